This design comes from an exercise in tuning for small area and a short achievable clock period on the open sky130 flow, not from production work.
RTL that was checked went through simulation tests only; none was proved equivalent to the original.
The runs stand in the order in which they began. Some may have run side by side, so a run need not build on the results above it, and the first need not be the original design.
The series may have gaps, and a smaller design here may also do less where the tests do not look.
Only the layout flow was run in runs 2 to 15, 18, 20, 21, 28 to 31 and 36 to 40; the RTL was not checked for function there.
The clock port is modelled as an ideal driver; clocking choices that lean on that would not hold on a real chip.
No activity file was given, so power comes from the tool's default toggle rates.

### flow/constraint.sdc
create_clock -name core_clock -period 8.0 [get_ports {clk}]
set_input_delay 1.6000 -clock core_clock [delete_from_list [all_inputs] [get_ports {clk}]]
set_output_delay 1.6000 -clock core_clock [all_outputs]
set_load 0.01 [all_outputs]
### flow/config.mk
export PLATFORM = sky130hd
export DESIGN_NAME = SCPU
export DESIGN_NICKNAME = SCPU
export VERILOG_FILES = /design/flow/design.v
export SDC_FILE = /design/flow/constraint.sdc
export NUM_CORES = 8
export LEC_CHECK = 0
export CAP_MARGIN = 20
export CORE_MARGIN = 2
export CORE_UTILIZATION = 40
export SLEW_MARGIN = 20
### flow/design.v
module SCPU(
    clk,
    rst_n,
    in_valid,
    instruction,
    MEM_out,
    busy,
    out_valid,
    out0,
    out1,
    out2,
    out3,
    out4,
    out5,
    out6,
    out7,
    out8,
    out9,
    out10,
    out11,
    out12,
    out13,
    out14,
    out15,
    WEN,
    ADDR,
    MEM_in
);
input clk, rst_n, in_valid;
input [18:0] instruction;  
output reg busy, out_valid;
output reg signed [15:0] out0, out1, out2, out3, out4, out5, out6, out7, out8, out9, out10, out11, out12, out13, out14, out15;
input signed [15:0] MEM_out;  
output reg WEN;  
output reg signed [15:0] MEM_in;  
output reg [12:0] ADDR;  
reg [18:0] instruction_ff,instruction_ff2;  
reg signed [15:0] rs,rt,rd,rl;  
reg [3:0] func,func_ff;  
reg signed [15:0] rs_ff,rt_ff,rd_ff,rl_ff;  
reg signed [7:0] imm,imm_ff;  
reg signed [31:0] mul,mul_ff;  
reg signed [15:0] data_out,data_out_ff;  
reg signed [15:0] data_out2,data_out2_ff;  
reg WEN_ff; 
reg signed [15:0] MEM_in_ff;
reg [12:0] ADDR_ff;
reg valid_ff,valid_ff2;  
always @(posedge clk or negedge rst_n) begin
	if(!rst_n)begin
		rs <= 0;
		rd <= 0;
		rt <= 0;
		rl <= 0;
		func <= 0;
		imm <= 0;
		instruction_ff <= 0;
		valid_ff <= 0;
	end
	else begin
		valid_ff <= in_valid;
		if(in_valid) begin  
			if(instruction[18:16]==0) begin 
				func <= instruction[3:0] ;
				if( instruction[15:12] == 0 ) rs <= out0;
				else if( instruction[15:12] == 1 ) rs <= out1;
				else if( instruction[15:12] == 2 ) rs <= out2;
				else if( instruction[15:12] == 3 ) rs <= out3;
				else if( instruction[15:12] == 4 ) rs <= out4;
				else if( instruction[15:12] == 5 ) rs <= out5;
				else if( instruction[15:12] == 6 ) rs <= out6;
				else if( instruction[15:12] == 7 ) rs <= out7;
				else if( instruction[15:12] == 8 ) rs <= out8;
				else if( instruction[15:12] == 9 ) rs <= out9;
				else if( instruction[15:12] == 10 ) rs <= out10;
				else if( instruction[15:12] == 11 ) rs <= out11;
				else if( instruction[15:12] == 12 ) rs <= out12;
				else if( instruction[15:12] == 13 ) rs <= out13;
				else if( instruction[15:12] == 14 ) rs <= out14;
				else rs <= out15;
				if( instruction[11:8] == 0 ) rt <= out0;
				else if( instruction[11:8] == 1 ) rt <= out1;
				else if( instruction[11:8] == 2 ) rt <= out2;
				else if( instruction[11:8] == 3 ) rt <= out3;
				else if( instruction[11:8] == 4 ) rt <= out4;
				else if( instruction[11:8] == 5 ) rt <= out5;
				else if( instruction[11:8] == 6 ) rt <= out6;
				else if( instruction[11:8] == 7 ) rt <= out7;
				else if( instruction[11:8] == 8 ) rt <= out8;
				else if( instruction[11:8] == 9 ) rt <= out9;
				else if( instruction[11:8] == 10 ) rt <= out10;
				else if( instruction[11:8] == 11 ) rt <= out11;
				else if( instruction[11:8] == 12 ) rt <= out12;
				else if( instruction[11:8] == 13 ) rt <= out13;
				else if( instruction[11:8] == 14 ) rt <= out14;
				else rt <= out15;
				if( instruction[7:4] == 0 ) rd <= out0;
				else if( instruction[7:4] == 1 ) rd <= out1;
				else if( instruction[7:4] == 2 ) rd <= out2;
				else if( instruction[7:4] == 3 ) rd <= out3;
				else if( instruction[7:4] == 4 ) rd <= out4;
				else if( instruction[7:4] == 5 ) rd <= out5;
				else if( instruction[7:4] == 6 ) rd <= out6;
				else if( instruction[7:4] == 7 ) rd <= out7;
				else if( instruction[7:4] == 8 ) rd <= out8;
				else if( instruction[7:4] == 9 ) rd <= out9;
				else if( instruction[7:4] == 10 ) rd <= out10;
				else if( instruction[7:4] == 11 ) rd <= out11;
				else if( instruction[7:4] == 12 ) rd <= out12;
				else if( instruction[7:4] == 13 ) rd <= out13;
				else if( instruction[7:4] == 14 ) rd <= out14;
				else rd <= out15;
			end
			else if((instruction[18:16]==1)||(instruction[18:16]==2)||(instruction[18:16]==7)) begin 
				if( instruction[15:12] == 0 ) rs <= out0;
				else if( instruction[15:12] == 1 ) rs <= out1;
				else if( instruction[15:12] == 2 ) rs <= out2;
				else if( instruction[15:12] == 3 ) rs <= out3;
				else if( instruction[15:12] == 4 ) rs <= out4;
				else if( instruction[15:12] == 5 ) rs <= out5;
				else if( instruction[15:12] == 6 ) rs <= out6;
				else if( instruction[15:12] == 7 ) rs <= out7;
				else if( instruction[15:12] == 8 ) rs <= out8;
				else if( instruction[15:12] == 9 ) rs <= out9;
				else if( instruction[15:12] == 10 ) rs <= out10;
				else if( instruction[15:12] == 11 ) rs <= out11;
				else if( instruction[15:12] == 12 ) rs <= out12;
				else if( instruction[15:12] == 13 ) rs <= out13;
				else if( instruction[15:12] == 14 ) rs <= out14;
				else rs <= out15;
				if( instruction[11:8] == 0 ) rt <= out0;
				else if( instruction[11:8] == 1 ) rt <= out1;
				else if( instruction[11:8] == 2 ) rt <= out2;
				else if( instruction[11:8] == 3 ) rt <= out3;
				else if( instruction[11:8] == 4 ) rt <= out4;
				else if( instruction[11:8] == 5 ) rt <= out5;
				else if( instruction[11:8] == 6 ) rt <= out6;
				else if( instruction[11:8] == 7 ) rt <= out7;
				else if( instruction[11:8] == 8 ) rt <= out8;
				else if( instruction[11:8] == 9 ) rt <= out9;
				else if( instruction[11:8] == 10 ) rt <= out10;
				else if( instruction[11:8] == 11 ) rt <= out11;
				else if( instruction[11:8] == 12 ) rt <= out12;
				else if( instruction[11:8] == 13 ) rt <= out13;
				else if( instruction[11:8] == 14 ) rt <= out14;
				else rt <= out15;
				if( instruction[7:4] == 0 ) rd <= out0;
				else if( instruction[7:4] == 1 ) rd <= out1;
				else if( instruction[7:4] == 2 ) rd <= out2;
				else if( instruction[7:4] == 3 ) rd <= out3;
				else if( instruction[7:4] == 4 ) rd <= out4;
				else if( instruction[7:4] == 5 ) rd <= out5;
				else if( instruction[7:4] == 6 ) rd <= out6;
				else if( instruction[7:4] == 7 ) rd <= out7;
				else if( instruction[7:4] == 8 ) rd <= out8;
				else if( instruction[7:4] == 9 ) rd <= out9;
				else if( instruction[7:4] == 10 ) rd <= out10;
				else if( instruction[7:4] == 11 ) rd <= out11;
				else if( instruction[7:4] == 12 ) rd <= out12;
				else if( instruction[7:4] == 13 ) rd <= out13;
				else if( instruction[7:4] == 14 ) rd <= out14;
				else rd <= out15;
				if( instruction[3:0] == 0 ) rl <= out0;
				else if( instruction[3:0] == 1 ) rl <= out1;
				else if( instruction[3:0] == 2 ) rl <= out2;
				else if( instruction[3:0] == 3 ) rl <= out3;
				else if( instruction[3:0] == 4 ) rl <= out4;
				else if( instruction[3:0] == 5 ) rl <= out5;
				else if( instruction[3:0] == 6 ) rl <= out6;
				else if( instruction[3:0] == 7 ) rl <= out7;
				else if( instruction[3:0] == 8 ) rl <= out8;
				else if( instruction[3:0] == 9 ) rl <= out9;
				else if( instruction[3:0] == 10 ) rl <= out10;
				else if( instruction[3:0] == 11 ) rl <= out11;
				else if( instruction[3:0] == 12 ) rl <= out12;
				else if( instruction[3:0] == 13 ) rl <= out13;
				else if( instruction[3:0] == 14 ) rl <= out14;
				else rl <= out15;
			end
			else if((instruction[18:16]==3)||(instruction[18:16]==4)||(instruction[18:16]==5)||(instruction[18:16]==6)) begin
				imm <= instruction[7:0] ;
				if( instruction[15:12] == 0 ) rs <= out0;
				else if( instruction[15:12] == 1 ) rs <= out1;
				else if( instruction[15:12] == 2 ) rs <= out2;
				else if( instruction[15:12] == 3 ) rs <= out3;
				else if( instruction[15:12] == 4 ) rs <= out4;
				else if( instruction[15:12] == 5 ) rs <= out5;
				else if( instruction[15:12] == 6 ) rs <= out6;
				else if( instruction[15:12] == 7 ) rs <= out7;
				else if( instruction[15:12] == 8 ) rs <= out8;
				else if( instruction[15:12] == 9 ) rs <= out9;
				else if( instruction[15:12] == 10 ) rs <= out10;
				else if( instruction[15:12] == 11 ) rs <= out11;
				else if( instruction[15:12] == 12 ) rs <= out12;
				else if( instruction[15:12] == 13 ) rs <= out13;
				else if( instruction[15:12] == 14 ) rs <= out14;
				else rs <= out15;
				if( instruction[11:8] == 0 ) rt <= out0;
				else if( instruction[11:8] == 1 ) rt <= out1;
				else if( instruction[11:8] == 2 ) rt <= out2;
				else if( instruction[11:8] == 3 ) rt <= out3;
				else if( instruction[11:8] == 4 ) rt <= out4;
				else if( instruction[11:8] == 5 ) rt <= out5;
				else if( instruction[11:8] == 6 ) rt <= out6;
				else if( instruction[11:8] == 7 ) rt <= out7;
				else if( instruction[11:8] == 8 ) rt <= out8;
				else if( instruction[11:8] == 9 ) rt <= out9;
				else if( instruction[11:8] == 10 ) rt <= out10;
				else if( instruction[11:8] == 11 ) rt <= out11;
				else if( instruction[11:8] == 12 ) rt <= out12;
				else if( instruction[11:8] == 13 ) rt <= out13;
				else if( instruction[11:8] == 14 ) rt <= out14;
				else rt <= out15;
			end
			else begin
				rs <= 0;
				rt <= 0;
				rd <= 0;
				rl <= 0;
				func <= 0;
				imm <= 0;
			end
			instruction_ff <= instruction ;  
		end
	end
end
always @(posedge clk) begin
	rs_ff <= rs;
	rt_ff <= rt;
	instruction_ff2 <= instruction_ff ;
end
always @(posedge clk or negedge rst_n) begin
	if(!rst_n) valid_ff2 <= 0;
	else valid_ff2 <= valid_ff;
end
always @ (*) begin
	data_out = 0;
	data_out2 = 0;
	mul = 0;
	WEN = 1;
	ADDR = rs[12:0] + imm;
	MEM_in = rt;
	if(instruction_ff[18:16]==0) begin
		case(func) 
			3'b000:		data_out= rs & rt ;    
			3'b001 : 	data_out = rs | rt ;   
			3'b010 : 	data_out = rs ^ rt ;   
			3'b011 :	data_out = rs + rt ;   
			3'b100 :	data_out = rs - rt ;   
		endcase
	end
	else if(instruction_ff[18:16]==1) begin 
		mul = rs * rt;
	end
	else if(instruction_ff[18:16]==2) begin 
		if(rs==rt) begin
			data_out = 1;
			data_out2 = 0;
		end
		else begin
			data_out = 0;
			data_out2 = 1;
		end
	end
	else if(instruction_ff[18:16]==3) begin
		data_out = rs + imm ;
	end
	else if(instruction_ff[18:16]==4) begin
		data_out = rs - imm ;
	end
	if(instruction_ff[18:16]==5) begin
		WEN = !valid_ff;  
		ADDR = rs[12:0] + imm;
		MEM_in = rt;
	end
	else if(instruction_ff[18:16]==6) begin
		WEN = 1;  
		ADDR = rs[12:0] + imm;
	end
	else if(instruction_ff[18:16]==7) begin
		if(rs<rt) begin
			data_out = 1;  
			data_out2 = 0;  
		end
		else begin
			data_out = 0;   
			data_out2 = 1;   
		end
	end
end
always @(posedge clk or negedge rst_n) begin
	if(!rst_n)begin
		out0 <= 0;
		out1 <= 0;
		out2 <= 0;
		out3 <= 0;
		out4 <= 0;
		out5 <= 0;
		out6 <= 0;
		out7 <= 0;
		out8 <= 0;
		out9 <= 0;
		out10 <= 0;
		out11 <= 0;
		out12 <= 0;
		out13 <= 0;
		out14 <= 0;
		out15 <= 0;
		out_valid <= 0;
		busy <= 0;
	end
	else begin
		if(!valid_ff2) begin
			out_valid <= 0;
		end
		else if(instruction_ff2[18:16]==0) begin
			out_valid <= 1;  
			if( instruction_ff2[7:4] == 0 ) out0 <= data_out_ff;
			else if( instruction_ff2[7:4] == 1 ) out1 <= data_out_ff;
			else if( instruction_ff2[7:4] == 2 ) out2 <= data_out_ff;
			else if( instruction_ff2[7:4] == 3 ) out3 <= data_out_ff;
			else if( instruction_ff2[7:4] == 4 ) out4 <= data_out_ff;
			else if( instruction_ff2[7:4] == 5 ) out5 <= data_out_ff;
			else if( instruction_ff2[7:4] == 6 ) out6 <= data_out_ff;
			else if( instruction_ff2[7:4] == 7 ) out7 <= data_out_ff;
			else if( instruction_ff2[7:4] == 8 ) out8 <= data_out_ff;
			else if( instruction_ff2[7:4] == 9 ) out9 <= data_out_ff;
			else if( instruction_ff2[7:4] == 10 ) out10 <= data_out_ff;
			else if( instruction_ff2[7:4] == 11 ) out11 <= data_out_ff;
			else if( instruction_ff2[7:4] == 12 ) out12 <= data_out_ff;
			else if( instruction_ff2[7:4] == 13 ) out13 <= data_out_ff;
			else if( instruction_ff2[7:4] == 14 ) out14 <= data_out_ff;
			else out15 <= data_out_ff;
		end
		else if(instruction_ff2[18:16]==1) begin 
			out_valid <= 1;
			if( instruction_ff2[7:4] == 0 ) out0 <= mul_ff[31:16];
			else if( instruction_ff2[7:4] == 1 ) out1 <= mul_ff[31:16];
			else if( instruction_ff2[7:4] == 2 ) out2 <= mul_ff[31:16];
			else if( instruction_ff2[7:4] == 3 ) out3 <= mul_ff[31:16];
			else if( instruction_ff2[7:4] == 4 ) out4 <= mul_ff[31:16];
			else if( instruction_ff2[7:4] == 5 ) out5 <= mul_ff[31:16];
			else if( instruction_ff2[7:4] == 6 ) out6 <= mul_ff[31:16];
			else if( instruction_ff2[7:4] == 7 ) out7 <= mul_ff[31:16];
			else if( instruction_ff2[7:4] == 8 ) out8 <= mul_ff[31:16];
			else if( instruction_ff2[7:4] == 9 ) out9 <= mul_ff[31:16];
			else if( instruction_ff2[7:4] == 10 ) out10 <= mul_ff[31:16];
			else if( instruction_ff2[7:4] == 11 ) out11 <= mul_ff[31:16];
			else if( instruction_ff2[7:4] == 12 ) out12 <= mul_ff[31:16];
			else if( instruction_ff2[7:4] == 13 ) out13 <= mul_ff[31:16];
			else if( instruction_ff2[7:4] == 14 ) out14 <= mul_ff[31:16];
			else out15 <= mul_ff[31:16];
			if( instruction_ff2[3:0] == 0 ) out0 <= mul_ff[15:0];
			else if( instruction_ff2[3:0] == 1 ) out1 <= mul_ff[15:0];
			else if( instruction_ff2[3:0] == 2 ) out2 <= mul_ff[15:0];
			else if( instruction_ff2[3:0] == 3 ) out3 <= mul_ff[15:0];
			else if( instruction_ff2[3:0] == 4 ) out4 <= mul_ff[15:0];
			else if( instruction_ff2[3:0] == 5 ) out5 <= mul_ff[15:0];
			else if( instruction_ff2[3:0] == 6 ) out6 <= mul_ff[15:0];
			else if( instruction_ff2[3:0] == 7 ) out7 <= mul_ff[15:0];
			else if( instruction_ff2[3:0] == 8 ) out8 <= mul_ff[15:0];
			else if( instruction_ff2[3:0] == 9 ) out9 <= mul_ff[15:0];
			else if( instruction_ff2[3:0] == 10 ) out10 <= mul_ff[15:0];
			else if( instruction_ff2[3:0] == 11 ) out11 <= mul_ff[15:0];
			else if( instruction_ff2[3:0] == 12 ) out12 <= mul_ff[15:0];
			else if( instruction_ff2[3:0] == 13 ) out13 <= mul_ff[15:0];
			else if( instruction_ff2[3:0] == 14 ) out14 <= mul_ff[15:0];
			else out15 <= mul_ff[15:0];
		end
		else if(instruction_ff2[18:16]==2) begin
			out_valid <= 1;
			if( instruction_ff2[7:4] == 0 ) out0 <= data_out_ff;
			else if( instruction_ff2[7:4] == 1 ) out1 <= data_out_ff;
			else if( instruction_ff2[7:4] == 2 ) out2 <= data_out_ff;
			else if( instruction_ff2[7:4] == 3 ) out3 <= data_out_ff;
			else if( instruction_ff2[7:4] == 4 ) out4 <= data_out_ff;
			else if( instruction_ff2[7:4] == 5 ) out5 <= data_out_ff;
			else if( instruction_ff2[7:4] == 6 ) out6 <= data_out_ff;
			else if( instruction_ff2[7:4] == 7 ) out7 <= data_out_ff;
			else if( instruction_ff2[7:4] == 8 ) out8 <= data_out_ff;
			else if( instruction_ff2[7:4] == 9 ) out9 <= data_out_ff;
			else if( instruction_ff2[7:4] == 10 ) out10 <= data_out_ff;
			else if( instruction_ff2[7:4] == 11 ) out11 <= data_out_ff;
			else if( instruction_ff2[7:4] == 12 ) out12 <= data_out_ff;
			else if( instruction_ff2[7:4] == 13 ) out13 <= data_out_ff;
			else if( instruction_ff2[7:4] == 14 ) out14 <= data_out_ff;
			else out15 <= data_out_ff;
			if( instruction_ff2[3:0] == 0 ) out0 <= data_out2_ff;
			else if( instruction_ff2[3:0] == 1 ) out1 <= data_out2_ff;
			else if( instruction_ff2[3:0] == 2 ) out2 <= data_out2_ff;
			else if( instruction_ff2[3:0] == 3 ) out3 <= data_out2_ff;
			else if( instruction_ff2[3:0] == 4 ) out4 <= data_out2_ff;
			else if( instruction_ff2[3:0] == 5 ) out5 <= data_out2_ff;
			else if( instruction_ff2[3:0] == 6 ) out6 <= data_out2_ff;
			else if( instruction_ff2[3:0] == 7 ) out7 <= data_out2_ff;
			else if( instruction_ff2[3:0] == 8 ) out8 <= data_out2_ff;
			else if( instruction_ff2[3:0] == 9 ) out9 <= data_out2_ff;
			else if( instruction_ff2[3:0] == 10 ) out10 <= data_out2_ff;
			else if( instruction_ff2[3:0] == 11 ) out11 <= data_out2_ff;
			else if( instruction_ff2[3:0] == 12 ) out12 <= data_out2_ff;
			else if( instruction_ff2[3:0] == 13 ) out13 <= data_out2_ff;
			else if( instruction_ff2[3:0] == 14 ) out14 <= data_out2_ff;
			else out15 <= data_out2_ff;
		end
		else if(instruction_ff2[18:16]==7) begin
			out_valid <= 1;
			if( instruction_ff2[7:4] == 0 ) out0 <= data_out_ff;
			else if( instruction_ff2[7:4] == 1 ) out1 <= data_out_ff;
			else if( instruction_ff2[7:4] == 2 ) out2 <= data_out_ff;
			else if( instruction_ff2[7:4] == 3 ) out3 <= data_out_ff;
			else if( instruction_ff2[7:4] == 4 ) out4 <= data_out_ff;
			else if( instruction_ff2[7:4] == 5 ) out5 <= data_out_ff;
			else if( instruction_ff2[7:4] == 6 ) out6 <= data_out_ff;
			else if( instruction_ff2[7:4] == 7 ) out7 <= data_out_ff;
			else if( instruction_ff2[7:4] == 8 ) out8 <= data_out_ff;
			else if( instruction_ff2[7:4] == 9 ) out9 <= data_out_ff;
			else if( instruction_ff2[7:4] == 10 ) out10 <= data_out_ff;
			else if( instruction_ff2[7:4] == 11 ) out11 <= data_out_ff;
			else if( instruction_ff2[7:4] == 12 ) out12 <= data_out_ff;
			else if( instruction_ff2[7:4] == 13 ) out13 <= data_out_ff;
			else if( instruction_ff2[7:4] == 14 ) out14 <= data_out_ff;
			else out15 <= data_out_ff;
			if( instruction_ff2[3:0] == 0 ) out0 <= data_out2_ff;
			else if( instruction_ff2[3:0] == 1 ) out1 <= data_out2_ff;
			else if( instruction_ff2[3:0] == 2 ) out2 <= data_out2_ff;
			else if( instruction_ff2[3:0] == 3 ) out3 <= data_out2_ff;
			else if( instruction_ff2[3:0] == 4 ) out4 <= data_out2_ff;
			else if( instruction_ff2[3:0] == 5 ) out5 <= data_out2_ff;
			else if( instruction_ff2[3:0] == 6 ) out6 <= data_out2_ff;
			else if( instruction_ff2[3:0] == 7 ) out7 <= data_out2_ff;
			else if( instruction_ff2[3:0] == 8 ) out8 <= data_out2_ff;
			else if( instruction_ff2[3:0] == 9 ) out9 <= data_out2_ff;
			else if( instruction_ff2[3:0] == 10 ) out10 <= data_out2_ff;
			else if( instruction_ff2[3:0] == 11 ) out11 <= data_out2_ff;
			else if( instruction_ff2[3:0] == 12 ) out12 <= data_out2_ff;
			else if( instruction_ff2[3:0] == 13 ) out13 <= data_out2_ff;
			else if( instruction_ff2[3:0] == 14 ) out14 <= data_out2_ff;
			else out15 <= data_out2_ff;
		end
		else if(instruction_ff2[18:16]==3) begin
			out_valid <= 1;
			if( instruction_ff2[11:8] == 0 ) out0 <= data_out_ff;
			else if( instruction_ff2[11:8] == 1 ) out1 <= data_out_ff;
			else if( instruction_ff2[11:8] == 2 ) out2 <= data_out_ff;
			else if( instruction_ff2[11:8] == 3 ) out3 <= data_out_ff;
			else if( instruction_ff2[11:8] == 4 ) out4 <= data_out_ff;
			else if( instruction_ff2[11:8] == 5 ) out5 <= data_out_ff;
			else if( instruction_ff2[11:8] == 6 ) out6 <= data_out_ff;
			else if( instruction_ff2[11:8] == 7 ) out7 <= data_out_ff;
			else if( instruction_ff2[11:8] == 8 ) out8 <= data_out_ff;
			else if( instruction_ff2[11:8] == 9 ) out9 <= data_out_ff;
			else if( instruction_ff2[11:8] == 10 ) out10 <= data_out_ff;
			else if( instruction_ff2[11:8] == 11 ) out11 <= data_out_ff;
			else if( instruction_ff2[11:8] == 12 ) out12 <= data_out_ff;
			else if( instruction_ff2[11:8] == 13 ) out13 <= data_out_ff;
			else if( instruction_ff2[11:8] == 14 ) out14 <= data_out_ff;
			else out15 <= data_out_ff;
		end
		else if(instruction_ff2[18:16]==4) begin
			out_valid <= 1;
			if( instruction_ff2[11:8] == 0 ) out0 <= data_out_ff;
			else if( instruction_ff2[11:8] == 1 ) out1 <= data_out_ff;
			else if( instruction_ff2[11:8] == 2 ) out2 <= data_out_ff;
			else if( instruction_ff2[11:8] == 3 ) out3 <= data_out_ff;
			else if( instruction_ff2[11:8] == 4 ) out4 <= data_out_ff;
			else if( instruction_ff2[11:8] == 5 ) out5 <= data_out_ff;
			else if( instruction_ff2[11:8] == 6 ) out6 <= data_out_ff;
			else if( instruction_ff2[11:8] == 7 ) out7 <= data_out_ff;
			else if( instruction_ff2[11:8] == 8 ) out8 <= data_out_ff;
			else if( instruction_ff2[11:8] == 9 ) out9 <= data_out_ff;
			else if( instruction_ff2[11:8] == 10 ) out10 <= data_out_ff;
			else if( instruction_ff2[11:8] == 11 ) out11 <= data_out_ff;
			else if( instruction_ff2[11:8] == 12 ) out12 <= data_out_ff;
			else if( instruction_ff2[11:8] == 13 ) out13 <= data_out_ff;
			else if( instruction_ff2[11:8] == 14 ) out14 <= data_out_ff;
			else out15 <= data_out_ff;
		end
		else if(instruction_ff2[18:16]==5) begin
			out_valid <= 1;
		end
		else if(instruction_ff2[18:16]==6) begin
			out_valid <= 1;
			if( instruction_ff2[11:8] == 0 ) out0 <= MEM_out;
			else if( instruction_ff2[11:8] == 1 ) out1 <= MEM_out;
			else if( instruction_ff2[11:8] == 2 ) out2 <= MEM_out;
			else if( instruction_ff2[11:8] == 3 ) out3 <= MEM_out;
			else if( instruction_ff2[11:8] == 4 ) out4 <= MEM_out;
			else if( instruction_ff2[11:8] == 5 ) out5 <= MEM_out;
			else if( instruction_ff2[11:8] == 6 ) out6 <= MEM_out;
			else if( instruction_ff2[11:8] == 7 ) out7 <= MEM_out;
			else if( instruction_ff2[11:8] == 8 ) out8 <= MEM_out;
			else if( instruction_ff2[11:8] == 9 ) out9 <= MEM_out;
			else if( instruction_ff2[11:8] == 10 ) out10 <= MEM_out;
			else if( instruction_ff2[11:8] == 11 ) out11 <= MEM_out;
			else if( instruction_ff2[11:8] == 12 ) out12 <= MEM_out;
			else if( instruction_ff2[11:8] == 13 ) out13 <= MEM_out;
			else if( instruction_ff2[11:8] == 14 ) out14 <= MEM_out;
			else out15 <= MEM_out;
		end
	end
end
always @(posedge clk) begin
	data_out_ff <= data_out;
	data_out2_ff <= data_out2;
	mul_ff <= mul;
end
endmodule
### flow/run.sh
#!/bin/bash
# synth_recipe.tcl (not shown) runs the flow's synth.tcl, then flattens the netlist and writes it again
# the make line also repeats each setting of config.mk as NAME=value (left out here)
make -C /OpenROAD-flow-scripts/flow DESIGN_CONFIG=/design/flow/config.mk WORK_HOME=/design/flow/orfs CLKGATE_MAP_FILE= SYNTH_SCRIPT=/design/flow/synth_recipe.tcl finish
==> metrics list, run 1 <==
- Measured in cells, the most critical reg-to-reg path has a length of 19.
* Hold_ws: 368 ps
* Ports placed on the boundary: 326
- Cell chain of the critical path: clkinv_1 > nor2_1 > fa_1 > inv_1 > fa_1 > fa_1 > fa_1 > fa_1 > fa_1 > inv_1 > ha_1 > nand3_1 > nor3_1 > or4b_1 > a21oi_1 > o31ai_1 > a21oi_1 > o21a_1 > nor3_2
* Worst min path class: flip-flop to flip-flop
- The layout has 11700 filler cells.
* Worst Path Class, Setup: flip-flop to flip-flop
- Along the worst hold path, the cell count comes to 0.
- Final setup skew: 45.8 ps
- Global-route total usage across every layer: 50.2%
- CTS Buf Count: 54
- Post-synthesis async set-or-reset flop share: 83.2%
- Of the total synthesized cell area, the portion taken by XOR and XNOR cells is 1.12%.
- Worst-margin pin slew: 1410 ps
- The die covers 120000 µm².
- The later pin in the worst-skew pair is clocked with a latency of 700 ps.
- Post-CTS setup-driven buffer insertion count: 0
- Across the run, the number of max-cap violations was 0.
- Final standard cell utilization of the core: 45.8%
* Worst Setup Start Kind: flip-flop
- Fin crit period: 7000 ps
* Placed instance count: 8115
- After synthesis, the cell types taking the most area are dfrtp_1, nand2_1, fa_1.
* Non-filler instance count after layout: 8269
* Number of detailed-routing iterations run before antenna repair: 12
- The first global-routing pass estimated 425 mm of wire.
- In this run the vertical extent of the chip is 346 µm.
* Share of final-layout standard cells stronger than drive strength 1: 8.29%
- Maximum buffer depth of the clock tree: 3
- After synthesis, the largest family of logic cells by area is compound AO/OA/AOI/OAI gates.
- Share of the synthesized area in compound gates (AO/OA/AOI/OAI): 27.2%
- Clock-pin slew was measured on the worst setup and hold paths at 70 ps.
* Kind of cell adding the most delay to the critical path: adder cells
- CTS tree: built
* Core region area: 116000 µm²
- The floorplan has 125 rows.
- Measured along the x axis, the die boundary spans 346 µm.
- Setup total negative slack on the finished layout was measured at 0 ps.
- Among the stages of the critical path, the cell type that occurs most often is fa_1.
- Area growth from synthesis to final layout: 13.4%
* Critical path depth in cells: 19
- Antenna-violating nets left: 0
- Max-slew violation count: 0
- In this run the register-to-register setup slack is 1000 ps.
- In this run the number of H-tree levels came out at 2.
- After synthesis, the largest area contributor takes up 17.0% of total cell area.
- Dividing the detail-routed wire length by the instance count gives 37.5 µm.
- Sequential standard cell area: 9280 µm²
- The worst setup path is captured at a flip-flop.
- Final hold violation count: 0
- During placement, the flow inserted port buffers numbering 324.
- Highest clock frequency the design can meet: 143 MHz
- Avg Inst Size Synth: 7.01 µm²
- Final period utilization: 87.5%
* Required time of the worst setup path: 8560 ps
- Leading cell type by number of instances after synthesis: nand2_1
- Summing every instance area after synthesis gives 46900 µm².
- Number of buffers inserted for hold repair after clock tree synthesis: 0
- The number of buffers and inverters on the critical path is 3.
- Setup repair after global routing left no endpoint under its margin.
- Share of cell area taken by muxes after synthesis: 4.45%
- Count of routing violations after the opening detailed-route iteration: 11200
- Summed over all layers, the global routing overflow is 0.
- For this run, the number of Yosys warnings is 1.
- The synthesized netlist devotes 15.6% of its cell area to adder and majority cells.
* Sequential fraction of the synthesis area: 19.7%
* Number of remaining DRC errors: 0
- In this run, synthesis inferred 0 flip-flops with an integrated enable.
* Worst slew slack as a fraction of its limit: 5.67%
- On the worst path, the slowest cell contributes a delay of 890 ps.
* Flip-flop count of the largest register after layout: 32
- The tree built by TritonCTS fans out to 382 sinks.
- Dominant register cell in the synthesized netlist: dfrtp_1
* Count of mapped cells out of synthesis: 6692
- The number of gates resized after CTS was 0.
- Entering global routing, the biggest net connects 96 pins.
- Area share of and/or/nand/nor cells after synthesis: 23.2%
* Multi-input combinational cell area: 33800 µm²
* Max stage delay cell, worst path: dfrtp_1
- The initial antenna violation count came to 41.
- Arrival time of the worst setup path: 7550 ps
- Cell chosen for the clock root: clkbuf_16
- Run status: finished clean
- Setup violations remaining at the end of the flow were counted as 0.
- Weighted congestion at the end of routability-driven global placement: 1.08
- The largest total area in the synthesized netlist belongs to dfrtp_1.
- The final route contains 57900 vias.
- Flops & latches, synth: 382
- Number of global-route vias before repair: 52000
- Using the TritonRoute via totals, the vias-per-cell ratio works out to 7.01.
- In the final design database the tool counted 7118 nets.
- Final wirelength: 310 mm
- Library cells used by synthesis: 112
- Maximum net fanout on the critical path: 17
* Largest register by flop count: mul_ff
- Detailed placement ended at an HPWL of 209 mm.
- Once the floorplan was initialized, standard cells occupied 40.4% of the core.
- Cell types with the highest counts after synthesis: nand2_1, nor2_1, a21oi_1, a31oi_1, o21ai_0
==> final cells by class <==
class / count / share of cell area, %
repair buffers: 510 / 8.84
flip-flops and latches: 382 / 17.4
well taps: 1524 / 3.58
clock buffers: 70 / 2.90
clock inverters: 31 / 0.567
multi-input cells: 5303 / 63.6
diodes: 47 / 0.221
inverters: 402 / 2.84
==> worst register-to-register path, cell delays in order (launching register included) <==
cell and delay, ps:
dfrtp_1 890, clkinv_1 680, nor2_1 300, fa_1 450
inv_1 100, fa_1 410, fa_1 460, fa_1 520
fa_1 440, fa_1 490, inv_1 40, ha_1 380
nand3_1 140, nor3_1 240, or4b_1 560, a21oi_1 250
o31ai_1 140, a21oi_1 180, o21a_1 140, nor3_2 40
==> routing by layer <==
layer / wire (µm) / global-route usage, % / up-vias / part of all wire [%]
met1: 116000 / 64.5 / 27700 / 37
met5: 687 / 2.56 / - / 0.22
li1: - / - / 23200 / -
met3: 52200 / 24.5 / 1408 / 17
met4: 27300 / 35.7 / 36 / 8.8
met2: 114000 / 64.0 / 5510 / 37
==> path summary, 6_finish.rpt <==
check / end / startpoint
min: instruction_ff2[2]$_DFF_P_ / instruction_ff[2]$_DFFE_PN0P_
max in group asynchronous: out14[14]$_DFFE_PN0P_ / rst_n
max reg2reg: mul_ff[30]$_SDFF_PP0_ / rs[9]$_DFFE_PN0P_
min reg2reg: instruction_ff2[2]$_DFF_P_ / instruction_ff[2]$_DFFE_PN0P_
min in group asynchronous: imm[5]$_DFFE_PN0P_ / rst_n
max: mul_ff[30]$_SDFF_PP0_ / rs[9]$_DFFE_PN0P_
==> per-stage QoR <==
step                      worst slack, ps  cell area [µm²]
after global placement               1220            51100
after detailed placement             1180            51100
final                                1000            53200
after global routing                  632            53100
after CTS                            1150            52900
after floorplan                      1990            46900
==> placed cells by master, fill, tap and decap left out, types with 142 or more instances in the layout <==
master | Yosys | routed
nand2_1 | 1654 | 1652
inv_1 | 384 | 378
a31oi_1 | 393 | 393
fa_1 | 266 | 266
a21oi_1 | 476 | 473
nor3_1 | 146 | 142
nor2_1 | 627 | 611
clkdlybuf4s50_1 | 0 | 315
o21ai_0 | 389 | 387
dfrtp_1 | 318 | 318
buf_4 | 29 | 181
ha_1 | 161 | 161
==> cell families (layout without fill, tap and decap cells) <==
group                      after synthesis  in the layout
DFF                                    382            382
muxes                                  156            156
buffers and inverters                 1007           1013
AOI/OAI and AO/OA                     1984           1984
other                                    1             48
xor gates and xnor gates                60             60
adders and majority gates              427            427
and+or+nand+nor                       2675           2675
Power of run 1 is not shown: default switching activity piles up to over one toggle a cycle in this logic, so the estimate is an artifact.
==> run 2: too many edits to list; what changed since run 1 <==
flow/design.v: 507 -> 503 lines; modules unchanged: 0
  SCPU: edited, 507 -> 503 lines, shown in part
==> module SCPU as of run 2, first 24 of 503 lines <==
module SCPU(clk, rst_n, in_valid, instruction, MEM_out, busy, out_valid, out0, out1, out2, out3, out4, out5, out6, out7, out8, out9, out10, out11, out12, out13, out14, out15, WEN, ADDR, MEM_in);
input clk, rst_n, in_valid;
input [18:0] instruction;
input [15:0] MEM_out;
output busy, out_valid, WEN;
output [12:0] ADDR;
output [15:0] MEM_in;
output reg [15:0] out0, out1, out2, out3, out4, out5, out6, out7, out8, out9, out10, out11, out12, out13, out14, out15;
assign busy = 1'b0;
wire [3:0] rs_a = instruction[15:12];
wire [3:0] rt_a = instruction[11:8];
reg [15:0] rdA, rdB;
always @(*) begin
  case (rs_a)
    4'd0: rdA = out0;
    4'd1: rdA = out1;
    4'd2: rdA = out2;
    4'd3: rdA = out3;
    4'd4: rdA = out4;
    4'd5: rdA = out5;
    4'd6: rdA = out6;
    4'd7: rdA = out7;
    4'd8: rdA = out8;
    4'd9: rdA = out9;
==> run 2 against run 1 <==
Synthesized cell count shrank 42%. Critical path depth down 7. Die area is 36% lower. Worst setup slack gained 1200 ps. Cell area shrank 33%. Sequential share of layout area up 7.5 points. Register-to-register slack improved by 2000 ps. Maximum frequency grew 21%. Non-clock buffer count down 52. Routed wire length fell by 50%. Via count shrank 41%. Sequential cell count down 2.
==> metrics list, run 2 <==
- Kind of cell adding the most delay to the critical path: compound AO/OA/AOI/OAI gates
- The max-slew violation total from the final report is 0.
* Post-CTS setup-driven buffer insertion count: 0
- Of all nets on the critical path, the largest fanout is 23.
* Dominant register cell in the synthesized netlist: dfrtp_1
- The library cells used most frequently in the layout, excluding fill and tap cells, are nand2_1, o21ai_0, nor2_1.
- After synthesis, the netlist uses 79 different library cells.
- DR vias/cell: 6.77
* Die Outline Area: 77000 µm²
* Mapped cell area: 29900 µm²
- Cell types with the highest counts after synthesis: nand2_1, o21ai_0, nor2_1, clkbuf_1, a22oi_1
- Number of detailed-routing iterations run before antenna repair: 7
* Fin crit period: 5800 ps
* Setup repair after global routing missed its margin: no
- DP Wirelength: 109 mm
- Nets: 4268
- After filler insertion, the fill cell instance count of the layout stands at 7245.
- Required time of the worst setup path: 6400 ps
* Initial antenna violation count: 7
- The worst path uses 72.6% of the clock period.
* Final setup skew: 31.6 ps
- Most frequent standard cell in the layout excluding fill and tap cells: nand2_1
- Input and output buffers added on the ports amount to 324.
- Type of destination of the critical path: output pin
* Final sum of negative setup slack: 0 ps
- The largest total area in the synthesized netlist belongs to dfrtp_1.
- Pin count of the biggest net entering global routing: 166
- Setup violations remaining at the end of the flow were counted as 0.
- Sequential fraction of the synthesis area: 29.8%
* Arrival time of the worst setup path: 4200 ps
* Avg Inst Size Synth: 7.70 µm²
* CP bufs+invs: 2
- Core region area: 74200 µm²
- Sum of overflow across all layers after global routing: 0
- CTS tree: built
* Cell chain of the critical path: ha_1 > inv_1 > fa_1 > nor2b_1 > o21ai_0 > a21boi_0 > o21ai_0 > a21boi_0 > o21a_1 > o2111ai_1 > xnor2_1 > clkdlybuf4s50_1
* Chip Width: 277 µm
- In the post-synthesis netlist, the cell with the most instances is nand2_1.
* Hold_ws: 362 ps
* Worst slew slack as a fraction of its limit: 18.7%
- Across all layers, the routed design uses 34100 vias.
- The H-tree was split into 2 levels.
- The first global-routing pass estimated 222 mm of wire.
* Worst min path class: flip-flop to flip-flop
* Post-detailed-route wirelength per cell: 30.7 µm
- The later pin in the worst-skew pair is clocked with a latency of 610 ps.
- Maximum buffer depth of the clock tree: 3
- The worst setup path is launched from a flip-flop.
- Final hold violation count: 0
- In this run the core area contains 100 standard-cell rows.
* Dominant cells by area after synthesis: dfrtp_1, dfxtp_1, a22oi_1
- In the synthesized netlist the async set-or-reset flop fraction comes to 68.7%.
- The final layout contains routed wiring with a total length of 154 mm.
- Share of final-layout standard cells stronger than drive strength 1: 7.08%
- Once detail routing completed, the nets flagged for antenna violations numbered 0.
- The cell sitting at the root of the clock tree is a clkbuf_16.
* Run status: finished clean
* Worst Path Class, Setup: flip-flop to output pin
- Highest clock frequency the design can meet: 172 MHz
- Power density over cell area: 417 nW/µm²
- Of the post-synthesis cell area, the dominant cell type holds 21.8%.
- From bottom edge to top edge, the die measures 277 µm.
- Global-route total usage across every layer: 38.6%
* # Max-Cap Violations: 0
* Total clock sinks: 380
- After detailed routing, the number of remaining DRC violations is 0.
- Max stage delay cell, worst path: dfxtp_1
- Ports placed on the boundary: 326
- Effective utilization at floorplan: 40.3%
* Worst VDD drop: 206 µV
- The number of global-route vias before repair was 31500.
* EDFF count, synth: 0
* CTS Buf Count: 43
* PostCTS Resize Cnt: 0
* Area growth from synthesis to final layout: 19.6%
- Number of synthesis warnings: 1
- Flops & latches, synth: 380
- Number of buffers inserted for hold repair after clock tree synthesis: 0
- Worst-margin pin slew: 1200 ps
* Leakage power summed over all cells: 14.3 nW
- The largest single stage delay on the critical path is 810 ps.
* Clock edge transition at the registers on the reported setup and hold paths: 70 ps
* Weighted congestion at the end of routability-driven global placement: 1.00
- Count of routing violations after the opening detailed-route iteration: 5628
* Count of mapped cells out of synthesis: 3885
[run 2: metrics by stage]
step / setup slack (ps) / total power, mW / util, % / cells / cell area [µm²]
after floorplan: 3730 / 8.16 / - / 3885 / 29900
after global placement: 2840 / 12.4 / 46.2 / 4958 / 34200
after detailed placement: 2820 / 12.4 / 46.2 / 4959 / 34300
after CTS: 2200 / 14.6 / 48.2 / 5036 / 35800
after global routing: 1860 / 15.5 / 48.2 / 5036 / 35800
final: 2200 / 14.9 / 48.2 / 5038 / 35800
[run 2: path summary, 6_finish.rpt]
check,endpoint,depth (start not counted),slack [ps],startpoint
min reg2reg,out_valid_r$_DFF_PN0_,0,360,v2$_DFF_PN0_
max,ADDR[12],12,2200,f1[0]$_DFF_P_
max reg2reg,q16_0$_DFF_P_,15,2980,B[6]$_DFF_P_
min in group asynchronous,out2[8]$_DFFE_PN0P_,1,1020,rst_n
max in group asynchronous,out11[14]$_DFFE_PN0P_,2,5490,rst_n
min,out_valid_r$_DFF_PN0_,0,360,v2$_DFF_PN0_
[run 2: worst reg2reg max path: cells and delay by family (launching register included)]
kind	cells	cell delay, ps
buffers and inverters	3	1020
AND/OR/NAND/NOR	2	620
flip-flops	1	310
adder cells (fa/ha/maj)	4	1910
AO/OA/AOI/OAI	6	1070
[run 2: routing by layer]
metal | global-route usage, % | wire length, µm | vias up
met4 | 20.8 | 10000 | 4
met2 | 54.3 | 63000 | 2699
li1 | - | - | 14500
met1 | 53.0 | 60500 | 16400
met3 | 11.2 | 20900 | 579
met5 | 0 | 26 | -
[run 2: final cells by class]
class / instances / area (µm²) / share of cell area, %
timing repair buffer: 458 / 4270 / 11.9
inverter: 150 / 563 / 1.57
sequential: 380 / 8920 / 24.9
antenna: 2 / 5.00 / 0.0140
multi-input combinational: 3002 / 19300 / 53.9
clock inverter: 24 / 305 / 0.853
clock buffer: 53 / 1200 / 3.37
tap: 969 / 1210 / 3.39
[run 2: power by group]
part / leakage (nW) / internal, mW / switching (mW) / total (mW)
clock network: 0.735 / 1.27 / 0.931 / 2.20
registers: 4.12 / 2.71 / 1.50 / 4.22
logic: 9.44 / 3.31 / 5.18 / 8.49
total: 14.3 / 7.29 / 7.61 / 14.9
[run 2: cells by family (layout without fill, tap and decap cells)]
group                    Yosys count  count (layout)  synth area share (%)
flip-flops                       380             380                  29.8
buffers and inverters            503             685                  6.38
other                              1               3                0.0125
multiplexers                      32              32                  1.09
XOR/XNOR                          78              78                  2.28
AND/OR/NAND/NOR                 1147            1147                  16.5
AO/OA/AOI/OAI                   1534            1534                  33.1
adder cells (fa/ha/maj)          210             210                  10.8
==> run 3: changes to the inputs <==
--- a/flow/config.mk
+++ b/flow/config.mk
@@ -8,4 +8,5 @@
 export CAP_MARGIN = 20
 export CORE_MARGIN = 2
 export CORE_UTILIZATION = 40
+export SETUP_SLACK_MARGIN = 5
 export SLEW_MARGIN = 20
==> run 3 against run 2 <==
Still clean on timing, DRC and antenna. Sequential share of layout area down 3.2 points. Via count increased by 13%. Register-to-register slack better by 1100 ps. Clock power about the same. Core utilization rose by 9.3 points. Critical endpoint unchanged. Largest power group unchanged.
==> metrics list, run 3 <==
- Run status: finished clean
* Type of destination of the critical path: output pin
* Final setup skew: 101 ps
* DR vias/cell: 7.02
- Final period utilization: 55.4%
* DP Wirelength: 119 mm
- Together, buffers and inverters on the worst path number 2.
* # Max-Cap Violations: 0
* Cell area after layout: 42700 µm²
- The internal portion of the total power is 9.01 mW.
* Net load switching power: 9.49 mW
- Die Outline Area: 77000 µm²
* Cell chosen for the clock root: clkbuf_16
- Post-detailed-route wirelength per cell: 34.4 µm
* Sequential fraction of the synthesis area: 29.8%
- For met1 alone, demand over resource in global routing was 58.0%.
- Final sum of negative setup slack: 0 ps
- The top cell type by area accounts for 21.8% of the synthesized area.
- Nets: 4708
- The floorplan has 100 rows.
* Maximum buffer depth of the clock tree: 3
- Pin count of the biggest net entering global routing: 138
- Antenna-violating nets left: 0
- Among all flip-flop cells after synthesis, the most frequent one is dfrtp_1.
- In this run, the clock network consumes 11.9% of the power.
- Of the total power, the share spent switching nets is 51.3%.
- Leading cell type by number of instances after synthesis: nand2_1
- Number of cells on the worst hold path: 0
- The signal on the critical path passes through ha_4 > inv_2 > fa_2 > nor2b_2 > o21ai_2 > a21boi_2 > o21ai_2 > a21boi_2 > o21a_1 > o2111ai_2 > xnor2_2 > buf_2.
* Effective utilization at floorplan: 40.3%
- Cell types with the highest counts after synthesis: nand2_1, o21ai_0, nor2_1, clkbuf_1, a22oi_1
* Power density over cell area: 434 nW/µm²
- Post-synthesis async set-or-reset flop share: 68.7%
- Among cell families on the critical path, the largest total delay comes from compound AO/OA/AOI/OAI gates.
- The initial antenna violation count came to 13.
- CTS tree: built
- Count of mapped cells out of synthesis: 3885
- Headroom to the max-slew limit came out at 17.7%.
- For this run, global-route usage on met3 was measured as 17.3%.
- Mapped cell area: 29900 µm²
- Setup repair after global routing missed its margin: yes
* Worst Setup Start Kind: flip-flop
* Required time of the worst setup path: 6400 ps
- Clock edge transition at the registers on the reported setup and hold paths: 60 ps
- The die is 277 µm wide.
- In the final layout, the share of cells above drive strength 1 is 29.7%.
- Vias post-DR: 38500
- Count of routing violations after the opening detailed-route iteration: 6850
- Top library cells by usage in the layout, fill and taps aside: nand2_1, buf_4, o21ai_0
- Max stage delay cell, worst path: dfxtp_4
* Worst min path class: flip-flop to flip-flop
* Worst-margin pin slew: 1230 ps
- Number of remaining DRC errors: 0
- Layer carrying the most global-route usage: met2
* Total clock sinks: 380
* Leakage power summed over all cells: 17.6 nW
- Static timing analysis puts the maximum clock frequency at 226 MHz.
- In this run the number of H-tree levels came out at 2.
- The critical path in this run is classified as flip-flop to output pin.
- EDFF count, synth: 0
* Number of global-route vias before repair: 35500
- Summed over all layers, the routed wires come to 189 mm.
- The netlist uses 79 different library cells.
- Pin placement for this block handled 326 I/O pins.
- dfrtp_1 takes more of the synthesized area than any other cell.
- Counting the buffers created by CTS gives 44.
- Global-route total usage across every layer: 46.9%
- Combinational logic is responsible for 65.4% of the overall power.
- The library cell used most frequently in the layout, excluding fill and tap cells, is nand2_1.
* Fin crit period: 4430 ps
- The total overflow left after global routing is 0.
- Count of input and output buffers: 324
- The tightest hold path in the finished design has a slack of 356 ps.
- Critical path depth in cells: 12
- Along the worst path, the maximum fanout reaches 3.
- Per report_power, the sequential group accounts for 22.7% of the total.
- The congestion estimate from routability-driven global placement came to 1.04.
- Setup violations remaining at the end of the flow were counted as 0.
- Clk latency of the worst-skew pair: 640 ps
- Standard cell area after detailed placement: 34500 µm²
* Die boundary height: 277 µm
- Area growth from synthesis to final layout: 42.6%
- Data on the critical path arrives at its endpoint at 2830 ps.
- IR analysis of the VDD net gives a maximum drop of 241 µV.
* Flops & latches, synth: 380
- The first detailed-routing pass took 10 iterations.
- Avg Inst Size Synth: 7.70 µm²
- Sorting the synthesized cells by area gives the leading types as dfrtp_1, dfxtp_1, a22oi_1.
* Logic depth of the worst register-to-register path: 13
* Wire length of the first global-routing pass: 264 mm
- The largest single stage delay on the critical path is 380 ps.
- For this run, the number of Yosys warnings is 1.
- Total design power: 18.5 mW
- Global routing used 66.5% of the available met2 tracks.
- The floorplan step defined a core boundary enclosing 74200 µm².
- The max-slew violation total from the final report is 0.
- Final hold violation count: 0
[run 3: cell counts after synthesis]
Identical to the previous run, type by type.
[run 3: timing repair]
action / CTS / global route
setup endpoints to repair: 537 / 297
pin swaps: 106 / 95
cloned: 31 / 3
resized for setup: 1103 / 213
hold buffers: 0 / 0
setup buffers: 346 / 72
[run 3: routing by layer]
layer	up-vias	wire length [µm]
li1	15400	-
met1	18100	65900
met2	3758	75200
met3	1190	28300
met4	16	19200
met5	-	180
[run 3: area by class of cell]
class / count / area (µm²)
inverters: 150 / 803
flip-flops and latches: 380 / 9280
repair buffers: 886 / 8710
diodes: 8 / 20.0
clock buffers: 59 / 1290
repair inverters: 9 / 138
multi-input cells: 3004 / 21000
clock inverters: 23 / 251
well taps: 969 / 1210
fillers: 6672 / 31500
[run 3: worst paths after layout]
path                         startpoint               endpoint  slack [ps]
min in group asynchronous         rst_n  out10[13]$_DFFE_PN0P_         840
hold reg to reg            v2$_DFF_PN0_  out_valid_r$_DFF_PN0_         360
hold / removal             v2$_DFF_PN0_  out_valid_r$_DFF_PN0_         360
setup / recovery           A[0]$_DFF_P_               ADDR[12]        3570
max in group asynchronous         rst_n   out10[1]$_DFFE_PN0P_        5950
setup reg to reg           A[3]$_DFF_P_          q16_0$_DFF_P_        4050
[run 3: metrics by stage]
| stage | setup WS [ps] | instances | util, % |
|---|---|---|---|
| 2_1_floorplan | 4340 | 3885 | - |
| 3_3_place_gp | 3060 | 4942 | 46.4 |
| 3_5_place_dp | 2980 | 4945 | 46.5 |
| 4_1_cts | 3530 | 5404 | 55.7 |
| 5_1_grt | 3500 | 5481 | 57.5 |
| 6_report | 3570 | 5488 | 57.5 |
[run 3: power groups by stage]
| stage | Clock, mW | Sequential (mW) | Combinational (mW) |
|---|---|---|---|
| final | 2.20 | 4.20 | 12.1 |
| after CTS | 2.18 | 4.10 | 10.9 |
| after global placement | 0 | 4.40 | 8.40 |
| after global routing | 2.26 | 4.17 | 12.5 |
| after floorplan | 0 | 3.74 | 4.65 |
| after detailed placement | 0 | 4.37 | 8.43 |
[run 3: cells by family after synthesis]
kind of cell	after synthesis	share of synthesized area, %
AOI/OAI and AO/OA	1534	33.1
muxes	32	1.09
xor gates and xnor gates	78	2.28
and+or+nand+nor	1147	16.5
other	1	0.0125
adders and majority gates	210	10.8
buffers and inverters	503	6.38
DFF	380	29.8
==> run 4: changes to the inputs <==
--- a/flow/design.v
+++ b/flow/design.v
@@ -60,10 +60,14 @@
   A <= rdA;
   B <= rdB;
 end
+wire [8:0] alo_n = {1'b0, rdA[7:0]} + {1'b0, instruction[7:0]};
+reg [7:0] alo;
+reg ac8;
+always @(posedge clk) begin alo <= alo_n[7:0]; ac8 <= alo_n[8]; end
 wire [7:0] imm = f1[7:0];
 wire [3:0] func = f1[3:0];
 assign WEN = ~(v1 & (op1 == 3'd5));
-assign ADDR = A[12:0] + {5'b0, imm};
+assign ADDR = {A[12:8] + {4'b0, ac8}, alo};
 assign MEM_in = B;
 wire mm = (op1 == 3'd1);
 wire [16:0] bx = {B, 1'b0};
==> flow/flow/run.sh (new file) <==
#!/bin/bash
set -euo pipefail
bash standard.sh "BUFFER_PORTS_ARGS=-buffer_cell sky130_fd_sc_hd__buf_1" finish > standard.log 2>&1
==> flow/standard.sh (new file) <==
#!/bin/bash
# synth_recipe.tcl (not shown) runs the flow's synth.tcl, then flattens the netlist and writes it again
# the make line also repeats each setting of config.mk as NAME=value (left out here)
make -C /OpenROAD-flow-scripts/flow DESIGN_CONFIG=/design/flow/config.mk WORK_HOME=/design/flow/orfs CLKGATE_MAP_FILE= SYNTH_SCRIPT=/design/flow/synth_recipe.tcl "${@:-finish}"
removed: flow/run.sh
==> run 4 against run 3 <==
Sequential share of layout area up 0.86 points. Worst setup slack better by 590 ps. Synthesized cell count down 0.77%. Non-clock buffer count fell by 97. Clock-buffer cell count up 8. Register-to-register slack better by 230 ps. First-iteration DRC count fell by 5.3%. Clock skew is 55 ps lower. Die area rose by 1.2%. Routed wire length up 2.1%. Hold slack gained 14 ps. Cell count decreased by 2.5%. Largest cell class unchanged.
==> metrics list, run 4 <==
* Run status: finished clean
* Count of routing violations after the opening detailed-route iteration: 6487
- Once detail routing completed, the nets flagged for antenna violations numbered 0.
- After routing the design area is 41000 µm².
- Clock latency on the worst-skew pair, taken at its later pin, is 630 ps.
- Final hold violation count: 0
* Flops & latches, synth: 389
- Vias post-DR: 37700
* Worst Setup Start Kind: primary input
- Dominant register cell in the synthesized netlist: dfrtp_1
- Worst slew slack as a fraction of its limit: 18.3%
* Area share of and/or/nand/nor cells after synthesis: 15.6%
* Type of destination of the critical path: flip-flop
- Post-synthesis async set-or-reset flop share: 67.1%
- Weighted congestion at the end of routability-driven global placement: 1.10
- Most frequent standard cell in the layout excluding fill and tap cells: o21ai_0
* XOR/XNOR share of the synthesized area: 2.34%
- Initial antenna violation count: 15
* Fin crit period: 3840 ps
- Row generation in the floorplan step produced 100 rows.
- Setup violations remaining at the end of the flow were counted as 0.
- In this run the standard cell core region covers 74700 µm².
- Nets: 4573
* Portion of synthesized cell area occupied by the leading cell type: 21.6%
- dfrtp_1 takes more of the synthesized area than any other cell.
* Cell types with the highest counts after synthesis: o21ai_0, nor2_1, nand2_1, clkbuf_1, dfrtp_1
- The floorplan step set the die height to 279 µm.
- Number of global-route vias before repair: 33800
* Post-detailed-route wirelength per cell: 36.0 µm
- In the layout the commonest cells are o21ai_0, nand2_1, nor2_1.
- Final wirelength: 193 mm
- Count of input and output buffers: 324
- Summing the sequential cell areas from Yosys gives 30.0% of the chip area.
- Library cells used by synthesis: 79
* Power density over cell area: 434 nW/µm²
* Required time of the worst setup path: 8520 ps
- DP Wirelength: 128 mm
- Of the total synthesized cell area, the portion taken by full adders, half adders and majority gates is 10.9%.
* CTS Buf Count: 46
- Dividing the final minimum period by the clock period gives 48.0%.
- Worst VDD drop: 270 µV
* Avg Inst Size Synth: 7.86 µm²
* Maximum net fanout on the critical path: 5
- By area, the combinational part of the netlist is dominated by compound AO/OA/AOI/OAI gates.
* Least setup slack across all paths after layout: 4160 ps
- For this run, the detailed router's first-pass iteration total came to 11.
* Worst min path class: flip-flop to flip-flop
* Total clock sinks: 389
* Chip Width: 279 µm
* Pre-CTS setup slack: 2610 ps
- Arrival time of the worst setup path: 4360 ps
* Setup repair after global routing missed its margin: yes
* Leading cell type by number of instances after synthesis: o21ai_0
- Share of the synthesized area in compound gates (AO/OA/AOI/OAI): 32.5%
* Dominant cells by area after synthesis: dfrtp_1, dfxtp_1, o21ai_0
- Max stage delay cell, worst path: nor3_4
* EDFF count, synth: 0
* Maximum level of the CTS H-tree: 2
* CTS tree: built
- Across the run, the number of max-cap violations was 0.
* Final setup skew: 45.3 ps
* Area growth from synthesis to final layout: 35.4%
* Global-route total usage across every layer: 47.2%
- Traced cell by cell, the critical path runs through buf_12 > buf_12 > nand2b_4 > buf_6 > buf_6 > nor3_4 > buf_4 > a22oi_1 > and3_1 > a41oi_4 > ha_4 > a21o_1 > a21oi_2 > o21bai_1 > a21oi_2 > nor2b_1 > o21ai_1 > nand2b_1.
* Mapped cell area: 30300 µm²
- Worst Path Class, Setup: primary input to flip-flop
* Maximum buffer depth of the clock tree: 3
* Number of remaining DRC errors: 0
* Max incr delay on CP: 280 ps
- Max-slew violation count: 0
- Highest clock frequency the design can meet: 260 MHz
* Sum of overflow across all layers after global routing: 0
- 326 I/O pins were placed.
- Final standard cell utilization of the core: 54.9%
- Count of mapped cells out of synthesis: 3855
- For this run, the number of Yosys warnings is 1.
- Cell chosen for the clock root: clkbuf_16
- Summing all placed instances gives a cell area of 32900 µm².
- Clock-pin slew was measured on the worst setup and hold paths at 60 ps.
- The die covers 77900 µm².
- Share of cell area taken by muxes after synthesis: 2.04%
- Pin count of the biggest net entering global routing: 142
* Leakage power summed over all cells: 16.4 nW
- In the final layout, the share of cells above drive strength 1 is 27.5%.
- DR vias/cell: 7.05
* FILL cells: 6693
- The first global-routing pass estimated 263 mm of wire.
- Worst-margin pin slew: 1220 ps
- Effective utilization at floorplan: 40.6%
- For the final routed database, the setup TNS stands at 0 ps.
-- run 4: changes by cell type in the layout (fill, tap and decap cells not counted), moves of 34 or more --
cell | previous run | this run
a22oi_1 | 305 | 181
clkdlybuf4s15_1 | 34 | 0
dfrtp_2 | 197 | 62
dfrtp_1 | 64 | 199
dlygate4sd2_1 | 216 | 0
buf_1 | 0 | 288
buf_4 | 411 | 294
nand2_1 | 419 | 342
-- run 4: per-stage QoR --
stage | hold WS [ps] | power [mW] | instances
after floorplan | 331 | 8.44 | 3855
after detailed placement | 342 | 12.2 | 4915
after CTS | 368 | 16.4 | 5284
after global placement | 337 | 12.2 | 4915
after global routing | 388 | 18.1 | 5343
final | 371 | 17.8 | 5349
-- run 4: logic make-up (layout without fill, tap and decap cells) --
| kind of cell | Yosys count | count (layout) |
|---|---|---|
| adders and majority gates | 215 | 215 |
| xor gates and xnor gates | 81 | 81 |
| DFF | 389 | 389 |
| muxes | 60 | 60 |
| other | 1 | 7 |
| and+or+nand+nor | 1095 | 1097 |
| AOI/OAI and AO/OA | 1499 | 1499 |
| buffers and inverters | 515 | 1032 |
-- run 4: worst paths after layout --
path | to | cells after the start | slack, ps | start
min in group asynchronous | out15[10]$_DFFE_PN0P_ | 2 | 1250 | rst_n
hold / removal | out_valid_r$_DFF_PN0_ | 0 | 370 | v2$_DFF_PN0_
hold reg to reg | out_valid_r$_DFF_PN0_ | 0 | 370 | v2$_DFF_PN0_
setup reg to reg | q16_0$_DFF_P_ | 17 | 4280 | B[8]$_DFF_P_
max in group asynchronous | out10[2]$_DFFE_PN0P_ | 3 | 5240 | rst_n
setup / recovery | ac8$_DFF_P_ | 18 | 4160 | instruction[13]
-- run 4: layer usage --
metal	share of wire, %	global-route usage [%]
met5	0.089	0.625
met4	8.7	30.0
met3	15	17.5
met2	40	66.9
met1	36	60.3
-- run 4: cell type report --
cell class	instances	area [µm²]	area share [%]
inverters	156	742	1.81
multi-input cells	2953	21600	52.7
diodes	6	15.0	0.0366
repair inverters	3	25.0	0.0610
repair buffers	789	6570	16.0
clock buffers	67	1350	3.30
clock inverters	17	206	0.503
flip-flops and latches	389	9270	22.6
well taps	969	1210	2.96
-- run 4: what timing repair did --
action                     4_1_cts  5_1_grt
setup buffers                  256       54
gates resized for setup        629      246
gates cloned                    29        3
setup endpoints to repair      324      327
hold buffers                     0        0
pin swaps                      166      136
-- run 4: worst max-delay path, delay by kind of cell --
| family | cells | cell delay [ps] |
|---|---|---|
| AO/OA/AOI/OAI | 7 | 1030 |
| AND/OR/NAND/NOR | 5 | 820 |
| buffers and inverters | 5 | 610 |
| adder cells (fa/ha/maj) | 1 | 260 |
-- run 4: power by group --
group / internal [mW] / switching [mW] / leakage, nW
combinational: 4.09 / 6.28 / 11.6
clock: 1.25 / 0.947 / 0.764
sequential: 2.84 / 2.37 / 4.07
==> run 5: changes to the inputs <==
--- a/flow/config.mk
+++ b/flow/config.mk
@@ -5,6 +5,7 @@
 export SDC_FILE = /design/flow/constraint.sdc
 export NUM_CORES = 8
 export LEC_CHECK = 0
+export ABC_CLOCK_PERIOD_IN_PS = 3000
 export CAP_MARGIN = 20
 export CORE_MARGIN = 2
 export CORE_UTILIZATION = 40
==> run 5 against run 4 <==
Non-clock buffer count did not move. Die area did not move. Clock power about the same. Sequential power hardly changed. Cell count did not move. Routed wire length did not move. Sequential share of layout area unchanged. Critical path depth did not move. Area after synthesis did not move. Register-to-register slack barely moved. Clock skew stayed put.
==> metrics list, run 5 <==
* Type of destination of the critical path: flip-flop
- FILL cells: 6693
* Maximum level of the CTS H-tree: 2
- Worst Setup SP: instruction[13]
- Number of cells on the worst hold path: 0
- Cell types with the highest counts after synthesis: o21ai_0, nor2_1, nand2_1, clkbuf_1, dfrtp_1
- Clk latency of the worst-skew pair: 630 ps
* Worst Min Path Start: v2$_DFF_PN0_
* CP bufs+invs: 5
- Relative to the synthesized area, the layout overhead comes to 35.4%.
- Leading cell type by number of instances after synthesis: o21ai_0
* Setup repair after global routing missed its margin: yes
* Worst VDD drop: 270 µV
- After detailed routing, the number of remaining DRC violations is 0.
* Worst-margin pin slew: 1220 ps
- Worst flop-to-flop path startpoint: B[8]$_DFF_P_
* Weighted congestion at the end of routability-driven global placement: 1.10
* Setup Viol. Count Final: 0
* Antenna-violating nets left: 0
- After clock tree synthesis, the clock-pin slew on the worst setup and hold paths is 60 ps.
- Arrival time of the worst setup path: 4360 ps
- Maximum net fanout on the critical path: 5
* DR vias/cell: 7.05
* Count of input and output buffers: 324
- The cell sitting at the root of the clock tree is a clkbuf_16.
* Run status: finished clean
- CTS Buf Count: 46
* Required time of the worst setup path: 8520 ps
- The most used flip-flop cell after synthesis is dfrtp_1.
* Share of final-layout standard cells stronger than drive strength 1: 27.5%
* Post-detailed-route wirelength per cell: 36.0 µm
- The share of the Yosys chip area taken by registers is 30.0%.
* Number of synthesis warnings: 1
- Max incr delay on CP: 280 ps
- The number of cells on the worst reg-to-reg path is 17.
- Between clock sinks in the finished design, the worst skew comes to 45.3 ps.
- Entering global routing, the biggest net connects 142 pins.
* Die Outline Area: 77900 µm²
* Final sum of negative setup slack: 0 ps
- STA classifies the critical path startpoint as a primary input.
* Most frequent standard cell in the layout excluding fill and tap cells: o21ai_0
* Number of detailed-routing iterations run before antenna repair: 11
* Maximum buffer depth of the clock tree: 3
- Max stage delay cell, worst path: nor3_4
- Flops & latches, synth: 389
- Count of standard-cell rows: 100
- Count of routing violations after the opening detailed-route iteration: 6487
* Effective utilization at floorplan: 40.6%
* Library cells used by synthesis: 79
* Number of global-route vias before repair: 33800
- Worst slew slack as a fraction of its limit: 18.3%
* # Max-Cap Violations: 0
* Power density over cell area: 434 nW/µm²
- Vias post-DR: 37700
* Total clock sinks: 389
- Highest clock frequency the design can meet: 260 MHz
- The initial antenna violation count is 15.
- The min-delay analysis places its worst path in the category flip-flop to flip-flop.
- Core region area: 74700 µm²
- Setup slack, reg-to-reg: 4280 ps
* Count of mapped cells out of synthesis: 3855
* Sum of overflow across all layers after global routing: 0
- In this run the vertical extent of the chip is 279 µm.
- For this design, the CTS-stage hold fixing added 0 buffers.
* Chip Width: 279 µm
- Leakage power summed over all cells: 16.4 nW
- Worst r2r dst: q16_0$_DFF_P_
- The worst path uses 48.0% of the clock period.
- Ports placed on the boundary: 326
- Traced cell by cell, the critical path runs through buf_12 > buf_12 > nand2b_4 > buf_6 > buf_6 > nor3_4 > buf_4 > a22oi_1 > and3_1 > a41oi_4 > ha_4 > a21o_1 > a21oi_2 > o21bai_1 > a21oi_2 > nor2b_1 > o21ai_1 > nand2b_1.
* Top cell type by total area after synthesis: dfrtp_1
- The critical path is of the primary input to flip-flop type.
* Wire length of the first global-routing pass: 263 mm
- Yosys mapped a number of flops with a built-in enable equal to 0.
- Global routing used 47.2% of the available tracks across all layers.
- The top cell types in the final layout, fill and taps aside, are o21ai_0, nand2_1, nor2_1.
* Kind of cell adding the most delay to the critical path: compound AO/OA/AOI/OAI gates
- Final wirelength: 193 mm
* Non-filler instance count after layout: 5349
- End of the worst hold path: out_valid_r$_DFF_PN0_
* Avg Inst Size Synth: 7.86 µm²
* Final hold violation count: 0
- The max-slew violation total from the final report came to 0.
- After synthesis, the share of flip-flops with an asynchronous set or reset is 67.1%.
- Summed over all nets, the half-perimeter wirelength after detailed placement is 128 mm.
- Placed instance count: 4915
* Fin crit period: 3840 ps
- CTS tree: built
- Portion of synthesized cell area occupied by the leading cell type: 21.6%
* Dominant cells by area after synthesis: dfrtp_1, dfxtp_1, o21ai_0
- In the final design database the tool counted 4573 nets.
- Mapped cell area: 30300 µm²
==> run 5: cell counts after synthesis <==
Identical to the previous run, type by type.
==> run 5: worst max-delay path by stage <==
| stage | endpoint | slack (ps) | depth (start not counted) |
|---|---|---|---|
| 6_report | ac8$_DFF_P_ | 4160 | 18 |
| 5_1_grt | ac8$_DFF_P_ | 4090 | 19 |
| 4_1_cts | ac8$_DFF_P_ | 4110 | 17 |
| 3_5_place_dp | ac8$_DFF_P_ | 2610 | 14 |
| 3_3_place_gp | ac8$_DFF_P_ | 2520 | 14 |
| 2_1_floorplan | ac8$_DFF_P_ | 3920 | 15 |
==> run 5: cell type report <==
cell class | instances | area [µm²] | area share (%)
clock inverter | 17 | 206 | 0.503
antenna | 6 | 15.0 | 0.0366
timing repair inverter | 3 | 25.0 | 0.0610
tap | 969 | 1210 | 2.96
multi-input combinational | 2953 | 21600 | 52.7
clock buffer | 67 | 1350 | 3.30
sequential | 389 | 9270 | 22.6
timing repair buffer | 789 | 6570 | 16.0
inverter | 156 | 742 | 1.81
==> run 5: cell families (layout without fill, tap and decap cells) <==
logic type / count (synthesis) / in the layout / synth area share [%]
adders and majority gates: 215 / 215 / 10.9
muxes: 60 / 60 / 2.04
DFF: 389 / 389 / 30.0
other: 1 / 7 / 0.0124
xor gates and xnor gates: 81 / 81 / 2.34
AOI/OAI and AO/OA: 1499 / 1499 / 32.5
buffers and inverters: 515 / 1032 / 6.57
and+or+nand+nor: 1095 / 1097 / 15.6
==> run 5: power by group <==
part           internal (mW)  switching (mW)  leakage (nW)
logic                   4.09            6.28          11.6
clock network           1.25           0.947         0.764
registers               2.84            2.37          4.07
total                   8.19            9.60          16.4
==> run 5: routing by layer <==
metal	wire length (µm)	vias up	part of all wire [%]	track usage [%]
met4	16700	16	8.7	30.0
li1	-	15000	-	-
met1	69700	18300	36	60.3
met5	172	-	0.089	0.625
met3	29100	930	15	17.5
met2	77100	3487	40	66.9
==> run 5: stage by stage <==
stage,hold slack [ps],instance area (µm²),utilization (%),setup WS [ps],power [mW]
finish,371,41000,54.9,4160,17.8
global route,388,41000,54.9,4090,18.1
CTS,368,39600,53.0,4110,16.4
detailed placement,342,32900,44.0,2610,12.2
global placement,337,32900,44.0,2520,12.2
floorplan,331,31300,-,3920,8.44
==> run 5: repair_timing <==
action                     in CTS  in global routing
cloned                         29                  3
pin swaps                     166                136
setup buffers                 256                 54
gates resized for setup       629                246
setup endpoints to repair     324                327
## Run 6: large edit since run 5, in outline
flow/design.v: 507 -> 568 lines; modules unchanged: 0
  SCPU: edited, 507 -> 164 lines, not shown
  scpu_rd: new, 18 lines, not shown
  scpu_ag: new, 9 lines, not shown
  scpu_mul: new, 277 lines, shown in part
  scpu_alu: new, 30 lines, not shown
  scpu_fin: new, 70 lines, not shown
==> module scpu_mul as of run 6, first 8 of 277 lines <==
module scpu_mul(a, b, mm, r);
input [15:0] a, b;
input mm;
output [61:0] r;
wire [16:0] bx = {b, 1'b0};
wire [16:0] ax = {a[15], a};
wire [7:0] one, two, ng, nsx;
assign one[0] = mm & (bx[1] ^ bx[0]);
--- a/flow/config.mk
+++ b/flow/config.mk
@@ -5,9 +5,10 @@
 export SDC_FILE = /design/flow/constraint.sdc
 export NUM_CORES = 8
 export LEC_CHECK = 0
-export ABC_CLOCK_PERIOD_IN_PS = 3000
 export CAP_MARGIN = 20
 export CORE_MARGIN = 2
 export CORE_UTILIZATION = 40
 export SETUP_SLACK_MARGIN = 5
 export SLEW_MARGIN = 20
+export SYNTH_HIERARCHICAL = 1
+export SYNTH_MINIMUM_KEEP_SIZE = 0
==> run 6 against run 5 <==
Worst setup slack improved by 150 ps. Total power is 21% higher. Hold slack worse by 18 ps. Core utilization is 1.7 points lower. Die area up 18%. First-iteration DRC count rose by 18%. Area after synthesis increased by 18%. Largest cell class unchanged. Highest routed layer unchanged.
==> metrics list, run 6 <==
* Run status: finished clean
* Worst flop-to-flop path startpoint: B[9]$_DFF_P_
- Number of detailed-routing iterations run before antenna repair: 9
- Pre-CTS setup slack: 3040 ps
- Dividing the detail-routed wire length by the instance count gives 37.7 µm.
- Global-route total usage across every layer: 43.5%
* Die boundary height: 303 µm
- Number of global-route vias before repair: 36500
- Entering global routing, the biggest net connects 155 pins.
- Counting instances, the worst hold path has a depth of 0.
- For the pin with the worst max-slew slack, the measured transition is 1280 ps.
- Met2 Track Usage GR: 57.9%
* Cell chosen for the clock root: clkbuf_16
- Antenna-violating nets left: 0
- In the finished design, the share of the clock period the worst path needs comes to 46.1%.
- Counting the fill cells in the layout gives 7675.
* Final setup skew: 38.7 ps
- The number of cells on the worst reg-to-reg path is 11.
* Clk latency of the worst-skew pair: 630 ps
- Wire length of the first global-routing pass: 286 mm
- Final wirelength: 214 mm
- The number of hold-slack violations in the final timing report came to 0.
* Cell chain of the critical path: buf_12 > xor2_4 > and2_4 > a222oi_1 > nand2b_4 > fa_2 > fa_2 > fa_1 > inv_2 > fa_2 > or2_4
* Arrival time of the worst setup path: 4180 ps
- Setup repair after global routing could not meet its margin everywhere.
* Count of standard-cell rows: 109
- For this design, the CTS-stage hold fixing added 0 buffers.
* Layer carrying the most global-route usage: met2
* Max incr delay on CP: 520 ps
* Weighted congestion at the end of routability-driven global placement: 1.03
* Vias post-DR: 41100
* Core region area: 88500 µm²
- Max-cap violations in this run came to 0.
- STA classifies the critical path endpoint as a flip-flop.
- Non-filler instance count after layout: 5679
* Count of input and output buffers: 324
* Critical path depth in cells: 11
* Top library cells by usage in the layout, fill and taps aside: a21oi_1, buf_1, nand3_1
- The floorplan step defined a die boundary enclosing 91900 µm².
- TritonCTS built the clock tree.
- Sequential standard cell area: 9430 µm²
- Grouping stages by cell kind, the critical path spends the most delay in adder cells.
* Worst VDD drop: 465 µV
* Area growth from synthesis to final layout: 31.5%
* Critical path's most frequent cell: fa_2
* Highest clock frequency the design can meet: 271 MHz
- Clock edge transition at the registers on the reported setup and hold paths: 60 ps
* Effective utilization at floorplan: 40.4%
- Counting the buffers created by CTS gives 46.
- During I/O placement, the number of pins put on the boundary was 326.
* Worst Setup Start Kind: flip-flop
- The wire-length estimate of the detail-placed layout is 124 mm.
- GR Util met1: 57.7%
* Worst min path class: flip-flop to flip-flop
- Total clock sinks: 395
- The library cell used most frequently in the layout, excluding fill and tap cells, is a21oi_1.
- Once placement completed, the tool counted placed cells totaling 5183.
- Chip Width: 303 µm
- The completed layout was analyzed and its total power is 21.6 mW.
- The longest clock path from root to sink contains 3 buffers.
* Setup slack, reg-to-reg: 4310 ps
- Mapped cell area: 35800 µm²
- Required time of the worst setup path: 8490 ps
- Of the cells placed in the final design, the portion with a size suffix greater than 1 is 32.8%.
- Met3 GRT Util: 17.6%
- After layout, the worst setup slack is 4310 ps.
* Avg Inst Size Synth: 8.50 µm²
- Worst r2r dst: q18_1$_DFF_P_
* Leakage power summed over all cells: 17.7 nW
- Sum of overflow across all layers after global routing: 0
- For this design the ratio of total power to cell area is 458 nW/µm².
- Final sum of negative setup slack: 0 ps
* Count of routing violations after the opening detailed-route iteration: 7639
- Max-slew violation count: 0
- Nets: 4702
* Max stage delay cell, worst path: fa_1
- Count of mapped cells out of synthesis: 4210
- CP endpoint: q18_1$_DFF_P_
- Worst slew slack as a fraction of its limit: 14.6%
- The critical path is of the flip-flop to flip-flop type.
* Initial antenna violation count: 15
* DR vias/cell: 7.23
- In the routed design, unresolved DRC markers number 0.
* Maximum net fanout on the critical path: 5
* CP bufs+invs: 2
- Maximum level of the CTS H-tree: 2
- Multi-input combinational cell area: 26000 µm²
* Fin crit period: 3690 ps
* Worst Setup SP: B[9]$_DFF_P_
- Yosys printed 9 warnings.
- Setup Viol. Count Final: 0
## run 6: report_power, final
part | internal, mW | switching, mW
combinational | 5.55 | 8.29
sequential | 2.90 | 2.37
clock | 1.47 | 0.977
## run 6: what timing repair did
| item | in CTS | in global routing |
|---|---|---|
| pin swaps | 148 | 211 |
| setup endpoints to repair | 410 | 286 |
| endpoints found under the hold margin | 0 | 0 |
| setup buffers | 223 | 100 |
| resized for setup | 634 | 340 |
| cloned | 57 | 19 |
## run 6: how the worst min path moves through the flow
stage                       startpoint  slack, ps      endpoint
after floorplan           v2$_DFF_PN0_        330  ov$_DFF_PN0_
after global placement    v2$_DFF_PN0_        340  ov$_DFF_PN0_
after detailed placement  v2$_DFF_PN0_        340  ov$_DFF_PN0_
after CTS                 v2$_DFF_PN0_        350  ov$_DFF_PN0_
after global routing      v2$_DFF_PN0_        360  ov$_DFF_PN0_
final                     v2$_DFF_PN0_        350  ov$_DFF_PN0_
## run 6: final cells by class
| type | instances | area share (%) |
|---|---|---|
| antenna | 12 | 0.0638 |
| clock buffer | 60 | 2.75 |
| clock inverter | 24 | 0.832 |
| inverter | 170 | 1.53 |
| multi-input combinational | 3058 | 55.3 |
| sequential | 395 | 20.0 |
| tap | 1165 | 3.10 |
| timing repair buffer | 794 | 16.3 |
| timing repair inverter | 1 | 0.0346 |
## run 6: routing by layer
metal	wire length (µm)	vias up	part of all wire, %
met3	35600	1142	17
met1	77300	19900	36
met4	20300	16	9.5
met2	80700	4004	38
li1	-	16000	-
met5	338	-	0.16
## run 6: stage by stage
step / util [%] / hold WS, ps / cell area (µm²)
after global routing: 53.1 / 360 / 47000
after floorplan: - / 331 / 36700
after global placement: 41.2 / 336 / 36500
final: 53.2 / 353 / 47100
after detailed placement: 41.3 / 341 / 36500
after CTS: 50.0 / 350 / 44300
## Run 7: large edit since run 6, in outline
flow/design.v: 568 -> 625 lines; modules unchanged: 3
  SCPU: edited, 164 -> 190 lines, shown in part
  scpu_mul: edited, 277 -> 221 lines, not shown
  scpu_fin: edited, 70 -> 157 lines, not shown
==> module SCPU as of run 7, first 14 of 190 lines <==
module SCPU(clk, rst_n, in_valid, instruction, MEM_out, busy, out_valid, out0, out1, out2, out3, out4, out5, out6, out7, out8, out9, out10, out11, out12, out13, out14, out15, WEN, ADDR, MEM_in);
input clk, rst_n, in_valid;
input [18:0] instruction;
input [15:0] MEM_out;
output busy, out_valid, WEN;
output [12:0] ADDR;
output [15:0] MEM_in;
output reg [15:0] out0, out1, out2, out3, out4, out5, out6, out7, out8, out9, out10, out11, out12, out13, out14, out15;
assign busy = 1'b0;
wire [15:0] rdA, rdB;
scpu_rd u_rd(.r({out15, out14, out13, out12, out11, out10, out9, out8, out7, out6, out5, out4, out3, out2, out1, out0}), .rs(instruction[15:12]), .rt(instruction[11:8]), .a(rdA), .b(rdB));
wire [7:0] alo_n;
wire ac8_n;
wire [4:0] ahp1_n;
==> run 7 against run 6 <==
Clock-buffer cell count increased by 15. First-iteration DRC count decreased by 10%. Critical path depth grew 4. Largest cell class unchanged.
==> metrics list, run 7 <==
- The run finished with no timing, DRC or antenna violations.
- For this run, design rule violations remaining after detail routing come to 0.
- The internal portion of the total power is 9.41 mW.
- Setup repair after global routing missed its margin: yes
- In the detailed route, the total length drawn on met2 is 75.8 mm.
- Most frequent standard cell in the layout excluding fill and tap cells: a21oi_1
- Along the worst path, the maximum fanout reaches 5.
* Arrival time of the worst setup path: 4170 ps
- The analysis attributes to cell leakage a power of 16.9 nW.
- For the pin with the worst max-slew slack, the measured transition is 1390 ps.
- CP endpoint: out10[14]$_DFFE_PN0P_
- Die Outline Area: 88000 µm²
- Worst Min Path Start: v2$_DFF_PN0_
- On the critical path the largest part of the delay comes from compound AO/OA/AOI/OAI gates.
- The initialized floorplan defines 107 standard-cell rows.
* Ports placed on the boundary: 326
* Maximum buffer depth of the clock tree: 3
- Count of mapped cells out of synthesis: 4024
* Fin crit period: 3690 ps
* Critical path depth in cells: 15
* Number of buffers inserted for hold repair after clock tree synthesis: 0
* Met3 routed WL: 28.3 mm
- Logic depth of the worst register-to-register path: 15
* Total design power: 20.5 mW
- Averaged over all synthesized cells, the footprint is 8.51 µm².
* DP Wirelength: 116 mm
- DR vias/cell: 6.96
- Setup violations remaining at the end of the flow were counted as 0.
- Relative to the synthesized area, the layout overhead comes to 28.5%.
- The worst-case IR drop observed on VDD is 349 µV.
- Met1 layer wirelength in the final routing: 69.5 mm
* Total clock sinks: 421
- The later pin in the worst-skew pair is clocked with a latency of 630 ps.
* Worst Setup SP: q12_2$_DFF_P_
* Max-slew violation count: 0
- For the worst setup path, the data required time is 8480 ps.
* Vias post-DR: 37700
- For this run, the share of the core covered by cells in the final layout is 51.8%.
- The initial antenna violation count came to 11.
* CTS Buf Count: 51
- Count of routing violations after the opening detailed-route iteration: 6845
* Worst Path Class, Setup: flip-flop to flip-flop
- Top library cells by usage in the layout, fill and taps aside: a21oi_1, buf_1, nand3_1
- With fillers left out, the area of the finished cells amounts to 44000 µm².
- Worst slew slack as a fraction of its limit: 7.49%
- The Yosys step of the flow raised 9 warnings.
- Static timing analysis puts the maximum clock frequency at 271 MHz.
* Max stage delay cell, worst path: fa_2
- Worst flop-to-flop path startpoint: q12_2$_DFF_P_
- Switching part of the total power: 54.2%
- Setup slack, reg-to-reg: 4310 ps
- The path class of the tightest hold or removal check is flip-flop to flip-flop.
- TritonCTS built the clock tree.
- Final sum of negative setup slack: 0 ps
* Standard cell area after detailed placement: 35500 µm²
- Nets: 4458
* Mapped cell area: 34200 µm²
- Per report_power, the sequential group accounts for 25.6% of the total.
- Among the stages of the critical path, the cell type that occurs most often is buf_6.
* Effective utilization at floorplan: 40.3%
* Multi-input combinational cell area: 24300 µm²
- The filler cells instantiated in the layout total 7695.
* Antenna-violating nets left: 0
- The critical path goes through fa_2 > ha_4 > and3_4 > a32o_2 > a31oi_4 > buf_6 > a21oi_4 > o211ai_1 > a21oi_2 > xor2_2 > buf_6 > mux2_4 > buf_12 > nor3_2 > o31ai_1.
* Wire length of the first global-routing pass: 260 mm
- Combinational logic is responsible for 62.4% of the overall power.
- The cell sitting at the root of the clock tree is a clkbuf_16.
- Clock edge transition at the registers on the reported setup and hold paths: 60 ps
* Sequential standard cell area: 9930 µm²
* Final hold violation count: 0
* Max incr delay on CP: 650 ps
* Sum of overflow across all layers after global routing: 0
- CP bufs+invs: 3
- Entering global routing, the biggest net connects 157 pins.
- Post-detailed-route wirelength per cell: 35.6 µm
- The clock network is responsible for 12.0% of the overall power.
- Input and output buffers added on the ports amount to 324.
- STA classifies the critical path startpoint as a flip-flop.
* Power density over cell area: 467 nW/µm²
- Share of final-layout standard cells stronger than drive strength 1: 30.7%
- Weighted congestion at the end of routability-driven global placement: 1.06
- Maximum level of the CTS H-tree: 2
- The number of global-route vias before repair came to 33400.
- The pre-antenna-repair detailed-routing pass consisted of 10 iterations.
- Routed signal wires occupy layers up through met5.
* Core region area: 85000 µm²
- Chip Width: 297 µm
- Across the routed clock network, the largest skew measured is 22.0 ps.
* Type of destination of the critical path: flip-flop
* Final wirelength: 193 mm
- Measured along the y axis, the die boundary spans 297 µm.
- # Max-Cap Violations: 0
- Worst r2r dst: out10[14]$_DFFE_PN0P_
- The worst path uses 46.1% of the clock period.
* Global-route total usage across every layer: 41.3%
* Net load switching power: 11.1 mW
-- run 7: layout make-up --
cell class | instances | area share [%]
clock buffer | 75 | 3.47
timing repair buffer | 693 | 13.7
multi-input combinational | 2928 | 55.3
timing repair inverter | 1 | 0.0199
antenna | 3 | 0.0171
sequential | 421 | 22.5
clock inverter | 20 | 0.534
inverter | 124 | 1.15
tap | 1144 | 3.25
-- run 7: worst register-to-register path, cell delays in order, from the launching register on --
cell and delay (ps):
dfxtp_2 320, fa_2 650, ha_4 240, and3_4 170, a32o_2 240, a31oi_4 230
buf_6 150, a21oi_4 60, o211ai_1 290, a21oi_2 120, xor2_2 210, buf_6 150
mux2_4 360, buf_12 180, nor3_2 100, o31ai_1 90
-- run 7: power by group through the flow --
stage	registers [mW]	clock network [mW]	logic (mW)
detailed placement	4.94	0	8.70
global placement	5.00	0	8.59
floorplan	4.08	0	5.38
finish	5.26	2.47	12.8
global route	5.12	2.55	13.0
CTS	5.01	2.47	11.0
-- run 7: repair_timing --
| action | CTS | global route |
|---|---|---|
| endpoints found under the setup margin | 418 | 331 |
| buffers inserted | 146 | 100 |
| cloned | 42 | 8 |
| pin swaps | 173 | 189 |
| resized for setup | 449 | 357 |
-- run 7: layer usage --
layer	vias to the layer above	track usage, %
met2	3382	56.5
met1	18300	53.7
met4	10	30.2
met3	876	14.1
met5	-	0
li1	15100	-
-- run 7: stage by stage --
| step | instances | hold WS, ps | setup slack (ps) |
|---|---|---|---|
| floorplan | 4024 | 331 | 4400 |
| global placement | 5012 | 336 | 3270 |
| detailed placement | 5012 | 349 | 3290 |
| CTS | 5295 | 362 | 4400 |
| global route | 5406 | 372 | 4260 |
| finish | 5409 | 357 | 4310 |
-- run 7: worst min-delay path by stage --
stage	end	slack (ps)	cells past startpoint
2_1_floorplan	ov$_DFF_PN0_	330	0
3_3_place_gp	ov$_DFF_PN0_	340	0
3_5_place_dp	ov$_DFF_PN0_	350	0
4_1_cts	ov$_DFF_PN0_	360	0
5_1_grt	ov$_DFF_PN0_	370	0
6_report	ov$_DFF_PN0_	360	0
==> run 8: changes to the inputs <==
==> flow/design.v: back to that of run 4 <==
--- a/flow/config.mk
+++ b/flow/config.mk
@@ -7,8 +7,6 @@
 export LEC_CHECK = 0
 export CAP_MARGIN = 20
 export CORE_MARGIN = 2
-export CORE_UTILIZATION = 40
+export CORE_UTILIZATION = 60
 export SETUP_SLACK_MARGIN = 5
 export SLEW_MARGIN = 20
-export SYNTH_HIERARCHICAL = 1
-export SYNTH_MINIMUM_KEEP_SIZE = 0
==> run 8 against run 7 <==
The flow now stops in global routing. Area after synthesis is 12% lower. Synthesized cell count decreased by 4.2%.
==> metrics list, run 8 <==
- The cell sitting at the root of the clock tree is a clkbuf_16.
- Weighted congestion at the end of routability-driven global placement: 1.19
- Mapped cell area: 30300 µm²
* CTS Buf Count: 40
- Wire length of the first global-routing pass: 309 mm
- Run status: stopped before the end
- Entering global routing, the biggest net connects 185 pins.
- Stage where the flow stopped: global routing
- DP Wirelength: 113 mm
* Count of mapped cells out of synthesis: 3855
- Number of global-route vias before repair: 43300
* Number of synthesis warnings: 1
- Maximum buffer depth of the clock tree: 3
* Flops & latches, synth: 389
- Leading cell type by number of instances after synthesis: o21ai_0
* Global-route total usage across every layer: 80.3%
- Die boundary height: 229 µm
- Synthesis instantiated 79 different standard cells from the library.
* Ports placed on the boundary: 326
- Sequential fraction of the synthesis area: 30.0%
- Top cell type by total area after synthesis: dfrtp_1
- The synthesized design contains 0 enable-type register cells.
* Effective utilization at floorplan: 60.6%
* Cell types with the highest counts after synthesis: o21ai_0, nor2_1, nand2_1, clkbuf_1, dfrtp_1
* Count of input and output buffers: 324
* Dominant cells by area after synthesis: dfrtp_1, dfxtp_1, o21ai_0
- Measured along the x axis, the die boundary spans 229 µm.
* Maximum level of the CTS H-tree: 2
* Count of standard-cell rows: 82
- Timing analysis after detailed placement gives a worst setup slack of 2720 ps.
- Post-synthesis async set-or-reset flop share: 67.1%
- Portion of synthesized cell area occupied by the leading cell type: 21.6%
* Dominant register cell in the synthesized netlist: dfrtp_1
- Avg Inst Size Synth: 7.86 µm²
* Total clock sinks: 389
- Err: [ERROR GRT-0116] Global routing finished with congestion. Check the congestion regions in the DRC Viewer.
- Global routing finished with a remaining overflow of 49.
## run 8: per-stage QoR
stage | instance area (µm²) | utilization [%] | instances | hold slack [ps]
after detailed placement | 32400 | 64.9 | 4611 | 371
after floorplan | 31300 | - | 3855 | 331
after global placement | 32400 | 64.9 | 4610 | 337
after CTS | 38500 | 77.0 | 4915 | 384
## run 8: worst max-delay path by stage
stage | slack [ps] | from | to
after floorplan | 3920 | instruction[13] | ac8$_DFF_P_
after global placement | 2730 | instruction[12] | ac8$_DFF_P_
after detailed placement | 2720 | instruction[14] | ac8$_DFF_P_
after CTS | 3920 | instruction[15] | ac8$_DFF_P_
## run 8: kinds of logic after synthesis
| family | share of synthesized area, % |
|---|---|
| compound gates | 32.5 |
| xor+xnor | 2.34 |
| fa+ha+maj | 10.9 |
| buf+inv | 6.57 |
| flops | 30.0 |
| mux | 2.04 |
| other cells | 0.0124 |
| simple gates | 15.6 |
## run 8: what timing repair did
item	in CTS
hold buffers	0
gates cloned	27
gates resized for setup	553
setup buffers	207
setup endpoints to repair	348
pin swaps	155
## run 8: per-layer routing
metal	global-route usage, %	GRT overflow
met4	75.8	22
met1	83.0	0
met3	67.2	2
met2	94.0	24
met5	33.8	1
==> run 9: changes to the inputs <==
--- a/flow/config.mk
+++ b/flow/config.mk
@@ -5,8 +5,9 @@
 export SDC_FILE = /design/flow/constraint.sdc
 export NUM_CORES = 8
 export LEC_CHECK = 0
+export ABC_AREA = 1
 export CAP_MARGIN = 20
 export CORE_MARGIN = 2
-export CORE_UTILIZATION = 60
+export CORE_UTILIZATION = 40
 export SETUP_SLACK_MARGIN = 5
 export SLEW_MARGIN = 20
==> run 9 against run 8 <==
The run now finishes clean. Area after synthesis shrank 5.1%. Synthesized cell count grew 5.1%.
==> metrics list, run 9 <==
* Nets: 4728
- Share of the synthesized area in compound gates (AO/OA/AOI/OAI): 16.4%
- Setup slack on the worst reg-to-reg path comes out at 4210 ps.
* Clock edge transition at the registers on the reported setup and hold paths: 60 ps
- 326 I/O pins were placed.
* Count of input and output buffers: 324
* Cell Int Power: 6.49 mW
* Maximum level of the CTS H-tree: 2
- The worst-case IR drop observed on VDD is 233 µV.
- Fin crit period: 3790 ps
- The floorplan step defined a die boundary enclosing 74000 µm².
* Clk latency of the worst-skew pair: 620 ps
* Main combinational cell family by area after synthesis: simple AND/OR/NAND/NOR gates
* Pre-CTS setup slack: 2970 ps
* Mapped cell area: 28700 µm²
* Worst r2r dst: q14_0$_DFF_P_
- Leakage power summed over all cells: 17.3 nW
* Share of cell area taken by muxes after synthesis: 0.109%
- Global routing used 40.2% of the available tracks.
- The final route contains 32900 vias.
- Antenna-violating nets left: 0
- Dividing the detail-routed via count by the number of cells gives 5.99.
- Per report_power, the sequential group accounts for 29.2% of the total.
* Post-synthesis async set-or-reset flop share: 67.1%
* Max incr delay on CP: 540 ps
- The number of global-route vias before repair was 31200.
- DP Wirelength: 111 mm
- Chip Width: 272 µm
- Worst Min Path Start: v2$_DFF_PN0_
- Of all nets on the critical path, the largest fanout is 8.
* Worst-margin pin slew: 1220 ps
* Post-synthesis adder-cell area fraction: 10.8%
* Required time of the worst setup path: 8480 ps
* Initial antenna violation count: 9
- Highest clock frequency the design can meet: 264 MHz
- Combinational fraction of design power: 55.0%
* Type of destination of the critical path: flip-flop
- In this run the clock root is driven by a clkbuf_16.
- In the final timing run, aggregate negative setup slack is 0 ps.
- Weighted congestion at the end of routability-driven global placement: 1.06
- Avg Inst Size Synth: 7.10 µm²
- Along the worst hold path, the cell count comes to 0.
- The max-slew violation total from the final report is 0.
- Synthesis inferred 389 register bits.
- # Max-Cap Violations: 0
* Worst Setup Start Kind: flip-flop
- Worst Path Class, Setup: flip-flop to flip-flop
- Most frequent standard cell in the layout excluding fill and tap cells: nand2_1
* Portion of synthesized cell area occupied by the leading cell type: 22.7%
- After detailed routing, the number of remaining DRC violations is 0.
- Total clock sinks: 389
* Worst min path class: flip-flop to flip-flop
- Pin count of the biggest net entering global routing: 162
- The post-route netlist has 17.9% of its cells at a drive strength greater than 1.
- Logic depth of the worst register-to-register path: 15
- Of the total power, the share spent switching nets is 54.3%.
- Setup violations remaining at the end of the flow were counted as 0.
- Dividing the final minimum period by the clock period gives 47.4%.
- Final setup skew: 46.1 ps
- Net load switching power: 7.71 mW
* Setup repair after global routing missed its margin: yes
* Worst slew slack as a fraction of its limit: 18.5%
- Worst flop-to-flop path startpoint: op1[0]$_DFF_P_
* Effective utilization at floorplan: 40.3%
- nand2_1 is the most common cell in the netlist.
* Number of detailed-routing iterations run before antenna repair: 7
* Library cells used by synthesis: 55
- Counting along the longest clock path gives a buffer depth of 3.
- Run status: finished clean
- Area growth from synthesis to final layout: 28.1%
- XOR/XNOR share of the synthesized area: 4.57%
- The floorplan step set the die height to 272 µm.
- Dominant cells by area after synthesis: dfrtp_1, nand2_1, inv_1
* Final hold violation count: 0
- Arrival time of the worst setup path: 4270 ps
- Power comes to 14.2 mW.
* FILL cells: 6998
- Final wirelength: 155 mm
- In this run, the number of DRC markers left after iteration 0 of detailed routing was 3992.
- After synthesis, flip-flops and latches occupy 31.6% of the total area.
- Core region area: 71400 µm²
- Kind of cell adding the most delay to the critical path: adder cells
* End of the worst hold path: out_valid_r$_DFF_PN0_
* Max stage delay cell, worst path: fa_1
- The most used flip-flop cell after synthesis is dfrtp_1.
- EDFF count, synth: 0
- Top cell type by total area after synthesis: dfrtp_1
- The clock network burns 15.8% of the power.
* Post-detailed-route wirelength per cell: 28.2 µm
* Sum of overflow across all layers after global routing: 0
- TritonCTS built the clock tree.
- Cell types with the highest counts after synthesis: nand2_1, inv_1, o22ai_1, nand3_1, dfrtp_1
- Cell chain of the critical path: inv_4 > nor2_4 > nand2_8 > buf_12 > buf_6 > nor2_4 > clkinv_4 > buf_12 > xor2_2 > fa_2 > fa_1 > fa_1 > inv_2 > fa_2 > or2_4
- Least setup slack across all paths after layout: 4210 ps
- The top cell types in the final layout, fill and taps aside, are nand2_1, inv_1, nand3_1.
- In this run, CTS created clock tree buffers numbering 46.
- Final standard cell utilization of the core: 51.6%
* Wire length of the first global-routing pass: 217 mm
* Area share of and/or/nand/nor cells after synthesis: 23.4%
* Count of standard-cell rows: 98
- Number of buffers inserted for hold repair after clock tree synthesis: 0
- CP bufs+invs: 6
* Count of mapped cells out of synthesis: 4050
- Number of synthesis warnings: 1
- Power density over cell area: 386 nW/µm²
run 9: changes by cell type after synthesis, moves of 187 or more:
cell      delta
inv_1      +604
nand2_1    +535
o21ai_0    -272
nand3_1    +268
o22ai_1    +263
a22oi_1    -198
nor2_1     -192
a21oi_1    -187
clkbuf_1   -187
run 9: logic make-up (layout without fill, tap and decap cells):
family          after synthesis  after routing
compound gates              740            740
xor+xnor                    150            150
fa+ha+maj                   197            197
buf+inv                     973           1452
flops                       389            389
mux                           3              3
other cells                   1              8
simple gates               1597           1599
run 9: layout make-up:
type | count | area (µm²) | share of cell area, %
timing repair inverter | 3 | 18.8 | 0.0510
antenna | 7 | 17.5 | 0.0476
timing repair buffer | 573 | 3710 | 10.1
inverter | 790 | 3170 | 8.60
multi-input combinational | 2690 | 18000 | 49.0
clock buffer | 66 | 1320 | 3.58
sequential | 389 | 9140 | 24.8
tap | 950 | 1190 | 3.23
clock inverter | 20 | 240 | 0.652
run 9: layer usage:
metal / track usage, % / part of all wire [%]
met1: 48.0 / 35
met2: 62.1 / 44
met3: 10.1 / 11
met4: 31.5 / 9.8
met5: 0 / 0.038
run 9: power groups by stage:
stage	registers, mW	logic [mW]	clock network (mW)
floorplan	3.72	3.74	0
global route	4.14	8.21	2.32
detailed placement	4.02	6.80	0
global placement	4.06	6.78	0
finish	4.15	7.81	2.24
CTS	4.03	7.25	2.25
run 9: metrics by stage:
stage	std cells	hold slack [ps]	instance area (µm²)
detailed placement	5189	337	31200
floorplan	4050	331	29200
finish	5488	345	36800
global placement	5189	335	31200
global route	5482	355	36800
CTS	5427	349	35600
run 9: worst max-delay path by stage:
| stage | to | cells past startpoint | startpoint |
|---|---|---|---|
| 2_1_floorplan | q18_1$_DFF_P_ | 14 | op1[0]$_DFF_P_ |
| 3_3_place_gp | ac8$_DFF_P_ | 15 | instruction[14] |
| 6_report | q14_0$_DFF_P_ | 15 | op1[0]$_DFF_P_ |
| 3_5_place_dp | ac8$_DFF_P_ | 15 | instruction[14] |
| 4_1_cts | q20_1$_DFF_P_ | 14 | op1[0]$_DFF_P_ |
| 5_1_grt | q18_1$_DFF_P_ | 17 | op1[0]$_DFF_P_ |
run 9: timing repair:
item	4_1_cts	5_1_grt
setup buffers	146	53
hold endpoints to repair	0	0
pin swaps	122	85
gates cloned	6	0
endpoints found under the setup margin	130	224
gates resized for setup	363	165
## Run 10: large edit since run 9, in outline
flow/design.v: 507 -> 569 lines; modules unchanged: 0
  SCPU: edited, 507 -> 163 lines, not shown
  scpu_s1: new, 23 lines, not shown
  scpu_s2: new, 303 lines, not shown
  scpu_s3: new, 80 lines, not shown
==> run 10 against run 9 <==
Still clean. Cell area shrank 0.68%. Routed wire length is 7.2% higher. Sequential share of layout area grew 1.6 points. Clock-buffer cell count is 6 higher. Cell count shrank 2.6%. Register-to-register slack better by 380 ps. Maximum frequency grew 8.9%. First-iteration DRC count is 3.4% higher. Area after synthesis down 1.3%. Non-clock buffer count up 13. Hold slack improved by 2.5 ps. Critical path type is now primary input to flip-flop.
==> metrics list, run 10 <==
- EDFF count, synth: 0
- Final standard cell utilization of the core: 52.1%
- The H-tree was split into 2 levels.
- CTS tree: built
- Setup repair after global routing missed its margin: yes
* Worst Setup Start Kind: primary input
- Worst slew slack as a fraction of its limit: 17.6%
- Final hold violation count: 0
* DR vias/cell: 6.06
- Of all cell types, the one taking the most synthesized area is dfrtp_1.
- Die boundary height: 270 µm
- The count of nets left with antenna violations once routing finished came out at 0.
- Core region area: 70100 µm²
- Count of routing violations after the opening detailed-route iteration: 4127
- The floorplan has 97 rows.
- Run status: finished clean
- The count of buffers added on input and output ports is 324.
- From synthesis to final layout, the design area changed by 28.9%.
* Clock edge transition at the registers on the reported setup and hold paths: 60 ps
* Share of final-layout standard cells stronger than drive strength 1: 18.5%
- Number of global-route vias before repair: 30300
- Subtracting the final worst setup slack from the clock period gives 3480 ps.
- For this design, the sink count on the clock tree is 411.
- Along the worst hold path, the cell count comes to 0.
* Worst min path class: flip-flop to flip-flop
- Number of buffers inserted for hold repair after clock tree synthesis: 0
* Cell chosen for the clock root: clkbuf_16
- Effective utilization at floorplan: 40.4%
* Worst Setup SP: instruction[15]
- The largest single stage delay on the critical path is 410 ps.
* Leading cell type by number of instances after synthesis: nand2_1
- The average instance in the mapped netlist occupies 7.30 µm².
- Setup Viol. Count Final: 0
- The library cell used most frequently in the layout, excluding fill and tap cells, is nand2_1.
- Sequential elements use 33.6% of the synthesized area.
- Logic depth of the worst register-to-register path: 13
- Global routing used 43.6% of the available tracks across all layers.
- Maximum buffer depth of the clock tree: 3
- Library cells used by synthesis: 53
- Die Outline Area: 73100 µm²
- After synthesis, the most frequently instantiated cells are nand2_1, inv_1, nor2_1, o22ai_1, dfrtp_1.
* Cell area after layout: 36600 µm²
- CTS Buf Count: 48
* Worst Min Path Start: v2$_DFF_PN0_
- Clk latency of the worst-skew pair: 640 ps
* End of the worst hold path: ov$_DFF_PN0_
- CP bufs+invs: 6
- STA puts the critical path data required time at 8510 ps.
* Arrival time of the worst setup path: 3990 ps
- Portion of synthesized cell area occupied by the leading cell type: 23.0%
- Yosys printed 3 warnings.
- Vias post-DR: 32400
- Summing every instance area after synthesis gives 28400 µm².
* Post-synthesis async set-or-reset flop share: 63.7%
* Final setup skew: 44.6 ps
- On the critical path the largest part of the delay comes from simple AND/OR/NAND/NOR gates.
* Final sum of negative setup slack: 0 ps
* Worst flop-to-flop path startpoint: B[3]$_DFF_P_
* Sequential standard cell area: 9670 µm²
- Count of mapped cells out of synthesis: 3884
- Max-slew violation count: 0
- Cell chain of the critical path: buf_16 > inv_12 > nand3_4 > clkinvlp_4 > buf_4 > nand2_1 > o211ai_1 > nor4_2 > nand4_1 > buf_4 > ha_4 > nand2_1 > a21oi_2 > nor2_1 > nor2_1 > buf_4 > nor2_1
* Number of detailed-routing iterations run before antenna repair: 8
- In this run the critical register-to-register path is captured at q18_1$_DFF_P_.
- Weighted congestion at the end of routability-driven global placement: 1.09
- The worst register-to-register path has a setup slack of 4590 ps.
- Sorting the synthesized cells by area gives the leading types as dfrtp_1, nand2_1, dfxtp_1.
* Standard cell area after detailed placement: 31000 µm²
- Final hold analysis gives a worst-case slack of 348 ps.
- Wire length of the first global-routing pass: 228 mm
- The net count of the finished layout is 4607.
- Worst Path Class, Setup: primary input to flip-flop
- Multi-input combinational cell area: 17900 µm²
- Max-cap violations in this run came to 0.
* Dominant register cell in the synthesized netlist: dfrtp_1
- Post-detailed-route wirelength per cell: 31.0 µm
- Chip Width: 270 µm
- The library cells used most frequently in the layout, excluding fill and tap cells, are nand2_1, inv_1, nor2_1.
- Flops & latches, synth: 411
- Static timing analysis puts the maximum clock frequency at 287 MHz.
- Pin count of the biggest net entering global routing: 148
* Final period utilization: 43.5%
- Ports placed on the boundary: 326
* Sum of overflow across all layers after global routing: 0
- For the pin with the worst max-slew slack, the measured transition is 1240 ps.
- Final wirelength: 166 mm
- Max stage delay cell, worst path: nor4_2
- DP Wirelength: 124 mm
* Number of remaining DRC errors: 0
- FILL cells: 6888
* Type of destination of the critical path: flip-flop
- The initial antenna violation count came to 7.
* Maximum net fanout on the critical path: 8
## run 10: cell types whose count changed after synthesis, sizes merged, moves of 53 or more
cell    change
inv       -241
nand3     -213
nor2      +205
a21oi     +123
o22ai      -71
a221oi     +53
## run 10: what timing repair did
| item | CTS | global route |
|---|---|---|
| cloned | 5 | 0 |
| gates resized for setup | 327 | 184 |
| pin swaps | 92 | 97 |
| buffers inserted | 160 | 55 |
| endpoints found under the setup margin | 130 | 182 |
## run 10: kinds of logic after synthesis
logic type	share of synthesized area, %
xor gates and xnor gates	4.60
other	0.0132
adders and majority gates	11.5
and+or+nand+nor	22.8
buffers and inverters	9.98
AOI/OAI and AO/OA	17.3
muxes	0.110
DFF	33.6
## run 10: final cells by class
| cell class | instances | share of cell area, % |
|---|---|---|
| Antenna cell | 6 | 0.0411 |
| Clock buffer | 72 | 4.01 |
| Clock inverter | 17 | 0.520 |
| Inverter | 549 | 6.31 |
| Multi-Input combinational cell | 2763 | 48.9 |
| Sequential cell | 411 | 26.4 |
| Tap cell | 940 | 3.22 |
| Timing Repair Buffer | 586 | 10.5 |
| Timing Repair inverter | 1 | 0.0137 |
## run 10: how the worst max path moves through the flow
stage          cells after the start                to  slack, ps
5_1_grt                           20  alo_r[7]$_DFF_P_       4400
2_1_floorplan                     20  alo_r[7]$_DFF_P_       4300
4_1_cts                           19     ac8_r$_DFF_P_       4610
3_5_place_dp                      17     ac8_r$_DFF_P_       2720
6_report                          17  alo_r[6]$_DFF_P_       4520
3_3_place_gp                      17  alo_r[7]$_DFF_P_       2680
## run 10: through the flow
stage	setup slack, ps	std cells
3_3_place_gp	2680	5027
3_5_place_dp	2720	5027
5_1_grt	4400	5339
4_1_cts	4610	5281
6_report	4520	5345
2_1_floorplan	4300	3884
## run 10: metal layers
| metal | GRT usage, % | wire, µm |
|---|---|---|
| met1 | 51.0 | 58400 |
| met2 | 68.3 | 72600 |
| met4 | 34.2 | 16600 |
| met5 | 0 | 38 |
| met3 | 11.0 | 18000 |
Power of run 10 is not shown: the default activity estimate is doubtful for this run.
==> run 11: changes to the inputs <==
--- a/flow/config.mk
+++ b/flow/config.mk
@@ -11,3 +11,5 @@
 export CORE_UTILIZATION = 40
 export SETUP_SLACK_MARGIN = 5
 export SLEW_MARGIN = 20
+export SYNTH_HIERARCHICAL = 1
+export SYNTH_MINIMUM_KEEP_SIZE = 0
==> run 11 against run 10 <==
Die area is 11% higher. Clock-buffer cell count shrank 1. Clock skew shrank 23 ps. Largest cell class unchanged. Highest routed layer unchanged. First-iteration DRC count shrank 2.1%. Global-route usage shrank 8.4 points. Routed wire length is 10% lower. Cell count grew 13%. Area after synthesis rose by 11%. Critical path depth down 5.
==> metrics list, run 11 <==
* Weighted congestion at the end of routability-driven global placement: 1.02
* Sum of overflow across all layers after global routing: 0
- Core region area: 78600 µm²
* Count of mapped cells out of synthesis: 4648
* Standard cell area after detailed placement: 33500 µm²
* Portion of synthesized cell area occupied by the leading cell type: 20.7%
* DR vias/cell: 5.71
- The tightest min-delay check is of the flip-flop to flip-flop type.
- DP Wirelength: 108 mm
* Effective utilization at floorplan: 40.2%
- The critical path is of the flip-flop to flip-flop type.
* Number of detailed-routing iterations run before antenna repair: 6
* Library cells used by synthesis: 60
* Flops & latches, synth: 412
- The library cells used most frequently in the layout, excluding fill and tap cells, are nand2_1, nor2_1, inv_1.
- Dominant register cell in the synthesized netlist: dfrtp_1
- TritonCTS built the clock tree.
- The largest individual stage delay along the critical path comes from the cell fa_1.
- CTS Buf Count: 49
* Number of global-route vias before repair: 32000
* Sequential fraction of the synthesis area: 30.3%
* Dominant cells by area after synthesis: dfrtp_1, nand2_1, dfxtp_1
* Number of synthesis warnings: 9
- CTS built an H-tree with a depth of 2.
- Wire length of the first global-routing pass: 215 mm
- Number of remaining DRC errors: 0
* Leading cell type by number of instances after synthesis: nand2_1
* Final setup skew: 21.9 ps
- The commonest cells after synthesis are nand2_1, nor2_1, inv_1, nand3_1, dfrtp_1.
- Cell area after layout: 38600 µm²
* Antenna-violating nets left: 0
- The synthesized design contains 0 enable-type register cells.
- Worst slew slack as a fraction of its limit: 22.3%
* Die Outline Area: 81200 µm²
- Count of standard-cell rows: 103
- Clock-pin slew was measured on the worst setup and hold paths at 60 ps.
- Entering global routing, the biggest net connects 115 pins.
- Count of routing violations after the opening detailed-route iteration: 4042
- STA classifies the critical path endpoint as a flip-flop.
- Setup repair after global routing missed its margin: yes
* Vias post-DR: 34600
- Fill cells in the final layout number 7839.
- Chip Width: 285 µm
- Initial antenna violation count: 4
- The area growth from synthesis to layout is 22.2%.
- Timing would allow up to 298 MHz.
* Final period utilization: 42.0%
- In this run the cell area of the synthesized design comes to 31600 µm².
- Global routing used 35.2% of the available tracks across all layers.
- Counting both buffers and inverters, the worst setup path holds a total of 5.
* Max-slew violation count: 0
- Final standard cell utilization of the core: 49.1%
* Final wirelength: 148 mm
* Arrival time of the worst setup path: 3900 ps
* Avg Inst Size Synth: 6.79 µm²
- Kind of cell adding the most delay to the critical path: adder cells
- The largest total area in the synthesized netlist belongs to dfrtp_1.
* Total clock sinks: 412
* Worst-margin pin slew: 1160 ps
- Run status: finished clean
* Fin crit period: 3360 ps
* Final hold violation count: 0
* Post-synthesis async set-or-reset flop share: 63.6%
* Post-detailed-route wirelength per cell: 24.5 µm
- From bottom edge to top edge, the die measures 285 µm.
- STA puts the critical path data required time at 8540 ps.
- During placement, the flow inserted port buffers numbering 324.
- In the final timing run, aggregate negative setup slack is 0 ps.
- No sink is reached through more buffers than the 3 on the longest clock path.
- # Max-Cap Violations: 0
- Walking the worst path, the cells encountered are clkinvlp_4 > buf_6 > o21ai_4 > clkbuf_16 > o22ai_4 > xor2_2 > fa_2 > inv_2 > fa_1 > fa_1 > inv_2 > fa_2.
- Setup Viol. Count Final: 0
- Share of final-layout standard cells stronger than drive strength 1: 16.6%
- Leaving out fill and tap cells, the most frequent cell in the layout is nand2_1.
- Cell chosen for the clock root: clkbuf_16
- Ports placed on the boundary: 326
- The worst setup path is launched from a flip-flop.
- Max incr delay on CP: 560 ps
- Maximum net fanout on the critical path: 4
- Clk latency of the worst-skew pair: 610 ps
- Nets: 5224
## run 11: changes by cell type after synthesis, moves of 50 or more
cell     previous run  this run
nand3_1           120       341
a21oi_1           182       103
inv_1             516       393
nand2_1           953      1390
nand4_1            27        77
nor2_1            415       674
o22ai_1           284       147
buf_4              19        83
## run 11: kinds of logic (layout without fill, tap and decap cells)
family | count (synthesis) | after routing | share of synthesized area, %
fa+ha+maj | 212 | 212 | 10.5
other cells | 2 | 3 | 0.0238
compound gates | 520 | 520 | 9.94
mux | 1 | 1 | 0.0317
simple gates | 2602 | 2604 | 34.5
buf+inv | 743 | 1107 | 10.4
flops | 412 | 412 | 30.3
xor+xnor | 156 | 156 | 4.33
## run 11: routing by layer
layer | GRT usage, % | part of all wire (%)
met3 | 6.88 | 10
met5 | 0 | 0.015
met1 | 46.2 | 39
met2 | 55.6 | 45
met4 | 16.9 | 5.9
## run 11: worst paths after layout
kind | endpoint | start | slack, ps | cells after the start
setup reg to reg | q17_1$_DFF_P_ | B[5]$_DFF_P_ | 4640 | 12
hold / removal | ov$_DFF_PN0_ | v2$_DFF_PN0_ | 350 | 0
min in group asynchronous | out11[11]$_DFF_PN0_ | rst_n | 1020 | 1
max in group asynchronous | out3[0]$_DFF_PN0_ | rst_n | 5800 | 2
setup / recovery | q17_1$_DFF_P_ | B[5]$_DFF_P_ | 4640 | 12
hold reg to reg | ov$_DFF_PN0_ | v2$_DFF_PN0_ | 350 | 0
## run 11: repair_timing
item,4_1_cts,5_1_grt
setup endpoints to repair,120,103
buffers inserted,145,35
cloned,7,2
gates resized for setup,286,142
hold endpoints to repair,0,0
hold buffers,0,0
pin swaps,69,98
## run 11: layout make-up
cell class,instances,area (µm²),area share (%)
Antenna cell,1,2.50,0.00649
Clock buffer,71,1430,3.71
Inverter,439,1910,4.94
Tap cell,1050,1310,3.40
Timing Repair inverter,2,13.8,0.0357
Multi-Input combinational cell,3495,20300,52.5
Clock inverter,20,280,0.726
Sequential cell,412,9670,25.1
Timing Repair Buffer,575,3710,9.61
## run 11: worst register-to-register path: cells and delay by family (launching register included)
kind                     cells  cell delay, ps
XOR/XNOR                     1             170
flip-flops                   1             410
adder cells (fa/ha/maj)      4            1890
AO/OA/AOI/OAI                2             270
buffers and inverters        5             560
## run 11: metrics by stage
step / cells / setup slack [ps] / hold slack, ps
floorplan: 4648 / 4310 / 331
global placement: 5784 / 2630 / 334
detailed placement: 5784 / 2590 / 335
CTS: 6027 / 4720 / 350
global route: 6064 / 4560 / 372
finish: 6065 / 4640 / 349
## run 11: modules after synthesis, one instance, submodules excluded
module	cells inside	copies in the design
scpu_s2	1052	1
SCPU	459	1
scpu_s1	879	1
scpu_s3	2258	1
Power of run 11 is not shown: the default activity estimate is doubtful for this run.
## Run 12: large edit since run 11, in outline
flow/design.v: 569 -> 623 lines; modules unchanged: 0
  SCPU: edited, 163 -> 189 lines, not shown
  scpu_s1: edited, 23 -> 25 lines, not shown
  scpu_s2: edited, 303 -> 247 lines, shown in part
  scpu_s3: edited, 80 -> 162 lines, not shown
==> module scpu_s2, changes in run 12, first 13 of 83 lines <==
@@ -2,7 +2,7 @@
 input [15:0] a, b;
 input [2:0] op;
 input [7:0] f;
-output [61:0] m;
+output [86:0] m;
 output [15:0] r1;
 output r2b;
 wire [16:0] bx = {b, 1'b0};
@@ -48,7 +48,7 @@
 assign nsx[6] = ~pp6[16];
 wire [16:0] pp7 = (({17{one[7]}} & ax) | ({17{two[7]}} & {ax[15:0], 1'b0})) ^ {17{ng[7]}};
 assign nsx[7] = ~pp7[16];
--- a/flow/config.mk
+++ b/flow/config.mk
@@ -11,5 +11,3 @@
 export CORE_UTILIZATION = 40
 export SETUP_SLACK_MARGIN = 5
 export SLEW_MARGIN = 20
-export SYNTH_HIERARCHICAL = 1
-export SYNTH_MINIMUM_KEEP_SIZE = 0
==> run 12 against run 11 <==
Cell count down 9.8%. Maximum frequency decreased by 2.4%. Global-route usage up 4.0 points. Non-clock buffer count shrank 17. Sequential share of layout area increased by 2.4 points. Critical endpoint is now c81_r$_DFF_P_. Largest cell class unchanged. Core utilization up 2.0 points. Clock-buffer cell count did not move.
==> metrics list, run 12 <==
- Cell chosen for the clock root: clkbuf_16
- Max incr delay on CP: 440 ps
- Highest clock frequency the design can meet: 291 MHz
- After detailed routing, the number of remaining DRC violations is 0.
* Worst min path class: flip-flop to flip-flop
* Topmost layer with routed signal wires: met4
* Clock edge transition at the registers on the reported setup and hold paths: 60 ps
- Met1 layer wirelength in the final routing: 58.1 mm
- Required time of the worst setup path: 8530 ps
- Nets: 4717
- Dominant cells by area after synthesis: dfrtp_1, nand2_1, dfxtp_1
- The cell count after synthesis came out at 4017.
- Setup repair after global routing missed its margin: yes
- Clock tree synthesis found a total of 441 sinks.
- For the final database, setup skew stands at 15.6 ps.
* Kind of cell adding the most delay to the critical path: adder cells
- Max-slew violation count: 0
* Setup Viol. Count Final: 0
- The share of synthesized area in the top cell type comes to 22.2%.
- The worst setup path is launched from a primary input.
* Critical path's most frequent cell: inv_2
* Final wirelength: 156 mm
- Fin crit period: 3440 ps
- The mapped netlist covers 29400 µm².
- Cell types with the highest counts after synthesis: nand2_1, inv_1, nor2_1, dfrtp_1, o22ai_1
- Of all flip-flops after synthesis, the portion carrying an async set or reset was 59.4%.
- Library cells used by synthesis: 60
- dfrtp_1 takes more of the synthesized area than any other cell.
- Number of global-route vias before repair: 29900
- Number of detailed-routing iterations run before antenna repair: 5
- Share of final-layout standard cells stronger than drive strength 1: 16.4%
- Count of routing violations after the opening detailed-route iteration: 3920
* Number of synthesis warnings: 3
* # Max-Cap Violations: 0
* CTS Buf Count: 52
- In the detailed route, the total length drawn on met3 is 17.5 mm.
* FILL cells: 7235
- Detailed routing inserted a total of 32100 vias.
* Dominant register cell in the synthesized netlist: dfrtp_1
* Maximum level of the CTS H-tree: 2
- The initial antenna violation count came to 1.
- Max stage delay cell, worst path: fa_2
* Routed wl met2: 69.4 mm
- After detailed routing, the number of vias per cell comes to 5.87.
* Wire length of the first global-routing pass: 214 mm
* Worst-margin pin slew: 1270 ps
- Die boundary height: 275 µm
- Summed over all layers, the global routing overflow is 0.
- Once detail routing completed, the nets flagged for antenna violations numbered 0.
- The die covers 75600 µm².
- The worst pin sits at a relative slew slack of 14.7%.
- Final period utilization: 43.0%
- The initial utilization of the core area, before any placement, comes to 40.3%.
- In this run the mean area of a mapped cell was 7.31 µm².
- After legalization and detailed placement, the total HPWL measured 113 mm.
- Summed over all failing endpoints, the final setup total negative slack is 0 ps.
- Count of input and output buffers: 324
- At the later pin of the worst-skew pair, clock insertion delay measures 640 ps.
- In this run the horizontal extent of the chip is 275 µm.
- Flops & latches, synth: 441
* Pin count of the biggest net entering global routing: 73
- Count of standard-cell rows: 99
* Type of destination of the critical path: flip-flop
- CP bufs+invs: 5
- The top cell types in the final layout, fill and taps aside, are nand2_1, inv_1, nor2_1.
- Weighted congestion at the end of routability-driven global placement: 1.05
- 326 I/O pins were placed.
- Walking the worst path, the cells encountered are buf_12 > clkinv_8 > nor2_4 > nand3_4 > inv_8 > a22o_1 > a211oi_2 > nand4_1 > ha_2 > inv_2 > fa_2 > inv_2 > ha_4 > nand3_2 > xnor2_1.
- For this run, the total global-route usage over all layers was measured as 39.2%.
* Area growth from synthesis to final layout: 26.7%
* Core region area: 72800 µm²
- Maximum buffer depth of the clock tree: 3
- After detailed routing, the average wire length per cell comes to 28.5 µm.
- Worst Path Class, Setup: primary input to flip-flop
* EDFF count, synth: 0
- The run finished with no timing, DRC or antenna violations.
- Final hold violation count: 0
- TritonCTS built the clock tree.
* Maximum net fanout on the critical path: 7
* Most frequent standard cell in the layout excluding fill and tap cells: nand2_1
- Arrival time of the worst setup path: 3970 ps
- Leading cell type by number of instances after synthesis: nand2_1
- Sequential cells were found to cover 34.5% of the synthesized design area.
[run 12: path summary, 6_finish.rpt]
check,start,endpoint,slack (ps),depth (start not counted)
setup reg to reg,B[7]$_DFF_P_,q15_2$_DFF_P_,5030,11
hold reg to reg,v2$_DFF_PN0_,ov$_DFF_PN0_,350,0
min in group asynchronous,rst_n,out0[11]$_DFFE_PN0P_,1200,2
hold / removal,v2$_DFF_PN0_,ov$_DFF_PN0_,350,0
max in group asynchronous,rst_n,out15[2]$_DFFE_PN0P_,5210,3
setup / recovery,instruction[13],c81_r$_DFF_P_,4560,15
[run 12: worst reg2reg max path: stages, from the launching register on]
cell and delay (ps):
dfxtp_2 360, buf_12 160, clkinvlp_4 120, buf_12 150, o21ai_4 220, buf_6 170, o22ai_2 70, xor2_1 190
fa_1 520, inv_2 40, fa_2 340, fa_1 490
[run 12: final cells by class]
type                    count  area [µm²]  share of cell area (%)
diodes                      1        2.50                 0.00672
clock inverters            25         278                   0.746
clock buffers              71        1530                    4.10
multi-input cells        2880       18200                    48.8
repair buffers            558        3600                    9.66
inverters                 533        2230                    5.99
flip-flops and latches    441       10200                    27.5
well taps                 959        1200                    3.22
repair inverters            1        7.51                  0.0202
[run 12: cell families (layout without fill, tap and decap cells)]
group                    count (synthesis)  after routing  share of synthesized area [%]
flip-flops                             441            441                           34.5
buffers and inverters                  707           1188                           9.79
adder cells (fa/ha/maj)                212            212                           11.3
AO/OA/AOI/OAI                          743            744                           15.2
other                                    1              2                         0.0128
multiplexers                             7              7                          0.260
AND/OR/NAND/NOR                       1755           1765                           24.4
XOR/XNOR                               151            151                           4.50
[run 12: layer usage]
layer,up-vias,GRT usage [%]
li1,14000,-
met1,15400,48.8
met2,2166,62.7
met3,554,9.16
met4,0,21.9
met5,-,0
[run 12: metrics by stage]
| step | worst slack [ps] | instance area [µm²] | cells | hold WS [ps] | util (%) |
|---|---|---|---|---|---|
| floorplan | 4270 | 29600 | 4017 | 331 | - |
| global placement | 2970 | 31700 | 5193 | 342 | 43.5 |
| detailed placement | 2960 | 31700 | 5193 | 343 | 43.5 |
| CTS | 4690 | 35700 | 5403 | 352 | 49.1 |
| global route | 4560 | 37200 | 5468 | 353 | 51.1 |
| finish | 4560 | 37200 | 5469 | 346 | 51.1 |
[run 12: timing repair]
| item | 4_1_cts | 5_1_grt |
|---|---|---|
| hold buffers | 0 | 0 |
| buffers inserted | 108 | 56 |
| hold endpoints to repair | 0 | 0 |
| gates resized for setup | 323 | 221 |
| pin swaps | 58 | 85 |
| cloned | 6 | 9 |
| setup endpoints to repair | 409 | 290 |
Power of run 12 is not shown: the default activity estimate is doubtful for this run.
## Run 13: large edit since run 12, in outline
flow/design.v: 623 -> 572 lines; modules unchanged: 1
  SCPU: edited, 189 -> 164 lines, not shown
  scpu_s2: edited, 247 -> 303 lines, shown in part
  scpu_s3: edited, 162 -> 80 lines, not shown
==> module scpu_s2, changes in run 13, first 13 of 83 lines <==
@@ -2,7 +2,7 @@
 input [15:0] a, b;
 input [2:0] op;
 input [7:0] f;
-output [86:0] m;
+output [61:0] m;
 output [15:0] r1;
 output r2b;
 wire [16:0] bx = {b, 1'b0};
@@ -48,7 +48,7 @@
 assign nsx[6] = ~pp6[16];
 wire [16:0] pp7 = (({17{one[7]}} & ax) | ({17{two[7]}} & {ax[15:0], 1'b0})) ^ {17{ng[7]}};
 assign nsx[7] = ~pp7[16];
==> run 13 against run 12 <==
Still clean. Via count down 0.11%. Worst setup slack better by 18 ps. Maximum frequency is 0.52% higher. Routed wire length down 2.8%. First-iteration DRC count decreased by 4.3%. Cell count decreased by 0.27%. Cell area down 0.80%. Clock-buffer cell count increased by 3. Critical endpoint unchanged.
==> metrics list, run 13 <==
* Clk latency of the worst-skew pair: 640 ps
- Count of input and output buffers: 324
* Post-detailed-route wirelength per cell: 27.8 µm
- STA classifies the critical path endpoint as a flip-flop.
* Mapped cell area: 29000 µm²
* Top library cells by usage in the layout, fill and taps aside: nand2_1, inv_1, nor2_1
- After synthesis, flip-flops and latches occupy 33.3% of the total area.
* Run status: finished clean
* Antenna-violating nets left: 0
* Maximum buffer depth of the clock tree: 3
* Sequential standard cell area: 9760 µm²
- The number of global-route vias before repair was 30100.
- Clock edge transition at the registers on the reported setup and hold paths: 60 ps
- Wire length of the first global-routing pass: 213 mm
- Detailed routing placed a total of 15.0 mm of wire on met3.
- Count of standard-cell rows: 98
- Cell chosen for the clock root: clkbuf_16
* Final period utilization: 42.8%
- TritonCTS built the clock tree.
- The routed design could run at a clock period as short as 3420 ps.
* Share of final-layout standard cells stronger than drive strength 1: 18.3%
- Met1 layer wirelength in the final routing: 56.7 mm
- The routed design uses 68.2 mm of met2 wire.
- Worst Setup Start Kind: primary input
- The min-delay analysis places its worst path in the category flip-flop to flip-flop.
- Dominant cells by area after synthesis: dfrtp_1, nand2_1, dfxtp_1
- Worst Setup SP: instruction[12]
* Die boundary height: 273 µm
* Max incr delay on CP: 430 ps
- Number of synthesis warnings: 3
- Number of remaining DRC errors: 0
- Ports placed on the boundary: 326
- Global routing finished with a remaining overflow of 0.
* Final sum of negative setup slack: 0 ps
- Dividing the synthesized area by the synthesized cell count gives 7.23 µm².
- The max-slew violation total from the final report was 0.
* Number of detailed-routing iterations run before antenna repair: 6
- The region available for standard cell placement spans 71600 µm².
* Highest clock frequency the design can meet: 292 MHz
- Worst slew slack as a fraction of its limit: 20.1%
- In the routed layout, each cell is associated on average with a via count of 5.88.
- Weighted congestion at the end of routability-driven global placement: 1.06
- The die covers 74600 µm².
- Number of cells on the worst hold path: 0
- Portion of synthesized cell area occupied by the leading cell type: 22.5%
* Initial antenna violation count: 3
- Logic depth of the worst register-to-register path: 12
- For this design, the CTS-stage hold fixing added 0 buffers.
- STA puts the critical path data required time at 8500 ps.
- Detailed placement ended at an HPWL of 113 mm.
- The finished cells cover 36900 µm².
- In the global route stage, overall resource usage came out at 39.3%.
* Worst Min Path Start: v2$_DFF_PN0_
* Post-synthesis async set-or-reset flop share: 62.8%
* Top cell type by total area after synthesis: dfrtp_1
- The synthesized netlist contains 59 unique library cells.
- Cell chain of the critical path: buf_12 > clkinv_8 > nor2_4 > buf_6 > nand3_4 > inv_4 > a221oi_2 > nand4_1 > ha_2 > inv_2 > fa_2 > inv_2 > ha_4 > nand3_2 > xnor2_1
- The routed layout has 32100 vias.
* Worst flop-to-flop path startpoint: B[8]$_DFF_P_
- Entering global routing, the biggest net connects 146 pins.
- Final setup skew: 40.9 ps
- Once placement finished, the instance area stood at 31600 µm².
- The initial utilization of the core area, before any placement, comes to 40.5%.
* Dominant register cell in the synthesized netlist: dfrtp_1
* Arrival time of the worst setup path: 3920 ps
- Setup repair after global routing missed its margin: yes
* Nets: 4713
* Cell types with the highest counts after synthesis: nand2_1, inv_1, nor2_1, o22ai_1, dfrtp_1
* Multi-input combinational cell area: 18200 µm²
* Count of mapped cells out of synthesis: 4006
- Chip Width: 273 µm
- Maximum level of the CTS H-tree: 2
- Maximum net fanout on the critical path: 10
* Final hold violation count: 0
* Flops & latches, synth: 417
- FILL cells: 7117
- Worst-margin pin slew: 1200 ps
- Critical path's most frequent cell: inv_2
- Final standard cell utilization of the core: 51.6%
- Worst Path Class, Setup: primary input to flip-flop
* Count of routing violations after the opening detailed-route iteration: 3752
- From synthesis to final layout, the design area changed by 27.4%.
- The largest individual stage delay along the critical path comes from the cell fa_2.
- CTS Buf Count: 49
- In this run the top signal layer used is met5.
- Setup Viol. Count Final: 0
* Leading cell type by number of instances after synthesis: nand2_1
- Yosys mapped a number of flops with a built-in enable equal to 0.
- Summed over all layers, the routed wires come to 152 mm.
- Total clock sinks: 417
- Most frequent standard cell in the layout excluding fill and tap cells: nand2_1
- # Max-Cap Violations: 0
run 13: cell count changes in the layout (fill, tap and decap cells not counted), sizes merged, moves of 5 or more:
| cell | change |
|---|---|
| nor4 | -5 |
| inv | +55 |
| a211oi | +7 |
| nand3 | -25 |
| o21a | +5 |
| nor2 | +5 |
| a22o | +5 |
| nor3 | +5 |
| nand2 | -49 |
| a21oi | -21 |
| dfxtp | -24 |
| o22ai | +29 |
run 13: area by class of cell:
cell class	instances	area share, %
repair buffers	561	9.70
inverters	599	6.91
multi-input cells	2835	49.2
diodes	1	0.00678
clock inverters	16	0.502
flip-flops and latches	417	26.4
repair inverters	1	0.0136
clock buffers	74	4.02
well taps	950	3.22
run 13: critical path, delay by kind of cell:
kind                     cells  cell delay, ps
AO/OA/AOI/OAI                1             290
XOR/XNOR                     1             130
adder cells (fa/ha/maj)      3             850
buffers and inverters        6             550
AND/OR/NAND/NOR              4             480
run 13: kinds of logic (layout without fill, tap and decap cells):
| logic type | after synthesis | after routing | share of synthesized area [%] |
|---|---|---|---|
| AO/OA/AOI/OAI | 765 | 767 | 16.2 |
| XOR/XNOR | 151 | 151 | 4.56 |
| adder cells (fa/ha/maj) | 211 | 211 | 11.4 |
| buffers and inverters | 756 | 1251 | 10.3 |
| flip-flops | 417 | 417 | 33.3 |
| multiplexers | 7 | 7 | 0.263 |
| other | 1 | 2 | 0.0129 |
| AND/OR/NAND/NOR | 1698 | 1698 | 23.9 |
run 13: final timing paths:
kind	end	slack [ps]
worst min-delay path	ov$_DFF_PN0_	360
worst min register to register	ov$_DFF_PN0_	360
min in group asynchronous	out2[9]$_DFFE_PN0P_	1060
worst max register to register	q21_1$_DFF_P_	4600
worst max-delay path	c81_r$_DFF_P_	4580
max in group asynchronous	out13[6]$_DFFE_PN0P_	5410
run 13: stage by stage:
step                      hold WS (ps)  cells  worst slack (ps)
final                              361   5454              4580
after global routing               377   5453              4550
after CTS                          363   5398              4680
after detailed placement           350   5166              2650
after global placement             337   5166              2730
after floorplan                    331   4006              4310
run 13: repair_timing:
item | in CTS | in global routing
pin swaps | 102 | 66
cloned | 3 | 0
buffers inserted | 139 | 55
gates resized for setup | 326 | 201
setup endpoints to repair | 187 | 196
run 13: per-layer routing:
metal,up-vias,track usage (%)
met1,15400,48.8
met2,2126,63.3
met4,2,23.5
li1,14000,-
met5,-,0
met3,597,7.64
Power of run 13 is not shown: the default activity estimate is doubtful for this run.
==> run 14: changes to the inputs <==
--- a/flow/design.v
+++ b/flow/design.v
@@ -182,9 +182,15 @@
 end
 assign rda = ta;
 assign rdb = tb;
-assign {c4, s0} = {1'b0, ta[3:0]} + {1'b0, ins[3:0]};
-assign {c80, s10} = {1'b0, ta[7:4]} + {1'b0, ins[7:4]};
-assign {c81, s11} = {1'b0, ta[7:4]} + {1'b0, ins[7:4]} + 5'd1;
+wire [7:0] ag = ta[7:0] & ins[7:0];
+wire [7:0] at = ta[7:0] | ins[7:0];
+wire [7:0] ap = ta[7:0] ^ ins[7:0];
+assign s0 = ap[3:0] ^ {(ag[0] & at[1] & at[2]) | (ag[1] & at[2]) | (ag[2]), (ag[0] & at[1]) | (ag[1]), (ag[0]), 1'b0};
+assign c4 = (ag[0] & at[1] & at[2] & at[3]) | (ag[1] & at[2] & at[3]) | (ag[2] & at[3]) | (ag[3]);
+assign s10 = ap[7:4] ^ {(ag[4] & at[5] & at[6]) | (ag[5] & at[6]) | (ag[6]), (ag[4] & at[5]) | (ag[5]), (ag[4]), 1'b0};
+assign c80 = (ag[4] & at[5] & at[6] & at[7]) | (ag[5] & at[6] & at[7]) | (ag[6] & at[7]) | (ag[7]);
+assign s11 = ap[7:4] ^ {(at[4] & at[5] & at[6]) | (ag[4] & at[5] & at[6]) | (ag[5] & at[6]) | (ag[6]), (at[4] & at[5]) | (ag[4] & at[5]) | (ag[5]), (at[4]) | (ag[4]), (1'b1)};
+assign c81 = (at[4] & at[5] & at[6] & at[7]) | (ag[4] & at[5] & at[6] & at[7]) | (ag[5] & at[6] & at[7]) | (ag[6] & at[7]) | (ag[7]);
 assign ahp1 = ta[12:8] + 5'd1;
 endmodule
 module scpu_s2(a, b, op, f, m, r1, r2b);
@@ -470,7 +476,8 @@
 wire [15:0] y0 = (op == 3'd0) ? b : {{8{f[7]}}, f};
 wire [15:0] sum = a + (y0 ^ {16{sub}}) + {15'd0, sub};
 wire eq = (a == b);
-wire lt = ($signed(a) < $signed(b));
+wire signed [15:0] sa = a, sb = b;
+wire lt = (sa < sb);
 wire cmp = (op == 3'd2) ? eq : lt;
 reg [15:0] t;
 always @(*) begin
==> run 14 against run 13 <==
Register-to-register slack is essentially flat. Critical path depth shrank 3. Still clean on timing, DRC and antenna. Sequential share of layout area grew 0.22 points. Cell count shrank 0.26%. First-iteration DRC count grew 11%. Die area grew 0.24%. Sequential cell count is the same. Highest routed layer unchanged. Non-clock buffer count grew 7.
==> metrics list, run 14 <==
- The flow ran to the end and the layout has no timing, DRC or antenna violations.
- At the end of the flow, the number of nets in the layout was 4704.
- For this design, the sink count on the clock tree is 417.
- The cell sitting at the root of the clock tree is a clkbuf_16.
- Pin count of the biggest net entering global routing: 158
* Number of remaining DRC errors: 0
* Worst Min Path Start: v2$_DFF_PN0_
- OpenSTA, run right after detailed placement, puts the worst setup slack at 3300 ps.
* Vias post-DR: 32600
- Setup slack, reg-to-reg: 4590 ps
* Hold_ws: 346 ps
- Global-route total usage across every layer: 41.5%
- Counting along the longest clock path gives a buffer depth of 3.
- The die covers 74800 µm².
- The area growth from synthesis to layout is 26.2%.
- The worst pin sits at a relative slew slack of 17.9%.
- In the post-route analysis, the smallest setup slack over all paths is 4590 ps.
* Number of global-route vias before repair: 30500
* Flops & latches, synth: 417
- STA classifies the critical path endpoint as a flip-flop.
- Leading cell type by number of instances after synthesis: nand2_1
- At the end of routability-driven placement, the weighted congestion stood at 1.07.
- Sequential elements use 33.3% of the synthesized area.
* Dominant register cell in the synthesized netlist: dfrtp_1
* Post-synthesis async set-or-reset flop share: 62.8%
- Top library cells by usage in the layout, fill and taps aside: nand2_1, inv_1, nor2_1
* Portion of synthesized cell area occupied by the leading cell type: 22.5%
- Max-slew violation count: 0
- Effective utilization at floorplan: 40.5%
- Buffers placed on the I/O ports in this run total 324.
- Number of synthesis warnings: 3
* Worst-margin pin slew: 1230 ps
- Clock tree synthesis inserted a total of 48 buffers.
* DP Wirelength: 118 mm
- Count of routing violations after the opening detailed-route iteration: 4182
* Logic depth of the worst register-to-register path: 12
- Setup Viol. Count Final: 0
- For the worst setup path, the data required time is 8480 ps.
* Final sum of negative setup slack: 0 ps
* Maximum net fanout on the critical path: 5
- The cell count after synthesis came out at 3992.
* Number of detailed-routing iterations run before antenna repair: 8
* Avg Inst Size Synth: 7.27 µm²
- Worst min path class: flip-flop to flip-flop
- Final period utilization: 42.7%
- The number of hold-slack violations in the final timing report came to 0.
* Worst flop-to-flop path startpoint: B[7]$_DFF_P_
* End of the worst hold path: ov$_DFF_PN0_
- In this run the horizontal extent of the chip is 273 µm.
* EDFF count, synth: 0
* Antenna-violating nets left: 0
* Worst Setup Start Kind: flip-flop
- Worst Path Class, Setup: flip-flop to flip-flop
- In this run the count of I/O pins placed on the die edge is 326.
* Share of final-layout standard cells stronger than drive strength 1: 17.4%
* Sum of overflow across all layers after global routing: 0
* CTS tree: built
- Highest clock frequency the design can meet: 293 MHz
- Dominant cells by area after synthesis: dfrtp_1, nand2_1, dfxtp_1
- Worst r2r dst: q15_1$_DFF_P_
- The H-tree generated during clock tree synthesis spans 2 levels.
- The region available for standard cell placement spans 71700 µm².
* Mapped cell area: 29000 µm²
- In the routed layout, each cell is associated on average with a via count of 5.99.
* Arrival time of the worst setup path: 3890 ps
- # Max-Cap Violations: 0
* Library cells used by synthesis: 65
- The initial antenna violation count is 4.
* Most frequent standard cell in the layout excluding fill and tap cells: nand2_1
- Final wirelength: 160 mm
- Clock edge transition at the registers on the reported setup and hold paths: 60 ps
- Clock skew on the completed layout was measured at 19.6 ps.
* Setup repair after global routing missed its margin: yes
* Cell types with the highest counts after synthesis: nand2_1, inv_1, nor2_1, o22ai_1, dfrtp_1
* Number of cells on the worst hold path: 0
- The first global-routing pass estimated 222 mm of wire.
* Top cell type by total area after synthesis: dfrtp_1
* Post-detailed-route wirelength per cell: 29.4 µm
* Clk latency of the worst-skew pair: 610 ps
* Count of standard-cell rows: 98
* Fin crit period: 3410 ps
* Die boundary height: 273 µm
run 14: what timing repair did:
| item | 4_1_cts | 5_1_grt |
|---|---|---|
| hold buffers | 0 | 0 |
| gates cloned | 4 | 3 |
| resized for setup | 258 | 192 |
| buffers inserted | 126 | 67 |
| endpoints found under the setup margin | 142 | 151 |
| pin swaps | 60 | 63 |
run 14: final cells by class:
cell class                      instances  area [µm²]
Clock inverter                         21         203
Multi-Input combinational cell       2833       17900
Timing Repair Buffer                  568        3670
Fill cell                            7109       35100
Timing Repair inverter                  1        5.00
Antenna cell                            1        2.50
Sequential cell                       417        9770
Inverter                              580        2510
Clock buffer                           69        1380
Tap cell                              950        1190
run 14: cells by family after synthesis:
family                     after synthesis  share of synthesized area, %
AOI/OAI and AO/OA                      789                          16.5
xor gates and xnor gates               152                          4.58
adders and majority gates              217                          11.6
buffers and inverters                  747                          10.3
DFF                                    417                          33.3
muxes                                    7                         0.263
other                                    1                        0.0129
and+or+nand+nor                       1662                          23.4
run 14: through the flow:
stage,util (%),cell area [µm²],cells
after floorplan,-,29800,3992
after global placement,44.1,31700,5147
after detailed placement,44.2,31700,5148
after CTS,49.2,35300,5368
after global routing,51.1,36600,5439
final,51.1,36600,5440
run 14: critical path: stages, from the launching register on:
cell and delay [ps]:
dfxtp_4 450, clkinvlp_4 260, o21ai_4 310, buf_6 140
o22ai_2 50, xor2_1 160, fa_2 520, inv_1 50
fa_2 330, inv_2 70, fa_2 420, inv_2 60
fa_2 440
run 14: worst max path at each step:
stage	from	slack, ps	endpoint
2_1_floorplan	instruction[15]	4570	s11_r[3]$_DFF_P_
3_3_place_gp	instruction[15]	3240	s11_r[3]$_DFF_P_
3_5_place_dp	instruction[15]	3300	s11_r[3]$_DFF_P_
4_1_cts	B[7]$_DFF_P_	4690	q19_1$_DFF_P_
5_1_grt	B[7]$_DFF_P_	4540	q21_1$_DFF_P_
6_report	B[7]$_DFF_P_	4590	q15_1$_DFF_P_
run 14: routing by layer:
metal	GRT usage (%)	part of all wire, %	vias to the layer above
met1	52.3	37	15600
li1	-	-	13900
met3	10.9	12	626
met4	26.5	7.9	2
met2	62.9	43	2443
met5	0	0.011	-
Power of run 14 is not shown: the default activity estimate is doubtful for this run.
==> run 15: too many edits to list; what changed since run 14 <==
flow/design.v: 579 -> 635 lines; modules unchanged: 1
  SCPU: edited, 164 -> 189 lines, not shown
  scpu_s2: edited, 304 -> 248 lines, not shown
  scpu_s3: edited, 80 -> 162 lines, not shown
  scpu_wbit: new, 5 lines
==> module scpu_wbit as of run 15 <==
module scpu_wbit(s2, w2, s1, w1, h, q, d);
input s2, w2, s1, w1, h, q;
output d;
assign d = (s2 & w2) | (s1 & w1) | (h & q);
endmodule
--- a/flow/config.mk
+++ b/flow/config.mk
@@ -9,5 +9,7 @@
 export CAP_MARGIN = 20
 export CORE_MARGIN = 2
 export CORE_UTILIZATION = 40
+export CTS_CLUSTER_DIAMETER = 100
+export CTS_CLUSTER_SIZE = 25
 export SETUP_SLACK_MARGIN = 5
 export SLEW_MARGIN = 20
==> run 15 against run 14 <==
Still clean on timing, DRC and antenna. Register-to-register slack gained 360 ps. Area after synthesis up 0.65%. Largest cell class unchanged. Die area grew 0.64%. First-iteration DRC count increased by 2.0%. Critical path depth decreased by 8. Maximum frequency is 5.2% higher. Sequential cell count up 24. Routed wire length decreased by 3.4%. Non-clock buffer count fell by 7. Cell count fell by 1.1%. Sequential share of layout area grew 1.6 points. Worst setup slack improved by 170 ps.
==> metrics list, run 15 <==
* Run status: finished clean
* Number of detailed-routing iterations run before antenna repair: 7
- Headroom to the max-slew limit came out at 3.50%.
- The library cells used most frequently in the layout, excluding fill and tap cells, are nand2_1, inv_1, nor2_1.
- Initial antenna violation count: 3
* # Max-Cap Violations: 0
* Setup slack, reg-to-reg: 4950 ps
- Clock edge transition at the registers on the reported setup and hold paths: 100 ps
* Fin crit period: 3240 ps
* Non-filler instance count after layout: 5382
* Antenna-violating nets left: 0
- EDFF count, synth: 0
- Buffers inserted to repair hold after CTS numbered 0.
- Flops & latches, synth: 441
- Area growth from synthesis to final layout: 24.0%
- The first global-routing pass estimated 212 mm of wire.
- For the final database, setup skew stands at 48.6 ps.
- Of the available clock period, the critical path in the final layout requires 40.5%.
- Worst r2r dst: q15_2$_DFF_P_
* Die Outline Area: 75300 µm²
* Post-synthesis async set-or-reset flop share: 59.4%
* Number of synthesis warnings: 3
- The first routing iteration left 4266 violations.
- Library cells used by synthesis: 62
- In this run the most critical hold path is launched from v2$_DFF_PN0_.
- After floorplanning, the core was divided into 99 placement rows.
* Chip Width: 274 µm
- Number of global-route vias before repair: 29600
- End of the worst hold path: ov$_DFF_PN0_
- In the final routed layout, each cell accounts on average for 28.7 µm.
- Vias post-DR: 32100
* Maximum net fanout on the critical path: 5
* Most frequent standard cell in the layout excluding fill and tap cells: nand2_1
- Based on the critical path, the design can be clocked at up to 308 MHz.
- Setup repair after global routing could not meet its margin everywhere.
* Dominant register cell in the synthesized netlist: dfrtp_1
- Final wirelength: 155 mm
- Core region area: 72700 µm²
- The initial utilization of the core area, before any placement, comes to 40.2%.
- In this run the count of I/O pins placed on the die edge is 326.
- Measured on the finished design, the core utilization comes to 49.9%.
* Cell chain of the critical path: a21o_4 > nand2_4 > o21ai_2 > buf_2
- Cell types with the highest counts after synthesis: nand2_1, inv_1, nor2_1, dfrtp_1, o22ai_1
* Max incr delay on CP: 480 ps
* Count of mapped cells out of synthesis: 3975
- In the final timing run, aggregate negative setup slack is 0 ps.
* Die boundary height: 274 µm
- Across every metal layer, demand over resource in global routing totals 39.0%.
- Setup slack on the critical path of the routed design comes to 4760 ps.
- Data arrives at the worst endpoint at 1640 ps.
- The tree built by TritonCTS fans out to 441 sinks.
- Worst Path Class, Setup: flip-flop to output pin
* Final hold violation count: 0
* Dominant cells by area after synthesis: dfrtp_1, nand2_1, dfxtp_1
* Setup Viol. Count Final: 0
* Number of remaining DRC errors: 0
* Sequential fraction of the synthesis area: 34.7%
* Worst min path class: flip-flop to flip-flop
- Counting instances, the worst hold path has a depth of 0.
- Avg Inst Size Synth: 7.35 µm²
- The worst register-to-register path has a depth of 10.
- Maximum level of the CTS H-tree: 1
- CTS Buf Count: 26
- Leading cell type by number of instances after synthesis: nand2_1
- For the worst-skew pair, the clock arrives at the later sink with an insertion delay of 660 ps.
* Required time of the worst setup path: 6400 ps
- In the final layout, the share of cells above drive strength 1 is 15.7%.
- DR vias/cell: 5.96
- Cell chosen for the clock root: clkbuf_16
- Sum of overflow across all layers after global routing: 0
* CTS tree: built
* Mapped cell area: 29200 µm²
- Together, buffers and inverters on the worst path number 1.
* Worst Setup Start Kind: flip-flop
- On the critical path the largest part of the delay comes from flip-flops.
- Type of destination of the critical path: output pin
* Worst-margin pin slew: 1440 ps
- At the end of routability-driven placement, the weighted congestion stood at 1.06.
- Max stage delay cell, worst path: dfxtp_1
- Pin count of the biggest net entering global routing: 149
* Max-slew violation count: 0
- In this run, placement finished with an instance count of 5144.
- Top cell type by total area after synthesis: dfrtp_1
* DP Wirelength: 115 mm
- Nets: 4663
- Worst flop-to-flop path startpoint: B[10]$_DFF_P_
- OpenSTA, run right after detailed placement, puts the worst setup slack at 3250 ps.
- The clock passes through at most 3 buffers.
- Count of input and output buffers: 324
- The synthesized design devotes to its leading area cell type 22.3% of total area.
run 15: changes by cell type after synthesis, sizes merged, moves of 6 or more:
cell,previous run,this run
inv,556,499
nand2,1019,1059
dfxtp,155,179
o21ai,175,154
a22oi,6,25
clkbuf,75,91
o22ai,268,252
a211oi,23,9
buf,92,78
o2111ai,12,26
a21oi,211,198
a221oi,50,38
nor4,7,16
a22o,0,6
run 15: cells by family after synthesis:
family,Yosys count,share of synthesized area [%]
AOI/OAI and AO/OA,751,15.7
xor gates and xnor gates,153,4.58
adders and majority gates,218,11.6
buffers and inverters,692,9.38
DFF,441,34.7
muxes,7,0.261
other,1,0.0128
and+or+nand+nor,1712,23.8
run 15: worst reg2reg max path, delay by kind of cell (launching register included):
family          cells  cell delay [ps]
flops               1              490
fa+ha+maj           3             1370
xor+xnor            1              100
buf+inv             3              520
simple gates        2              240
compound gates      1              180
run 15: worst max-delay path by stage:
stage	to	slack (ps)	cells after the start	from
floorplan	c81_r$_DFF_P_	4630	14	instruction[15]
global placement	s10_r[1]$_DFF_P_	3260	11	instruction[15]
detailed placement	s10_r[2]$_DFF_P_	3250	11	instruction[15]
CTS	ADDR[10]	4780	3	c4_r$_DFF_P_
global route	ADDR[9]	4740	4	c4_r$_DFF_P_
finish	ADDR[9]	4760	4	c80_r$_DFF_P_
run 15: per-stage QoR:
stage	area, µm²	hold slack [ps]
6_report	36200	371
5_1_grt	36200	382
4_1_cts	34300	376
3_5_place_dp	31500	350
3_3_place_gp	31500	348
2_1_floorplan	29400	331
run 15: final cells by class:
| cell class | count | area (µm²) |
|---|---|---|
| sequential | 441 | 10200 |
| clock inverter | 12 | 170 |
| fill | 7167 | 36500 |
| clock buffer | 31 | 691 |
| tap | 959 | 1200 |
| multi-input combinational | 2854 | 18100 |
| antenna | 1 | 2.50 |
| inverter | 523 | 2250 |
| timing repair buffer | 561 | 3600 |
run 15: repair_timing:
action                     CTS  global route
buffers inserted            91            86
resized for setup          301           239
gates cloned                 6            10
pin swaps                   34            84
setup endpoints to repair  367           335
run 15: per-layer routing:
metal  global-route usage, %  up-vias  wire (µm)
met5                       0        -         27
met4                    22.1        4      11200
met1                    49.1    15500      58300
met3                    8.31      556      16700
met2                    62.0     2183      68500
li1                        -    13800          -
Power of run 15 is not shown: the default activity estimate is doubtful for this run.
==> run 16: changes to the inputs <==
--- a/flow/design.v
+++ b/flow/design.v
@@ -625,7 +625,13 @@
 wire [15:0] w2 = mul ? p[15:0] : {15'd0, r2b};
 genvar g;
 generate for (g = 0; g < 16; g = g + 1) begin : wb
-  assign nr[16*g +: 16] = (we2 && d2 == g) ? w2 : (we1 && d1 == g) ? w1 : r[16*g +: 16];
+  wire s2 = we2 && d2 == g;
+  wire s1 = we1 && d1 == g && !s2;
+  wire h = !(s1 | s2);
+  genvar k;
+  for (k = 0; k < 16; k = k + 1) begin : bt
+    scpu_wbit u(.s2(s2), .w2(w2[k]), .s1(s1), .w1(w1[k]), .h(h), .q(r[16*g+k]), .d(nr[16*g+k]));
+  end
 end endgenerate
 endmodule
 module scpu_wbit(s2, w2, s1, w1, h, q, d);
--- a/flow/config.mk
+++ b/flow/config.mk
@@ -13,3 +13,5 @@
 export CTS_CLUSTER_SIZE = 25
 export SETUP_SLACK_MARGIN = 5
 export SLEW_MARGIN = 20
+export SYNTH_HIERARCHICAL = 1
+export SYNTH_MINIMUM_KEEP_SIZE = 0
==> run 16 against run 15 <==
Register-to-register slack better by 70 ps. Worst setup slack better by 120 ps. Core utilization is 0.59 points lower. Sequential cell count is 2 higher. Cell area is 1.2% higher. Critical endpoint is now ADDR[5]. Clock-buffer cell count is 2 lower. Via count is 2.4% higher. Highest routed layer is now met4.
==> metrics list, run 16 <==
- Number of synthesis warnings: 9
* Leading cell type by number of instances after synthesis: nand2_1
* Final wirelength: 153 mm
- Maximum level of the CTS H-tree: 1
* Met3 GRT Util: 7.03%
* Worst slew slack as a fraction of its limit: 16.9%
* Number of remaining DRC errors: 0
* CP bufs+invs: 2
- Of all flip-flops after synthesis, the portion carrying an async set or reset was 59.1%.
- The endpoint identified for the worst register-to-register timing path is q17_2$_DFF_P_.
- Routability-driven placement finished with a final weighted congestion of 1.03.
* Avg Inst Size Synth: 7.21 µm²
* Count of mapped cells out of synthesis: 4164
- Sorting the synthesized cells by how often they occur yields nand2_1, nand3_1, inv_1, dfrtp_1, nor2_1.
* Initial antenna violation count: 0
- Post-detailed-route wirelength per cell: 27.4 µm
- Critical path depth in cells: 3
- Summing over every cut layer, the via total after detailed routing is 32900.
- EDFF count, synth: 0
- Walking the worst path, the cells encountered are buf_4 > o21ai_4 > buf_2.
- Entering global routing, the biggest net connects 157 pins.
* Maximum net fanout on the critical path: 8
* Clk latency of the worst-skew pair: 660 ps
- After global routing, the most crowded layer is met2.
- The biggest area contributor in the post-synthesis netlist is dfrtp_1.
* Global-route total usage across every layer: 37.7%
* Count of input and output buffers: 324
* DP Wirelength: 113 mm
- Highest clock frequency the design can meet: 320 MHz
- Area growth from synthesis to final layout: 22.1%
- For the worst flop-to-flop path, the logic depth is 11.
- Dominant register cell in the synthesized netlist: dfrtp_1
- After synthesis the netlist holds a flip-flop and latch count of 443.
- Antenna-violating nets left: 0
- Final setup skew: 33.2 ps
* Total clock sinks: 443
- Run status: finished clean
- Worst Min Path Start: v2$_DFF_PN0_
- The tree is rooted in a clkbuf_16.
- Number of detailed-routing iterations run before antenna repair: 6
* Wire length of the first global-routing pass: 215 mm
* Mapped cell area: 30000 µm²
- Portion of synthesized cell area occupied by the leading cell type: 21.7%
- Type of destination of the critical path: output pin
* Clock edge transition at the registers on the reported setup and hold paths: 100 ps
- Counting instances, the worst hold path has a depth of 0.
* Nets: 4857
- The worst hold path terminates at ov$_DFF_PN0_.
- Ports placed on the boundary: 326
* Arrival time of the worst setup path: 1520 ps
- Worst Setup Start Kind: flip-flop
- In the final layout, the share of cells above drive strength 1 is 15.7%.
* Setup Viol. Count Final: 0
- Required time of the worst setup path: 6400 ps
* Final standard cell utilization of the core: 49.3%
* Worst min path class: flip-flop to flip-flop
- Final hold violation count: 0
- Final sum of negative setup slack: 0 ps
* CTS tree: built
- N_diodes: 0
- FILL cells: 7359
- Library cells used by synthesis: 56
* Kind of cell adding the most delay to the critical path: flip-flops
- The worst setup path is of the flip-flop to output pin kind.
- Count of standard-cell rows: 100
- Sum of overflow across all layers after global routing: 0
* GR Util met1: 49.2%
* Max incr delay on CP: 410 ps
* Met2 Track Usage GR: 59.9%
- From left edge to right edge, the die measures 278 µm.
* Number of global-route vias before repair: 30400
- Max-slew violation count: 0
- Count of routing violations after the opening detailed-route iteration: 3983
* Worst flop-to-flop path startpoint: B[9]$_DFF_P_
* DR vias/cell: 5.89
- Top library cells by usage in the layout, fill and taps aside: nand2_1, nand3_1, inv_1
- # Max-Cap Violations: 0
- The floorplan step set the die height to 278 µm.
- Setup slack, reg-to-reg: 5020 ps
- The floorplan step defined a die boundary enclosing 77300 µm².
- Setup repair after global routing could not meet its margin everywhere.
- For the pin with the worst max-slew slack, the measured transition is 1250 ps.
- Effective utilization at floorplan: 40.3%
* Core region area: 74400 µm²
- After clock tree synthesis, the flow added hold-fix buffers numbering 0.
* Sequential fraction of the synthesis area: 33.9%
- Buffers inserted during clock tree synthesis total 27.
- Dominant cells by area after synthesis: dfrtp_1, nand2_1, dfxtp_1
- Most frequent standard cell in the layout excluding fill and tap cells: nand2_1
- On the critical path, the stage with the largest delay is an instance of dfxtp_4.
- The worst path uses 39.0% of the clock period.
- No sink is reached through more buffers than the 3 on the longest clock path.
- For the finished layout, the period the worst path requires is 3120 ps.
==> run 16: kinds of logic after synthesis <==
logic type / share of synthesized area [%]
AOI/OAI and AO/OA: 9.27
xor gates and xnor gates: 4.49
adders and majority gates: 11.5
buffers and inverters: 8.60
DFF: 33.9
muxes: 0.0333
other: 0.0250
and+or+nand+nor: 32.2
==> run 16: what timing repair did <==
action                                  CTS  global route
endpoints found under the setup margin  360           351
hold endpoints to repair                  0             0
gates cloned                              9             6
buffers inserted                         85            82
resized for setup                       245           284
pin swaps                                37            81
==> run 16: metal layers <==
metal / vias to the layer above / part of all wire [%]
met5: - / 0
met4: 0 / 6.3
met3: 508 / 11
met2: 2278 / 44
met1: 15700 / 38
li1: 14400 / -
==> run 16: how the worst max path moves through the flow <==
| stage | end | slack, ps | from |
|---|---|---|---|
| 2_1_floorplan | c81_r$_DFF_P_ | 4660 | instruction[12] |
| 3_3_place_gp | s11_r[3]$_DFF_P_ | 3460 | instruction[15] |
| 3_5_place_dp | s11_r[3]$_DFF_P_ | 3430 | instruction[15] |
| 4_1_cts | ADDR[12] | 4820 | c4_r$_DFF_P_ |
| 5_1_grt | s0_r[3]$_DFF_P_ | 4840 | instruction[14] |
| 6_report | ADDR[5] | 4880 | c4_r$_DFF_P_ |
==> run 16: area by class of cell <==
class / count / area (µm²) / share of cell area [%]
Multi-Input combinational cell: 3142 / 18700 / 51.0
Sequential cell: 443 / 10300 / 28.1
Timing Repair Buffer: 576 / 3780 / 10.3
Inverter: 403 / 1730 / 4.71
Tap cell: 969 / 1210 / 3.31
Clock buffer: 29 / 683 / 1.86
Clock inverter: 17 / 240 / 0.655
Timing Repair inverter: 4 / 30.0 / 0.0819
==> run 16: stage by stage <==
step | instance area, µm² | hold WS, ps | worst slack (ps) | instances
floorplan | 30200 | 331 | 4660 | 4165
global placement | 32200 | 333 | 3460 | 5355
detailed placement | 32300 | 336 | 3430 | 5355
CTS | 34900 | 359 | 4820 | 5495
global route | 36700 | 379 | 4840 | 5583
finish | 36700 | 356 | 4880 | 5583
==> run 16: per-module statistics from Yosys, one instance, submodules excluded <==
module	flip-flops and latches	cells	area (µm²)
scpu_wbit	0	4	16.3
SCPU	443	505	10500
scpu_s2	0	997	7190
scpu_s1	0	930	4550
scpu_s3	0	708	3660
Power of run 16 is not shown: the default activity estimate is doubtful for this run.
==> run 17: changes to the inputs <==
==> flow/flow/run.sh (replaced) <==
#!/bin/bash
set -euo pipefail
MARGIN=5.3
bash standard.sh "BUFFER_PORTS_ARGS=-buffer_cell sky130_fd_sc_hd__buf_1" "SETUP_SLACK_MARGIN=$MARGIN" finish > standard.log 2>&1
--- a/flow/config.mk
+++ b/flow/config.mk
@@ -11,7 +11,6 @@
 export CORE_UTILIZATION = 40
 export CTS_CLUSTER_DIAMETER = 100
 export CTS_CLUSTER_SIZE = 25
-export SETUP_SLACK_MARGIN = 5
 export SLEW_MARGIN = 20
 export SYNTH_HIERARCHICAL = 1
 export SYNTH_MINIMUM_KEEP_SIZE = 0
==> run 17 against run 16 <==
Area after synthesis is the same. First-iteration DRC count grew 22%. Synthesized cell count is the same. Routed wire length grew 16%.
==> metrics list, run 17 <==
- The run finished with no timing, DRC or antenna violations.
- Leaving out fill and tap cells, the most frequent cell in the layout is nand2_1.
* Area growth from synthesis to final layout: 55.3%
- At the later pin of the worst-skew pair, clock insertion delay measures 680 ps.
- Final period utilization: 39.0%
- Kind of cell adding the most delay to the critical path: flip-flops
- Final sum of negative setup slack: 0 ps
* Setup slack, reg-to-reg: 4990 ps
* Final setup skew: 54.7 ps
* CTS Buf Count: 29
- Effective utilization at floorplan: 40.3%
- STA classifies the critical path startpoint as a flip-flop.
- After detailed placement, the total cell area comes to 32600 µm².
- Together, buffers and inverters on the worst path number 2.
* Die boundary height: 278 µm
* Count of input and output buffers: 324
* DP Wirelength: 115 mm
- The biggest area contributor in the post-synthesis netlist is dfrtp_1.
- Arrival time of the worst setup path: 1520 ps
* Placed instance count: 5356
- The max-slew violation total from the final report is 0.
- The total area inside the core boundary comes to 74400 µm².
- Setup Viol. Count Final: 0
- Maximum level of the CTS H-tree: 1
- Type of destination of the critical path: output pin
- In this run the tightest slew margin relative to its limit is 15.5%.
- Clock edge transition at the registers on the reported setup and hold paths: 100 ps
- Leading cell type by number of instances after synthesis: nand2_1
- EDFF count, synth: 0
- For this run, design rule violations remaining after detail routing come to 0.
* Post-detailed-route wirelength per cell: 29.6 µm
- Library cells used by synthesis: 56
* Sequential fraction of the synthesis area: 33.9%
- Total clock sinks: 443
- For this run, the leading register cell type out of synthesis is dfrtp_1.
- Number of synthesis warnings: 9
- Non-filler instance count after layout: 5997
* Final wirelength: 177 mm
- Synthesis handed over a netlist of 4164 instances.
* Ports placed on the boundary: 326
- Maximum net fanout on the critical path: 4
- Top library cells by usage in the layout, fill and taps aside: nand2_1, buf_4, inv_1
- The initial antenna violation count came to 5.
- Final hold violation count: 0
* Flops & latches, synth: 443
- Cell chosen for the clock root: clkbuf_16
- Global routing used 41.9% of the available tracks across all layers.
- Portion of synthesized cell area occupied by the leading cell type: 21.7%
- Counting flops with an async set or reset pin after synthesis yields a share of 59.1%.
- Entering global routing, the biggest net connects 148 pins.
- After floorplanning, the core was divided into 100 placement rows.
* Nets: 5265
* Cell types with the highest counts after synthesis: nand2_1, nand3_1, inv_1, dfrtp_1, nor2_1
- Worst r2r dst: q16_2$_DFF_P_
* # Max-Cap Violations: 0
- Chip Width: 278 µm
- The critical path in this run is classified as flip-flop to output pin.
- Mapped cell area: 30000 µm²
* Weighted congestion at the end of routability-driven global placement: 1.07
* Dominant cells by area after synthesis: dfrtp_1, nand2_1, dfxtp_1
* Worst-margin pin slew: 1260 ps
- Summing over every cut layer, the via total after detailed routing is 36900.
* End of the worst hold path: ov$_DFF_PN0_
* Die Outline Area: 77300 µm²
- Number of detailed-routing iterations run before antenna repair: 9
- Logic depth of the worst register-to-register path: 10
- Cell area after layout: 46600 µm²
- Once detail routing completed, the nets flagged for antenna violations numbered 0.
- Worst min path class: flip-flop to flip-flop
* Avg Inst Size Synth: 7.21 µm²
* Number of cells on the worst hold path: 0
* Cell chain of the critical path: buf_8 > o21ai_4 > buf_6
* Wire length of the first global-routing pass: 237 mm
- Setup repair after global routing missed its margin: yes
* Fin crit period: 3120 ps
- Among all stages on the critical path, the largest delay is contributed by dfxtp_4.
- Maximum buffer depth of the clock tree: 3
* Hold_ws: 358 ps
- In this run the most critical hold path is launched from v2$_DFF_PN0_.
- Highest clock frequency the design can meet: 321 MHz
- STA puts the critical path data required time at 6400 ps.
- Dividing the detail-routed via count by the number of cells gives 6.15.
- The detailed router finished its first iteration with 4863 violations.
- CTS tree: built
- The post-route netlist has 46.5% of its cells at a drive strength greater than 1.
* Worst flop-to-flop path startpoint: B[7]$_DFF_P_
- In this design, the stage delay of the slowest critical-path cell is 390 ps.
- Number of global-route vias before repair: 33400
* Sum of overflow across all layers after global routing: 0
[run 17: layout make-up]
type / instances / area (µm²)
Antenna cell: 1 / 2.50
Fill cell: 6121 / 27800
Multi-Input combinational cell: 3151 / 23300
Clock inverter: 17 / 282
Inverter: 403 / 1780
Sequential cell: 443 / 10500
Clock buffer: 36 / 762
Timing Repair inverter: 3 / 23.8
Tap cell: 969 / 1210
Timing Repair Buffer: 974 / 8730
[run 17: timing repair]
action | CTS | global route
gates resized for setup | 1004 | 1285
gates cloned | 22 | 10
hold buffers | 0 | 0
endpoints found under the setup margin | 653 | 658
setup buffers | 439 | 116
pin swaps | 160 | 407
[run 17: routing by layer]
metal / vias to the layer above / global-route usage [%] / part of all wire, % / wire length [µm]
li1: 15200 / - / - / -
met1: 17700 / 51.0 / 35 / 61800
met4: 10 / 25.5 / 8.9 / 15800
met3: 917 / 12.5 / 13 / 23800
met2: 2998 / 65.4 / 43 / 75900
met5: - / 0 / 0.047 / 84
[run 17: worst register-to-register path, stage by stage (launching register included)]
cell and delay (ps):
dfxtp_4 480, buf_6 170, clkinvlp_4 150, buf_6 150, o21ai_4 210, o22ai_2 100, xor2_1 180, fa_2 540
inv_2 40, fa_2 360, fa_2 520
[run 17: cells by family after synthesis]
kind of cell    count (synthesis)  share of synthesized area (%)
xor+xnor                      154                           4.49
mux                             1                         0.0333
flops                         443                           33.9
compound gates                459                           9.27
buf+inv                       583                           8.60
fa+ha+maj                     222                           11.5
other cells                     2                         0.0250
simple gates                 2300                           32.2
[run 17: Yosys stat by module, one instance, submodules excluded]
module	area (µm²)	cells	times used
SCPU	10500	505	1
scpu_s1	4550	930	1
scpu_s2	7190	997	1
scpu_s3	3660	708	1
scpu_wbit	16.3	4	256
[run 17: how the worst max path moves through the flow]
stage                    startpoint              end  slack (ps)  cells past startpoint
detailed placement  instruction[15]  s0_r[3]$_DFF_P_        3480                     13
CTS                    c4_r$_DFF_P_          ADDR[4]        4870                      3
global route           c4_r$_DFF_P_          ADDR[9]        4860                      5
global placement    instruction[15]  s0_r[3]$_DFF_P_        3500                     13
finish                 c4_r$_DFF_P_          ADDR[4]        4880                      3
floorplan           instruction[12]    c81_r$_DFF_P_        4660                     17
[run 17: through the flow]
| step | util, % | setup slack (ps) |
|---|---|---|
| final | 62.6 | 4880 |
| after global routing | 62.6 | 4860 |
| after CTS | 54.8 | 4870 |
| after detailed placement | 43.7 | 3480 |
| after global placement | 43.7 | 3500 |
| after floorplan | - | 4660 |
Power of run 17 is not shown: the default activity estimate is doubtful for this run.
--- run 18: outline of the changes from run 17 ---
flow/design.v: 641 -> 590 lines; modules unchanged: 2
  SCPU: edited, 189 -> 164 lines, not shown
  scpu_s2: edited, 248 -> 304 lines, not shown
  scpu_s3: edited, 168 -> 86 lines, not shown
==> flow/flow/run.sh (replaced) <==
#!/bin/bash
set -euo pipefail
bash standard.sh "BUFFER_PORTS_ARGS=-buffer_cell sky130_fd_sc_hd__buf_1" finish > standard.log 2>&1
--- a/flow/config.mk
+++ b/flow/config.mk
@@ -11,6 +11,7 @@
 export CORE_UTILIZATION = 40
 export CTS_CLUSTER_DIAMETER = 100
 export CTS_CLUSTER_SIZE = 25
+export SETUP_SLACK_MARGIN = 5
 export SLEW_MARGIN = 20
 export SYNTH_HIERARCHICAL = 1
 export SYNTH_MINIMUM_KEEP_SIZE = 0
==> run 18 against run 17 <==
Highest routed layer unchanged. Routed wire length fell by 8.7%. Area after synthesis fell by 1.9%. Sequential cell count fell by 25. Cell count fell by 7.0%. Die area fell by 1.9%. Critical endpoint is now q15_1$_DFF_P_.
==> metrics list, run 18 <==
* Library cells used by synthesis: 57
- Leaving out fill and tap cells, the most frequent cells in the layout are nand2_1, nand3_1, inv_1.
* Weighted congestion at the end of routability-driven global placement: 1.04
- In the routed layout, each cell is associated on average with a via count of 5.95.
- Post-synthesis async set-or-reset flop share: 62.7%
- Fin crit period: 3370 ps
- The number of hold-slack violations in the final timing report came to 0.
- Counting flops with a built-in enable in the synthesized netlist gives 0.
- The die is 275 µm tall.
- Setup repair after global routing could not meet its margin everywhere.
- The run finished with no timing, DRC or antenna violations.
- Final period utilization: 42.1%
* Number of synthesis warnings: 9
* Core region area: 73000 µm²
* Vias post-DR: 33200
- Share of final-layout standard cells stronger than drive strength 1: 17.4%
* Ports placed on the boundary: 326
- Pin count of the biggest net entering global routing: 155
- The die is 275 µm wide.
* Setup Viol. Count Final: 0
- After synthesis, the cell types taking the most area are dfrtp_1, nand2_1, dfxtp_1.
- Summing the areas of all xor and xnor instances in the mapped netlist gives 4.61% of the synthesized area.
- Of the post-synthesis cell area, the dominant cell type holds 22.2%.
- Initial antenna violation count: 6
* CTS tree: built
- Mapped cell area: 29500 µm²
- Flops & latches, synth: 418
* Worst-margin pin slew: 1310 ps
- The first routing iteration left 4246 violations.
- In the routed design, unresolved DRC markers number 0.
- For the final routed database, the setup TNS stands at 0 ps.
- The layout has 7267 filler cells.
* Dominant register cell in the synthesized netlist: dfrtp_1
- Area share of and/or/nand/nor cells after synthesis: 32.5%
- By count the netlist is led by nand2_1, inv_1, nand3_1, dfrtp_1, nor2_1.
- Maximum buffer depth of the clock tree: 3
- Effective utilization at floorplan: 40.4%
* Top cell type by total area after synthesis: dfrtp_1
* Clock edge transition at the registers on the reported setup and hold paths: 110 ps
- The first detailed-routing pass ran for 7 iterations.
- Most frequent standard cell in the layout excluding fill and tap cells: nand2_1
* # Max-Cap Violations: 0
* Max-slew violation count: 0
- The share of the Yosys chip area taken by registers is 32.8%.
- Wire length of the first global-routing pass: 226 mm
- Worst Path Class, Setup: flip-flop to flip-flop
* Global-route total usage across every layer: 41.6%
- The number of cells on the worst reg-to-reg path is 11.
* Count of mapped cells out of synthesis: 4147
- The synthesized netlist devotes 9.65% of its cell area to compound gates.
- For this design, the CTS-stage hold fixing added 0 buffers.
- Post-synthesis adder-cell area fraction: 11.6%
- A synthesized cell averages 7.11 µm².
- Leading cell type by number of instances after synthesis: nand2_1
- Required time of the worst setup path: 8550 ps
- Compared with the post-synthesis result, the final layout area differs by 23.3%.
- Worst min path class: flip-flop to flip-flop
* CTS Buf Count: 25
- The floorplan step defined a die boundary enclosing 75900 µm².
- Sum of overflow across all layers after global routing: 0
- Nets: 4859
* Hold_ws: 363 ps
* Clk latency of the worst-skew pair: 640 ps
- Along the worst path, the maximum fanout reaches 6.
- Count of standard-cell rows: 99
- Highest clock frequency the design can meet: 297 MHz
* Number of global-route vias before repair: 30600
- Counting instances, the worst hold path has a depth of 0.
* DP Wirelength: 119 mm
* Type of destination of the critical path: flip-flop
- Antenna-violating nets left: 0
- After synthesis, the largest family of logic cells by area is simple AND/OR/NAND/NOR gates.
- The cell sitting at the root of the clock tree is a clkbuf_16.
- After detailed routing, the average wire length per cell comes to 29.0 µm.
- Final wirelength: 162 mm
- The clock net in this run drives a total of 418 sinks.
- Final standard cell utilization of the core: 49.8%
- STA puts the critical path data arrival time at 3920 ps.
- Port buffering added 324 buffers.
- Worst Setup Start Kind: flip-flop
* Share of cell area taken by muxes after synthesis: 0.0340%
- Worst slew slack as a fraction of its limit: 12.9%
- CTS built an H-tree with a depth of 1.
* Final setup skew: 53.0 ps
[run 18: cell types whose count changed after synthesis, moves of 6 or more]
cell	previous run	this run
nand3_1	390	384
buf_2	48	40
buf_4	85	71
nand2_2	24	15
inv_1	356	387
dfxtp_1	181	156
[run 18: what timing repair did]
item	CTS	global route
gates cloned	5	0
resized for setup	292	185
endpoints found under the setup margin	212	160
hold endpoints to repair	0	0
buffers inserted	165	38
pin swaps	74	77
[run 18: final timing paths]
path	startpoint	slack, ps	to
setup reg to reg	B[3]$_DFF_P_	4630	q15_1$_DFF_P_
setup / recovery	B[3]$_DFF_P_	4630	q15_1$_DFF_P_
hold reg to reg	v2$_DFF_PN0_	360	ov$_DFF_PN0_
hold / removal	v2$_DFF_PN0_	360	ov$_DFF_PN0_
min in group asynchronous	rst_n	1000	out6[6]$_DFF_PN0_
max in group asynchronous	rst_n	5540	out14[12]$_DFF_PN0_
[run 18: final cells by class]
cell class	count	area (µm²)	area share [%]
Clock buffer	33	656	1.80
Timing Repair Buffer	589	3810	10.5
Multi-Input combinational cell	3131	18800	51.7
Clock inverter	12	165	0.454
Timing Repair inverter	2	13.8	0.0379
Tap cell	959	1200	3.30
Antenna cell	1	2.50	0.00688
Inverter	434	1890	5.19
Sequential cell	418	9830	27.0
[run 18: per-layer routing]
metal  global-route usage, %  up-vias  wire length, µm
met5                       0        -               46
met4                    23.8        8            12800
met3                    9.50      634            16900
met2                    66.2     2288            72300
met1                    51.8    15900            60000
li1                        -    14300                -
[run 18: modules after synthesis, one instance, submodules excluded]
module	cells inside	flip-flops and latches
SCPU	480	418
scpu_s1	930	0
scpu_s2	1039	0
scpu_s3	674	0
scpu_wbit	4	0
[run 18: through the flow]
stage          std cells  area [µm²]  worst slack [ps]
6_report            5579       36400              4630
5_1_grt             5578       36300              4570
4_1_cts             5540       35400              4680
3_5_place_dp        5325       32100              3190
3_3_place_gp        5324       32100              3220
2_1_floorplan       4147       30300              4660
[run 18: cells by family (layout without fill, tap and decap cells)]
family          after synthesis  count (layout)
compound gates              465             466
buf+inv                     599            1070
mux                           1               1
fa+ha+maj                   220             220
other cells                   2               3
simple gates               2287            2287
xor+xnor                    155             155
flops                       418             418
[run 18: worst max-delay path, stage by stage, from the launching register on]
cell,delay (ps)
dfxtp_4,530
nor2_4,120
o21ai_4,300
buf_6,150
o22ai_2,50
xor2_1,160
fa_2,350
inv_2,60
fa_1,440
fa_1,530
inv_2,40
fa_2,510
Power of run 18 is not shown: the default activity estimate is doubtful for this run.
==> run 19: changes to the inputs <==
==> flow/design.v: back to that of run 16 <==
--- a/flow/config.mk
+++ b/flow/config.mk
@@ -11,7 +11,7 @@
 export CORE_UTILIZATION = 40
 export CTS_CLUSTER_DIAMETER = 100
 export CTS_CLUSTER_SIZE = 25
-export SETUP_SLACK_MARGIN = 5
+export SETUP_SLACK_MARGIN = 4.8
 export SLEW_MARGIN = 20
 export SYNTH_HIERARCHICAL = 1
 export SYNTH_MINIMUM_KEEP_SIZE = 0
==> run 19 against run 18 <==
Die area rose by 1.9%. Cell count fell by 1.5%. Hold slack lost 3.1 ps. Sequential cell count increased by 25.
==> metrics list, run 19 <==
- Summing the areas of all compound-gate instances in the mapped netlist gives 9.27% of the synthesized area.
- Sequential standard cell area: 10200 µm²
* Number of buffers inserted for hold repair after clock tree synthesis: 0
* Cell types with the highest counts after synthesis: nand2_1, nand3_1, inv_1, dfrtp_1, nor2_1
- Dominant cells by area after synthesis: dfrtp_1, nand2_1, dfxtp_1
* Setup slack, reg-to-reg: 4700 ps
- The worst hold path belongs to the class flip-flop to flip-flop.
* Final hold violation count: 0
- Maximum level of the CTS H-tree: 1
- Portion of synthesized cell area occupied by the leading cell type: 21.7%
* Maximum buffer depth of the clock tree: 3
* Arrival time of the worst setup path: 3790 ps
- Count of mapped cells out of synthesis: 4164
- The synthesized netlist devotes 4.49% of its cell area to XOR and XNOR gates.
* Area growth from synthesis to final layout: 15.3%
* Number of synthesis warnings: 9
- Die boundary height: 278 µm
- Setup Viol. Count Final: 0
- The netlist uses 56 different library cells.
- Clock edge transition at the registers on the reported setup and hold paths: 100 ps
- In the routed layout, each cell is associated on average with a via count of 5.86.
* Initial antenna violation count: 5
- Final wirelength: 149 mm
* Number of global-route vias before repair: 29800
- Dominant register cell in the synthesized netlist: dfrtp_1
* Count of routing violations after the opening detailed-route iteration: 3968
- After layout, the worst path uses 41.2% of the clock period.
- Final sum of negative setup slack: 0 ps
- Type of destination of the critical path: flip-flop
- In the post-synthesis netlist, the cell with the most instances is nand2_1.
- Worst slew slack as a fraction of its limit: 5.65%
* Weighted congestion at the end of routability-driven global placement: 1.02
- CTS tree: built
- Required time of the worst setup path: 8490 ps
- Maximum net fanout on the critical path: 17
- Setup repair after global routing missed its margin: yes
* Worst-margin pin slew: 1410 ps
* # Max-Cap Violations: 0
- For this run, design rule violations remaining after detail routing come to 0.
- Sequential fraction of the synthesis area: 33.9%
* DP Wirelength: 113 mm
* Post-synthesis adder-cell area fraction: 11.5%
- Die Outline Area: 77300 µm²
* Wire length of the first global-routing pass: 211 mm
* Worst Path Class, Setup: flip-flop to flip-flop
* Area share of and/or/nand/nor cells after synthesis: 32.2%
- Highest clock frequency the design can meet: 303 MHz
- Clock tree synthesis found a total of 443 sinks.
- The library cell used most frequently in the layout, excluding fill and tap cells, is nand2_1.
- FILL cells: 7582
- Run status: finished clean
* Cell chosen for the clock root: clkbuf_16
- Chip Width: 278 µm
- TritonCTS created 25 clock buffers.
* Mapped cell area: 30000 µm²
* Fin crit period: 3300 ps
- Sum of overflow across all layers after global routing: 0
* Clk latency of the worst-skew pair: 630 ps
- Worst Setup Start Kind: flip-flop
- In the layout the commonest cells are nand2_1, nand3_1, inv_1.
- In the final design database the tool counted 4768 nets.
- In the synthesized netlist the async set-or-reset flop fraction comes to 59.1%.
- In this run the tool buffered the top-level ports with 324 buffer cells.
- Multi-input combinational cell area: 18000 µm²
- The final route contains 32200 vias.
- Averaged over all synthesized cells, the footprint is 7.21 µm².
- Effective utilization at floorplan: 40.3%
* Pin count of the biggest net entering global routing: 113
- The largest total area in the synthesized netlist belongs to dfrtp_1.
- Share of cell area taken by muxes after synthesis: 0.0333%
- Global routing used 37.0% of the available tracks across all layers.
* Final setup skew: 49.3 ps
- In the final routed layout, each cell accounts on average for 27.1 µm.
- Synthesis inferred 443 register bits.
* Core region area: 74400 µm²
- Antenna-violating nets left: 0
- During I/O placement, the number of pins put on the boundary was 326.
* Number of detailed-routing iterations run before antenna repair: 7
- Share of final-layout standard cells stronger than drive strength 1: 9.88%
- Counting flops with a built-in enable in the synthesized netlist gives 0.
* Main combinational cell family by area after synthesis: simple AND/OR/NAND/NOR gates
- Max-slew violation count: 0
- Count of standard-cell rows: 100
run 19: changes by cell type after synthesis, sizes merged, moves of 3 or more:
| cell | previous run | this run |
|---|---|---|
| a211oi | 17 | 14 |
| nand3 | 391 | 401 |
| xnor2 | 17 | 13 |
| nand2 | 1509 | 1517 |
| dfxtp | 156 | 181 |
| buf | 127 | 146 |
| nor2 | 247 | 244 |
| clkbuf | 38 | 34 |
| o21bai | 9 | 6 |
| xor2 | 138 | 141 |
| inv | 417 | 385 |
run 19: per-module statistics from Yosys (local to each module, per instance):
module,area [µm²],cells,flip-flops and latches
scpu_s1,4550,930,0
SCPU,10500,505,443
scpu_wbit,16.3,4,0
scpu_s2,7190,997,0
scpu_s3,3660,708,0
run 19: repair_timing:
action                                  4_1_cts  5_1_grt
pin swaps                                    14       28
endpoints found under the setup margin      188      277
gates cloned                                  3        2
buffers inserted                             36       53
resized for setup                           106      113
run 19: path summary, 6_finish.rpt:
check	endpoint	start	depth (start not counted)
setup / recovery	out13[1]$_DFF_PN0_	ld2$_DFF_P_	5
hold / removal	ov$_DFF_PN0_	v2$_DFF_PN0_	0
setup reg to reg	out13[1]$_DFF_PN0_	ld2$_DFF_P_	5
hold reg to reg	ov$_DFF_PN0_	v2$_DFF_PN0_	0
max in group asynchronous	out12[7]$_DFF_PN0_	rst_n	2
min in group asynchronous	out3[11]$_DFF_PN0_	rst_n	1
run 19: stage by stage:
stage          instances  util (%)  instance area, µm²  setup slack [ps]  hold WS (ps)
5_1_grt             5497      46.5               34600              4620           370
2_1_floorplan       4165         -               30200              4660           331
4_1_cts             5440      45.4               33800              4800           363
6_report            5497      46.5               34600              4700           360
3_5_place_dp        5356      43.3               32300              3410           339
3_3_place_gp        5356      43.3               32200              3430           335
run 19: cells by family after synthesis:
family                     after synthesis
AOI/OAI and AO/OA                      459
muxes                                    1
DFF                                    443
buffers and inverters                  583
and+or+nand+nor                       2300
other                                    2
adders and majority gates              222
xor gates and xnor gates               154
run 19: cell type report:
type                    count  area share [%]
multi-input cells        3140            51.9
flip-flops and latches    443            29.5
repair buffers            494            7.93
inverters                 403            4.81
well taps                 969            3.50
clock buffers              35            1.97
clock inverters            10           0.390
repair inverters            1          0.0253
diodes                      2          0.0144
run 19: metal layers:
layer | wire length [µm] | global-route usage (%) | part of all wire, %
met1 | 58200 | 48.6 | 39
met2 | 65700 | 58.3 | 44
met3 | 15500 | 7.47 | 10
met4 | 9280 | 18.1 | 6.2
met5 | 27 | 0 | 0.018
run 19: critical path: stages, from the launching register on:
cell and delay [ps]:
dfxtp_1 820, inv_1 620, o21ai_1 1250, nand2_8 250
nand2_1 160, nand3_1 80
Power of run 19 is not shown: the default activity estimate is doubtful for this run.
--- run 20: outline of the changes from run 19 ---
flow/design.v: 641 -> 785 lines; modules unchanged: 3
  scpu_s1: edited, 31 -> 29 lines, not shown
  scpu_s2: edited, 248 -> 384 lines, not shown
  scpu_rbit: new, 5 lines
  scpu_pbit: new, 5 lines
==> module scpu_rbit as of run 20 <==
module scpu_rbit(s, d, y);
input [15:0] s, d;
output y;
assign y = |(s & d);
endmodule
==> module scpu_pbit as of run 20 <==
module scpu_pbit(one, two, ng, a, am1, p);
input one, two, ng, a, am1;
output p;
assign p = ((one & a) | (two & am1)) ^ ng;
endmodule
--- a/flow/config.mk
+++ b/flow/config.mk
@@ -5,7 +5,6 @@
 export SDC_FILE = /design/flow/constraint.sdc
 export NUM_CORES = 8
 export LEC_CHECK = 0
-export ABC_AREA = 1
 export CAP_MARGIN = 20
 export CORE_MARGIN = 2
 export CORE_UTILIZATION = 40
==> run 20 against run 19 <==
Via count fell by 14%. Routed wire length shrank 4.2%. Area after synthesis shrank 3.0%. Critical path type unchanged. Die area shrank 3.0%. First-iteration DRC count rose by 15%. Synthesized cell count decreased by 35%.
==> metrics list, run 20 <==
- Highest clock frequency the design can meet: 268 MHz
- Post-synthesis async set-or-reset flop share: 59.1%
- In this run the critical register-to-register path is launched from q4_0$_DFF_P_.
- Number of remaining DRC errors: 0
- The die is 274 µm tall.
- Measured against its own limit, the worst slew margin works out to 17.9%.
- Worst r2r dst: out6[13]$_DFF_PN0_
- Setup slack, reg-to-reg: 4270 ps
- Data on the critical path arrives at its endpoint at 4220 ps.
* Standard cell area after detailed placement: 32400 µm²
* Non-filler instance count after layout: 4212
- Data on the critical path is required at its endpoint by 8490 ps.
* Total design power: 15.6 mW
* Number of detailed-routing iterations run before antenna repair: 10
* Weighted congestion at the end of routability-driven global placement: 0.990
- Leakage power summed over all cells: 16.0 nW
- Share of the synthesized area in compound gates (AO/OA/AOI/OAI): 30.9%
- The count of nets left with antenna violations once routing finished came out at 0.
- In this run, post-CTS hold repair placed 0 buffers.
* Maximum net fanout on the critical path: 9
- Core region area: 71700 µm²
* Wire length of the first global-routing pass: 199 mm
* Count of input and output buffers: 324
- Pre-CTS setup slack: 3190 ps
- The setup path with the least slack is of type flip-flop to flip-flop.
- Once the floorplan was initialized, standard cells occupied 40.6% of the core.
- The worst setup path is captured at a flip-flop.
- Once placement completed, the tool counted placed cells totaling 3969.
* Number of synthesis warnings: 8
* Count of routing violations after the opening detailed-route iteration: 4551
- TritonCTS built the clock tree.
* Number of cells on the worst hold path: 0
- In this run the clock root is driven by a clkbuf_16.
* Area share of and/or/nand/nor cells after synthesis: 6.61%
- After routing the design area is 36300 µm².
- Post-detailed-route wirelength per cell: 33.8 µm
- Power density over cell area: 429 nW/µm²
* Run status: finished clean
- STA classifies the critical path startpoint as a flip-flop.
* Share of cell area taken by muxes after synthesis: 1.14%
- Max-slew violation count: 0
- Area growth from synthesis to final layout: 24.8%
- Clock-pin slew was measured on the worst setup and hold paths at 110 ps.
- Sum of overflow across all layers after global routing: 0
- CTS Buf Count: 25
- Setup total negative slack on the finished layout was measured at 0 ps.
* Main combinational cell family by area after synthesis: compound AO/OA/AOI/OAI gates
- Number of global-route vias before repair: 27100
- Of the available clock period, the critical path in the final layout requires 46.6%.
* Least setup slack across all paths after layout: 4270 ps
- The clock net in this run drives a total of 443 sinks.
* Flops & latches, synth: 443
- Measured along the x axis, the die boundary spans 274 µm.
* Final wirelength: 143 mm
- Maximum level of the CTS H-tree: 1
- Nets: 3504
- Worst min path class: flip-flop to flip-flop
* Worst-margin pin slew: 1230 ps
* DP Wirelength: 97.7 mm
* Most frequent standard cell in the layout excluding fill and tap cells: inv_1
- By count the netlist is led by inv_1, dfrtp_1, a222oi_1, dfxtp_1, xnor2_1.
- Synthesis produced 2713 cells.
- The die covers 75000 µm².
- The worst register-to-register path has a depth of 16.
- Count of standard-cell rows: 98
- Final hold violation count: 0
- The initial antenna violation count is 4.
- In the layout the commonest cells are inv_1, buf_1, dfrtp_1.
* Vias post-DR: 27800
- Setup repair after global routing missed its margin: yes
- Entering global routing, the biggest net connects 159 pins.
- Hold timing on the final database bottoms out at a slack of 373 ps.
* Ports placed on the boundary: 326
- In the synthesized netlist the dominant register cell turns out to be dfrtp_1.
* Setup Viol. Count Final: 0
- In the final layout, the share of cells above drive strength 1 is 26.1%.
- Final setup skew: 27.3 ps
* Avg Inst Size Synth: 10.7 µm²
- The clock passes through at most 3 buffers.
- Summing the areas of all fa, ha and maj instances in the mapped netlist gives 12.0% of the synthesized area.
- Mapped cell area: 29100 µm²
- Fin crit period: 3730 ps
- dfrtp_1 takes more of the synthesized area than any other cell.
* EDFF count, synth: 0
- XOR/XNOR share of the synthesized area: 6.16%
- Sequential fraction of the synthesis area: 35.0%
- Cells fill 50.7% of the core in the end.
- For hold timing, the worst endpoint is ov$_DFF_PN0_.
- The worst hold path begins at v2$_DFF_PN0_.
- Across every metal layer, demand over resource in global routing totals 36.6%.
- Worst VDD drop: 348 µV
- The later pin in the worst-skew pair is clocked with a latency of 620 ps.
- DR vias/cell: 6.59
* Portion of synthesized cell area occupied by the leading cell type: 22.4%
- Leading cell type by number of instances after synthesis: inv_1
- Dominant cells by area after synthesis: dfrtp_1, dfxtp_1, a222oi_1
- Library cells used by synthesis: 87
- # Max-Cap Violations: 0
==> run 20: changes by cell type in the layout (fill, tap and decap cells not counted), moves of 141 or more <==
cell	before	now
a222oi_1	0	256
nand2_1	1465	50
nand3_1	377	18
o22ai_1	150	9
xnor2_1	13	158
==> run 20: worst max-delay path by stage <==
stage | cells after the start | endpoint | slack, ps | startpoint
floorplan | 9 | s10_r[3]$_DFF_P_ | 4530 | instruction[13]
finish | 16 | out6[13]$_DFF_PN0_ | 4270 | q4_0$_DFF_P_
global placement | 11 | s10_r[3]$_DFF_P_ | 3320 | instruction[15]
detailed placement | 11 | s10_r[3]$_DFF_P_ | 3190 | instruction[15]
global route | 16 | out10[13]$_DFF_PN0_ | 4180 | q4_0$_DFF_P_
CTS | 16 | out2[13]$_DFF_PN0_ | 4240 | q4_0$_DFF_P_
==> run 20: kinds of logic after synthesis <==
| group | Yosys count |
|---|---|
| mux | 31 |
| fa+ha+maj | 225 |
| flops | 443 |
| buf+inv | 548 |
| xor+xnor | 205 |
| simple gates | 369 |
| other cells | 3 |
| compound gates | 889 |
==> run 20: per-module statistics from Yosys, one instance, submodules excluded <==
module     flip-flops and latches  copies in the design  cells inside  area (µm²)
SCPU                          443                     1           470       10400
scpu_pbit                       0                   136             2        21.3
scpu_rbit                       0                    32             9         101
scpu_s1                         0                     1           104         702
scpu_s2                         0                     1           640        5290
scpu_s3                         0                     1           427        3050
scpu_wbit                       0                   256             2        13.8
==> run 20: timing repair <==
action / 4_1_cts / 5_1_grt
setup endpoints to repair: 359 / 315
setup buffers: 133 / 56
pin swaps: 75 / 60
gates cloned: 4 / 2
hold endpoints to repair: 0 / 0
resized for setup: 176 / 69
==> run 20: power breakdown <==
part	total, mW	switching (mW)	internal (mW)
Combinational	9.49	5.69	3.81
Sequential	4.55	1.46	3.09
Clock	1.53	0.890	0.638
==> run 20: per-layer routing <==
layer | GRT usage [%] | vias up | part of all wire [%]
met5 | 0.128 | - | 0.021
met4 | 20.4 | 4 | 6.7
met3 | 7.91 | 378 | 10
met2 | 58.7 | 1806 | 46
met1 | 45.8 | 14200 | 37
li1 | - | 11400 | -
==> run 20: final cells by class <==
cell class	instances	area, µm²
multi-input cells	1730	18200
clock inverters	11	135
repair buffers	609	4240
inverters	432	1620
well taps	950	1190
clock buffers	35	683
flip-flops and latches	443	10200
fillers	6571	35400
diodes	2	5.00
==> run 20: critical path: stages (launching register included) <==
cell      delay, ps
dfxtp_2         330
inv_2            30
fa_1            550
inv_2            50
ha_4            150
or3_4           370
o221a_4         280
a211oi_4        240
buf_6           160
nor4_4           60
or3b_4          400
a311oi_4        280
a211oi_4         50
buf_6           160
buf_12          150
a222oi_1        260
inv_1            70
==> run 21: changes to the inputs <==
--- a/flow/config.mk
+++ b/flow/config.mk
@@ -10,7 +10,7 @@
 export CORE_UTILIZATION = 40
 export CTS_CLUSTER_DIAMETER = 100
 export CTS_CLUSTER_SIZE = 25
-export SETUP_SLACK_MARGIN = 4.8
+export SETUP_SLACK_MARGIN = 5
 export SLEW_MARGIN = 20
 export SYNTH_HIERARCHICAL = 1
 export SYNTH_MINIMUM_KEEP_SIZE = 0
==> run 21 against run 20 <==
Cell count grew 1.7%. Clock skew rose by 8.6 ps. Core utilization grew 1.8 points. Register-to-register slack gained 180 ps. Routed wire length is 1.7% higher. Sequential share of layout area fell by 0.80 points. Via count increased by 1.3%. Area after synthesis unchanged. Critical path depth down 2. Die area is the same. First-iteration DRC count is 2.5% higher. Largest cell class unchanged. Highest routed layer unchanged.
==> metrics list, run 21 <==
* Run status: finished clean
- Library cells used by synthesis: 87
- Global-route total usage across every layer: 37.4%
* Count of mapped cells out of synthesis: 2713
* Hold_ws: 369 ps
- DR vias/cell: 6.57
- In the final routed layout, each cell accounts on average for 33.8 µm.
- Cells fill 52.5% of the core in the end.
- Sequential elements use 35.0% of the synthesized area.
- Die boundary height: 274 µm
- Share of final-layout standard cells stronger than drive strength 1: 30.7%
- The path with the worst hold slack has its endpoint at ov$_DFF_PN0_.
- In this run the number of H-tree levels came out at 1.
* Cell chosen for the clock root: clkbuf_16
- The min-delay analysis places its worst path in the category flip-flop to flip-flop.
* Chip Width: 274 µm
* Number of detailed-routing iterations run before antenna repair: 12
- After synthesis the cells add up to 29100 µm².
- Initial antenna violation count: 6
* Max-slew violation count: 0
- Clock skew on the completed layout was measured at 35.9 ps.
* Clk latency of the worst-skew pair: 650 ps
- Count of input and output buffers: 324
* Top library cells by usage in the layout, fill and taps aside: inv_1, buf_1, a222oi_1
* Worst Path Class, Setup: flip-flop to flip-flop
- Setup repair after global routing missed its margin: yes
- Counting cells, the worst reg-to-reg path comes to 14.
* Die Outline Area: 75000 µm²
- Most frequent standard cell in the layout excluding fill and tap cells: inv_1
* Worst slew slack as a fraction of its limit: 15.1%
- Standard cell area after detailed placement: 32500 µm²
* Total clock sinks: 443
- In this run, synthesis produced a sequential element count of 443.
- Arrival time of the worst setup path: 4050 ps
* Nets: 3575
- Number of synthesis warnings: 8
- Yosys mapped a number of flops with a built-in enable equal to 0.
* Avg Inst Size Synth: 10.7 µm²
* Placed instance count: 3962
- Cell area after layout: 37600 µm²
- OpenSTA, run right after detailed placement, puts the worst setup slack at 3320 ps.
- FILL cells: 6439
* Number of remaining DRC errors: 0
* Portion of synthesized cell area occupied by the leading cell type: 22.4%
* Core region area: 71700 µm²
- At the end of routability-driven placement, the weighted congestion stood at 1.01.
- CTS Buf Count: 26
- STA classifies the critical path startpoint as a flip-flop.
- Dividing the final minimum period by the clock period gives 44.3%.
* Pin count of the biggest net entering global routing: 162
- Vias post-DR: 28100
- After clock tree synthesis, the clock-pin slew on the worst setup and hold paths is 90 ps.
- Effective utilization at floorplan: 40.6%
- Number of cells on the worst hold path: 0
* Worst Min Path Start: v2$_DFF_PN0_
* Setup slack, reg-to-reg: 4450 ps
- By area the synthesized netlist is led by dfrtp_1, dfxtp_1, a222oi_1.
- Number of global-route vias before repair: 27700
- Dominant register cell in the synthesized netlist: dfrtp_1
- DP Wirelength: 98.9 mm
- Number of buffers inserted for hold repair after clock tree synthesis: 0
- TritonCTS built the clock tree.
- The first global-routing pass estimated 203 mm of wire.
* # Max-Cap Violations: 0
- Along the worst path, the maximum fanout reaches 16.
- Worst r2r dst: out0[13]$_DFF_PN0_
* Final hold violation count: 0
- Maximum buffer depth of the clock tree: 3
* Area growth from synthesis to final layout: 29.2%
* Count of standard-cell rows: 98
- Type of destination of the critical path: flip-flop
- At the pin with the least slew margin, the transition time is 1270 ps.
- The routed design has 145 mm of wire.
* Count of routing violations after the opening detailed-route iteration: 4663
- Antenna-violating nets left: 0
- Setup violations remaining at the end of the flow were counted as 0.
* Top cell type by total area after synthesis: dfrtp_1
* Cell types with the highest counts after synthesis: inv_1, dfrtp_1, a222oi_1, dfxtp_1, xnor2_1
- The worst-case IR drop observed on VDD is 342 µV.
- Of all flip-flops after synthesis, the portion carrying an async set or reset was 59.1%.
- Summed over all layers, the global routing overflow is 0.
* Non-filler instance count after layout: 4284
- Leading cell type by number of instances after synthesis: inv_1
* Power density over cell area: 432 nW/µm²
- Power comes to 16.3 mW.
* Required time of the worst setup path: 8500 ps
* Ports placed on the boundary: 326
- Fin crit period: 3550 ps
- Leakage power summed over all cells: 16.5 nW
- The worst register-to-register path begins at q4_0$_DFF_P_.
* Final sum of negative setup slack: 0 ps
* Least setup slack across all paths after layout: 4450 ps
- Highest clock frequency the design can meet: 282 MHz
==> run 21: final cells by class <==
type / instances / area (µm²) / share of cell area (%)
diodes: 2 / 5.00 / 0.0133
clock inverters: 11 / 191 / 0.509
well taps: 950 / 1190 / 3.16
clock buffers: 37 / 723 / 1.92
inverters: 432 / 1620 / 4.32
multi-input cells: 1732 / 18600 / 49.3
repair buffers: 677 / 5030 / 13.4
flip-flops and latches: 443 / 10300 / 27.4
==> run 21: critical path: stages (launching register included) <==
cell	delay (ps)
dfxtp_2	340
inv_2	40
fa_1	540
inv_2	60
ha_4	160
or3_4	370
o221a_4	250
a211oi_4	260
nor4_2	100
or3b_4	410
a311oi_4	260
a211oi_4	90
buf_12	200
a222oi_1	240
inv_1	80
==> run 21: how the worst max path moves through the flow <==
stage	start	to	slack [ps]	depth (start not counted)
floorplan	instruction[13]	s10_r[3]$_DFF_P_	4560	9
global placement	instruction[15]	s11_r[3]$_DFF_P_	3400	11
detailed placement	instruction[14]	s11_r[3]$_DFF_P_	3320	10
CTS	q4_0$_DFF_P_	out0[13]$_DFF_PN0_	4360	14
global route	q4_0$_DFF_P_	out15[13]$_DFF_PN0_	4270	14
finish	q4_0$_DFF_P_	out0[13]$_DFF_PN0_	4450	14
==> run 21: cell families after synthesis <==
| logic type | share of synthesized area [%] |
|---|---|
| compound gates | 30.9 |
| simple gates | 6.61 |
| other cells | 0.0387 |
| mux | 1.14 |
| fa+ha+maj | 12.0 |
| flops | 35.0 |
| buf+inv | 8.19 |
| xor+xnor | 6.16 |
==> run 21: routing by layer <==
metal / track usage (%) / share of wire, % / vias up
li1: - / - / 11600
met1: 45.0 / 36 / 14200
met2: 59.4 / 45 / 1932
met3: 9.11 / 11 / 436
met4: 24.4 / 8.4 / 8
met5: 0 / 0.037 / -
==> run 21: power breakdown <==
| part | internal, mW | total, mW | leakage [nW] | switching [mW] |
|---|---|---|---|---|
| Clock | 0.704 | 1.63 | 0.431 | 0.922 |
| Combinational | 4.12 | 10.1 | 11.1 | 5.95 |
| Sequential | 3.11 | 4.57 | 4.95 | 1.47 |
==> run 21: modules after synthesis, one instance, submodules excluded <==
module     cells inside  flip-flops and latches
SCPU                470                     443
scpu_s1             104                       0
scpu_rbit             9                       0
scpu_s3             427                       0
scpu_wbit             2                       0
scpu_pbit             2                       0
scpu_s2             640                       0
==> run 21: what timing repair did <==
action	in CTS	in global routing
cloned	8	5
endpoints found under the setup margin	406	319
resized for setup	253	118
pin swaps	106	85
setup buffers	208	50
==> run 22: changes to the inputs <==
==> flow/design.v: back to that of run 16 <==
==> flow/flow/run.sh (replaced) <==
#!/bin/bash
# The standard layout with two changes:
# 1. After the standard synthesis, the combinational logic between the
#    registers (and the full/half adder cells) is mapped again by abc with an
#    area-recovering &nf script (flow/remap.abc). Registers, adder cells,
#    their names and their connections are kept exactly as the standard
#    synthesis made them.
# 2. The port buffers are plain buf_1 cells (the resizer may still resize
#    them) instead of the default choice.
# Each tool's output goes to a log file of its own in this folder.
set -euo pipefail
HERE=$(pwd)
PORTS="BUFFER_PORTS_ARGS=-buffer_cell sky130_fd_sc_hd__buf_1"
RES=$HERE/orfs/results/$FLOW_PLATFORM/SCPU/base
LIB=$FLOW_HOME/platforms/$FLOW_PLATFORM/lib/sky130_fd_sc_hd__tt_025C_1v80.lib
YOSYS=$(command -v yosys || echo $FLOW_HOME/../tools/install/yosys/bin/yosys)

# 1. standard synthesis
bash standard.sh "$PORTS" $RES/1_2_yosys.v > standard_synth.log 2>&1
cp $RES/1_2_yosys.v $HERE/standard_1_2_yosys.v

# 2. remap the combinational logic
python3 flow/comb_lib.py $LIB $HERE/comb.lib fa_,ha_,fah,conb,lpflow,probe > comb_lib.log 2>&1
cat > $HERE/remap.ys <<EOY
read_liberty -lib $LIB
read_liberty -overwrite $HERE/comb.lib
read_verilog $HERE/standard_1_2_yosys.v
hierarchy -check -top $FLOW_TOP
flatten
opt_clean -purge
read_liberty -lib -overwrite $LIB
tee -o $HERE/remap_before.txt stat -liberty $LIB
abc -liberty $HERE/comb.lib -script $HERE/flow/remap.abc
opt_clean -purge
hilomap -singleton -hicell sky130_fd_sc_hd__conb_1 HI -locell sky130_fd_sc_hd__conb_1 LO
splitnets
opt_clean -purge
tee -o $HERE/remap_after.txt stat -liberty $LIB
check -assert
write_verilog -noattr -nohex -nodec $HERE/remapped_1_2_yosys.v
EOY
$YOSYS -l remap.log -q $HERE/remap.ys > /dev/null 2>&1
cp $HERE/remapped_1_2_yosys.v $RES/1_2_yosys.v
touch $RES/1_2_yosys.v

# 3. the rest of the standard layout
bash standard.sh "$PORTS" finish > standard.log 2>&1
==> flow/flow/comb_lib.py (new file) <==
#!/usr/bin/env python3
# write a liberty holding only the combinational cells (no ff/latch, no fa/ha) of the input liberty
import re, sys
src = open(sys.argv[1]).read()
skip = set(sys.argv[3].split(',')) if len(sys.argv) > 3 else set()
m = re.search(r'\n\s*cell\s*\(', src)
head = src[:m.start()]
parts = re.split(r'(\n\s*cell\s*\()', src[m.start():])
out = [head]
i = 1
body_end = None
cells = []
while i < len(parts):
    cells.append(parts[i] + parts[i+1]); i += 2
# the last cell chunk carries the library's closing brace
last = cells[-1]
close = last.rstrip()
assert close.endswith('}')
cells[-1] = close[:-1]
for c in cells:
    name = re.match(r'\s*cell\s*\(\s*"?(\w+)"?', c.strip()).group(1)
    if re.search(r'\b(ff|latch|statetable)\s*\(', c): continue
    short = name.replace('sky130_fd_sc_hd__', '')
    if any(short.startswith(s) for s in skip): continue
    out.append(c)
out.append('\n}\n')
open(sys.argv[2], 'w').write(''.join(out))
==> flow/flow/remap.abc (new file) <==
&get -n
&st
&dch
&nf -R 1000
&put
topo
--- a/flow/config.mk
+++ b/flow/config.mk
@@ -5,6 +5,7 @@
 export SDC_FILE = /design/flow/constraint.sdc
 export NUM_CORES = 8
 export LEC_CHECK = 0
+export ABC_AREA = 1
 export CAP_MARGIN = 20
 export CORE_MARGIN = 2
 export CORE_UTILIZATION = 40
==> run 22 against run 21 <==
Register-to-register slack improved by 170 ps. Largest cell class unchanged. Hold slack got worse by 1.1 ps. Sequential cell count did not move. Global-route usage rose by 7.3 points. Cell count fell by 1.9%. Maximum frequency rose by 4.3%. Clock-buffer cell count fell by 4. Critical path type is now primary input to flip-flop. Sequential share of layout area rose by 1.0 points. Via count rose by 6.0%. Non-clock buffer count rose by 21. Die area fell by 11%.
==> metrics list, run 22 <==
- Type of destination of the critical path: flip-flop
- With fillers left out, the area of the finished cells amounts to 36200 µm².
* Avg Inst Size Synth: 9.92 µm²
- Data on the critical path arrives at its endpoint at 3940 ps.
* Highest clock frequency the design can meet: 294 MHz
* Logic depth of the worst register-to-register path: 15
* Clock edge transition at the registers on the reported setup and hold paths: 90 ps
- In the layout the commonest cells are a22oi_1, buf_1, buf_4.
- In this run the tightest slew margin relative to its limit is 19.4%.
- Standard cell area after detailed placement: 29600 µm²
- The first global-routing pass estimated 214 mm of wire.
- Core region area: 64100 µm²
* Sum of overflow across all layers after global routing: 0
- Global-route total usage across every layer: 44.6%
- Relative to the synthesized area, the layout overhead comes to 40.2%.
- The number of hold-slack violations in the final timing report was 0.
* Clk latency of the worst-skew pair: 650 ps
* Maximum buffer depth of the clock tree: 3
- The synthesized netlist occupies a cell area of 25800 µm².
* Vias post-DR: 29800
- For this design, the CTS-stage hold fixing added 0 buffers.
- Max-slew violation count: 0
* Cell chosen for the clock root: clkbuf_16
- CTS tree: built
* Worst Path Class, Setup: primary input to flip-flop
- Number of global-route vias before repair: 28600
- Final sum of negative setup slack: 0 ps
- After detailed routing, the average wire length per cell comes to 37.2 µm.
* Antenna-violating nets left: 0
- Worst Setup Start Kind: primary input
- The first routing iteration left 5117 violations.
* DR vias/cell: 7.10
- Before antenna repair, the detailed router went through 15 iterations.
- Clock tree synthesis inserted a total of 25 buffers.
- For this run, the number of Yosys warnings is 9.
- Setup slack, reg-to-reg: 4620 ps
* Worst-margin pin slew: 1210 ps
- Ports placed on the boundary: 326
* Final setup skew: 41.8 ps
- # Max-Cap Violations: 0
- Setup repair after global routing could not meet its margin everywhere.
* Share of final-layout standard cells stronger than drive strength 1: 29.2%
- The initialized floorplan defines 93 standard-cell rows.
- Die boundary height: 258 µm
* Maximum level of the CTS H-tree: 1
- The die covers 66600 µm².
* Chip Width: 258 µm
- Number of cells on the worst hold path: 0
- Worst min path class: flip-flop to flip-flop
- End of the worst hold path: ov$_DFF_PN0_
- The initial antenna violation count was 5.
* Final period utilization: 42.5%
* Setup Viol. Count Final: 0
- Total clock sinks: 443
* Effective utilization at floorplan: 40.3%
- Wires add up to 156 mm.
- DP Wirelength: 99.8 mm
- Worst Min Path Start: v2$_DFF_PN0_
- Nets: 3589
* Most frequent standard cell in the layout excluding fill and tap cells: a22oi_1
- Required time of the worst setup path: 8540 ps
- Fin crit period: 3400 ps
* Maximum net fanout on the critical path: 16
- Worst r2r dst: out14[9]$_DFF_PN0_
- Count of mapped cells out of synthesis: 2601
- Buffers placed on the I/O ports in this run total 324.
- Number of remaining DRC errors: 0
* Weighted congestion at the end of routability-driven global placement: 1.01
* Worst flop-to-flop path startpoint: q4_0$_DFF_P_
- The run finished with no timing, DRC or antenna violations.
- Entering global routing, the biggest net connects 111 pins.
- Counting the fill cells in the layout gives 5598.
run 22: changes by cell type in the layout (fill, tap and decap cells not counted), moves of 127 or more:
cell	delta
inv_1	-424
a22oi_1	+368
a222oi_1	-160
nand2_1	+154
o21ai_2	+131
a22oi_2	-127
run 22: final cells by class:
type,count,area (µm²),area share [%]
Clock buffer,33,656,1.81
Inverter,119,508,1.40
Clock inverter,11,128,0.353
Tap cell,855,1070,2.96
Multi-Input combinational cell,2042,18300,50.7
Timing Repair Buffer,698,5210,14.4
Sequential cell,443,10300,28.4
Antenna cell,2,5.00,0.0138
run 22: layer usage:
metal	up-vias	GRT usage (%)	wire length (µm)	share of wire, %
li1	11600	-	-	-
met1	14700	54.2	55600	36
met2	2675	65.4	65400	42
met3	833	16.9	21400	14
met4	7	30.8	13900	8.9
met5	-	0.997	170	0.11
run 22: how the worst max path moves through the flow:
stage	start	slack, ps	endpoint	cells past startpoint
after floorplan	instruction[13]	4360	s11_r[3]$_DFF_P_	11
after global placement	instruction[14]	3170	c81_r$_DFF_P_	8
after detailed placement	instruction[14]	3100	c81_r$_DFF_P_	8
after CTS	c4_r$_DFF_P_	4600	ADDR[8]	5
after global routing	q4_0$_DFF_P_	4530	out3[12]$_DFF_PN0_	19
final	instruction[15]	4600	s11_r[3]$_DFF_P_	13
run 22: critical path: stages:
cell,delay [ps]
buf_12,120
buf_16,130
and3_4,280
a22oi_1,250
nand2_1,100
or4_4,550
clkinv_4,80
ha_4,140
clkinv_4,50
a21oi_4,180
o21ai_4,90
a21oi_2,190
xnor2_1,140
run 22: what timing repair did:
action                                  in CTS  in global routing
buffers inserted                           165                 86
endpoints found under the setup margin     382                372
cloned                                      14                  4
gates resized for setup                    633                297
pin swaps                                  201                144
hold endpoints to repair                     0                  0
run 22: stage by stage:
step / setup slack [ps] / utilization [%] / cells / hold WS [ps]
after floorplan: 4360 / - / 2602 / 331
final: 4600 / 56.4 / 4203 / 367
after global routing: 4530 / 56.4 / 4201 / 387
after CTS: 4600 / 53.5 / 4110 / 373
after global placement: 3170 / 46.2 / 3885 / 343
after detailed placement: 3100 / 46.2 / 3887 / 343
Power of run 22 is not shown: the default activity estimate is doubtful for this run.
==> run 23: changes to the inputs <==
==> flow/flow/run.sh (replaced) <==
#!/bin/bash
set -euo pipefail
bash standard.sh "BUFFER_PORTS_ARGS=-buffer_cell sky130_fd_sc_hd__buf_1" finish > standard.log 2>&1
--- a/flow/config.mk
+++ b/flow/config.mk
@@ -8,7 +8,7 @@
 export ABC_AREA = 1
 export CAP_MARGIN = 20
 export CORE_MARGIN = 2
-export CORE_UTILIZATION = 40
+export CORE_UTILIZATION = 45
 export CTS_CLUSTER_DIAMETER = 100
 export CTS_CLUSTER_SIZE = 25
 export SETUP_SLACK_MARGIN = 5
removed: flow/flow/comb_lib.py
removed: flow/flow/remap.abc
==> run 23 against run 22 <==
Clock skew shrank 1.4 ps. Die area grew 3.4%. Core utilization shrank 1.8 points. Sequential share of layout area grew 0.15 points. Critical path depth shrank 9. Via count grew 9.6%. Register-to-register slack gained 390 ps. Sequential cell count is the same. Clock-buffer cell count shrank 1. Routed wire length shrank 1.4%. Non-clock buffer count shrank 158. Synthesized cell count grew 60%.
==> metrics list, run 23 <==
- Worst Setup Start Kind: flip-flop
- Post-synthesis async set-or-reset flop share: 59.1%
- CTS Buf Count: 26
* Hold_ws: 373 ps
- Fin crit period: 3160 ps
- Global-route total usage across every layer: 42.7%
* Max stage delay cell, worst path: dfxtp_4
- After layout, the worst path uses 39.5% of the clock period.
- Number of buffers inserted for hold repair after clock tree synthesis: 0
- In this run the core area contains 94 standard-cell rows.
* Die boundary height: 262 µm
* Final hold violation count: 0
* Arrival time of the worst setup path: 1560 ps
* Flops & latches, synth: 443
- The post-route netlist has 14.3% of its cells at a drive strength greater than 1.
- The count of buffers added on input and output ports is 324.
- dfrtp_1 takes more of the synthesized area than any other cell.
* Maximum level of the CTS H-tree: 1
- Number of detailed-routing iterations run before antenna repair: 6
- The die covers 68800 µm².
- Share of cell area taken by muxes after synthesis: 0.0333%
- Setup Viol. Count Final: 0
- Final sum of negative setup slack: 0 ps
* Maximum buffer depth of the clock tree: 3
- Entering global routing, the biggest net connects 147 pins.
- STA classifies the critical path endpoint as an output pin.
* Number of remaining DRC errors: 0
- Summed over all nets, the half-perimeter wirelength after detailed placement is 115 mm.
- The initial utilization of the core area, before any placement, comes to 45.5%.
- On the worst path, the slowest cell contributes a delay of 390 ps.
- DR vias/cell: 6.00
* Portion of synthesized cell area occupied by the leading cell type: 21.7%
- The cell count after synthesis came out at 4164.
* Maximum net fanout on the critical path: 7
* Max-slew violation count: 0
- CTS tree: built
- After clock tree synthesis, the clock-pin slew on the worst setup and hold paths is 100 ps.
- By count the netlist is led by nand2_1, nand3_1, inv_1, dfrtp_1, nor2_1.
* Final standard cell utilization of the core: 54.7%
- The die is 262 µm wide.
- Of the synthesized area, sequential elements account for 33.9%.
- Total clock sinks: 443
- Yosys printed 9 warnings.
* Post-synthesis adder-cell area fraction: 11.5%
- The congestion estimate from routability-driven global placement came to 1.02.
- Kind of cell adding the most delay to the critical path: flip-flops
* Area share of and/or/nand/nor cells after synthesis: 32.2%
- For this run, the post-layout net count is 4821.
* Critical path's most frequent cell: buf_6
- At the later pin of the worst-skew pair, clock insertion delay measures 650 ps.
- The first global-routing pass estimated 217 mm of wire.
* Vias post-DR: 32700
- The netlist uses 56 different library cells.
* # Max-Cap Violations: 0
* Initial antenna violation count: 4
* Run status: finished clean
- CP bufs+invs: 3
- Each instance of the synthesized netlist takes up on average 7.21 µm².
* Top library cells by usage in the layout, fill and taps aside: nand2_1, nand3_1, inv_1
* Share of the synthesized area in compound gates (AO/OA/AOI/OAI): 9.27%
- In this run the remaining antenna-violating nets after routing total 0.
- The setup path with the least slack is of type flip-flop to output pin.
- The core region is 66000 µm².
* Area growth from synthesis to final layout: 20.1%
* Leading cell type by number of instances after synthesis: nand2_1
* Cell chain of the critical path: buf_6 > buf_6 > o21ai_4 > buf_6
- By area, the combinational part of the netlist is dominated by simple AND/OR/NAND/NOR gates.
* Ports placed on the boundary: 326
* Dominant register cell in the synthesized netlist: dfrtp_1
- The synthesized netlist devotes 4.49% of its cell area to XOR and XNOR gates.
* Final setup skew: 40.4 ps
* Most frequent standard cell in the layout excluding fill and tap cells: nand2_1
- In this run the cell area of the synthesized design comes to 30000 µm².
- The synthesized design contains 0 enable-type register cells.
* Worst slew slack as a fraction of its limit: 19.1%
- Setup repair after global routing could not meet its margin everywhere.
- By area the synthesized netlist is led by dfrtp_1, nand2_1, dfxtp_1.
- The number of global-route vias before repair came to 30400.
- Dividing the detail-routed wire length by the instance count gives 28.3 µm.
* Count of routing violations after the opening detailed-route iteration: 4230
- Final wirelength: 154 mm
- Highest clock frequency the design can meet: 317 MHz
- The path class of the tightest hold or removal check is flip-flop to flip-flop.
* Sum of overflow across all layers after global routing: 0
- Cell chosen for the clock root: clkbuf_16
- Fill cells in the final layout number 6482.
- At the pin with the least slew margin, the transition time is 1210 ps.
* Required time of the worst setup path: 6400 ps
==> run 23: changes by cell type in the layout (fill, tap and decap cells not counted), sizes merged, moves of 148 or more <==
cell and change:
a22oi -374, buf -159, inv +372, nand2 +1303, nand3 +368, o21ai -153, xnor2 -148
==> run 23: worst reg2reg max path, stage by stage (launching register included) <==
cell,delay [ps]
dfxtp_2,350
buf_12,150
inv_2,80
buf_12,160
nand2_4,130
o21ai_4,100
buf_4,160
o22ai_1,160
xor2_1,220
fa_1,470
fa_1,420
inv_1,80
fa_1,400
==> run 23: path summary, 6_finish.rpt <==
| path | start | end | slack (ps) | cells after the start |
|---|---|---|---|---|
| setup / recovery | c4_r$_DFF_P_ | ADDR[4] | 4840 | 4 |
| hold / removal | v2$_DFF_PN0_ | ov$_DFF_PN0_ | 370 | 0 |
| setup reg to reg | B[9]$_DFF_P_ | q20_2$_DFF_P_ | 5010 | 12 |
| hold reg to reg | v2$_DFF_PN0_ | ov$_DFF_PN0_ | 370 | 0 |
| max in group asynchronous | rst_n | out13[0]$_DFF_PN0_ | 5330 | 3 |
| min in group asynchronous | rst_n | out1[7]$_DFF_PN0_ | 890 | 1 |
==> run 23: logic make-up (layout without fill, tap and decap cells) <==
kind of cell,after synthesis,in the layout
and+or+nand+nor,2300,2306
buffers and inverters,583,989
AOI/OAI and AO/OA,459,460
DFF,443,443
adders and majority gates,222,222
xor gates and xnor gates,154,154
other,2,4
muxes,1,1
==> run 23: area by class of cell <==
cell class,instances,area [µm²],share of cell area (%)
inverters,403,1700,4.72
repair inverters,1,11.3,0.0312
diodes,1,2.50,0.00694
well taps,864,1080,3.00
repair buffers,540,3520,9.75
flip-flops and latches,443,10300,28.6
multi-input cells,3146,18600,51.5
clock inverters,13,171,0.475
clock buffers,32,693,1.92
==> run 23: per-stage QoR <==
step                worst slack, ps  instance area, µm²  cells
floorplan                      4660               30200   4165
global placement               3450               32100   5244
detailed placement             3390               32100   5244
CTS                            4790               34700   5380
global route                   4810               36100   5442
finish                         4840               36100   5443
==> run 23: timing repair <==
action / 4_1_cts / 5_1_grt
gates cloned: 8 / 9
setup buffers: 83 / 53
gates resized for setup: 249 / 204
pin swaps: 35 / 55
endpoints found under the setup margin: 356 / 333
==> run 23: per-module statistics from Yosys (local to each module, per instance) <==
module     copies in the design  cells
SCPU                          1    505
scpu_s2                       1    997
scpu_s1                       1    930
scpu_s3                       1    708
scpu_wbit                   256      4
==> run 23: metal layers <==
layer	global-route usage, %	share of wire (%)	vias up
met5	0	0.0091	-
met4	22.8	6.8	4
met3	7.64	10	497
met2	68.7	45	2159
met1	54.9	38	15700
li1	-	-	14300
Power of run 23 is not shown: the default activity estimate is doubtful for this run.
==> run 24: changes to the inputs <==
--- a/flow/config.mk
+++ b/flow/config.mk
@@ -8,10 +8,11 @@
 export ABC_AREA = 1
 export CAP_MARGIN = 20
 export CORE_MARGIN = 2
-export CORE_UTILIZATION = 45
+export CORE_UTILIZATION = 40
 export CTS_CLUSTER_DIAMETER = 100
 export CTS_CLUSTER_SIZE = 25
 export SETUP_SLACK_MARGIN = 5
 export SLEW_MARGIN = 20
 export SYNTH_HIERARCHICAL = 1
 export SYNTH_MINIMUM_KEEP_SIZE = 0
+export TNS_END_PERCENT = 5
==> run 24 against run 23 <==
First-iteration DRC count is 3.9% lower. Critical path type is now primary input to flip-flop. Sequential cell count unchanged. Synthesized cell count stayed put. Still clean on timing, DRC and antenna. Area after synthesis did not move. Hold slack worse by 2.8 ps. Cell area decreased by 2.9%.
==> metrics list, run 24 <==
- Run status: finished clean
- Number of global-route vias before repair: 30100
- CTS tree: built
- After clock tree synthesis, the flow added hold-fix buffers numbering 0.
- In this run the standard cell core region covers 74400 µm².
* Maximum level of the CTS H-tree: 1
- Final period utilization: 40.0%
- In this run the clock root is driven by a clkbuf_16.
- Grouping stages by cell kind, the critical path spends the most delay in simple AND/OR/NAND/NOR gates.
- Dominant register cell in the synthesized netlist: dfrtp_1
- Count of standard-cell rows: 100
- The worst setup path is launched from a primary input.
- Max incr delay on CP: 410 ps
- Post-synthesis adder-cell area fraction: 11.5%
* # Max-Cap Violations: 0
- Leading cell type by number of instances after synthesis: nand2_1
- After synthesis, the cell types taking the most area are dfrtp_1, nand2_1, dfxtp_1.
- Type of destination of the critical path: flip-flop
- Detailed placement ended at an HPWL of 115 mm.
- The critical path goes through buf_1 > nor2_1 > nand3_1 > inv_1 > nand2_1 > nand4_1 > nor3_1 > nand3_1.
* Count of mapped cells out of synthesis: 4164
- Max-slew violation count: 0
- Worst Path Class, Setup: primary input to flip-flop
- The pre-antenna-repair detailed-routing pass consisted of 6 iterations.
* Multi-input combinational cell area: 18100 µm²
- In the routed design, unresolved DRC markers number 0.
- Highest clock frequency the design can meet: 313 MHz
- From bottom edge to top edge, the die measures 278 µm.
- Setup violations remaining at the end of the flow were counted as 0.
- Summing over every cut layer, the via total after detailed routing is 32500.
- Post-detailed-route wirelength per cell: 28.0 µm
- Headroom to the max-slew limit came out at 14.2%.
- Top cell type by total area after synthesis: dfrtp_1
- Among the stages of the critical path, the cell type that occurs most often is nand3_1.
* Initial antenna violation count: 4
- Of the cells placed in the final design, the portion with a size suffix greater than 1 is 10.5%.
- Chip Width: 278 µm
- FILL cells: 7509
- At the worst endpoint, the arrival time is 3630 ps.
* Flops & latches, synth: 443
- Top library cells by usage in the layout, fill and taps aside: nand2_1, nand3_1, inv_1
* Pin count of the biggest net entering global routing: 133
- Pre-CTS setup slack: 3450 ps
- The count of buffers added on input and output ports is 324.
- Portion of synthesized cell area occupied by the leading cell type: 21.7%
* Weighted congestion at the end of routability-driven global placement: 1.02
* Required time of the worst setup path: 8430 ps
- EDFF count, synth: 0
- For this configuration, the core starts out at a cell density of 40.3%.
* Number of synthesis warnings: 9
- Global routing finished with a remaining overflow of 0.
- After detailed routing, the total wire length is 154 mm.
* Clock edge transition at the registers on the reported setup and hold paths: 100 ps
* Maximum buffer depth of the clock tree: 3
* CP bufs+invs: 2
* Worst-margin pin slew: 1280 ps
- Using the TritonRoute via totals, the vias-per-cell ratio works out to 5.91.
* Total clock sinks: 443
- A synthesized cell averages 7.21 µm².
- After the last flow step, the layout net total stands at 4773.
- On the final layout, the worst clock skew is 61.6 ps.
* Most frequent standard cell in the layout excluding fill and tap cells: nand2_1
- The first global-routing pass estimated 216 mm of wire.
- Mapped cell area: 30000 µm²
* Area share of and/or/nand/nor cells after synthesis: 32.2%
* Antenna-violating nets left: 0
- In this run the worst path has a maximum fanout of 13.
- Final sum of negative setup slack: 0 ps
* Clk latency of the worst-skew pair: 660 ps
- After synthesis, flip-flops and latches occupy 33.9% of the total area.
* XOR/XNOR share of the synthesized area: 4.49%
* Cell types with the highest counts after synthesis: nand2_1, nand3_1, inv_1, dfrtp_1, nor2_1
- Main combinational cell family by area after synthesis: simple AND/OR/NAND/NOR gates
- Final hold violation count: 0
- Share of cell area taken by muxes after synthesis: 0.0333%
* Worst min path class: flip-flop to flip-flop
* Ports placed on the boundary: 326
- The area growth from synthesis to layout is 16.6%.
- Setup repair after global routing missed its margin: yes
* Max stage delay cell, worst path: inv_1
- Count of routing violations after the opening detailed-route iteration: 4063
- In the synthesized netlist the async set-or-reset flop fraction comes to 59.1%.
* CTS Buf Count: 25
* Share of the synthesized area in compound gates (AO/OA/AOI/OAI): 9.27%
- After synthesis, the netlist uses 56 different library cells.
- Die Outline Area: 77300 µm²
- The sequential cells in the finished layout cover a total of 10200 µm².
* Global-route total usage across every layer: 38.2%
- Fin crit period: 3200 ps
- Least setup slack across all paths after layout: 4800 ps
run 24: cell counts after synthesis:
No cell type changed its count.
run 24: path summary, 6_finish.rpt:
path	from	end	slack (ps)	cells after the start
max in group asynchronous	rst_n	out12[7]$_DFF_PN0_	5710	2
setup reg to reg	ld2$_DFF_P_	out14[11]$_DFF_PN0_	4890	5
hold / removal	v2$_DFF_PN0_	ov$_DFF_PN0_	370	0
min in group asynchronous	rst_n	out6[12]$_DFF_PN0_	980	1
setup / recovery	instruction[8]	B[7]$_DFF_P_	4800	8
hold reg to reg	v2$_DFF_PN0_	ov$_DFF_PN0_	370	0
run 24: cell families after synthesis:
family / after synthesis
AO/OA/AOI/OAI: 459
other: 2
XOR/XNOR: 154
flip-flops: 443
adder cells (fa/ha/maj): 222
multiplexers: 1
AND/OR/NAND/NOR: 2300
buffers and inverters: 583
run 24: worst register-to-register path, delay by kind of cell (launching register included):
family | cells | cell delay [ps]
flip-flops | 1 | 790
AND/OR/NAND/NOR | 3 | 710
AO/OA/AOI/OAI | 1 | 880
buffers and inverters | 1 | 630
run 24: metal layers:
metal  global-route usage, %  vias to the layer above  part of all wire (%)
met5                       0                        -                 0.025
met3                    7.29                      495                    11
li1                        -                    14200                     -
met1                    50.9                    15700                    39
met4                    17.9                        6                   5.9
met2                    59.8                     2142                    44
run 24: area by class of cell:
type | instances | area share, %
tap | 969 | 3.46
clock inverter | 13 | 0.511
multi-input combinational | 3145 | 51.8
antenna | 4 | 0.0286
timing repair inverter | 3 | 0.0750
sequential | 443 | 29.2
inverter | 403 | 4.74
clock buffer | 30 | 1.96
timing repair buffer | 492 | 8.25
run 24: repair_timing:
item                                    4_1_cts  5_1_grt
endpoints found under the setup margin      360      373
pin swaps                                    34       14
cloned                                        7        7
setup buffers                                64       17
resized for setup                           185       94
run 24: per-stage QoR:
stage / hold slack (ps) / std cells / area [µm²] / util [%]
6_report: 370 / 5502 / 35000 / 47.1
5_1_grt: 386 / 5498 / 35000 / 47.0
4_1_cts: 373 / 5474 / 34400 / 46.2
3_5_place_dp: 342 / 5360 / 32300 / 43.4
3_3_place_gp: 347 / 5360 / 32300 / 43.4
2_1_floorplan: 331 / 4165 / 30200 / -
run 24: per-module statistics from Yosys (local to each module, per instance):
module / cells inside / flops+latches
SCPU: 505 / 443
scpu_s2: 997 / 0
scpu_wbit: 4 / 0
scpu_s3: 708 / 0
scpu_s1: 930 / 0
Power of run 24 is not shown: the default activity estimate is doubtful for this run.
==> run 25: changes to the inputs <==
==> flow/flow/run.sh (replaced) <==
#!/bin/bash
set -euo pipefail
bash standard.sh "BUFFER_PORTS_ARGS=-buffer_cell sky130_fd_sc_hd__buf_1" RECOVER_POWER=100 finish > standard.log 2>&1
==> run 25 against run 24 <==
The layout now fails its checks (capacitance limit, slew limit). Worst setup slack worse by 2100 ps. Hold slack worse by 3.1 ps. Routed wire length hardly changed. Die area stayed put. Via count is 0.22% higher. Critical path depth is 2 higher. Maximum frequency is 40% lower. Highest routed layer unchanged.
==> metrics list, run 25 <==
- Entering global routing, the biggest net connects 133 pins.
- The path class of the tightest hold or removal check is flip-flop to flip-flop.
- In the finished design, the share of the clock period the worst path needs comes to 66.7%.
- Chip Width: 278 µm
- Worst r2r dst: q14_2$_DFF_P_
- Number of cells on the worst hold path: 0
- Maximum buffer depth of the clock tree: 3
- The worst path needs 5330 ps of the cycle, external delays included.
- Ports placed on the boundary: 326
* Area growth from synthesis to final layout: 14.4%
- Weighted congestion at the end of routability-driven global placement: 1.02
* Maximum level of the CTS H-tree: 1
- Final hold violation count: 0
* Final setup skew: 59.9 ps
- Across the run, the number of max-cap violations was 9.
- In the post-synthesis netlist, the cell with the most instances is nand2_1.
* Setup slack, reg-to-reg: 2670 ps
- In the routed layout, each cell is associated on average with a via count of 5.92.
- Summing the areas of all compound-gate instances in the mapped netlist gives 9.27% of the synthesized area.
- Once detail routing completed, the nets flagged for antenna violations numbered 0.
- Worst flop-to-flop path startpoint: B[3]$_DFF_P_
- Data on the critical path is required at its endpoint by 8570 ps.
* DP Wirelength: 115 mm
* Die Outline Area: 77300 µm²
- Of all cell types, the one taking the most synthesized area is dfrtp_1.
- For this run the aggregate overflow at the end of global routing stands at 0.
- Avg Inst Size Synth: 7.21 µm²
- Top library cells by usage in the layout, fill and taps aside: nand2_1, nand3_1, inv_1
- The final route contains 32600 vias.
- Setup violations remaining at the end of the flow were counted as 0.
- After floorplanning, the core was sized to cover 74400 µm².
- Most frequent standard cell in the layout excluding fill and tap cells: nand2_1
- For the worst setup path, the data arrival time is 5900 ps.
- By area, the combinational part of the netlist is dominated by simple AND/OR/NAND/NOR gates.
* Clk latency of the worst-skew pair: 650 ps
- In this run, synthesis produced a sequential element count of 443.
- Total clock sinks: 443
* Post-detailed-route wirelength per cell: 28.0 µm
* Logic depth of the worst register-to-register path: 10
* Area share of and/or/nand/nor cells after synthesis: 32.2%
* Initial antenna violation count: 10
- Multiplexer cells account for 0.0333% of the synthesized area.
- CTS tree: built
* Wire length of the first global-routing pass: 216 mm
* Number of detailed-routing iterations run before antenna repair: 6
* Dominant register cell in the synthesized netlist: dfrtp_1
* Reasons for failing layout checks: capacitance limit, slew limit
- Yosys printed 9 warnings.
- Summing the areas of all xor and xnor instances in the mapped netlist gives 4.49% of the synthesized area.
- Share of final-layout standard cells stronger than drive strength 1: 8.21%
- The final layout contains 4773 nets.
- The count of buffers added on input and output ports is 324.
- The worst setup path is of the flip-flop to flip-flop kind.
- STA classifies the critical path endpoint as a flip-flop.
* Count of standard-cell rows: 100
* End of the worst hold path: ov$_DFF_PN0_
- Number of remaining DRC errors: 0
- Highest clock frequency the design can meet: 187 MHz
- Count of routing violations after the opening detailed-route iteration: 4135
* Setup repair after global routing missed its margin: yes
- Synthesis produced 4164 cells.
- The tree is rooted in a clkbuf_16.
* Maximum net fanout on the critical path: 19
- At the pin with the least slew margin, the transition time is 2440 ps.
* Max-slew violation count: 154
* Final wirelength: 154 mm
* Clock edge transition at the registers on the reported setup and hold paths: 110 ps
* Cell types with the highest counts after synthesis: nand2_1, nand3_1, inv_1, dfrtp_1, nor2_1
* Worst slew slack as a fraction of its limit: -62.7%
- The run finished, with violations left.
- Of the total synthesized cell area, the portion taken by full adders, half adders and majority gates is 11.5%.
* EDFF count, synth: 0
* Final sum of negative setup slack: 0 ps
- Global-route total usage across every layer: 38.2%
- CTS Buf Count: 25
- Effective utilization at floorplan: 40.3%
- The number of global-route vias before repair came to 30100.
- The netlist uses 56 different library cells.
- Worst Min Path Start: v2$_DFF_PN0_
- The floorplan step set the die height to 278 µm.
* Portion of synthesized cell area occupied by the leading cell type: 21.7%
* Post-synthesis async set-or-reset flop share: 59.1%
- Of the synthesized area, sequential elements account for 33.9%.
- Mapped cell area: 30000 µm²
- The worst setup path is launched from a flip-flop.
* Dominant cells by area after synthesis: dfrtp_1, nand2_1, dfxtp_1
==> run 25: cell counts after synthesis <==
No cell type changed its count.
==> run 25: through the flow <==
step / setup slack, ps / area (µm²) / util (%) / hold WS, ps / std cells
after floorplan: 4650 / 30200 / - / 331 / 4165
after global placement: 3510 / 32300 / 43.4 / 347 / 5360
after detailed placement: 3450 / 32300 / 43.4 / 342 / 5360
after CTS: 4770 / 34400 / 46.2 / 373 / 5474
after global routing: 2460 / 34400 / 46.2 / 386 / 5499
final: 2670 / 34400 / 46.2 / 367 / 5504
==> run 25: worst max-delay path, stage by stage, from the launching register on <==
cell        delay (ps)
dfxtp_1            330
clkbuf_1          1020
clkinvlp_2        1060
o21ai_0            340
clkbuf_1           600
o22ai_1            180
xor2_1             210
fa_1               410
inv_1               90
fa_1               480
fa_1               550
==> run 25: worst max path at each step <==
stage               startpoint                  end  slack (ps)  depth (start not counted)
6_report          B[3]$_DFF_P_        q14_2$_DFF_P_        2670                         10
5_1_grt           B[3]$_DFF_P_        q18_2$_DFF_P_        2460                          9
4_1_cts          q20_0$_DFF_P_  out11[11]$_DFF_PN0_        4770                         13
3_5_place_dp   instruction[15]     s11_r[3]$_DFF_P_        3450                         16
3_3_place_gp   instruction[15]      s0_r[3]$_DFF_P_        3510                         13
2_1_floorplan  instruction[14]     s11_r[3]$_DFF_P_        4650                         18
==> run 25: timing repair <==
item,4_1_cts,5_1_grt
buffers inserted,64,17
endpoints found under the hold margin,0,0
setup endpoints to repair,360,373
hold buffers,0,0
gates resized for setup,185,94
cloned,7,7
pin swaps,34,14
==> run 25: layer usage <==
layer,routed length [µm],track usage (%),vias up,share of wire [%]
li1,-,-,14200,-
met1,59900,50.9,15600,39
met2,67700,59.8,2266,44
met3,17300,7.29,490,11
met4,9050,17.9,10,5.9
met5,69,0,-,0.045
==> run 25: area by class of cell <==
type | count | area, µm²
Sequential cell | 443 | 10200
Timing Repair inverter | 3 | 26.3
Clock buffer | 30 | 686
Tap cell | 969 | 1210
Fill cell | 7625 | 40100
Inverter | 403 | 1650
Clock inverter | 13 | 179
Antenna cell | 6 | 15.0
Multi-Input combinational cell | 3145 | 17700
Timing Repair Buffer | 492 | 2690
==> run 25: cells by family after synthesis <==
group / count (synthesis)
and+or+nand+nor: 2300
muxes: 1
other: 2
buffers and inverters: 583
adders and majority gates: 222
AOI/OAI and AO/OA: 459
DFF: 443
xor gates and xnor gates: 154
==> run 25: Yosys stat by module, one instance, submodules excluded <==
module	cells	flip-flops and latches	times used
SCPU	505	443	1
scpu_s2	997	0	1
scpu_s1	930	0	1
scpu_s3	708	0	1
scpu_wbit	4	0	256
Power of run 25 is not shown: the default activity estimate is doubtful for this run.
==> run 26: changes to the inputs <==
==> flow/flow/run.sh (replaced) <==
#!/bin/bash
set -euo pipefail
bash standard.sh "BUFFER_PORTS_ARGS=-buffer_cell sky130_fd_sc_hd__buf_1" "POST_CTS_TCL=$(pwd)/flow/post_cts.tcl" finish > standard.log 2>&1
==> flow/flow/post_cts.tcl (new file) <==
# After CTS and its timing repair: downsize cells that are off the paths
# that limit the period (keeping the setup slack margin), then legalize.
log_cmd repair_timing -recover_power 100 -setup_margin $::env(SETUP_SLACK_MARGIN) -match_cell_footprint -verbose
set result [catch { detailed_placement } msg]
if { $result != 0 } { error "Detailed placement failed after power recovery: $msg" }
log_cmd estimate_parasitics -placement
report_worst_slack
--- a/flow/config.mk
+++ b/flow/config.mk
@@ -6,13 +6,13 @@
 export NUM_CORES = 8
 export LEC_CHECK = 0
 export ABC_AREA = 1
-export CAP_MARGIN = 20
+export CAP_MARGIN = 0
 export CORE_MARGIN = 2
 export CORE_UTILIZATION = 40
 export CTS_CLUSTER_DIAMETER = 100
 export CTS_CLUSTER_SIZE = 25
 export SETUP_SLACK_MARGIN = 5
-export SLEW_MARGIN = 20
+export SLEW_MARGIN = 0
 export SYNTH_HIERARCHICAL = 1
 export SYNTH_MINIMUM_KEEP_SIZE = 0
 export TNS_END_PERCENT = 5
==> run 26 against run 25 <==
Highest routed layer unchanged. Cell count increased by 0.96%. Area after synthesis unchanged. Now clean on timing, DRC and antenna. Worst setup slack better by 2100 ps. Clock skew about the same. Global-route usage hardly changed.
==> metrics list, run 26 <==
- Sequential fraction of the synthesis area: 33.9%
* Max stage delay cell, worst path: inv_1
- Final sum of negative setup slack: 0 ps
- The floorplan step defined a core boundary enclosing 74400 µm².
* Kind of cell adding the most delay to the critical path: simple AND/OR/NAND/NOR gates
- Setup repair after global routing could not meet its margin everywhere.
* Placed instance count: 5360
- Critical path's most frequent cell: nand3_1
* Count of input and output buffers: 324
- Type of destination of the critical path: flip-flop
* Avg Inst Size Synth: 7.21 µm²
- Synthesis produced a netlist whose cell count is 4164.
- Antenna-violating nets left: 0
- Counting flops and latches in the post-synthesis netlist gives 443.
- Pre-CTS setup slack: 3450 ps
* Area growth from synthesis to final layout: 18.6%
- Top library cells by usage in the layout, fill and taps aside: nand2_1, nand3_1, inv_1
- Most frequent standard cell in the layout excluding fill and tap cells: nand2_1
* Number of remaining DRC errors: 0
- Nets: 4831
* Setup Viol. Count Final: 0
- The setup path with the least slack is of type primary input to flip-flop.
- Worst slew slack as a fraction of its limit: 11.0%
* Final hold violation count: 0
- TritonCTS built the clock tree.
* Number of detailed-routing iterations run before antenna repair: 7
- Chip Width: 278 µm
- The worst setup path is launched from a primary input.
- Arrival time of the worst setup path: 3630 ps
* Mapped cell area: 30000 µm²
- Ranked by instance count, the synthesized netlist is headed by nand2_1, nand3_1, inv_1, dfrtp_1, nor2_1.
* Die Outline Area: 77300 µm²
- For this design, the sink count on the clock tree is 443.
- Of all cell types, the one taking the most synthesized area is dfrtp_1.
* Logic depth of the worst register-to-register path: 6
* Initial antenna violation count: 3
- Highest clock frequency the design can meet: 312 MHz
* Sum of overflow across all layers after global routing: 0
- Final wirelength: 156 mm
- Topmost layer with routed signal wires: met5
- Clock skew on the completed layout was measured at 60.0 ps.
* Weighted congestion at the end of routability-driven global placement: 1.02
- Once detailed placement completed, the half-perimeter wirelength came to 115 mm.
* Dominant cells by area after synthesis: dfrtp_1, nand2_1, dfxtp_1
- After detailed routing, the wire length on met1 is 61.1 mm.
- Die boundary height: 278 µm
- Along the worst hold path, the cell count comes to 0.
- For this block, the via count after detailed routing is 32700.
* Leading cell type by number of instances after synthesis: nand2_1
* Portion of synthesized cell area occupied by the leading cell type: 21.7%
- DR vias/cell: 5.89
- Dividing the final minimum period by the clock period gives 40.0%.
- After the first detailed-routing iteration, the DRC count stood at 4150.
* Post-synthesis async set-or-reset flop share: 59.1%
- Clock edge transition at the registers on the reported setup and hold paths: 100 ps
- EDFF count, synth: 0
- The worst path in the final design needs a cycle of 3200 ps, including I/O delays and setup.
- The worst path meets setup with 4800 ps of slack.
- # Max-Cap Violations: 0
- The max-slew violation total from the final report was 0.
- Detailed routing placed a total of 68.8 mm of wire on met2.
- Counting both buffers and inverters, the worst setup path holds a total of 2.
- Critical path depth in cells: 8
- The flow ran to the end and the layout has no timing, DRC or antenna violations.
* Number of global-route vias before repair: 30000
- Pin count of the biggest net entering global routing: 133
- Ports placed on the boundary: 326
- For this run, the slowest stage of the critical path takes 420 ps.
* Share of final-layout standard cells stronger than drive strength 1: 11.8%
- For this configuration, the core starts out at a cell density of 40.3%.
* Post-detailed-route wirelength per cell: 28.0 µm
* Worst-margin pin slew: 1330 ps
- After detailed placement, the total cell area comes to 32300 µm².
- The Yosys step of the flow raised 9 warnings.
- In this run the worst hold path is classified as flip-flop to flip-flop.
- Non-filler instance count after layout: 5557
- Cell chain of the critical path: buf_1 > nor2_1 > nand3_1 > inv_1 > nand2_1 > nand4_1 > nor3_1 > nand3_1
- At the worst endpoint, the required time is 8430 ps.
- Count of standard-cell rows: 100
- Global routing used 38.2% of the available tracks.
* Wire length of the first global-routing pass: 216 mm
- In this run, distinct cell masters in the synthesized netlist total 56.
- The clock reaches the later pin of the worst-skew pair after 650 ps.
- Cell area after layout: 35600 µm²
* Met3 routed WL: 16.8 mm
- Maximum net fanout on the critical path: 13
- In the synthesized netlist the dominant register cell turns out to be dfrtp_1.
## run 26: path summary, 6_finish.rpt
path | start | endpoint | slack [ps]
setup / recovery | instruction[8] | B[7]$_DFF_P_ | 4800
hold / removal | v2$_DFF_PN0_ | ov$_DFF_PN0_ | 370
setup reg to reg | ld2$_DFF_P_ | out13[3]$_DFF_PN0_ | 4940
hold reg to reg | v2$_DFF_PN0_ | ov$_DFF_PN0_ | 370
max in group asynchronous | rst_n | we1$_DFF_PN0_ | 6070
min in group asynchronous | rst_n | out7[12]$_DFF_PN0_ | 790
## run 26: kinds of logic (layout without fill, tap and decap cells)
family | Yosys count | after routing | synth area share [%]
and+or+nand+nor | 2300 | 2304 | 32.2
buffers and inverters | 583 | 1000 | 8.60
AOI/OAI and AO/OA | 459 | 460 | 9.27
DFF | 443 | 443 | 33.9
adders and majority gates | 222 | 222 | 11.5
xor gates and xnor gates | 154 | 154 | 4.49
other | 2 | 4 | 0.0250
muxes | 1 | 1 | 0.0333
## run 26: cell type report
cell class,count,area (µm²)
Sequential cell,443,10200
Clock inverter,13,179
Fill cell,7468,38800
Antenna cell,1,2.50
Clock buffer,30,686
Multi-Input combinational cell,3144,18200
Inverter,403,1680
Timing Repair inverter,4,33.8
Timing Repair Buffer,550,3400
Tap cell,969,1210
## run 26: metrics by stage
stage	utilization, %	hold WS, ps
after detailed placement	43.4	342
after floorplan	-	331
after global routing	47.8	386
final	47.8	367
after global placement	43.4	347
## run 26: per-layer routing
metal	up-vias	track usage [%]
met5	-	0
li1	14300	-
met4	4	17.8
met2	2229	59.8
met3	498	7.12
met1	15700	51.0
## run 26: Yosys stat by module, one instance, submodules excluded
module     cells  copies in the design  flip-flops and latches  area, µm²
scpu_s1      930                     1                       0       4550
scpu_s2      997                     1                       0       7190
scpu_s3      708                     1                       0       3660
scpu_wbit      4                   256                       0       16.3
SCPU         505                     1                     443      10500
Power of run 26 is not shown: the default activity estimate is doubtful for this run.
==> run 27: changes to the inputs <==
==> flow/flow/run.sh (replaced) <==
#!/bin/bash
set -euo pipefail
bash standard.sh "BUFFER_PORTS_ARGS=-buffer_cell sky130_fd_sc_hd__buf_1" finish > standard.log 2>&1
removed: flow/flow/post_cts.tcl
==> run 27 against run 26 <==
Still clean on timing, DRC and antenna. Maximum frequency is 1.6% higher. Core utilization decreased by 0.82 points. Cell count fell by 1.1%. Sequential cell count unchanged. Cell area is 1.7% lower. Critical endpoint is now ADDR[6]. Largest cell class unchanged.
==> metrics list, run 27 <==
* Worst Path Class, Setup: flip-flop to output pin
- After synthesis the netlist holds a flip-flop and latch count of 443.
- nand2_1 is the most common cell in the netlist.
* Cell chosen for the clock root: clkbuf_16
- Pin count of the biggest net entering global routing: 133
* Maximum buffer depth of the clock tree: 3
* Die boundary height: 278 µm
- Sorting the synthesized cells by area gives the leading types as dfrtp_1, nand2_1, dfxtp_1.
* Worst r2r dst: out14[11]$_DFF_PN0_
- Sequential fraction of the synthesis area: 33.9%
* Pre-CTS setup slack: 3450 ps
- The worst register-to-register path has a depth of 5.
- 0 antenna diodes ended up in the layout.
* Clk latency of the worst-skew pair: 660 ps
- TritonCTS built the clock tree.
* Required time of the worst setup path: 6400 ps
- In this run the worst setup path terminates at ADDR[6].
- In this run the cell area measured after placement is 32300 µm².
- For the pin with the worst max-slew slack, the measured transition is 1270 ps.
* EDFF count, synth: 0
- The detail route stage leaves a number of antenna-violating nets equal to 0.
- The most used flip-flop cell after synthesis is dfrtp_1.
- Type of destination of the critical path: output pin
* Highest clock frequency the design can meet: 317 MHz
- FILL cells: 7514
* Final wirelength: 154 mm
- Cells fill 47.0% of the core in the end.
- After floorplanning, the core was sized to cover 74400 µm².
- The area growth from synthesis to layout is 16.5%.
* DR vias/cell: 5.91
- The number of hold-slack violations in the final timing report was 0.
- The clock period could shrink to 3150 ps.
* Mapped cell area: 30000 µm²
- Top library cells by usage in the layout, fill and taps aside: nand2_1, nand3_1, inv_1
* Worst slew slack as a fraction of its limit: 15.0%
- Cell types with the highest counts after synthesis: nand2_1, nand3_1, inv_1, dfrtp_1, nor2_1
* Setup repair after global routing missed its margin: yes
- Share of final-layout standard cells stronger than drive strength 1: 10.5%
- In the routed design, unresolved DRC markers number 0.
- At the end of routability-driven placement, the weighted congestion stood at 1.02.
* Initial antenna violation count: 4
- Count of input and output buffers: 324
* Worst flop-to-flop path startpoint: ld2$_DFF_P_
- In the final design database the tool counted 4773 nets.
- On the final layout, the worst clock skew is 63.6 ps.
- After layout, the worst path uses 39.4% of the clock period.
- Chip Width: 278 µm
* Max-slew violation count: 0
- Count of routing violations after the opening detailed-route iteration: 3980
- For the final routed database, the setup TNS stands at 0 ps.
- Effective utilization at floorplan: 40.3%
* Portion of synthesized cell area occupied by the leading cell type: 21.7%
* Setup Viol. Count Final: 0
* Sum of overflow across all layers after global routing: 0
- After routing the design area is 35000 µm².
- Wire length of the first global-routing pass: 216 mm
- The worst hold path belongs to the class flip-flop to flip-flop.
- Number of synthesis warnings: 9
- DP Wirelength: 115 mm
- Post-detailed-route wirelength per cell: 28.0 µm
- For this run, the total global-route usage over all layers was measured as 38.2%.
- Total clock sinks: 443
- Library cells used by synthesis: 56
- Tracing the worst setup path back leads to its startpoint at c4_r$_DFF_P_.
- Counting the buffers created by CTS gives 25.
* Number of detailed-routing iterations run before antenna repair: 8
- Ports placed on the boundary: 326
- Worst Setup Start Kind: flip-flop
- The number of global-route vias before repair was 30100.
- Buffers inserted to repair hold after CTS numbered 0.
* Least setup slack across all paths after layout: 4850 ps
- Most frequent standard cell in the layout excluding fill and tap cells: nand2_1
- The die covers 77300 µm².
- Along the worst path, the maximum fanout reaches 4.
* # Max-Cap Violations: 0
* Avg Inst Size Synth: 7.21 µm²
* Setup slack, reg-to-reg: 4890 ps
* Count of standard-cell rows: 100
- Post-synthesis async set-or-reset flop share: 59.1%
* Count of mapped cells out of synthesis: 4164
- The flow ran to the end and the layout has no timing, DRC or antenna violations.
* Arrival time of the worst setup path: 1550 ps
- Top cell type by total area after synthesis: dfrtp_1
- Clock edge transition at the registers on the reported setup and hold paths: 100 ps
- Maximum level of the CTS H-tree: 1
* Vias post-DR: 32500
-- run 27: cell type report --
cell class              instances  area [µm²]  share of cell area (%)
repair buffers                492        2890                    8.26
multi-input cells            3145       18100                    51.8
flip-flops and latches        443       10200                    29.2
clock inverters                13         179                   0.511
clock buffers                  30         686                    1.96
well taps                     969        1210                    3.46
inverters                     403        1660                    4.74
repair inverters                3        26.3                  0.0751
-- run 27: kinds of logic after synthesis --
logic type                 count (synthesis)  synth area share, %
and+or+nand+nor                         2300                 32.2
buffers and inverters                    583                 8.60
AOI/OAI and AO/OA                        459                 9.27
DFF                                      443                 33.9
adders and majority gates                222                 11.5
xor gates and xnor gates                 154                 4.49
other                                      2               0.0250
muxes                                      1               0.0333
-- run 27: layer usage --
layer	track usage, %	up-vias	wire length, µm
met2	59.8	2117	67800
met5	0	-	22
met4	17.9	4	8830
met3	7.29	466	16600
met1	50.9	15700	60800
li1	-	14200	-
-- run 27: worst min-delay path by stage --
stage / start / endpoint / slack (ps) / depth (start not counted)
2_1_floorplan: v2$_DFF_PN0_ / ov$_DFF_PN0_ / 330 / 0
3_3_place_gp: v2$_DFF_PN0_ / ov$_DFF_PN0_ / 350 / 0
3_5_place_dp: v2$_DFF_PN0_ / ov$_DFF_PN0_ / 340 / 0
4_1_cts: v2$_DFF_PN0_ / ov$_DFF_PN0_ / 370 / 0
5_1_grt: v2$_DFF_PN0_ / ov$_DFF_PN0_ / 390 / 0
6_report: v2$_DFF_PN0_ / ov$_DFF_PN0_ / 370 / 0
-- run 27: timing repair --
| action | 4_1_cts | 5_1_grt |
|---|---|---|
| setup endpoints to repair | 360 | 373 |
| gates resized for setup | 185 | 93 |
| setup buffers | 64 | 17 |
| pin swaps | 34 | 13 |
| gates cloned | 7 | 7 |
-- run 27: metrics by stage --
step                      std cells  hold slack (ps)
final                          5498              368
after CTS                      5474              373
after global routing           5498              386
after floorplan                4165              331
after detailed placement       5360              342
after global placement         5360              347
-- run 27: Yosys stat by module, one instance, submodules excluded --
module	copies in the design	cells inside
SCPU	1	505
scpu_wbit	256	4
scpu_s2	1	997
scpu_s3	1	708
scpu_s1	1	930
-- run 27: critical path, cell delays in order (launching register included) --
cell and delay (ps):
dfxtp_4 370, clkbuf_4 200, o21ai_4 210, clkbuf_2 170
Power of run 27 is not shown: the default activity estimate is doubtful for this run.
==> run 28: changes to the inputs <==
--- a/flow/design.v
+++ b/flow/design.v
@@ -11,7 +11,71 @@
 wire [3:0] s0_n, s10_n, s11_n;
 wire c4_n, c80_n, c81_n;
 wire [4:0] ahp1_n;
-scpu_s1 u_s1(.r({out15, out14, out13, out12, out11, out10, out9, out8, out7, out6, out5, out4, out3, out2, out1, out0}), .ins(instruction), .rda(rdA), .rdb(rdB), .s0(s0_n), .c4(c4_n), .s10(s10_n), .c80(c80_n), .s11(s11_n), .c81(c81_n), .ahp1(ahp1_n));
+wire [255:0] xi_s1_r = {out15, out14, out13, out12, out11, out10, out9, out8, out7, out6, out5, out4, out3, out2, out1, out0};
+wire [18:0] xi_s1_ins = instruction;
+wire [15:0] xo_s1_rda;
+assign rdA = xo_s1_rda;
+wire [15:0] xo_s1_rdb;
+assign rdB = xo_s1_rdb;
+wire [3:0] xo_s1_s0;
+assign s0_n = xo_s1_s0;
+wire  xo_s1_c4;
+assign c4_n = xo_s1_c4;
+wire [3:0] xo_s1_s10;
+assign s10_n = xo_s1_s10;
+wire  xo_s1_c80;
+assign c80_n = xo_s1_c80;
+wire [3:0] xo_s1_s11;
+assign s11_n = xo_s1_s11;
+wire  xo_s1_c81;
+assign c81_n = xo_s1_c81;
+wire [4:0] xo_s1_ahp1;
+assign ahp1_n = xo_s1_ahp1;
+if (1) begin : s1
+  wire [255:0] r = xi_s1_r;
+  wire [18:0] ins = xi_s1_ins;
+  wire [15:0] rda;
+  assign xo_s1_rda = rda;
+  wire [15:0] rdb;
+  assign xo_s1_rdb = rdb;
+  wire [3:0] s0;
+  assign xo_s1_s0 = s0;
+  wire  c4;
+  assign xo_s1_c4 = c4;
+  wire [3:0] s10;
+  assign xo_s1_s10 = s10;
+  wire  c80;
+  assign xo_s1_c80 = c80;
+  wire [3:0] s11;
+  assign xo_s1_s11 = s11;
+  wire  c81;
+  assign xo_s1_c81 = c81;
+  wire [4:0] ahp1;
+  assign xo_s1_ahp1 = ahp1;
+wire [15:0] sa = 16'd1 << ins[15:12];
+wire [15:0] sb = 16'd1 << ins[11:8];
+reg [15:0] ta, tb;
+integer i;
+always @(*) begin
+  ta = 16'd0; tb = 16'd0;
+  for (i = 0; i < 16; i = i + 1) begin
+    ta = ta | (r[16*i +: 16] & {16{sa[i]}});
+    tb = tb | (r[16*i +: 16] & {16{sb[i]}});
+  end
+end
+assign rda = ta;
+assign rdb = tb;
+wire [7:0] ag = ta[7:0] & ins[7:0];
+wire [7:0] at = ta[7:0] | ins[7:0];
+wire [7:0] ap = ta[7:0] ^ ins[7:0];
+assign s0 = ap[3:0] ^ {(ag[0] & at[1] & at[2]) | (ag[1] & at[2]) | (ag[2]), (ag[0] & at[1]) | (ag[1]), (ag[0]), 1'b0};
+assign c4 = (ag[0] & at[1] & at[2] & at[3]) | (ag[1] & at[2] & at[3]) | (ag[2] & at[3]) | (ag[3]);
+assign s10 = ap[7:4] ^ {(ag[4] & at[5] & at[6]) | (ag[5] & at[6]) | (ag[6]), (ag[4] & at[5]) | (ag[5]), (ag[4]), 1'b0};
+assign c80 = (ag[4] & at[5] & at[6] & at[7]) | (ag[5] & at[6] & at[7]) | (ag[6] & at[7]) | (ag[7]);
+assign s11 = ap[7:4] ^ {(at[4] & at[5] & at[6]) | (ag[4] & at[5] & at[6]) | (ag[5] & at[6]) | (ag[6]), (at[4] & at[5]) | (ag[4] & at[5]) | (ag[5]), (at[4]) | (ag[4]), (1'b1)};
+assign c81 = (at[4] & at[5] & at[6] & at[7]) | (ag[4] & at[5] & at[6] & at[7]) | (ag[5] & at[6] & at[7]) | (ag[6] & at[7]) | (ag[7]);
+assign ahp1 = ta[12:8] + 5'd1;
+end
 reg v1, wen_r;
 reg [2:0] op1;
 reg [11:0] f1;
@@ -38,193 +102,27 @@
 wire [86:0] mrow;
 wire [15:0] r1_n;
 wire r2b_n;
-scpu_s2 u_s2(.a(A), .b(B), .op(op1), .f(f1[7:0]), .m(mrow), .r1(r1_n), .r2b(r2b_n));
-reg v2, we1, we2, ld2, mul2, ov, r2b_r;
-reg [3:0] d1, d2;
-reg [15:0] r1_r;
-reg q0_0, q0_1, q1_0, q2_0, q2_1, q2_2, q3_0, q3_1, q4_0, q4_1, q4_2, q5_0, q5_1, q5_2, q6_0, q6_1, q6_2, q7_0, q7_1, q7_2, q8_0, q8_1, q8_2, q9_0, q9_1, q9_2, q10_0, q10_1, q10_2, q11_0, q11_1, q11_2, q12_0, q12_1, q12_2, q13_0, q13_1, q13_2, q14_0, q14_1, q14_2, q15_0, q15_1, q15_2, q16_0, q16_1, q16_2, q17_0, q17_1, q17_2, q18_0, q18_1, q18_2, q19_0, q19_1, q19_2, q20_0, q20_1, q20_2, q21_0, q21_1, q21_2, q22_0, q22_1, q22_2, q23_0, q23_1, q23_2, q24_0, q24_1, q24_2, q25_0, q25_1, q25_2, q26_0, q26_1, q26_2, q27_0, q27_1, q27_2, q28_0, q28_1, q28_2, q29_0, q29_1, q30_0, q31_0;
-always @(posedge clk or negedge rst_n)
-  if (!rst_n) begin v2 <= 1'b0; we1 <= 1'b0; we2 <= 1'b0; end
-  else begin
-    v2 <= v1;
-    we1 <= v1 & (op1 != 3'd5);
-    we2 <= v1 & ((op1 == 3'd1) | (op1 == 3'd2) | (op1 == 3'd7));
-  end
-always @(posedge clk) begin
-  ld2 <= (op1 == 3'd6);
-  mul2 <= (op1 == 3'd1);
-  d1 <= ((op1 == 3'd3) | (op1 == 3'd4) | (op1 == 3'd6)) ? f1[11:8] : f1[7:4];
-  d2 <= f1[3:0];
-  r1_r <= r1_n;
-  r2b_r <= r2b_n;
-  q0_0 <= mrow[0];
-  q0_1 <= mrow[1];
-  q1_0 <= mrow[2];
-  q2_0 <= mrow[3];
-  q2_1 <= mrow[4];
-  q2_2 <= mrow[5];
-  q3_0 <= mrow[6];
-  q3_1 <= mrow[7];
-  q4_0 <= mrow[8];
-  q4_1 <= mrow[9];
-  q4_2 <= mrow[10];
-  q5_0 <= mrow[11];
-  q5_1 <= mrow[12];
-  q5_2 <= mrow[13];
-  q6_0 <= mrow[14];
-  q6_1 <= mrow[15];
-  q6_2 <= mrow[16];
-  q7_0 <= mrow[17];
-  q7_1 <= mrow[18];
-  q7_2 <= mrow[19];
-  q8_0 <= mrow[20];
-  q8_1 <= mrow[21];
-  q8_2 <= mrow[22];
-  q9_0 <= mrow[23];
-  q9_1 <= mrow[24];
-  q9_2 <= mrow[25];
-  q10_0 <= mrow[26];
-  q10_1 <= mrow[27];
-  q10_2 <= mrow[28];
-  q11_0 <= mrow[29];
-  q11_1 <= mrow[30];
-  q11_2 <= mrow[31];
-  q12_0 <= mrow[32];
-  q12_1 <= mrow[33];
-  q12_2 <= mrow[34];
-  q13_0 <= mrow[35];
-  q13_1 <= mrow[36];
-  q13_2 <= mrow[37];
-  q14_0 <= mrow[38];
-  q14_1 <= mrow[39];
-  q14_2 <= mrow[40];
-  q15_0 <= mrow[41];
-  q15_1 <= mrow[42];
-  q15_2 <= mrow[43];
-  q16_0 <= mrow[44];
-  q16_1 <= mrow[45];
-  q16_2 <= mrow[46];
-  q17_0 <= mrow[47];
-  q17_1 <= mrow[48];
-  q17_2 <= mrow[49];
-  q18_0 <= mrow[50];
-  q18_1 <= mrow[51];
-  q18_2 <= mrow[52];
-  q19_0 <= mrow[53];
-  q19_1 <= mrow[54];
-  q19_2 <= mrow[55];
-  q20_0 <= mrow[56];
-  q20_1 <= mrow[57];
-  q20_2 <= mrow[58];
-  q21_0 <= mrow[59];
-  q21_1 <= mrow[60];
-  q21_2 <= mrow[61];
-  q22_0 <= mrow[62];
-  q22_1 <= mrow[63];
-  q22_2 <= mrow[64];
-  q23_0 <= mrow[65];
-  q23_1 <= mrow[66];
-  q23_2 <= mrow[67];
-  q24_0 <= mrow[68];
-  q24_1 <= mrow[69];
-  q24_2 <= mrow[70];
-  q25_0 <= mrow[71];
-  q25_1 <= mrow[72];
-  q25_2 <= mrow[73];
-  q26_0 <= mrow[74];
-  q26_1 <= mrow[75];
-  q26_2 <= mrow[76];
-  q27_0 <= mrow[77];
-  q27_1 <= mrow[78];
-  q27_2 <= mrow[79];
-  q28_0 <= mrow[80];
-  q28_1 <= mrow[81];
-  q28_2 <= mrow[82];
-  q29_0 <= mrow[83];
-  q29_1 <= mrow[84];
-  q30_0 <= mrow[85];
-  q31_0 <= mrow[86];
-end
-wire [255:0] nrf;
-scpu_s3 u_s3(.q({q31_0, q30_0, q29_1, q29_0, q28_2, q28_1, q28_0, q27_2, q27_1, q27_0, q26_2, q26_1, q26_0, q25_2, q25_1, q25_0, q24_2, q24_1, q24_0, q23_2, q23_1, q23_0, q22_2, q22_1, q22_0, q21_2, q21_1, q21_0, q20_2, q20_1, q20_0, q19_2, q19_1, q19_0, q18_2, q18_1, q18_0, q17_2, q17_1, q17_0, q16_2, q16_1, q16_0, q15_2, q15_1, q15_0, q14_2, q14_1, q14_0, q13_2, q13_1, q13_0, q12_2, q12_1, q12_0, q11_2, q11_1, q11_0, q10_2, q10_1, q10_0, q9_2, q9_1, q9_0, q8_2, q8_1, q8_0, q7_2, q7_1, q7_0, q6_2, q6_1, q6_0, q5_2, q5_1, q5_0, q4_2, q4_1, q4_0, q3_1, q3_0, q2_2, q2_1, q2_0, q1_0, q0_1, q0_0}), .r1(r1_r), .r2b(r2b_r), .mul(mul2), .ld(ld2), .we1(we1), .we2(we2), .d1(d1), .d2(d2), .mo(MEM_out), .r({out15, out14, out13, out12, out11, out10, out9, out8, out7, out6, out5, out4, out3, out2, out1, out0}), .nr(nrf));
-assign out_valid = ov;
-always @(posedge clk or negedge rst_n)
-  if (!rst_n) begin
-    ov <= 1'b0;
-    out0 <= 16'd0;
-    out1 <= 16'd0;
-    out2 <= 16'd0;
-    out3 <= 16'd0;
-    out4 <= 16'd0;
-    out5 <= 16'd0;
-    out6 <= 16'd0;
-    out7 <= 16'd0;
-    out8 <= 16'd0;
-    out9 <= 16'd0;
-    out10 <= 16'd0;
-    out11 <= 16'd0;
-    out12 <= 16'd0;
-    out13 <= 16'd0;
-    out14 <= 16'd0;
-    out15 <= 16'd0;
-  end else begin
-    ov <= v2;
-    out0 <= nrf[15:0];
-    out1 <= nrf[31:16];
-    out2 <= nrf[47:32];
-    out3 <= nrf[63:48];
-    out4 <= nrf[79:64];
-    out5 <= nrf[95:80];
-    out6 <= nrf[111:96];
-    out7 <= nrf[127:112];
-    out8 <= nrf[143:128];
-    out9 <= nrf[159:144];
-    out10 <= nrf[175:160];
-    out11 <= nrf[191:176];
-    out12 <= nrf[207:192];
-    out13 <= nrf[223:208];
-    out14 <= nrf[239:224];
-    out15 <= nrf[255:240];
-  end
-endmodule
-module scpu_s1(r, ins, rda, rdb, s0, c4, s10, c80, s11, c81, ahp1);
-input [255:0] r;
-input [18:0] ins;
-output [15:0] rda, rdb;
-output [3:0] s0, s10, s11;
-output c4, c80, c81;
-output [4:0] ahp1;
-wire [15:0] sa = 16'd1 << ins[15:12];
-wire [15:0] sb = 16'd1 << ins[11:8];
-reg [15:0] ta, tb;
-integer i;
-always @(*) begin
-  ta = 16'd0; tb = 16'd0;
-  for (i = 0; i < 16; i = i + 1) begin
-    ta = ta | (r[16*i +: 16] & {16{sa[i]}});
-    tb = tb | (r[16*i +: 16] & {16{sb[i]}});
-  end
-end
-assign rda = ta;
-assign rdb = tb;
-wire [7:0] ag = ta[7:0] & ins[7:0];
-wire [7:0] at = ta[7:0] | ins[7:0];
-wire [7:0] ap = ta[7:0] ^ ins[7:0];
-assign s0 = ap[3:0] ^ {(ag[0] & at[1] & at[2]) | (ag[1] & at[2]) | (ag[2]), (ag[0] & at[1]) | (ag[1]), (ag[0]), 1'b0};
-assign c4 = (ag[0] & at[1] & at[2] & at[3]) | (ag[1] & at[2] & at[3]) | (ag[2] & at[3]) | (ag[3]);
-assign s10 = ap[7:4] ^ {(ag[4] & at[5] & at[6]) | (ag[5] & at[6]) | (ag[6]), (ag[4] & at[5]) | (ag[5]), (ag[4]), 1'b0};
-assign c80 = (ag[4] & at[5] & at[6] & at[7]) | (ag[5] & at[6] & at[7]) | (ag[6] & at[7]) | (ag[7]);
-assign s11 = ap[7:4] ^ {(at[4] & at[5] & at[6]) | (ag[4] & at[5] & at[6]) | (ag[5] & at[6]) | (ag[6]), (at[4] & at[5]) | (ag[4] & at[5]) | (ag[5]), (at[4]) | (ag[4]), (1'b1)};
-assign c81 = (at[4] & at[5] & at[6] & at[7]) | (ag[4] & at[5] & at[6] & at[7]) | (ag[5] & at[6] & at[7]) | (ag[6] & at[7]) | (ag[7]);
-assign ahp1 = ta[12:8] + 5'd1;
-endmodule
-module scpu_s2(a, b, op, f, m, r1, r2b);
-input [15:0] a, b;
-input [2:0] op;
-input [7:0] f;
-output [86:0] m;
-output [15:0] r1;
-output r2b;
+wire [15:0] xi_s2_a = A;
+wire [15:0] xi_s2_b = B;
+wire [2:0] xi_s2_op = op1;
+wire [7:0] xi_s2_f = f1[7:0];
+wire [86:0] xo_s2_m;
+assign mrow = xo_s2_m;
+wire [15:0] xo_s2_r1;
+assign r1_n = xo_s2_r1;
+wire  xo_s2_r2b;
+assign r2b_n = xo_s2_r2b;
+if (1) begin : s2
+  wire [15:0] a = xi_s2_a;
+  wire [15:0] b = xi_s2_b;
+  wire [2:0] op = xi_s2_op;
+  wire [7:0] f = xi_s2_f;
+  wire [86:0] m;
+  assign xo_s2_m = m;
+  wire [15:0] r1;
+  assign xo_s2_r1 = r1;
+  wire  r2b;
+  assign xo_s2_r2b = r2b;
 wire [16:0] bx = {b, 1'b0};
 wire [16:0] ax = {a[15], a};
 wire [7:0] one, two, ng, nsx;
@@ -465,14 +363,141 @@
 end
 assign r1 = t;
 assign r2b = ~cmp;
-endmodule
-module scpu_s3(q, r1, r2b, mul, ld, we1, we2, d1, d2, mo, r, nr);
-input [86:0] q;
-input [15:0] r1, mo;
-input r2b, mul, ld, we1, we2;
-input [3:0] d1, d2;
-input [255:0] r;
-output [255:0] nr;
+end
+reg v2, we1, we2, ld2, mul2, ov, r2b_r;
+reg [3:0] d1, d2;
+reg [15:0] r1_r;
+reg q0_0, q0_1, q1_0, q2_0, q2_1, q2_2, q3_0, q3_1, q4_0, q4_1, q4_2, q5_0, q5_1, q5_2, q6_0, q6_1, q6_2, q7_0, q7_1, q7_2, q8_0, q8_1, q8_2, q9_0, q9_1, q9_2, q10_0, q10_1, q10_2, q11_0, q11_1, q11_2, q12_0, q12_1, q12_2, q13_0, q13_1, q13_2, q14_0, q14_1, q14_2, q15_0, q15_1, q15_2, q16_0, q16_1, q16_2, q17_0, q17_1, q17_2, q18_0, q18_1, q18_2, q19_0, q19_1, q19_2, q20_0, q20_1, q20_2, q21_0, q21_1, q21_2, q22_0, q22_1, q22_2, q23_0, q23_1, q23_2, q24_0, q24_1, q24_2, q25_0, q25_1, q25_2, q26_0, q26_1, q26_2, q27_0, q27_1, q27_2, q28_0, q28_1, q28_2, q29_0, q29_1, q30_0, q31_0;
+always @(posedge clk or negedge rst_n)
+  if (!rst_n) begin v2 <= 1'b0; we1 <= 1'b0; we2 <= 1'b0; end
+  else begin
+    v2 <= v1;
+    we1 <= v1 & (op1 != 3'd5);
+    we2 <= v1 & ((op1 == 3'd1) | (op1 == 3'd2) | (op1 == 3'd7));
+  end
+always @(posedge clk) begin
+  ld2 <= (op1 == 3'd6);
+  mul2 <= (op1 == 3'd1);
+  d1 <= ((op1 == 3'd3) | (op1 == 3'd4) | (op1 == 3'd6)) ? f1[11:8] : f1[7:4];
+  d2 <= f1[3:0];
+  r1_r <= r1_n;
+  r2b_r <= r2b_n;
+  q0_0 <= mrow[0];
+  q0_1 <= mrow[1];
+  q1_0 <= mrow[2];
+  q2_0 <= mrow[3];
+  q2_1 <= mrow[4];
+  q2_2 <= mrow[5];
+  q3_0 <= mrow[6];
+  q3_1 <= mrow[7];
+  q4_0 <= mrow[8];
+  q4_1 <= mrow[9];
+  q4_2 <= mrow[10];
+  q5_0 <= mrow[11];
+  q5_1 <= mrow[12];
+  q5_2 <= mrow[13];
+  q6_0 <= mrow[14];
+  q6_1 <= mrow[15];
+  q6_2 <= mrow[16];
+  q7_0 <= mrow[17];
+  q7_1 <= mrow[18];
+  q7_2 <= mrow[19];
+  q8_0 <= mrow[20];
+  q8_1 <= mrow[21];
+  q8_2 <= mrow[22];
+  q9_0 <= mrow[23];
+  q9_1 <= mrow[24];
+  q9_2 <= mrow[25];
+  q10_0 <= mrow[26];
+  q10_1 <= mrow[27];
+  q10_2 <= mrow[28];
+  q11_0 <= mrow[29];
+  q11_1 <= mrow[30];
+  q11_2 <= mrow[31];
+  q12_0 <= mrow[32];
+  q12_1 <= mrow[33];
+  q12_2 <= mrow[34];
+  q13_0 <= mrow[35];
+  q13_1 <= mrow[36];
+  q13_2 <= mrow[37];
+  q14_0 <= mrow[38];
+  q14_1 <= mrow[39];
+  q14_2 <= mrow[40];
+  q15_0 <= mrow[41];
+  q15_1 <= mrow[42];
+  q15_2 <= mrow[43];
+  q16_0 <= mrow[44];
+  q16_1 <= mrow[45];
+  q16_2 <= mrow[46];
+  q17_0 <= mrow[47];
+  q17_1 <= mrow[48];
+  q17_2 <= mrow[49];
+  q18_0 <= mrow[50];
+  q18_1 <= mrow[51];
+  q18_2 <= mrow[52];
+  q19_0 <= mrow[53];
+  q19_1 <= mrow[54];
+  q19_2 <= mrow[55];
+  q20_0 <= mrow[56];
+  q20_1 <= mrow[57];
+  q20_2 <= mrow[58];
+  q21_0 <= mrow[59];
+  q21_1 <= mrow[60];
+  q21_2 <= mrow[61];
+  q22_0 <= mrow[62];
+  q22_1 <= mrow[63];
+  q22_2 <= mrow[64];
+  q23_0 <= mrow[65];
+  q23_1 <= mrow[66];
+  q23_2 <= mrow[67];
+  q24_0 <= mrow[68];
+  q24_1 <= mrow[69];
+  q24_2 <= mrow[70];
+  q25_0 <= mrow[71];
+  q25_1 <= mrow[72];
+  q25_2 <= mrow[73];
+  q26_0 <= mrow[74];
+  q26_1 <= mrow[75];
+  q26_2 <= mrow[76];
+  q27_0 <= mrow[77];
+  q27_1 <= mrow[78];
+  q27_2 <= mrow[79];
+  q28_0 <= mrow[80];
+  q28_1 <= mrow[81];
+  q28_2 <= mrow[82];
+  q29_0 <= mrow[83];
+  q29_1 <= mrow[84];
+  q30_0 <= mrow[85];
+  q31_0 <= mrow[86];
+end
+wire [255:0] nrf;
+wire [86:0] xi_s3_q = {q31_0, q30_0, q29_1, q29_0, q28_2, q28_1, q28_0, q27_2, q27_1, q27_0, q26_2, q26_1, q26_0, q25_2, q25_1, q25_0, q24_2, q24_1, q24_0, q23_2, q23_1, q23_0, q22_2, q22_1, q22_0, q21_2, q21_1, q21_0, q20_2, q20_1, q20_0, q19_2, q19_1, q19_0, q18_2, q18_1, q18_0, q17_2, q17_1, q17_0, q16_2, q16_1, q16_0, q15_2, q15_1, q15_0, q14_2, q14_1, q14_0, q13_2, q13_1, q13_0, q12_2, q12_1, q12_0, q11_2, q11_1, q11_0, q10_2, q10_1, q10_0, q9_2, q9_1, q9_0, q8_2, q8_1, q8_0, q7_2, q7_1, q7_0, q6_2, q6_1, q6_0, q5_2, q5_1, q5_0, q4_2, q4_1, q4_0, q3_1, q3_0, q2_2, q2_1, q2_0, q1_0, q0_1, q0_0};
+wire [15:0] xi_s3_r1 = r1_r;
+wire  xi_s3_r2b = r2b_r;
+wire  xi_s3_mul = mul2;
+wire  xi_s3_ld = ld2;
+wire  xi_s3_we1 = we1;
+wire  xi_s3_we2 = we2;
+wire [3:0] xi_s3_d1 = d1;
+wire [3:0] xi_s3_d2 = d2;
+wire [15:0] xi_s3_mo = MEM_out;
+wire [255:0] xi_s3_r = {out15, out14, out13, out12, out11, out10, out9, out8, out7, out6, out5, out4, out3, out2, out1, out0};
+wire [255:0] xo_s3_nr;
+assign nrf = xo_s3_nr;
+if (1) begin : s3
+  wire [86:0] q = xi_s3_q;
+  wire [15:0] r1 = xi_s3_r1;
+  wire  r2b = xi_s3_r2b;
+  wire  mul = xi_s3_mul;
+  wire  ld = xi_s3_ld;
+  wire  we1 = xi_s3_we1;
+  wire  we2 = xi_s3_we2;
+  wire [3:0] d1 = xi_s3_d1;
+  wire [3:0] d2 = xi_s3_d2;
+  wire [15:0] mo = xi_s3_mo;
+  wire [255:0] r = xi_s3_r;
+  wire [255:0] nr;
+  assign xo_s3_nr = nr;
 wire q0_0 = q[0];
 wire q0_1 = q[1];
 wire q1_0 = q[2];
@@ -624,7 +649,7 @@
 wire [15:0] w1 = mul ? p[31:16] : x1;
 wire [15:0] w2 = mul ? p[15:0] : {15'd0, r2b};
 genvar g;
-generate for (g = 0; g < 16; g = g + 1) begin : wb
+for (g = 0; g < 16; g = g + 1) begin : wb
   wire s2 = we2 && d2 == g;
   wire s1 = we1 && d1 == g && !s2;
   wire h = !(s1 | s2);
@@ -632,7 +657,47 @@
   for (k = 0; k < 16; k = k + 1) begin : bt
     scpu_wbit u(.s2(s2), .w2(w2[k]), .s1(s1), .w1(w1[k]), .h(h), .q(r[16*g+k]), .d(nr[16*g+k]));
   end
-end endgenerate
+end
+end
+assign out_valid = ov;
+always @(posedge clk or negedge rst_n)
+  if (!rst_n) begin
+    ov <= 1'b0;
+    out0 <= 16'd0;
+    out1 <= 16'd0;
+    out2 <= 16'd0;
+    out3 <= 16'd0;
+    out4 <= 16'd0;
+    out5 <= 16'd0;
+    out6 <= 16'd0;
+    out7 <= 16'd0;
+    out8 <= 16'd0;
+    out9 <= 16'd0;
+    out10 <= 16'd0;
+    out11 <= 16'd0;
+    out12 <= 16'd0;
+    out13 <= 16'd0;
+    out14 <= 16'd0;
+    out15 <= 16'd0;
+  end else begin
+    ov <= v2;
+    out0 <= nrf[15:0];
+    out1 <= nrf[31:16];
+    out2 <= nrf[47:32];
+    out3 <= nrf[63:48];
+    out4 <= nrf[79:64];
+    out5 <= nrf[95:80];
+    out6 <= nrf[111:96];
+    out7 <= nrf[127:112];
+    out8 <= nrf[143:128];
+    out9 <= nrf[159:144];
+    out10 <= nrf[175:160];
+    out11 <= nrf[191:176];
+    out12 <= nrf[207:192];
+    out13 <= nrf[223:208];
+    out14 <= nrf[239:224];
+    out15 <= nrf[255:240];
+  end
 endmodule
 module scpu_wbit(s2, w2, s1, w1, h, q, d);
 input s2, w2, s1, w1, h, q;
--- a/flow/config.mk
+++ b/flow/config.mk
@@ -6,13 +6,13 @@
 export NUM_CORES = 8
 export LEC_CHECK = 0
 export ABC_AREA = 1
-export CAP_MARGIN = 0
+export CAP_MARGIN = 10
 export CORE_MARGIN = 2
 export CORE_UTILIZATION = 40
 export CTS_CLUSTER_DIAMETER = 100
 export CTS_CLUSTER_SIZE = 25
 export SETUP_SLACK_MARGIN = 5
-export SLEW_MARGIN = 0
+export SLEW_MARGIN = 10
 export SYNTH_HIERARCHICAL = 1
 export SYNTH_MINIMUM_KEEP_SIZE = 0
-export TNS_END_PERCENT = 5
+export TNS_END_PERCENT = 20
==> run 28 against run 27 <==
Highest routed layer unchanged. Cell area is 0.22% lower. Via count is 4.0% lower. Global-route usage is 3.5 points higher. Maximum frequency is 2.9% lower. Register-to-register slack better by 70 ps. Critical endpoint is now ADDR[9]. Still clean on timing, DRC and antenna. Critical path depth stayed put. Core utilization is 2.9 points higher.
==> metrics list, run 28 <==
- Run status: finished clean
- After filler insertion, the fill cell instance count of the layout stands at 7022.
- Clk latency of the worst-skew pair: 660 ps
* Effective utilization at floorplan: 40.4%
- In the final design database the tool counted 4476 nets.
- Area share of and/or/nand/nor cells after synthesis: 27.3%
- Final wirelength: 157 mm
- Count of mapped cells out of synthesis: 3761
- In this run the standard cell core region covers 70000 µm².
* DP Wirelength: 117 mm
- Post-synthesis adder-cell area fraction: 12.0%
- For the pin with the worst max-slew slack, the measured transition is 1310 ps.
* Number of cells on the worst hold path: 0
- Setup slack on the worst reg-to-reg path comes out at 4960 ps.
- TritonCTS created 28 clock buffers.
* Mapped cell area: 28300 µm²
- Weighted congestion at the end of routability-driven global placement: 1.04
- Sequential standard cell area: 10200 µm²
* Max-slew violation count: 0
* Maximum net fanout on the critical path: 6
* Dominant register cell in the synthesized netlist: dfrtp_1
- Cell chosen for the clock root: clkbuf_16
- Number of buffers inserted for hold repair after clock tree synthesis: 0
* Share of the synthesized area in compound gates (AO/OA/AOI/OAI): 13.2%
* Worst min path class: flip-flop to flip-flop
- The number of hold-slack violations in the final timing report came to 0.
* Vias post-DR: 31200
- Post-synthesis async set-or-reset flop share: 59.4%
- With fillers left out, the area of the finished cells amounts to 34900 µm².
- Before antenna repair, the detailed router went through 8 iterations.
- Clock edge transition at the registers on the reported setup and hold paths: 100 ps
- Die boundary height: 270 µm
* Most frequent standard cell in the layout excluding fill and tap cells: nand2_1
- After the first detailed-routing iteration, the DRC count stood at 3710.
- Worst Setup Start Kind: flip-flop
- Of the post-synthesis cell area, the part taken by muxes is 0.234%.
- The clock passes through at most 3 buffers.
- The worst pin sits at a relative slew slack of 12.5%.
- The worst path needs 3250 ps of the cycle, external delays included.
- After detailed routing, the average wire length per cell comes to 30.3 µm.
- Number of remaining DRC errors: 0
- # Max-Cap Violations: 0
- Final setup skew: 52.0 ps
* Area growth from synthesis to final layout: 23.5%
- For this run, the top clock speed supported by timing is 308 MHz.
- Antenna-violating nets left: 0
- The number of cells on the worst reg-to-reg path is 13.
- Dividing the detail-routed via count by the number of cells gives 6.02.
- The first global-routing pass estimated 221 mm of wire.
- Worst Path Class, Setup: flip-flop to output pin
* Avg Inst Size Synth: 7.52 µm²
* Top cell type by total area after synthesis: dfrtp_1
- Share of final-layout standard cells stronger than drive strength 1: 13.6%
- Arrival time of the worst setup path: 1650 ps
* Standard cell area after detailed placement: 31200 µm²
- Sum of overflow across all layers after global routing: 0
- In this run the biggest area consumer among cell types represents 23.1% of the synthesized area.
* Cell types with the highest counts after synthesis: nand2_1, nand3_1, inv_1, dfrtp_1, nor2_1
- Top library cells by usage in the layout, fill and taps aside: nand2_1, inv_1, nand3_1
- CTS tree: built
- Required time of the worst setup path: 6400 ps
- Die Outline Area: 72900 µm²
- CTS built an H-tree with a depth of 1.
* Global-route total usage across every layer: 41.7%
* Number of synthesis warnings: 7
* Flops & latches, synth: 441
* Final period utilization: 40.6%
- Among all cell types in the netlist, the one instantiated most often is nand2_1.
- Multi-input combinational cell area: 17800 µm²
- 326 I/O pins were placed.
* Setup repair after global routing missed its margin: yes
- The initialized floorplan defines 97 standard-cell rows.
- The initial antenna violation count is 5.
- Pin count of the biggest net entering global routing: 148
* Main combinational cell family by area after synthesis: simple AND/OR/NAND/NOR gates
* Final sum of negative setup slack: 0 ps
- Setup violations remaining at the end of the flow were counted as 0.
- Count of input and output buffers: 324
* Library cells used by synthesis: 57
* Number of global-route vias before repair: 29700
- After Yosys synthesis, XOR and XNOR cells account for 4.80% of the synthesized area.
- Sequential fraction of the synthesis area: 35.9%
* Chip Width: 270 µm
* Total clock sinks: 441
- By area the synthesized netlist is led by dfrtp_1, nand2_1, dfxtp_1.
- Yosys mapped a number of flops with a built-in enable equal to 0.
* Type of destination of the critical path: output pin
==> run 28: final timing paths <==
kind | start | end
worst min register to register | v2$_DFF_PN0_ | ov$_DFF_PN0_
worst max register to register | q9_0$_DFF_P_ | out9[0]$_DFF_PN0_
min in group asynchronous | rst_n | out9[1]$_DFF_PN0_
worst max-delay path | c4_r$_DFF_P_ | ADDR[9]
max in group asynchronous | rst_n | out0[11]$_DFF_PN0_
worst min-delay path | v2$_DFF_PN0_ | ov$_DFF_PN0_
==> run 28: modules after synthesis (local to each module, per instance) <==
module	times used	cell area (µm²)	cells	flops+latches
SCPU	1	24100	2737	441
scpu_wbit	256	16.3	4	0
==> run 28: per-stage QoR <==
stage | hold WS [ps] | setup WS (ps) | utilization (%) | instances
finish | 359 | 4750 | 49.9 | 5183
CTS | 364 | 4730 | 48.6 | 5151
detailed placement | 340 | 3180 | 44.5 | 5021
floorplan | 331 | 4540 | - | 3761
global route | 378 | 4730 | 49.9 | 5182
global placement | 347 | 3140 | 44.5 | 5021
==> run 28: worst max-delay path, cell delays in order (launching register included) <==
cell and delay, ps:
dfxtp_4 410, a21o_4 270, o21ai_4 170, buf_2 150
==> run 28: cell families after synthesis <==
group | count (synthesis)
AOI/OAI and AO/OA | 606
xor gates and xnor gates | 155
adders and majority gates | 218
buffers and inverters | 485
DFF | 441
muxes | 6
other | 1
and+or+nand+nor | 1849
==> run 28: layer usage <==
metal	routed length [µm]	up-vias	global-route usage [%]
li1	-	13500	-
met1	59700	15100	52.9
met2	69500	2092	65.2
met3	17300	514	10.5
met4	10700	4	22.6
met5	31	-	0
==> run 28: timing repair <==
item	CTS	global route
gates resized for setup	300	165
pin swaps	48	19
hold endpoints to repair	0	0
gates cloned	4	3
setup buffers	75	27
setup endpoints to repair	427	387
==> run 28: final cells by class <==
cell class,instances,share of cell area (%)
Antenna cell,2,0.0143
Clock inverter,12,0.720
Timing Repair Buffer,515,8.66
Clock buffer,39,2.28
Sequential cell,441,29.2
Inverter,395,4.92
Tap cell,940,3.37
Multi-Input combinational cell,2839,50.9
Power of run 28 is not shown: the default activity estimate is doubtful for this run.
==> run 29: changes to the inputs <==
--- a/flow/design.v
+++ b/flow/design.v
@@ -650,13 +650,7 @@
 wire [15:0] w2 = mul ? p[15:0] : {15'd0, r2b};
 genvar g;
 for (g = 0; g < 16; g = g + 1) begin : wb
-  wire s2 = we2 && d2 == g;
-  wire s1 = we1 && d1 == g && !s2;
-  wire h = !(s1 | s2);
-  genvar k;
-  for (k = 0; k < 16; k = k + 1) begin : bt
-    scpu_wbit u(.s2(s2), .w2(w2[k]), .s1(s1), .w1(w1[k]), .h(h), .q(r[16*g+k]), .d(nr[16*g+k]));
-  end
+  assign nr[16*g +: 16] = (we2 && d2 == g) ? w2 : (we1 && d1 == g) ? w1 : r[16*g +: 16];
 end
 end
 assign out_valid = ov;
@@ -699,8 +693,3 @@
     out15 <= nrf[255:240];
   end
 endmodule
-module scpu_wbit(s2, w2, s1, w1, h, q, d);
-input s2, w2, s1, w1, h, q;
-output d;
-assign d = (s2 & w2) | (s1 & w1) | (h & q);
-endmodule
--- a/flow/config.mk
+++ b/flow/config.mk
@@ -13,6 +13,4 @@
 export CTS_CLUSTER_SIZE = 25
 export SETUP_SLACK_MARGIN = 5
 export SLEW_MARGIN = 10
-export SYNTH_HIERARCHICAL = 1
-export SYNTH_MINIMUM_KEEP_SIZE = 0
 export TNS_END_PERCENT = 20
==> run 29 against run 28 <==
Largest cell class unchanged. Worst setup slack better by 5.0 ps. Sequential cell count stayed put. Via count is 0.94% higher. Critical path depth is 1 higher. Clock-buffer cell count is 2 lower. Critical endpoint is now ADDR[10]. Clock skew is 7.6 ps higher. Global-route usage is 4.9 points lower. Core utilization is 2.3 points lower.
==> metrics list, run 29 <==
- FILL cells: 7512
- Of the cells placed in the final design, the portion with a size suffix greater than 1 is 11.6%.
- For this design the top-level I/O count stands at 326.
- Entering global routing, the biggest net connects 98 pins.
- The path class of the tightest hold or removal check is flip-flop to flip-flop.
- TritonCTS built the clock tree.
* Worst Path Class, Setup: flip-flop to output pin
- Highest clock frequency the design can meet: 308 MHz
* Avg Inst Size Synth: 7.41 µm²
* Initial antenna violation count: 1
- In the final routed layout, each cell accounts on average for 27.4 µm.
* Share of the synthesized area in compound gates (AO/OA/AOI/OAI): 15.6%
- After detailed routing, the number of vias per cell comes to 5.90.
- Library cells used by synthesis: 65
* Run status: finished clean
- Fin crit period: 3240 ps
- Leading cell type by number of instances after synthesis: nand2_1
- CTS Buf Count: 27
* Number of buffers inserted for hold repair after clock tree synthesis: 0
* Number of synthesis warnings: 1
- For this block, the via count after detailed routing is 31500.
- The library cell used most frequently in the layout, excluding fill and tap cells, is nand2_1.
* Main combinational cell family by area after synthesis: simple AND/OR/NAND/NOR gates
- For this run, the leading register cell type out of synthesis is dfrtp_1.
* Die Outline Area: 76500 µm²
- Worst-margin pin slew: 1180 ps
- Weighted congestion at the end of routability-driven global placement: 1.07
- Leaving out fill and tap cells, the most frequent cells in the layout are nand2_1, inv_1, nor2_1.
- EDFF count, synth: 0
- Between clock sinks in the finished design, the worst skew comes to 59.5 ps.
- The max-slew violation total from the final report came to 0.
- Setup Viol. Count Final: 0
- Count of standard-cell rows: 99
- Final hold violation count: 0
* Number of remaining DRC errors: 0
- Core region area: 73300 µm²
* Cell types with the highest counts after synthesis: nand2_1, inv_1, nor2_1, o22ai_1, dfrtp_1
- Flops & latches, synth: 441
* Top cell type by total area after synthesis: dfrtp_1
- Clock-pin slew was measured on the worst setup and hold paths at 100 ps.
- Chip Width: 277 µm
- The tool flagged a number of max-cap violations equal to 0.
* Post-synthesis async set-or-reset flop share: 59.4%
- Maximum level of the CTS H-tree: 1
- Wire length of the first global-routing pass: 208 mm
- Sequential fraction of the synthesis area: 34.1%
- The die is 277 µm tall.
- After synthesis, the cell types taking the most area are dfrtp_1, dfxtp_1, nand2_1.
- Portion of synthesized cell area occupied by the leading cell type: 22.0%
* Setup repair after global routing missed its margin: yes
- Global routing consumed, on the met1 layer, 45.5% of the routing resources.
- Final period utilization: 40.5%
- Area share of and/or/nand/nor cells after synthesis: 23.8%
- Global routing used 36.8% of the available tracks across all layers.
- The number of global-route vias before repair was 29700.
- Effective utilization at floorplan: 40.6%
- Area growth from synthesis to final layout: 17.3%
* DP Wirelength: 112 mm
- Of all nets on the critical path, the largest fanout is 6.
* Number of detailed-routing iterations run before antenna repair: 6
- Count of routing violations after the opening detailed-route iteration: 4187
* Final wirelength: 146 mm
* Mapped cell area: 29700 µm²
- Once detail routing completed, the nets flagged for antenna violations numbered 0.
* Cell chosen for the clock root: clkbuf_16
* Post-synthesis adder-cell area fraction: 11.4%
- The worst setup path is captured at an output pin.
* N_diodes: 0
* Met2 Track Usage GR: 59.5%
* Worst slew slack as a fraction of its limit: 21.3%
* Met3 GRT Util: 7.18%
- Counting every sink on the clock net gives 441.
- Summing the areas of all xor and xnor instances in the mapped netlist gives 4.48% of the synthesized area.
- Data arrives at the worst endpoint at 1640 ps.
- Clk latency of the worst-skew pair: 650 ps
* Layer carrying the most global-route usage: met2
* Count of mapped cells out of synthesis: 4015
- Required time of the worst setup path: 6400 ps
- Worst Setup Start Kind: flip-flop
- The longest clock path from root to sink contains 3 buffers.
* Final sum of negative setup slack: 0 ps
- Nets: 4608
* Count of input and output buffers: 324
- The total overflow left after global routing is 0.
* Share of cell area taken by muxes after synthesis: 0.257%
## run 29: worst paths after layout
path,from,to,slack (ps),cells after the start
setup / recovery,c4_r$_DFF_P_,ADDR[10],4760,4
hold / removal,v2$_DFF_PN0_,ov$_DFF_PN0_,370,0
setup reg to reg,B[1]$_DFF_P_,q16_2$_DFF_P_,4920,11
hold reg to reg,v2$_DFF_PN0_,ov$_DFF_PN0_,370,0
max in group asynchronous,rst_n,v2$_DFF_PN0_,5460,2
min in group asynchronous,rst_n,out11[11]$_DFFE_PN0P_,1120,1
## run 29: kinds of logic (layout without fill, tap and decap cells)
family                   count (synthesis)  count (layout)
buffers and inverters                  763            1119
XOR/XNOR                               152             152
AO/OA/AOI/OAI                          772             773
flip-flops                             441             441
other                                    1               1
AND/OR/NAND/NOR                       1661            1661
multiplexers                             7               7
adder cells (fa/ha/maj)                218             218
## run 29: layer usage
metal	vias up	routed length, µm	share of wire, %
met5	-	10	0.0068
li1	13800	-	-
met4	2	11400	7.8
met2	2153	65700	45
met3	541	14700	10
met1	15000	54400	37
## run 29: critical path, cell delays in order (launching register included)
cell and delay, ps:
dfxtp_4 420, a21o_4 300, nand2_4 100, o21ai_4 70
buf_6 120
## run 29: area by class of cell
type                       instances  area, µm²  area share (%)
clock buffer                      37        743            2.13
clock inverter                    12        181           0.520
inverter                         586       2390            6.86
multi-input combinational       2812      17300            49.6
sequential                       441      10200            29.2
tap                              959       1200            3.44
timing repair buffer             483       2860            8.20
timing repair inverter             1       3.75          0.0108
## run 29: stage by stage
stage	std cells	setup WS (ps)	cell area (µm²)	hold WS (ps)	utilization [%]
floorplan	4015	4540	29800	331	-
global placement	5174	3440	31800	333	43.3
detailed placement	5174	3450	31800	353	43.3
CTS	5308	4760	34300	375	46.7
global route	5331	4730	34900	384	47.6
finish	5331	4760	34900	367	47.6
## run 29: what timing repair did
action | in CTS | in global routing
endpoints found under the setup margin | 243 | 346
resized for setup | 243 | 78
cloned | 4 | 0
pin swaps | 42 | 18
setup buffers | 81 | 23
Power of run 29 is not shown: the default activity estimate is doubtful for this run.
==> run 30: changes to the inputs <==
--- a/flow/design.v
+++ b/flow/design.v
@@ -650,7 +650,13 @@
 wire [15:0] w2 = mul ? p[15:0] : {15'd0, r2b};
 genvar g;
 for (g = 0; g < 16; g = g + 1) begin : wb
-  assign nr[16*g +: 16] = (we2 && d2 == g) ? w2 : (we1 && d1 == g) ? w1 : r[16*g +: 16];
+  wire s2 = we2 && d2 == g;
+  wire s1 = we1 && d1 == g && !s2;
+  wire h = !(s1 | s2);
+  genvar k;
+  for (k = 0; k < 16; k = k + 1) begin : bt
+    scpu_wbit u(.s2(s2), .w2(w2[k]), .s1(s1), .w1(w1[k]), .h(h), .q(r[16*g+k]), .d(nr[16*g+k]));
+  end
 end
 end
 assign out_valid = ov;
@@ -693,3 +699,8 @@
     out15 <= nrf[255:240];
   end
 endmodule
+module scpu_wbit(s2, w2, s1, w1, h, q, d);
+input s2, w2, s1, w1, h, q;
+output d;
+assign d = (s2 & w2) | (s1 & w1) | (h & q);
+endmodule
==> flow/flow/run.sh (replaced) <==
#!/bin/bash
# The standard layout with two changes:
# 1. After the standard synthesis, the combinational logic between the
#    registers (and the full/half adder cells) is mapped again by abc with an
#    area-recovering &nf script (flow/remap.abc). Registers, adder cells,
#    their names and their connections are kept exactly as the standard
#    synthesis made them.
# 2. The port buffers are plain buf_1 cells (the resizer may still resize
#    them) instead of the default choice.
# Each tool's output goes to a log file of its own in this folder.
set -euo pipefail
HERE=$(pwd)
PORTS="BUFFER_PORTS_ARGS=-buffer_cell sky130_fd_sc_hd__buf_1"
RES=$HERE/orfs/results/$FLOW_PLATFORM/SCPU/base
LIB=$FLOW_HOME/platforms/$FLOW_PLATFORM/lib/sky130_fd_sc_hd__tt_025C_1v80.lib
YOSYS=$(command -v yosys || echo $FLOW_HOME/../tools/install/yosys/bin/yosys)

# 1. standard synthesis
bash standard.sh "$PORTS" $RES/1_2_yosys.v > standard_synth.log 2>&1
cp $RES/1_2_yosys.v $HERE/standard_1_2_yosys.v

# 2. remap the combinational logic
python3 flow/comb_lib.py $LIB $HERE/comb.lib fa_,ha_,fah,conb,lpflow,probe > comb_lib.log 2>&1
cat > $HERE/remap.ys <<EOY
read_liberty -lib $LIB
read_liberty -overwrite $HERE/comb.lib
read_verilog $HERE/standard_1_2_yosys.v
hierarchy -check -top $FLOW_TOP
flatten
opt_clean -purge
read_liberty -lib -overwrite $LIB
tee -o $HERE/remap_before.txt stat -liberty $LIB
abc -liberty $HERE/comb.lib -script $HERE/flow/remap.abc
opt_clean -purge
hilomap -singleton -hicell sky130_fd_sc_hd__conb_1 HI -locell sky130_fd_sc_hd__conb_1 LO
splitnets
opt_clean -purge
tee -o $HERE/remap_after.txt stat -liberty $LIB
check -assert
write_verilog -noattr -nohex -nodec $HERE/remapped_1_2_yosys.v
EOY
$YOSYS -l remap.log -q $HERE/remap.ys > /dev/null 2>&1
cp $HERE/remapped_1_2_yosys.v $RES/1_2_yosys.v
touch $RES/1_2_yosys.v

# 3. the rest of the standard layout
bash standard.sh "$PORTS" finish > standard.log 2>&1
==> flow/flow/comb_lib.py (new file) <==
#!/usr/bin/env python3
# write a liberty holding only the combinational cells (no ff/latch, no fa/ha) of the input liberty
import re, sys
src = open(sys.argv[1]).read()
skip = set(sys.argv[3].split(',')) if len(sys.argv) > 3 else set()
m = re.search(r'\n\s*cell\s*\(', src)
head = src[:m.start()]
parts = re.split(r'(\n\s*cell\s*\()', src[m.start():])
out = [head]
i = 1
body_end = None
cells = []
while i < len(parts):
    cells.append(parts[i] + parts[i+1]); i += 2
# the last cell chunk carries the library's closing brace
last = cells[-1]
close = last.rstrip()
assert close.endswith('}')
cells[-1] = close[:-1]
for c in cells:
    name = re.match(r'\s*cell\s*\(\s*"?(\w+)"?', c.strip()).group(1)
    if re.search(r'\b(ff|latch|statetable)\s*\(', c): continue
    short = name.replace('sky130_fd_sc_hd__', '')
    if any(short.startswith(s) for s in skip): continue
    out.append(c)
out.append('\n}\n')
open(sys.argv[2], 'w').write(''.join(out))
==> flow/flow/remap.abc (new file) <==
&get -n
&st
&dch
&nf
&put
topo
--- a/flow/config.mk
+++ b/flow/config.mk
@@ -13,4 +13,6 @@
 export CTS_CLUSTER_SIZE = 25
 export SETUP_SLACK_MARGIN = 5
 export SLEW_MARGIN = 10
+export SYNTH_HIERARCHICAL = 1
+export SYNTH_MINIMUM_KEEP_SIZE = 0
 export TNS_END_PERCENT = 20
==> run 30 against run 29 <==
Synthesized cell count down 35%. Die area down 13%. Highest routed layer unchanged. Non-clock buffer count increased by 128. Clock skew is essentially flat. Still clean on timing, DRC and antenna. Global-route usage rose by 5.4 points. Worst setup slack worse by 160 ps. First-iteration DRC count is 16% higher. Largest cell class unchanged. Sequential cell count unchanged.
==> metrics list, run 30 <==
* Met1 layer wirelength in the final routing: 50.9 mm
- The die is 259 µm wide.
- For this run, the slowest stage of the critical path takes 600 ps.
* Worst Setup Start Kind: primary input
- Routed wl met2: 62.1 mm
* Effective utilization at floorplan: 40.3%
* Mapped cell area: 26000 µm²
- Ports placed on the boundary: 326
* Maximum net fanout on the critical path: 5
- Met3 routed WL: 19.9 mm
* Maximum level of the CTS H-tree: 1
- Type of destination of the critical path: flip-flop
- FILL cells: 5817
* Setup Viol. Count Final: 0
* Max stage delay cell, worst path: or4_4
- Setup repair after global routing could not meet its margin everywhere.
- The clock arrives with 59.4 ps of skew.
- In the finished design, the share of the clock period the worst path needs comes to 42.5%.
- After detailed routing, the number of vias per cell comes to 7.00.
* Number of buffers inserted for hold repair after clock tree synthesis: 0
- Run status: finished clean
* Initial antenna violation count: 4
- Traced cell by cell, the critical path runs through buf_12 > buf_12 > buf_6 > and4b_4 > a221o_1 > or4_4 > clkinv_4 > ha_4 > clkinv_4 > a21oi_4 > o21ai_2 > a21oi_2 > xnor2_1.
- Avg Inst Size Synth: 9.88 µm²
- The worst path in the final design needs a cycle of 3400 ps, including I/O delays and setup.
- Broken down by cell family, the worst path's largest delay share belongs to simple AND/OR/NAND/NOR gates.
* Count of standard-cell rows: 93
- After clock tree synthesis, the clock-pin slew on the worst setup and hold paths is 90 ps.
- At the end of the flow, the number of nets in the layout was 3523.
- Across the run, the number of max-cap violations was 0.
* Topmost layer with routed signal wires: met5
* Wire length of the first global-routing pass: 205 mm
- The max-slew violation total from the final report is 0.
- Worst slew slack as a fraction of its limit: 10.2%
* CTS Buf Count: 25
* Highest clock frequency the design can meet: 294 MHz
- Maximum buffer depth of the clock tree: 3
- Count of routing violations after the opening detailed-route iteration: 4842
- Worst Path Class, Setup: primary input to flip-flop
- Total clock sinks: 441
- Global-route total usage across every layer: 42.2%
- Data on the critical path is required at its endpoint by 8550 ps.
- Count of input and output buffers: 324
- CTS tree: built
* Clk latency of the worst-skew pair: 660 ps
- Count of mapped cells out of synthesis: 2627
* Arrival time of the worst setup path: 3950 ps
* Share of final-layout standard cells stronger than drive strength 1: 19.2%
- Number of detailed-routing iterations run before antenna repair: 14
* Number of global-route vias before repair: 28300
- Top library cells by usage in the layout, fill and taps aside: a22oi_1, buf_1, nand2_1
- Relative to the synthesized area, the layout overhead comes to 31.5%.
- Setup slack, reg-to-reg: 4670 ps
- Worst-margin pin slew: 1340 ps
* DP Wirelength: 97.6 mm
* Most frequent standard cell in the layout excluding fill and tap cells: a22oi_1
- The routed layout has 29000 vias.
* Final wirelength: 147 mm
- In the final routed layout, each cell accounts on average for 35.6 µm.
* Sum of overflow across all layers after global routing: 0
* Core region area: 64300 µm²
* Final hold violation count: 0
- Final sum of negative setup slack: 0 ps
- In this run the remaining antenna-violating nets after routing total 0.
* Die Outline Area: 66900 µm²
- Entering global routing, the biggest net connects 138 pins.
- Clock tree synthesis selected as its root buffer the cell clkbuf_16.
* Number of synthesis warnings: 7
- Counting both buffers and inverters, the worst setup path holds a total of 5.
- For this run, design rule violations remaining after detail routing come to 0.
- The die is 259 µm tall.
- At the end of routability-driven placement, the weighted congestion stood at 1.01.
- Worst min path class: flip-flop to flip-flop
[run 30: worst register-to-register path: stages (launching register included)]
cell      delay [ps]
dfxtp_2          340
fa_1             520
ha_4             340
nand2_2          110
o31ai_4          370
a211o_1          260
nor4bb_1         360
o21ai_0          160
a31oi_1          240
buf_4            300
o21ai_0          160
[run 30: worst paths after layout]
path,startpoint,end,depth (start not counted)
min in group asynchronous,rst_n,out7[7]$_DFF_PN0_,1
worst max register to register,q4_0$_DFF_P_,out8[14]$_DFF_PN0_,10
worst min-delay path,v2$_DFF_PN0_,ov$_DFF_PN0_,0
worst max-delay path,instruction[15],s11_r[3]$_DFF_P_,13
worst min register to register,v2$_DFF_PN0_,ov$_DFF_PN0_,0
max in group asynchronous,rst_n,out14[10]$_DFF_PN0_,2
[run 30: layer usage]
| metal | vias up | track usage [%] |
|---|---|---|
| met4 | 8 | 30.4 |
| met2 | 2601 | 63.6 |
| met3 | 779 | 13.8 |
| met5 | - | 0.712 |
| met1 | 14000 | 50.5 |
| li1 | 11600 | - |
[run 30: through the flow]
stage	setup slack, ps	instance area [µm²]	instances	hold WS (ps)	utilization (%)
2_1_floorplan	4400	26300	2627	331	-
3_5_place_dp	3160	29500	3899	341	45.8
6_report	4600	34100	4141	363	53.0
5_1_grt	4570	34100	4140	385	53.0
4_1_cts	4610	33200	4106	367	51.6
3_3_place_gp	3210	29500	3899	342	45.8
[run 30: what timing repair did]
action | 4_1_cts | 5_1_grt
cloned | 8 | 4
resized for setup | 332 | 149
buffers inserted | 154 | 30
setup endpoints to repair | 392 | 337
pin swaps | 99 | 49
[run 30: cell type report]
| cell class | instances | area (µm²) | share of cell area (%) |
|---|---|---|---|
| Multi-Input combinational cell | 2062 | 17400 | 51.0 |
| Sequential cell | 441 | 10200 | 29.9 |
| Timing Repair Buffer | 611 | 4100 | 12.0 |
| Tap cell | 855 | 1070 | 3.13 |
| Clock buffer | 34 | 669 | 1.96 |
| Inverter | 126 | 519 | 1.52 |
| Clock inverter | 11 | 143 | 0.418 |
| Antenna cell | 1 | 2.50 | 0.00733 |
Power of run 30 is not shown: the default activity estimate is doubtful for this run.
==> run 31: changes to the inputs <==
--- a/flow/design.v
+++ b/flow/design.v
@@ -650,13 +650,7 @@
 wire [15:0] w2 = mul ? p[15:0] : {15'd0, r2b};
 genvar g;
 for (g = 0; g < 16; g = g + 1) begin : wb
-  wire s2 = we2 && d2 == g;
-  wire s1 = we1 && d1 == g && !s2;
-  wire h = !(s1 | s2);
-  genvar k;
-  for (k = 0; k < 16; k = k + 1) begin : bt
-    scpu_wbit u(.s2(s2), .w2(w2[k]), .s1(s1), .w1(w1[k]), .h(h), .q(r[16*g+k]), .d(nr[16*g+k]));
-  end
+  assign nr[16*g +: 16] = (we2 && d2 == g) ? w2 : (we1 && d1 == g) ? w1 : r[16*g +: 16];
 end
 end
 assign out_valid = ov;
@@ -699,8 +693,3 @@
     out15 <= nrf[255:240];
   end
 endmodule
-module scpu_wbit(s2, w2, s1, w1, h, q, d);
-input s2, w2, s1, w1, h, q;
-output d;
-assign d = (s2 & w2) | (s1 & w1) | (h & q);
-endmodule
==> flow/flow/run.sh (replaced) <==
#!/bin/bash
set -euo pipefail
bash standard.sh "BUFFER_PORTS_ARGS=-buffer_cell sky130_fd_sc_hd__buf_1" finish > standard.log 2>&1
--- a/flow/config.mk
+++ b/flow/config.mk
@@ -11,8 +11,6 @@
 export CORE_UTILIZATION = 40
 export CTS_CLUSTER_DIAMETER = 100
 export CTS_CLUSTER_SIZE = 25
-export SETUP_SLACK_MARGIN = 5
+export SETUP_SLACK_MARGIN = 4.6
 export SLEW_MARGIN = 10
-export SYNTH_HIERARCHICAL = 1
-export SYNTH_MINIMUM_KEEP_SIZE = 0
 export TNS_END_PERCENT = 20
removed: flow/flow/comb_lib.py
removed: flow/flow/remap.abc
==> run 31 against run 30 <==
Routed wire length is 3.1% lower. Register-to-register slack worse by 70 ps. Cell area is 2.7% lower. Maximum frequency is 4.4% lower. Area after synthesis is 15% higher. Worst setup slack worse by 160 ps. Global-route usage is 6.3 points lower. Via count is 6.8% higher. Hold slack worse by 6.4 ps. Clock-buffer cell count is 1 higher. First-iteration DRC count is 17% lower. Sequential share of layout area is 0.63 points higher.
==> metrics list, run 31 <==
- Mapped cell area: 29700 µm²
* Core region area: 73300 µm²
- Vias post-DR: 31000
- CTS built an H-tree with a depth of 1.
- Logic depth of the worst register-to-register path: 10
- Global routing used 35.9% of the available tracks across all layers.
* Setup repair after global routing missed its margin: yes
* Leading cell type by number of instances after synthesis: nand2_1
- Counting both buffers and inverters, the worst setup path holds a total of 2.
* Number of buffers inserted for hold repair after clock tree synthesis: 0
- Max-slew violation count: 0
- The clock drives 441 sinks.
- Cell chosen for the clock root: clkbuf_16
* Nets: 4525
- Highest clock frequency the design can meet: 281 MHz
* Top cell type by total area after synthesis: dfrtp_1
* Most frequent standard cell in the layout excluding fill and tap cells: nand2_1
- Count of routing violations after the opening detailed-route iteration: 4025
- Sum of overflow across all layers after global routing: 0
* Number of synthesis warnings: 1
* Share of final-layout standard cells stronger than drive strength 1: 7.27%
- The die covers 76500 µm².
* Clk latency of the worst-skew pair: 650 ps
* Clock edge transition at the registers on the reported setup and hold paths: 100 ps
* Dominant register cell in the synthesized netlist: dfrtp_1
- Portion of synthesized cell area occupied by the leading cell type: 22.0%
* Count of standard-cell rows: 99
- The critical path starts at A[12]$_DFF_P_.
- Required time of the worst setup path: 6400 ps
- The tightest min-delay check is of the flip-flop to flip-flop type.
- Wire length of the first global-routing pass: 204 mm
* # Max-Cap Violations: 0
* Worst Min Path Start: v2$_DFF_PN0_
- Port buffering added 324 buffers.
* Cell types with the highest counts after synthesis: nand2_1, inv_1, nor2_1, o22ai_1, dfrtp_1
- Counting I/O delays and the setup requirement, the final critical path takes 3560 ps.
- At the pin with the least slew margin, the transition time is 1260 ps.
- Of all flip-flops after synthesis, the portion carrying an async set or reset was 59.4%.
- Final setup skew: 59.3 ps
- The worst pin sits at a relative slew slack of 16.0%.
- Worst flop-to-flop path startpoint: B[7]$_DFF_P_
- The number of global-route vias before repair is 29200.
* Count of mapped cells out of synthesis: 4015
* Type of destination of the critical path: output pin
- DR vias/cell: 5.90
- In this design, the stage delay of the slowest critical-path cell is 540 ps.
- The number of different library cells used by synthesis comes to 65.
- Worst Setup Start Kind: flip-flop
- Avg Inst Size Synth: 7.41 µm²
- Weighted congestion at the end of routability-driven global placement: 1.05
- The critical path is of the flip-flop to output pin type.
- The pre-antenna-repair detailed-routing pass consisted of 7 iterations.
- The initial utilization of the core area, before any placement, comes to 40.6%.
* Share of the synthesized area in compound gates (AO/OA/AOI/OAI): 15.6%
- Share of cell area taken by muxes after synthesis: 0.257%
- Of the synthesized area, sequential elements account for 34.1%.
- N_diodes: 0
* Final hold violation count: 0
* Final period utilization: 44.5%
- After synthesis, the largest family of logic cells by area is simple AND/OR/NAND/NOR gates.
* Die boundary height: 277 µm
* Post-detailed-route wirelength per cell: 27.2 µm
- After Yosys synthesis, and, or, nand and nor cells account for 23.8% of the synthesized area.
- Cell chain of the critical path: clkinv_4 > o21ai_1 > buf_1
- Ports placed on the boundary: 326
- Of the total synthesized cell area, the portion taken by full adders, half adders and majority gates is 11.4%.
* Setup slack, reg-to-reg: 4600 ps
- XOR/XNOR share of the synthesized area: 4.48%
* Final sum of negative setup slack: 0 ps
* Setup Viol. Count Final: 0
- CTS Buf Count: 27
* Number of cells on the worst hold path: 0
- Initial antenna violation count: 3
- Kind of cell adding the most delay to the critical path: flip-flops
- Antenna-violating nets left: 0
* Worst r2r dst: q21_2$_DFF_P_
- Flops & latches, synth: 441
* Top library cells by usage in the layout, fill and taps aside: nand2_1, inv_1, nor2_1
* Final wirelength: 143 mm
- Max stage delay cell, worst path: dfxtp_1
* End of the worst hold path: ov$_DFF_PN0_
- For this run, design rule violations remaining after detail routing come to 0.
- Along the worst path, the maximum fanout reaches 18.
* EDFF count, synth: 0
* DP Wirelength: 112 mm
- Yosys attributes the largest share of cell area to dfrtp_1, dfxtp_1, nand2_1.
* CTS tree: built
* Maximum buffer depth of the clock tree: 3
- For the worst setup path, the data arrival time is 1960 ps.
- Chip Width: 277 µm
* Area growth from synthesis to final layout: 11.7%
- The flow ran to the end and the layout has no timing, DRC or antenna violations.
- Pin count of the biggest net entering global routing: 140
run 31: area by class of cell:
cell class                      instances  area (µm²)
Inverter                              586        2280
Clock inverter                         14         224
Fill cell                            7572       40100
Sequential cell                       441       10100
Multi-Input combinational cell       2811       16700
Timing Repair Buffer                  402        1890
Clock buffer                           35         716
Tap cell                              959        1200
run 31: what timing repair did:
item,in CTS,in global routing
setup buffers,7,15
endpoints found under the hold margin,0,0
pin swaps,2,9
endpoints found under the setup margin,71,62
gates resized for setup,52,37
run 31: kinds of logic after synthesis:
family | count (synthesis)
other | 1
AND/OR/NAND/NOR | 1661
flip-flops | 441
buffers and inverters | 763
multiplexers | 7
XOR/XNOR | 152
AO/OA/AOI/OAI | 772
adder cells (fa/ha/maj) | 218
run 31: how the worst max path moves through the flow:
| stage | cells past startpoint | end | slack [ps] |
|---|---|---|---|
| floorplan | 16 | s11_r[3]$_DFF_P_ | 4540 |
| global placement | 15 | s11_r[3]$_DFF_P_ | 3490 |
| detailed placement | 15 | s11_r[3]$_DFF_P_ | 3460 |
| CTS | 3 | ADDR[12] | 4530 |
| global route | 14 | r1_r[15]$_DFF_P_ | 4450 |
| finish | 3 | ADDR[12] | 4440 |
run 31: worst register-to-register path: cells and delay by family (launching register included):
family | cells | cell delay (ps)
fa+ha+maj | 3 | 1380
simple gates | 2 | 530
compound gates | 1 | 170
xor+xnor | 1 | 180
buf+inv | 3 | 520
flops | 1 | 530
run 31: metal layers:
layer | up-vias | GRT usage [%] | wire length, µm
met5 | - | 0 | 23
li1 | 13600 | - | -
met4 | 4 | 20.5 | 10700
met2 | 2074 | 58.2 | 64200
met3 | 499 | 6.08 | 13500
met1 | 14800 | 45.5 | 54400
run 31: stage by stage:
| step | instances | area, µm² | setup WS [ps] | util, % | hold WS (ps) |
|---|---|---|---|---|---|
| 6_report | 5248 | 33200 | 4440 | 45.3 | 357 |
| 5_1_grt | 5248 | 33200 | 4450 | 45.3 | 367 |
| 4_1_cts | 5232 | 32900 | 4530 | 44.9 | 359 |
| 3_5_place_dp | 5176 | 31800 | 3460 | 43.3 | 336 |
| 3_3_place_gp | 5176 | 31800 | 3490 | 43.3 | 334 |
| 2_1_floorplan | 4015 | 29800 | 4540 | - | 331 |
Power of run 31 is not shown: the default activity estimate is doubtful for this run.
==> run 32: changes to the inputs <==
==> flow/design.v: back to that of run 16 <==
==> flow/config.mk (replaced) <==
export PLATFORM = sky130hd
export DESIGN_NAME = SCPU
export DESIGN_NICKNAME = SCPU
export VERILOG_FILES = /design/flow/design.v
export SDC_FILE = /design/flow/constraint.sdc
export NUM_CORES = 8
export LEC_CHECK = 0
export ABC_AREA = 1
export CAP_MARGIN = 0
export CORE_MARGIN = 2
export CORE_UTILIZATION = 40
export CTS_CLUSTER_DIAMETER = 100
export CTS_CLUSTER_SIZE = 25
export PLACE_DENSITY = 0.75
export SETUP_SLACK_MARGIN = 5
export SLEW_MARGIN = 0
export SYNTH_HIERARCHICAL = 1
export SYNTH_MINIMUM_KEEP_SIZE = 0
export TNS_END_PERCENT = 5
==> run 32 against run 31 <==
Critical path depth is 2 lower. Global-route usage rose by 1.5 points. Clock-buffer cell count up 1. Cell area is 5.3% higher. Clock skew is 16 ps higher. First-iteration DRC count increased by 6.4%. Hold slack lost 1.1 ps. Maximum frequency up 13%. Register-to-register slack improved by 330 ps. Worst setup slack gained 420 ps. Largest cell class unchanged.
==> metrics list, run 32 <==
* Library cells used by synthesis: 56
* Cell chosen for the clock root: clkbuf_16
* Type of destination of the critical path: output pin
- Avg Inst Size Synth: 7.21 µm²
- Count of mapped cells out of synthesis: 4164
- Most frequent standard cell in the layout excluding fill and tap cells: nand2_1
- Arrival time of the worst setup path: 1540 ps
* Count of standard-cell rows: 100
- Sum of overflow across all layers after global routing: 0
- Setup repair after global routing could not meet its margin everywhere.
- Ports placed on the boundary: 326
- Measured on the finished design, the core utilization comes to 47.0%.
- Weighted congestion at the end of routability-driven global placement: 1.05
- Pin count of the biggest net entering global routing: 144
* Top library cells by usage in the layout, fill and taps aside: nand2_1, nand3_1, inv_1
- Global-route total usage across every layer: 37.4%
- The startpoint identified for the worst register-to-register timing path is B[11]$_DFF_P_.
* Final wirelength: 151 mm
- The first global-routing pass estimated 214 mm of wire.
- The number of global-route vias before repair came to 30900.
* DR vias/cell: 6.02
- Flops & latches, synth: 443
- Maximum level of the CTS H-tree: 1
* CTS Buf Count: 26
- Nets: 4763
* Core region area: 74400 µm²
- Effective utilization at floorplan: 40.3%
- In this run the tightest slew margin relative to its limit is 6.76%.
- Of all nets on the critical path, the largest fanout is 5.
- Clock tree synthesis found a total of 443 sinks.
- The number of hold-slack violations in the final timing report is 0.
- Clk latency of the worst-skew pair: 670 ps
- Broken down by cell family, the worst path's largest delay share belongs to flip-flops.
- Chip Width: 278 µm
- Antenna-violating nets left: 0
* Worst Setup Start Kind: flip-flop
- # Max-Cap Violations: 0
- The largest total area in the synthesized netlist belongs to dfrtp_1.
* Worst-margin pin slew: 1390 ps
- Setup slack, reg-to-reg: 4930 ps
- Setup violations remaining at the end of the flow were counted as 0.
* Final setup skew: 75.5 ps
- Clock edge transition at the registers on the reported setup and hold paths: 100 ps
- The largest individual stage delay along the critical path comes from the cell dfrtp_1.
- Worst Min Path Start: v2$_DFF_PN0_
- After detailed routing, the average wire length per cell comes to 27.5 µm.
- The clock passes through at most 3 buffers.
- Portion of synthesized cell area occupied by the leading cell type: 21.7%
- TritonCTS built the clock tree.
- The initial antenna violation count is 4.
- Worst min path class: flip-flop to flip-flop
- Dominant register cell in the synthesized netlist: dfrtp_1
- Cell chain of the critical path: buf_1
- After layout, the worst path uses 39.3% of the clock period.
* Max-slew violation count: 0
- The first detailed-routing pass ran for 7 iterations.
- Worst Path Class, Setup: flip-flop to output pin
- Share of final-layout standard cells stronger than drive strength 1: 10.5%
- In this run the vertical extent of the chip is 278 µm.
- CP bufs+invs: 1
- Die Outline Area: 77300 µm²
* Leading cell type by number of instances after synthesis: nand2_1
- Dominant cells by area after synthesis: dfrtp_1, nand2_1, dfxtp_1
- Post-synthesis async set-or-reset flop share: 59.1%
- DP Wirelength: 114 mm
- Subtracting the final worst setup slack from the clock period gives 3140 ps.
- In the routed design, unresolved DRC markers number 0.
- Vias post-DR: 33100
- In this run the tool buffered the top-level ports with 324 buffer cells.
- Counting instances in the post-synthesis netlist gives the leading cell types as nand2_1, nand3_1, inv_1, dfrtp_1, nor2_1.
- Count of routing violations after the opening detailed-route iteration: 4281
- Mapped cell area: 30000 µm²
- For this run, the register share of the synthesized area comes to 33.9%.
- Setup total negative slack on the finished layout was measured at 0 ps.
- Run status: finished clean
- Hold_ws: 356 ps
* EDFF count, synth: 0
- Max incr delay on CP: 660 ps
- From synthesis to final layout, the design area changed by 16.4%.
* Required time of the worst setup path: 6400 ps
* Worst Setup SP: out11[13]$_DFF_PN0_
- Highest clock frequency the design can meet: 318 MHz
* Number of synthesis warnings: 9
run 32: cell types whose count changed after synthesis, sizes merged, moves of 11 or more:
cell / before / now
a21oi: 186 / 91
a22o: 0 / 11
a22oi: 19 / 4
buf: 101 / 146
clkbuf: 76 / 34
inv: 566 / 385
nand2: 980 / 1517
nand3: 172 / 401
nand4: 28 / 90
nor2: 381 / 244
nor3: 53 / 34
nor4: 25 / 5
o21ai: 168 / 123
o22ai: 309 / 152
run 32: through the flow:
stage	setup WS [ps]	area (µm²)	std cells
final	4860	35000	5493
after floorplan	4650	30200	4165
after global routing	4820	35000	5492
after CTS	4800	34200	5452
after detailed placement	3480	32200	5350
after global placement	3470	32200	5350
run 32: layout make-up:
| cell class | count | area (µm²) |
|---|---|---|
| timing repair inverter | 2 | 20.0 |
| sequential | 443 | 10200 |
| antenna | 1 | 2.50 |
| tap | 969 | 1210 |
| multi-input combinational | 3141 | 18100 |
| inverter | 403 | 1700 |
| timing repair buffer | 486 | 2780 |
| fill | 7437 | 39500 |
| clock buffer | 36 | 719 |
| clock inverter | 12 | 190 |
run 32: path summary, 6_finish.rpt:
| check | cells after the start | endpoint |
|---|---|---|
| max | 1 | out11[13] |
| min | 0 | ov$_DFF_PN0_ |
| max reg2reg | 10 | q20_2$_DFF_P_ |
| min reg2reg | 0 | ov$_DFF_PN0_ |
| max in group asynchronous | 3 | out6[4]$_DFF_PN0_ |
| min in group asynchronous | 1 | out0[7]$_DFF_PN0_ |
run 32: cells by family (layout without fill, tap and decap cells):
group / after synthesis / count (layout) / synth area share, %
simple gates: 2300 / 2302 / 32.2
buf+inv: 583 / 939 / 8.60
compound gates: 459 / 459 / 9.27
flops: 443 / 443 / 33.9
fa+ha+maj: 222 / 222 / 11.5
xor+xnor: 154 / 154 / 4.49
other cells: 2 / 4 / 0.0250
mux: 1 / 1 / 0.0333
run 32: timing repair:
action,CTS,global route
pin swaps,29,30
buffers inserted,50,37
cloned,4,3
hold buffers,0,0
endpoints found under the setup margin,365,394
resized for setup,171,108
run 32: layer usage:
metal / share of wire, % / GRT usage, % / wire (µm) / vias to the layer above
met3: 13 / 10.4 / 19600 / 699
met2: 44 / 58.3 / 65700 / 2654
met4: 8.0 / 22.7 / 12000 / 6
li1: - / - / - / 14200
met1: 36 / 46.2 / 53700 / 15500
met5: 0.023 / 0 / 34 / -
run 32: modules after synthesis (local to each module, per instance):
module / times used / cell area, µm² / flip-flops and latches
scpu_s2: 1 / 7190 / 0
scpu_wbit: 256 / 16.3 / 0
SCPU: 1 / 10500 / 443
scpu_s1: 1 / 4550 / 0
scpu_s3: 1 / 3660 / 0
run 32: worst register-to-register path, stage by stage (launching register included):
cell and delay [ps]:
dfxtp_2 390, inv_6 200, nand2_1 200, nand2_1 170, nand2_4 150, o22ai_1 190, xor2_1 230, fa_1 460
fa_1 430, inv_1 80, fa_1 410
Power of run 32 is not shown: the default activity estimate is doubtful for this run.
==> run 33: changes to the inputs <==
--- a/flow/config.mk
+++ b/flow/config.mk
@@ -11,7 +11,7 @@
 export CORE_UTILIZATION = 40
 export CTS_CLUSTER_DIAMETER = 100
 export CTS_CLUSTER_SIZE = 25
-export PLACE_DENSITY = 0.75
+export PLACE_DENSITY = 0.5
 export SETUP_SLACK_MARGIN = 5
 export SLEW_MARGIN = 0
 export SYNTH_HIERARCHICAL = 1
==> run 33 against run 32 <==
Area after synthesis unchanged. Critical path depth unchanged. First-iteration DRC count shrank 9.8%. Sequential share of layout area is 0.11 points lower. Clock skew down 32 ps.
==> metrics list, run 33 <==
- Die Outline Area: 77300 µm²
- DR vias/cell: 5.74
* Portion of synthesized cell area occupied by the leading cell type: 21.7%
- CTS Buf Count: 28
- Summing the areas of all xor and xnor instances in the mapped netlist gives 4.49% of the synthesized area.
- The clock reaches the later pin of the worst-skew pair after 650 ps.
- Run status: finished clean
- The initial antenna violation count was 3.
- Sorting the synthesized cells by area gives the leading types as dfrtp_1, nand2_1, dfxtp_1.
* Weighted congestion at the end of routability-driven global placement: 1.00
* Worst-margin pin slew: 1240 ps
- Summing the sequential cell areas from Yosys gives 33.9% of the chip area.
- Fin crit period: 3190 ps
* Antenna-violating nets left: 0
* Maximum buffer depth of the clock tree: 3
- Dominant register cell in the synthesized netlist: dfrtp_1
* Max stage delay cell, worst path: dfxtp_1
* Max incr delay on CP: 730 ps
- Before antenna repair, the detailed router went through 6 iterations.
- Worst Path Class, Setup: flip-flop to output pin
- Number of synthesis warnings: 9
- Hold_ws: 366 ps
* Global-route total usage across every layer: 39.0%
- Logic depth of the worst register-to-register path: 6
* Pin count of the biggest net entering global routing: 93
- The multi-input combinational cells in the finished layout cover a total of 18100 µm².
- Count of standard-cell rows: 100
* Setup repair after global routing missed its margin: yes
- Top cell type by total area after synthesis: dfrtp_1
- Sequential standard cell area: 10200 µm²
* CP bufs+invs: 1
- Yosys instantiated no cell more often than nand2_1.
* Nets: 4774
* Post-detailed-route wirelength per cell: 28.2 µm
* Mapped cell area: 30000 µm²
- After detailed routing, the number of remaining DRC violations is 0.
* Cell area after layout: 35100 µm²
* Count of input and output buffers: 324
- After Yosys synthesis, full adders, half adders and majority gates account for 11.5% of the synthesized area.
- Share of the synthesized area in compound gates (AO/OA/AOI/OAI): 9.27%
* Setup slack, reg-to-reg: 4920 ps
- STA classifies the critical path startpoint as a flip-flop.
* Number of cells on the worst hold path: 0
* Highest clock frequency the design can meet: 314 MHz
* Final sum of negative setup slack: 0 ps
- Final hold violation count: 0
- After synthesis, the largest family of logic cells by area is simple AND/OR/NAND/NOR gates.
- Share of cell area taken by muxes after synthesis: 0.0333%
- Measured against its own limit, the worst slew margin works out to 17.0%.
- The number of hold buffers added after CTS was 0.
- Clock tree synthesis found a total of 443 sinks.
- After clock tree synthesis, the clock-pin slew on the worst setup and hold paths is 100 ps.
- Counting the fill cells in the layout gives 7644.
- For this block, the routed nets add up to 155 mm of wire.
- DP Wirelength: 119 mm
* Area share of and/or/nand/nor cells after synthesis: 32.2%
- The die is 278 µm tall.
- Required time of the worst setup path: 6400 ps
- CTS built an H-tree with a depth of 1.
- The library cell used most frequently in the layout, excluding fill and tap cells, is nand2_1.
- The number of global-route vias before repair is 29500.
- In the final layout, the share of cells above drive strength 1 is 10.7%.
- Yosys mapped the design onto 56 distinct sky130hd cell types.
* Avg Inst Size Synth: 7.21 µm²
- Max-cap violations in this run came to 0.
* Core region area: 74400 µm²
- The startpoint identified for the worst register-to-register timing path is A[14]$_DFF_P_.
- End of the worst hold path: ov$_DFF_PN0_
- Chip Width: 278 µm
- Grouping stages by cell kind, the critical path spends the most delay in flip-flops.
* Cell types with the highest counts after synthesis: nand2_1, nand3_1, inv_1, dfrtp_1, nor2_1
- Setup violations remaining at the end of the flow were counted as 0.
- Top library cells by usage in the layout, fill and taps aside: nand2_1, nand3_1, inv_1
* Effective utilization at floorplan: 40.3%
* Count of mapped cells out of synthesis: 4164
- Flops & latches, synth: 443
- Vias post-DR: 31600
* Standard cell area after detailed placement: 32300 µm²
- Count of routing violations after the opening detailed-route iteration: 3863
- Of all flip-flops after synthesis, the portion carrying an async set or reset was 59.1%.
- Arrival time of the worst setup path: 1590 ps
* CTS tree: built
- Area growth from synthesis to final layout: 16.9%
- Ports placed on the boundary: 326
- Wire length of the first global-routing pass: 220 mm
- The max-slew violation total from the final report came to 0.
* Final period utilization: 39.8%
* Worst r2r dst: q17_2$_DFF_P_
* Cell chosen for the clock root: clkbuf_16
* Worst min path class: flip-flop to flip-flop
* Sum of overflow across all layers after global routing: 0
* EDFF count, synth: 0
- Maximum net fanout on the critical path: 6
* Worst Min Path Start: v2$_DFF_PN0_
- Type of destination of the critical path: output pin
- Cell chain of the critical path: buf_1
- Final setup skew: 43.6 ps
run 33: cell counts after synthesis:
Identical to the previous run, type by type.
run 33: worst max path at each step:
stage | start | to | depth (start not counted)
after detailed placement | instruction[15] | c81_r$_DFF_P_ | 17
after CTS | q4_0$_DFF_P_ | out6[5]$_DFF_PN0_ | 17
final | B[14]$_DFF_P_ | MEM_in[14] | 1
after floorplan | instruction[14] | s11_r[3]$_DFF_P_ | 18
after global routing | instruction[14] | c81_r$_DFF_P_ | 14
after global placement | instruction[15] | c81_r$_DFF_P_ | 17
run 33: final cells by class:
| class | count | share of cell area [%] |
|---|---|---|
| multi-input cells | 3143 | 51.6 |
| flip-flops and latches | 443 | 29.1 |
| repair buffers | 494 | 8.18 |
| inverters | 403 | 4.80 |
| well taps | 969 | 3.45 |
| clock buffers | 36 | 2.14 |
| clock inverters | 16 | 0.691 |
| repair inverters | 1 | 0.0250 |
| diodes | 3 | 0.0214 |
run 33: logic make-up (layout without fill, tap and decap cells):
family | Yosys count | in the layout
AND/OR/NAND/NOR | 2300 | 2304
buffers and inverters | 583 | 950
AO/OA/AOI/OAI | 459 | 459
flip-flops | 443 | 443
adder cells (fa/ha/maj) | 222 | 222
XOR/XNOR | 154 | 154
other | 2 | 6
multiplexers | 1 | 1
run 33: stage by stage:
step	setup slack (ps)	util [%]	std cells
floorplan	4650	-	4165
global placement	3360	43.4	5366
detailed placement	3230	43.4	5366
CTS	4770	46.2	5478
global route	4780	47.1	5505
finish	4810	47.2	5508
run 33: repair_timing:
| item | 4_1_cts | 5_1_grt |
|---|---|---|
| setup endpoints to repair | 379 | 374 |
| cloned | 4 | 4 |
| resized for setup | 179 | 104 |
| pin swaps | 31 | 21 |
| buffers inserted | 56 | 23 |
run 33: per-layer routing:
layer	vias to the layer above	track usage, %	part of all wire [%]
li1	14200	-	-
met1	15400	50.9	40
met2	1659	63.9	47
met3	369	5.90	7.8
met4	6	17.3	5.3
met5	-	0	0.025
run 33: modules after synthesis (local to each module, per instance):
| module | area, µm² | cells inside | copies in the design |
|---|---|---|---|
| scpu_wbit | 16.3 | 4 | 256 |
| SCPU | 10500 | 505 | 1 |
| scpu_s1 | 4550 | 930 | 1 |
| scpu_s2 | 7190 | 997 | 1 |
| scpu_s3 | 3660 | 708 | 1 |
Power of run 33 is not shown: the default activity estimate is doubtful for this run.
==> run 34: changes to the inputs <==
--- a/flow/design.v
+++ b/flow/design.v
@@ -11,7 +11,76 @@
 wire [3:0] s0_n, s10_n, s11_n;
 wire c4_n, c80_n, c81_n;
 wire [4:0] ahp1_n;
-scpu_s1 u_s1(.r({out15, out14, out13, out12, out11, out10, out9, out8, out7, out6, out5, out4, out3, out2, out1, out0}), .ins(instruction), .rda(rdA), .rdb(rdB), .s0(s0_n), .c4(c4_n), .s10(s10_n), .c80(c80_n), .s11(s11_n), .c81(c81_n), .ahp1(ahp1_n));
+wire [255:0] xi_s1_r = {out15, out14, out13, out12, out11, out10, out9, out8, out7, out6, out5, out4, out3, out2, out1, out0};
+wire [18:0] xi_s1_ins = instruction;
+wire [15:0] xo_s1_rda;
+assign rdA = xo_s1_rda;
+wire [15:0] xo_s1_rdb;
+assign rdB = xo_s1_rdb;
+wire [3:0] xo_s1_s0;
+assign s0_n = xo_s1_s0;
+wire  xo_s1_c4;
+assign c4_n = xo_s1_c4;
+wire [3:0] xo_s1_s10;
+assign s10_n = xo_s1_s10;
+wire  xo_s1_c80;
+assign c80_n = xo_s1_c80;
+wire [3:0] xo_s1_s11;
+assign s11_n = xo_s1_s11;
+wire  xo_s1_c81;
+assign c81_n = xo_s1_c81;
+wire [4:0] xo_s1_ahp1;
+assign ahp1_n = xo_s1_ahp1;
+if (1) begin : s1
+  wire [255:0] r = xi_s1_r;
+  wire [18:0] ins = xi_s1_ins;
+  wire [15:0] rda;
+  assign xo_s1_rda = rda;
+  wire [15:0] rdb;
+  assign xo_s1_rdb = rdb;
+  wire [3:0] s0;
+  assign xo_s1_s0 = s0;
+  wire  c4;
+  assign xo_s1_c4 = c4;
+  wire [3:0] s10;
+  assign xo_s1_s10 = s10;
+  wire  c80;
+  assign xo_s1_c80 = c80;
+  wire [3:0] s11;
+  assign xo_s1_s11 = s11;
+  wire  c81;
+  assign xo_s1_c81 = c81;
+  wire [4:0] ahp1;
+  assign xo_s1_ahp1 = ahp1;
+wire [15:0] sa = 16'd1 << ins[15:12];
+wire [15:0] sb = 16'd1 << ins[11:8];
+wire [15:0] sa0, sa1, sb0, sb1;
+scpu_dec4 da0(.a(ins[15:12]), .y(sa0));
+scpu_dec4 da1(.a(ins[15:12]), .y(sa1));
+scpu_dec4 db0(.a(ins[11:8]), .y(sb0));
+scpu_dec4 db1(.a(ins[11:8]), .y(sb1));
+reg [15:0] ta, tb;
+integer i;
+always @(*) begin
+  ta = 16'd0; tb = 16'd0;
+  for (i = 0; i < 16; i = i + 1) begin
+    ta = ta | (r[16*i +: 16] & {{8{sa1[i]}}, {8{sa0[i]}}});
+    tb = tb | (r[16*i +: 16] & {{8{sb1[i]}}, {8{sb0[i]}}});
+  end
+end
+assign rda = ta;
+assign rdb = tb;
+wire [7:0] ag = ta[7:0] & ins[7:0];
+wire [7:0] at = ta[7:0] | ins[7:0];
+wire [7:0] ap = ta[7:0] ^ ins[7:0];
+assign s0 = ap[3:0] ^ {(ag[0] & at[1] & at[2]) | (ag[1] & at[2]) | (ag[2]), (ag[0] & at[1]) | (ag[1]), (ag[0]), 1'b0};
+assign c4 = (ag[0] & at[1] & at[2] & at[3]) | (ag[1] & at[2] & at[3]) | (ag[2] & at[3]) | (ag[3]);
+assign s10 = ap[7:4] ^ {(ag[4] & at[5] & at[6]) | (ag[5] & at[6]) | (ag[6]), (ag[4] & at[5]) | (ag[5]), (ag[4]), 1'b0};
+assign c80 = (ag[4] & at[5] & at[6] & at[7]) | (ag[5] & at[6] & at[7]) | (ag[6] & at[7]) | (ag[7]);
+assign s11 = ap[7:4] ^ {(at[4] & at[5] & at[6]) | (ag[4] & at[5] & at[6]) | (ag[5] & at[6]) | (ag[6]), (at[4] & at[5]) | (ag[4] & at[5]) | (ag[5]), (at[4]) | (ag[4]), (1'b1)};
+assign c81 = (at[4] & at[5] & at[6] & at[7]) | (ag[4] & at[5] & at[6] & at[7]) | (ag[5] & at[6] & at[7]) | (ag[6] & at[7]) | (ag[7]);
+assign ahp1 = ta[12:8] + 5'd1;
+end
 reg v1, wen_r;
 reg [2:0] op1;
 reg [11:0] f1;
@@ -38,193 +107,27 @@
 wire [86:0] mrow;
 wire [15:0] r1_n;
 wire r2b_n;
-scpu_s2 u_s2(.a(A), .b(B), .op(op1), .f(f1[7:0]), .m(mrow), .r1(r1_n), .r2b(r2b_n));
-reg v2, we1, we2, ld2, mul2, ov, r2b_r;
-reg [3:0] d1, d2;
-reg [15:0] r1_r;
-reg q0_0, q0_1, q1_0, q2_0, q2_1, q2_2, q3_0, q3_1, q4_0, q4_1, q4_2, q5_0, q5_1, q5_2, q6_0, q6_1, q6_2, q7_0, q7_1, q7_2, q8_0, q8_1, q8_2, q9_0, q9_1, q9_2, q10_0, q10_1, q10_2, q11_0, q11_1, q11_2, q12_0, q12_1, q12_2, q13_0, q13_1, q13_2, q14_0, q14_1, q14_2, q15_0, q15_1, q15_2, q16_0, q16_1, q16_2, q17_0, q17_1, q17_2, q18_0, q18_1, q18_2, q19_0, q19_1, q19_2, q20_0, q20_1, q20_2, q21_0, q21_1, q21_2, q22_0, q22_1, q22_2, q23_0, q23_1, q23_2, q24_0, q24_1, q24_2, q25_0, q25_1, q25_2, q26_0, q26_1, q26_2, q27_0, q27_1, q27_2, q28_0, q28_1, q28_2, q29_0, q29_1, q30_0, q31_0;
-always @(posedge clk or negedge rst_n)
-  if (!rst_n) begin v2 <= 1'b0; we1 <= 1'b0; we2 <= 1'b0; end
-  else begin
-    v2 <= v1;
-    we1 <= v1 & (op1 != 3'd5);
-    we2 <= v1 & ((op1 == 3'd1) | (op1 == 3'd2) | (op1 == 3'd7));
-  end
-always @(posedge clk) begin
-  ld2 <= (op1 == 3'd6);
-  mul2 <= (op1 == 3'd1);
-  d1 <= ((op1 == 3'd3) | (op1 == 3'd4) | (op1 == 3'd6)) ? f1[11:8] : f1[7:4];
-  d2 <= f1[3:0];
-  r1_r <= r1_n;
-  r2b_r <= r2b_n;
-  q0_0 <= mrow[0];
-  q0_1 <= mrow[1];
-  q1_0 <= mrow[2];
-  q2_0 <= mrow[3];
-  q2_1 <= mrow[4];
-  q2_2 <= mrow[5];
-  q3_0 <= mrow[6];
-  q3_1 <= mrow[7];
-  q4_0 <= mrow[8];
-  q4_1 <= mrow[9];
-  q4_2 <= mrow[10];
-  q5_0 <= mrow[11];
-  q5_1 <= mrow[12];
-  q5_2 <= mrow[13];
-  q6_0 <= mrow[14];
-  q6_1 <= mrow[15];
-  q6_2 <= mrow[16];
-  q7_0 <= mrow[17];
-  q7_1 <= mrow[18];
-  q7_2 <= mrow[19];
-  q8_0 <= mrow[20];
-  q8_1 <= mrow[21];
-  q8_2 <= mrow[22];
-  q9_0 <= mrow[23];
-  q9_1 <= mrow[24];
-  q9_2 <= mrow[25];
-  q10_0 <= mrow[26];
-  q10_1 <= mrow[27];
-  q10_2 <= mrow[28];
-  q11_0 <= mrow[29];
-  q11_1 <= mrow[30];
-  q11_2 <= mrow[31];
-  q12_0 <= mrow[32];
-  q12_1 <= mrow[33];
-  q12_2 <= mrow[34];
-  q13_0 <= mrow[35];
-  q13_1 <= mrow[36];
-  q13_2 <= mrow[37];
-  q14_0 <= mrow[38];
-  q14_1 <= mrow[39];
-  q14_2 <= mrow[40];
-  q15_0 <= mrow[41];
-  q15_1 <= mrow[42];
-  q15_2 <= mrow[43];
-  q16_0 <= mrow[44];
-  q16_1 <= mrow[45];
-  q16_2 <= mrow[46];
-  q17_0 <= mrow[47];
-  q17_1 <= mrow[48];
-  q17_2 <= mrow[49];
-  q18_0 <= mrow[50];
-  q18_1 <= mrow[51];
-  q18_2 <= mrow[52];
-  q19_0 <= mrow[53];
-  q19_1 <= mrow[54];
-  q19_2 <= mrow[55];
-  q20_0 <= mrow[56];
-  q20_1 <= mrow[57];
-  q20_2 <= mrow[58];
-  q21_0 <= mrow[59];
-  q21_1 <= mrow[60];
-  q21_2 <= mrow[61];
-  q22_0 <= mrow[62];
-  q22_1 <= mrow[63];
-  q22_2 <= mrow[64];
-  q23_0 <= mrow[65];
-  q23_1 <= mrow[66];
-  q23_2 <= mrow[67];
-  q24_0 <= mrow[68];
-  q24_1 <= mrow[69];
-  q24_2 <= mrow[70];
-  q25_0 <= mrow[71];
-  q25_1 <= mrow[72];
-  q25_2 <= mrow[73];
-  q26_0 <= mrow[74];
-  q26_1 <= mrow[75];
-  q26_2 <= mrow[76];
-  q27_0 <= mrow[77];
-  q27_1 <= mrow[78];
-  q27_2 <= mrow[79];
-  q28_0 <= mrow[80];
-  q28_1 <= mrow[81];
-  q28_2 <= mrow[82];
-  q29_0 <= mrow[83];
-  q29_1 <= mrow[84];
-  q30_0 <= mrow[85];
-  q31_0 <= mrow[86];
-end
-wire [255:0] nrf;
-scpu_s3 u_s3(.q({q31_0, q30_0, q29_1, q29_0, q28_2, q28_1, q28_0, q27_2, q27_1, q27_0, q26_2, q26_1, q26_0, q25_2, q25_1, q25_0, q24_2, q24_1, q24_0, q23_2, q23_1, q23_0, q22_2, q22_1, q22_0, q21_2, q21_1, q21_0, q20_2, q20_1, q20_0, q19_2, q19_1, q19_0, q18_2, q18_1, q18_0, q17_2, q17_1, q17_0, q16_2, q16_1, q16_0, q15_2, q15_1, q15_0, q14_2, q14_1, q14_0, q13_2, q13_1, q13_0, q12_2, q12_1, q12_0, q11_2, q11_1, q11_0, q10_2, q10_1, q10_0, q9_2, q9_1, q9_0, q8_2, q8_1, q8_0, q7_2, q7_1, q7_0, q6_2, q6_1, q6_0, q5_2, q5_1, q5_0, q4_2, q4_1, q4_0, q3_1, q3_0, q2_2, q2_1, q2_0, q1_0, q0_1, q0_0}), .r1(r1_r), .r2b(r2b_r), .mul(mul2), .ld(ld2), .we1(we1), .we2(we2), .d1(d1), .d2(d2), .mo(MEM_out), .r({out15, out14, out13, out12, out11, out10, out9, out8, out7, out6, out5, out4, out3, out2, out1, out0}), .nr(nrf));
-assign out_valid = ov;
-always @(posedge clk or negedge rst_n)
-  if (!rst_n) begin
-    ov <= 1'b0;
-    out0 <= 16'd0;
-    out1 <= 16'd0;
-    out2 <= 16'd0;
-    out3 <= 16'd0;
-    out4 <= 16'd0;
-    out5 <= 16'd0;
-    out6 <= 16'd0;
-    out7 <= 16'd0;
-    out8 <= 16'd0;
-    out9 <= 16'd0;
-    out10 <= 16'd0;
-    out11 <= 16'd0;
-    out12 <= 16'd0;
-    out13 <= 16'd0;
-    out14 <= 16'd0;
-    out15 <= 16'd0;
-  end else begin
-    ov <= v2;
-    out0 <= nrf[15:0];
-    out1 <= nrf[31:16];
-    out2 <= nrf[47:32];
-    out3 <= nrf[63:48];
-    out4 <= nrf[79:64];
-    out5 <= nrf[95:80];
-    out6 <= nrf[111:96];
-    out7 <= nrf[127:112];
-    out8 <= nrf[143:128];
-    out9 <= nrf[159:144];
-    out10 <= nrf[175:160];
-    out11 <= nrf[191:176];
-    out12 <= nrf[207:192];
-    out13 <= nrf[223:208];
-    out14 <= nrf[239:224];
-    out15 <= nrf[255:240];
-  end
-endmodule
-module scpu_s1(r, ins, rda, rdb, s0, c4, s10, c80, s11, c81, ahp1);
-input [255:0] r;
-input [18:0] ins;
-output [15:0] rda, rdb;
-output [3:0] s0, s10, s11;
-output c4, c80, c81;
-output [4:0] ahp1;
-wire [15:0] sa = 16'd1 << ins[15:12];
-wire [15:0] sb = 16'd1 << ins[11:8];
-reg [15:0] ta, tb;
-integer i;
-always @(*) begin
-  ta = 16'd0; tb = 16'd0;
-  for (i = 0; i < 16; i = i + 1) begin
-    ta = ta | (r[16*i +: 16] & {16{sa[i]}});
-    tb = tb | (r[16*i +: 16] & {16{sb[i]}});
-  end
-end
-assign rda = ta;
-assign rdb = tb;
-wire [7:0] ag = ta[7:0] & ins[7:0];
-wire [7:0] at = ta[7:0] | ins[7:0];
-wire [7:0] ap = ta[7:0] ^ ins[7:0];
-assign s0 = ap[3:0] ^ {(ag[0] & at[1] & at[2]) | (ag[1] & at[2]) | (ag[2]), (ag[0] & at[1]) | (ag[1]), (ag[0]), 1'b0};
-assign c4 = (ag[0] & at[1] & at[2] & at[3]) | (ag[1] & at[2] & at[3]) | (ag[2] & at[3]) | (ag[3]);
-assign s10 = ap[7:4] ^ {(ag[4] & at[5] & at[6]) | (ag[5] & at[6]) | (ag[6]), (ag[4] & at[5]) | (ag[5]), (ag[4]), 1'b0};
-assign c80 = (ag[4] & at[5] & at[6] & at[7]) | (ag[5] & at[6] & at[7]) | (ag[6] & at[7]) | (ag[7]);
-assign s11 = ap[7:4] ^ {(at[4] & at[5] & at[6]) | (ag[4] & at[5] & at[6]) | (ag[5] & at[6]) | (ag[6]), (at[4] & at[5]) | (ag[4] & at[5]) | (ag[5]), (at[4]) | (ag[4]), (1'b1)};
-assign c81 = (at[4] & at[5] & at[6] & at[7]) | (ag[4] & at[5] & at[6] & at[7]) | (ag[5] & at[6] & at[7]) | (ag[6] & at[7]) | (ag[7]);
-assign ahp1 = ta[12:8] + 5'd1;
-endmodule
-module scpu_s2(a, b, op, f, m, r1, r2b);
-input [15:0] a, b;
-input [2:0] op;
-input [7:0] f;
-output [86:0] m;
-output [15:0] r1;
-output r2b;
+wire [15:0] xi_s2_a = A;
+wire [15:0] xi_s2_b = B;
+wire [2:0] xi_s2_op = op1;
+wire [7:0] xi_s2_f = f1[7:0];
+wire [86:0] xo_s2_m;
+assign mrow = xo_s2_m;
+wire [15:0] xo_s2_r1;
+assign r1_n = xo_s2_r1;
+wire  xo_s2_r2b;
+assign r2b_n = xo_s2_r2b;
+if (1) begin : s2
+  wire [15:0] a = xi_s2_a;
+  wire [15:0] b = xi_s2_b;
+  wire [2:0] op = xi_s2_op;
+  wire [7:0] f = xi_s2_f;
+  wire [86:0] m;
+  assign xo_s2_m = m;
+  wire [15:0] r1;
+  assign xo_s2_r1 = r1;
+  wire  r2b;
+  assign xo_s2_r2b = r2b;
 wire [16:0] bx = {b, 1'b0};
 wire [16:0] ax = {a[15], a};
 wire [7:0] one, two, ng, nsx;
@@ -465,14 +368,141 @@
 end
 assign r1 = t;
 assign r2b = ~cmp;
-endmodule
-module scpu_s3(q, r1, r2b, mul, ld, we1, we2, d1, d2, mo, r, nr);
-input [86:0] q;
-input [15:0] r1, mo;
-input r2b, mul, ld, we1, we2;
-input [3:0] d1, d2;
-input [255:0] r;
-output [255:0] nr;
+end
+reg v2, we1, we2, ld2, mul2, ov, r2b_r;
+reg [3:0] d1, d2;
+reg [15:0] r1_r;
+reg q0_0, q0_1, q1_0, q2_0, q2_1, q2_2, q3_0, q3_1, q4_0, q4_1, q4_2, q5_0, q5_1, q5_2, q6_0, q6_1, q6_2, q7_0, q7_1, q7_2, q8_0, q8_1, q8_2, q9_0, q9_1, q9_2, q10_0, q10_1, q10_2, q11_0, q11_1, q11_2, q12_0, q12_1, q12_2, q13_0, q13_1, q13_2, q14_0, q14_1, q14_2, q15_0, q15_1, q15_2, q16_0, q16_1, q16_2, q17_0, q17_1, q17_2, q18_0, q18_1, q18_2, q19_0, q19_1, q19_2, q20_0, q20_1, q20_2, q21_0, q21_1, q21_2, q22_0, q22_1, q22_2, q23_0, q23_1, q23_2, q24_0, q24_1, q24_2, q25_0, q25_1, q25_2, q26_0, q26_1, q26_2, q27_0, q27_1, q27_2, q28_0, q28_1, q28_2, q29_0, q29_1, q30_0, q31_0;
+always @(posedge clk or negedge rst_n)
+  if (!rst_n) begin v2 <= 1'b0; we1 <= 1'b0; we2 <= 1'b0; end
+  else begin
+    v2 <= v1;
+    we1 <= v1 & (op1 != 3'd5);
+    we2 <= v1 & ((op1 == 3'd1) | (op1 == 3'd2) | (op1 == 3'd7));
+  end
+always @(posedge clk) begin
+  ld2 <= (op1 == 3'd6);
+  mul2 <= (op1 == 3'd1);
+  d1 <= ((op1 == 3'd3) | (op1 == 3'd4) | (op1 == 3'd6)) ? f1[11:8] : f1[7:4];
+  d2 <= f1[3:0];
+  r1_r <= r1_n;
+  r2b_r <= r2b_n;
+  q0_0 <= mrow[0];
+  q0_1 <= mrow[1];
+  q1_0 <= mrow[2];
+  q2_0 <= mrow[3];
+  q2_1 <= mrow[4];
+  q2_2 <= mrow[5];
+  q3_0 <= mrow[6];
+  q3_1 <= mrow[7];
+  q4_0 <= mrow[8];
+  q4_1 <= mrow[9];
+  q4_2 <= mrow[10];
+  q5_0 <= mrow[11];
+  q5_1 <= mrow[12];
+  q5_2 <= mrow[13];
+  q6_0 <= mrow[14];
+  q6_1 <= mrow[15];
+  q6_2 <= mrow[16];
+  q7_0 <= mrow[17];
+  q7_1 <= mrow[18];
+  q7_2 <= mrow[19];
+  q8_0 <= mrow[20];
+  q8_1 <= mrow[21];
+  q8_2 <= mrow[22];
+  q9_0 <= mrow[23];
+  q9_1 <= mrow[24];
+  q9_2 <= mrow[25];
+  q10_0 <= mrow[26];
+  q10_1 <= mrow[27];
+  q10_2 <= mrow[28];
+  q11_0 <= mrow[29];
+  q11_1 <= mrow[30];
+  q11_2 <= mrow[31];
+  q12_0 <= mrow[32];
+  q12_1 <= mrow[33];
+  q12_2 <= mrow[34];
+  q13_0 <= mrow[35];
+  q13_1 <= mrow[36];
+  q13_2 <= mrow[37];
+  q14_0 <= mrow[38];
+  q14_1 <= mrow[39];
+  q14_2 <= mrow[40];
+  q15_0 <= mrow[41];
+  q15_1 <= mrow[42];
+  q15_2 <= mrow[43];
+  q16_0 <= mrow[44];
+  q16_1 <= mrow[45];
+  q16_2 <= mrow[46];
+  q17_0 <= mrow[47];
+  q17_1 <= mrow[48];
+  q17_2 <= mrow[49];
+  q18_0 <= mrow[50];
+  q18_1 <= mrow[51];
+  q18_2 <= mrow[52];
+  q19_0 <= mrow[53];
+  q19_1 <= mrow[54];
+  q19_2 <= mrow[55];
+  q20_0 <= mrow[56];
+  q20_1 <= mrow[57];
+  q20_2 <= mrow[58];
+  q21_0 <= mrow[59];
+  q21_1 <= mrow[60];
+  q21_2 <= mrow[61];
+  q22_0 <= mrow[62];
+  q22_1 <= mrow[63];
+  q22_2 <= mrow[64];
+  q23_0 <= mrow[65];
+  q23_1 <= mrow[66];
+  q23_2 <= mrow[67];
+  q24_0 <= mrow[68];
+  q24_1 <= mrow[69];
+  q24_2 <= mrow[70];
+  q25_0 <= mrow[71];
+  q25_1 <= mrow[72];
+  q25_2 <= mrow[73];
+  q26_0 <= mrow[74];
+  q26_1 <= mrow[75];
+  q26_2 <= mrow[76];
+  q27_0 <= mrow[77];
+  q27_1 <= mrow[78];
+  q27_2 <= mrow[79];
+  q28_0 <= mrow[80];
+  q28_1 <= mrow[81];
+  q28_2 <= mrow[82];
+  q29_0 <= mrow[83];
+  q29_1 <= mrow[84];
+  q30_0 <= mrow[85];
+  q31_0 <= mrow[86];
+end
+wire [255:0] nrf;
+wire [86:0] xi_s3_q = {q31_0, q30_0, q29_1, q29_0, q28_2, q28_1, q28_0, q27_2, q27_1, q27_0, q26_2, q26_1, q26_0, q25_2, q25_1, q25_0, q24_2, q24_1, q24_0, q23_2, q23_1, q23_0, q22_2, q22_1, q22_0, q21_2, q21_1, q21_0, q20_2, q20_1, q20_0, q19_2, q19_1, q19_0, q18_2, q18_1, q18_0, q17_2, q17_1, q17_0, q16_2, q16_1, q16_0, q15_2, q15_1, q15_0, q14_2, q14_1, q14_0, q13_2, q13_1, q13_0, q12_2, q12_1, q12_0, q11_2, q11_1, q11_0, q10_2, q10_1, q10_0, q9_2, q9_1, q9_0, q8_2, q8_1, q8_0, q7_2, q7_1, q7_0, q6_2, q6_1, q6_0, q5_2, q5_1, q5_0, q4_2, q4_1, q4_0, q3_1, q3_0, q2_2, q2_1, q2_0, q1_0, q0_1, q0_0};
+wire [15:0] xi_s3_r1 = r1_r;
+wire  xi_s3_r2b = r2b_r;
+wire  xi_s3_mul = mul2;
+wire  xi_s3_ld = ld2;
+wire  xi_s3_we1 = we1;
+wire  xi_s3_we2 = we2;
+wire [3:0] xi_s3_d1 = d1;
+wire [3:0] xi_s3_d2 = d2;
+wire [15:0] xi_s3_mo = MEM_out;
+wire [255:0] xi_s3_r = {out15, out14, out13, out12, out11, out10, out9, out8, out7, out6, out5, out4, out3, out2, out1, out0};
+wire [255:0] xo_s3_nr;
+assign nrf = xo_s3_nr;
+if (1) begin : s3
+  wire [86:0] q = xi_s3_q;
+  wire [15:0] r1 = xi_s3_r1;
+  wire  r2b = xi_s3_r2b;
+  wire  mul = xi_s3_mul;
+  wire  ld = xi_s3_ld;
+  wire  we1 = xi_s3_we1;
+  wire  we2 = xi_s3_we2;
+  wire [3:0] d1 = xi_s3_d1;
+  wire [3:0] d2 = xi_s3_d2;
+  wire [15:0] mo = xi_s3_mo;
+  wire [255:0] r = xi_s3_r;
+  wire [255:0] nr;
+  assign xo_s3_nr = nr;
 wire q0_0 = q[0];
 wire q0_1 = q[1];
 wire q1_0 = q[2];
@@ -624,7 +654,7 @@
 wire [15:0] w1 = mul ? p[31:16] : x1;
 wire [15:0] w2 = mul ? p[15:0] : {15'd0, r2b};
 genvar g;
-generate for (g = 0; g < 16; g = g + 1) begin : wb
+for (g = 0; g < 16; g = g + 1) begin : wb
   wire s2 = we2 && d2 == g;
   wire s1 = we1 && d1 == g && !s2;
   wire h = !(s1 | s2);
@@ -632,7 +662,52 @@
   for (k = 0; k < 16; k = k + 1) begin : bt
     scpu_wbit u(.s2(s2), .w2(w2[k]), .s1(s1), .w1(w1[k]), .h(h), .q(r[16*g+k]), .d(nr[16*g+k]));
   end
-end endgenerate
+end
+end
+assign out_valid = ov;
+always @(posedge clk or negedge rst_n)
+  if (!rst_n) begin
+    ov <= 1'b0;
+    out0 <= 16'd0;
+    out1 <= 16'd0;
+    out2 <= 16'd0;
+    out3 <= 16'd0;
+    out4 <= 16'd0;
+    out5 <= 16'd0;
+    out6 <= 16'd0;
+    out7 <= 16'd0;
+    out8 <= 16'd0;
+    out9 <= 16'd0;
+    out10 <= 16'd0;
+    out11 <= 16'd0;
+    out12 <= 16'd0;
+    out13 <= 16'd0;
+    out14 <= 16'd0;
+    out15 <= 16'd0;
+  end else begin
+    ov <= v2;
+    out0 <= nrf[15:0];
+    out1 <= nrf[31:16];
+    out2 <= nrf[47:32];
+    out3 <= nrf[63:48];
+    out4 <= nrf[79:64];
+    out5 <= nrf[95:80];
+    out6 <= nrf[111:96];
+    out7 <= nrf[127:112];
+    out8 <= nrf[143:128];
+    out9 <= nrf[159:144];
+    out10 <= nrf[175:160];
+    out11 <= nrf[191:176];
+    out12 <= nrf[207:192];
+    out13 <= nrf[223:208];
+    out14 <= nrf[239:224];
+    out15 <= nrf[255:240];
+  end
+endmodule
+module scpu_dec4(a, y);
+input [3:0] a;
+output [15:0] y;
+assign y = 16'd1 << a;
 endmodule
 module scpu_wbit(s2, w2, s1, w1, h, q, d);
 input s2, w2, s1, w1, h, q;
--- a/flow/config.mk
+++ b/flow/config.mk
@@ -11,7 +11,6 @@
 export CORE_UTILIZATION = 40
 export CTS_CLUSTER_DIAMETER = 100
 export CTS_CLUSTER_SIZE = 25
-export PLACE_DENSITY = 0.5
 export SETUP_SLACK_MARGIN = 5
 export SLEW_MARGIN = 0
 export SYNTH_HIERARCHICAL = 1
==> run 34 against run 33 <==
The layout now fails its checks (capacitance limit, slew limit). Cell area decreased by 4.4%. Die area decreased by 5.5%. Core utilization increased by 0.66 points. Routed wire length decreased by 11%. Global-route usage decreased by 2.8 points.
==> metrics list, run 34 <==
* Run status: finished with violations
- The number of global-route vias before repair is 28300.
- The count of nets left with antenna violations once routing finished came out at 0.
* Pin count of the biggest net entering global routing: 152
* Max stage delay cell, worst path: dfxtp_4
- Wire length of the first global-routing pass: 197 mm
- Cells fill 47.8% of the core in the end.
* Die Outline Area: 73100 µm²
- After clock tree synthesis, the clock-pin slew on the worst setup and hold paths is 100 ps.
* Post-synthesis async set-or-reset flop share: 59.4%
* Final hold violation count: 0
- Count of routing violations after the opening detailed-route iteration: 3736
- During synthesis, Yosys emitted a total of 7 warnings.
- Count of standard-cell rows: 97
* CP bufs+invs: 1
* Top cell type by total area after synthesis: dfrtp_1
- Count of input and output buffers: 324
- Measured against its own limit, the worst slew margin works out to -3.41%.
* Cell types with the highest counts after synthesis: nand2_1, nand3_1, dfrtp_1, nor2_1, inv_1
- Arrival time of the worst setup path: 1590 ps
- Sum of overflow across all layers after global routing: 0
* Dominant cells by area after synthesis: dfrtp_1, nand2_1, dfxtp_1
- Worst Path Class, Setup: flip-flop to output pin
- The area growth from synthesis to layout is 18.3%.
- After layout, the worst path uses 39.8% of the clock period.
- Worst Setup Start Kind: flip-flop
- Subtracting the final worst setup slack from the clock period gives 3190 ps.
- # Max-Cap Violations: 1
- Dividing the detail-routed wire length by the instance count gives 27.0 µm.
- Hold_ws: 371 ps
- Final wirelength: 138 mm
- The signal on the critical path passes through a21o_4 > nand2_1 > o21ai_2 > buf_2.
* Number of remaining DRC errors: 0
- CTS built an H-tree with a depth of 1.
- Effective utilization at floorplan: 40.4%
- Library cells used by synthesis: 61
- Leading cell type by number of instances after synthesis: nand2_1
* Worst min path class: flip-flop to flip-flop
* CTS Buf Count: 25
* CTS tree: built
- FILL cells: 7128
- The worst setup path is captured at an output pin.
- Synthesis inferred 441 register bits.
- The tree is rooted in a clkbuf_16.
- Global-route total usage across every layer: 36.2%
- The later pin in the worst-skew pair is clocked with a latency of 640 ps.
- Mapped cell area: 28400 µm²
* Max-slew violation count: 3
- Final setup skew: 43.0 ps
- Of all nets on the critical path, the largest fanout is 6.
- Nets: 4412
- Dominant register cell in the synthesized netlist: dfrtp_1
- On the critical path the largest part of the delay comes from flip-flops.
* Initial antenna violation count: 3
* Most frequent standard cell in the layout excluding fill and tap cells: nand2_1
* Die boundary height: 270 µm
- Synthesis produced a netlist whose cell count is 3808.
- For this run, the detailed router's first-pass iteration total came to 8.
- Max incr delay on CP: 420 ps
* Setup repair after global routing missed its margin: yes
- The worst register-to-register path has a setup slack of 4910 ps.
- The routed layout has 30300 vias.
* DP Wirelength: 101 mm
* Reasons for failing layout checks: capacitance limit, slew limit
- In the layout the commonest cells are nand2_1, nand3_1, buf_1.
- Using the TritonRoute via totals, the vias-per-cell ratio works out to 5.91.
- Of the synthesized area, sequential elements account for 35.8%.
- Setup Viol. Count Final: 0
- A synthesized cell averages 7.45 µm².
- Required time of the worst setup path: 6400 ps
- Total clock sinks: 441
* Weighted congestion at the end of routability-driven global placement: 1.01
* Worst-margin pin slew: 1530 ps
- After routing, the total negative slack on setup checks comes to 0 ps.
- The die is 270 µm wide.
- In this run the biggest area consumer among cell types represents 23.0% of the synthesized area.
* Maximum buffer depth of the clock tree: 3
- For this run, the top clock speed supported by timing is 314 MHz.
* Ports placed on the boundary: 326
- EDFF count, synth: 0
* Share of final-layout standard cells stronger than drive strength 1: 10.1%
- After floorplanning, the core was sized to cover 70100 µm².
-- run 34: layer usage --
| layer | wire length, µm | track usage (%) | up-vias |
|---|---|---|---|
| li1 | - | - | 13400 |
| met1 | 54000 | 47.6 | 14700 |
| met2 | 63400 | 58.8 | 1847 |
| met3 | 14200 | 6.84 | 371 |
| met4 | 6650 | 14.4 | 2 |
| met5 | 11 | 0 | - |
-- run 34: cell families (layout without fill, tap and decap cells) --
kind of cell | after synthesis | in the layout | synth area share (%)
AO/OA/AOI/OAI | 535 | 536 | 11.7
buffers and inverters | 383 | 747 | 5.39
multiplexers | 6 | 6 | 0.247
adder cells (fa/ha/maj) | 218 | 218 | 12.0
AND/OR/NAND/NOR | 2068 | 2069 | 30.1
other | 1 | 2 | 0.0132
flip-flops | 441 | 441 | 35.8
XOR/XNOR | 156 | 156 | 4.82
-- run 34: repair_timing --
action	in CTS	in global routing
buffers inserted	13	22
setup endpoints to repair	337	336
hold buffers	0	0
cloned	2	3
resized for setup	152	210
pin swaps	6	41
-- run 34: worst paths after layout --
path | startpoint | endpoint | cells after the start
max reg2reg | q23_0$_DFF_P_ | out6[9]$_DFF_PN0_ | 12
max in group asynchronous | rst_n | out0[3]$_DFF_PN0_ | 2
min in group asynchronous | rst_n | out10[0]$_DFF_PN0_ | 1
min | v2$_DFF_PN0_ | ov$_DFF_PN0_ | 0
max | c4_r$_DFF_P_ | ADDR[9] | 4
min reg2reg | v2$_DFF_PN0_ | ov$_DFF_PN0_ | 0
-- run 34: through the flow --
stage | cell area, µm² | worst slack, ps | instances
after global routing | 33500 | 4750 | 5115
after floorplan | 28400 | 4520 | 3808
after detailed placement | 31000 | 3150 | 5029
after CTS | 32400 | 4770 | 5089
final | 33500 | 4810 | 5115
after global placement | 31000 | 3150 | 5029
-- run 34: cell type report --
| cell class | instances | area (µm²) | area share (%) |
|---|---|---|---|
| diodes | 1 | 2.50 | 0.00746 |
| inverters | 251 | 1030 | 3.07 |
| repair buffers | 451 | 2450 | 7.32 |
| clock buffers | 35 | 663 | 1.98 |
| multi-input cells | 2986 | 17900 | 53.4 |
| flip-flops and latches | 441 | 10200 | 30.3 |
| well taps | 940 | 1180 | 3.51 |
| clock inverters | 10 | 131 | 0.392 |
-- run 34: modules after synthesis (local to each module, per instance) --
| module | cell area, µm² | cells |
|---|---|---|
| SCPU | 23700 | 2664 |
| scpu_dec4 | 126 | 30 |
| scpu_wbit | 16.3 | 4 |
Power of run 34 is not shown: the default activity estimate is doubtful for this run.
==> run 35: changes to the inputs <==
--- a/flow/config.mk
+++ b/flow/config.mk
@@ -6,13 +6,13 @@
 export NUM_CORES = 8
 export LEC_CHECK = 0
 export ABC_AREA = 1
-export CAP_MARGIN = 0
+export CAP_MARGIN = 10
 export CORE_MARGIN = 2
 export CORE_UTILIZATION = 40
 export CTS_CLUSTER_DIAMETER = 100
 export CTS_CLUSTER_SIZE = 25
 export SETUP_SLACK_MARGIN = 5
-export SLEW_MARGIN = 0
+export SLEW_MARGIN = 10
 export SYNTH_HIERARCHICAL = 1
 export SYNTH_MINIMUM_KEEP_SIZE = 0
-export TNS_END_PERCENT = 5
+export TNS_END_PERCENT = 20
==> run 35 against run 34 <==
Now clean on timing, DRC and antenna. Synthesized cell count unchanged. Clock-buffer cell count rose by 1. Maximum frequency fell by 1.9%. Critical path depth stayed put. Core utilization decreased by 0.20 points. Via count up 0.28%. Routed wire length rose by 0.86%. First-iteration DRC count is 5.6% lower. Cell area shrank 0.41%. Non-clock buffer count is 2 lower. Largest cell class unchanged.
==> metrics list, run 35 <==
- During placement, the flow inserted port buffers numbering 324.
- The worst path uses 40.6% of the clock period.
- For the worst setup path, the data required time is 6400 ps.
- Count of mapped cells out of synthesis: 3808
- Count of standard-cell rows: 97
* Max-slew violation count: 0
- The number of global-route vias before repair was 28700.
* Share of final-layout standard cells stronger than drive strength 1: 9.44%
- In this run, synthesis inferred 0 flip-flops with an integrated enable.
- Setup repair after global routing could not meet its margin everywhere.
- After detailed routing, the average wire length per cell comes to 27.3 µm.
- The layout has 7137 filler cells.
- The first global-routing pass estimated 199 mm of wire.
* Final sum of negative setup slack: 0 ps
- STA classifies the critical path startpoint as a flip-flop.
* Post-synthesis async set-or-reset flop share: 59.4%
* Core region area: 70100 µm²
- Worst-margin pin slew: 1250 ps
* Number of synthesis warnings: 7
* Sequential fraction of the synthesis area: 35.8%
* Cell types with the highest counts after synthesis: nand2_1, nand3_1, dfrtp_1, nor2_1, inv_1
- Entering global routing, the biggest net connects 74 pins.
* Die Outline Area: 73100 µm²
- Antenna-violating nets left: 0
- The synthesized design spends more area on one cell type than any other, namely dfrtp_1.
- In this run, the number of DRC markers left after iteration 0 of detailed routing was 3525.
* Worst Path Class, Setup: flip-flop to output pin
* Clk latency of the worst-skew pair: 640 ps
- Arrival time of the worst setup path: 1650 ps
* Top library cells by usage in the layout, fill and taps aside: nand2_1, nand3_1, buf_1
- Global-route total usage across every layer: 36.5%
* Multi-input combinational cell area: 17700 µm²
- The number of buffers and inverters on the critical path is 1.
* Mapped cell area: 28400 µm²
* Maximum net fanout on the critical path: 6
* Highest clock frequency the design can meet: 308 MHz
- The die is 270 µm tall.
- Weighted congestion at the end of routability-driven global placement: 1.03
- 326 I/O pins were placed.
* Cell area after layout: 33400 µm²
- Cell chain of the critical path: a21o_4 > nand2_1 > o21ai_2 > buf_2
- Setup violations remaining at the end of the flow were counted as 0.
- Run status: finished clean
- Dominant cells by area after synthesis: dfrtp_1, nand2_1, dfxtp_1
- TritonCTS built the clock tree.
- CTS built an H-tree with a depth of 1.
* Most frequent standard cell in the layout excluding fill and tap cells: nand2_1
- # Max-Cap Violations: 0
- Initial antenna violation count: 3
- Final hold violation count: 0
- DP Wirelength: 102 mm
* CTS Buf Count: 25
* Cell chosen for the clock root: clkbuf_16
- Worst min path class: flip-flop to flip-flop
- Dividing the synthesized area by the synthesized cell count gives 7.45 µm².
- Global routing finished with a remaining overflow of 0.
- The netlist uses 61 different library cells.
- Across the whole layout, storage elements account for 10200 µm².
- After clock tree synthesis, the clock-pin slew on the worst setup and hold paths is 100 ps.
- The most used flip-flop cell after synthesis is dfrtp_1.
- Leading cell type by number of instances after synthesis: nand2_1
- Number of remaining DRC errors: 0
* Nets: 4411
- Measured along the x axis, the die boundary spans 270 µm.
- Max stage delay cell, worst path: dfxtp_4
- No sink is reached through more buffers than the 3 on the longest clock path.
* Number of buffers inserted for hold repair after clock tree synthesis: 0
- Subtracting the final worst setup slack from the clock period gives 3250 ps.
* Standard cell area after detailed placement: 31000 µm²
- The synthesized design devotes to its leading area cell type 23.0% of total area.
* Max incr delay on CP: 420 ps
* Total clock sinks: 441
- Once the floorplan was initialized, standard cells occupied 40.4% of the core.
- Kind of cell adding the most delay to the critical path: flip-flops
* Area growth from synthesis to final layout: 17.8%
* DR vias/cell: 5.93
- For this block, the routed nets add up to 139 mm of wire.
- The final route contains 30300 vias.
* Final setup skew: 54.9 ps
- Number of detailed-routing iterations run before antenna repair: 7
* Worst slew slack as a fraction of its limit: 16.4%
- Type of destination of the critical path: output pin
- Flops & latches, synth: 441
## run 35: cell types whose count changed in the layout (fill, tap and decap cells not counted), moves of 4 or more
| cell | before | now |
|---|---|---|
| buf_2 | 9 | 5 |
| ha_1 | 102 | 109 |
| ha_4 | 21 | 17 |
| inv_1 | 212 | 217 |
| inv_2 | 12 | 8 |
| nand2_1 | 1300 | 1305 |
| nand3_1 | 368 | 364 |
| nand3_2 | 3 | 11 |
| nand3_4 | 7 | 3 |
| nor2_1 | 194 | 199 |
| nor2_2 | 21 | 28 |
| nor2_4 | 23 | 11 |
| o21ai_0 | 102 | 98 |
| o21ai_1 | 20 | 25 |
## run 35: logic make-up after synthesis
kind of cell / synth area share (%)
DFF: 35.8
buffers and inverters: 5.39
xor gates and xnor gates: 4.82
other: 0.0132
AOI/OAI and AO/OA: 11.7
muxes: 0.247
adders and majority gates: 12.0
and+or+nand+nor: 30.1
## run 35: area by class of cell
type,count,share of cell area [%]
diodes,1,0.00749
repair buffers,449,7.46
multi-input cells,2987,53.1
inverters,251,3.05
clock inverters,10,0.435
clock buffers,36,2.00
well taps,940,3.52
flip-flops and latches,441,30.5
## run 35: worst register-to-register path, stage by stage (launching register included)
cell	delay, ps
dfxtp_1	520
inv_1	230
nand2_4	290
nand2_1	110
nand2_1	100
nand2_1	70
nand2_1	110
inv_1	80
fa_1	460
nand2_1	100
o211ai_1	170
buf_4	190
or2_2	260
nand3_1	80
o21ai_0	160
## run 35: per-module statistics from Yosys (local to each module, per instance)
module | flops+latches | cells | area, µm²
SCPU | 441 | 2664 | 23700
scpu_wbit | 0 | 4 | 16.3
scpu_dec4 | 0 | 30 | 126
## run 35: worst paths after layout
check	startpoint	end	slack (ps)	cells past startpoint
max in group asynchronous	rst_n	out4[9]$_DFF_PN0_	5350	2
hold reg to reg	v2$_DFF_PN0_	ov$_DFF_PN0_	380	0
setup / recovery	c4_r$_DFF_P_	ADDR[9]	4750	4
hold / removal	v2$_DFF_PN0_	ov$_DFF_PN0_	380	0
min in group asynchronous	rst_n	out8[1]$_DFF_PN0_	1080	1
setup reg to reg	op1[2]$_DFF_P_	r1_r[6]$_DFF_P_	4890	14
## run 35: metal layers
layer | vias up | global-route usage, % | part of all wire, %
li1 | 13400 | - | -
met1 | 14600 | 47.3 | 39
met2 | 1896 | 58.7 | 46
met3 | 456 | 7.49 | 10
met4 | 0 | 16.6 | 5.5
met5 | - | 0 | 0
## run 35: timing repair
item                       4_1_cts  5_1_grt
pin swaps                       13       21
buffers inserted                23       13
cloned                           4        3
setup endpoints to repair      364      341
gates resized for setup        186      123
## run 35: through the flow
stage | setup WS [ps] | hold slack, ps | std cells | utilization, %
2_1_floorplan | 4520 | 331 | 3808 | -
3_3_place_gp | 3330 | 336 | 5025 | 44.2
3_5_place_dp | 3340 | 353 | 5025 | 44.2
4_1_cts | 4740 | 378 | 5098 | 46.6
5_1_grt | 4730 | 393 | 5114 | 47.6
6_report | 4750 | 379 | 5115 | 47.6
Power of run 35 is not shown: the default activity estimate is doubtful for this run.
==> run 36: changes to the inputs <==
--- a/flow/design.v
+++ b/flow/design.v
@@ -79,7 +79,7 @@
 assign c80 = (ag[4] & at[5] & at[6] & at[7]) | (ag[5] & at[6] & at[7]) | (ag[6] & at[7]) | (ag[7]);
 assign s11 = ap[7:4] ^ {(at[4] & at[5] & at[6]) | (ag[4] & at[5] & at[6]) | (ag[5] & at[6]) | (ag[6]), (at[4] & at[5]) | (ag[4] & at[5]) | (ag[5]), (at[4]) | (ag[4]), (1'b1)};
 assign c81 = (at[4] & at[5] & at[6] & at[7]) | (ag[4] & at[5] & at[6] & at[7]) | (ag[5] & at[6] & at[7]) | (ag[6] & at[7]) | (ag[7]);
-assign ahp1 = ta[12:8] + 5'd1;
+assign ahp1 = ta[12:8] ^ {&ta[11:8], &ta[10:8], &ta[9:8], ta[8], 1'b1};
 end
 reg v1, wen_r;
 reg [2:0] op1;
@@ -101,8 +101,9 @@
   ahp1_r <= ahp1_n;
 end
 assign WEN = wen_r;
-wire c8 = c80_r | (c4_r & c81_r);
-assign ADDR = {c8 ? ahp1_r : A[12:8], c4_r ? s11_r : s10_r, s0_r};
+wire [4:0] hx1 = c81_r ? ahp1_r : A[12:8];
+wire [4:0] hx0 = c80_r ? ahp1_r : A[12:8];
+assign ADDR = {c4_r ? hx1 : hx0, c4_r ? s11_r : s10_r, s0_r};
 assign MEM_in = B;
 wire [86:0] mrow;
 wire [15:0] r1_n;
@@ -346,7 +347,63 @@
 wire [3:0] func = f[3:0];
 wire sub = ((op == 3'd0) & (func == 4'd4)) | (op == 3'd4);
 wire [15:0] y0 = (op == 3'd0) ? b : {{8{f[7]}}, f};
-wire [15:0] sum = a + (y0 ^ {16{sub}}) + {15'd0, sub};
+wire [15:0] sum;
+wire [15:0] yx = y0 ^ {16{sub}};
+wire [15:0] ad_g = a & yx;
+wire [15:0] ad_t = a | yx;
+wire [15:0] ad_p = a ^ yx;
+wire ad_c0 = sub;
+wire ad_G0 = ad_g[0] | (ad_t[0] & ad_c0);
+wire ad_G0_1 = ad_g[1] | (ad_t[1] & ad_G0);
+wire ad_G0_3 = ad_g[3] | (ad_t[3] & ad_g[2]);
+wire ad_T0_3 = ad_t[3] & ad_t[2];
+wire ad_G0_5 = ad_g[5] | (ad_t[5] & ad_g[4]);
+wire ad_T0_5 = ad_t[5] & ad_t[4];
+wire ad_G0_7 = ad_g[7] | (ad_t[7] & ad_g[6]);
+wire ad_T0_7 = ad_t[7] & ad_t[6];
+wire ad_G0_9 = ad_g[9] | (ad_t[9] & ad_g[8]);
+wire ad_T0_9 = ad_t[9] & ad_t[8];
+wire ad_G0_11 = ad_g[11] | (ad_t[11] & ad_g[10]);
+wire ad_T0_11 = ad_t[11] & ad_t[10];
+wire ad_G0_13 = ad_g[13] | (ad_t[13] & ad_g[12]);
+wire ad_T0_13 = ad_t[13] & ad_t[12];
+wire ad_G0_15 = ad_g[15] | (ad_t[15] & ad_g[14]);
+wire ad_T0_15 = ad_t[15] & ad_t[14];
+wire ad_G1_2 = ad_g[2] | (ad_t[2] & ad_G0_1);
+wire ad_G1_3 = ad_G0_3 | (ad_T0_3 & ad_G0_1);
+wire ad_G1_6 = ad_g[6] | (ad_t[6] & ad_G0_5);
+wire ad_T1_6 = ad_t[6] & ad_T0_5;
+wire ad_G1_7 = ad_G0_7 | (ad_T0_7 & ad_G0_5);
+wire ad_T1_7 = ad_T0_7 & ad_T0_5;
+wire ad_G1_10 = ad_g[10] | (ad_t[10] & ad_G0_9);
+wire ad_T1_10 = ad_t[10] & ad_T0_9;
+wire ad_G1_11 = ad_G0_11 | (ad_T0_11 & ad_G0_9);
+wire ad_T1_11 = ad_T0_11 & ad_T0_9;
+wire ad_G1_14 = ad_g[14] | (ad_t[14] & ad_G0_13);
+wire ad_T1_14 = ad_t[14] & ad_T0_13;
+wire ad_G1_15 = ad_G0_15 | (ad_T0_15 & ad_G0_13);
+wire ad_T1_15 = ad_T0_15 & ad_T0_13;
+wire ad_G2_4 = ad_g[4] | (ad_t[4] & ad_G1_3);
+wire ad_G2_5 = ad_G0_5 | (ad_T0_5 & ad_G1_3);
+wire ad_G2_6 = ad_G1_6 | (ad_T1_6 & ad_G1_3);
+wire ad_G2_7 = ad_G1_7 | (ad_T1_7 & ad_G1_3);
+wire ad_G2_12 = ad_g[12] | (ad_t[12] & ad_G1_11);
+wire ad_T2_12 = ad_t[12] & ad_T1_11;
+wire ad_G2_13 = ad_G0_13 | (ad_T0_13 & ad_G1_11);
+wire ad_T2_13 = ad_T0_13 & ad_T1_11;
+wire ad_G2_14 = ad_G1_14 | (ad_T1_14 & ad_G1_11);
+wire ad_T2_14 = ad_T1_14 & ad_T1_11;
+wire ad_G2_15 = ad_G1_15 | (ad_T1_15 & ad_G1_11);
+wire ad_T2_15 = ad_T1_15 & ad_T1_11;
+wire ad_G3_8 = ad_g[8] | (ad_t[8] & ad_G2_7);
+wire ad_G3_9 = ad_G0_9 | (ad_T0_9 & ad_G2_7);
+wire ad_G3_10 = ad_G1_10 | (ad_T1_10 & ad_G2_7);
+wire ad_G3_11 = ad_G1_11 | (ad_T1_11 & ad_G2_7);
+wire ad_G3_12 = ad_G2_12 | (ad_T2_12 & ad_G2_7);
+wire ad_G3_13 = ad_G2_13 | (ad_T2_13 & ad_G2_7);
+wire ad_G3_14 = ad_G2_14 | (ad_T2_14 & ad_G2_7);
+wire ad_G3_15 = ad_G2_15 | (ad_T2_15 & ad_G2_7);
+assign sum = ad_p ^ {ad_G3_14, ad_G3_13, ad_G3_12, ad_G3_11, ad_G3_10, ad_G3_9, ad_G3_8, ad_G2_7, ad_G2_6, ad_G2_5, ad_G2_4, ad_G1_3, ad_G1_2, ad_G0_1, ad_G0, ad_c0};
 wire eq = (a == b);
 wire signed [15:0] sa = a, sb = b;
 wire lt = (sa < sb);
==> run 36 against run 35 <==
Synthesized cell count rose by 2.2%. Core utilization is 0.51 points lower. Cell count is 1.8% higher. Hold slack gained 51 ps. First-iteration DRC count grew 2.9%. Highest routed layer is now met5.
==> metrics list, run 36 <==
- Ports placed on the boundary: 326
- GR Util met1: 45.9%
- Worst-margin pin slew: 1400 ps
- Met2 Track Usage GR: 57.1%
- Highest clock frequency the design can meet: 292 MHz
- The number of hold-slack violations in the final timing report came to 0.
* Number of detailed-routing iterations run before antenna repair: 6
- Clock edge transition at the registers on the reported setup and hold paths: 100 ps
- Detailed placement ended at an HPWL of 101 mm.
- Each instance of the synthesized netlist takes up on average 7.39 µm².
- The synthesized design contains 0 enable-type register cells.
* Nets: 4507
* Share of final-layout standard cells stronger than drive strength 1: 9.14%
* Worst Path Class, Setup: flip-flop to output pin
* Antenna-violating nets left: 0
- In this run the worst hold path is classified as flip-flop to flip-flop.
- Portion of synthesized cell area occupied by the leading cell type: 22.7%
- Dividing the final minimum period by the clock period gives 42.9%.
* Top cell type by total area after synthesis: dfrtp_1
- Initial antenna violation count: 4
* DR vias/cell: 5.88
- Sequential fraction of the synthesis area: 35.3%
- Sequential standard cell area: 10200 µm²
* Hold_ws: 430 ps
- The most common cell in the synthesized netlist is nand2_1.
- The max-slew violation total from the final report is 0.
- Post-synthesis async set-or-reset flop share: 59.4%
* CTS tree: built
- Maximum net fanout on the critical path: 6
- STA classifies the critical path startpoint as a flip-flop.
- The clock passes through at most 3 buffers.
- Core region area: 71400 µm²
* FILL cells: 7264
- Required time of the worst setup path: 6400 ps
- Weighted congestion at the end of routability-driven global placement: 1.03
- Sorting the synthesized cells by how often they occur yields nand2_1, nand3_1, inv_1, dfrtp_1, nor2_1.
* Count of standard-cell rows: 98
- Synthesis instantiated 55 different standard cells from the library.
- Cell chosen for the clock root: clkbuf_16
* Mapped cell area: 28700 µm²
* Most frequent standard cell in the layout excluding fill and tap cells: nand2_1
- Run status: finished clean
- Type of destination of the critical path: output pin
- Clk latency of the worst-skew pair: 640 ps
* Number of global-route vias before repair: 28600
- From synthesis to final layout, the design area changed by 17.0%.
- The multi-input combinational cells in the finished layout cover a total of 17800 µm².
- Top library cells by usage in the layout, fill and taps aside: nand2_1, nand3_1, buf_1
- The floorplan step set the die height to 272 µm.
- Worst slew slack as a fraction of its limit: 5.72%
* Setup repair after global routing missed its margin: yes
* Count of input and output buffers: 324
- The layer flagged by global routing as most heavily used is met2.
* Maximum level of the CTS H-tree: 1
- The die is 272 µm wide.
- Count of mapped cells out of synthesis: 3890
- Pin count of the biggest net entering global routing: 111
- For this run, the number of Yosys warnings is 7.
- The first global-routing pass estimated 196 mm of wire.
- Setup violations remaining at the end of the flow were counted as 0.
* Global-route total usage across every layer: 35.6%
* Final sum of negative setup slack: 0 ps
* # Max-Cap Violations: 0
- STA puts the critical path data arrival time at 1830 ps.
- Total clock sinks: 441
- Effective utilization at floorplan: 40.3%
* Final setup skew: 39.1 ps
- Global routing used 6.86% of the available met3 tracks.
- For this run the aggregate overflow at the end of global routing stands at 0.
- Number of remaining DRC errors: 0
- Sorting the synthesized cells by area gives the leading types as dfrtp_1, nand2_1, dfxtp_1.
- The detailed router finished its first iteration with 3626 violations.
- After detailed routing, the total wire length is 136 mm.
- CTS Buf Count: 26
- The detailed router placed 30600 vias in this run.
- In this run, synthesis produced a sequential element count of 441.
* Dominant register cell in the synthesized netlist: dfrtp_1
- Die Outline Area: 74000 µm²
* Post-detailed-route wirelength per cell: 26.1 µm
* Fin crit period: 3430 ps
## run 36: changes by cell type in the layout (fill, tap and decap cells not counted), moves of 12 or more
| cell | before | now |
|---|---|---|
| a21oi_1 | 107 | 75 |
| ha_1 | 109 | 133 |
| ha_4 | 17 | 0 |
| inv_1 | 217 | 260 |
| nand2_1 | 1305 | 1382 |
| nor2_1 | 199 | 187 |
## run 36: path summary, 6_finish.rpt
| check | start | end | slack, ps | depth (start not counted) |
|---|---|---|---|---|
| max | c4_r$_DFF_P_ | ADDR[11] | 4570 | 5 |
| min | f1[3]$_DFF_P_ | d2[3]$_DFF_P_ | 430 | 0 |
| max reg2reg | q17_0$_DFF_P_ | out5[7]$_DFF_PN0_ | 4770 | 13 |
| min reg2reg | f1[3]$_DFF_P_ | d2[3]$_DFF_P_ | 430 | 0 |
| max in group asynchronous | rst_n | out14[1]$_DFF_PN0_ | 5790 | 2 |
| min in group asynchronous | rst_n | out8[11]$_DFF_PN0_ | 1060 | 1 |
## run 36: layout make-up
type                            instances  area share, %
Multi-Input combinational cell       3028           52.9
Sequential cell                       441           30.3
Timing Repair Buffer                  441           6.87
Inverter                              296           3.66
Tap cell                              950           3.54
Clock buffer                           33           2.08
Clock inverter                         15          0.581
Timing Repair inverter                  1         0.0223
Antenna cell                            3         0.0223
## run 36: stage by stage
stage / worst slack [ps] / cell area, µm² / instances / util, %
after CTS: 4590 / 33200 / 5193 / 46.6
after detailed placement: 3440 / 31300 / 5108 / 43.9
after global routing: 4540 / 33600 / 5205 / 47.1
after floorplan: 4670 / 28800 / 3890 / -
after global placement: 3500 / 31300 / 5108 / 43.9
final: 4570 / 33600 / 5208 / 47.1
## run 36: critical path, cell delays in order (launching register included)
cell,delay (ps)
dfxtp_4,400
clkinvlp_4,220
a21oi_1,180
o21ai_1,90
o21ai_2,110
buf_2,190
## run 36: metal layers
metal	up-vias	part of all wire, %
met1	14800	39
li1	13500	-
met4	4	6.0
met2	1896	45
met5	-	0.020
met3	441	10
## run 36: logic make-up after synthesis
logic type	Yosys count	synth area share, %
XOR/XNOR	153	4.66
AND/OR/NAND/NOR	2148	30.8
other	1	0.0130
adder cells (fa/ha/maj)	234	12.6
buffers and inverters	425	5.82
flip-flops	441	35.3
multiplexers	3	0.113
AO/OA/AOI/OAI	485	10.7
## run 36: Yosys stat by module, one instance, submodules excluded
module	times used	cells inside	area [µm²]
scpu_dec4	4	30	126
scpu_wbit	256	4	16.3
SCPU	1	2746	24100
## run 36: timing repair
item,4_1_cts,5_1_grt
gates cloned,2,3
resized for setup,235,77
setup endpoints to repair,378,350
hold buffers,0,0
pin swaps,21,13
buffers inserted,35,9
Power of run 36 is not shown: the default activity estimate is doubtful for this run.
==> run 37: changes to the inputs <==
==> flow/flow/run.sh (replaced) <==
#!/bin/bash
# The standard layout, with two changes:
# 1. The port buffers are plain buf_1 cells (the resizer may still resize
#    them) instead of the default choice.
# 2. Two passes: the first pass is the standard layout. The second pass
#    redoes the layout from detailed routing on: before it, the gates are
#    resized (sizing and pin swaps only) with the parasitics extracted from
#    the first pass's routed layout, then legalized and globally routed again
#    (flow/postroute_resize.tcl, a PRE_DETAIL_ROUTE hook).
# Each tool's output goes to a log file of its own in this folder.
set -euo pipefail
HERE=$(pwd)
PORTS="BUFFER_PORTS_ARGS=-buffer_cell sky130_fd_sc_hd__buf_1"
RES=$HERE/orfs/results/$FLOW_PLATFORM/SCPU/base

bash standard.sh "$PORTS" finish > standard_pass1.log 2>&1
mkdir -p pass1
cp $RES/6_final.spef pass1/6_final.spef
cp out/final.def pass1/final.def
rm -f out/final.def
for f in $RES/5_2_route.odb $RES/5_3_fillcell.odb $RES/5_route.odb $RES/5_route.sdc $RES/6_*; do rm -f $f; done
export POSTROUTE_SPEF=$HERE/pass1/6_final.spef
bash standard.sh "$PORTS" "PRE_DETAIL_ROUTE_TCL=$HERE/flow/postroute_resize.tcl" finish > standard_pass2.log 2>&1
==> flow/flow/postroute_resize.tcl (new file) <==
# PRE_DETAIL_ROUTE hook of the second layout pass: resize gates with the
# parasitics extracted from the first pass's routed layout (same netlist), so
# that timing repair sees real wires rather than estimates; then legalize and
# route globally again before the detailed routing.
if { [info exists ::env(POSTROUTE_SPEF)] && [file exists $::env(POSTROUTE_SPEF)] } {
  source $::env(PLATFORM_DIR)/setRC.tcl
  set_propagated_clock [all_clocks]
  estimate_parasitics -placement
  read_spef $::env(POSTROUTE_SPEF)
  puts "post-route resize: worst slack before [worst_slack -max]"
  if { [env_var_exists_and_non_empty DONT_USE_CELLS] } {
    set_dont_use $::env(DONT_USE_CELLS)
  }
  repair_timing -setup -setup_margin $::env(SETUP_SLACK_MARGIN) -sequence "sizeup,swap" \
    -match_cell_footprint -verbose
  puts "post-route resize: worst slack after [worst_slack -max]"
  set_placement_padding -global \
    -left $::env(CELL_PAD_IN_SITES_DETAIL_PLACEMENT) \
    -right $::env(CELL_PAD_IN_SITES_DETAIL_PLACEMENT)
  detailed_placement
  check_placement -verbose
  source $::env(FASTROUTE_TCL)
  global_route -congestion_report_file $::env(REPORTS_DIR)/congestion_postroute_resize.rpt \
    {*}$::env(GLOBAL_ROUTE_ARGS)
}
==> run 37 against run 36 <==
Global-route usage did not move. Core utilization rose by 0.35 points. Largest cell class unchanged. Die area did not move. Maximum frequency barely moved.
==> metrics list, run 37 <==
- The run finished with no timing, DRC or antenna violations.
- For this run, the register share of the synthesized area comes to 35.3%.
- The floorplan step set the die height to 272 µm.
- For this design the top-level I/O count stands at 326.
- Counting along the longest clock path gives a buffer depth of 3.
- # Max-Cap Violations: 0
- After layout, the worst path uses 42.9% of the clock period.
- Setup repair after global routing missed its margin: yes
* Top library cells by usage in the layout, fill and taps aside: nand2_1, nand3_1, buf_1
* Number of buffers inserted for hold repair after clock tree synthesis: 0
- FILL cells: 7252
- Non-filler instance count after layout: 5206
* DR vias/cell: 5.91
* Worst flop-to-flop path startpoint: B[9]$_DFF_P_
* Cell types with the highest counts after synthesis: nand2_1, nand3_1, inv_1, dfrtp_1, nor2_1
- The tightest min-delay check is of the flip-flop to flip-flop type.
- Count of standard-cell rows: 98
- Core region area: 71400 µm²
- Portion of synthesized cell area occupied by the leading cell type: 22.7%
- Vias post-DR: 30800
- Worst Setup Start Kind: flip-flop
- The floorplan step defined a die boundary enclosing 74000 µm².
- Final hold violation count: 0
- Clock edge transition at the registers on the reported setup and hold paths: 100 ps
- The detail route stage leaves a number of antenna-violating nets equal to 0.
- In the synthesized netlist, the number of instances is 3890.
- Setup violations remaining at the end of the flow were counted as 0.
* Pin count of the biggest net entering global routing: 111
- For this run the aggregate overflow at the end of global routing stands at 0.
- Placed instance count: 5108
* Worst slew slack as a fraction of its limit: 6.39%
* Count of routing violations after the opening detailed-route iteration: 3562
- Number of synthesis warnings: 7
- Across all hold checks on the routed design, the worst slack comes to 430 ps.
- For the worst setup path, the data arrival time is 1830 ps.
* Maximum net fanout on the critical path: 6
* Post-detailed-route wirelength per cell: 26.1 µm
- The net count of the finished layout is 4507.
- The HPWL after detailed placement is 101 mm.
- Of all flip-flops after synthesis, the portion carrying an async set or reset was 59.4%.
- Worst Min Path Start: f1[0]$_DFF_P_
- Number of remaining DRC errors: 0
- Flops & latches, synth: 441
* Dominant register cell in the synthesized netlist: dfrtp_1
- Avg Inst Size Synth: 7.39 µm²
- For the worst setup path, the data required time is 6400 ps.
- CTS Buf Count: 26
* CTS tree: built
* Highest clock frequency the design can meet: 292 MHz
* EDFF count, synth: 0
- Share of final-layout standard cells stronger than drive strength 1: 10.0%
* Most frequent standard cell in the layout excluding fill and tap cells: nand2_1
* Chip Width: 272 µm
* Clk latency of the worst-skew pair: 640 ps
* Area growth from synthesis to final layout: 17.8%
- Wire length of the first global-routing pass: 196 mm
* Fin crit period: 3430 ps
- Final standard cell utilization of the core: 47.5%
- The initial antenna violation count came to 4.
- The max-slew violation total from the final report came to 0.
- CTS placed an instance of clkbuf_16 at the clock tree root.
- Number of global-route vias before repair: 28600
* Top cell type by total area after synthesis: dfrtp_1
* Dominant cells by area after synthesis: dfrtp_1, nand2_1, dfxtp_1
- Tracing the worst setup path back leads to its startpoint at c4_r$_DFF_P_.
* Final sum of negative setup slack: 0 ps
* Number of detailed-routing iterations run before antenna repair: 6
- Sequential standard cell area: 10200 µm²
* Count of input and output buffers: 324
- The congestion estimate from routability-driven global placement came to 1.03.
- Maximum level of the CTS H-tree: 1
- Wires add up to 136 mm.
- The clock arrives with 43.9 ps of skew.
- STA classifies the critical path endpoint as an output pin.
* Global-route total usage across every layer: 35.6%
* Library cells used by synthesis: 55
- The clock net in this run drives a total of 441 sinks.
- For the pin with the worst max-slew slack, the measured transition is 1390 ps.
- By startpoint and endpoint, the worst setup path is classified as flip-flop to output pin.
* Effective utilization at floorplan: 40.3%
* Multi-input combinational cell area: 18000 µm²
- Leading cell type by number of instances after synthesis: nand2_1
- Mapped cell area: 28700 µm²
[run 37: cell counts after synthesis]
Identical to the previous run, type by type.
[run 37: through the flow]
step	cell area [µm²]	setup slack [ps]
2_1_floorplan	28800	4670
3_3_place_gp	31300	3500
3_5_place_dp	31300	3440
4_1_cts	33200	4590
5_1_grt	33600	4540
6_report	33900	4570
[run 37: layout make-up]
cell class,count,share of cell area [%]
clock inverter,15,0.576
sequential,441,30.1
clock buffer,33,2.06
antenna,1,0.00739
inverter,296,3.65
multi-input combinational,3028,53.1
tap,950,3.51
timing repair inverter,1,0.0222
timing repair buffer,441,6.96
[run 37: layer usage]
layer	track usage (%)	part of all wire (%)	up-vias	wire, µm
li1	-	-	13500	-
met1	45.9	39	14900	52500
met2	57.1	45	1930	61600
met3	6.86	10	443	13600
met4	17.8	6.1	0	8280
met5	0	0	-	0
[run 37: Yosys stat by module, one instance, submodules excluded]
module     flops+latches  copies in the design  area, µm²
scpu_dec4              0                     4        126
SCPU                 441                     1      24100
scpu_wbit              0                   256       16.3
[run 37: repair_timing]
action,in CTS,in global routing
pin swaps,21,13
setup buffers,35,9
endpoints found under the setup margin,378,350
gates resized for setup,235,77
cloned,2,3
[run 37: cell families (layout without fill, tap and decap cells)]
logic type	after synthesis	count (layout)	synth area share, %
muxes	3	3	0.113
buffers and inverters	425	786	5.82
and+or+nand+nor	2148	2152	30.8
adders and majority gates	234	234	12.6
AOI/OAI and AO/OA	485	485	10.7
DFF	441	441	35.3
other	1	2	0.0130
xor gates and xnor gates	153	153	4.66
[run 37: final timing paths]
check / depth (start not counted) / to / slack, ps
worst max-delay path: 5 / ADDR[10] / 4570
worst min-delay path: 0 / d2[0]$_DFF_P_ / 430
worst max register to register: 13 / q20_2$_DFF_P_ / 4960
worst min register to register: 0 / d2[0]$_DFF_P_ / 430
max in group asynchronous: 2 / out10[3]$_DFF_PN0_ / 5800
min in group asynchronous: 1 / out8[11]$_DFF_PN0_ / 1060
[run 37: worst max-delay path: stages, from the launching register on]
cell and delay, ps:
dfxtp_4 400, clkinvlp_4 230, a21oi_1 190, o21ai_1 100, o21ai_2 90, buf_2 170
Power of run 37 is not shown: the default activity estimate is doubtful for this run.
==> run 38: changes to the inputs <==
--- a/flow/design.v
+++ b/flow/design.v
@@ -103,7 +103,9 @@
 assign WEN = wen_r;
 wire [4:0] hx1 = c81_r ? ahp1_r : A[12:8];
 wire [4:0] hx0 = c80_r ? ahp1_r : A[12:8];
-assign ADDR = {c4_r ? hx1 : hx0, c4_r ? s11_r : s10_r, s0_r};
+wire [8:0] ahi;
+scpu_amux u_amux(.s(c4_r), .a({hx0, s10_r}), .b({hx1, s11_r}), .y(ahi));
+assign ADDR = {ahi, s0_r};
 assign MEM_in = B;
 wire [86:0] mrow;
 wire [15:0] r1_n;
@@ -708,8 +710,9 @@
 wire [31:0] fc = {1'b0, fhc2, fhs2, ffs24, ffs23, ffs22, ffs21, ffs20, ffs19, ffs18, ffs17, ffs16, ffs15, ffs14, ffs13, ffs12, ffs11, ffs10, ffs9, ffs8, ffs7, ffs6, ffs5, ffs4, ffs3, ffs2, ffs1, ffs0, fhs1, fhs0, 1'b0, q0_1};
 wire [31:0] p = fs + fc;
 wire [15:0] x1 = ld ? mo : r1;
-wire [15:0] w1 = mul ? p[31:16] : x1;
-wire [15:0] w2 = mul ? p[15:0] : {15'd0, r2b};
+wire [15:0] w1a, w2a, w1b, w2b;
+scpu_wmux u_wa(.mul(mul), .p(p), .x1(x1), .r2b(r2b), .w1(w1a), .w2(w2a));
+scpu_wmux u_wb(.mul(mul), .p(p), .x1(x1), .r2b(r2b), .w1(w1b), .w2(w2b));
 genvar g;
 for (g = 0; g < 16; g = g + 1) begin : wb
   wire s2 = we2 && d2 == g;
@@ -717,7 +720,7 @@
   wire h = !(s1 | s2);
   genvar k;
   for (k = 0; k < 16; k = k + 1) begin : bt
-    scpu_wbit u(.s2(s2), .w2(w2[k]), .s1(s1), .w1(w1[k]), .h(h), .q(r[16*g+k]), .d(nr[16*g+k]));
+    scpu_wbit u(.s2(s2), .w2(g < 8 ? w2a[k] : w2b[k]), .s1(s1), .w1(g < 8 ? w1a[k] : w1b[k]), .h(h), .q(r[16*g+k]), .d(nr[16*g+k]));
   end
 end
 end
@@ -761,6 +764,20 @@
     out15 <= nrf[255:240];
   end
 endmodule
+module scpu_wmux(mul, p, x1, r2b, w1, w2);
+input mul, r2b;
+input [31:0] p;
+input [15:0] x1;
+output [15:0] w1, w2;
+assign w1 = mul ? p[31:16] : x1;
+assign w2 = mul ? p[15:0] : {15'd0, r2b};
+endmodule
+module scpu_amux(s, a, b, y);
+input s;
+input [8:0] a, b;
+output [8:0] y;
+assign y = s ? b : a;
+endmodule
 module scpu_dec4(a, y);
 input [3:0] a;
 output [15:0] y;
==> flow/flow/run.sh (replaced) <==
#!/bin/bash
set -euo pipefail
bash standard.sh "BUFFER_PORTS_ARGS=-buffer_cell sky130_fd_sc_hd__buf_1" finish > standard.log 2>&1
removed: flow/flow/postroute_resize.tcl
==> run 38 against run 37 <==
Maximum frequency up 8.3%. Critical endpoint is now ADDR[8]. Global-route usage is 0.082 points higher. Area after synthesis rose by 1.7%. Clock-buffer cell count did not move. Sequential share of layout area is 0.60 points lower. Still clean. Clock skew fell by 14 ps. Via count grew 0.79%. Hold slack lost 68 ps. First-iteration DRC count rose by 11%. Register-to-register slack about the same.
==> metrics list, run 38 <==
- N_diodes: 0
* Final sum of negative setup slack: 0 ps
- CTS tree: built
* Final wirelength: 137 mm
* Leading cell type by number of instances after synthesis: nand2_1
* Worst Path Class, Setup: flip-flop to output pin
- Core region area: 72600 µm²
- Post-synthesis async set-or-reset flop share: 59.4%
- Entering global routing, the biggest net connects 165 pins.
- Counting distinct cell types in the post-synthesis netlist gives 57.
- Run status: finished clean
- The number of hold-slack violations in the final timing report was 0.
- The critical path goes through clkinv_8 > o21ai_2 > nand2_1 > nand2_2 > buf_6.
- Count of input and output buffers: 324
- The synthesized design contains 441 register bits.
- Count of mapped cells out of synthesis: 3941
- Before antenna repair, the detailed router went through 6 iterations.
* Count of routing violations after the opening detailed-route iteration: 3951
- After clock tree synthesis, the clock-pin slew on the worst setup and hold paths is 110 ps.
- Summing the areas of all fa, ha and maj instances in the mapped netlist gives 12.4% of the synthesized area.
- On the critical path, the stage with the largest delay is an instance of dfxtp_4.
* Number of remaining DRC errors: 0
* Cell chosen for the clock root: clkbuf_16
- XOR/XNOR share of the synthesized area: 5.15%
- Count of standard-cell rows: 99
- EDFF count, synth: 0
- Highest clock frequency the design can meet: 316 MHz
- Post-detailed-route wirelength per cell: 25.9 µm
- The clock passes through at most 3 buffers.
- DR vias/cell: 5.89
* Share of final-layout standard cells stronger than drive strength 1: 11.7%
- The worst path needs 3170 ps of the cycle, external delays included.
- Sum of overflow across all layers after global routing: 0
- Arrival time of the worst setup path: 1570 ps
- In this design, the stage delay of the slowest critical-path cell is 450 ps.
- Worst-margin pin slew: 1310 ps
- The worst hold path belongs to the class flip-flop to flip-flop.
- The clock reaches the later pin of the worst-skew pair after 630 ps.
* CP bufs+invs: 2
* DP Wirelength: 103 mm
- Non-filler instance count after layout: 5265
* Final period utilization: 39.6%
* Die boundary height: 274 µm
* Top library cells by usage in the layout, fill and taps aside: nand2_1, nand3_1, buf_1
- Counting the buffers created by CTS gives 25.
- For this run, the leading register cell type out of synthesis is dfrtp_1.
* Cell types with the highest counts after synthesis: nand2_1, nand3_1, inv_1, dfrtp_1, nor2_1
- At the end of the flow, the number of nets in the layout was 4559.
* Total clock sinks: 441
* Sequential fraction of the synthesis area: 34.7%
- The die is 274 µm wide.
- Wire length of the first global-routing pass: 199 mm
* Mapped cell area: 29200 µm²
- Area growth from synthesis to final layout: 18.2%
* Worst slew slack as a fraction of its limit: 12.7%
* Dominant cells by area after synthesis: dfrtp_1, nand2_1, dfxtp_1
* Number of global-route vias before repair: 29100
- The count of nets left with antenna violations once routing finished came out at 0.
- Initial antenna violation count: 5
- The worst setup path is captured at an output pin.
- For this run, the number of Yosys warnings is 7.
* Ports placed on the boundary: 326
- Global-route total usage across every layer: 35.7%
- Portion of synthesized cell area occupied by the leading cell type: 22.3%
- Vias post-DR: 31000
- Share of cell area taken by muxes after synthesis: 0.728%
* Weighted congestion at the end of routability-driven global placement: 1.02
- Along the worst path, the maximum fanout reaches 3.
* Setup repair after global routing missed its margin: yes
- The synthesized design spends more area on one cell type than any other, namely dfrtp_1.
- Max-cap violations in this run came to 0.
* Setup Viol. Count Final: 0
- In this run the mean area of a mapped cell was 7.42 µm².
* Worst Setup Start Kind: flip-flop
- Most frequent standard cell in the layout excluding fill and tap cells: nand2_1
- Final setup skew: 29.7 ps
- Data on the critical path is required at its endpoint by 6400 ps.
- Max-slew violation count: 0
- Die Outline Area: 75200 µm²
- For this configuration, the core starts out at a cell density of 40.3%.
- By area, the combinational part of the netlist is dominated by simple AND/OR/NAND/NOR gates.
- The cell family contributing the most delay on the critical path is flip-flops.
- Area share of and/or/nand/nor cells after synthesis: 30.2%
- Share of the synthesized area in compound gates (AO/OA/AOI/OAI): 10.5%
- Maximum level of the CTS H-tree: 1
* Placed instance count: 5149
-- run 38: repair_timing --
action | CTS | global route
hold buffers | 0 | 0
endpoints found under the setup margin | 360 | 340
setup buffers | 53 | 6
pin swaps | 38 | 29
gates cloned | 10 | 1
resized for setup | 311 | 131
-- run 38: cell families (layout without fill, tap and decap cells) --
kind of cell / count (synthesis) / after routing
xor gates and xnor gates: 172 / 172
adders and majority gates: 234 / 234
buffers and inverters: 449 / 812
DFF: 441 / 441
AOI/OAI and AO/OA: 463 / 464
and+or+nand+nor: 2162 / 2163
other: 1 / 1
muxes: 19 / 19
-- run 38: path summary, 6_finish.rpt --
kind | from | end | slack [ps] | depth (start not counted)
setup / recovery | A[8]$_DFF_P_ | ADDR[8] | 4830 | 5
hold / removal | v2$_DFF_PN0_ | ov$_DFF_PN0_ | 360 | 0
setup reg to reg | q4_0$_DFF_P_ | out9[5]$_DFF_PN0_ | 4960 | 13
hold reg to reg | v2$_DFF_PN0_ | ov$_DFF_PN0_ | 360 | 0
max in group asynchronous | rst_n | out1[13]$_DFF_PN0_ | 5740 | 2
min in group asynchronous | rst_n | out10[6]$_DFF_PN0_ | 940 | 1
-- run 38: area by class of cell --
type,instances,area [µm²]
Clock buffer,33,656
Clock inverter,13,170
Fill cell,7390,38100
Inverter,315,1340
Multi-Input combinational cell,3053,18500
Sequential cell,441,10200
Tap cell,959,1200
Timing Repair Buffer,445,2440
Timing Repair inverter,6,52.6
-- run 38: Yosys stat by module, one instance, submodules excluded --
module | times used | cells inside | area (µm²)
SCPU | 1 | 2594 | 23700
scpu_amux | 1 | 29 | 116
scpu_dec4 | 4 | 30 | 126
scpu_wbit | 256 | 4 | 16.3
scpu_wmux | 2 | 87 | 358
-- run 38: routing by layer --
metal	vias up	wire length (µm)	track usage [%]	share of wire (%)
li1	13600	-	-	-
met1	14900	54300	48.2	40
met2	2070	60100	55.1	44
met3	369	16000	8.84	12
met4	4	5990	13.2	4.4
met5	-	21	0	0.015
-- run 38: per-stage QoR --
stage | util, % | cell area, µm² | setup slack [ps] | hold WS (ps)
floorplan | - | 29300 | 4690 | 331
global placement | 43.5 | 31600 | 3420 | 344
detailed placement | 43.5 | 31600 | 3340 | 342
CTS | 46.8 | 33900 | 4860 | 364
global route | 47.6 | 34500 | 4800 | 378
finish | 47.6 | 34500 | 4830 | 362
Power of run 38 is not shown: the default activity estimate is doubtful for this run.
==> run 39: changes to the inputs <==
==> flow/flow/run.sh (replaced) <==
#!/bin/bash
# The standard layout, with two changes:
# 1. The port buffers are plain buf_1 cells (the resizer may still resize
#    them) instead of the default choice.
# 2. Two passes: the first pass is the standard layout. The second pass
#    redoes the layout from detailed routing on: before it, the gates are
#    resized (sizing and pin swaps only) with the parasitics extracted from
#    the first pass's routed layout, then legalized and globally routed again
#    (flow/postroute_resize.tcl, a PRE_DETAIL_ROUTE hook).
# Each tool's output goes to a log file of its own in this folder.
set -euo pipefail
HERE=$(pwd)
PORTS="BUFFER_PORTS_ARGS=-buffer_cell sky130_fd_sc_hd__buf_1"
RES=$HERE/orfs/results/$FLOW_PLATFORM/SCPU/base

bash standard.sh "$PORTS" finish > standard_pass1.log 2>&1
mkdir -p pass1
cp $RES/6_final.spef pass1/6_final.spef
cp out/final.def pass1/final.def
rm -f out/final.def
for f in $RES/5_2_route.odb $RES/5_3_fillcell.odb $RES/5_route.odb $RES/5_route.sdc $RES/6_*; do rm -f $f; done
export POSTROUTE_SPEF=$HERE/pass1/6_final.spef
bash standard.sh "$PORTS" "PRE_DETAIL_ROUTE_TCL=$HERE/flow/postroute_resize.tcl" finish > standard_pass2.log 2>&1
==> flow/flow/postroute_resize.tcl (new file) <==
# PRE_DETAIL_ROUTE hook of the second layout pass: resize gates with the
# parasitics extracted from the first pass's routed layout (same netlist), so
# that timing repair sees real wires rather than estimates; then legalize and
# route globally again before the detailed routing.
if { [info exists ::env(POSTROUTE_SPEF)] && [file exists $::env(POSTROUTE_SPEF)] } {
  source $::env(PLATFORM_DIR)/setRC.tcl
  set_propagated_clock [all_clocks]
  estimate_parasitics -placement
  read_spef $::env(POSTROUTE_SPEF)
  puts "post-route resize: worst slack before [worst_slack -max]"
  if { [env_var_exists_and_non_empty DONT_USE_CELLS] } {
    set_dont_use $::env(DONT_USE_CELLS)
  }
  repair_timing -setup -setup_margin $::env(SETUP_SLACK_MARGIN) -sequence "sizeup,swap" \
    -match_cell_footprint -verbose
  puts "post-route resize: worst slack after [worst_slack -max]"
  set_placement_padding -global \
    -left $::env(CELL_PAD_IN_SITES_DETAIL_PLACEMENT) \
    -right $::env(CELL_PAD_IN_SITES_DETAIL_PLACEMENT)
  detailed_placement
  check_placement -verbose
  source $::env(FASTROUTE_TCL)
  global_route -congestion_report_file $::env(REPORTS_DIR)/congestion_postroute_resize.rpt \
    {*}$::env(GLOBAL_ROUTE_ARGS)
}
==> run 39 against run 38 <==
Critical endpoint is now ADDR[12]. Clock-buffer cell count did not move. Routed wire length is essentially flat. Die area is the same. Maximum frequency is 0.49% higher. Highest routed layer is now met4. Synthesized cell count stayed put. Global-route usage unchanged. Cell count about the same. Cell area up 0.26%. Largest cell class unchanged. Sequential share of layout area barely moved. Non-clock buffer count stayed put.
==> metrics list, run 39 <==
- Sequential cells were found to cover 34.7% of the synthesized design area.
* Die Outline Area: 75200 µm²
* Nets: 4559
* Cell chain of the critical path: clkinv_8 > o21ai_2 > nand2_1 > nand2_2 > buf_6
* Antenna-violating nets left: 0
- Dominant register cell in the synthesized netlist: dfrtp_1
* # Max-Cap Violations: 0
* Maximum net fanout on the critical path: 3
- Worst Path Class, Setup: flip-flop to output pin
* Core region area: 72600 µm²
- Top library cells by usage in the layout, fill and taps aside: nand2_1, nand3_1, buf_1
* CTS Buf Count: 25
- Leading cell type by number of instances after synthesis: nand2_1
* Number of detailed-routing iterations run before antenna repair: 8
* Final sum of negative setup slack: 0 ps
- Setup Viol. Count Final: 0
- Share of final-layout standard cells stronger than drive strength 1: 12.2%
- Maximum buffer depth of the clock tree: 3
* Pin count of the biggest net entering global routing: 165
- Maximum level of the CTS H-tree: 1
- The synthesized design spends more area on one cell type than any other, namely dfrtp_1.
- Detailed routing inserted a total of 31000 vias.
- Setup repair after global routing missed its margin: yes
* Run status: finished clean
- The tree is rooted in a clkbuf_16.
* Chip Width: 274 µm
- Worst min path class: flip-flop to flip-flop
- The max-slew violation total from the final report came to 0.
- DR vias/cell: 5.88
- During synthesis, Yosys emitted a total of 7 warnings.
- Sum of overflow across all layers after global routing: 0
* Type of destination of the critical path: output pin
- CP bufs+invs: 2
* Library cells used by synthesis: 57
- Worst-margin pin slew: 1280 ps
- Effective utilization at floorplan: 40.3%
* Final setup skew: 29.4 ps
* Area growth from synthesis to final layout: 18.5%
* Required time of the worst setup path: 6400 ps
- After synthesis, the most frequently instantiated cells are nand2_1, nand3_1, inv_1, dfrtp_1, nor2_1.
- Worst Setup Start Kind: flip-flop
- EDFF count, synth: 0
- Final wirelength: 137 mm
- After layout, the worst path uses 39.4% of the clock period.
- Count of routing violations after the opening detailed-route iteration: 4020
- Die boundary height: 274 µm
- Number of buffers inserted for hold repair after clock tree synthesis: 0
- Number of remaining DRC errors: 0
- Averaged over all synthesized cells, the footprint is 7.42 µm².
- Max incr delay on CP: 450 ps
* FILL cells: 7377
* Flops & latches, synth: 441
- The number of hold-slack violations in the final timing report is 0.
- At the later pin of the worst-skew pair, clock insertion delay measures 630 ps.
- Ports placed on the boundary: 326
- Routability-driven placement finished with a final weighted congestion of 1.02.
* Clock edge transition at the registers on the reported setup and hold paths: 110 ps
- Dominant cells by area after synthesis: dfrtp_1, nand2_1, dfxtp_1
- The slowest stage of the critical path is the dfxtp_4 cell.
* CTS tree: built
- Across every metal layer, demand over resource in global routing totals 35.7%.
- The smallest clock period supported by the final layout is computed as 3150 ps.
- Post-detailed-route wirelength per cell: 25.9 µm
- Clock tree synthesis found a total of 441 sinks.
- The number of global-route vias before repair is 29100.
- Kind of cell adding the most delay to the critical path: flip-flops
- After technology mapping, the gate count stands at 3941.
- Portion of synthesized cell area occupied by the leading cell type: 22.3%
- Arrival time of the worst setup path: 1550 ps
- Initial antenna violation count: 5
- For this run, the top clock speed supported by timing is 317 MHz.
* Post-synthesis async set-or-reset flop share: 59.4%
* Count of input and output buffers: 324
- DP Wirelength: 103 mm
- The first global-routing pass estimated 199 mm of wire.
* Most frequent standard cell in the layout excluding fill and tap cells: nand2_1
- Mapped cell area: 29200 µm²
* Worst slew slack as a fraction of its limit: 14.1%
- Count of standard-cell rows: 99
==> run 39: repair_timing <==
item	in CTS	in global routing
hold endpoints to repair	0	0
buffers inserted	53	6
pin swaps	38	29
cloned	10	1
endpoints found under the setup margin	360	340
resized for setup	311	131
==> run 39: Yosys stat by module, one instance, submodules excluded <==
module	cells	copies in the design	area [µm²]	flops+latches
scpu_wbit	4	256	16.3	0
scpu_wmux	87	2	358	0
scpu_amux	29	1	116	0
SCPU	2594	1	23700	441
scpu_dec4	30	4	126	0
==> run 39: layout make-up <==
type / instances / area [µm²] / area share [%]
Clock inverter: 13 / 170 / 0.491
Inverter: 315 / 1350 / 3.90
Tap cell: 959 / 1200 / 3.47
Sequential cell: 441 / 10200 / 29.5
Antenna cell: 1 / 2.50 / 0.00723
Timing Repair Buffer: 445 / 2470 / 7.14
Clock buffer: 33 / 656 / 1.89
Timing Repair inverter: 6 / 55.1 / 0.159
Multi-Input combinational cell: 3053 / 18500 / 53.5
==> run 39: per-layer routing <==
| metal | global-route usage (%) | vias up | share of wire [%] |
|---|---|---|---|
| li1 | - | 13600 | - |
| met1 | 48.2 | 14900 | 40 |
| met2 | 55.1 | 2040 | 44 |
| met3 | 8.84 | 387 | 12 |
| met4 | 13.2 | 0 | 4.7 |
| met5 | 0 | - | 0 |
==> run 39: kinds of logic (layout without fill, tap and decap cells) <==
| kind of cell | count (synthesis) | count (layout) | share of synthesized area [%] |
|---|---|---|---|
| other | 1 | 2 | 0.0128 |
| AO/OA/AOI/OAI | 463 | 464 | 10.5 |
| buffers and inverters | 449 | 812 | 6.29 |
| AND/OR/NAND/NOR | 2162 | 2163 | 30.2 |
| adder cells (fa/ha/maj) | 234 | 234 | 12.4 |
| XOR/XNOR | 172 | 172 | 5.16 |
| multiplexers | 19 | 19 | 0.728 |
| flip-flops | 441 | 441 | 34.7 |
==> run 39: path summary, 6_finish.rpt <==
check / start / end / slack [ps] / cells after the start
setup / recovery: A[12]$_DFF_P_ / ADDR[12] / 4850 / 5
hold / removal: v2$_DFF_PN0_ / ov$_DFF_PN0_ / 360 / 0
setup reg to reg: A[15]$_DFF_P_ / q19_2$_DFF_P_ / 4970 / 8
hold reg to reg: v2$_DFF_PN0_ / ov$_DFF_PN0_ / 360 / 0
max in group asynchronous: rst_n / out5[14]$_DFF_PN0_ / 5670 / 2
min in group asynchronous: rst_n / out10[6]$_DFF_PN0_ / 950 / 1
==> run 39: metrics by stage <==
stage	util (%)	hold WS, ps	instances	cell area (µm²)	setup slack [ps]
after floorplan	-	331	3941	29300	4690
after global placement	43.5	344	5149	31600	3420
after detailed placement	43.5	342	5149	31600	3340
after CTS	46.8	364	5258	33900	4860
after global routing	47.6	378	5265	34500	4800
final	47.7	362	5266	34600	4850
Power of run 39 is not shown: the default activity estimate is doubtful for this run.
==> run 40: changes to the inputs <==
--- a/flow/flow/run.sh
+++ b/flow/flow/run.sh
@@ -10,14 +10,15 @@
 # Each tool's output goes to a log file of its own in this folder.
 set -euo pipefail
 HERE=$(pwd)
+MARGIN=5.2
 PORTS="BUFFER_PORTS_ARGS=-buffer_cell sky130_fd_sc_hd__buf_1"
 RES=$HERE/orfs/results/$FLOW_PLATFORM/SCPU/base
 
-bash standard.sh "$PORTS" finish > standard_pass1.log 2>&1
+bash standard.sh "$PORTS" "SETUP_SLACK_MARGIN=$MARGIN" finish > standard_pass1.log 2>&1
 mkdir -p pass1
 cp $RES/6_final.spef pass1/6_final.spef
 cp out/final.def pass1/final.def
 rm -f out/final.def
 for f in $RES/5_2_route.odb $RES/5_3_fillcell.odb $RES/5_route.odb $RES/5_route.sdc $RES/6_*; do rm -f $f; done
 export POSTROUTE_SPEF=$HERE/pass1/6_final.spef
-bash standard.sh "$PORTS" "PRE_DETAIL_ROUTE_TCL=$HERE/flow/postroute_resize.tcl" finish > standard_pass2.log 2>&1
+bash standard.sh "$PORTS" "SETUP_SLACK_MARGIN=$MARGIN" "PRE_DETAIL_ROUTE_TCL=$HERE/flow/postroute_resize.tcl" finish > standard_pass2.log 2>&1
--- a/flow/config.mk
+++ b/flow/config.mk
@@ -11,7 +11,6 @@
 export CORE_UTILIZATION = 40
 export CTS_CLUSTER_DIAMETER = 100
 export CTS_CLUSTER_SIZE = 25
-export SETUP_SLACK_MARGIN = 5
 export SLEW_MARGIN = 10
 export SYNTH_HIERARCHICAL = 1
 export SYNTH_MINIMUM_KEEP_SIZE = 0
==> run 40 against run 39 <==
Cell area rose by 9.0%. Maximum frequency decreased by 1.6%. Sequential share of layout area fell by 1.6 points. Global-route usage grew 0.32 points. Core utilization grew 4.3 points. Routed wire length rose by 2.8%. Critical path depth unchanged. Clock-buffer cell count grew 2. Non-clock buffer count grew 81. Sequential cell count unchanged. Register-to-register slack improved by 60 ps. Worst setup slack worse by 51 ps.
==> metrics list, run 40 <==
- Summing every instance area after synthesis gives 29200 µm².
* Max-slew violation count: 0
- At the end of routability-driven placement, the weighted congestion stood at 1.03.
- The min-delay analysis places its worst path in the category flip-flop to flip-flop.
- Sorting the synthesized cells by area gives the leading types as dfrtp_1, nand2_1, dfxtp_1.
- Worst Min Path Start: v2$_DFF_PN0_
* Post-detailed-route wirelength per cell: 26.3 µm
* Worst Path Class, Setup: flip-flop to output pin
* CTS tree: built
- The worst setup path is captured at an output pin.
- By count the netlist is led by nand2_1, nand3_1, inv_1, dfrtp_1, nor2_1.
- Final period utilization: 40.0%
* Worst flop-to-flop path startpoint: q16_0$_DFF_P_
- EDFF count, synth: 0
- Avg Inst Size Synth: 7.42 µm²
* Clock edge transition at the registers on the reported setup and hold paths: 110 ps
- For this design, the slowest cell found on the critical path is dfxtp_4.
- The initial antenna violation count was 7.
* Max incr delay on CP: 460 ps
- The endpoint identified for the worst register-to-register timing path is out9[5]$_DFF_PN0_.
* Antenna-violating nets left: 0
- Wires add up to 140 mm.
* CTS Buf Count: 25
- FILL cells: 7078
* Setup Viol. Count Final: 0
* Effective utilization at floorplan: 40.3%
- Nets: 4640
- In the post-synthesis netlist, the cell with the most instances is nand2_1.
- The number of hold-slack violations in the final timing report is 0.
- Number of global-route vias before repair: 29300
- The total area inside the core boundary comes to 72600 µm².
- Maximum net fanout on the critical path: 3
* # Max-Cap Violations: 0
* Count of input and output buffers: 324
- The share of the Yosys chip area taken by registers is 34.7%.
* Global-route total usage across every layer: 36.0%
- Compared with the post-synthesis result, the final layout area differs by 29.1%.
- Arrival time of the worst setup path: 1600 ps
- Count of standard-cell rows: 99
- Number of detailed-routing iterations run before antenna repair: 6
- Pin count of the biggest net entering global routing: 108
- Highest clock frequency the design can meet: 312 MHz
- Wire length of the first global-routing pass: 201 mm
* Ports placed on the boundary: 326
- Dominant register cell in the synthesized netlist: dfrtp_1
- At the pin with the least slew margin, the transition time is 1350 ps.
- During synthesis, Yosys emitted a total of 7 warnings.
- Once layout is complete, the utilization of the core stands at 52.0%.
- Number of cells on the worst hold path: 0
- Chip Width: 274 µm
* Flops & latches, synth: 441
- The final route contains 31700 vias.
- End of the worst hold path: ov$_DFF_PN0_
- For the worst setup path, the data required time is 6400 ps.
* Maximum level of the CTS H-tree: 1
* Sum of overflow across all layers after global routing: 0
- Across all register-to-register paths, the minimum setup slack is 5030 ps.
- Number of remaining DRC errors: 0
- Die boundary height: 274 µm
- Final setup skew: 45.2 ps
- Worst Setup Start Kind: flip-flop
- The number of hold buffers added after CTS was 0.
- Synthesis instantiated 57 different standard cells from the library.
- The flow ran to the end and the layout has no timing, DRC or antenna violations.
- Clk latency of the worst-skew pair: 630 ps
* Final sum of negative setup slack: 0 ps
* Fin crit period: 3200 ps
- Top cell type by total area after synthesis: dfrtp_1
* Count of mapped cells out of synthesis: 3941
- Total clock sinks: 441
- DP Wirelength: 102 mm
* Post-synthesis async set-or-reset flop share: 59.4%
* Count of routing violations after the opening detailed-route iteration: 4161
* Share of final-layout standard cells stronger than drive strength 1: 26.7%
- Worst slew slack as a fraction of its limit: 9.57%
- Logic depth of the worst register-to-register path: 11
- Setup repair after global routing missed its margin: yes
- The share of synthesized area in the top cell type comes to 22.3%.
- The library cells used most frequently in the layout, excluding fill and tap cells, are nand2_1, nand3_1, inv_1.
- The die covers 75200 µm².
- Maximum buffer depth of the clock tree: 3
- Using the TritonRoute via totals, the vias-per-cell ratio works out to 5.93.
* Most frequent standard cell in the layout excluding fill and tap cells: nand2_1
- The tree is rooted in a clkbuf_16.
* Cell chain of the critical path: clkinv_8 > o21ai_2 > nand2_1 > nand2_2 > buf_6
-- run 40: cell counts after synthesis --
Identical to the previous run, type by type.
-- run 40: cell type report --
cell class	instances	area (µm²)	share of cell area (%)
repair inverters	5	43.8	0.116
multi-input cells	3054	19800	52.5
clock buffers	35	673	1.78
diodes	1	2.50	0.00663
clock inverters	11	135	0.358
inverters	315	1410	3.74
flip-flops and latches	441	10500	27.9
well taps	959	1200	3.18
repair buffers	526	3940	10.5
-- run 40: timing repair --
item,in CTS,in global routing
gates resized for setup,508,218
pin swaps,88,102
buffers inserted,111,31
setup endpoints to repair,655,600
gates cloned,11,0
-- run 40: critical path: cells and delay by family, from the launching register on --
kind | cells | cell delay [ps]
flops | 1 | 460
buf+inv | 2 | 190
simple gates | 2 | 180
compound gates | 1 | 120
-- run 40: cells by family after synthesis --
| group | count (synthesis) | share of synthesized area [%] |
|---|---|---|
| flip-flops | 441 | 34.7 |
| AO/OA/AOI/OAI | 463 | 10.5 |
| adder cells (fa/ha/maj) | 234 | 12.4 |
| AND/OR/NAND/NOR | 2162 | 30.2 |
| multiplexers | 19 | 0.728 |
| XOR/XNOR | 172 | 5.16 |
| other | 1 | 0.0128 |
| buffers and inverters | 449 | 6.29 |
-- run 40: worst max-delay path by stage --
stage	startpoint	to	slack (ps)	depth (start not counted)
global placement	instruction[15]	c81_r$_DFF_P_	3460	15
detailed placement	instruction[15]	s0_r[3]$_DFF_P_	3380	11
CTS	A[12]$_DFF_P_	ADDR[12]	4840	5
global route	A[12]$_DFF_P_	ADDR[12]	4800	5
floorplan	instruction[15]	c81_r$_DFF_P_	4730	16
finish	A[12]$_DFF_P_	ADDR[12]	4800	5
-- run 40: routing by layer --
metal | vias to the layer above | track usage (%) | part of all wire (%)
met5 | - | 0 | 0
met1 | 15300 | 48.6 | 39
li1 | 13800 | - | -
met2 | 2124 | 55.4 | 44
met4 | 0 | 14.3 | 5.4
met3 | 500 | 8.50 | 12
-- run 40: stage by stage --
stage                     setup slack (ps)  cell area, µm²  hold slack (ps)  instances
after detailed placement              3380           31600              342       5147
after CTS                             4840           35200              365       5315
after global routing                  4800           36300              391       5346
after global placement                3460           31600              340       5147
final                                 4800           37700              368       5347
after floorplan                       4730           29300              331       3941
-- run 40: modules after synthesis, one instance, submodules excluded --
module,cells inside,area [µm²],flops+latches
SCPU,2594,23700,441
scpu_wmux,87,358,0
scpu_dec4,30,126,0
scpu_amux,29,116,0
scpu_wbit,4,16.3,0
Power of run 40 is not shown: the default activity estimate is doubtful for this run.
==> run 41: changes to the inputs <==
==> flow/design.v: back to that of run 34 <==
==> run 41 against run 40 <==
Still clean. Area after synthesis fell by 2.9%. Sequential cell count did not move. Core utilization rose by 2.2 points. Cell area rose by 0.72%. Cell count fell by 2.2%. Maximum frequency fell by 1.2%. Routed wire length rose by 5.4%. First-iteration DRC count fell by 10%. Synthesized cell count fell by 3.4%. Clock skew rose by 9.5 ps. Register-to-register slack got worse by 110 ps.
==> metrics list, run 41 <==
- Least setup slack across all paths after layout: 4760 ps
- Global routing finished with a remaining overflow of 0.
- Die boundary height: 270 µm
- Across all layers, the routed design uses 31900 vias.
* Portion of synthesized cell area occupied by the leading cell type: 23.0%
- Clock-pin slew was measured on the worst setup and hold paths at 110 ps.
* Final period utilization: 40.5%
- The first TritonRoute pass finished after 7 iterations.
- Count of standard-cell rows: 97
- The first routing iteration left 3737 violations.
* Pin count of the biggest net entering global routing: 106
- Area growth from synthesis to final layout: 34.0%
* Top library cells by usage in the layout, fill and taps aside: nand2_1, nand3_1, dfrtp_2
- Excluding fillers, the count of instances in the completed layout stands at 5231.
* Logic depth of the worst register-to-register path: 12
- Dominant register cell in the synthesized netlist: dfrtp_1
- Library cells used by synthesis: 61
- 326 I/O pins were placed.
- TritonCTS built the clock tree.
- The first global-routing pass estimated 206 mm of wire.
* DP Wirelength: 103 mm
- Initial antenna violation count: 2
* Worst flop-to-flop path startpoint: B[9]$_DFF_P_
- Share of the synthesized area in compound gates (AO/OA/AOI/OAI): 11.7%
* Main combinational cell family by area after synthesis: simple AND/OR/NAND/NOR gates
- Summing the areas of all and, or, nand and nor instances in the mapped netlist gives 30.1% of the synthesized area.
* Worst-margin pin slew: 1270 ps
* Most frequent standard cell in the layout excluding fill and tap cells: nand2_1
- Top cell type by total area after synthesis: dfrtp_1
* Worst min path class: flip-flop to flip-flop
- Hold_ws: 393 ps
* Mapped cell area: 28400 µm²
* Cell chain of the critical path: a21o_4 > nand2_1 > o21ai_2 > buf_2
- Antenna-violating nets left: 0
* Die Outline Area: 73100 µm²
* Required time of the worst setup path: 6400 ps
- The net count of the finished layout is 4524.
- Share of final-layout standard cells stronger than drive strength 1: 28.7%
* CTS Buf Count: 26
* Count of mapped cells out of synthesis: 3808
* Multi-input combinational cell area: 19500 µm²
- Setup violations remaining at the end of the flow were counted as 0.
- XOR/XNOR share of the synthesized area: 4.82%
- Cell types with the highest counts after synthesis: nand2_1, nand3_1, dfrtp_1, nor2_1, inv_1
- EDFF count, synth: 0
- The flow ran to the end and the layout has no timing, DRC or antenna violations.
- Flops & latches, synth: 441
* # Max-Cap Violations: 0
- The final layout contains routed wiring with a total length of 148 mm.
* Count of input and output buffers: 324
- In the global route stage, overall resource usage came out at 38.1%.
- The worst hold path begins at v2$_DFF_PN0_.
- Arrival time of the worst setup path: 1640 ps
- The sequential cells in the finished layout cover a total of 10500 µm².
- The number of hold-slack violations in the final timing report came to 0.
- Leading cell type by number of instances after synthesis: nand2_1
- Counting the fill cells in the layout gives 6737.
- Measured against its own limit, the worst slew margin works out to 14.8%.
- Worst Path Class, Setup: flip-flop to output pin
* Placed instance count: 5018
- Counting instances, the worst hold path has a depth of 0.
- The worst setup path is captured at an output pin.
* Core region area: 70100 µm²
- Maximum net fanout on the critical path: 6
* Max stage delay cell, worst path: dfxtp_4
- Maximum level of the CTS H-tree: 1
* Number of buffers inserted for hold repair after clock tree synthesis: 0
- The max-slew violation total from the final report is 0.
* Avg Inst Size Synth: 7.45 µm²
* Highest clock frequency the design can meet: 308 MHz
- The synthesized netlist devotes 12.0% of its cell area to adder and majority cells.
- Cell chosen for the clock root: clkbuf_16
- In the final routed layout, each cell accounts on average for 28.3 µm.
- Weighted congestion at the end of routability-driven global placement: 1.03
- Worst Setup SP: c4_r$_DFF_P_
* DR vias/cell: 6.09
* Share of cell area taken by muxes after synthesis: 0.247%
- Number of global-route vias before repair: 29400
* Max incr delay on CP: 470 ps
- Chip Width: 270 µm
- For this run, design rule violations remaining after detail routing come to 0.
- The worst path needs 3240 ps of the cycle, external delays included.
- The clock reaches the later pin of the worst-skew pair after 650 ps.
- Pre-CTS setup slack: 3510 ps
- STA classifies the critical path startpoint as a flip-flop.
- Total clock sinks: 441
- Maximum buffer depth of the clock tree: 3
- Dominant cells by area after synthesis: dfrtp_1, nand2_1, dfxtp_1
- Final sum of negative setup slack: 0 ps
- For this configuration, the core starts out at a cell density of 40.4%.
- Final setup skew: 54.7 ps
- Sequential elements use 35.8% of the synthesized area.
* Setup repair after global routing missed its margin: yes
- Of all flip-flops after synthesis, the portion carrying an async set or reset was 59.4%.
* Number of synthesis warnings: 7
[run 41: cell types whose count changed in the layout (fill, tap and decap cells not counted), moves of 22 or more]
| cell | delta |
|---|---|
| nand2_1 | -173 |
| inv_1 | -53 |
| o21ai_0 | +29 |
| nor2_2 | -22 |
| nor2_1 | +48 |
| a221oi_1 | -23 |
| a21oi_1 | +37 |
| buf_1 | -23 |
| buf_6 | +37 |
| nand3_2 | +22 |
[run 41: logic make-up after synthesis]
kind of cell               count (synthesis)
AOI/OAI and AO/OA                        535
xor gates and xnor gates                 156
adders and majority gates                218
buffers and inverters                    383
DFF                                      441
muxes                                      6
other                                      1
and+or+nand+nor                         2068
[run 41: modules after synthesis, one instance, submodules excluded]
module     cell area (µm²)  cells  flip-flops and latches
scpu_dec4              126     30                       0
SCPU                 23700   2664                     441
scpu_wbit             16.3      4                       0
[run 41: timing repair]
| item | in CTS | in global routing |
|---|---|---|
| pin swaps | 94 | 90 |
| endpoints found under the setup margin | 659 | 615 |
| gates cloned | 11 | 7 |
| setup buffers | 79 | 65 |
| resized for setup | 379 | 351 |
| hold endpoints to repair | 0 | 0 |
[run 41: final cells by class]
type	count	area share, %
multi-input cells	2990	51.4
inverters	251	2.83
flip-flops and latches	441	27.7
repair inverters	1	0.0132
well taps	940	3.09
repair buffers	557	12.6
diodes	3	0.0198
clock buffers	38	2.00
clock inverters	10	0.398
[run 41: worst paths after layout]
kind	slack, ps	to
min in group asynchronous	1080	out12[0]$_DFF_PN0_
min reg2reg	390	ov$_DFF_PN0_
max in group asynchronous	5720	out1[11]$_DFF_PN0_
max reg2reg	4920	q16_2$_DFF_P_
max	4760	ADDR[10]
min	390	ov$_DFF_PN0_
[run 41: worst max-delay path: cells and delay by family, from the launching register on]
kind	cells	cell delay, ps
AOI/OAI and AO/OA	2	310
buffers and inverters	1	150
DFF	1	470
and+or+nand+nor	1	90
[run 41: per-layer routing]
layer	wire, µm	GRT usage (%)	vias up	part of all wire (%)
met5	0	0	-	0
met4	8740	17.0	0	5.9
met3	15500	7.40	536	10
met2	67200	61.2	2160	45
met1	56700	49.8	15500	38
li1	-	-	13600	-
[run 41: through the flow]
stage / utilization (%) / instance area (µm²)
2_1_floorplan: - / 28500
6_report: 54.2 / 38000
4_1_cts: 48.9 / 34300
5_1_grt: 51.6 / 36200
3_3_place_gp: 44.3 / 31100
3_5_place_dp: 44.3 / 31100
Power of run 41 is not shown: the default activity estimate is doubtful for this run.
==> run 42: changes to the inputs <==
--- a/flow/flow/run.sh
+++ b/flow/flow/run.sh
@@ -10,15 +10,14 @@
 # Each tool's output goes to a log file of its own in this folder.
 set -euo pipefail
 HERE=$(pwd)
-MARGIN=5.2
 PORTS="BUFFER_PORTS_ARGS=-buffer_cell sky130_fd_sc_hd__buf_1"
 RES=$HERE/orfs/results/$FLOW_PLATFORM/SCPU/base
 
-bash standard.sh "$PORTS" "SETUP_SLACK_MARGIN=$MARGIN" finish > standard_pass1.log 2>&1
+bash standard.sh "$PORTS" finish > standard_pass1.log 2>&1
 mkdir -p pass1
 cp $RES/6_final.spef pass1/6_final.spef
 cp out/final.def pass1/final.def
 rm -f out/final.def
 for f in $RES/5_2_route.odb $RES/5_3_fillcell.odb $RES/5_route.odb $RES/5_route.sdc $RES/6_*; do rm -f $f; done
 export POSTROUTE_SPEF=$HERE/pass1/6_final.spef
-bash standard.sh "$PORTS" "SETUP_SLACK_MARGIN=$MARGIN" "PRE_DETAIL_ROUTE_TCL=$HERE/flow/postroute_resize.tcl" finish > standard_pass2.log 2>&1
+bash standard.sh "$PORTS" "PRE_DETAIL_ROUTE_TCL=$HERE/flow/postroute_resize.tcl" finish > standard_pass2.log 2>&1
--- a/flow/config.mk
+++ b/flow/config.mk
@@ -11,6 +11,7 @@
 export CORE_UTILIZATION = 40
 export CTS_CLUSTER_DIAMETER = 100
 export CTS_CLUSTER_SIZE = 25
+export SETUP_SLACK_MARGIN = 5
 export SLEW_MARGIN = 10
 export SYNTH_HIERARCHICAL = 1
 export SYNTH_MINIMUM_KEEP_SIZE = 0
==> run 42 against run 41 <==
Largest cell class unchanged. Still clean on timing, DRC and antenna. Register-to-register slack improved by 60 ps. Sequential share of layout area increased by 2.7 points. Non-clock buffer count decreased by 108.
==> metrics list, run 42 <==
- Number of buffers inserted for hold repair after clock tree synthesis: 0
- Avg Inst Size Synth: 7.45 µm²
- TritonCTS built the clock tree.
* Worst-margin pin slew: 1260 ps
* Clock edge transition at the registers on the reported setup and hold paths: 100 ps
* Portion of synthesized cell area occupied by the leading cell type: 23.0%
- The region available for standard cell placement spans 70100 µm².
- Run status: finished clean
- Dividing the detail-routed wire length by the instance count gives 27.3 µm.
- For this configuration, the core starts out at a cell density of 40.4%.
* Hold_ws: 377 ps
- Ports placed on the boundary: 326
* Standard cell area after detailed placement: 31000 µm²
- Maximum level of the CTS H-tree: 1
- The clock passes through at most 3 buffers.
* Max incr delay on CP: 460 ps
- EDFF count, synth: 0
- Total clock sinks: 441
- Leading cell type by number of instances after synthesis: nand2_1
* Final period utilization: 40.6%
- Weighted congestion at the end of routability-driven global placement: 1.03
* Multi-input combinational cell area: 17800 µm²
- Initial antenna violation count: 3
* Highest clock frequency the design can meet: 308 MHz
- Area growth from synthesis to final layout: 18.4%
* Post-synthesis async set-or-reset flop share: 59.4%
- Die boundary height: 270 µm
* Top cell type by total area after synthesis: dfrtp_1
- The finished layout holds 5117 standard cells, fillers aside.
- The number of global-route vias before repair came to 28700.
* Worst Path Class, Setup: flip-flop to output pin
* CTS Buf Count: 25
- For this run, the register share of the synthesized area comes to 35.8%.
- Library cells used by synthesis: 61
- The cell area that synthesis handed to floorplanning was 28400 µm².
- The max-slew violation total from the final report came to 0.
* Sum of overflow across all layers after global routing: 0
- Setup Viol. Count Final: 0
- By area the synthesized netlist is led by dfrtp_1, nand2_1, dfxtp_1.
- Die Outline Area: 73100 µm²
- Final wirelength: 139 mm
* Count of routing violations after the opening detailed-route iteration: 3574
* Share of final-layout standard cells stronger than drive strength 1: 10.2%
* Antenna-violating nets left: 0
- Setup repair after global routing could not meet its margin everywhere.
- Pin count of the biggest net entering global routing: 74
* Count of mapped cells out of synthesis: 3808
* Worst slew slack as a fraction of its limit: 15.7%
- Required time of the worst setup path: 6400 ps
- FILL cells: 7119
- The number of buffers and inverters on the critical path is 1.
- Dominant register cell in the synthesized netlist: dfrtp_1
- Sequential standard cell area: 10200 µm²
* Wire length of the first global-routing pass: 199 mm
- For this run, the number of Yosys warnings is 7.
* Count of input and output buffers: 324
- Final setup skew: 56.1 ps
* Nets: 4411
- Row generation in the floorplan step produced 97 rows.
- Arrival time of the worst setup path: 1650 ps
- Most frequent standard cell in the layout excluding fill and tap cells: nand2_1
- Placed instance count: 5025
* Number of detailed-routing iterations run before antenna repair: 7
* Global-route total usage across every layer: 36.5%
* Final hold violation count: 0
- STA classifies the critical path startpoint as a flip-flop.
* Maximum net fanout on the critical path: 6
* Cell area after layout: 33600 µm²
- On the critical path, the stage with the largest delay is an instance of dfxtp_4.
* Cell chain of the critical path: a21o_4 > nand2_1 > o21ai_2 > buf_2
* Clk latency of the worst-skew pair: 640 ps
- Kind of cell adding the most delay to the critical path: flip-flops
- From left edge to right edge, the die measures 270 µm.
- Flops & latches, synth: 441
* Worst min path class: flip-flop to flip-flop
* Top library cells by usage in the layout, fill and taps aside: nand2_1, nand3_1, buf_1
- # Max-Cap Violations: 0
* DP Wirelength: 102 mm
- The smallest clock period supported by the final layout is computed as 3250 ps.
- DR vias/cell: 5.96
- Cell types with the highest counts after synthesis: nand2_1, nand3_1, dfrtp_1, nor2_1, inv_1
* Number of remaining DRC errors: 0
- Adding up every negative setup slack in the final design gives 0 ps.
* Vias post-DR: 30500
- Type of destination of the critical path: output pin
- CTS placed an instance of clkbuf_16 at the clock tree root.
run 42: cell types whose count changed in the layout (fill, tap and decap cells not counted), moves of 45 or more:
cell	before	now
nand3_1	319	364
buf_6	155	6
buf_1	157	310
buf_4	159	101
nand2_1	1222	1305
dfrtp_2	229	9
dfrtp_1	32	252
nand2_2	60	12
run 42: modules after synthesis (local to each module, per instance):
module	flip-flops and latches	times used	area [µm²]	cells
scpu_dec4	0	4	126	30
SCPU	441	1	23700	2664
scpu_wbit	0	256	16.3	4
run 42: area by class of cell:
cell class	count	share of cell area, %
multi-input cells	2987	53.1
flip-flops and latches	441	30.4
repair buffers	449	7.55
well taps	940	3.50
inverters	251	3.05
clock buffers	36	1.99
clock inverters	10	0.432
diodes	3	0.0223
run 42: routing by layer:
metal | GRT usage (%) | share of wire [%]
met5 | 0 | 0
met4 | 16.6 | 5.3
met2 | 58.7 | 46
met1 | 47.3 | 39
met3 | 7.49 | 10
run 42: logic make-up after synthesis:
| group | share of synthesized area [%] |
|---|---|
| DFF | 35.8 |
| buffers and inverters | 5.39 |
| other | 0.0132 |
| xor gates and xnor gates | 4.82 |
| adders and majority gates | 12.0 |
| muxes | 0.247 |
| and+or+nand+nor | 30.1 |
| AOI/OAI and AO/OA | 11.7 |
run 42: per-stage QoR:
step,setup slack (ps),utilization [%]
finish,4750,47.9
global route,4730,47.6
CTS,4740,46.6
detailed placement,3340,44.2
global placement,3330,44.2
floorplan,4520,-
run 42: worst paths after layout:
path / end / from / slack (ps) / depth (start not counted)
max in group asynchronous: out5[14]$_DFF_PN0_ / rst_n / 5350 / 2
worst min-delay path: ov$_DFF_PN0_ / v2$_DFF_PN0_ / 380 / 0
min in group asynchronous: out8[1]$_DFF_PN0_ / rst_n / 1100 / 1
worst min register to register: ov$_DFF_PN0_ / v2$_DFF_PN0_ / 380 / 0
worst max register to register: q21_2$_DFF_P_ / B[6]$_DFF_P_ / 4980 / 11
worst max-delay path: ADDR[9] / c4_r$_DFF_P_ / 4750 / 4
run 42: worst reg2reg max path, delay by kind of cell, from the launching register on:
family | cells | cell delay, ps
flip-flops | 1 | 550
adder cells (fa/ha/maj) | 3 | 1340
XOR/XNOR | 1 | 140
buffers and inverters | 3 | 340
AO/OA/AOI/OAI | 2 | 240
AND/OR/NAND/NOR | 2 | 290
run 42: repair_timing:
item                                    4_1_cts  5_1_grt
endpoints found under the setup margin      364      341
setup buffers                                23       13
resized for setup                           186      123
pin swaps                                    13       21
gates cloned                                  4        3
Power of run 42 is not shown: the default activity estimate is doubtful for this run.
==> run 43: changes to the inputs <==
--- a/flow/config.mk
+++ b/flow/config.mk
@@ -8,7 +8,7 @@
 export ABC_AREA = 1
 export CAP_MARGIN = 10
 export CORE_MARGIN = 2
-export CORE_UTILIZATION = 40
+export CORE_UTILIZATION = 45
 export CTS_CLUSTER_DIAMETER = 100
 export CTS_CLUSTER_SIZE = 25
 export SETUP_SLACK_MARGIN = 5
==> run 43 against run 42 <==
Still clean on timing, DRC and antenna. Hold slack lost 11 ps. Non-clock buffer count rose by 11. Worst setup slack improved by 22 ps. Critical path type unchanged.
==> metrics list, run 43 <==
- Hold timing on the final database bottoms out at a slack of 366 ps.
- Type of destination of the critical path: output pin
- In the synthesized netlist, the cells that appear most often are nand2_1, nand3_1, dfrtp_1, nor2_1, inv_1.
- Core region area: 62700 µm²
- Chip Width: 255 µm
* # Max-Cap Violations: 0
* Count of mapped cells out of synthesis: 3808
* Portion of synthesized cell area occupied by the leading cell type: 23.0%
- Summed over all failing endpoints, the final setup total negative slack is 0 ps.
- Number of synthesis warnings: 7
- Number of buffers inserted for hold repair after clock tree synthesis: 0
* Run status: finished clean
- Count of routing violations after the opening detailed-route iteration: 3186
- Cell area after layout: 34000 µm²
* EDFF count, synth: 0
- Mapped cell area: 28400 µm²
- The number of different library cells used by synthesis comes to 61.
* Fin crit period: 3220 ps
- Max stage delay cell, worst path: dfxtp_4
- Worst Setup Start Kind: flip-flop
* Top cell type by total area after synthesis: dfrtp_1
- Summed over all nets, the half-perimeter wirelength after detailed placement is 101 mm.
- Clock latency on the worst-skew pair, taken at its later pin, is 630 ps.
* CP bufs+invs: 1
- Placed instance count: 4931
* Die boundary height: 255 µm
- CTS built an H-tree with a depth of 1.
- Cell chosen for the clock root: clkbuf_16
- Avg Inst Size Synth: 7.45 µm²
- Number of detailed-routing iterations run before antenna repair: 5
- Area growth from synthesis to final layout: 19.8%
- The initial antenna violation count was 4.
- The library cell used most frequently in the layout, excluding fill and tap cells, is nand2_1.
- Post-detailed-route wirelength per cell: 27.4 µm
- Along the worst path, the maximum fanout reaches 6.
* Global-route total usage across every layer: 41.1%
- Standard cell area after detailed placement: 30900 µm²
* Vias post-DR: 30600
* Effective utilization at floorplan: 45.2%
- CTS Buf Count: 25
- Sequential fraction of the synthesis area: 35.8%
* Highest clock frequency the design can meet: 310 MHz
- Antenna-violating nets left: 0
- The worst hold path belongs to the class flip-flop to flip-flop.
- Clock-pin slew was measured on the worst setup and hold paths at 110 ps.
* Leading cell type by number of instances after synthesis: nand2_1
* Final hold violation count: 0
- Final setup skew: 41.0 ps
- Synthesis inferred 441 register bits.
- Excluding fillers, the count of instances in the completed layout stands at 5039.
* Final period utilization: 40.3%
- The layout has 6088 filler cells.
- Worst slew slack as a fraction of its limit: 15.6%
- Dividing the detail-routed via count by the number of cells gives 6.07.
- The longest clock path from root to sink contains 3 buffers.
- TritonCTS built the clock tree.
- Die Outline Area: 65100 µm²
* Setup Viol. Count Final: 0
- Count of standard-cell rows: 92
* Arrival time of the worst setup path: 1620 ps
- The net count of the finished layout is 4423.
- Required time of the worst setup path: 6400 ps
* Share of final-layout standard cells stronger than drive strength 1: 11.4%
- Post-synthesis async set-or-reset flop share: 59.4%
- Top library cells by usage in the layout, fill and taps aside: nand2_1, nand3_1, buf_1
- Dominant cells by area after synthesis: dfrtp_1, nand2_1, dfxtp_1
- The critical path is of the flip-flop to output pin type.
- Pin count of the biggest net entering global routing: 125
- Weighted congestion at the end of routability-driven global placement: 1.05
* Setup repair after global routing missed its margin: yes
- The multi-input combinational cells in the finished layout cover a total of 18200 µm².
- Number of remaining DRC errors: 0
- Sum of overflow across all layers after global routing: 0
* Max incr delay on CP: 460 ps
- The number of global-route vias before repair was 28700.
- After detailed routing, the total wire length is 138 mm.
* Ports placed on the boundary: 326
* Kind of cell adding the most delay to the critical path: flip-flops
* Max-slew violation count: 0
- Across the whole layout, storage elements account for 10200 µm².
* Worst-margin pin slew: 1270 ps
* Cell chain of the critical path: a21o_4 > nand2_1 > o21ai_1 > buf_2
- The most used flip-flop cell after synthesis is dfrtp_1.
- The count of buffers added on input and output ports is 324.
* Total clock sinks: 441
* Wire length of the first global-routing pass: 195 mm
==> run 43: layout make-up <==
class                   instances  area share [%]
diodes                          7          0.0516
clock buffers                  35            1.95
clock inverters                11           0.446
inverters                     251            3.08
multi-input cells            2988            53.6
flip-flops and latches        441            30.0
well taps                     846            3.12
repair buffers                460            7.83
==> run 43: modules after synthesis (local to each module, per instance) <==
module,cells inside,area [µm²],times used
scpu_wbit,4,16.3,256
scpu_dec4,30,126,4
SCPU,2664,23700,1
==> run 43: metal layers <==
metal,up-vias,global-route usage [%],share of wire [%],wire length (µm)
met5,-,0,0,0
met4,0,21.7,6.4,8870
met3,495,9.46,10,14300
met2,1846,65.8,45,62200
met1,14800,51.7,38,52700
li1,13400,-,-,-
==> run 43: path summary, 6_finish.rpt <==
kind | start | to | slack, ps | cells past startpoint
min in group asynchronous | rst_n | out14[6]$_DFF_PN0_ | 1130 | 1
max in group asynchronous | rst_n | out0[12]$_DFF_PN0_ | 5240 | 2
worst max register to register | B[9]$_DFF_P_ | q20_2$_DFF_P_ | 4970 | 11
worst min register to register | v2$_DFF_PN0_ | ov$_DFF_PN0_ | 370 | 0
worst min-delay path | v2$_DFF_PN0_ | ov$_DFF_PN0_ | 370 | 0
worst max-delay path | c4_r$_DFF_P_ | ADDR[9] | 4780 | 4
==> run 43: kinds of logic after synthesis <==
kind of cell / share of synthesized area, %
and+or+nand+nor: 30.1
AOI/OAI and AO/OA: 11.7
DFF: 35.8
buffers and inverters: 5.39
adders and majority gates: 12.0
xor gates and xnor gates: 4.82
muxes: 0.247
other: 0.0132
==> run 43: stage by stage <==
stage	setup WS, ps	util (%)
floorplan	4520	-
global placement	3130	49.3
detailed placement	3120	49.3
CTS	4760	52.4
global route	4740	53.8
finish	4780	54.2
==> run 43: what timing repair did <==
item,CTS,global route
gates cloned,5,3
resized for setup,244,150
endpoints found under the setup margin,388,372
setup buffers,30,17
pin swaps,20,15
Power of run 43 is not shown: the default activity estimate is doubtful for this run.
==> run 44: changes to the inputs <==
--- a/flow/config.mk
+++ b/flow/config.mk
@@ -8,9 +8,9 @@
 export ABC_AREA = 1
 export CAP_MARGIN = 10
 export CORE_MARGIN = 2
-export CORE_UTILIZATION = 45
-export CTS_CLUSTER_DIAMETER = 100
-export CTS_CLUSTER_SIZE = 25
+export CORE_UTILIZATION = 40
+export CTS_CLUSTER_DIAMETER = 80
+export CTS_CLUSTER_SIZE = 30
 export SETUP_SLACK_MARGIN = 5
 export SLEW_MARGIN = 10
 export SYNTH_HIERARCHICAL = 1
==> run 44 against run 43 <==
Hold slack improved by 20 ps. Maximum frequency fell by 1.2%. Core utilization fell by 5.6 points. Routed wire length rose by 1.0%. Still clean. Die area rose by 12%. Highest routed layer unchanged. Clock-buffer cell count fell by 5.
==> metrics list, run 44 <==
* Cell chosen for the clock root: clkbuf_16
- The run finished with no timing, DRC or antenna violations.
- Counting every instance in the synthesized netlist gives 3808.
* DP Wirelength: 102 mm
* Max incr delay on CP: 460 ps
- Each instance of the synthesized netlist takes up on average 7.45 µm².
- Worst-margin pin slew: 1210 ps
- The worst setup path is captured at an output pin.
- Portion of synthesized cell area occupied by the leading cell type: 23.0%
- The worst pin sits at a relative slew slack of 19.6%.
- Worst Path Class, Setup: flip-flop to output pin
* Core region area: 70100 µm²
* Number of synthesis warnings: 7
* Maximum net fanout on the critical path: 5
- Count of standard-cell rows: 97
- Data on the critical path is required at its endpoint by 6400 ps.
* DR vias/cell: 5.98
- FILL cells: 7088
- In the post-synthesis netlist, the cell with the most instances is nand2_1.
- Top library cells by usage in the layout, fill and taps aside: nand2_1, nand3_1, buf_1
- Sequential standard cell area: 10200 µm²
* Cell types with the highest counts after synthesis: nand2_1, nand3_1, dfrtp_1, nor2_1, inv_1
* CTS tree: built
- The critical path goes through a21o_4 > nand2_1 > o21ai_2 > buf_2.
- Together, buffers and inverters on the worst path number 1.
- Setup repair after global routing could not meet its margin everywhere.
* Mapped cell area: 28400 µm²
* Top cell type by total area after synthesis: dfrtp_1
- Buffers placed on the I/O ports in this run total 324.
- After detailed routing, the total wire length is 139 mm.
- Of the cells placed in the final design, the portion with a size suffix greater than 1 is 11.6%.
- Die Outline Area: 73100 µm²
* Pin count of the biggest net entering global routing: 74
* Global-route total usage across every layer: 36.5%
* Flops & latches, synth: 441
* Ports placed on the boundary: 326
- Worst min path class: flip-flop to flip-flop
- Arrival time of the worst setup path: 1660 ps
- Once layout is complete, the utilization of the core stands at 48.5%.
- Dominant cells by area after synthesis: dfrtp_1, nand2_1, dfxtp_1
- After detailed routing, the number of remaining DRC violations is 0.
- STA classifies the critical path startpoint as a flip-flop.
- Wire length of the first global-routing pass: 199 mm
- Post-synthesis async set-or-reset flop share: 59.4%
- The die is 270 µm tall.
- Fin crit period: 3260 ps
* Highest clock frequency the design can meet: 306 MHz
- Kind of cell adding the most delay to the critical path: flip-flops
- No sink is reached through more buffers than the 3 on the longest clock path.
- After detailed routing, the average wire length per cell comes to 27.2 µm.
- In the final timing run, aggregate negative setup slack is 0 ps.
- The congestion estimate from routability-driven global placement came to 1.03.
- Most frequent standard cell in the layout excluding fill and tap cells: nand2_1
- The number of hold-slack violations in the final timing report was 0.
- Max-slew violation count: 0
- Number of detailed-routing iterations run before antenna repair: 6
* Max stage delay cell, worst path: dfxtp_2
- Dominant register cell in the synthesized netlist: dfrtp_1
- Total clock sinks: 441
* Library cells used by synthesis: 61
- Effective utilization at floorplan: 40.4%
- Vias post-DR: 30700
* Setup Viol. Count Final: 0
- Buffers inserted during clock tree synthesis total 29.
- Antenna-violating nets left: 0
* Nets: 4418
- The detailed router finished its first iteration with 3523 violations.
- The initial antenna violation count was 5.
- Number of buffers inserted for hold repair after clock tree synthesis: 0
- Number of global-route vias before repair: 28600
- Final period utilization: 40.8%
* Final setup skew: 64.5 ps
- The tool flagged a number of max-cap violations equal to 0.
* Sum of overflow across all layers after global routing: 0
- Clk latency of the worst-skew pair: 670 ps
- From synthesis to final layout, the design area changed by 20.1%.
* Chip Width: 270 µm
* Multi-input combinational cell area: 18000 µm²
* Sequential fraction of the synthesis area: 35.8%
- CTS built an H-tree with a depth of 1.
- EDFF count, synth: 0
* Clock edge transition at the registers on the reported setup and hold paths: 110 ps
[run 44: routing by layer]
layer / global-route usage [%] / part of all wire [%]
met3: 7.81 / 9.4
met4: 16.3 / 4.9
met1: 47.1 / 39
met2: 58.7 / 46
met5: 0 / 0
[run 44: cell families after synthesis]
family,Yosys count,share of synthesized area (%)
muxes,6,0.247
buffers and inverters,383,5.39
adders and majority gates,218,12.0
and+or+nand+nor,2068,30.1
AOI/OAI and AO/OA,535,11.7
xor gates and xnor gates,156,4.82
other,1,0.0132
DFF,441,35.8
[run 44: stage by stage]
| stage | cell area, µm² | setup WS [ps] | cells | hold slack, ps |
|---|---|---|---|---|
| floorplan | 28400 | 4520 | 3808 | 331 |
| global placement | 31000 | 3330 | 5025 | 336 |
| detailed placement | 31000 | 3340 | 5025 | 353 |
| CTS | 32900 | 4750 | 5099 | 380 |
| global route | 33800 | 4730 | 5124 | 394 |
| finish | 34100 | 4740 | 5126 | 385 |
[run 44: worst reg2reg max path, stage by stage, from the launching register on]
cell,delay (ps)
dfxtp_2,370
buf_12,200
clkinvlp_4,160
o21ai_1,190
buf_6,210
o22ai_1,110
xor2_1,190
fa_1,510
inv_1,50
fa_1,420
inv_1,90
fa_1,410
[run 44: cell type report]
type | count | share of cell area, %
multi-input cells | 2986 | 52.8
inverters | 251 | 3.06
flip-flops and latches | 441 | 30.0
clock buffers | 30 | 2.17
diodes | 2 | 0.0147
clock inverters | 23 | 1.03
well taps | 940 | 3.45
repair buffers | 453 | 7.49
[run 44: Yosys stat by module, one instance, submodules excluded]
module,flops+latches,cells
SCPU,441,2664
scpu_dec4,0,30
scpu_wbit,0,4
[run 44: repair_timing]
action / CTS / global route
gates resized for setup: 181 / 175
gates cloned: 3 / 3
setup endpoints to repair: 369 / 356
buffers inserted: 18 / 22
pin swaps: 12 / 36
[run 44: path summary, 6_finish.rpt]
path	start	end	slack [ps]	depth (start not counted)
worst max-delay path	c81_r$_DFF_P_	ADDR[10]	4740	4
worst min-delay path	v2$_DFF_PN0_	ov$_DFF_PN0_	390	0
worst max register to register	B[7]$_DFF_P_	q21_2$_DFF_P_	4970	11
worst min register to register	v2$_DFF_PN0_	ov$_DFF_PN0_	390	0
max in group asynchronous	rst_n	out4[9]$_DFF_PN0_	5280	2
min in group asynchronous	rst_n	out8[1]$_DFF_PN0_	1070	1
Power of run 44 is not shown: the default activity estimate is doubtful for this run.

separate check: timing with driven ports:
In the flow no input, the clock included, has a driving cell. The finished layouts below were timed again as built, in two steps. Step 1: set_driving_cell puts a clkbuf_16 on clk and a buf_2 on each other input, an assumption about the parent block. Step 2, shift: input delay + t, output delay - t, t = (earliest + latest rising clock arrival at the registers) / 2. This alone moves slack from input paths to output paths. Slacks: no drivers / after step 1 / after step 2; pairs: no drivers / after step 1.
run	t (ns)	setup slack, ns	worst hold slack (ns)
run 1	0.753	1.001 / 1.001 / 1.001	0.368 / 0.368 / 0.368
run 2	0.651	2.195 / 2.133 / 2.785	0.362 / 0.362 / 0.362
run 3	0.663	3.571 / 3.502 / 4.052	0.356 / 0.356 / 0.356
run 4	0.678	4.159 / 4.167 / 3.488	0.371 / 0.371 / 0.371
run 5	0.678	4.159 / 4.167 / 3.488	0.371 / 0.371 / 0.371
run 6	0.679	4.309 / 4.309 / 3.956	0.353 / 0.353 / 0.353
run 7	0.700	4.308 / 4.308 / 4.034	0.357 / 0.357 / 0.357
run 9	0.667	4.211 / 4.211 / 3.848	0.345 / 0.345 / 0.345
run 10	0.682	4.522 / 4.448 / 3.766	0.348 / 0.348 / 0.348
run 11	0.675	4.642 / 4.626 / 3.951	0.349 / 0.349 / 0.349
run 12	0.701	4.559 / 4.550 / 3.849	0.346 / 0.346 / 0.346
run 13	0.685	4.577 / 4.524 / 3.839	0.361 / 0.361 / 0.361
run 14	0.669	4.588 / 4.588 / 4.232	0.346 / 0.346 / 0.346
run 15	0.701	4.757 / 4.688 / 4.257	0.371 / 0.371 / 0.371
run 16	0.709	4.876 / 4.805 / 4.253	0.356 / 0.356 / 0.356
run 17	0.724	4.882 / 4.811 / 4.215	0.358 / 0.358 / 0.358
run 18	0.688	4.633 / 4.633 / 4.128	0.363 / 0.363 / 0.363
run 19	0.679	4.702 / 4.702 / 4.128	0.360 / 0.360 / 0.360
run 20	0.679	4.272 / 4.272 / 4.055	0.373 / 0.373 / 0.373
run 21	0.696	4.454 / 4.454 / 4.186	0.369 / 0.369 / 0.369
run 22	0.692	4.600 / 4.538 / 3.908	0.367 / 0.367 / 0.367
run 23	0.703	4.842 / 4.770 / 4.171	0.373 / 0.373 / 0.373
run 24	0.701	4.802 / 4.776 / 4.135	0.370 / 0.370 / 0.370
run 25	0.699	2.665 / 2.665 / 2.665	0.367 / 0.367 / 0.367
run 26	0.697	4.799 / 4.785 / 4.131	0.367 / 0.367 / 0.367
run 27	0.700	4.849 / 4.775 / 4.185	0.368 / 0.368 / 0.368
run 28	0.698	4.753 / 4.689 / 4.135	0.359 / 0.359 / 0.359
run 29	0.696	4.758 / 4.683 / 4.180	0.367 / 0.367 / 0.367
run 30	0.702	4.599 / 4.531 / 3.845	0.363 / 0.363 / 0.363
run 31	0.695	4.443 / 4.370 / 3.873	0.357 / 0.357 / 0.357
run 32	0.698	4.860 / 4.790 / 4.120	0.356 / 0.356 / 0.356
run 33	0.698	4.815 / 4.743 / 4.138	0.366 / 0.366 / 0.366
run 34	0.680	4.814 / 4.746 / 4.199	0.371 / 0.371 / 0.371
run 35	0.679	4.751 / 4.682 / 4.119	0.379 / 0.379 / 0.379
run 36	0.695	4.571 / 4.500 / 4.237	0.430 / 0.430 / 0.430
run 37	0.693	4.571 / 4.500 / 4.275	0.430 / 0.430 / 0.430
run 38	0.686	4.834 / 4.766 / 4.143	0.362 / 0.362 / 0.362
run 39	0.681	4.849 / 4.783 / 4.188	0.362 / 0.362 / 0.362
run 40	0.679	4.798 / 4.731 / 4.205	0.368 / 0.368 / 0.368
run 41	0.691	4.758 / 4.688 / 4.179	0.393 / 0.393 / 0.393
run 42	0.680	4.753 / 4.684 / 4.235	0.377 / 0.377 / 0.377
run 43	0.678	4.775 / 4.706 / 4.240	0.366 / 0.366 / 0.366
run 44	0.704	4.737 / 4.667 / 4.220	0.385 / 0.385 / 0.385
The setup slack of run 10, which loses most, moves by -0.074 ns with the drivers and by -0.756 ns with both steps.
